From an optimization exercise on the open Yosys and OpenROAD flow, aimed at small area; shortcuts taken in it are not production practice. The RTL was checked by simulation tests, not by an equivalence proof against the original design. The runs stand in the order in which they began. Some may have run side by side, so a run need not build on the results above it, and the first need not be the original design. Not every run is shown, and edits may drop behaviour that the tests do not exercise.

### run.sh
#!/bin/bash
# synth_recipe.tcl (not shown) runs the flow's synth.tcl, then flattens the netlist and writes it again
# the make line also repeats each setting of config.mk as NAME=value (left out here)
make -C /OpenROAD-flow-scripts/flow DESIGN_CONFIG=/design/flow/config.mk WORK_HOME=/design/flow/orfs CLKGATE_MAP_FILE= SYNTH_SCRIPT=/design/flow/synth_recipe.tcl finish
### config.mk
export PLATFORM = sky130hd
export DESIGN_NAME = avr_cpu
export DESIGN_NICKNAME = avr_cpu
export VERILOG_FILES = /design/flow/design.v
export SDC_FILE = /design/flow/constraint.sdc
export NUM_CORES = 4
export LEC_CHECK = 0
export ABC_AREA = 1
export CAP_MARGIN = 20
export CORE_MARGIN = 2
export CORE_UTILIZATION = 35
export SLEW_MARGIN = 20
### constraint.sdc
create_clock -name core_clock -period 12.0 [get_ports {clk}]
set_input_delay 2.4000 -clock core_clock [delete_from_list [all_inputs] [get_ports {clk}]]
set_output_delay 2.4000 -clock core_clock [all_outputs]
set_load 0.01 [all_outputs]
### design.v
`timescale 1 ns / 1 ns
module Adder(
              A, 
	      B, 
	      CI, 
	      S, 
	      CO
	      );
   parameter AdderType = 1;
   input [15:0]    A;
   input [15:0]    B;
   input           CI;
   output [15:0]   S;
   output          CO;
   generate
      if (AdderType == 1)
      begin : AdderType1Gen
         CLA16B1x16S CLA16B1x16S_Inst(.A(A), .B(B), .CI(CI), .S(S), .CO(CO));
      end
   endgenerate
   generate
      if (AdderType == 2)
      begin : AdderType2Gen
         CLA16B2x8S CLA16B2x8S_Inst(.A(A), .B(B), .CI(CI), .S(S), .CO(CO));
      end
   endgenerate
   generate
      if (AdderType == 3)
      begin : AdderType3Gen
         CLA16B4x4S CLA16B4x4S_Inst(.A(A), .B(B), .CI(CI), .S(S), .CO(CO));
      end
   endgenerate
   generate
      if (AdderType == 0)
      begin : AdderType0Gen
         StandAdder #(.AdderWidth(16)) StandAdder_Inst(.A(A), .B(B), .CI(CI), .S(S), .CO(CO));
      end
   endgenerate
endmodule
`timescale 1 ns / 1 ns
module CLA16B(a_in, b_in, c_in, s_out, c_out);
   input [15:0]  a_in;
   input [15:0]  b_in;
   input         c_in;
   output [15:0] s_out;
   output        c_out;
   wire [15:0]   G;
   wire [15:0]   P;
   wire [15:0]   Co;
   assign G = a_in & b_in;
   assign P = a_in | b_in;
   assign Co[0] = G[0] | (P[0] & c_in);
   assign Co[1] = G[1] | (P[1] & G[0]) | (P[1] & P[0] & c_in);
   assign Co[2] = G[2] | (P[2] & G[1]) | (P[2] & P[1] & G[0]) | (P[2] & P[1] & P[0] & c_in);
   assign Co[3] = G[3] | (P[3] & G[2]) | (P[3] & P[2] & G[1]) | (P[3] & P[2] & P[1] & G[0]) | (P[3] & P[2] & P[1] & P[0] & c_in);
   assign Co[4] = G[4] | (P[4] & G[3]) | (P[4] & P[3] & G[2]) | (P[4] & P[3] & P[2] & G[1]) | (P[4] & P[3] & P[2] & P[1] & G[0]) | (P[4] & P[3] & P[2] & P[1] & P[0] & c_in);
   assign Co[5] = G[5] | (P[5] & G[4]) | (P[5] & P[4] & G[3]) | (P[5] & P[4] & P[3] & G[2]) | (P[5] & P[4] & P[3] & P[2] & G[1]) | (P[5] & P[4] & P[3] & P[2] & P[1] & G[0]) | (P[5] & P[4] & P[3] & P[2] & P[1] & P[0] & c_in);
   assign Co[6] = G[6] | (P[6] & G[5]) | (P[6] & P[5] & G[4]) | (P[6] & P[5] & P[4] & G[3]) | (P[6] & P[5] & P[4] & P[3] & G[2]) | (P[6] & P[5] & P[4] & P[3] & P[2] & G[1]) | (P[6] & P[5] & P[4] & P[3] & P[2] & P[1] & G[0]) | (P[6] & P[5] & P[4] & P[3] & P[2] & P[1] & P[0] & c_in);
   assign Co[7] = G[7] | (P[7] & G[6]) | (P[7] & P[6] & G[5]) | (P[7] & P[6] & P[5] & G[4]) | (P[7] & P[6] & P[5] & P[4] & G[3]) | (P[7] & P[6] & P[5] & P[4] & P[3] & G[2]) | (P[7] & P[6] & P[5] & P[4] & P[3] & P[2] & G[1]) | (P[7] & P[6] & P[5] & P[4] & P[3] & P[2] & P[1] & G[0]) | (P[7] & P[6] & P[5] & P[4] & P[3] & P[2] & P[1] & P[0] & c_in);
   assign Co[8] = G[8] | (P[8] & G[7]) | (P[8] & P[7] & G[6]) | (P[8] & P[7] & P[6] & G[5]) | (P[8] & P[7] & P[6] & P[5] & G[4]) | (P[8] & P[7] & P[6] & P[5] & P[4] & G[3]) | (P[8] & P[7] & P[6] & P[5] & P[4] & P[3] & G[2]) | (P[8] & P[7] & P[6] & P[5] & P[4] & P[3] & P[2] & G[1]) | (P[8] & P[7] & P[6] & P[5] & P[4] & P[3] & P[2] & P[1] & G[0]) | (P[8] & P[7] & P[6] & P[5] & P[4] & P[3] & P[2] & P[1] & P[0] & c_in);
   assign Co[9] = G[9] | (P[9] & G[8]) | (P[9] & P[8] & G[7]) | (P[9] & P[8] & P[7] & G[6]) | (P[9] & P[8] & P[7] & P[6] & G[5]) | (P[9] & P[8] & P[7] & P[6] & P[5] & G[4]) | (P[9] & P[8] & P[7] & P[6] & P[5] & P[4] & G[3]) | (P[9] & P[8] & P[7] & P[6] & P[5] & P[4] & P[3] & G[2]) | (P[9] & P[8] & P[7] & P[6] & P[5] & P[4] & P[3] & P[2] & G[1]) | (P[9] & P[8] & P[7] & P[6] & P[5] & P[4] & P[3] & P[2] & P[1] & G[0]) | (P[9] & P[8] & P[7] & P[6] & P[5] & P[4] & P[3] & P[2] & P[1] & P[0] & c_in);
   assign Co[10] = G[10] | (P[10] & G[9]) | (P[10] & P[9] & G[8]) | (P[10] & P[9] & P[8] & G[7]) | (P[10] & P[9] & P[8] & P[7] & G[6]) | (P[10] & P[9] & P[8] & P[7] & P[6] & G[5]) | (P[10] & P[9] & P[8] & P[7] & P[6] & P[5] & G[4]) | (P[10] & P[9] & P[8] & P[7] & P[6] & P[5] & P[4] & G[3]) | (P[10] & P[9] & P[8] & P[7] & P[6] & P[5] & P[4] & P[3] & G[2]) | (P[10] & P[9] & P[8] & P[7] & P[6] & P[5] & P[4] & P[3] & P[2] & G[1]) | (P[10] & P[9] & P[8] & P[7] & P[6] & P[5] & P[4] & P[3] & P[2] & P[1] & G[0]) | (P[10] & P[9] & P[8] & P[7] & P[6] & P[5] & P[4] & P[3] & P[2] & P[1] & P[0] & c_in);
   assign Co[11] = G[11] | (P[11] & G[10]) | (P[11] & P[10] & G[9]) | (P[11] & P[10] & P[9] & G[8]) | (P[11] & P[10] & P[9] & P[8] & G[7]) | (P[11] & P[10] & P[9] & P[8] & P[7] & G[6]) | (P[11] & P[10] & P[9] & P[8] & P[7] & P[6] & G[5]) | (P[11] & P[10] & P[9] & P[8] & P[7] & P[6] & P[5] & G[4]) | (P[11] & P[10] & P[9] & P[8] & P[7] & P[6] & P[5] & P[4] & G[3]) | (P[11] & P[10] & P[9] & P[8] & P[7] & P[6] & P[5] & P[4] & P[3] & G[2]) | (P[11] & P[10] & P[9] & P[8] & P[7] & P[6] & P[5] & P[4] & P[3] & P[2] & G[1]) | (P[11] & P[10] & P[9] & P[8] & P[7] & P[6] & P[5] & P[4] & P[3] & P[2] & P[1] & G[0]) | (P[11] & P[10] & P[9] & P[8] & P[7] & P[6] & P[5] & P[4] & P[3] & P[2] & P[1] & P[0] & c_in);
   assign Co[12] = G[12] | (P[12] & G[11]) | (P[12] & P[11] & G[10]) | (P[12] & P[11] & P[10] & G[9]) | (P[12] & P[11] & P[10] & P[9] & G[8]) | (P[12] & P[11] & P[10] & P[9] & P[8] & G[7]) | (P[12] & P[11] & P[10] & P[9] & P[8] & P[7] & G[6]) | (P[12] & P[11] & P[10] & P[9] & P[8] & P[7] & P[6] & G[5]) | (P[12] & P[11] & P[10] & P[9] & P[8] & P[7] & P[6] & P[5] & G[4]) | (P[12] & P[11] & P[10] & P[9] & P[8] & P[7] & P[6] & P[5] & P[4] & G[3]) | (P[12] & P[11] & P[10] & P[9] & P[8] & P[7] & P[6] & P[5] & P[4] & P[3] & G[2]) | (P[12] & P[11] & P[10] & P[9] & P[8] & P[7] & P[6] & P[5] & P[4] & P[3] & P[2] & G[1]) | (P[12] & P[11] & P[10] & P[9] & P[8] & P[7] & P[6] & P[5] & P[4] & P[3] & P[2] & P[1] & G[0]) | (P[12] & P[11] & P[10] & P[9] & P[8] & P[7] & P[6] & P[5] & P[4] & P[3] & P[2] & P[1] & P[0] & c_in);
   assign Co[13] = G[13] | (P[13] & G[12]) | (P[13] & P[12] & G[11]) | (P[13] & P[12] & P[11] & G[10]) | (P[13] & P[12] & P[11] & P[10] & G[9]) | (P[13] & P[12] & P[11] & P[10] & P[9] & G[8]) | (P[13] & P[12] & P[11] & P[10] & P[9] & P[8] & G[7]) | (P[13] & P[12] & P[11] & P[10] & P[9] & P[8] & P[7] & G[6]) | (P[13] & P[12] & P[11] & P[10] & P[9] & P[8] & P[7] & P[6] & G[5]) | (P[13] & P[12] & P[11] & P[10] & P[9] & P[8] & P[7] & P[6] & P[5] & G[4]) | (P[13] & P[12] & P[11] & P[10] & P[9] & P[8] & P[7] & P[6] & P[5] & P[4] & G[3]) | (P[13] & P[12] & P[11] & P[10] & P[9] & P[8] & P[7] & P[6] & P[5] & P[4] & P[3] & G[2]) | (P[13] & P[12] & P[11] & P[10] & P[9] & P[8] & P[7] & P[6] & P[5] & P[4] & P[3] & P[2] & G[1]) | (P[13] & P[12] & P[11] & P[10] & P[9] & P[8] & P[7] & P[6] & P[5] & P[4] & P[3] & P[2] & P[1] & G[0]) | (P[13] & P[12] & P[11] & P[10] & P[9] & P[8] & P[7] & P[6] & P[5] & P[4] & P[3] & P[2] & P[1] & P[0] & c_in);
   assign Co[14] = G[14] | (P[14] & G[13]) | (P[14] & P[13] & G[12]) | (P[14] & P[13] & P[12] & G[11]) | (P[14] & P[13] & P[12] & P[11] & G[10]) | (P[14] & P[13] & P[12] & P[11] & P[10] & G[9]) | (P[14] & P[13] & P[12] & P[11] & P[10] & P[9] & G[8]) | (P[14] & P[13] & P[12] & P[11] & P[10] & P[9] & P[8] & G[7]) | (P[14] & P[13] & P[12] & P[11] & P[10] & P[9] & P[8] & P[7] & G[6]) | (P[14] & P[13] & P[12] & P[11] & P[10] & P[9] & P[8] & P[7] & P[6] & G[5]) | (P[14] & P[13] & P[12] & P[11] & P[10] & P[9] & P[8] & P[7] & P[6] & P[5] & G[4]) | (P[14] & P[13] & P[12] & P[11] & P[10] & P[9] & P[8] & P[7] & P[6] & P[5] & P[4] & G[3]) | (P[14] & P[13] & P[12] & P[11] & P[10] & P[9] & P[8] & P[7] & P[6] & P[5] & P[4] & P[3] & G[2]) | (P[14] & P[13] & P[12] & P[11] & P[10] & P[9] & P[8] & P[7] & P[6] & P[5] & P[4] & P[3] & P[2] & G[1]) | (P[14] & P[13] & P[12] & P[11] & P[10] & P[9] & P[8] & P[7] & P[6] & P[5] & P[4] & P[3] & P[2] & P[1] & G[0]) | (P[14] & P[13] & P[12] & P[11] & P[10] & P[9] & P[8] & P[7] & P[6] & P[5] & P[4] & P[3] & P[2] & P[1] & P[0] & c_in);
   assign Co[15] = G[15] | (P[15] & G[14]) | (P[15] & P[14] & G[13]) | (P[15] & P[14] & P[13] & G[12]) | (P[15] & P[14] & P[13] & P[12] & G[11]) | (P[15] & P[14] & P[13] & P[12] & P[11] & G[10]) | (P[15] & P[14] & P[13] & P[12] & P[11] & P[10] & G[9]) | (P[15] & P[14] & P[13] & P[12] & P[11] & P[10] & P[9] & G[8]) | (P[15] & P[14] & P[13] & P[12] & P[11] & P[10] & P[9] & P[8] & G[7]) | (P[15] & P[14] & P[13] & P[12] & P[11] & P[10] & P[9] & P[8] & P[7] & G[6]) | (P[15] & P[14] & P[13] & P[12] & P[11] & P[10] & P[9] & P[8] & P[7] & P[6] & G[5]) | (P[15] & P[14] & P[13] & P[12] & P[11] & P[10] & P[9] & P[8] & P[7] & P[6] & P[5] & G[4]) | (P[15] & P[14] & P[13] & P[12] & P[11] & P[10] & P[9] & P[8] & P[7] & P[6] & P[5] & P[4] & G[3]) | (P[15] & P[14] & P[13] & P[12] & P[11] & P[10] & P[9] & P[8] & P[7] & P[6] & P[5] & P[4] & P[3] & G[2]) | (P[15] & P[14] & P[13] & P[12] & P[11] & P[10] & P[9] & P[8] & P[7] & P[6] & P[5] & P[4] & P[3] & P[2] & G[1]) | (P[15] & P[14] & P[13] & P[12] & P[11] & P[10] & P[9] & P[8] & P[7] & P[6] & P[5] & P[4] & P[3] & P[2] & P[1] & G[0]) | (P[15] & P[14] & P[13] & P[12] & P[11] & P[10] & P[9] & P[8] & P[7] & P[6] & P[5] & P[4] & P[3] & P[2] & P[1] & P[0] & c_in);
   assign s_out[0] = a_in[0] ^ b_in[0] ^ c_in;
      assign s_out[15:1] = a_in[15:1] ^ b_in[15:1] ^ Co[14:0];
      assign c_out = Co[15];  
endmodule  
`timescale 1 ns / 1 ns
module CLA16B1x16S(A, B, CI, S, CO);
   input [15:0]  A;
   input [15:0]  B;
   input         CI;
   output [15:0] S;
   output        CO;
   CLA16B CLA16B_Inst(.a_in(A[15:0]), .b_in(B[15:0]), .c_in(CI), .s_out(S[15:0]), .c_out(CO));
endmodule
`timescale 1 ns / 1 ns
module CLA16B2x8S(A, B, CI, S, CO);
   input [15:0]  A;
   input [15:0]  B;
   input         CI;
   output [15:0] S;
   output        CO;
   wire          InternalCarry;
   CLA8B AdderB0to7_Inst(.a_in(A[7:0]), .b_in(B[7:0]), .c_in(CI), .s_out(S[7:0]), .c_out(InternalCarry));
   CLA8B AdderB8to15_Inst(.a_in(A[15:8]), .b_in(B[15:8]), .c_in(InternalCarry), .s_out(S[15:8]), .c_out(CO));
endmodule
`timescale 1 ns / 1 ns
module CLA16B4x4S(A, B, CI, S, CO);
   input [15:0]  A;
   input [15:0]  B;
   input         CI;
   output [15:0] S;
   output        CO;
   wire [2:0]    InternalCarry;
   CLA4B AdderB0to3_Inst(.a_in(A[3:0]), .b_in(B[3:0]), .c_in(CI), .s_out(S[3:0]), .c_out(InternalCarry[0]));
   CLA4B AdderB4to7_Inst(.a_in(A[7:4]), .b_in(B[7:4]), .c_in(InternalCarry[0]), .s_out(S[7:4]), .c_out(InternalCarry[1]));
   CLA4B AdderB8to11_Inst(.a_in(A[11:8]), .b_in(B[11:8]), .c_in(InternalCarry[1]), .s_out(S[11:8]), .c_out(InternalCarry[2]));
   CLA4B AdderB12to15_Inst(.a_in(A[15:12]), .b_in(B[15:12]), .c_in(InternalCarry[2]), .s_out(S[15:12]), .c_out(CO));
endmodule
`timescale 1 ns / 1 ns
module StandAdder(A, B, CI, S, CO);
   parameter               AdderWidth = 16;
   input [AdderWidth-1:0]  A;
   input [AdderWidth-1:0]  B;
   input                   CI;
   output [AdderWidth-1:0] S;
   output                  CO;
   wire [AdderWidth-1+1:0] TmpRes;
   assign TmpRes = (({1'b0, A}) + ({1'b0, B})) + CI;
   assign S = TmpRes[AdderWidth-1:0];
   assign CO = TmpRes[AdderWidth-1+1];
endmodule
`timescale 1 ns / 1 ns
module mul8x8comb(
                  rd_in, 
		  rr_in, 
		  p_sum_out, 
		  p_carry_out, 
		  muls, 
		  mulsu
		  );
   input [7:0]   rd_in;
   input [7:0]   rr_in;
   output [15:0] p_sum_out;
   output [15:0] p_carry_out;
   input         muls;
   input         mulsu;
   parameter     CDnCr = 1'b0;
   wire [7+1:0]  Rs9In;
   wire [3:0]    ShiftPPLeft;
   wire [3:0]    NegPP;
   wire [3:0]    ClrPP;
   wire [15:0]   PartialProduct[4:0];		 
   wire [7+1:0]  PX;		 
   wire [7+1:0]  MX;		 
   wire [15:0]   CSA_AIn[4:0];
   wire [15:0]   CSA_BIn[4:0];
   wire [15:0]   CSA_CarryIn[4:0];
   wire [15:0]   CSA_SumOut[4:0];
   wire [15:0]   CSA_CarryOut[4:0];
   wire [6:0]    PX_H_Vector;		 
   wire [6:0]    MX_H_Vector;		 
   assign PX_H_Vector = {7{PX[7+1]}};
   assign MX_H_Vector = {7{MX[7+1]}};
   assign Rs9In = {rr_in, 1'b0};
   generate		 
    genvar        i;
     for (i = 0; i < 4; i = i + 1)
      begin : BoothDecoder
       assign ShiftPPLeft[i] = (Rs9In[i * 2 + 2:i * 2] == 3'b011 | Rs9In[i * 2 + 2:i * 2] == 3'b100) ? 1'b1 : 1'b0;
       assign NegPP[i] = (Rs9In[i * 2 + 2] == 1'b1) ? 1'b1 : 1'b0;		    
       assign ClrPP[i] = (Rs9In[i * 2 + 2:i * 2] == 3'b000 | Rs9In[i * 2 + 2:i * 2] == 3'b111) ? 1'b1 : 1'b0;  
      end
   endgenerate
      assign PX = ((muls  || mulsu )) ? {rd_in[7], rd_in} :      
                                        {1'b0, rd_in};		 
      assign MX = ((muls  || mulsu )) ? (~({rd_in[7], rd_in})) + 9'd1 :     
                                        (~({1'b0, rd_in})) + 9'd1;	    
      assign PartialProduct[0] = (ClrPP[0]) ? {16{1'b0}} : 		 
                                 (!ShiftPPLeft[0] && !NegPP[0]) ? {PX_H_Vector[6:0], PX} : 		 
                                 (!ShiftPPLeft[0] && NegPP[0]) ? {MX_H_Vector[6:0], MX} : 		 
                                 (ShiftPPLeft[0] && !NegPP[0]) ? {PX_H_Vector[6:0 + 1], PX, 1'b0} : 		 
                                 (ShiftPPLeft[0] && NegPP[0]) ? {MX_H_Vector[6:0 + 1], MX, 1'b0} : 		 
                                 {16{CDnCr}};
      assign PartialProduct[1] = (ClrPP[1]) ? {16{1'b0}} : 		 
                                 (!ShiftPPLeft[1] && !NegPP[1]) ? {PX_H_Vector[6:0 + 2], PX, 2'b00} : 		 
                                 (!ShiftPPLeft[1] && NegPP[1]) ? {MX_H_Vector[6:0 + 2], MX, 2'b00} : 		 
                                 (ShiftPPLeft[1] && !NegPP[1]) ? {PX_H_Vector[6:0 + 3], PX, 3'b000} : 		 
                                 (ShiftPPLeft[1] && NegPP[1]) ? {MX_H_Vector[6:0 + 3], MX, 3'b000} : 		 
                                 {16{CDnCr}};
      assign PartialProduct[2] = (ClrPP[2]) ? {16{1'b0}} : 		 
                                 (!ShiftPPLeft[2] && !NegPP[2]) ? {PX_H_Vector[6:0 + 4], PX, 4'b0000} : 		 
                                 (!ShiftPPLeft[2] && NegPP[2]) ? {MX_H_Vector[6:0 + 4], MX, 4'b0000} : 		 
                                 (ShiftPPLeft[2] && !NegPP[2]) ? {PX_H_Vector[6:0 + 5], PX, 5'b00000} : 		 
                                 (ShiftPPLeft[2] && NegPP[2]) ? {MX_H_Vector[6:0 + 5], MX, 5'b00000} : 		 
                                 {16{CDnCr}};
      assign PartialProduct[3] = (ClrPP[3]) ? {16{1'b0}} : 		 
                                 (!ShiftPPLeft[3] && !NegPP[3]) ? {PX_H_Vector[6:0 + 6], PX, 6'b000000} : 		 
                                 (!ShiftPPLeft[3] && NegPP[3]) ? {MX_H_Vector[6:0 + 6], MX, 6'b000000} : 		 
                                 (ShiftPPLeft[3] && !NegPP[3]) ? {PX, 7'b0000000} : 		 
                                 (ShiftPPLeft[3] && NegPP[3]) ? {MX, 7'b0000000} : 		 
                                 {16{1'b0}};
      assign PartialProduct[4] = ((((!muls && !mulsu) || mulsu) && Rs9In[7+1])) ? {PX[7+1 - 1:0], 8'b00000000} : 		 
                                 {16{1'b0}};
      assign CSA_AIn[0]     = PartialProduct[0];
      assign CSA_BIn[0]     = {16{1'b0}};
      assign CSA_CarryIn[0] = {16{1'b0}};
      generate
       genvar	     k;
       genvar	     j;
       for (k = 1; k <= 4; k = k + 1)
       begin : CSA_Connection
          assign CSA_AIn[k] = PartialProduct[k];
          assign CSA_BIn[k] = CSA_SumOut[k - 1];
          assign CSA_CarryIn[k] = {CSA_CarryOut[k - 1][14:0], 1'b0};
       end
       for (j = 0; j <= 4; j = j + 1)
        begin : CarrySaveAdders
         assign CSA_SumOut[j] = CSA_AIn[j] ^ CSA_BIn[j] ^ CSA_CarryIn[j];
         assign CSA_CarryOut[j] = (CSA_AIn[j] & CSA_BIn[j]) | ((CSA_AIn[j] | CSA_BIn[j]) & CSA_CarryIn[j]);
        end
       endgenerate
            assign p_sum_out = CSA_SumOut[4];      
            assign p_carry_out = CSA_CarryOut[4];  
endmodule  
`timescale 1 ns / 1 ns
module avr_mul(ireset, cp2, cp2en, fmul, muls, mulsu, rd_in, rr_in, mr_out, mc_out, mz_out);
   parameter     use_rst = 1;
   input         ireset;
   input         cp2;
   input         cp2en;
   input         fmul;		 
   input         muls;		 
   input         mulsu;		 
   input [7:0]   rd_in;
   input [7:0]   rr_in;
   output [15:0] mr_out;
   output        mc_out;		 
   output        mz_out;
   wire [15:0]   mr_out_tmp;
   wire [15:0]   p_sum_out;
   wire [15:0]   p_carry_out;
   wire [15:0]   p_carry_out_sh;
   reg [15:0]    adder_a_in;
   reg [15:0]    adder_b_in;
   wire [15:0]   adder_out;
   wire          gnd;
   reg           rr_zero_fl;
   reg           rd_zero_fl;
   assign gnd = 1'b0;
   mul8x8comb mul8x8comb_inst(.rd_in(rd_in), .rr_in(rr_in), .p_sum_out(p_sum_out), .p_carry_out(p_carry_out), .muls(muls), .mulsu(mulsu));
   assign p_carry_out_sh = {p_carry_out[15 - 1:0], 1'b0};
   generate
      if (use_rst == 0)
      begin : reset_is_not_used
         always @(posedge cp2)
         begin: partial_sum_carry_rg
            begin
               if (cp2en == 1'b1)		 
               begin
                  adder_a_in <= p_sum_out;
                  adder_b_in <= p_carry_out_sh;
               end
            end
         end
      end
   endgenerate
   generate
      if (use_rst == 1)
      begin : reset_is_used
         always @(negedge ireset or posedge cp2)
         begin: partial_sum_carry_rg
            if (ireset == 1'b0)		 
            begin
               adder_a_in <= {16{1'b0}};
               adder_b_in <= {16{1'b0}};
            end
            else 		 
            begin
               if (cp2en == 1'b1)		 
               begin
                  adder_a_in <= p_sum_out;
                  adder_b_in <= p_carry_out_sh;
               end
            end
         end
      end
   endgenerate
   Adder #(.AdderType(1)) Adder_Inst(.A(adder_a_in), .B(adder_b_in), .CI(gnd), .S(adder_out), .CO());
   assign mr_out_tmp = ((fmul == 1'b0)) ? adder_out : 		 
                       {adder_out[15 - 1:0], 1'b0};		 
   assign mc_out = adder_out[15];
   assign mz_out = rr_zero_fl | rd_zero_fl;
   assign mr_out = mr_out_tmp;
   generate
      if (use_rst == 1)
      begin : impl_rst
         always @(posedge cp2 or negedge ireset)
         begin: zero_det_seq
            if (ireset == 1'b0)		 
            begin
               rr_zero_fl <= 1'b0;
               rd_zero_fl <= 1'b0;
            end
            else 		 
            begin
               if (cp2en == 1'b1)		 
               begin
                  if (rr_in == 8'h00)
                     rr_zero_fl <= 1'b1;
                  else
                     rr_zero_fl <= 1'b0;
                  if (rd_in == 8'h00)
                     rd_zero_fl <= 1'b1;
                  else
                     rd_zero_fl <= 1'b0;
               end
            end
            end  
         end  
      endgenerate
      generate
         if (use_rst == 0)
         begin : impl_no_rst
            always @(posedge cp2)
            begin: zero_det_seq
               begin
                  if (cp2en == 1'b1)		 
                  begin
                     if (rr_in == 8'h00)
                        rr_zero_fl <= 1'b1;
                     else
                        rr_zero_fl <= 1'b0;
                     if (rd_in == 8'h00)
                        rd_zero_fl <= 1'b1;
                     else
                        rd_zero_fl <= 1'b0;
                  end
               end
               end  
            end  
         endgenerate
endmodule
`timescale 1 ns / 1 ns
module alu_avr(
               alu_data_r_in, 
               alu_data_d_in, 
	       alu_c_flag_in, 
	       alu_z_flag_in, 
	       idc_add, 
	       idc_adc, 
	       idc_adiw, 
	       idc_sub, 
	       idc_subi, 
	       idc_sbc, 
	       idc_sbci, 
	       idc_sbiw, 
	       adiw_st, 
	       sbiw_st, 
	       idc_and, 
	       idc_andi, 
	       idc_or, 
	       idc_ori, 
	       idc_eor, 
	       idc_com, 
	       idc_neg, 
	       idc_inc, 
	       idc_dec, 
	       idc_cp, 
	       idc_cpc, 
	       idc_cpi, 
	       idc_cpse, 
	       idc_lsr, 
	       idc_ror, 
	       idc_asr, 
	       idc_swap, 
	       alu_data_out, 
	       alu_c_flag_out, 
	       alu_z_flag_out, 
	       alu_n_flag_out, 
	       alu_v_flag_out, 
	       alu_s_flag_out, 
	       alu_h_flag_out
	       );
   input [7:0]  alu_data_r_in;
   input [7:0]  alu_data_d_in;
   input        alu_c_flag_in;
   input        alu_z_flag_in;
   input        idc_add;
   input        idc_adc;
   input        idc_adiw;
   input        idc_sub;
   input        idc_subi;
   input        idc_sbc;
   input        idc_sbci;
   input        idc_sbiw;
   input        adiw_st;
   input        sbiw_st;
   input        idc_and;
   input        idc_andi;
   input        idc_or;
   input        idc_ori;
   input        idc_eor;
   input        idc_com;
   input        idc_neg;
   input        idc_inc;
   input        idc_dec;
   input        idc_cp;
   input        idc_cpc;
   input        idc_cpi;
   input        idc_cpse;
   input        idc_lsr;
   input        idc_ror;
   input        idc_asr;
   input        idc_swap;
   output [7:0] alu_data_out;
   output       alu_c_flag_out;
   output       alu_z_flag_out;
   output       alu_n_flag_out;
   output       alu_v_flag_out;
   output       alu_s_flag_out;
   output       alu_h_flag_out;
   wire [7:0]   alu_data_out_int;
   wire         alu_z_flag_out_int;
   wire         alu_c_flag_in_int;		 
   wire         alu_n_flag_out_int;
   wire         alu_v_flag_out_int;
   wire         alu_c_flag_out_int;
   wire         adder_nadd_sub;		 
   wire         adder_v_flag_out;
   wire [8:0]   adder_carry;
   wire [8:0]   adder_d_in;
   wire [8:0]   adder_r_in;
   wire [8:0]   adder_out;
   wire [8:0]   neg_op_carry;
   wire [8:0]   neg_op_out;
   wire [7:0]   incdec_op_carry;
   wire [7:0]   incdec_op_out;
   wire [7:0]   com_op_out;
   wire [7:0]   and_op_out;
   wire [7:0]   or_op_out;
   wire [7:0]   eor_op_out;
   wire [7:0]   right_shift_out;
   wire [7:0]   swap_out;
   assign adder_nadd_sub = (idc_sub | idc_subi | idc_sbc | idc_sbci | idc_sbiw | sbiw_st | idc_cp | idc_cpc | idc_cpi | idc_cpse);		 
   assign alu_c_flag_in_int = alu_c_flag_in & (idc_adc | adiw_st | idc_sbc | idc_sbci | sbiw_st | idc_cpc | idc_ror);
   assign alu_z_flag_out = (alu_z_flag_out_int & (~(adiw_st | sbiw_st | idc_cpc | idc_sbc | idc_sbci))) | ((alu_z_flag_in & alu_z_flag_out_int) & (adiw_st | sbiw_st)) | (alu_z_flag_in & alu_z_flag_out_int & (idc_cpc | idc_sbc | idc_sbci));		 
   assign alu_n_flag_out = alu_n_flag_out_int;
   assign alu_v_flag_out = alu_v_flag_out_int;
   assign alu_c_flag_out = alu_c_flag_out_int;
   assign alu_data_out = alu_data_out_int;
   assign adder_d_in = {1'b0, alu_data_d_in};
   assign adder_r_in = {1'b0, alu_data_r_in};
   assign adder_out[0]     = adder_d_in[0] ^ adder_r_in[0] ^ alu_c_flag_in_int;
   assign adder_carry[0]   = ((adder_d_in[0] ^ adder_nadd_sub) & adder_r_in[0]) | (((adder_d_in[0] ^ adder_nadd_sub) | adder_r_in[0]) & alu_c_flag_in_int);
   assign adder_out[8:1]   = adder_d_in[8:1] ^ adder_r_in[8:1] ^ adder_carry[7:0];
   assign adder_carry[8:1] = ((adder_d_in[8:1] ^ {8{adder_nadd_sub}}) & adder_r_in[8:1]) | (((adder_d_in[8:1] ^ {8{adder_nadd_sub}}) | adder_r_in[8:1]) & adder_carry[7:0]);
      assign adder_v_flag_out = (((adder_d_in[7] & adder_r_in[7] & (~adder_out[7])) | ((~adder_d_in[7]) & (~adder_r_in[7]) & adder_out[7])) & (~adder_nadd_sub)) | (((adder_d_in[7] & (~adder_r_in[7]) & (~adder_out[7])) | ((~adder_d_in[7]) & adder_r_in[7] & adder_out[7])) & adder_nadd_sub);		 
      assign neg_op_out[0]     = alu_data_d_in[0];
      assign neg_op_carry[0]   = ~alu_data_d_in[0];
      assign neg_op_out[7:1]   = (~alu_data_d_in[7:1]) ^ neg_op_carry[6:0];
      assign neg_op_carry[7:1] = (~alu_data_d_in[7:1]) & neg_op_carry[6:0];
         assign neg_op_out[8]   = ~neg_op_carry[7];
         assign neg_op_carry[8] = neg_op_carry[7];		 
         assign incdec_op_out[0]     = ~alu_data_d_in[0];
         assign incdec_op_carry[0]   = alu_data_d_in[0] ^ idc_dec;
         assign incdec_op_out[7:1]   = alu_data_d_in[7:1] ^ incdec_op_carry[6:0];
         assign incdec_op_carry[7:1] = (alu_data_d_in[7:1] ^ {7{idc_dec}}) & incdec_op_carry[6:0];
            assign com_op_out = (~alu_data_d_in);
            assign and_op_out = alu_data_d_in & alu_data_r_in;
            assign or_op_out = alu_data_d_in | alu_data_r_in;
            assign eor_op_out = alu_data_d_in ^ alu_data_r_in;
            assign right_shift_out[7] = (idc_ror & alu_c_flag_in_int) | (idc_asr & alu_data_d_in[7]);		 
	    assign right_shift_out[6:0] = alu_data_d_in[7:1];
                  assign swap_out = {alu_data_d_in[3:0] , alu_data_d_in[7:4]};		     
assign alu_data_out_int[7:0] = (adder_out[7:0]       & {8{(idc_add | idc_adc | (idc_adiw | adiw_st) | idc_sub | idc_subi | idc_sbc | idc_sbci | (idc_sbiw | sbiw_st) | idc_cpse | idc_cp | idc_cpc | idc_cpi)}}) | 
                               (neg_op_out[7:0]      & {8{idc_neg}}) |                           
			       (incdec_op_out[7:0]   & {8{(idc_inc | idc_dec)}}) | 	         
			       (com_op_out[7:0]      & {8{idc_com}}) |  		         
			       (and_op_out[7:0]      & {8{(idc_and | idc_andi)}}) | 	         
			       (or_op_out[7:0]       & {8{(idc_or | idc_ori)}}) | 	         
			       (eor_op_out[7:0]      & {8{idc_eor}}) |  		         
			       (right_shift_out[7:0] & {8{(idc_lsr | idc_ror | idc_asr)}}) |     
			       (swap_out[7:0]        & {8{idc_swap}});			         
 assign alu_h_flag_out = (adder_carry[3] & (idc_add | idc_adc | idc_sub | idc_subi | idc_sbc | idc_sbci | idc_cp | idc_cpc | idc_cpi)) | ((~neg_op_carry[3]) & idc_neg);	  
 assign alu_s_flag_out = alu_n_flag_out_int ^ alu_v_flag_out_int;
 assign alu_v_flag_out_int = (adder_v_flag_out & (idc_add | idc_adc | idc_sub | idc_subi | idc_sbc | idc_sbci | adiw_st | sbiw_st | idc_cp | idc_cpi | idc_cpc)) | ((alu_data_d_in[7] & neg_op_carry[6]) & idc_neg) | ((~alu_data_d_in[7]) & incdec_op_carry[6] & idc_inc) | (alu_data_d_in[7] & incdec_op_carry[6] & idc_dec) | ((alu_n_flag_out_int ^ alu_c_flag_out_int) & (idc_lsr | idc_ror | idc_asr));		  
 assign alu_n_flag_out_int = alu_data_out_int[7];
 assign alu_z_flag_out_int = ~(|alu_data_out_int);
 assign alu_c_flag_out_int = (adder_out[8] & (idc_add | idc_adc | (idc_adiw | adiw_st) | idc_sub | idc_subi | idc_sbc | idc_sbci | (idc_sbiw | sbiw_st) | idc_cp | idc_cpc | idc_cpi)) | ((~alu_z_flag_out_int) & idc_neg) | (alu_data_d_in[0] & (idc_lsr | idc_ror | idc_asr)) | idc_com;		  
endmodule  
`timescale 1 ns / 1 ns
module bit_processor(
   		     input  wire        cp2,
   		     input  wire        cp2en,
   		     input  wire        ireset,
   		     input  wire [2:0]  bit_num_r_io,	   
   		     input  wire [7:0]  dbusin,  	   
   		     output wire [7:0]  bitpr_io_out,	   
   		     input  wire [7:0]  sreg_out,	   
   		     input  wire [2:0]  branch,  	   
   		     output wire [7:0]  bit_pr_sreg_out,   
   		     output wire [7:0]  bld_op_out,	   
   		     input  wire [7:0]  reg_rd_out,	   
   		     output wire        bit_test_op_out,   
   		     input  wire        sbi_st,
   		     input  wire        cbi_st,
   		     input  wire        idc_bst,
   		     input  wire        idc_bset,
   		     input  wire        idc_bclr,
   		     input  wire        idc_sbic,
   		     input  wire        idc_sbis,
   		     input  wire        idc_sbrs,
   		     input  wire        idc_sbrc,
   		     input  wire        idc_brbs,
   		     input  wire        idc_brbc,
   		     input  wire        idc_reti 	       
   		     );
   localparam LP_SYNC_RST = 0;  
   wire         sreg_t_flag;		 
   reg [7:0]    temp_in_data_current;
   wire[7:0]    temp_in_data_next;
   wire [7:0]   sreg_t_temp;
   wire [7:0]   bit_num_decode;
   wire [7:0]   bit_pr_sreg_out_int;
   wire [7:0]   bit_test_in;
   wire [7:0]   bit_test_mux_out;
   wire [7:0]   branch_decode;
   wire [7:0]   branch_mux;
function[7:0] fn_bit_num_dcd;
 input[2:0]    arg;
 reg[7:0]      res;    
 integer       i;
  begin
   res = {8{1'b0}};
   for(i=0;i<8;i=i+1) begin
    res[i] = (i[2:0] == arg) ? 1'b1 : 1'b0;
   end  
  fn_bit_num_dcd = res; 
  end
endfunction  
   assign sreg_t_flag = sreg_out[6];
   always @(posedge cp2 or negedge ireset)
   begin: main_seq
      if (!ireset)
       temp_in_data_current <= {8{1'b0}};
      else 
      begin
       temp_in_data_current <= temp_in_data_next;
      end
   end  
assign sreg_t_temp[0]   = (bit_num_decode[0]) ? reg_rd_out[0] : 1'b0;
assign sreg_t_temp[7:1] = (bit_num_decode[7:1] & reg_rd_out[7:1]) | (~bit_num_decode[7:1] & sreg_t_temp[6:0]);
assign bit_pr_sreg_out_int[6:0] = ({7{idc_bset}} & (~reg_rd_out[6:0])) | ((~{7{idc_bclr}}) & reg_rd_out[6:0]);
assign bit_pr_sreg_out_int[7] = (idc_bset & (~reg_rd_out[7])) | ((~idc_bclr) & reg_rd_out[7]) | idc_reti;
assign bit_pr_sreg_out = (idc_bst) ? {bit_pr_sreg_out_int[7], sreg_t_temp[7], bit_pr_sreg_out_int[5:0]} : bit_pr_sreg_out_int;
assign bit_test_in = (idc_sbis || idc_sbic) ? dbusin : reg_rd_out;
assign bit_test_mux_out[0] = (bit_num_decode[0]) ? bit_test_in[0] : 1'b0;
assign bit_test_mux_out[7:1] = (bit_num_decode[7:1] & bit_test_in[7:1]) | (~bit_num_decode[7:1] & bit_test_mux_out[6:0]);					     
assign bit_test_op_out = (bit_test_mux_out[7] & (idc_sbis | idc_sbrs)) | ((~bit_test_mux_out[7]) & (idc_sbic | idc_sbrc)) | (branch_mux[7] & idc_brbs) | ((~branch_mux[7]) & idc_brbc);
assign branch_mux[0] = (branch_decode[0]) ? sreg_out[0] : 1'b0;
assign branch_mux[7:1] = (branch_decode[7:1] & sreg_out[7:1]) | (~branch_decode[7:1] & branch_mux[6:0]);			 
assign bld_op_out = (fn_bit_num_dcd(bit_num_r_io) & {8{sreg_t_flag}}) | (~fn_bit_num_dcd(bit_num_r_io) & reg_rd_out);
assign branch_decode = fn_bit_num_dcd(branch); 
assign bit_num_decode = fn_bit_num_dcd(bit_num_r_io); 
 generate
  genvar       i;
   for (i = 0; i < 8; i = i + 1)
    begin : sbi_cbi_dcd_gen
      assign bitpr_io_out[i] = (sbi_st && bit_num_decode[i]) ? 1'b1 :   
                               (cbi_st && bit_num_decode[i]) ? 1'b0 :   
                               temp_in_data_current[i];		       
    end  
   if(LP_SYNC_RST) begin : sync_rst
    assign temp_in_data_next = (!ireset) ? {8{1'b0}} : ((cp2en) ? dbusin : temp_in_data_current);
   end  
   else begin : async_rst
    assign temp_in_data_next = (cp2en) ? dbusin : temp_in_data_current;
   end  
 endgenerate
endmodule  
`timescale 1 ns / 1 ns
module io_adr_dec #(
                    parameter pc22b = 0
		    ) 
		    (
   		     input wire [5:0]  adr,
   		     input wire        iore,
   		     input wire [7:0]  dbusin_ext,
   		     output reg [7:0]  dbusin_int,
   		     input wire [7:0]  spl_out,
   		     input wire [7:0]  sph_out,
   		     input wire [7:0]  sreg_out,
   		     input wire [7:0]  rampz_out,
   		     input wire [7:0]  eind_out
                     );
parameter P_SPL_Address   = 6'h3D;  
parameter P_SPH_Address   = 6'h3E;  
parameter P_SREG_Address  = 6'h3F;  
parameter P_RAMPZ_Address = 6'h3B;  
parameter P_EIND_Address  = 6'h3C;  
   generate
      if (!pc22b)
      begin : no_eind
         always @*
         begin: out_mux_comb
            if (iore)
               case (adr)
                  P_SPL_Address   : dbusin_int = spl_out;
                  P_SPH_Address   : dbusin_int = sph_out;
                  P_SREG_Address  : dbusin_int = sreg_out;
                  P_RAMPZ_Address : dbusin_int = rampz_out;
                  default         : dbusin_int = dbusin_ext;
               endcase
            else
               dbusin_int = dbusin_ext;
            end  
         end  
         else  
         begin : eind_is_impl
            always @*
            begin: out_mux_comb
               if (iore)
                  case (adr)
                     P_SPL_Address   : dbusin_int = spl_out;
                     P_SPH_Address   : dbusin_int = sph_out;
                     P_SREG_Address  : dbusin_int = sreg_out;
                     P_RAMPZ_Address : dbusin_int = rampz_out;
                     P_EIND_Address  : dbusin_int = eind_out;
                     default         : dbusin_int = dbusin_ext;
                  endcase
               else
                  dbusin_int = dbusin_ext;
               end  
            end  
         endgenerate
endmodule  
`timescale 1 ns / 1 ns
module io_reg_file(
                   cp2, 
		   cp2en, 
		   ireset, 
		   adr, 
		   iowe, 
		   dbusout, 
		   sreg_fl_in, 
		   sreg_out, 
		   sreg_fl_wr_en, 
		   spl_out, 
		   sph_out, 
		   sp_ndown_up, 
		   sp_en, 
		   rampz_out, 
		   eind_out
		   );
   parameter             pc22b = 0;
   parameter             eind_width = 1;
   parameter             rampz_width = 1;
   input                 cp2;
   input                 cp2en;
   input                 ireset;
   input [5:0]           adr;
   input                 iowe;
   input [7:0]           dbusout;
   input [7:0]           sreg_fl_in;
   output [7:0]          sreg_out;
   input [7:0]           sreg_fl_wr_en;		 
   output [7:0]          spl_out;
   output [7:0]          sph_out;
   input                 sp_ndown_up;		 
   input                 sp_en;		 
   output reg [7:0]      rampz_out;
   output [7:0]          eind_out;
   reg    [7:0]          eind_out;  
   reg [7:0]             spl_current;
   reg [7:0]             spl_next;
   reg [7:0]             sph_current;
   reg [7:0]             sph_next;
   reg [7:0]             sreg_current;
   reg [7:0]             sreg_next;
   reg [rampz_width-1:0] rampz_current;
   reg [rampz_width-1:0] rampz_next;
   reg [eind_width-1:0]  eind_current;
   reg [eind_width-1:0]  eind_next;
   wire [15:0]           sp_res;
parameter P_SPL_Address   = 6'h3D;  
parameter P_SPH_Address   = 6'h3E;  
parameter P_SREG_Address  = 6'h3F;  
parameter P_RAMPZ_Address = 6'h3B;  
parameter P_EIND_Address  = 6'h3C;  
   assign sp_res = (!sp_ndown_up) ? (({sph_current, spl_current}) - 16'd1) :    
                                    (({sph_current, spl_current}) + 16'd1);     
   always @(cp2en or adr or iowe or dbusout or sreg_fl_in or sreg_fl_wr_en or sp_res or sp_en or spl_current or sph_current or 
            sreg_current or rampz_current)
   begin: next_regs_comb
      integer               i;
      spl_next   = spl_current;
      sph_next   = sph_current;
      sreg_next  = sreg_current;
      rampz_next = rampz_current;
      if (cp2en)		 
      begin
         if (iowe)		 
         begin
            if (adr == P_SPL_Address)
               spl_next = dbusout;		 
            if (adr == P_SPH_Address)
               sph_next = dbusout;		 
         end
         else if (sp_en)		 
         begin
            spl_next = sp_res[7:0];
            sph_next = sp_res[15:8];
         end
         if (iowe)		 
         begin
            if (adr == P_SREG_Address)
               sreg_next = dbusout;		 
         end
         else 
	 begin
            for (i = 0; i < 8; i = i + 1)
             if (sreg_fl_wr_en[i])
                  sreg_next[i] = sreg_fl_in[i];
         end 
         if (iowe && adr == P_RAMPZ_Address)		 
            rampz_next = dbusout[rampz_width-1:0];
      end
      end  
      generate
        if (!pc22b)
         begin : no_eind
	  always @(*)  
           eind_out = {8{1'b0}};
         end
        else   
        begin : eind_is_impl
         always @(cp2en or adr or iowe or dbusout or eind_current)
          begin: next_eind_comb
           eind_next = eind_current;
           if (iowe && adr == P_EIND_Address)		 
            eind_next = dbusout[eind_width-1:0];
           end  
          always @(posedge cp2 or negedge ireset)
           begin: eind_seq
            if (!ireset)	    
             eind_current <= {eind_width{1'b0}};
            else	    
             eind_current <= eind_next;
            end  
           always @(eind_current)
            begin: eind_gen_comb
             integer i;
	     eind_out = {8{1'b0}};
             for (i = 0; i < 8; i = i + 1)
              if (i < eind_width)
               eind_out[i] = eind_current[i];
             end  
           end  
        endgenerate
  always @(posedge cp2 or negedge ireset)
  begin: regs_seq
     if (!ireset)	    
     begin
	spl_current   <= {8{1'b0}};
	sph_current   <= {8{1'b0}};
	sreg_current  <= {8{1'b0}};
	rampz_current <= {rampz_width{1'b0}};
     end
     else	    
     begin
	spl_current   <= spl_next;
	sph_current   <= sph_next;
	sreg_current  <= sreg_next;
	rampz_current <= rampz_next;
     end
     end  
     assign spl_out  = spl_current;
     assign sph_out  = sph_current;
     assign sreg_out = sreg_current;
     always @(rampz_current)
     begin: rampz_gen_comb
      integer i;
      rampz_out = {8{1'b0}};  
      for (i = 0; i < rampz_width; i = i + 1)
       rampz_out[i] = rampz_current[i];
     end  
endmodule  
`timescale 1 ns / 1 ns
module reg_file(
                cp2, 
		cp2en, 
		ireset, 
		reg_rd_in, 
		reg_rd_out, 
		reg_rd_adr, 
		reg_rr_out, 
		reg_rr_adr, 
		reg_rd_wr, 
		post_inc, 
		pre_dec, 
		reg_h_wr, 
		reg_h_out, 
		reg_h_adr, 
		reg_z_out, 
		w_op, 
		reg_rd_hb_in, 
		reg_rr_hb_out, 
		spm_out
		);
   parameter     use_rst = 1;  
   input         cp2;
   input         cp2en;
   input         ireset;
   input [7:0]   reg_rd_in;
   output [7:0]  reg_rd_out;
   input [4:0]   reg_rd_adr;
   output [7:0]  reg_rr_out;
   input [4:0]   reg_rr_adr;
   input         reg_rd_wr;
   input         post_inc;		 
   input         pre_dec;		 
   input         reg_h_wr;
   output [15:0] reg_h_out;
   input [2:0]   reg_h_adr;		 
   output [15:0] reg_z_out;		 
   input         w_op;
   input [7:0]   reg_rd_hb_in;
   output [7:0]  reg_rr_hb_out;
   output [15:0] spm_out;
   reg [7:0]     gprf_current[0:31];
   reg [7:0]     gprf_next[0:31];
   wire [15:0]   reg_h_in;
   wire [15:0]   sg_adr16_postinc;
   wire [15:0]   sg_adr16_predec;
   reg [15:0]    sg_tmp_h_data;
   localparam LP_GPRF_VECT_LEN = 8*32;
   reg [LP_GPRF_VECT_LEN-1:0]     gprf_current_vect;
   reg [LP_GPRF_VECT_LEN-1:0]     gprf_next_vect;   
   always@*
   begin : vec_array_cnv
   integer i;
   integer j;
   reg[7:0] tmp_rg_v2a;
   reg[7:0] tmp_rg_a2v;
    for(i = 0;i < 32;i = i + 1) begin
     tmp_rg_a2v = gprf_next[i];
     for(j = 0;j < 8;j = j + 1) begin
      gprf_next_vect[i*8+j] = tmp_rg_a2v[j];
      tmp_rg_v2a[j] = gprf_current_vect[i*8+j];
     end
      gprf_current[i] = tmp_rg_v2a; 
    end
   end  
   generate
    if (!use_rst)
     begin : impl_no_rst
      always @(posedge cp2)
      begin: gprf_seq
            gprf_current_vect <= gprf_next_vect;   
         end  
      end  
      else  
      begin : impl_rst
         always @(posedge cp2 or negedge ireset)
         begin: gprf_seq
            if (!ireset)
             gprf_current_vect <= {LP_GPRF_VECT_LEN{1'b0}};   
            else 
             gprf_current_vect <= gprf_next_vect;   
            end  
         end  
    endgenerate
         assign sg_adr16_postinc = sg_tmp_h_data + 1;		 
         assign sg_adr16_predec  = sg_tmp_h_data - 1;		 
         assign reg_h_out = ((pre_dec)) ? sg_adr16_predec : 		 
                            sg_tmp_h_data;		 
         assign reg_h_in = ((post_inc)) ? sg_adr16_postinc : 		 
                           sg_adr16_predec;		 
         always @(*)
         begin: hi_regs_mux_comb
            sg_tmp_h_data = {16{1'b0}};
            case (reg_h_adr)
               3'b001 :		 
                  sg_tmp_h_data = {gprf_current[27], gprf_current[26]};
               3'b010 :		 
                  sg_tmp_h_data = {gprf_current[29], gprf_current[28]};
               3'b100 :		 
                  sg_tmp_h_data = {gprf_current[31], gprf_current[30]};
               default :
                  sg_tmp_h_data = {16{1'b0}};
            endcase
            end  
            always @(*)
            begin: gprf_comb
               integer       i;
               for(i = 0; i < 32; i = i + 1) gprf_next[i] = gprf_current[i];		 
               if (cp2en)		 
               begin
                  if (reg_rd_wr)		 
                  begin
                     for (i = 0; i < 32; i = i + 1)
                        if ( reg_rd_adr == i[4:0])
                           gprf_next[i] = reg_rd_in;
                     if (w_op)		 
                        for (i = 0; i < 32; i = i + 1)
                         if ((reg_rd_adr[4:0] + 5'd1) == i[4:0])    
                              gprf_next[i] = reg_rd_hb_in;
                  end
                  else if (reg_h_wr)		 
                     case (reg_h_adr)
                        3'b001 :		 
                           begin
                              gprf_next[26] = reg_h_in[7:0];
                              gprf_next[27] = reg_h_in[15:8];
                           end
                        3'b010 :		 
                           begin
                              gprf_next[28] = reg_h_in[7:0];
                              gprf_next[29] = reg_h_in[15:8];
                           end
                        3'b100 :		 
                           begin
                              gprf_next[30] = reg_h_in[7:0];
                              gprf_next[31] = reg_h_in[15:8];
                           end
                        default : ;  
                     endcase
               end
               end   
               assign reg_rd_out = gprf_current[reg_rd_adr];
               assign reg_rr_out = gprf_current[reg_rr_adr];
               assign reg_z_out = {gprf_current[31], gprf_current[30]};
	       wire[4:0] reg_rr_hb_idx = (reg_rr_adr + 1);  
               assign reg_rr_hb_out = gprf_current[reg_rr_hb_idx];		 
               assign spm_out = {gprf_current[1], gprf_current[0]};
endmodule  
`timescale 1 ns / 1 ps
module pm_fetch_dec(
                    cp2, 
		    cp2en, 
		    ireset, 
		    valid_instr, 
		    insert_nop, 
		    block_irq, 
		    change_flow, 
		    pc, 
		    inst, 
		    adr, 
		    iore, 
		    iowe, 
		    ramadr, 
		    ramre, 
		    ramwe, 
		    cpuwait, 
		    dbusin, 
		    dbusout, 
		    irqlines, 
		    irqack, 
		    irqackad, 
		    sleepi, 
		    irqok, 
		    wdri, 
		    alu_data_r_in, 
		    idc_add_out, 
		    idc_adc_out, 
		    idc_adiw_out, 
		    idc_sub_out, 
		    idc_subi_out, 
		    idc_sbc_out, 
		    idc_sbci_out, 
		    idc_sbiw_out, 
		    adiw_st_out, 
		    sbiw_st_out, 
		    idc_and_out, 
		    idc_andi_out, 
		    idc_or_out, 
		    idc_ori_out, 
		    idc_eor_out, 
		    idc_com_out, 
		    idc_neg_out, 
		    idc_inc_out, 
		    idc_dec_out, 
		    idc_cp_out, 
		    idc_cpc_out, 
		    idc_cpi_out, 
		    idc_cpse_out, 
		    idc_lsr_out, 
		    idc_ror_out, 
		    idc_asr_out, 
		    idc_swap_out, 
		    alu_data_out, 
		    alu_c_flag_out, 
		    alu_z_flag_out, 
		    alu_n_flag_out, 
		    alu_v_flag_out, 
		    alu_s_flag_out, 
		    alu_h_flag_out, 
		    reg_rd_in, 
		    reg_rd_out, 
		    reg_rd_adr, 
		    reg_rr_out, 
		    reg_rr_adr, 
		    reg_rd_wr, 
		    post_inc, 
		    pre_dec, 
		    reg_h_wr, 
		    reg_h_out, 
		    reg_h_adr, 
		    reg_z_out, 
		    w_op, 
		    reg_rd_hb_in, 
		    reg_rr_hb_out, 
		    sreg_fl_in, 
		    globint, 
		    sreg_fl_wr_en, 
		    spl_out, 
		    sph_out, 
		    sp_ndown_up, 
		    sp_en, 
		    rampz_out, 
		    bit_num_r_io, 
		    bitpr_io_out, 
		    branch, 
		    bit_pr_sreg_out, 
		    bld_op_out, 
		    bit_test_op_out, 
		    sbi_st_out, 
		    cbi_st_out, 
		    idc_bst_out, 
		    idc_bset_out, 
		    idc_bclr_out, 
		    idc_sbic_out, 
		    idc_sbis_out, 
		    idc_sbrs_out, 
		    idc_sbrc_out, 
		    idc_brbs_out, 
		    idc_brbc_out, 
		    idc_reti_out, 
		    fmul, 
		    muls, 
		    mulsu, 
		    mr_out, 
		    mc_out, 
		    mz_out, 
		    spm_inst, 
		    spm_wait, 
		    eind_out
		    );
   parameter              pc22b = 0;   
   parameter              irqs_width = 23;
   input                  cp2;
   input                  cp2en;
   input                  ireset;
   output                 valid_instr;
   input                  insert_nop;
   input                  block_irq;
   output                 change_flow;
   output [15:0]          pc;
   input [15:0]           inst;
   output [5:0]           adr;
   output                 iore;
   output                 iowe;
   output [15:0]          ramadr;
   output                 ramre;
   output                 ramwe;
   input                  cpuwait;
   input [7:0]            dbusin;
   output [7:0]           dbusout;
   input [irqs_width-1:0] irqlines;
   output                 irqack;
   output [4:0]           irqackad;
   output                 sleepi;
   output                 irqok;
   output                 wdri;
   output [7:0]           alu_data_r_in;
   output                 idc_add_out;
   output                 idc_adc_out;
   output                 idc_adiw_out;
   output                 idc_sub_out;
   output                 idc_subi_out;
   output                 idc_sbc_out;
   output                 idc_sbci_out;
   output                 idc_sbiw_out;
   output                 adiw_st_out;
   output                 sbiw_st_out;
   output                 idc_and_out;
   output                 idc_andi_out;
   output                 idc_or_out;
   output                 idc_ori_out;
   output                 idc_eor_out;
   output                 idc_com_out;
   output                 idc_neg_out;
   output                 idc_inc_out;
   output                 idc_dec_out;
   output                 idc_cp_out;
   output                 idc_cpc_out;
   output                 idc_cpi_out;
   output                 idc_cpse_out;
   output                 idc_lsr_out;
   output                 idc_ror_out;
   output                 idc_asr_out;
   output                 idc_swap_out;
   input [7:0]            alu_data_out;
   input                  alu_c_flag_out;
   input                  alu_z_flag_out;
   input                  alu_n_flag_out;
   input                  alu_v_flag_out;
   input                  alu_s_flag_out;
   input                  alu_h_flag_out;
   output [7:0]           reg_rd_in;
   input [7:0]            reg_rd_out;
   output [4:0]           reg_rd_adr;
   input [7:0]            reg_rr_out;
   output [4:0]           reg_rr_adr;
   output                 reg_rd_wr;
   output                 post_inc;		 
   output                 pre_dec;		 
   output                 reg_h_wr;
   input [15:0]           reg_h_out;
   output [2:0]           reg_h_adr;		 
   input [15:0]           reg_z_out;		 
   output                 w_op;
   output [7:0]           reg_rd_hb_in;
   input [7:0]            reg_rr_hb_out;
   output [7:0]           sreg_fl_in;
   input                  globint;		 
   output [7:0]           sreg_fl_wr_en;		 
   input [7:0]            spl_out;
   input [7:0]            sph_out;
   output                 sp_ndown_up;		 
   output                 sp_en;		 
   input [7:0]            rampz_out;
   output [2:0]           bit_num_r_io;		 
   input [7:0]            bitpr_io_out;		 
   output [2:0]           branch;		 
   input [7:0]            bit_pr_sreg_out;		 
   input [7:0]            bld_op_out;		 
   input                  bit_test_op_out;		 
   output                 sbi_st_out;
   output                 cbi_st_out;
   output                 idc_bst_out;
   output                 idc_bset_out;
   output                 idc_bclr_out;
   output                 idc_sbic_out;
   output                 idc_sbis_out;
   output                 idc_sbrs_out;
   output                 idc_sbrc_out;
   output                 idc_brbs_out;
   output                 idc_brbc_out;
   output                 idc_reti_out;
   output                 fmul;		 
   output                 muls;		 
   output                 mulsu;		 
   input [15:0]           mr_out;
   input                  mc_out;		 
   input                  mz_out;		 
   output                 spm_inst;
   input                  spm_wait;
   input [5:0]            eind_out;
   wire [15:0]            ramadr_reg_in;		 
   wire                   ramadr_reg_en;		 
   reg                    irqack_int_current;
   reg [4:0]              irqackad_int_current;
   wire                   two_word_inst;		 
   localparam  const_ram_to_reg  = 11'b00000000000;	      
   localparam  const_ram_to_io_a = 11'b00000000001;	      
   localparam  const_ram_to_io_b = 11'b00000000010;	      
   wire [4:0]             adiw_sbiw_encoder_out;
   reg [4:0]              adiw_sbiw_encoder_mux_out_current;
   reg [15:0]             program_counter_tmp_current;		 
   wire [15:0]            program_counter;
   wire [15:0]            program_counter_in;
   reg [7:0]              program_counter_high_fr_current;		 
   reg [7:0]              pc_low_current;
   reg [7:0]              pc_high_current;
   wire                   pc_low_en;
   wire                   pc_high_en;
   wire [15:0]            offset_brbx;		 
   wire [15:0]            offset_rxx;		 
   wire                   pa15_pm;		 
   wire                   alu_reg_wr;		 
   reg                    reg_file_adr_space_current;		 
   reg                    io_file_adr_space_current;		 
   wire                   irq_start;
   reg                    nirq_st0_current;
   reg                    irq_st1_current;
   reg                    irq_st2_current;
   reg                    irq_st3_current;
   reg                    ncall_st0_current;
   reg                    call_st1_current;
   reg                    call_st2_current;
   reg                    call_st3_current;
   reg                    nrcall_st0_current;
   reg                    rcall_st1_current;
   reg                    rcall_st2_current;
   reg                    nicall_st0_current;
   reg                    icall_st1_current;
   reg                    icall_st2_current;
   reg                    njmp_st0_current;
   reg                    jmp_st1_current;
   reg                    jmp_st2_current;
   reg                    ijmp_st_current;
   reg                    rjmp_st_current;
   reg                    nret_st0_current;
   reg                    ret_st1_current;
   reg                    ret_st2_current;
   reg                    ret_st3_current;
   reg                    nreti_st0_current;
   reg                    reti_st1_current;
   reg                    reti_st2_current;
   reg                    reti_st3_current;
   reg                    brxx_st_current;		 
   reg                    adiw_st_current;
   reg                    sbiw_st_current;
   reg                    nskip_inst_st0_current;
   reg                    skip_inst_st1_current;
   reg                    skip_inst_st2_current;		 
   wire                   skip_inst_start;
   reg                    nlpm_st0_current;
   reg                    lpm_st1_current;
   reg                    lpm_st2_current;
   reg                    sts_st_current;
   reg                    lds_st_current;
   reg                    st_st_current;
   reg                    ld_st_current;
   reg                    sbi_st_current;
   reg                    cbi_st_current;
   reg                    push_st_current;
   reg                    pop_st_current;
   wire                   nop_insert_st;
   wire                   cpu_busy;
   wire [5:0]             adr_int;
   wire                   iore_int;
   wire                   iowe_int;
   reg [15:0]             ramadr_int_current;
   reg                    ramre_int_current;
   reg                    ramwe_int_current;
   wire [7:0]             dbusout_int;
   reg [15:0]             instruction_reg_current;		 
   wire [15:0]            instruction_code_reg;		 
   wire                   irq_int;
   reg[15:0]              irq_vector_adr;
   reg [15:0]             pc_for_interrupt_current;
   wire [7:0]             dex_dat8_immed;		 
   wire [5:0]             dex_dat6_immed;		 
   wire [11:0]            dex_adr12mem_s;		 
   wire [5:0]             dex_adr6port;		 
   wire [4:0]             dex_adr5port;		 
   wire [5:0]             dex_adr_disp;		 
   wire [2:0]             dex_condition;		 
   wire [2:0]             dex_bitnum_sreg;		 
   wire [4:0]             dex_adrreg_r;		 
   wire [4:0]             dex_adrreg_d;		 
   wire [2:0]             dex_bitop_bitnum;		 
   wire [6:0]             dex_brxx_offset;		 
   wire [1:0]             dex_adiw_sbiw_reg_adr;		 
   reg [4:0]              dex_adrreg_d_latched_current;		 
   reg [7:0]              gp_reg_tmp_current;		 
   reg [4:0]              cbi_sbi_io_adr_tmp_current;		 
   reg [2:0]              cbi_sbi_bit_num_tmp_current;		 
   wire                   idc_adc;		 
   wire                   idc_add;		 
   wire                   idc_adiw;		 
   wire                   idc_and;		 
   wire                   idc_andi;		 
   wire                   idc_asr;		 
   wire                   idc_bclr;		 
   wire                   idc_bld;		 
   wire                   idc_brbc;		 
   wire                   idc_brbs;		 
   wire                   idc_bset;		 
   wire                   idc_bst;		 
   wire                   idc_call;		 
   wire                   idc_cbi;		 
   wire                   idc_com;		 
   wire                   idc_cp;		 
   wire                   idc_cpc;		 
   wire                   idc_cpi;		 
   wire                   idc_cpse;		 
   wire                   idc_dec;		 
   wire                   idc_elpm;		 
   wire                   idc_eor;		 
   wire                   idc_icall;		 
   wire                   idc_ijmp;		 
   wire                   idc_in;		 
   wire                   idc_inc;		 
   wire                   idc_jmp;		 
   wire                   idc_ld_x;		 
   wire                   idc_ld_y;		 
   wire                   idc_ldd_y;		 
   wire                   idc_ld_z;		 
   wire                   idc_ldd_z;		 
   wire                   idc_ldi;		 
   wire                   idc_lds;		 
   wire                   idc_lpm;		 
   wire                   idc_lsr;		 
   wire                   idc_mov;		 
   wire                   idc_neg;		 
   wire                   idc_nop;		 
   wire                   idc_or;		 
   wire                   idc_ori;		 
   wire                   idc_out;		 
   wire                   idc_pop;		 
   wire                   idc_push;		 
   wire                   idc_rcall;		 
   wire                   idc_ret;		 
   wire                   idc_reti;		 
   wire                   idc_rjmp;		 
   wire                   idc_ror;		 
   wire                   idc_sbc;		 
   wire                   idc_sbci;		 
   wire                   idc_sbi;		 
   wire                   idc_sbic;		 
   wire                   idc_sbis;		 
   wire                   idc_sbiw;		 
   wire                   idc_sbrc;		 
   wire                   idc_sbrs;		 
   wire                   idc_sleep;		 
   wire                   idc_st_x;		 
   wire                   idc_st_y;		 
   wire                   idc_std_y;		 
   wire                   idc_st_z;		 
   wire                   idc_std_z;		 
   wire                   idc_sts;		 
   wire                   idc_sub;		 
   wire                   idc_subi;		 
   wire                   idc_swap;		 
   wire                   idc_wdr;		 
   wire                   idc_psinc;		 
   wire                   idc_prdec;		 
   wire                   idc_lpm_ext;
   wire                   idc_elpm_ext;
   wire                   lpm_e_ext_post_inc;
   wire                   idc_movw;
   wire                   idc_spm;
   wire                   idc_mul;
   wire                   idc_muls;
   wire                   idc_mulsu;
   wire                   idc_fmul;
   wire                   idc_fmuls;
   wire                   idc_fmulsu;
   reg                    nlpm_e_st0_current;
   reg                    lpm_e_st1_current;
   reg                    lpm_e_st2_current;
   reg                    reg_z_out_lsb_rg_current;		 
   reg                    mul_st_current;		 
   reg                    muls_st_current;		 
   reg                    xmulx_st_current;		 
   reg                    fmulx_st_current;		 
   reg                    nspm_st0_current;
   reg                    spm_st1_current;
   reg                    spm_st2_current;
   wire [7:0]             sreg_bop_wr_en;
   wire                   sreg_adr_eq;
   parameter P_SREG_Address = 6'h3F;  
   wire sreg_c_wr_en  ;  
   wire sreg_z_wr_en  ;  
   wire sreg_n_wr_en  ;  
   wire sreg_v_wr_en  ;  
   wire sreg_s_wr_en  ;  
   wire sreg_h_wr_en  ;  
   wire sreg_t_wr_en  ;  
   wire sreg_i_wr_en  ;  
   assign sreg_fl_wr_en[0] = sreg_c_wr_en;
   assign sreg_fl_wr_en[1] = sreg_z_wr_en;
   assign sreg_fl_wr_en[2] = sreg_n_wr_en;
   assign sreg_fl_wr_en[3] = sreg_v_wr_en;
   assign sreg_fl_wr_en[4] = sreg_s_wr_en;
   assign sreg_fl_wr_en[5] = sreg_h_wr_en;
   assign sreg_fl_wr_en[6] = sreg_t_wr_en;
   assign sreg_fl_wr_en[7] = sreg_i_wr_en;
   assign two_word_inst = ((({instruction_reg_current[15:9], instruction_reg_current[3:1]} == 10'b1001010111) | ({instruction_reg_current[15:9], instruction_reg_current[3:1]} == 10'b1001010110)) | ({instruction_reg_current[15:9], instruction_reg_current[3:0]} == 11'b10010000000) | ({instruction_reg_current[15:9], instruction_reg_current[3:0]} == 11'b10010010000)) ? 1'b1 : 		 
                          1'b0;		 
   assign dex_dat8_immed = {instruction_reg_current[11:8], instruction_reg_current[3:0]};
   assign dex_dat6_immed = {instruction_reg_current[7:6], instruction_reg_current[3:0]};
   assign dex_adr12mem_s = instruction_reg_current[11:0];
   assign dex_adr6port = {instruction_reg_current[10:9], instruction_reg_current[3:0]};
   assign dex_adr5port = instruction_reg_current[7:3];
   assign dex_adr_disp = {instruction_reg_current[13], instruction_reg_current[11:10], instruction_reg_current[2:0]};
   assign dex_condition = instruction_reg_current[2:0];
   assign dex_bitop_bitnum = instruction_reg_current[2:0];		 
   assign dex_bitnum_sreg = instruction_reg_current[6:4];
   assign dex_adrreg_r = {instruction_reg_current[9], instruction_reg_current[3:0]};
   assign dex_adrreg_d = instruction_reg_current[8:4];
   assign dex_brxx_offset = instruction_reg_current[9:3];		 
   assign dex_adiw_sbiw_reg_adr = instruction_reg_current[5:4];		 
   assign adiw_sbiw_encoder_out = {2'b11, dex_adiw_sbiw_reg_adr, 1'b0};
   assign instruction_code_reg = ((nop_insert_st == 1'b1 | insert_nop == 1'b1)) ? {16{1'b0}} : 		 
                                 instruction_reg_current;		 
   assign nop_insert_st = adiw_st_current | sbiw_st_current | cbi_st_current | sbi_st_current | rjmp_st_current | ijmp_st_current | pop_st_current | push_st_current | brxx_st_current | ld_st_current | st_st_current | ncall_st0_current | nirq_st0_current | nret_st0_current | nreti_st0_current | nlpm_st0_current | njmp_st0_current | nrcall_st0_current | nicall_st0_current | sts_st_current | lds_st_current | nskip_inst_st0_current | nlpm_e_st0_current | (mul_st_current | muls_st_current | xmulx_st_current) | nspm_st0_current;
   assign idc_adc = (instruction_code_reg[15:10] == 6'b000111) ? 1'b1 : 		 
                    1'b0;
   assign idc_add = (instruction_code_reg[15:10] == 6'b000011) ? 1'b1 : 		 
                    1'b0;
   assign idc_adiw = (instruction_code_reg[15:8] == 8'b10010110) ? 1'b1 : 		 
                     1'b0;
   assign idc_and = (instruction_code_reg[15:10] == 6'b001000) ? 1'b1 : 		 
                    1'b0;
   assign idc_andi = (instruction_code_reg[15:12] == 4'b0111) ? 1'b1 : 		 
                     1'b0;
   assign idc_asr = ({instruction_code_reg[15:9], instruction_code_reg[3:0]} == 11'b10010100101) ? 1'b1 : 		 
                    1'b0;
   assign idc_bclr = ({instruction_code_reg[15:7], instruction_code_reg[3:0]} == 13'b1001010011000) ? 1'b1 : 		 
                     1'b0;
   assign idc_bld = ({instruction_code_reg[15:9], instruction_code_reg[3]} == 8'b11111000) ? 1'b1 : 		 
                    1'b0;
   assign idc_brbc = (instruction_code_reg[15:10] == 6'b111101) ? 1'b1 : 		 
                     1'b0;
   assign idc_brbs = (instruction_code_reg[15:10] == 6'b111100) ? 1'b1 : 		 
                     1'b0;
   assign idc_bset = ({instruction_code_reg[15:7], instruction_code_reg[3:0]} == 13'b1001010001000) ? 1'b1 : 		 
                     1'b0;
   assign idc_bst = (instruction_code_reg[15:9] == 7'b1111101) ? 1'b1 : 		 
                    1'b0;
   assign idc_call = ({instruction_code_reg[15:9], instruction_code_reg[3:1]} == 10'b1001010111) ? 1'b1 : 		 
                     1'b0;
   assign idc_cbi = (instruction_code_reg[15:8] == 8'b10011000) ? 1'b1 : 		 
                    1'b0;
   assign idc_com = ({instruction_code_reg[15:9], instruction_code_reg[3:0]} == 11'b10010100000) ? 1'b1 : 		 
                    1'b0;
   assign idc_cp = (instruction_code_reg[15:10] == 6'b000101) ? 1'b1 : 		 
                   1'b0;
   assign idc_cpc = (instruction_code_reg[15:10] == 6'b000001) ? 1'b1 : 		 
                    1'b0;
   assign idc_cpi = (instruction_code_reg[15:12] == 4'b0011) ? 1'b1 : 		 
                    1'b0;
   assign idc_cpse = (instruction_code_reg[15:10] == 6'b000100) ? 1'b1 : 		 
                     1'b0;
   assign idc_dec = ({instruction_code_reg[15:9], instruction_code_reg[3:0]} == 11'b10010101010) ? 1'b1 : 		 
                    1'b0;
   assign idc_elpm = (instruction_code_reg == 16'b1001010111011000) ? 1'b1 : 		 
                     1'b0;
   assign idc_eor = (instruction_code_reg[15:10] == 6'b001001) ? 1'b1 : 		 
                    1'b0;
   assign idc_icall = ({instruction_code_reg[15:8], instruction_code_reg[3:0]} == 12'b100101011001) ? 1'b1 : 		 
                      1'b0;
   assign idc_ijmp = ({instruction_code_reg[15:8], instruction_code_reg[3:0]} == 12'b100101001001) ? 1'b1 : 		 
                     1'b0;
   assign idc_in = (instruction_code_reg[15:11] == 5'b10110) ? 1'b1 : 		 
                   1'b0;
   assign idc_inc = ({instruction_code_reg[15:9], instruction_code_reg[3:0]} == 11'b10010100011) ? 1'b1 : 		 
                    1'b0;
   assign idc_jmp = ({instruction_code_reg[15:9], instruction_code_reg[3:1]} == 10'b1001010110) ? 1'b1 : 		 
                    1'b0;
   assign idc_ld_x = ({instruction_code_reg[15:9], instruction_code_reg[3:0]} == 11'b10010001100 | {instruction_code_reg[15:9], instruction_code_reg[3:0]} == 11'b10010001101 | {instruction_code_reg[15:9], instruction_code_reg[3:0]} == 11'b10010001110) ? 1'b1 : 
                     1'b0;
   assign idc_ld_y = (({instruction_code_reg[15:9], instruction_code_reg[3:0]} == 11'b10010001001 | {instruction_code_reg[15:9], instruction_code_reg[3:0]} == 11'b10010001010)) ? 1'b1 : 
                     1'b0;
   assign idc_ldd_y = ({instruction_code_reg[15:14], instruction_code_reg[12], instruction_code_reg[9], instruction_code_reg[3]} == 5'b10001) ? 1'b1 : 		 
                      1'b0;
   assign idc_ld_z = (({instruction_code_reg[15:9], instruction_code_reg[3:0]} == 11'b10010000001 | {instruction_code_reg[15:9], instruction_code_reg[3:0]} == 11'b10010000010)) ? 1'b1 : 
                     1'b0;
   assign idc_ldd_z = ({instruction_code_reg[15:14], instruction_code_reg[12], instruction_code_reg[9], instruction_code_reg[3]} == 5'b10000) ? 1'b1 : 		 
                      1'b0;
   assign idc_ldi = (instruction_code_reg[15:12] == 4'b1110) ? 1'b1 : 		 
                    1'b0;
   assign idc_lds = ({instruction_code_reg[15:9], instruction_code_reg[3:0]} == 11'b10010000000) ? 1'b1 : 		 
                    1'b0;
   assign idc_lpm = (instruction_code_reg == 16'b1001010111001000) ? 1'b1 : 		 
                    1'b0;
   assign idc_lsr = ({instruction_code_reg[15:9], instruction_code_reg[3:0]} == 11'b10010100110) ? 1'b1 : 		 
                    1'b0;
   assign idc_mov = (instruction_code_reg[15:10] == 6'b001011) ? 1'b1 : 		 
                    1'b0;
   assign idc_neg = ({instruction_code_reg[15:9], instruction_code_reg[3:0]} == 11'b10010100001) ? 1'b1 : 		 
                    1'b0;
   assign idc_nop = (instruction_code_reg == 16'b0000000000000000) ? 1'b1 : 		 
                    1'b0;
   assign idc_or = (instruction_code_reg[15:10] == 6'b001010) ? 1'b1 : 		 
                   1'b0;
   assign idc_ori = (instruction_code_reg[15:12] == 4'b0110) ? 1'b1 : 		 
                    1'b0;
   assign idc_out = (instruction_code_reg[15:11] == 5'b10111) ? 1'b1 : 		 
                    1'b0;
   assign idc_pop = ({instruction_code_reg[15:9], instruction_code_reg[3:0]} == 11'b10010001111) ? 1'b1 : 		 
                    1'b0;
   assign idc_push = ({instruction_code_reg[15:9], instruction_code_reg[3:0]} == 11'b10010011111) ? 1'b1 : 		 
                     1'b0;
   assign idc_rcall = (instruction_code_reg[15:12] == 4'b1101) ? 1'b1 : 		 
                      1'b0;
   assign idc_ret = ({instruction_code_reg[15:7], instruction_code_reg[4:0]} == 14'b10010101001000) ? 1'b1 : 		 
                    1'b0;
   assign idc_reti = ({instruction_code_reg[15:7], instruction_code_reg[4:0]} == 14'b10010101011000) ? 1'b1 : 		 
                     1'b0;
   assign idc_rjmp = (instruction_code_reg[15:12] == 4'b1100) ? 1'b1 : 		 
                     1'b0;
   assign idc_ror = ({instruction_code_reg[15:9], instruction_code_reg[3:0]} == 11'b10010100111) ? 1'b1 : 		 
                    1'b0;
   assign idc_sbc = (instruction_code_reg[15:10] == 6'b000010) ? 1'b1 : 		 
                    1'b0;
   assign idc_sbci = (instruction_code_reg[15:12] == 4'b0100) ? 1'b1 : 		 
                     1'b0;
   assign idc_sbi = (instruction_code_reg[15:8] == 8'b10011010) ? 1'b1 : 		 
                    1'b0;
   assign idc_sbic = (instruction_code_reg[15:8] == 8'b10011001) ? 1'b1 : 		 
                     1'b0;
   assign idc_sbis = (instruction_code_reg[15:8] == 8'b10011011) ? 1'b1 : 		 
                     1'b0;
   assign idc_sbiw = (instruction_code_reg[15:8] == 8'b10010111) ? 1'b1 : 		 
                     1'b0;
   assign idc_sbrc = (instruction_code_reg[15:9] == 7'b1111110) ? 1'b1 : 		 
                     1'b0;
   assign idc_sbrs = (instruction_code_reg[15:9] == 7'b1111111) ? 1'b1 : 		 
                     1'b0;
   assign idc_sleep = ({instruction_code_reg[15:5], instruction_code_reg[3:0]} == 15'b100101011001000) ? 1'b1 : 		 
                      1'b0;
   assign idc_st_x = ({instruction_code_reg[15:9], instruction_code_reg[3:0]} == 11'b10010011100 | {instruction_code_reg[15:9], instruction_code_reg[3:0]} == 11'b10010011101 | {instruction_code_reg[15:9], instruction_code_reg[3:0]} == 11'b10010011110) ? 1'b1 : 
                     1'b0;
   assign idc_st_y = (({instruction_code_reg[15:9], instruction_code_reg[3:0]} == 11'b10010011001 | {instruction_code_reg[15:9], instruction_code_reg[3:0]} == 11'b10010011010)) ? 1'b1 : 
                     1'b0;
   assign idc_std_y = ({instruction_code_reg[15:14], instruction_code_reg[12], instruction_code_reg[9], instruction_code_reg[3]} == 5'b10011) ? 1'b1 : 		 
                      1'b0;
   assign idc_st_z = (({instruction_code_reg[15:9], instruction_code_reg[3:0]} == 11'b10010010001 | {instruction_code_reg[15:9], instruction_code_reg[3:0]} == 11'b10010010010)) ? 1'b1 : 
                     1'b0;
   assign idc_std_z = ({instruction_code_reg[15:14], instruction_code_reg[12], instruction_code_reg[9], instruction_code_reg[3]} == 5'b10010) ? 1'b1 : 		 
                      1'b0;
   assign idc_sts = ({instruction_code_reg[15:9], instruction_code_reg[3:0]} == 11'b10010010000) ? 1'b1 : 		 
                    1'b0;
   assign idc_sub = (instruction_code_reg[15:10] == 6'b000110) ? 1'b1 : 		 
                    1'b0;
   assign idc_subi = (instruction_code_reg[15:12] == 4'b0101) ? 1'b1 : 		 
                     1'b0;
   assign idc_swap = ({instruction_code_reg[15:9], instruction_code_reg[3:0]} == 11'b10010100010) ? 1'b1 : 		 
                     1'b0;
   assign idc_wdr = ({instruction_code_reg[15:5], instruction_code_reg[3:0]} == 15'b100101011011000) ? 1'b1 : 		 
                    1'b0;
   assign idc_psinc = ((instruction_code_reg[1:0] == 2'b01 & (idc_st_x | idc_st_y | idc_st_z | idc_ld_x | idc_ld_y | idc_ld_z) == 1'b1)) ? 1'b1 : 		 
                      1'b0;
   assign idc_prdec = ((instruction_code_reg[1:0] == 2'b10 & (idc_st_x | idc_st_y | idc_st_z | idc_ld_x | idc_ld_y | idc_ld_z) == 1'b1)) ? 1'b1 : 		 
                      1'b0;
   assign idc_lpm_ext = ((instruction_code_reg[15:9] == 7'b1001000 & instruction_code_reg[3:1] == 3'b010)) ? 1'b1 : 		 
                        1'b0;
   assign lpm_e_ext_post_inc = (instruction_code_reg[0] == 1'b1) ? 1'b1 : 		 
                               1'b0;
   assign idc_elpm_ext = ((instruction_code_reg[15:9] == 7'b1001000 & instruction_code_reg[3:1] == 3'b011)) ? 1'b1 : 		 
                         1'b0;
   assign idc_movw = ((instruction_code_reg[15:8] == 8'b00000001)) ? 1'b1 : 		 
                     1'b0;
   assign idc_spm = ((instruction_code_reg == 16'b1001010111101000)) ? 1'b1 : 		 
                    1'b0;
   assign idc_mul = ((instruction_code_reg[15:10] == 6'b100111)) ? 1'b1 : 		 
                    1'b0;
   assign idc_muls = ((instruction_code_reg[15:8] == 8'b00000010)) ? 1'b1 : 		 
                     1'b0;
   assign idc_mulsu = ((instruction_code_reg[15:7] == 9'b000000110 & instruction_code_reg[3] == 1'b0)) ? 1'b1 : 		 
                      1'b0;
   assign idc_fmul = ((instruction_code_reg[15:7] == 9'b000000110 & instruction_code_reg[3] == 1'b1)) ? 1'b1 : 		 
                     1'b0;
   assign idc_fmuls = ((instruction_code_reg[15:7] == 9'b000000111 & instruction_code_reg[3] == 1'b0)) ? 1'b1 : 		 
                      1'b0;
   assign idc_fmulsu = ((instruction_code_reg[15:7] == 9'b000000111 & instruction_code_reg[3] == 1'b1)) ? 1'b1 : 		 
                       1'b0;
   assign ramadr_reg_en = idc_ld_x | idc_ld_y | idc_ldd_y | idc_ld_z | idc_ldd_z | idc_lds | idc_st_x | idc_st_y | idc_std_y | idc_st_z | idc_std_z | idc_sts | idc_push | idc_pop | idc_rcall | (rcall_st1_current & (~cpuwait)) | idc_icall | (icall_st1_current & (~cpuwait)) | call_st1_current | (call_st2_current & (~cpuwait)) | irq_st1_current | (irq_st2_current & (~cpuwait)) | idc_ret | (ret_st1_current & (~cpuwait)) | idc_reti | (reti_st1_current & (~cpuwait));		 
   assign ramadr_reg_in = ((idc_rcall | (rcall_st1_current & (~cpuwait)) | idc_icall | (icall_st1_current & (~cpuwait)) | call_st1_current | (call_st2_current & (~cpuwait)) | irq_st1_current | (irq_st2_current & (~cpuwait)) | idc_push) == 1'b1) ? {sph_out, spl_out} :  
                          ((idc_ret | (ret_st1_current & (~cpuwait)) | idc_reti | (reti_st1_current & (~cpuwait)) | idc_pop) == 1'b1) ? ({sph_out, spl_out}) + 16'd1 : 		 
                          ((idc_lds | idc_sts) == 1'b1) ? inst : 		 
                          ((idc_ld_x | idc_ld_y | idc_ld_z | idc_st_x | idc_st_y | idc_st_z) == 1'b1) ? reg_h_out : 		 
                          (reg_h_out + ({9'b000000000, dex_adr_disp}));		 
   assign ramadr = ramadr_int_current;
   assign alu_reg_wr = idc_adc | idc_add | idc_adiw | adiw_st_current | idc_sub | idc_subi | idc_sbc | idc_sbci | idc_sbiw | sbiw_st_current | idc_and | idc_andi | idc_or | idc_ori | idc_eor | idc_com | idc_neg | idc_inc | idc_dec | idc_lsr | idc_ror | idc_asr | idc_swap;
   assign reg_rd_wr = idc_in | alu_reg_wr | idc_bld | (pop_st_current | ld_st_current | lds_st_current) | ((st_st_current | sts_st_current) & reg_file_adr_space_current) | lpm_st2_current | idc_ldi | idc_mov | lpm_e_st2_current | idc_movw | (mul_st_current | muls_st_current | xmulx_st_current);		 
   assign reg_rd_adr = ((idc_subi | idc_sbci | idc_andi | idc_ori | idc_cpi | idc_ldi | idc_muls) == 1'b1) ? {1'b1, dex_adrreg_d[3:0]} : 		 
                       ((lpm_st2_current == 1'b1 | mul_st_current == 1'b1 | muls_st_current == 1'b1 | xmulx_st_current == 1'b1)) ? 5'b00000 : 		 
                       ((idc_adiw | idc_sbiw) == 1'b1) ? adiw_sbiw_encoder_out : 
                       ((adiw_st_current | sbiw_st_current) == 1'b1) ? adiw_sbiw_encoder_mux_out_current : 
                       ((((st_st_current | sts_st_current) & (~reg_file_adr_space_current)) | ld_st_current | lds_st_current | pop_st_current | lpm_e_st2_current) == 1'b1) ? dex_adrreg_d_latched_current : 		 
                       (((st_st_current | sts_st_current) & reg_file_adr_space_current) == 1'b1) ? ramadr_int_current[4:0] : 		 
                       ((idc_movw == 1'b1)) ? {dex_adrreg_d[4 - 1:0], 1'b0} : 		 
                       ((idc_mulsu == 1'b1 | idc_fmul == 1'b1 | idc_fmuls == 1'b1 | idc_fmulsu == 1'b1)) ? {2'b10, dex_adrreg_d[2:0]} : 		 
                       dex_adrreg_d;
   assign reg_rr_adr = (((ld_st_current | lds_st_current) & reg_file_adr_space_current) == 1'b1) ? ramadr_int_current[4:0] : 		 
                       (((st_st_current | sts_st_current) & reg_file_adr_space_current) == 1'b1) ? dex_adrreg_d_latched_current : 		 
                       ((idc_movw == 1'b1)) ? {dex_adrreg_r[3:0], 1'b0} : 		 
                       ((idc_muls == 1'b1)) ? {1'b1, dex_adrreg_r[3:0]} : 		 
                       ((idc_mulsu == 1'b1 | idc_fmul == 1'b1 | idc_fmuls == 1'b1 | idc_fmulsu == 1'b1)) ? {2'b10, dex_adrreg_r[2:0]} : 		 
                       dex_adrreg_r;
   assign reg_rd_in = ((idc_in | ((lds_st_current | ld_st_current) & (~reg_file_adr_space_current)) | pop_st_current) == 1'b1) ? dbusin : 		 
                      (((lds_st_current | ld_st_current) & reg_file_adr_space_current) == 1'b1) ? reg_rr_out : 
                      (((st_st_current | sts_st_current) & reg_file_adr_space_current) == 1'b1) ? gp_reg_tmp_current : 		 
                      ((idc_bld == 1'b1)) ? bld_op_out : 		 
                      ((idc_mov == 1'b1 | idc_movw == 1'b1)) ? reg_rr_out : 		 
                      (((lpm_st2_current == 1'b1 | lpm_e_st2_current == 1'b1) & reg_z_out_lsb_rg_current == 1'b1)) ? instruction_reg_current[15:8] : 		 
                      (((lpm_st2_current == 1'b1 | lpm_e_st2_current == 1'b1) & reg_z_out_lsb_rg_current == 1'b0)) ? instruction_reg_current[7:0] : 		 
                      (idc_ldi == 1'b1) ? dex_dat8_immed : 
                      ((mul_st_current == 1'b1 | muls_st_current == 1'b1 | xmulx_st_current == 1'b1)) ? mr_out[7:0] : 		 
                      alu_data_out;		 
   assign iore_int = idc_in | idc_sbi | idc_cbi | idc_sbic | idc_sbis | ((ld_st_current | lds_st_current) & io_file_adr_space_current);		 
   assign iowe_int = (((idc_out | sbi_st_current | cbi_st_current) | ((st_st_current | sts_st_current) & io_file_adr_space_current)) == 1'b1) ? 1'b1 : 		 
                     1'b0;
   assign adr_int = ((idc_in | idc_out) == 1'b1) ? dex_adr6port : 		 
                    ((idc_cbi | idc_sbi | idc_sbic | idc_sbis) == 1'b1) ? {1'b0, dex_adr5port} : 		 
                    ((cbi_st_current | sbi_st_current) == 1'b1) ? {1'b0, cbi_sbi_io_adr_tmp_current} : 		 
                    {ramadr_int_current[6], ramadr_int_current[4:0]};		 
   generate
         genvar                 i;
         for (i = 0; i < 8; i = i + 1)
         begin : dbusout_mux_logic
            assign dbusout_int[i] = (reg_rd_out[i] & (idc_push | idc_sts | (idc_st_x | idc_st_y | idc_std_y | idc_st_z | idc_std_z))) | (gp_reg_tmp_current[i] & (st_st_current | sts_st_current)) | (bitpr_io_out[i] & (cbi_st_current | sbi_st_current)) | (program_counter[i] & (idc_rcall | idc_icall | call_st1_current)) | (program_counter_high_fr_current[i] & (rcall_st1_current | icall_st1_current | call_st2_current)) | (pc_for_interrupt_current[i] & irq_st1_current) | (pc_for_interrupt_current[i + 8] & irq_st2_current) | (reg_rd_out[i] & idc_out);		 
         end
      endgenerate
      assign alu_data_r_in = ((idc_subi | idc_sbci | idc_andi | idc_ori | idc_cpi) == 1'b1) ? dex_dat8_immed : 
                             ((idc_adiw | idc_sbiw) == 1'b1) ? {2'b00, dex_dat6_immed} : 
                             ((adiw_st_current | sbiw_st_current) == 1'b1) ? 8'b00000000 : 
                             reg_rr_out;
      assign pa15_pm = rampz_out[0] & (idc_elpm | idc_elpm_ext | idc_spm);		 
      assign offset_brbx = ((dex_brxx_offset[6] == 1'b0)) ? {10'b0000000000, dex_brxx_offset[5:0]} : 		 
                           {10'b1111111111, dex_brxx_offset[5:0]};		 
      assign offset_rxx = ((dex_adr12mem_s[11] == 1'b0)) ? {5'b00000, dex_adr12mem_s[10:0]} : 		 
                          {5'b11111, dex_adr12mem_s[10:0]};		 
      assign program_counter = {pc_high_current, pc_low_current};
      assign program_counter_in = (((idc_brbc | idc_brbs) & bit_test_op_out) == 1'b1) ? program_counter + offset_brbx : 		 
                                  ((idc_rjmp | idc_rcall) == 1'b1) ? program_counter + offset_rxx : 		 
                                  ((idc_ijmp | idc_icall) == 1'b1) ? reg_z_out : 		 
                                  ((idc_lpm | idc_elpm | idc_lpm_ext | idc_elpm_ext | idc_spm) == 1'b1) ? {pa15_pm, reg_z_out[15:1]} : 		 
                                  ((jmp_st1_current | call_st1_current) == 1'b1) ? instruction_reg_current : 		 
                                  (irq_st1_current == 1'b1) ? {10'b0000000000, irqackad_int_current, 1'b0} : 		 
                                  ((ret_st1_current | reti_st1_current) == 1'b1) ? {dbusin, 8'b00000000} : 		 
                                  ((ret_st2_current | reti_st2_current) == 1'b1) ? {8'b00000000, dbusin} : 		 
                                  ((lpm_st1_current | lpm_e_st1_current | (spm_st1_current & (~spm_wait))) == 1'b1) ? program_counter_tmp_current : 		 
                                  program_counter + 16'd1;		 
      assign pc_low_en = (~(idc_ld_x | idc_ld_y | idc_ld_z | idc_ldd_y | idc_ldd_z | idc_st_x | idc_st_y | idc_st_z | idc_std_y | idc_std_z | ((sts_st_current | lds_st_current) & cpuwait) | idc_adiw | idc_sbiw | idc_push | idc_pop | idc_cbi | idc_sbi | rcall_st1_current | icall_st1_current | call_st2_current | irq_st2_current | cpuwait | ret_st1_current | reti_st1_current | (idc_mul | idc_muls | idc_mulsu | idc_fmul | idc_fmuls | idc_fmulsu) | (spm_st1_current & spm_wait)));		 
      assign pc_high_en = (~(idc_ld_x | idc_ld_y | idc_ld_z | idc_ldd_y | idc_ldd_z | idc_st_x | idc_st_y | idc_st_z | idc_std_y | idc_std_z | ((sts_st_current | lds_st_current) & cpuwait) | idc_adiw | idc_sbiw | idc_push | idc_pop | idc_cbi | idc_sbi | rcall_st1_current | icall_st1_current | call_st2_current | irq_st2_current | cpuwait | ret_st2_current | reti_st2_current | (idc_mul | idc_muls | idc_mulsu | idc_fmul | idc_fmuls | idc_fmulsu) | (spm_st1_current & spm_wait)));		 
      assign pc = program_counter;
      assign skip_inst_start = ((idc_sbrc | idc_sbrs | idc_sbic | idc_sbis) & bit_test_op_out) | (idc_cpse & alu_z_flag_out);
      assign irq_int = |irqlines;
	always@*
	 begin : irq_vector_adr_gen
	  integer i;
	  reg[15:0] i_plus_one;
	  irq_vector_adr = {16{1'b0}};
	  for(i = irqs_width-1;i >= 0;i = i - 1) begin
	    i_plus_one = i[15:0] + 16'h1;
	    if(irqlines[i]) irq_vector_adr = {i_plus_one[14:0],1'b0};
	   end
	 end  
      assign cpu_busy = idc_adiw | idc_sbiw | idc_cbi | idc_sbi | idc_rjmp | idc_ijmp | idc_jmp | jmp_st1_current | ((idc_brbc | idc_brbs) & bit_test_op_out) | idc_lpm | idc_elpm | lpm_st1_current | skip_inst_start | (skip_inst_st1_current & two_word_inst) | idc_ld_x | idc_ld_y | idc_ldd_y | idc_ld_z | idc_ldd_z | (ld_st_current & cpuwait) | idc_st_x | idc_st_y | idc_std_y | idc_st_z | idc_std_z | (st_st_current & cpuwait) | idc_lds | (lds_st_current & cpuwait) | idc_sts | (sts_st_current & cpuwait) | idc_rcall | rcall_st1_current | (rcall_st2_current & cpuwait) | idc_icall | icall_st1_current | (icall_st2_current & cpuwait) | idc_call | call_st1_current | call_st2_current | (call_st3_current & cpuwait) | idc_push | (push_st_current & cpuwait) | idc_pop | (pop_st_current & cpuwait) | (idc_bclr & sreg_bop_wr_en[7]) | (iowe_int & sreg_adr_eq & (~dbusout_int[7])) | nirq_st0_current | idc_ret | ret_st1_current | ret_st2_current | idc_reti | reti_st1_current | reti_st2_current | idc_lpm_ext | idc_elpm_ext | lpm_e_st1_current | (idc_mul | idc_muls | idc_mulsu | idc_fmul | idc_fmuls | idc_fmulsu) | (idc_spm | spm_st1_current);		 
      assign sreg_adr_eq = (adr_int == P_SREG_Address[5:0]) ? 1'b1 : 1'b0;  
      assign irq_start = irq_int & (~cpu_busy) & globint & (~block_irq);		 
      assign irqack = irqack_int_current;
      assign irqackad = irqackad_int_current;
      generate
         begin : sreg_bop_wr_en_gen
            genvar                 i;
            for (i = 0; i < 8; i = i + 1)
            begin : bclr_bset_op_en_logic
               assign sreg_bop_wr_en[i] = (dex_bitnum_sreg == i[2:0] && (idc_bclr | idc_bset) == 1'b1) ? 1'b1 : 1'b0;  
            end
         end
         endgenerate
         assign sreg_c_wr_en = idc_add | idc_adc | (idc_adiw | adiw_st_current) | idc_sub | idc_subi | idc_sbc | idc_sbci | (idc_sbiw | sbiw_st_current) | idc_com | idc_neg | idc_cp | idc_cpc | idc_cpi | idc_lsr | idc_ror | idc_asr | sreg_bop_wr_en[0] | mul_st_current | muls_st_current | xmulx_st_current;
         assign sreg_z_wr_en = idc_add | idc_adc | (idc_adiw | adiw_st_current) | idc_sub | idc_subi | idc_sbc | idc_sbci | (idc_sbiw | sbiw_st_current) | idc_cp | idc_cpc | idc_cpi | idc_and | idc_andi | idc_or | idc_ori | idc_eor | idc_com | idc_neg | idc_inc | idc_dec | idc_lsr | idc_ror | idc_asr | sreg_bop_wr_en[1] | mul_st_current | muls_st_current | xmulx_st_current;
         assign sreg_n_wr_en = idc_add | idc_adc | adiw_st_current | idc_sub | idc_subi | idc_sbc | idc_sbci | sbiw_st_current | idc_cp | idc_cpc | idc_cpi | idc_and | idc_andi | idc_or | idc_ori | idc_eor | idc_com | idc_neg | idc_inc | idc_dec | idc_lsr | idc_ror | idc_asr | sreg_bop_wr_en[2];
         assign sreg_v_wr_en = idc_add | idc_adc | adiw_st_current | idc_sub | idc_subi | idc_sbc | idc_sbci | sbiw_st_current | idc_neg | idc_com | idc_inc | idc_dec | idc_cp | idc_cpc | idc_cpi | idc_lsr | idc_ror | idc_asr | sreg_bop_wr_en[3] | idc_and | idc_andi | idc_or | idc_ori | idc_eor;		 
         assign sreg_s_wr_en = idc_add | idc_adc | adiw_st_current | idc_sub | idc_subi | idc_sbc | idc_sbci | sbiw_st_current | idc_cp | idc_cpc | idc_cpi | idc_and | idc_andi | idc_or | idc_ori | idc_eor | idc_com | idc_neg | idc_inc | idc_dec | idc_lsr | idc_ror | idc_asr | sreg_bop_wr_en[4];
         assign sreg_h_wr_en = idc_add | idc_adc | idc_sub | idc_subi | idc_cp | idc_cpc | idc_cpi | idc_sbc | idc_sbci | idc_neg | sreg_bop_wr_en[5];
         assign sreg_t_wr_en = idc_bst | sreg_bop_wr_en[6];
         assign sreg_i_wr_en = irq_st1_current | reti_st3_current | sreg_bop_wr_en[7];		 
         assign sreg_fl_in = ((idc_bst | idc_bclr | idc_bset) == 1'b1) ? bit_pr_sreg_out : 
                             ((mul_st_current == 1'b1 | muls_st_current == 1'b1 | xmulx_st_current == 1'b1)) ? {6'b000000, mz_out, mc_out} : 		 
                             {reti_st3_current, 1'b0, alu_h_flag_out, alu_s_flag_out, alu_v_flag_out, alu_n_flag_out, alu_z_flag_out, alu_c_flag_out};
         assign idc_add_out = idc_add;
         assign idc_adc_out = idc_adc;
         assign idc_adiw_out = idc_adiw;
         assign idc_sub_out = idc_sub;
         assign idc_subi_out = idc_subi;
         assign idc_sbc_out = idc_sbc;
         assign idc_sbci_out = idc_sbci;
         assign idc_sbiw_out = idc_sbiw;
         assign adiw_st_out = adiw_st_current;
         assign sbiw_st_out = sbiw_st_current;
         assign idc_and_out = idc_and;
         assign idc_andi_out = idc_andi;
         assign idc_or_out = idc_or;
         assign idc_ori_out = idc_ori;
         assign idc_eor_out = idc_eor;
         assign idc_com_out = idc_com;
         assign idc_neg_out = idc_neg;
         assign idc_inc_out = idc_inc;
         assign idc_dec_out = idc_dec;
         assign idc_cp_out = idc_cp;
         assign idc_cpc_out = idc_cpc;
         assign idc_cpi_out = idc_cpi;
         assign idc_cpse_out = idc_cpse;
         assign idc_lsr_out = idc_lsr;
         assign idc_ror_out = idc_ror;
         assign idc_asr_out = idc_asr;
         assign idc_swap_out = idc_swap;
         assign sbi_st_out = sbi_st_current;
         assign cbi_st_out = cbi_st_current;
         assign idc_bst_out = idc_bst;
         assign idc_bset_out = idc_bset;
         assign idc_bclr_out = idc_bclr;
         assign idc_sbic_out = idc_sbic;
         assign idc_sbis_out = idc_sbis;
         assign idc_sbrs_out = idc_sbrs;
         assign idc_sbrc_out = idc_sbrc;
         assign idc_brbs_out = idc_brbs;
         assign idc_brbc_out = idc_brbc;
         assign idc_reti_out = idc_reti;
         assign post_inc = idc_psinc | ((idc_lpm_ext | idc_elpm_ext) & lpm_e_ext_post_inc);		 
         assign pre_dec = idc_prdec;
         assign reg_h_wr = ((idc_st_x | idc_st_y | idc_st_z | idc_ld_x | idc_ld_y | idc_ld_z) & (idc_psinc | idc_prdec)) | ((idc_lpm_ext | idc_elpm_ext) & lpm_e_ext_post_inc);		 
         assign reg_h_adr[0] = idc_st_x | idc_ld_x;
         assign reg_h_adr[1] = idc_st_y | idc_std_y | idc_ld_y | idc_ldd_y;
         assign reg_h_adr[2] = idc_st_z | idc_std_z | idc_ld_z | idc_ldd_z | ((idc_lpm_ext | idc_elpm_ext) & lpm_e_ext_post_inc);		 
         assign sp_ndown_up = idc_pop | idc_ret | (ret_st1_current & (~cpuwait)) | idc_reti | (reti_st1_current & (~cpuwait));		 
         assign sp_en = idc_push | idc_pop | idc_rcall | (rcall_st1_current & (~cpuwait)) | idc_icall | (icall_st1_current & (~cpuwait)) | idc_ret | (ret_st1_current & (~cpuwait)) | idc_reti | (reti_st1_current & (~cpuwait)) | call_st1_current | (call_st2_current & (~cpuwait)) | irq_st1_current | (irq_st2_current & (~cpuwait));		 
         assign branch = dex_condition;
         assign bit_num_r_io = ((cbi_st_current | sbi_st_current) == 1'b1) ? cbi_sbi_bit_num_tmp_current : 
                               dex_bitop_bitnum;
         assign adr = adr_int;
         assign ramre = ramre_int_current;
         assign ramwe = ramwe_int_current;
         assign iore = iore_int;
         assign iowe = iowe_int;
         assign dbusout = dbusout_int;
         assign sleepi = idc_sleep;
         assign irqok = irq_int;
         assign wdri = idc_wdr;
         assign w_op = idc_movw | (mul_st_current | muls_st_current | xmulx_st_current);		 
         assign reg_rd_hb_in = ((idc_movw == 1'b1)) ? reg_rr_hb_out : 		 
                               mr_out[15:8];
         assign change_flow = rjmp_st_current | nrcall_st0_current | brxx_st_current | ncall_st0_current | ijmp_st_current | nirq_st0_current | njmp_st0_current | nicall_st0_current | nskip_inst_st0_current;
         assign valid_instr = (~(adiw_st_current | sbiw_st_current | cbi_st_current | sbi_st_current | rjmp_st_current | ijmp_st_current | pop_st_current | push_st_current | brxx_st_current | ld_st_current | st_st_current | ncall_st0_current | nirq_st0_current | nret_st0_current | nreti_st0_current | nlpm_st0_current | njmp_st0_current | nrcall_st0_current | nicall_st0_current | sts_st_current | lds_st_current | nskip_inst_st0_current | nlpm_e_st0_current | (mul_st_current | muls_st_current | xmulx_st_current) | nspm_st0_current));		 
         assign fmul = fmulx_st_current;		 
         assign muls = idc_muls | idc_fmuls;		 
         assign mulsu = idc_mulsu | idc_fmulsu;		 
         assign spm_inst = idc_spm;
reg [15:0]instruction_reg_next;		   
reg [4:0] dex_adrreg_d_latched_next;	   
reg [4:0] adiw_sbiw_encoder_mux_out_next;
reg [15:0]ramadr_int_next;
reg       reg_file_adr_space_next;        
reg       io_file_adr_space_next;	  
reg       ramre_int_next;
reg       ramwe_int_next;
reg [7:0] gp_reg_tmp_next;		  
reg [7:0] program_counter_high_fr_next;		 
reg [15:0]program_counter_tmp_next;		 
reg [7:0] pc_low_next;
reg [7:0] pc_high_next;
reg [15:0]pc_for_interrupt_next;
reg	  nskip_inst_st0_next;
reg	  skip_inst_st1_next;
reg	  skip_inst_st2_next;		      
reg	  adiw_st_next;
reg	  sbiw_st_next;
reg	  nlpm_st0_next;
reg	  lpm_st1_next;
reg	  lpm_st2_next;
reg	  nlpm_e_st0_next;
reg	  lpm_e_st1_next;
reg	  lpm_e_st2_next;
reg       reg_z_out_lsb_rg_next;		 
reg	  mul_st_next;  	      
reg	  muls_st_next; 	      
reg	  xmulx_st_next;	      
reg	  fmulx_st_next;	      
reg	  nspm_st0_next;
reg	  spm_st1_next;
reg	  spm_st2_next;
reg	  lds_st_next;
reg	  sts_st_next;
reg	  njmp_st0_next;
reg	  jmp_st1_next;
reg	  jmp_st2_next;
reg	  nrcall_st0_next;
reg	  rcall_st1_next;
reg	  rcall_st2_next;
reg	  nicall_st0_next;
reg	  icall_st1_next;
reg	  icall_st2_next;
reg	  ncall_st0_next;
reg	  call_st1_next;
reg	  call_st2_next;
reg	  call_st3_next;
reg	  nret_st0_next;
reg	  ret_st1_next;
reg	  ret_st2_next;
reg	  ret_st3_next;
reg	  nreti_st0_next;
reg	  reti_st1_next;
reg	  reti_st2_next;
reg	  reti_st3_next;
reg	  nirq_st0_next;
reg	  irq_st1_next;
reg	  irq_st2_next;
reg	  irq_st3_next;
reg	  irqack_int_next;
reg [4:0] irqackad_int_next;
reg	  ijmp_st_next;
reg	  rjmp_st_next;
reg	  brxx_st_next; 	      
reg	  st_st_next;
reg	  ld_st_next;
reg	  sbi_st_next;
reg	  cbi_st_next;
reg	  push_st_next;
reg	  pop_st_next;
reg [4:0] cbi_sbi_io_adr_tmp_next;	      
reg [2:0] cbi_sbi_bit_num_tmp_next;	      
always @(posedge cp2 or negedge ireset)
 begin: main_seq
  if (!ireset) begin		 
   instruction_reg_current           <= {16{1'b0}};
   dex_adrreg_d_latched_current      <= {5{1'b0}};
   adiw_sbiw_encoder_mux_out_current <= {5{1'b0}};
   ramadr_int_current                <= {16{1'b0}};
   reg_file_adr_space_current        <= 1'b0;
   io_file_adr_space_current         <= 1'b0;
   ramre_int_current                 <= 1'b0;
   ramwe_int_current                 <= 1'b0;
   gp_reg_tmp_current                <= {8{1'b0}};
   program_counter_high_fr_current   <= {8{1'b0}};
   program_counter_tmp_current       <= {16{1'b0}};
   pc_low_current                    <= {8{1'b0}};
   pc_high_current                   <= {8{1'b0}};
   pc_for_interrupt_current          <= {16{1'b0}};
   nskip_inst_st0_current            <= 1'b0;
   skip_inst_st1_current             <= 1'b0;
   skip_inst_st2_current             <= 1'b0;
   adiw_st_current                   <= 1'b0;
   sbiw_st_current                   <= 1'b0;
   nlpm_st0_current                  <= 1'b0;
   lpm_st1_current                   <= 1'b0;
   lpm_st2_current                   <= 1'b0;
   nlpm_e_st0_current                <= 1'b0;
   lpm_e_st1_current                 <= 1'b0;
   lpm_e_st2_current                 <= 1'b0;
   reg_z_out_lsb_rg_current          <= 1'b0;
   mul_st_current                    <= 1'b0;
   muls_st_current                   <= 1'b0;
   xmulx_st_current                  <= 1'b0;
   fmulx_st_current                  <= 1'b0;
   nspm_st0_current                  <= 1'b0;
   spm_st1_current                   <= 1'b0;
   spm_st2_current                   <= 1'b0;
   lds_st_current                    <= 1'b0;
   sts_st_current                    <= 1'b0; 
   njmp_st0_current      	     <= 1'b0;
   jmp_st1_current  	             <= 1'b0;
   jmp_st2_current  	             <= 1'b0;
   nrcall_st0_current                <= 1'b0;
   rcall_st1_current                 <= 1'b0;
   rcall_st2_current                 <= 1'b0;
   nicall_st0_current                <= 1'b0;
   icall_st1_current                 <= 1'b0;
   icall_st2_current                 <= 1'b0;
   ncall_st0_current                 <= 1'b0;
   call_st1_current                  <= 1'b0;
   call_st2_current                  <= 1'b0;
   call_st3_current                  <= 1'b0;
   nret_st0_current                  <= 1'b0;
   ret_st1_current                   <= 1'b0;
   ret_st2_current                   <= 1'b0;
   ret_st3_current                   <= 1'b0;
   nreti_st0_current                 <= 1'b0;
   reti_st1_current                  <= 1'b0;
   reti_st2_current                  <= 1'b0;
   reti_st3_current                  <= 1'b0;
   nirq_st0_current                  <= 1'b0;
   irq_st1_current                   <= 1'b0;
   irq_st2_current                   <= 1'b0;
   irq_st3_current                   <= 1'b0;
   irqack_int_current	             <= 1'b0;
   irqackad_int_current              <= {5{1'b0}};
   rjmp_st_current	             <= 1'b0;
   ijmp_st_current	             <= 1'b0;
   push_st_current	             <= 1'b0;
   pop_st_current	             <= 1'b0;
   brxx_st_current	             <= 1'b0;
   ld_st_current	             <= 1'b0;
   st_st_current	             <= 1'b0;
   sbi_st_current	             <= 1'b0;
   cbi_st_current	             <= 1'b0;
   cbi_sbi_io_adr_tmp_current        <= {5{1'b0}};
   cbi_sbi_bit_num_tmp_current       <= {3{1'b0}};
  end	 
  else begin		        
   instruction_reg_current           <= instruction_reg_next;
   dex_adrreg_d_latched_current      <= dex_adrreg_d_latched_next;
   adiw_sbiw_encoder_mux_out_current <= adiw_sbiw_encoder_mux_out_next;
   ramadr_int_current                <= ramadr_int_next;
   reg_file_adr_space_current        <= reg_file_adr_space_next;
   io_file_adr_space_current         <= io_file_adr_space_next;
   ramre_int_current                 <= ramre_int_next;
   ramwe_int_current                 <= ramwe_int_next;
   gp_reg_tmp_current                <= gp_reg_tmp_next;
   program_counter_high_fr_current   <= program_counter_high_fr_next;
   program_counter_tmp_current       <= program_counter_tmp_next;
   pc_low_current                    <= pc_low_next;
   pc_high_current                   <= pc_high_next;
   pc_for_interrupt_current          <= pc_for_interrupt_next;
   nskip_inst_st0_current	     <= nskip_inst_st0_next;
   skip_inst_st1_current	     <= skip_inst_st1_next;
   skip_inst_st2_current	     <= skip_inst_st2_next;
   adiw_st_current		     <= adiw_st_next;
   sbiw_st_current		     <= sbiw_st_next;
   nlpm_st0_current                  <= nlpm_st0_next;
   lpm_st1_current                   <= lpm_st1_next;
   lpm_st2_current                   <= lpm_st2_next;
   nlpm_e_st0_current		     <= nlpm_e_st0_next;
   lpm_e_st1_current		     <= lpm_e_st1_next;
   lpm_e_st2_current		     <= lpm_e_st2_next;
   reg_z_out_lsb_rg_current          <= reg_z_out_lsb_rg_next;
   mul_st_current  		     <= mul_st_next;  
   muls_st_current 		     <= muls_st_next; 
   xmulx_st_current		     <= xmulx_st_next;
   fmulx_st_current		     <= fmulx_st_next;
   nspm_st0_current		     <= nspm_st0_next;
   spm_st1_current 		     <= spm_st1_next;
   spm_st2_current 		     <= spm_st2_next;
   lds_st_current  		     <= lds_st_next;
   sts_st_current  		     <= sts_st_next;
   njmp_st0_current		     <= njmp_st0_next;
   jmp_st1_current 		     <= jmp_st1_next;
   jmp_st2_current 		     <= jmp_st2_next; 
   nrcall_st0_current                <= nrcall_st0_next;
   rcall_st1_current                 <= rcall_st1_next;
   rcall_st2_current                 <= rcall_st2_next;
   nicall_st0_current                <= nicall_st0_next;
   icall_st1_current                 <= icall_st1_next;
   icall_st2_current                 <= icall_st2_next;
   ncall_st0_current                 <= ncall_st0_next;
   call_st1_current                  <= call_st1_next;
   call_st2_current                  <= call_st2_next;
   call_st3_current                  <= call_st3_next;
   nret_st0_current                  <= nret_st0_next;
   ret_st1_current                   <= ret_st1_next;
   ret_st2_current                   <= ret_st2_next;
   ret_st3_current                   <= ret_st3_next;
   nreti_st0_current                 <= nreti_st0_next;
   reti_st1_current                  <= reti_st1_next;
   reti_st2_current                  <= reti_st2_next;
   reti_st3_current                  <= reti_st3_next;
   nirq_st0_current                  <= nirq_st0_next;
   irq_st1_current                   <= irq_st1_next;
   irq_st2_current                   <= irq_st2_next;
   irq_st3_current                   <= irq_st3_next;
   irqack_int_current	             <= irqack_int_next;
   irqackad_int_current              <= irqackad_int_next;
   rjmp_st_current	             <= rjmp_st_next;
   ijmp_st_current	             <= ijmp_st_next;
   push_st_current	             <= push_st_next;
   pop_st_current	             <= pop_st_next;
   brxx_st_current	             <= brxx_st_next;
   ld_st_current	             <= ld_st_next;
   st_st_current	             <= st_st_next;
   sbi_st_current	             <= sbi_st_next;
   cbi_st_current	             <= cbi_st_next;
   cbi_sbi_io_adr_tmp_current        <= cbi_sbi_io_adr_tmp_next;
   cbi_sbi_bit_num_tmp_current       <= cbi_sbi_bit_num_tmp_next;
  end
 end
always @*
 begin: main_comb
   instruction_reg_next           = instruction_reg_current;
   dex_adrreg_d_latched_next      = dex_adrreg_d_latched_current;
   adiw_sbiw_encoder_mux_out_next = adiw_sbiw_encoder_mux_out_current; 
   ramadr_int_next                = ramadr_int_current;
   reg_file_adr_space_next        = reg_file_adr_space_current;
   io_file_adr_space_next         = io_file_adr_space_current; 
   ramre_int_next                 = ramre_int_current; 
   ramwe_int_next                 = ramwe_int_current;
   gp_reg_tmp_next                = gp_reg_tmp_current;
   program_counter_high_fr_next   = program_counter_high_fr_current; 
   program_counter_tmp_next       = program_counter_tmp_current; 
   pc_low_next                    = pc_low_current; 	 
   pc_high_next 		  = pc_high_current;
   pc_for_interrupt_next          = pc_for_interrupt_current;
   nskip_inst_st0_next            = nskip_inst_st0_current; 
   skip_inst_st1_next             = skip_inst_st1_current;  
   skip_inst_st2_next             = skip_inst_st2_current;  
   adiw_st_next                   = adiw_st_current;
   sbiw_st_next                   = sbiw_st_current;
   nlpm_st0_next                  = nlpm_st0_current;	      
   lpm_st1_next                   = lpm_st1_current;	      
   lpm_st2_next                   = lpm_st2_current;		     
   nlpm_e_st0_next                = nlpm_e_st0_current; 
   lpm_e_st1_next                 = lpm_e_st1_current;  
   lpm_e_st2_next                 = lpm_e_st2_current;  
   reg_z_out_lsb_rg_next          = reg_z_out_lsb_rg_current;
   mul_st_next                    = mul_st_current;	
   muls_st_next                   = muls_st_current;	
   xmulx_st_next                  = xmulx_st_current;	
   fmulx_st_next                  = fmulx_st_current;
   nspm_st0_next                  = nspm_st0_current; 
   spm_st1_next                   = spm_st1_current;  
   spm_st2_next                   = spm_st2_current;  
   lds_st_next                    = lds_st_current;
   sts_st_next                    = sts_st_current;  
   njmp_st0_next                  = njmp_st0_current;
   jmp_st1_next                   = jmp_st1_current;  
   jmp_st2_next                   = jmp_st2_current;	
   nrcall_st0_next                = nrcall_st0_current;
   rcall_st1_next                 = rcall_st1_current;
   rcall_st2_next                 = rcall_st2_current;
   nicall_st0_next                = nicall_st0_current;
   icall_st1_next                 = icall_st1_current; 
   icall_st2_next                 = icall_st2_current; 
   ncall_st0_next                 = ncall_st0_current; 
   call_st1_next                  = call_st1_current;  
   call_st2_next                  = call_st2_current;  
   call_st3_next                  = call_st3_current;  
   nret_st0_next                  = nret_st0_current;  
   ret_st1_next                   = ret_st1_current;	
   ret_st2_next                   = ret_st2_current;	
   ret_st3_next                   = ret_st3_current;	
   nreti_st0_next                 = nreti_st0_current; 
   reti_st1_next                  = reti_st1_current;  
   reti_st2_next                  = reti_st2_current;  
   reti_st3_next                  = reti_st3_current;  
   nirq_st0_next                  = nirq_st0_current;  
   irq_st1_next                   = irq_st1_current;	
   irq_st2_next                   = irq_st2_current;	
   irq_st3_next                   = irq_st3_current;	
   irqack_int_next	          =  irqack_int_current;	     
   irqackad_int_next	          =  irqackad_int_current;       
   rjmp_st_next 	          =  rjmp_st_current;	    
   ijmp_st_next 	          =  ijmp_st_current;	    
   push_st_next 	          =  push_st_current;	    
   pop_st_next  	          =  pop_st_current;	    
   brxx_st_next 	          =  brxx_st_current;	    
   ld_st_next		          =  ld_st_current; 	    
   st_st_next		          =  st_st_current; 	    
   sbi_st_next  	          =  sbi_st_current;	    
   cbi_st_next  	          =  cbi_st_current;	    
   cbi_sbi_io_adr_tmp_next        =  cbi_sbi_io_adr_tmp_current; 
   cbi_sbi_bit_num_tmp_next       =  cbi_sbi_bit_num_tmp_current;
  if (cp2en) begin		 
   instruction_reg_next = inst;
   if (((idc_ld_x || idc_ld_y || idc_ldd_y || idc_ld_z || idc_ldd_z) || idc_sts || (idc_st_x || idc_st_y || idc_std_y || idc_st_z || idc_std_z) || idc_lds || idc_pop || idc_lpm_ext || idc_elpm_ext))
    dex_adrreg_d_latched_next = dex_adrreg_d;
   adiw_sbiw_encoder_mux_out_next = adiw_sbiw_encoder_out + 1; 
   if (ramadr_reg_en)
    ramadr_int_next = ramadr_reg_in;
   if (ramadr_reg_en)
   begin
      if (ramadr_reg_in[15:5] == const_ram_to_reg)
   	 reg_file_adr_space_next = 1'b1;	        
      else
   	 reg_file_adr_space_next = 1'b0;
   end
   if (ramadr_reg_en)
   begin
      if (ramadr_reg_in[15:5] == const_ram_to_io_a || ramadr_reg_in[15:5] == const_ram_to_io_b)
   	 io_file_adr_space_next = 1'b1;	        
      else
   	 io_file_adr_space_next = 1'b0;
   end
   case (ramre_int_current)
      1'b0 :
   	 if (ramadr_reg_in[15:5] != const_ram_to_io_a && ramadr_reg_in[15:5] != const_ram_to_io_b && ramadr_reg_in[15:5] != const_ram_to_reg
	 && (idc_ld_x || idc_ld_y || idc_ldd_y || idc_ld_z || idc_ldd_z || idc_lds || idc_pop || idc_ret || idc_reti)) 	        
   	    ramre_int_next = 1'b1;
      1'b1 :
   	 if (((ld_st_current || lds_st_current || pop_st_current || ret_st2_current || reti_st2_current) && (~cpuwait)))
   	    ramre_int_next = 1'b0;
      default : ramre_int_next = 1'b0;
   endcase 
   case (ramwe_int_current)
      1'b0 :
   	 if (ramadr_reg_in[15:5] != const_ram_to_io_a && ramadr_reg_in[15:5] != const_ram_to_io_b && ramadr_reg_in[15:5] != const_ram_to_reg
	 && (idc_st_x || idc_st_y || idc_std_y || idc_st_z || idc_std_z || idc_sts || idc_push || idc_rcall || idc_icall || call_st1_current
	 || irq_st1_current))	        
   	    ramwe_int_next = 1'b1;
      1'b1 :
   	 if (((st_st_current || sts_st_current || push_st_current || rcall_st2_current || icall_st2_current ||
	 call_st3_current || irq_st3_current) && (~cpuwait)))
   	    ramwe_int_next = 1'b0;
      default : ramwe_int_next = 1'b0;
   endcase
   if (((idc_st_x || idc_st_y || idc_std_y || idc_st_z || idc_std_z) || idc_sts))		   
    gp_reg_tmp_next = reg_rd_out;
   if ((idc_rcall || idc_icall || call_st1_current || irq_st1_current))
    program_counter_high_fr_next = program_counter[15:8];	      
   if ((idc_lpm || idc_elpm || idc_lpm_ext || idc_elpm_ext || idc_spm))	     
    program_counter_tmp_next = program_counter;
   if (pc_low_en)
      pc_low_next  = program_counter_in[7:0];
   if (pc_high_en)
      pc_high_next = program_counter_in[15:8];
   if (irq_start)
      pc_for_interrupt_next = program_counter;
   nskip_inst_st0_next = ((~nskip_inst_st0_current) & skip_inst_start) | (nskip_inst_st0_current & (~((skip_inst_st1_current & (~two_word_inst)) | skip_inst_st2_current)));
   skip_inst_st1_next  = ((~skip_inst_st1_current) & (~nskip_inst_st0_current) & skip_inst_start);
   skip_inst_st2_next  = (~skip_inst_st2_current) & skip_inst_st1_current & two_word_inst;
   adiw_st_next = (~adiw_st_current) & idc_adiw;
   sbiw_st_next = (~sbiw_st_current) & idc_sbiw;
   nlpm_st0_next = ((~nlpm_st0_current) & (idc_lpm | idc_elpm)) | (nlpm_st0_current & (~lpm_st2_current));
   lpm_st1_next  = ((~lpm_st1_current) & (~nlpm_st0_current) & (idc_lpm | idc_elpm));	     
   lpm_st2_next  = (~lpm_st2_current) & lpm_st1_current;
   case (nlpm_e_st0_current)
      1'b0 :
   	 if (idc_lpm_ext || idc_elpm_ext)
   	    nlpm_e_st0_next = 1'b1;
      1'b1 :
   	 if (lpm_e_st2_current)
   	    nlpm_e_st0_next = 1'b0;
      default : nlpm_e_st0_next = 1'b0;
   endcase
   case (lpm_e_st1_current)
      1'b0 :
   	 if (!nlpm_e_st0_current && (idc_lpm_ext || idc_elpm_ext))
   	    lpm_e_st1_next = 1'b1;
      1'b1 :
   	 lpm_e_st1_next = 1'b0;
      default : lpm_e_st1_next = 1'b0;
   endcase
   lpm_e_st2_next = lpm_e_st1_current;
    if (idc_lpm || idc_elpm || idc_lpm_ext || idc_elpm_ext)
       reg_z_out_lsb_rg_next = reg_z_out[0];
    case (mul_st_current)
       1'b0 :
    	  if (idc_mul)
    	     mul_st_next = 1'b1;
       1'b1 :
    	  mul_st_next = 1'b0;
       default : mul_st_next = 1'b0;
    endcase
    case (muls_st_current)
       1'b0 :
    	  if (idc_muls)
    	     muls_st_next = 1'b1;
       1'b1 :
    	  muls_st_next = 1'b0;
       default : muls_st_next = 1'b0;
    endcase
    case (xmulx_st_current)
       1'b0 :
    	  if (idc_mulsu || idc_fmul || idc_fmuls || idc_fmulsu)
    	     xmulx_st_next = 1'b1;
       1'b1 :
    	  xmulx_st_next = 1'b0;
       default :  xmulx_st_next = 1'b0;
    endcase
    case (fmulx_st_current)
       1'b0 :
    	  if (idc_fmul || idc_fmuls || idc_fmulsu)
    	     fmulx_st_next = 1'b1;
       1'b1 :
    	  fmulx_st_next = 1'b0;
       default : fmulx_st_next = 1'b0;
    endcase
    case (nspm_st0_current)
       1'b0 :
    	  if (idc_spm)
    	     nspm_st0_next = 1'b1;
       1'b1 :
    	  if (spm_st2_current)
    	     nspm_st0_next = 1'b0;
       default : nspm_st0_next = 1'b0;
    endcase
    case (spm_st1_current)
       1'b0 :
    	  if (!nspm_st0_current && idc_spm)
    	     spm_st1_next = 1'b1;
       1'b1 :
    	  if (!spm_wait)
    	     spm_st1_next = 1'b0;
       default : spm_st1_next = 1'b0;
    endcase
    case (spm_st2_current)
       1'b0 :
    	  if (spm_st1_current && !spm_wait)
    	     spm_st2_next = 1'b1;
       1'b1 :
    	  spm_st2_next = 1'b0;
       default : spm_st2_next = 1'b0;
    endcase
    lds_st_next = ((~lds_st_current) & idc_lds) | (lds_st_current & cpuwait);
    sts_st_next = ((~sts_st_current) & idc_sts) | (sts_st_current & cpuwait);
    njmp_st0_next = ((~njmp_st0_current) & idc_jmp) | (njmp_st0_current & (~jmp_st2_current));
    jmp_st1_next  = (~jmp_st1_current) & (~njmp_st0_current) & idc_jmp;	     
    jmp_st2_next  = (~jmp_st2_current) & jmp_st1_current;
    nrcall_st0_next = ((~nrcall_st0_current) & idc_rcall) | (nrcall_st0_current & (~(rcall_st2_current & (~cpuwait))));
    rcall_st1_next  = ((~rcall_st1_current) & (~nrcall_st0_current) & idc_rcall) | (rcall_st1_current & cpuwait);
    rcall_st2_next  = ((~rcall_st2_current) & rcall_st1_current & (~cpuwait)) | (rcall_st2_current & cpuwait);
    nicall_st0_next = ((~nicall_st0_current) & idc_icall) | (nicall_st0_current & (~(icall_st2_current & (~cpuwait))));
    icall_st1_next  = ((~icall_st1_current) & (~nicall_st0_current) & idc_icall) | (icall_st1_current & cpuwait);
    icall_st2_next  = ((~icall_st2_current) & icall_st1_current & (~cpuwait)) | (icall_st2_current & cpuwait);
    ncall_st0_next = ((~ncall_st0_current) & idc_call) | (ncall_st0_current & (~(call_st3_current & (~cpuwait))));
    call_st1_next  = (~call_st1_current) & (~ncall_st0_current) & idc_call;
    call_st2_next  = ((~call_st2_current) & call_st1_current) | (call_st2_current & cpuwait);
    call_st3_next  = ((~call_st3_current) & call_st2_current & (~cpuwait)) | (call_st3_current & cpuwait);
    nret_st0_next = ((~nret_st0_current) & idc_ret) | (nret_st0_current & (~ret_st3_current));
    ret_st1_next  = ((~ret_st1_current) & (~nret_st0_current) & idc_ret) | (ret_st1_current & cpuwait);
    ret_st2_next  = ((~ret_st2_current) & ret_st1_current & (~cpuwait)) | (ret_st2_current & cpuwait);
    ret_st3_next  = (~ret_st3_current) & ret_st2_current & (~cpuwait);
    nreti_st0_next = ((~nreti_st0_current) & idc_reti) | (nreti_st0_current & (~reti_st3_current));
    reti_st1_next  = ((~reti_st1_current) & (~nreti_st0_current) & idc_reti) | (reti_st1_current & cpuwait);
    reti_st2_next  = ((~reti_st2_current) & reti_st1_current & (~cpuwait)) | (reti_st2_current & cpuwait);
    reti_st3_next  = (~reti_st3_current) & reti_st2_current & (~cpuwait);
    nirq_st0_next = ((~nirq_st0_current) & irq_start) | (nirq_st0_current & (~(irq_st3_current & (~cpuwait))));
    irq_st1_next = ((~irq_st1_current) & (~nirq_st0_current) & irq_start);
    irq_st2_next = ((~irq_st2_current) & irq_st1_current) | (irq_st2_current & cpuwait);
    irq_st3_next = ((~irq_st3_current) & irq_st2_current & (~cpuwait)) | (irq_st3_current & cpuwait);
    irqack_int_next = (~irqack_int_current) & irq_start;
    irqackad_int_next = irq_vector_adr[5:1];  
    rjmp_st_next = idc_rjmp;	      
    ijmp_st_next = idc_ijmp;
    push_st_next = ((~push_st_current) & idc_push) | (push_st_current & cpuwait);
    pop_st_next = ((~pop_st_current) & idc_pop) | (pop_st_current & cpuwait);
    brxx_st_next = (~brxx_st_current) & (idc_brbc | idc_brbs) & bit_test_op_out;
    ld_st_next = ((~ld_st_current) & (idc_ld_x | idc_ld_y | idc_ldd_y | idc_ld_z | idc_ldd_z)) | (ld_st_current & cpuwait);
    st_st_next = ((~st_st_current) & (idc_st_x | idc_st_y | idc_std_y | idc_st_z | idc_std_z)) | (st_st_current & cpuwait);
    sbi_st_next = (~sbi_st_current) & idc_sbi;
    cbi_st_next = (~cbi_st_current) & idc_cbi;
    cbi_sbi_io_adr_tmp_next = dex_adr5port;
    cbi_sbi_bit_num_tmp_next = dex_bitop_bitnum;
   end  
  end
endmodule  
`timescale 1 ns / 1 ns
module avr_core #(
   		 parameter		impl_mul    = 1,
   		 parameter		use_rst     = 1,
   		 parameter		pc22b       = 0,
   		 parameter		eind_width  = 1,
   		 parameter		rampz_width = 1,
   		 parameter		irqs_width  = 23
                 ) 
		 (
   		  input wire		      cp2,
   		  input wire		      cp2en,
   		  input wire		      ireset,
   		  output wire		      valid_instr,
   		  input wire		      insert_nop,
   		  input wire		      block_irq,
   		  output wire		      change_flow,
   		  output wire [15:0]	      pc,
   		  input wire [15:0]	      inst,
   		  output wire [5:0]	      adr,
   		  output wire		      iore,
   		  output wire		      iowe,
   		  output wire [15:0]	      ramadr,
   		  output wire		      ramre,
   		  output wire		      ramwe,
   		  input wire		      cpuwait,
   		  input wire [7:0]	      dbusin,
   		  output wire [7:0]	      dbusout,
   		  input wire [irqs_width-1:0] irqlines,
   		  output wire		      irqack,
   		  output wire [4:0]	      irqackad,
   		  output wire		      sleepi,
   		  output wire		      irqok,
   		  output wire		      globint,
   		  output wire		      wdri,
   		  output wire [15:0]	      spm_out,
   		  output wire		      spm_inst,
   		  input wire		      spm_wait
		);
   wire [7:0]             dbusin_int;
   wire                   idc_add;
   wire                   idc_adc;
   wire                   idc_adiw;
   wire                   idc_sub;
   wire                   idc_subi;
   wire                   idc_sbc;
   wire                   idc_sbci;
   wire                   idc_sbiw;
   wire                   adiw_st;
   wire                   sbiw_st;
   wire                   idc_and;
   wire                   idc_andi;
   wire                   idc_or;
   wire                   idc_ori;
   wire                   idc_eor;
   wire                   idc_com;
   wire                   idc_neg;
   wire                   idc_inc;
   wire                   idc_dec;
   wire                   idc_cp;
   wire                   idc_cpc;
   wire                   idc_cpi;
   wire                   idc_cpse;
   wire                   idc_lsr;
   wire                   idc_ror;
   wire                   idc_asr;
   wire                   idc_swap;
   wire                   sbi_st;
   wire                   cbi_st;
   wire                   idc_bst;
   wire                   idc_bset;
   wire                   idc_bclr;
   wire                   idc_sbic;
   wire                   idc_sbis;
   wire                   idc_sbrs;
   wire                   idc_sbrc;
   wire                   idc_brbs;
   wire                   idc_brbc;
   wire                   idc_reti;
   wire [7:0]             alu_data_r_in;
   wire [7:0]             alu_data_out;
   wire [7:0]             reg_rd_in;
   wire [7:0]             reg_rd_out;
   wire [7:0]             reg_rr_out;
   wire [4:0]             reg_rd_adr;
   wire [4:0]             reg_rr_adr;
   wire [15:0]            reg_h_out;
   wire [15:0]            reg_z_out;
   wire [2:0]             reg_h_adr;
   wire                   reg_rd_wr;
   wire                   post_inc;
   wire                   pre_dec;
   wire                   reg_h_wr;
   wire [7:0]             sreg_fl_in;
   wire [7:0]             sreg_out;
   wire [7:0]             sreg_fl_wr_en;
   wire [7:0]             spl_out;
   wire [7:0]             sph_out;
   wire [7:0]             rampz_out;
   wire                   sp_ndown_up;
   wire                   sp_en;
   wire [2:0]             bit_num_r_io;
   wire [2:0]             branch;
   wire [7:0]             bitpr_io_out;
   wire [7:0]             bit_pr_sreg_out;
   wire [7:0]             bld_op_out;
   wire                   bit_test_op_out;
   wire                   alu_c_flag_out;
   wire                   alu_z_flag_out;
   wire                   alu_n_flag_out;
   wire                   alu_v_flag_out;
   wire                   alu_s_flag_out;
   wire                   alu_h_flag_out;
   wire                   w_op;
   wire [7:0]             reg_rd_hb_in;
   wire [7:0]             reg_rr_hb_out;
   wire                   fmul;		 
   wire                   muls;		 
   wire                   mulsu;		 
   wire [15:0]            mr_out;
   wire                   mc_out;		 
   wire                   mz_out;		 
   wire [7:0]             eind_out;
   pm_fetch_dec #(
                  .pc22b            (pc22b), 
		  .irqs_width       (irqs_width)
		  ) 
   pm_fetch_dec_Inst (
                    .cp2             (cp2), 
		    .cp2en           (cp2en), 
		    .ireset          (ireset), 
		    .valid_instr     (valid_instr), 
		    .insert_nop      (insert_nop), 
		    .block_irq       (block_irq), 
		    .change_flow     (change_flow), 
		    .pc              (pc), 
		    .inst            (inst), 
		    .adr             (adr), 
		    .iore            (iore), 
		    .iowe            (iowe), 
		    .ramadr          (ramadr), 
		    .ramre           (ramre), 
		    .ramwe           (ramwe), 
		    .cpuwait         (cpuwait), 
		    .dbusin          (dbusin_int), 
		    .dbusout         (dbusout), 
		    .irqlines        (irqlines), 
		    .irqack          (irqack), 
		    .irqackad        (irqackad), 
		    .sleepi          (sleepi), 
		    .irqok           (irqok), 
		    .wdri            (wdri), 
		    .alu_data_r_in   (alu_data_r_in), 
		    .idc_add_out     (idc_add), 
		    .idc_adc_out     (idc_adc), 
		    .idc_adiw_out    (idc_adiw), 
		    .idc_sub_out     (idc_sub), 
		    .idc_subi_out    (idc_subi), 
		    .idc_sbc_out     (idc_sbc), 
		    .idc_sbci_out    (idc_sbci), 
		    .idc_sbiw_out    (idc_sbiw), 
		    .adiw_st_out     (adiw_st), 
		    .sbiw_st_out     (sbiw_st), 
		    .idc_and_out     (idc_and), 
		    .idc_andi_out    (idc_andi), 
		    .idc_or_out      (idc_or), 
		    .idc_ori_out     (idc_ori), 
		    .idc_eor_out     (idc_eor), 
		    .idc_com_out     (idc_com), 
		    .idc_neg_out     (idc_neg), 
		    .idc_inc_out     (idc_inc), 
		    .idc_dec_out     (idc_dec), 
		    .idc_cp_out      (idc_cp), 
		    .idc_cpc_out     (idc_cpc), 
		    .idc_cpi_out     (idc_cpi), 
		    .idc_cpse_out    (idc_cpse), 
		    .idc_lsr_out     (idc_lsr), 
		    .idc_ror_out     (idc_ror), 
		    .idc_asr_out     (idc_asr), 
		    .idc_swap_out    (idc_swap), 
		    .alu_data_out    (alu_data_out), 
		    .alu_c_flag_out  (alu_c_flag_out), 
		    .alu_z_flag_out  (alu_z_flag_out), 
		    .alu_n_flag_out  (alu_n_flag_out), 
		    .alu_v_flag_out  (alu_v_flag_out), 
		    .alu_s_flag_out  (alu_s_flag_out), 
		    .alu_h_flag_out  (alu_h_flag_out), 
		    .reg_rd_in       (reg_rd_in), 
		    .reg_rd_out      (reg_rd_out), 
		    .reg_rd_adr      (reg_rd_adr), 
		    .reg_rr_out      (reg_rr_out), 
		    .reg_rr_adr      (reg_rr_adr), 
		    .reg_rd_wr       (reg_rd_wr), 
		    .post_inc        (post_inc), 
		    .pre_dec         (pre_dec), 
		    .reg_h_wr        (reg_h_wr), 
		    .reg_h_out       (reg_h_out), 
		    .reg_h_adr       (reg_h_adr), 
		    .reg_z_out       (reg_z_out), 
		    .w_op            (w_op), 
		    .reg_rd_hb_in    (reg_rd_hb_in), 
		    .reg_rr_hb_out   (reg_rr_hb_out), 
		    .sreg_fl_in      (sreg_fl_in), 
		    .globint         (sreg_out[7]), 
		    .sreg_fl_wr_en   (sreg_fl_wr_en), 
		    .spl_out         (spl_out), 
		    .sph_out         (sph_out), 
		    .sp_ndown_up     (sp_ndown_up), 
		    .sp_en           (sp_en), 
		    .rampz_out       (rampz_out), 
		    .bit_num_r_io    (bit_num_r_io), 
		    .bitpr_io_out    (bitpr_io_out), 
		    .branch          (branch), 
		    .bit_pr_sreg_out (bit_pr_sreg_out), 
		    .bld_op_out      (bld_op_out), 
		    .bit_test_op_out (bit_test_op_out), 
		    .sbi_st_out      (sbi_st), 
		    .cbi_st_out      (cbi_st), 
		    .idc_bst_out     (idc_bst), 
		    .idc_bset_out    (idc_bset), 
		    .idc_bclr_out    (idc_bclr), 
		    .idc_sbic_out    (idc_sbic), 
		    .idc_sbis_out    (idc_sbis), 
		    .idc_sbrs_out    (idc_sbrs), 
		    .idc_sbrc_out    (idc_sbrc), 
		    .idc_brbs_out    (idc_brbs), 
		    .idc_brbc_out    (idc_brbc), 
		    .idc_reti_out    (idc_reti), 
		    .fmul            (fmul), 
		    .muls            (muls), 
		    .mulsu           (mulsu), 
		    .mr_out          (mr_out), 
		    .mc_out          (mc_out), 
		    .mz_out          (mz_out), 
		    .spm_inst        (spm_inst), 
		    .spm_wait        (spm_wait), 
		    .eind_out        (eind_out[5:0])
		    );		
   reg_file #(
              .use_rst        (use_rst)
	      ) 
     GPRF_Inst(
               .cp2           (cp2), 
	       .cp2en         (cp2en), 
	       .ireset        (ireset), 
	       .reg_rd_in     (reg_rd_in), 
	       .reg_rd_out    (reg_rd_out), 
	       .reg_rd_adr    (reg_rd_adr), 
	       .reg_rr_out    (reg_rr_out), 
	       .reg_rr_adr    (reg_rr_adr), 
	       .reg_rd_wr     (reg_rd_wr), 
	       .post_inc      (post_inc), 
	       .pre_dec       (pre_dec), 
	       .reg_h_wr      (reg_h_wr), 
	       .reg_h_out     (reg_h_out), 
	       .reg_h_adr     (reg_h_adr), 
	       .reg_z_out     (reg_z_out), 
	       .w_op          (w_op), 
	       .reg_rd_hb_in  (reg_rd_hb_in), 
	       .reg_rr_hb_out (reg_rr_hb_out), 
	       .spm_out       (spm_out)
	       );
   bit_processor BP_Inst(
                         .cp2             (cp2), 
			 .cp2en           (cp2en), 
			 .ireset          (ireset), 
			 .bit_num_r_io    (bit_num_r_io), 
			 .dbusin          (dbusin_int), 
			 .bitpr_io_out    (bitpr_io_out), 
			 .sreg_out        (sreg_out), 
			 .branch          (branch), 
			 .bit_pr_sreg_out (bit_pr_sreg_out), 
			 .bld_op_out      (bld_op_out), 
			 .reg_rd_out      (reg_rd_out), 
			 .bit_test_op_out (bit_test_op_out), 
			 .sbi_st          (sbi_st), 
			 .cbi_st          (cbi_st), 
			 .idc_bst         (idc_bst), 
			 .idc_bset 	  (idc_bset), 
			 .idc_bclr 	  (idc_bclr), 
			 .idc_sbic 	  (idc_sbic), 
			 .idc_sbis 	  (idc_sbis), 
			 .idc_sbrs 	  (idc_sbrs), 
			 .idc_sbrc 	  (idc_sbrc), 
			 .idc_brbs 	  (idc_brbs), 
			 .idc_brbc 	  (idc_brbc), 
			 .idc_reti 	  (idc_reti)
			 );
   io_adr_dec #(
                .pc22b     (pc22b)
	        ) 
   io_dec_Inst(
               .adr        (adr), 
	       .iore       (iore), 
	       .dbusin_int (dbusin_int), 
	       .dbusin_ext (dbusin), 
	       .spl_out    (spl_out), 
	       .sph_out    (sph_out), 
	       .sreg_out   (sreg_out), 
	       .rampz_out  (rampz_out), 
	       .eind_out   (eind_out)
	       );		 
   io_reg_file #(
                 .pc22b       (pc22b), 
		 .eind_width  (eind_width), 
		 .rampz_width (rampz_width)) 
   IORegs_Inst(
               .cp2           (cp2), 
	       .cp2en         (cp2en), 
	       .ireset        (ireset), 
	       .adr           (adr), 
	       .iowe          (iowe), 
	       .dbusout       (dbusout), 
	       .sreg_fl_in    (sreg_fl_in), 
	       .sreg_out      (sreg_out), 
	       .sreg_fl_wr_en (sreg_fl_wr_en), 
	       .spl_out       (spl_out), 
	       .sph_out       (sph_out), 
	       .sp_ndown_up   (sp_ndown_up), 
	       .sp_en         (sp_en), 
	       .rampz_out     (rampz_out), 
	       .eind_out      (eind_out)
	       );
   alu_avr ALU_Inst(
                    .alu_data_r_in  (alu_data_r_in), 
		    .alu_data_d_in  (reg_rd_out), 
		    .alu_c_flag_in  (sreg_out[0]), 
		    .alu_z_flag_in  (sreg_out[1]), 
		    .idc_add        (idc_add), 
		    .idc_adc        (idc_adc), 
		    .idc_adiw       (idc_adiw), 
		    .idc_sub        (idc_sub), 
		    .idc_subi       (idc_subi), 
		    .idc_sbc        (idc_sbc), 
		    .idc_sbci       (idc_sbci), 
		    .idc_sbiw       (idc_sbiw), 
		    .adiw_st        (adiw_st), 
		    .sbiw_st        (sbiw_st), 
		    .idc_and        (idc_and), 
		    .idc_andi       (idc_andi), 
		    .idc_or         (idc_or), 
		    .idc_ori        (idc_ori), 
		    .idc_eor        (idc_eor), 
		    .idc_com        (idc_com), 
		    .idc_neg        (idc_neg), 
		    .idc_inc        (idc_inc), 
		    .idc_dec        (idc_dec), 
		    .idc_cp         (idc_cp), 
		    .idc_cpc        (idc_cpc), 
		    .idc_cpi        (idc_cpi), 
		    .idc_cpse       (idc_cpse), 
		    .idc_lsr        (idc_lsr), 
		    .idc_ror        (idc_ror), 
		    .idc_asr        (idc_asr), 
		    .idc_swap       (idc_swap), 
		    .alu_data_out   (alu_data_out), 
		    .alu_c_flag_out (alu_c_flag_out), 
		    .alu_z_flag_out (alu_z_flag_out), 
		    .alu_n_flag_out (alu_n_flag_out), 
		    .alu_v_flag_out (alu_v_flag_out), 
		    .alu_s_flag_out (alu_s_flag_out), 
		    .alu_h_flag_out (alu_h_flag_out)
		    );
   generate
      if (impl_mul == 1)
      begin : mul_is_used
         avr_mul #(
	           .use_rst   (use_rst)
		   ) 
         avr_mul_Inst(
	              .ireset (ireset), 
		      .cp2    (cp2), 
		      .cp2en  (cp2en), 
		      .fmul   (fmul), 
		      .muls   (muls), 
		      .mulsu  (mulsu), 
		      .rd_in  (reg_rd_out), 
		      .rr_in  (reg_rr_out), 
		      .mr_out (mr_out), 
		      .mc_out (mc_out), 
		      .mz_out (mz_out)
		      );		 
      end
     else  
      begin : no_mul
         assign mr_out = {16{1'b0}};
         assign mc_out = 1'b0;		 
         assign mz_out = 1'b0;		 
      end
   endgenerate
   assign globint = sreg_out[7];		 
endmodule  
`timescale 1 ns / 1 ns
module avr_cpu (
    input  wire        clk,
    input  wire        rst_n,
    output wire [15:0] pc,
    input  wire [15:0] inst,
    output wire [5:0]  adr,
    output wire        iore,
    output wire        iowe,
    output wire [15:0] ramadr,
    output wire        ramre,
    output wire        ramwe,
    input  wire        cpuwait,
    input  wire [7:0]  dbusin,
    output wire [7:0]  dbusout,
    input  wire [22:0] irqlines,
    output wire        irqack,
    output wire [4:0]  irqackad,
    output wire        sleepi,
    output wire        irqok,
    output wire        globint,
    output wire        wdri,
    output wire [15:0] spm_out,
    output wire        spm_inst,
    input  wire        spm_wait,
    output wire        valid_instr,
    output wire        change_flow
);
   avr_core #(
      .impl_mul    (1),
      .use_rst     (1),
      .pc22b       (0),
      .eind_width  (1),
      .rampz_width (8),
      .irqs_width  (23)
   ) core (
      .cp2         (clk),
      .cp2en       (1'b1),
      .ireset      (rst_n),
      .valid_instr (valid_instr),
      .insert_nop  (1'b0),
      .block_irq   (1'b0),
      .change_flow (change_flow),
      .pc          (pc),
      .inst        (inst),
      .adr         (adr),
      .iore        (iore),
      .iowe        (iowe),
      .ramadr      (ramadr),
      .ramre       (ramre),
      .ramwe       (ramwe),
      .cpuwait     (cpuwait),
      .dbusin      (dbusin),
      .dbusout     (dbusout),
      .irqlines    (irqlines),
      .irqack      (irqack),
      .irqackad    (irqackad),
      .sleepi      (sleepi),
      .irqok       (irqok),
      .globint     (globint),
      .wdri        (wdri),
      .spm_out     (spm_out),
      .spm_inst    (spm_inst),
      .spm_wait    (spm_wait)
   );
endmodule
==> results of run 1 <==
[sequential cells by signal, summed over array words and instances (netlist names), 10 cells and up, named ones only]
name,flops
core.pm_fetch_dec_Inst.pc_for_interrupt_current,16
core.pm_fetch_dec_Inst.program_counter_tmp_current,16
core.pm_fetch_dec_Inst.ramadr_int_current,16
core.mul_is_used.avr_mul_Inst.adder_b_in,10
core.mul_is_used.avr_mul_Inst.adder_a_in,16
core.pm_fetch_dec_Inst.instruction_reg_current,16
core.GPRF_Inst.gprf_current_vect,256
[routing by layer]
layer  part of all wire, %  vias to the layer above  track usage, %  wire, um
met5                 0.044                        -               0       132
met4                   4.5                       20           16.72     13390
met3                    14                      721           16.65     43350
met2                    39                     4283           59.58    115700
met1                    43                    27330           63.19    127700
li1                      -                    23700               -         -
[area by class of cell]
type	instances	area (um2)	area share (%)
multi-input cells	5204	27670	54.36
flip-flops and latches	499	12490	24.53
inverters	916	3443	6.764
repair buffers	324	2828	5.555
well taps	1662	2079	4.085
clock buffers	92	1933	3.798
clock inverters	28	437.9	0.8603
diodes	10	25.02	0.04916
[per-stage QoR]
stage          instance area, um2  std cells  hold slack, ps
2_1_floorplan               44690       6916           375.1
3_3_place_gp                48430       8601           389.2
3_5_place_dp                48450       8601           401.6
4_1_cts                     50820       8721           408.0
5_1_grt                     50880       8725           414.2
6_report                    50900       8735           409.6
[cells in the mapped netlist, types with 15 or more instances]
cell type and number:
o211ai_1 138, inv_2 27, o221ai_1 60, dfrtp_1 499, clkinv_1 24, nand2_2 28
o21ai_1 46, fa_1 30, a221oi_1 66, a22oi_1 29, clkbuf_1 227, o2111ai_1 35
nor4_1 47, a211oi_1 28, nor2_1 741, or2_2 20, nand4_1 78, o21ai_0 849
a31oi_1 25, inv_1 864, nor2_2 15, nor3_1 78, o21bai_1 123, a21oi_1 376
nand3_1 330, buf_2 42, nand2_1 1488, o22ai_1 213, ha_1 104, xnor2_1 21
xor2_1 81
[worst max-delay path, cell delays in order, from the launching register on]
cell and delay [ps]:
dfrtp_1 400, nor2_2 360, nand2_1 120, nor2_2 140
nand2_2 90, nor2_8 480, nand2_1 470, nand2_2 250
nor2_1 100, nor2_4 190, inv_1 60, nor2_1 110
nand2_2 120, nand2_2 110, a21boi_2 580, nand3_4 230
nor2_4 400, nand2_1 570, inv_2 350, nand2_1 90
nand2_1 310, nor2_1 150, nand4_1 160, nor2_1 80
nand3b_1 240, nand2_1 410, o2111ai_1 910, clkdlybuf4s50_1 700
[logic make-up after synthesis]
logic type / synth area share (%)
and+or+nand+nor: 27.40
AOI/OAI and AO/OA: 27.83
buffers and inverters: 10.49
DFF: 27.94
adders and majority gates: 4.256
xor gates and xnor gates: 1.999
muxes: 0.06999
other: 0.008391
[final timing paths]
kind	from	endpoint	slack, ps	cells past startpoint
setup / recovery	core.pm_fetch_dec_Inst.sbiw_st_current$_DFF_PN0_	dbusout[5]	620	27
hold / removal	core.pm_fetch_dec_Inst.lpm_e_st1_current$_DFF_PN0_	core.pm_fetch_dec_Inst.lpm_e_st2_current$_DFF_PN0_	410	0
setup reg to reg	core.pm_fetch_dec_Inst.sbiw_st_current$_DFF_PN0_	core.GPRF_Inst.gprf_current_vect[137]$_DFFE_PN0N_	1390	43
hold reg to reg	core.pm_fetch_dec_Inst.lpm_e_st1_current$_DFF_PN0_	core.pm_fetch_dec_Inst.lpm_e_st2_current$_DFF_PN0_	410	0
max in group asynchronous	rst_n	core.pm_fetch_dec_Inst.pc_low_current[7]$_DFFE_PN0N_	8000	3
min in group asynchronous	rst_n	core.GPRF_Inst.gprf_current_vect[160]$_DFFE_PN0N_	1710	1
[placed cells by master, fill, tap and decap left out, types with 11 or more instances in the layout]
master           Yosys  final
o211ai_1           138    138
a22oi_1             29     29
o22ai_1            213    213
clkbuf_8             0     12
a21oi_1            376    376
o2111ai_1           35     35
a221oi_1            66     65
o21bai_1           123    123
xnor2_1             21     21
clkdlybuf4s50_1      0    128
nand2_2             28     30
clkbuf_16            0     69
o21ai_1             46     42
o31ai_1             13     13
nand3_1            330    330
nand2_1           1488   1485
nor2_2              15     17
clkbuf_1           227     11
ha_1               104    104
fa_1                30     30
a31oi_1             25     25
buf_4                8    187
or2_2               20     20
clkinv_1            24     23
nor2_4              13     14
inv_2               27     27
inv_1              864    864
dfrtp_1            499    499
nor3_1              78     78
o21ai_0            849    846
nor4_1              47     43
o221ai_1            60     60
nor2_1             741    738
xor2_1              81     81
a211oi_1            28     27
nand4_1             78     78
==> results.py, run 1 <==
metrics = {
    "status": {
        "status": "finished clean",
    },
    "clock_tree": {
        "tritoncts": "done",
        "numCtsBuffers": 68,
        "clock_sinks": 499,
        "cts_setup_buffers": 0,
        "clock_path_buffers": 3,
        "clk_latency_ps": 700,
        "ctsResizeCount": 0,
        "postCtsHoldBufs": 0,
        "clkTransAtPathRegs_ps": 70,
        "cts_root_buf": "clkbuf_16",
        "htreeDepth": 3,
    },
    "sta": {
        "post-route-period-util_pct": 94.83,
        "max_freq_mhz": 87.87,
        "setup_ws_ps": 620.1,
        "tightest_slew_ps": 1304,
        "setup_viol_count_final": 0,
        "maxSlewHeadroom_pct": 12.24,
        "fin_tns_setup_ps": 0,
        "rsz0062_at_grt": "false",
        "fin_worst_skew_ps": 29.80,
        "post-route-min-period_ps": 11380,
        "slew_violations": 0,
        "hold_viol_final": 0,
    },
    "synthesis": {
        "ys_seq_area_share_pct": 27.94,
        "synth-warning-count": 9,
        "ys_seq_elements": 499,
        "synth.distinct_cells": 83,
        "syn_inst": 6916,
        "synth_top_area_share_pct": 27.94,
        "yosys.area.top_type": "dfrtp_1",
        "synth-main-ff-cell": "dfrtp_1",
        "ys_top_cells_by_area": "dfrtp_1 28%, nand2_1 12%, o21ai_0 9.5%, inv_1 7.3%, nor2_1 6.2%",
        "async_reset_ff_share_pct": 100.0,
        "synthesis.area_um2": 44690,
        "synth-edff-count": 0,
        "avgSynthCellArea_um2": 6.462,
    },
    "cells_and_area": {
        "syn_to_final_growth_pct": 13.90,
        "fillers": 13830,
        "post-route-util_pct": 40.02,
        "drive_gt1_share_pct": 6.796,
        "nNetsFinal": 7198,
    },
    "die": {
        "die_area_um2": 130600,
        "die_x_um": 361.3,
        "die_h_um": 361.3,
        "initial_core_util_pct": 35.14,
        "fp-row-count": 131,
        "core_area_um2": 127200,
        "ios": 130,
    },
    "grt": {
        "grt_antenna_before_repair": 30,
        "grt_pass1_wl_um": 408000,
        "grt_remaining_overflow": 0,
        "grt_max_degree": 134,
        "grt_usage_pct": 44.30,
        "grt_pass1_vias": 49780,
    },
    "critical_path": {
        "critPathKind": "reg2out",
        "end_kind": "output pin",
        "required_ps": 9600,
        "startpoint_type": "flip-flop",
        "path_max_fanout": 28,
        "arrival_ps": 8980,
    },
    "routing": {
        "first_pass_iters": 7,
        "drtIter0Drc": 9497,
        "drtAntennaViolNets": 0,
        "drt_wl_total_um": 300300,
        "avgViaCountPerCell": 6.417,
        "wl_per_cell_um": 34.38,
        "vias": 56050,
        "drc": 0,
    },
    "placement": {
        "io_buffers": 129,
        "gp_congestion": 1.131,
        "dpl.hpwl_um": 232900,
        "place_ws_ps": 1813,
    },
    "flow_run": {
        "max_cap_viol_count": 0,
    },
    "hold_path": {
        "min_path_type": "reg2reg",
    },
}
Power of run 1 is not shown: default switching activity piles up to over one toggle a cycle in this logic, so the estimate is an artifact.
==> run 2: changes to the inputs <==
--- a/design.v
+++ b/design.v
@@ -103,17 +103,24 @@
    CLA4B AdderB12to15_Inst(.a_in(A[15:12]), .b_in(B[15:12]), .c_in(InternalCarry[2]), .s_out(S[15:12]), .c_out(CO));
 endmodule
 `timescale 1 ns / 1 ns
-module StandAdder(A, B, CI, S, CO);
-   parameter               AdderWidth = 16;
-   input [AdderWidth-1:0]  A;
-   input [AdderWidth-1:0]  B;
-   input                   CI;
-   output [AdderWidth-1:0] S;
-   output                  CO;
-   wire [AdderWidth-1+1:0] TmpRes;
-   assign TmpRes = (({1'b0, A}) + ({1'b0, B})) + CI;
-   assign S = TmpRes[AdderWidth-1:0];
-   assign CO = TmpRes[AdderWidth-1+1];
+module StandAdder #(parameter AdderWidth = 16) (
+   input  wire [AdderWidth-1:0] A,
+   input  wire [AdderWidth-1:0] B,
+   input  wire                  CI,
+   output wire [AdderWidth-1:0] S,
+   output wire                  CO
+);
+   wire [AdderWidth:0] c;
+   assign c[0] = CI;
+   genvar i;
+   generate
+      for (i = 0; i < AdderWidth; i = i + 1)
+      begin : fa
+         assign S[i]   = A[i] ^ B[i] ^ c[i];
+         assign c[i+1] = (A[i] & B[i]) | (c[i] & (A[i] ^ B[i]));
+      end
+   endgenerate
+   assign CO = c[AdderWidth];
 endmodule
 `timescale 1 ns / 1 ns
 module mul8x8comb(
@@ -209,122 +216,243 @@
             assign p_carry_out = CSA_CarryOut[4];  
 endmodule  
 `timescale 1 ns / 1 ns
-module avr_mul(ireset, cp2, cp2en, fmul, muls, mulsu, rd_in, rr_in, mr_out, mc_out, mz_out);
-   parameter     use_rst = 1;
-   input         ireset;
-   input         cp2;
-   input         cp2en;
-   input         fmul;		 
-   input         muls;		 
-   input         mulsu;		 
-   input [7:0]   rd_in;
-   input [7:0]   rr_in;
-   output [15:0] mr_out;
-   output        mc_out;		 
-   output        mz_out;
-   wire [15:0]   mr_out_tmp;
-   wire [15:0]   p_sum_out;
-   wire [15:0]   p_carry_out;
-   wire [15:0]   p_carry_out_sh;
-   reg [15:0]    adder_a_in;
-   reg [15:0]    adder_b_in;
-   wire [15:0]   adder_out;
-   wire          gnd;
-   reg           rr_zero_fl;
-   reg           rd_zero_fl;
-   assign gnd = 1'b0;
-   mul8x8comb mul8x8comb_inst(.rd_in(rd_in), .rr_in(rr_in), .p_sum_out(p_sum_out), .p_carry_out(p_carry_out), .muls(muls), .mulsu(mulsu));
-   assign p_carry_out_sh = {p_carry_out[15 - 1:0], 1'b0};
-   generate
-      if (use_rst == 0)
-      begin : reset_is_not_used
-         always @(posedge cp2)
-         begin: partial_sum_carry_rg
-            begin
-               if (cp2en == 1'b1)		 
-               begin
-                  adder_a_in <= p_sum_out;
-                  adder_b_in <= p_carry_out_sh;
-               end
-            end
-         end
-      end
-   endgenerate
-   generate
-      if (use_rst == 1)
-      begin : reset_is_used
-         always @(negedge ireset or posedge cp2)
-         begin: partial_sum_carry_rg
-            if (ireset == 1'b0)		 
-            begin
-               adder_a_in <= {16{1'b0}};
-               adder_b_in <= {16{1'b0}};
-            end
-            else 		 
-            begin
-               if (cp2en == 1'b1)		 
-               begin
-                  adder_a_in <= p_sum_out;
-                  adder_b_in <= p_carry_out_sh;
-               end
-            end
-         end
-      end
-   endgenerate
-   Adder #(.AdderType(1)) Adder_Inst(.A(adder_a_in), .B(adder_b_in), .CI(gnd), .S(adder_out), .CO());
-   assign mr_out_tmp = ((fmul == 1'b0)) ? adder_out : 		 
-                       {adder_out[15 - 1:0], 1'b0};		 
-   assign mc_out = adder_out[15];
-   assign mz_out = rr_zero_fl | rd_zero_fl;
-   assign mr_out = mr_out_tmp;
-   generate
-      if (use_rst == 1)
-      begin : impl_rst
-         always @(posedge cp2 or negedge ireset)
-         begin: zero_det_seq
-            if (ireset == 1'b0)		 
-            begin
-               rr_zero_fl <= 1'b0;
-               rd_zero_fl <= 1'b0;
-            end
-            else 		 
-            begin
-               if (cp2en == 1'b1)		 
-               begin
-                  if (rr_in == 8'h00)
-                     rr_zero_fl <= 1'b1;
-                  else
-                     rr_zero_fl <= 1'b0;
-                  if (rd_in == 8'h00)
-                     rd_zero_fl <= 1'b1;
-                  else
-                     rd_zero_fl <= 1'b0;
-               end
-            end
-            end  
-         end  
-      endgenerate
-      generate
-         if (use_rst == 0)
-         begin : impl_no_rst
-            always @(posedge cp2)
-            begin: zero_det_seq
-               begin
-                  if (cp2en == 1'b1)		 
-                  begin
-                     if (rr_in == 8'h00)
-                        rr_zero_fl <= 1'b1;
-                     else
-                        rr_zero_fl <= 1'b0;
-                     if (rd_in == 8'h00)
-                        rd_zero_fl <= 1'b1;
-                     else
-                        rd_zero_fl <= 1'b0;
-                  end
-               end
-               end  
-            end  
-         endgenerate
+module avr_mul(
+   input  wire        fmul,      
+   input  wire        muls,      
+   input  wire        mulsu,     
+   input  wire [7:0]  rd_in,
+   input  wire [7:0]  rr_in,
+   output wire [15:0] mr_out,
+   output wire        mc_out,    
+   output wire        mz_out     
+);
+   wire sa = rd_in[7] & (muls | mulsu);
+   wire sb = rr_in[7] & muls;
+   wire w0 = (rd_in[0] & rr_in[0]);
+   wire w1 = (rd_in[0] & rr_in[1]);
+   wire w2 = (rd_in[1] & rr_in[0]);
+   wire w3 = (rd_in[0] & rr_in[2]);
+   wire w4 = (rd_in[1] & rr_in[1]);
+   wire w5 = (rd_in[2] & rr_in[0]);
+   wire w6 = (rd_in[0] & rr_in[3]);
+   wire w7 = (rd_in[1] & rr_in[2]);
+   wire w8 = (rd_in[2] & rr_in[1]);
+   wire w9 = (rd_in[3] & rr_in[0]);
+   wire w10 = (rd_in[0] & rr_in[4]);
+   wire w11 = (rd_in[1] & rr_in[3]);
+   wire w12 = (rd_in[2] & rr_in[2]);
+   wire w13 = (rd_in[3] & rr_in[1]);
+   wire w14 = (rd_in[4] & rr_in[0]);
+   wire w15 = (rd_in[0] & rr_in[5]);
+   wire w16 = (rd_in[1] & rr_in[4]);
+   wire w17 = (rd_in[2] & rr_in[3]);
+   wire w18 = (rd_in[3] & rr_in[2]);
+   wire w19 = (rd_in[4] & rr_in[1]);
+   wire w20 = (rd_in[5] & rr_in[0]);
+   wire w21 = (rd_in[0] & rr_in[6]);
+   wire w22 = (rd_in[1] & rr_in[5]);
+   wire w23 = (rd_in[2] & rr_in[4]);
+   wire w24 = (rd_in[3] & rr_in[3]);
+   wire w25 = (rd_in[4] & rr_in[2]);
+   wire w26 = (rd_in[5] & rr_in[1]);
+   wire w27 = (rd_in[6] & rr_in[0]);
+   wire w28 = (rd_in[0] & rr_in[7]);
+   wire w29 = (rd_in[1] & rr_in[6]);
+   wire w30 = (rd_in[2] & rr_in[5]);
+   wire w31 = (rd_in[3] & rr_in[4]);
+   wire w32 = (rd_in[4] & rr_in[3]);
+   wire w33 = (rd_in[5] & rr_in[2]);
+   wire w34 = (rd_in[6] & rr_in[1]);
+   wire w35 = (rd_in[7] & rr_in[0]);
+   wire w36 = (rd_in[1] & rr_in[7]);
+   wire w37 = (rd_in[2] & rr_in[6]);
+   wire w38 = (rd_in[3] & rr_in[5]);
+   wire w39 = (rd_in[4] & rr_in[4]);
+   wire w40 = (rd_in[5] & rr_in[3]);
+   wire w41 = (rd_in[6] & rr_in[2]);
+   wire w42 = (rd_in[7] & rr_in[1]);
+   wire w43 = ~(sa & rr_in[0]);
+   wire w44 = ~(sb & rd_in[0]);
+   wire w45 = (rd_in[2] & rr_in[7]);
+   wire w46 = (rd_in[3] & rr_in[6]);
+   wire w47 = (rd_in[4] & rr_in[5]);
+   wire w48 = (rd_in[5] & rr_in[4]);
+   wire w49 = (rd_in[6] & rr_in[3]);
+   wire w50 = (rd_in[7] & rr_in[2]);
+   wire w51 = ~(sa & rr_in[1]);
+   wire w52 = ~(sb & rd_in[1]);
+   wire w53 = 1'b1;
+   wire w54 = (rd_in[3] & rr_in[7]);
+   wire w55 = (rd_in[4] & rr_in[6]);
+   wire w56 = (rd_in[5] & rr_in[5]);
+   wire w57 = (rd_in[6] & rr_in[4]);
+   wire w58 = (rd_in[7] & rr_in[3]);
+   wire w59 = ~(sa & rr_in[2]);
+   wire w60 = ~(sb & rd_in[2]);
+   wire w61 = (rd_in[4] & rr_in[7]);
+   wire w62 = (rd_in[5] & rr_in[6]);
+   wire w63 = (rd_in[6] & rr_in[5]);
+   wire w64 = (rd_in[7] & rr_in[4]);
+   wire w65 = ~(sa & rr_in[3]);
+   wire w66 = ~(sb & rd_in[3]);
+   wire w67 = (rd_in[5] & rr_in[7]);
+   wire w68 = (rd_in[6] & rr_in[6]);
+   wire w69 = (rd_in[7] & rr_in[5]);
+   wire w70 = ~(sa & rr_in[4]);
+   wire w71 = ~(sb & rd_in[4]);
+   wire w72 = (rd_in[6] & rr_in[7]);
+   wire w73 = (rd_in[7] & rr_in[6]);
+   wire w74 = ~(sa & rr_in[5]);
+   wire w75 = ~(sb & rd_in[5]);
+   wire w76 = (rd_in[7] & rr_in[7]);
+   wire w77 = ~(sa & rr_in[6]);
+   wire w78 = ~(sb & rd_in[6]);
+   wire w79 = ~(sa & rr_in[7]);
+   wire w80 = ~(sb & rd_in[7]);
+   wire w81 = w3 ^ w4 ^ w5;
+   wire w82 = (w3 & w4) | (w5 & (w3 ^ w4));
+   wire w83 = w6 ^ w7 ^ w8;
+   wire w84 = (w6 & w7) | (w8 & (w6 ^ w7));
+   wire w85 = w9 ^ w82 ^ w83;
+   wire w86 = (w9 & w82) | (w83 & (w9 ^ w82));
+   wire w87 = w10 ^ w11 ^ w12;
+   wire w88 = (w10 & w11) | (w12 & (w10 ^ w11));
+   wire w89 = w13 ^ w14 ^ w84;
+   wire w90 = (w13 & w14) | (w84 & (w13 ^ w14));
+   wire w91 = w86 ^ w87 ^ w89;
+   wire w92 = (w86 & w87) | (w89 & (w86 ^ w87));
+   wire w93 = w15 ^ w16 ^ w17;
+   wire w94 = (w15 & w16) | (w17 & (w15 ^ w16));
+   wire w95 = w18 ^ w19 ^ w20;
+   wire w96 = (w18 & w19) | (w20 & (w18 ^ w19));
+   wire w97 = w88 ^ w90 ^ w92;
+   wire w98 = (w88 & w90) | (w92 & (w88 ^ w90));
+   wire w99 = w93 ^ w95 ^ w97;
+   wire w100 = (w93 & w95) | (w97 & (w93 ^ w95));
+   wire w101 = w21 ^ w22 ^ w23;
+   wire w102 = (w21 & w22) | (w23 & (w21 ^ w22));
+   wire w103 = w24 ^ w25 ^ w26;
+   wire w104 = (w24 & w25) | (w26 & (w24 ^ w25));
+   wire w105 = w27 ^ w94 ^ w96;
+   wire w106 = (w27 & w94) | (w96 & (w27 ^ w94));
+   wire w107 = w98 ^ w100 ^ w101;
+   wire w108 = (w98 & w100) | (w101 & (w98 ^ w100));
+   wire w109 = w103 ^ w105 ^ w107;
+   wire w110 = (w103 & w105) | (w107 & (w103 ^ w105));
+   wire w111 = w28 ^ w29 ^ w30;
+   wire w112 = (w28 & w29) | (w30 & (w28 ^ w29));
+   wire w113 = w31 ^ w32 ^ w33;
+   wire w114 = (w31 & w32) | (w33 & (w31 ^ w32));
+   wire w115 = w34 ^ w35 ^ w102;
+   wire w116 = (w34 & w35) | (w102 & (w34 ^ w35));
+   wire w117 = w104 ^ w106 ^ w108;
+   wire w118 = (w104 & w106) | (w108 & (w104 ^ w106));
+   wire w119 = w110 ^ w111 ^ w113;
+   wire w120 = (w110 & w111) | (w113 & (w110 ^ w111));
+   wire w121 = w115 ^ w117 ^ w119;
+   wire w122 = (w115 & w117) | (w119 & (w115 ^ w117));
+   wire w123 = w36 ^ w37 ^ w38;
+   wire w124 = (w36 & w37) | (w38 & (w36 ^ w37));
+   wire w125 = w39 ^ w40 ^ w41;
+   wire w126 = (w39 & w40) | (w41 & (w39 ^ w40));
+   wire w127 = w42 ^ w43 ^ w44;
+   wire w128 = (w42 & w43) | (w44 & (w42 ^ w43));
+   wire w129 = w112 ^ w114 ^ w116;
+   wire w130 = (w112 & w114) | (w116 & (w112 ^ w114));
+   wire w131 = w118 ^ w120 ^ w122;
+   wire w132 = (w118 & w120) | (w122 & (w118 ^ w120));
+   wire w133 = w123 ^ w125 ^ w127;
+   wire w134 = (w123 & w125) | (w127 & (w123 ^ w125));
+   wire w135 = w129 ^ w131 ^ w133;
+   wire w136 = (w129 & w131) | (w133 & (w129 ^ w131));
+   wire w137 = w45 ^ w46 ^ w47;
+   wire w138 = (w45 & w46) | (w47 & (w45 ^ w46));
+   wire w139 = w48 ^ w49 ^ w50;
+   wire w140 = (w48 & w49) | (w50 & (w48 ^ w49));
+   wire w141 = w51 ^ w52 ^ w53;
+   wire w142 = (w51 & w52) | (w53 & (w51 ^ w52));
+   wire w143 = w124 ^ w126 ^ w128;
+   wire w144 = (w124 & w126) | (w128 & (w124 ^ w126));
+   wire w145 = w130 ^ w132 ^ w134;
+   wire w146 = (w130 & w132) | (w134 & (w130 ^ w132));
+   wire w147 = w136 ^ w137 ^ w139;
+   wire w148 = (w136 & w137) | (w139 & (w136 ^ w137));
+   wire w149 = w141 ^ w143 ^ w145;
+   wire w150 = (w141 & w143) | (w145 & (w141 ^ w143));
+   wire w151 = w54 ^ w55 ^ w56;
+   wire w152 = (w54 & w55) | (w56 & (w54 ^ w55));
+   wire w153 = w57 ^ w58 ^ w59;
+   wire w154 = (w57 & w58) | (w59 & (w57 ^ w58));
+   wire w155 = w60 ^ w138 ^ w140;
+   wire w156 = (w60 & w138) | (w140 & (w60 ^ w138));
+   wire w157 = w142 ^ w144 ^ w146;
+   wire w158 = (w142 & w144) | (w146 & (w142 ^ w144));
+   wire w159 = w148 ^ w150 ^ w151;
+   wire w160 = (w148 & w150) | (w151 & (w148 ^ w150));
+   wire w161 = w153 ^ w155 ^ w157;
+   wire w162 = (w153 & w155) | (w157 & (w153 ^ w155));
+   wire w163 = w61 ^ w62 ^ w63;
+   wire w164 = (w61 & w62) | (w63 & (w61 ^ w62));
+   wire w165 = w64 ^ w65 ^ w66;
+   wire w166 = (w64 & w65) | (w66 & (w64 ^ w65));
+   wire w167 = w152 ^ w154 ^ w156;
+   wire w168 = (w152 & w154) | (w156 & (w152 ^ w154));
+   wire w169 = w158 ^ w160 ^ w162;
+   wire w170 = (w158 & w160) | (w162 & (w158 ^ w160));
+   wire w171 = w163 ^ w165 ^ w167;
+   wire w172 = (w163 & w165) | (w167 & (w163 ^ w165));
+   wire w173 = w67 ^ w68 ^ w69;
+   wire w174 = (w67 & w68) | (w69 & (w67 ^ w68));
+   wire w175 = w70 ^ w71 ^ w164;
+   wire w176 = (w70 & w71) | (w164 & (w70 ^ w71));
+   wire w177 = w166 ^ w168 ^ w170;
+   wire w178 = (w166 & w168) | (w170 & (w166 ^ w168));
+   wire w179 = w172 ^ w173 ^ w175;
+   wire w180 = (w172 & w173) | (w175 & (w172 ^ w173));
+   wire w181 = w72 ^ w73 ^ w74;
+   wire w182 = (w72 & w73) | (w74 & (w72 ^ w73));
+   wire w183 = w75 ^ w174 ^ w176;
+   wire w184 = (w75 & w174) | (w176 & (w75 ^ w174));
+   wire w185 = w178 ^ w180 ^ w181;
+   wire w186 = (w178 & w180) | (w181 & (w178 ^ w180));
+   wire w187 = w76 ^ w77 ^ w78;
+   wire w188 = (w76 & w77) | (w78 & (w76 ^ w77));
+   wire w189 = w182 ^ w184 ^ w186;
+   wire w190 = (w182 & w184) | (w186 & (w182 ^ w184));
+   wire w191 = w79 ^ w80 ^ w188;
+   wire w192 = w1 ^ w2;
+   wire w193 = w1 & w2;
+   wire w194 = w81 ^ w193;
+   wire w195 = w81 & w193;
+   wire w196 = w85 ^ w195;
+   wire w197 = w85 & w195;
+   wire w198 = w91 ^ w197;
+   wire w199 = w91 & w197;
+   wire w200 = w99 ^ w199;
+   wire w201 = w99 & w199;
+   wire w202 = w109 ^ w201;
+   wire w203 = w109 & w201;
+   wire w204 = w121 ^ w203;
+   wire w205 = w121 & w203;
+   wire w206 = w135 ^ w205;
+   wire w207 = w135 & w205;
+   wire w208 = w147 ^ w149 ^ w207;
+   wire w209 = (w147 & w149) | (w207 & (w147 ^ w149));
+   wire w210 = w159 ^ w161 ^ w209;
+   wire w211 = (w159 & w161) | (w209 & (w159 ^ w161));
+   wire w212 = w169 ^ w171 ^ w211;
+   wire w213 = (w169 & w171) | (w211 & (w169 ^ w171));
+   wire w214 = w177 ^ w179 ^ w213;
+   wire w215 = (w177 & w179) | (w213 & (w177 ^ w179));
+   wire w216 = w183 ^ w185 ^ w215;
+   wire w217 = (w183 & w185) | (w215 & (w183 ^ w185));
+   wire w218 = w187 ^ w189 ^ w217;
+   wire w219 = (w187 & w189) | (w217 & (w187 ^ w189));
+   wire w220 = w190 ^ w191 ^ w219;
+   wire [15:0] p = {w220, w218, w216, w214, w212, w210, w208, w206, w204, w202, w200, w198, w196, w194, w192, w0};
+   assign mr_out = fmul ? {p[14:0], 1'b0} : p;
+   assign mc_out = p[15];
+   assign mz_out = ~(|rd_in) | ~(|rr_in);
 endmodule
 `timescale 1 ns / 1 ns
 module alu_avr(
@@ -635,6 +763,7 @@
 		   sph_out, 
 		   sp_ndown_up, 
 		   sp_en, 
+		   sp_res, 
 		   rampz_out, 
 		   eind_out
 		   );
@@ -667,14 +796,13 @@
    reg [rampz_width-1:0] rampz_next;
    reg [eind_width-1:0]  eind_current;
    reg [eind_width-1:0]  eind_next;
-   wire [15:0]           sp_res;
+   output [15:0]         sp_res;
 parameter P_SPL_Address   = 6'h3D;  
 parameter P_SPH_Address   = 6'h3E;  
 parameter P_SREG_Address  = 6'h3F;  
 parameter P_RAMPZ_Address = 6'h3B;  
 parameter P_EIND_Address  = 6'h3C;  
-   assign sp_res = (!sp_ndown_up) ? (({sph_current, spl_current}) - 16'd1) :    
-                                    (({sph_current, spl_current}) + 16'd1);     
+   StandAdder #(.AdderWidth(16)) sp_adder(.A({sph_current, spl_current}), .B({{15{~sp_ndown_up}}, 1'b1}), .CI(1'b0), .S(sp_res), .CO());
    always @(cp2en or adr or iowe or dbusout or sreg_fl_in or sreg_fl_wr_en or sp_res or sp_en or spl_current or sph_current or 
             sreg_current or rampz_current)
    begin: next_regs_comb
@@ -773,152 +901,70 @@
 endmodule  
 `timescale 1 ns / 1 ns
 module reg_file(
-                cp2, 
-		cp2en, 
-		ireset, 
-		reg_rd_in, 
-		reg_rd_out, 
-		reg_rd_adr, 
-		reg_rr_out, 
-		reg_rr_adr, 
-		reg_rd_wr, 
-		post_inc, 
-		pre_dec, 
-		reg_h_wr, 
-		reg_h_out, 
-		reg_h_adr, 
-		reg_z_out, 
-		w_op, 
-		reg_rd_hb_in, 
-		reg_rr_hb_out, 
-		spm_out
-		);
-   parameter     use_rst = 1;  
-   input         cp2;
-   input         cp2en;
-   input         ireset;
-   input [7:0]   reg_rd_in;
-   output [7:0]  reg_rd_out;
-   input [4:0]   reg_rd_adr;
-   output [7:0]  reg_rr_out;
-   input [4:0]   reg_rr_adr;
-   input         reg_rd_wr;
-   input         post_inc;		 
-   input         pre_dec;		 
-   input         reg_h_wr;
-   output [15:0] reg_h_out;
-   input [2:0]   reg_h_adr;		 
-   output [15:0] reg_z_out;		 
-   input         w_op;
-   input [7:0]   reg_rd_hb_in;
-   output [7:0]  reg_rr_hb_out;
-   output [15:0] spm_out;
-   reg [7:0]     gprf_current[0:31];
-   reg [7:0]     gprf_next[0:31];
-   wire [15:0]   reg_h_in;
-   wire [15:0]   sg_adr16_postinc;
-   wire [15:0]   sg_adr16_predec;
-   reg [15:0]    sg_tmp_h_data;
-   localparam LP_GPRF_VECT_LEN = 8*32;
-   reg [LP_GPRF_VECT_LEN-1:0]     gprf_current_vect;
-   reg [LP_GPRF_VECT_LEN-1:0]     gprf_next_vect;   
-   always@*
-   begin : vec_array_cnv
-   integer i;
-   integer j;
-   reg[7:0] tmp_rg_v2a;
-   reg[7:0] tmp_rg_a2v;
-    for(i = 0;i < 32;i = i + 1) begin
-     tmp_rg_a2v = gprf_next[i];
-     for(j = 0;j < 8;j = j + 1) begin
-      gprf_next_vect[i*8+j] = tmp_rg_a2v[j];
-      tmp_rg_v2a[j] = gprf_current_vect[i*8+j];
-     end
-      gprf_current[i] = tmp_rg_v2a; 
-    end
-   end  
+                input  wire        cp2,
+                input  wire        ireset,
+                input  wire [7:0]  reg_rd_in,
+                output wire [7:0]  reg_rd_out,
+                input  wire [4:0]  reg_rd_adr,      
+                input  wire [4:0]  reg_wr_adr,      
+                output wire [7:0]  reg_rr_out,
+                input  wire [4:0]  reg_rr_adr,
+                input  wire        reg_rd_wr,
+                input  wire        post_inc,
+                input  wire        pre_dec,
+                input  wire        reg_h_wr,
+                output wire [15:0] reg_h_out,
+                input  wire [2:0]  reg_h_adr,       
+                input  wire [15:0] reg_h_addend,    
+                output wire [15:0] reg_h_sum,       
+                output wire [15:0] reg_z_out,
+                input  wire        w_op,            
+                input  wire [7:0]  reg_rd_hb_in,
+                output wire [7:0]  reg_rr_hb_out,   
+                output wire [15:0] spm_out
+                );
+   wire [255:0] gv;                    
+   wire [15:0] x_reg = gv[26*8 +: 16];
+   wire [15:0] y_reg = gv[28*8 +: 16];
+   wire [15:0] z_reg = gv[30*8 +: 16];
+   wire [15:0] h_data = (x_reg & {16{reg_h_adr[0]}}) |
+                        (y_reg & {16{reg_h_adr[1]}}) |
+                        (z_reg & {16{reg_h_adr[2]}});
+   wire [15:0] reg_h_in;
+   StandAdder #(.AdderWidth(16)) h_adder(.A(h_data), .B(reg_h_addend), .CI(1'b0), .S(reg_h_in), .CO());
+   assign reg_h_sum = reg_h_in;
+   assign reg_h_out = pre_dec ? reg_h_in : h_data;
+   wire [15:0] rr_pair = gv[reg_rr_adr[4:1]*16 +: 16];
+   assign reg_rr_out    = reg_rr_adr[0] ? rr_pair[15:8] : rr_pair[7:0];
+   assign reg_rr_hb_out = rr_pair[15:8];
+   assign reg_rd_out = gv[reg_rd_adr*8 +: 8];
+   assign reg_z_out = z_reg;
+   assign spm_out   = gv[15:0];
+   wire h_wr = ~reg_rd_wr & reg_h_wr;
+   wire [7:0] odd_data = w_op ? reg_rd_hb_in : reg_rd_in;
+   genvar i;
    generate
-    if (!use_rst)
-     begin : impl_no_rst
-      always @(posedge cp2)
-      begin: gprf_seq
-            gprf_current_vect <= gprf_next_vect;   
-         end  
-      end  
-      else  
-      begin : impl_rst
+      for (i = 0; i < 32; i = i + 1)
+      begin : regs
+         wire       hsel = (i == 26 || i == 27) ? reg_h_adr[0] :
+                           (i == 28 || i == 29) ? reg_h_adr[1] :
+                           (i == 30 || i == 31) ? reg_h_adr[2] : 1'b0;
+         wire       rd_sel  = (i % 2 == 1) ? (reg_rd_wr & (reg_wr_adr[4:1] == (i / 2)) & (reg_wr_adr[0] | w_op)) :
+                                             (reg_rd_wr & (reg_wr_adr == i));
+         wire [7:0] rd_data = (i % 2 == 1) ? odd_data : reg_rd_in;
+         wire       h_sel   = h_wr & hsel;
+         wire [7:0] h_byte  = (i % 2 == 1) ? reg_h_in[15:8] : reg_h_in[7:0];
+         reg  [7:0] q;
          always @(posedge cp2 or negedge ireset)
-         begin: gprf_seq
             if (!ireset)
-             gprf_current_vect <= {LP_GPRF_VECT_LEN{1'b0}};   
-            else 
-             gprf_current_vect <= gprf_next_vect;   
-            end  
-         end  
-    endgenerate
-         assign sg_adr16_postinc = sg_tmp_h_data + 1;		 
-         assign sg_adr16_predec  = sg_tmp_h_data - 1;		 
-         assign reg_h_out = ((pre_dec)) ? sg_adr16_predec : 		 
-                            sg_tmp_h_data;		 
-         assign reg_h_in = ((post_inc)) ? sg_adr16_postinc : 		 
-                           sg_adr16_predec;		 
-         always @(*)
-         begin: hi_regs_mux_comb
-            sg_tmp_h_data = {16{1'b0}};
-            case (reg_h_adr)
-               3'b001 :		 
-                  sg_tmp_h_data = {gprf_current[27], gprf_current[26]};
-               3'b010 :		 
-                  sg_tmp_h_data = {gprf_current[29], gprf_current[28]};
-               3'b100 :		 
-                  sg_tmp_h_data = {gprf_current[31], gprf_current[30]};
-               default :
-                  sg_tmp_h_data = {16{1'b0}};
-            endcase
-            end  
-            always @(*)
-            begin: gprf_comb
-               integer       i;
-               for(i = 0; i < 32; i = i + 1) gprf_next[i] = gprf_current[i];		 
-               if (cp2en)		 
-               begin
-                  if (reg_rd_wr)		 
-                  begin
-                     for (i = 0; i < 32; i = i + 1)
-                        if ( reg_rd_adr == i[4:0])
-                           gprf_next[i] = reg_rd_in;
-                     if (w_op)		 
-                        for (i = 0; i < 32; i = i + 1)
-                         if ((reg_rd_adr[4:0] + 5'd1) == i[4:0])    
-                              gprf_next[i] = reg_rd_hb_in;
-                  end
-                  else if (reg_h_wr)		 
-                     case (reg_h_adr)
-                        3'b001 :		 
-                           begin
-                              gprf_next[26] = reg_h_in[7:0];
-                              gprf_next[27] = reg_h_in[15:8];
-                           end
-                        3'b010 :		 
-                           begin
-                              gprf_next[28] = reg_h_in[7:0];
-                              gprf_next[29] = reg_h_in[15:8];
-                           end
-                        3'b100 :		 
-                           begin
-                              gprf_next[30] = reg_h_in[7:0];
-                              gprf_next[31] = reg_h_in[15:8];
-                           end
-                        default : ;  
-                     endcase
-               end
-               end   
-               assign reg_rd_out = gprf_current[reg_rd_adr];
-               assign reg_rr_out = gprf_current[reg_rr_adr];
-               assign reg_z_out = {gprf_current[31], gprf_current[30]};
-	       wire[4:0] reg_rr_hb_idx = (reg_rr_adr + 1);  
-               assign reg_rr_hb_out = gprf_current[reg_rr_hb_idx];		 
-               assign spm_out = {gprf_current[1], gprf_current[0]};
+               q <= 8'h00;
+            else if (rd_sel)
+               q <= rd_data;
+            else if (h_sel)
+               q <= h_byte;
+         assign gv[i*8 +: 8] = q;
+      end
+   endgenerate
 endmodule  
 `timescale 1 ns / 1 ps
 module pm_fetch_dec(
@@ -984,6 +1030,7 @@
 		    reg_rd_in, 
 		    reg_rd_out, 
 		    reg_rd_adr, 
+		    reg_wr_adr, 
 		    reg_rr_out, 
 		    reg_rr_adr, 
 		    reg_rd_wr, 
@@ -992,6 +1039,9 @@
 		    reg_h_wr, 
 		    reg_h_out, 
 		    reg_h_adr, 
+		    reg_h_addend, 
+		    reg_h_sum, 
+		    sp_res, 
 		    reg_z_out, 
 		    w_op, 
 		    reg_rd_hb_in, 
@@ -1096,6 +1146,7 @@
    output [7:0]           reg_rd_in;
    input [7:0]            reg_rd_out;
    output [4:0]           reg_rd_adr;
+   output [4:0]           reg_wr_adr;
    input [7:0]            reg_rr_out;
    output [4:0]           reg_rr_adr;
    output                 reg_rd_wr;
@@ -1104,6 +1155,9 @@
    output                 reg_h_wr;
    input [15:0]           reg_h_out;
    output [2:0]           reg_h_adr;		 
+   output [15:0]          reg_h_addend;	 
+   input  [15:0]          reg_h_sum;		 
+   input  [15:0]          sp_res;		 
    input [15:0]           reg_z_out;		 
    output                 w_op;
    output [7:0]           reg_rd_hb_in;
@@ -1145,18 +1199,18 @@
    input [5:0]            eind_out;
    wire [15:0]            ramadr_reg_in;		 
    wire                   ramadr_reg_en;		 
-   reg                    irqack_int_current;
+   wire                    irqack_int_current;
    reg [4:0]              irqackad_int_current;
    wire                   two_word_inst;		 
    localparam  const_ram_to_reg  = 11'b00000000000;	      
    localparam  const_ram_to_io_a = 11'b00000000001;	      
    localparam  const_ram_to_io_b = 11'b00000000010;	      
    wire [4:0]             adiw_sbiw_encoder_out;
-   reg [4:0]              adiw_sbiw_encoder_mux_out_current;
+   wire [4:0]             adiw_sbiw_encoder_mux_out_current;
    reg [15:0]             program_counter_tmp_current;		 
    wire [15:0]            program_counter;
    wire [15:0]            program_counter_in;
-   reg [7:0]              program_counter_high_fr_current;		 
+   wire [7:0]             program_counter_high_fr_current;		 
    reg [7:0]              pc_low_current;
    reg [7:0]              pc_high_current;
    wire                   pc_low_en;
@@ -1168,45 +1222,45 @@
    reg                    reg_file_adr_space_current;		 
    reg                    io_file_adr_space_current;		 
    wire                   irq_start;
-   reg                    nirq_st0_current;
+   wire                    nirq_st0_current;
    reg                    irq_st1_current;
    reg                    irq_st2_current;
    reg                    irq_st3_current;
-   reg                    ncall_st0_current;
+   wire                    ncall_st0_current;
    reg                    call_st1_current;
    reg                    call_st2_current;
    reg                    call_st3_current;
-   reg                    nrcall_st0_current;
+   wire                    nrcall_st0_current;
    reg                    rcall_st1_current;
    reg                    rcall_st2_current;
-   reg                    nicall_st0_current;
+   wire                    nicall_st0_current;
    reg                    icall_st1_current;
    reg                    icall_st2_current;
-   reg                    njmp_st0_current;
+   wire                    njmp_st0_current;
    reg                    jmp_st1_current;
    reg                    jmp_st2_current;
-   reg                    ijmp_st_current;
+   wire                    ijmp_st_current;
    reg                    rjmp_st_current;
-   reg                    nret_st0_current;
+   wire                    nret_st0_current;
    reg                    ret_st1_current;
    reg                    ret_st2_current;
    reg                    ret_st3_current;
-   reg                    nreti_st0_current;
+   wire                    nreti_st0_current;
    reg                    reti_st1_current;
    reg                    reti_st2_current;
    reg                    reti_st3_current;
-   reg                    brxx_st_current;		 
+   wire                    brxx_st_current;		 
    reg                    adiw_st_current;
    reg                    sbiw_st_current;
-   reg                    nskip_inst_st0_current;
+   wire                    nskip_inst_st0_current;
    reg                    skip_inst_st1_current;
    reg                    skip_inst_st2_current;		 
    wire                   skip_inst_start;
-   reg                    nlpm_st0_current;
+   wire                    nlpm_st0_current;
    reg                    lpm_st1_current;
    reg                    lpm_st2_current;
-   reg                    sts_st_current;
-   reg                    lds_st_current;
+   wire                    sts_st_current;
+   wire                    lds_st_current;
    reg                    st_st_current;
    reg                    ld_st_current;
    reg                    sbi_st_current;
@@ -1226,7 +1280,7 @@
    wire [15:0]            instruction_code_reg;		 
    wire                   irq_int;
    reg[15:0]              irq_vector_adr;
-   reg [15:0]             pc_for_interrupt_current;
+   wire [15:0]            pc_for_interrupt_current;		 
    wire [7:0]             dex_dat8_immed;		 
    wire [5:0]             dex_dat6_immed;		 
    wire [11:0]            dex_adr12mem_s;		 
@@ -1325,15 +1379,15 @@
    wire                   idc_fmul;
    wire                   idc_fmuls;
    wire                   idc_fmulsu;
-   reg                    nlpm_e_st0_current;
+   wire                    nlpm_e_st0_current;
    reg                    lpm_e_st1_current;
    reg                    lpm_e_st2_current;
    reg                    reg_z_out_lsb_rg_current;		 
    reg                    mul_st_current;		 
    reg                    muls_st_current;		 
    reg                    xmulx_st_current;		 
-   reg                    fmulx_st_current;		 
-   reg                    nspm_st0_current;
+   reg [1:0]              prev_ir_hi_current;		 
+   wire                    nspm_st0_current;
    reg                    spm_st1_current;
    reg                    spm_st2_current;
    wire [7:0]             sreg_bop_wr_en;
@@ -1347,6 +1401,25 @@
    wire sreg_h_wr_en  ;  
    wire sreg_t_wr_en  ;  
    wire sreg_i_wr_en  ;  
+   assign nirq_st0_current = irq_st1_current | irq_st2_current | irq_st3_current;
+   assign nreti_st0_current = reti_st1_current | reti_st2_current | reti_st3_current;
+   assign nret_st0_current = ret_st1_current | ret_st2_current | ret_st3_current;
+   assign ncall_st0_current = call_st1_current | call_st2_current | call_st3_current;
+   assign nicall_st0_current = icall_st1_current | icall_st2_current;
+   assign nrcall_st0_current = rcall_st1_current | rcall_st2_current;
+   assign njmp_st0_current = jmp_st1_current | jmp_st2_current;
+   assign nspm_st0_current = spm_st1_current | spm_st2_current;
+   assign nlpm_e_st0_current = lpm_e_st1_current | lpm_e_st2_current;
+   assign nlpm_st0_current = lpm_st1_current | lpm_st2_current;
+   assign nskip_inst_st0_current = skip_inst_st1_current | skip_inst_st2_current;
+   assign program_counter_high_fr_current = program_counter_tmp_current[15:8];
+   assign pc_for_interrupt_current        = program_counter_tmp_current;
+   assign adiw_sbiw_encoder_mux_out_current = {2'b11, cbi_sbi_io_adr_tmp_current[2:1], 1'b1};
+   assign lds_st_current = 1'b0;
+   assign sts_st_current = 1'b0;
+   assign ijmp_st_current = 1'b0;
+   assign brxx_st_current = 1'b0;
+   assign irqack_int_current = irq_st1_current;
    assign sreg_fl_wr_en[0] = sreg_c_wr_en;
    assign sreg_fl_wr_en[1] = sreg_z_wr_en;
    assign sreg_fl_wr_en[2] = sreg_n_wr_en;
@@ -1538,14 +1611,16 @@
                        1'b0;
    assign ramadr_reg_en = idc_ld_x | idc_ld_y | idc_ldd_y | idc_ld_z | idc_ldd_z | idc_lds | idc_st_x | idc_st_y | idc_std_y | idc_st_z | idc_std_z | idc_sts | idc_push | idc_pop | idc_rcall | (rcall_st1_current & (~cpuwait)) | idc_icall | (icall_st1_current & (~cpuwait)) | call_st1_current | (call_st2_current & (~cpuwait)) | irq_st1_current | (irq_st2_current & (~cpuwait)) | idc_ret | (ret_st1_current & (~cpuwait)) | idc_reti | (reti_st1_current & (~cpuwait));		 
    assign ramadr_reg_in = ((idc_rcall | (rcall_st1_current & (~cpuwait)) | idc_icall | (icall_st1_current & (~cpuwait)) | call_st1_current | (call_st2_current & (~cpuwait)) | irq_st1_current | (irq_st2_current & (~cpuwait)) | idc_push) == 1'b1) ? {sph_out, spl_out} :  
-                          ((idc_ret | (ret_st1_current & (~cpuwait)) | idc_reti | (reti_st1_current & (~cpuwait)) | idc_pop) == 1'b1) ? ({sph_out, spl_out}) + 16'd1 : 		 
+                          ((idc_ret | (ret_st1_current & (~cpuwait)) | idc_reti | (reti_st1_current & (~cpuwait)) | idc_pop) == 1'b1) ? sp_res : 		 
                           ((idc_lds | idc_sts) == 1'b1) ? inst : 		 
                           ((idc_ld_x | idc_ld_y | idc_ld_z | idc_st_x | idc_st_y | idc_st_z) == 1'b1) ? reg_h_out : 		 
-                          (reg_h_out + ({9'b000000000, dex_adr_disp}));		 
+                          reg_h_sum;		 
+   assign reg_h_addend = (idc_ldd_y | idc_ldd_z | idc_std_y | idc_std_z) ? {10'b0000000000, dex_adr_disp} :
+                         post_inc ? 16'h0001 : 16'hFFFF;
    assign ramadr = ramadr_int_current;
    assign alu_reg_wr = idc_adc | idc_add | idc_adiw | adiw_st_current | idc_sub | idc_subi | idc_sbc | idc_sbci | idc_sbiw | sbiw_st_current | idc_and | idc_andi | idc_or | idc_ori | idc_eor | idc_com | idc_neg | idc_inc | idc_dec | idc_lsr | idc_ror | idc_asr | idc_swap;
    assign reg_rd_wr = idc_in | alu_reg_wr | idc_bld | (pop_st_current | ld_st_current | lds_st_current) | ((st_st_current | sts_st_current) & reg_file_adr_space_current) | lpm_st2_current | idc_ldi | idc_mov | lpm_e_st2_current | idc_movw | (mul_st_current | muls_st_current | xmulx_st_current);		 
-   assign reg_rd_adr = ((idc_subi | idc_sbci | idc_andi | idc_ori | idc_cpi | idc_ldi | idc_muls) == 1'b1) ? {1'b1, dex_adrreg_d[3:0]} : 		 
+   assign reg_wr_adr = ((idc_subi | idc_sbci | idc_andi | idc_ori | idc_cpi | idc_ldi | idc_muls) == 1'b1) ? {1'b1, dex_adrreg_d[3:0]} : 		 
                        ((lpm_st2_current == 1'b1 | mul_st_current == 1'b1 | muls_st_current == 1'b1 | xmulx_st_current == 1'b1)) ? 5'b00000 : 		 
                        ((idc_adiw | idc_sbiw) == 1'b1) ? adiw_sbiw_encoder_out : 
                        ((adiw_st_current | sbiw_st_current) == 1'b1) ? adiw_sbiw_encoder_mux_out_current : 
@@ -1554,7 +1629,18 @@
                        ((idc_movw == 1'b1)) ? {dex_adrreg_d[4 - 1:0], 1'b0} : 		 
                        ((idc_mulsu == 1'b1 | idc_fmul == 1'b1 | idc_fmuls == 1'b1 | idc_fmulsu == 1'b1)) ? {2'b10, dex_adrreg_d[2:0]} : 		 
                        dex_adrreg_d;
-   assign reg_rr_adr = (((ld_st_current | lds_st_current) & reg_file_adr_space_current) == 1'b1) ? ramadr_int_current[4:0] : 		 
+   wire [9:0]  mul_ir = {prev_ir_hi_current, cbi_sbi_io_adr_tmp_current, cbi_sbi_bit_num_tmp_current};
+   wire        mul_any_st = mul_st_current | muls_st_current | xmulx_st_current;
+   wire [4:0]  mul_rd_adr = mul_st_current  ? mul_ir[8:4] :
+                            muls_st_current ? {1'b1, mul_ir[7:4]} :
+                                              {2'b10, mul_ir[6:4]};
+   wire [4:0]  mul_rr_adr = mul_st_current  ? {mul_ir[9], mul_ir[3:0]} :
+                            muls_st_current ? {1'b1, mul_ir[3:0]} :
+                                              {2'b10, mul_ir[2:0]};
+   assign reg_rd_adr = mul_any_st ? mul_rd_adr : reg_wr_adr;
+   wire [4:0] reg_rr_adr_int;
+   assign reg_rr_adr = mul_any_st ? mul_rr_adr : reg_rr_adr_int;
+   assign reg_rr_adr_int = (((ld_st_current | lds_st_current) & reg_file_adr_space_current) == 1'b1) ? ramadr_int_current[4:0] : 		 
                        (((st_st_current | sts_st_current) & reg_file_adr_space_current) == 1'b1) ? dex_adrreg_d_latched_current : 		 
                        ((idc_movw == 1'b1)) ? {dex_adrreg_r[3:0], 1'b0} : 		 
                        ((idc_muls == 1'b1)) ? {1'b1, dex_adrreg_r[3:0]} : 		 
@@ -1594,8 +1680,12 @@
       assign offset_rxx = ((dex_adr12mem_s[11] == 1'b0)) ? {5'b00000, dex_adr12mem_s[10:0]} : 		 
                           {5'b11111, dex_adr12mem_s[10:0]};		 
       assign program_counter = {pc_high_current, pc_low_current};
-      assign program_counter_in = (((idc_brbc | idc_brbs) & bit_test_op_out) == 1'b1) ? program_counter + offset_brbx : 		 
-                                  ((idc_rjmp | idc_rcall) == 1'b1) ? program_counter + offset_rxx : 		 
+      wire        pc_brbx  = (idc_brbc | idc_brbs) & bit_test_op_out;
+      wire [15:0] pc_addend = pc_brbx ? offset_brbx : ((idc_rjmp | idc_rcall) == 1'b1) ? offset_rxx : 16'd1;
+      wire [15:0] pc_sum;
+      StandAdder #(.AdderWidth(16)) pc_adder(.A(program_counter), .B(pc_addend), .CI(1'b0), .S(pc_sum), .CO());
+      assign program_counter_in = (pc_brbx == 1'b1) ? pc_sum : 		 
+                                  ((idc_rjmp | idc_rcall) == 1'b1) ? pc_sum : 		 
                                   ((idc_ijmp | idc_icall) == 1'b1) ? reg_z_out : 		 
                                   ((idc_lpm | idc_elpm | idc_lpm_ext | idc_elpm_ext | idc_spm) == 1'b1) ? {pa15_pm, reg_z_out[15:1]} : 		 
                                   ((jmp_st1_current | call_st1_current) == 1'b1) ? instruction_reg_current : 		 
@@ -1603,7 +1693,7 @@
                                   ((ret_st1_current | reti_st1_current) == 1'b1) ? {dbusin, 8'b00000000} : 		 
                                   ((ret_st2_current | reti_st2_current) == 1'b1) ? {8'b00000000, dbusin} : 		 
                                   ((lpm_st1_current | lpm_e_st1_current | (spm_st1_current & (~spm_wait))) == 1'b1) ? program_counter_tmp_current : 		 
-                                  program_counter + 16'd1;		 
+                                  pc_sum;		 
       assign pc_low_en = (~(idc_ld_x | idc_ld_y | idc_ld_z | idc_ldd_y | idc_ldd_z | idc_st_x | idc_st_y | idc_st_z | idc_std_y | idc_std_z | ((sts_st_current | lds_st_current) & cpuwait) | idc_adiw | idc_sbiw | idc_push | idc_pop | idc_cbi | idc_sbi | rcall_st1_current | icall_st1_current | call_st2_current | irq_st2_current | cpuwait | ret_st1_current | reti_st1_current | (idc_mul | idc_muls | idc_mulsu | idc_fmul | idc_fmuls | idc_fmulsu) | (spm_st1_current & spm_wait)));		 
       assign pc_high_en = (~(idc_ld_x | idc_ld_y | idc_ld_z | idc_ldd_y | idc_ldd_z | idc_st_x | idc_st_y | idc_st_z | idc_std_y | idc_std_z | ((sts_st_current | lds_st_current) & cpuwait) | idc_adiw | idc_sbiw | idc_push | idc_pop | idc_cbi | idc_sbi | rcall_st1_current | icall_st1_current | call_st2_current | irq_st2_current | cpuwait | ret_st2_current | reti_st2_current | (idc_mul | idc_muls | idc_mulsu | idc_fmul | idc_fmuls | idc_fmulsu) | (spm_st1_current & spm_wait)));		 
       assign pc = program_counter;
@@ -1708,9 +1798,9 @@
                                mr_out[15:8];
          assign change_flow = rjmp_st_current | nrcall_st0_current | brxx_st_current | ncall_st0_current | ijmp_st_current | nirq_st0_current | njmp_st0_current | nicall_st0_current | nskip_inst_st0_current;
          assign valid_instr = (~(adiw_st_current | sbiw_st_current | cbi_st_current | sbi_st_current | rjmp_st_current | ijmp_st_current | pop_st_current | push_st_current | brxx_st_current | ld_st_current | st_st_current | ncall_st0_current | nirq_st0_current | nret_st0_current | nreti_st0_current | nlpm_st0_current | njmp_st0_current | nrcall_st0_current | nicall_st0_current | sts_st_current | lds_st_current | nskip_inst_st0_current | nlpm_e_st0_current | (mul_st_current | muls_st_current | xmulx_st_current) | nspm_st0_current));		 
-         assign fmul = fmulx_st_current;		 
-         assign muls = idc_muls | idc_fmuls;		 
-         assign mulsu = idc_mulsu | idc_fmulsu;		 
+         assign fmul  = xmulx_st_current & (mul_ir[7] | mul_ir[3]);		 
+         assign muls  = muls_st_current | (xmulx_st_current & mul_ir[7] & ~mul_ir[3]);		 
+         assign mulsu = xmulx_st_current & ~(mul_ir[7] ^ mul_ir[3]);		 
          assign spm_inst = idc_spm;
 reg [15:0]instruction_reg_next;		   
 reg [4:0] dex_adrreg_d_latched_next;	   
@@ -1741,7 +1831,6 @@
 reg	  mul_st_next;  	      
 reg	  muls_st_next; 	      
 reg	  xmulx_st_next;	      
-reg	  fmulx_st_next;	      
 reg	  nspm_st0_next;
 reg	  spm_st1_next;
 reg	  spm_st2_next;
@@ -1790,71 +1879,52 @@
   if (!ireset) begin		 
    instruction_reg_current           <= {16{1'b0}};
    dex_adrreg_d_latched_current      <= {5{1'b0}};
-   adiw_sbiw_encoder_mux_out_current <= {5{1'b0}};
    ramadr_int_current                <= {16{1'b0}};
    reg_file_adr_space_current        <= 1'b0;
    io_file_adr_space_current         <= 1'b0;
    ramre_int_current                 <= 1'b0;
    ramwe_int_current                 <= 1'b0;
    gp_reg_tmp_current                <= {8{1'b0}};
-   program_counter_high_fr_current   <= {8{1'b0}};
    program_counter_tmp_current       <= {16{1'b0}};
    pc_low_current                    <= {8{1'b0}};
    pc_high_current                   <= {8{1'b0}};
-   pc_for_interrupt_current          <= {16{1'b0}};
-   nskip_inst_st0_current            <= 1'b0;
    skip_inst_st1_current             <= 1'b0;
    skip_inst_st2_current             <= 1'b0;
    adiw_st_current                   <= 1'b0;
    sbiw_st_current                   <= 1'b0;
-   nlpm_st0_current                  <= 1'b0;
    lpm_st1_current                   <= 1'b0;
    lpm_st2_current                   <= 1'b0;
-   nlpm_e_st0_current                <= 1'b0;
    lpm_e_st1_current                 <= 1'b0;
    lpm_e_st2_current                 <= 1'b0;
    reg_z_out_lsb_rg_current          <= 1'b0;
    mul_st_current                    <= 1'b0;
    muls_st_current                   <= 1'b0;
    xmulx_st_current                  <= 1'b0;
-   fmulx_st_current                  <= 1'b0;
-   nspm_st0_current                  <= 1'b0;
+   prev_ir_hi_current                <= 2'b00;
    spm_st1_current                   <= 1'b0;
    spm_st2_current                   <= 1'b0;
-   lds_st_current                    <= 1'b0;
-   sts_st_current                    <= 1'b0; 
-   njmp_st0_current      	     <= 1'b0;
    jmp_st1_current  	             <= 1'b0;
    jmp_st2_current  	             <= 1'b0;
-   nrcall_st0_current                <= 1'b0;
    rcall_st1_current                 <= 1'b0;
    rcall_st2_current                 <= 1'b0;
-   nicall_st0_current                <= 1'b0;
    icall_st1_current                 <= 1'b0;
    icall_st2_current                 <= 1'b0;
-   ncall_st0_current                 <= 1'b0;
    call_st1_current                  <= 1'b0;
    call_st2_current                  <= 1'b0;
    call_st3_current                  <= 1'b0;
-   nret_st0_current                  <= 1'b0;
    ret_st1_current                   <= 1'b0;
    ret_st2_current                   <= 1'b0;
    ret_st3_current                   <= 1'b0;
-   nreti_st0_current                 <= 1'b0;
    reti_st1_current                  <= 1'b0;
    reti_st2_current                  <= 1'b0;
    reti_st3_current                  <= 1'b0;
-   nirq_st0_current                  <= 1'b0;
    irq_st1_current                   <= 1'b0;
    irq_st2_current                   <= 1'b0;
    irq_st3_current                   <= 1'b0;
-   irqack_int_current	             <= 1'b0;
    irqackad_int_current              <= {5{1'b0}};
    rjmp_st_current	             <= 1'b0;
-   ijmp_st_current	             <= 1'b0;
    push_st_current	             <= 1'b0;
    pop_st_current	             <= 1'b0;
-   brxx_st_current	             <= 1'b0;
    ld_st_current	             <= 1'b0;
    st_st_current	             <= 1'b0;
    sbi_st_current	             <= 1'b0;
@@ -1865,71 +1935,52 @@
   else begin		        
    instruction_reg_current           <= instruction_reg_next;
    dex_adrreg_d_latched_current      <= dex_adrreg_d_latched_next;
-   adiw_sbiw_encoder_mux_out_current <= adiw_sbiw_encoder_mux_out_next;
    ramadr_int_current                <= ramadr_int_next;
    reg_file_adr_space_current        <= reg_file_adr_space_next;
    io_file_adr_space_current         <= io_file_adr_space_next;
    ramre_int_current                 <= ramre_int_next;
    ramwe_int_current                 <= ramwe_int_next;
    gp_reg_tmp_current                <= gp_reg_tmp_next;
-   program_counter_high_fr_current   <= program_counter_high_fr_next;
    program_counter_tmp_current       <= program_counter_tmp_next;
    pc_low_current                    <= pc_low_next;
    pc_high_current                   <= pc_high_next;
-   pc_for_interrupt_current          <= pc_for_interrupt_next;
-   nskip_inst_st0_current	     <= nskip_inst_st0_next;
    skip_inst_st1_current	     <= skip_inst_st1_next;
    skip_inst_st2_current	     <= skip_inst_st2_next;
    adiw_st_current		     <= adiw_st_next;
    sbiw_st_current		     <= sbiw_st_next;
-   nlpm_st0_current                  <= nlpm_st0_next;
    lpm_st1_current                   <= lpm_st1_next;
    lpm_st2_current                   <= lpm_st2_next;
-   nlpm_e_st0_current		     <= nlpm_e_st0_next;
    lpm_e_st1_current		     <= lpm_e_st1_next;
    lpm_e_st2_current		     <= lpm_e_st2_next;
    reg_z_out_lsb_rg_current          <= reg_z_out_lsb_rg_next;
    mul_st_current  		     <= mul_st_next;  
    muls_st_current 		     <= muls_st_next; 
    xmulx_st_current		     <= xmulx_st_next;
-   fmulx_st_current		     <= fmulx_st_next;
-   nspm_st0_current		     <= nspm_st0_next;
+   prev_ir_hi_current		     <= instruction_reg_current[9:8];
    spm_st1_current 		     <= spm_st1_next;
    spm_st2_current 		     <= spm_st2_next;
-   lds_st_current  		     <= lds_st_next;
-   sts_st_current  		     <= sts_st_next;
-   njmp_st0_current		     <= njmp_st0_next;
    jmp_st1_current 		     <= jmp_st1_next;
    jmp_st2_current 		     <= jmp_st2_next; 
-   nrcall_st0_current                <= nrcall_st0_next;
    rcall_st1_current                 <= rcall_st1_next;
    rcall_st2_current                 <= rcall_st2_next;
-   nicall_st0_current                <= nicall_st0_next;
    icall_st1_current                 <= icall_st1_next;
    icall_st2_current                 <= icall_st2_next;
-   ncall_st0_current                 <= ncall_st0_next;
    call_st1_current                  <= call_st1_next;
    call_st2_current                  <= call_st2_next;
    call_st3_current                  <= call_st3_next;
-   nret_st0_current                  <= nret_st0_next;
    ret_st1_current                   <= ret_st1_next;
    ret_st2_current                   <= ret_st2_next;
    ret_st3_current                   <= ret_st3_next;
-   nreti_st0_current                 <= nreti_st0_next;
    reti_st1_current                  <= reti_st1_next;
    reti_st2_current                  <= reti_st2_next;
    reti_st3_current                  <= reti_st3_next;
-   nirq_st0_current                  <= nirq_st0_next;
    irq_st1_current                   <= irq_st1_next;
    irq_st2_current                   <= irq_st2_next;
    irq_st3_current                   <= irq_st3_next;
-   irqack_int_current	             <= irqack_int_next;
    irqackad_int_current              <= irqackad_int_next;
    rjmp_st_current	             <= rjmp_st_next;
-   ijmp_st_current	             <= ijmp_st_next;
    push_st_current	             <= push_st_next;
    pop_st_current	             <= pop_st_next;
-   brxx_st_current	             <= brxx_st_next;
    ld_st_current	             <= ld_st_next;
    st_st_current	             <= st_st_next;
    sbi_st_current	             <= sbi_st_next;
@@ -1941,19 +1992,16 @@
 always @*
  begin: main_comb
    instruction_reg_next           = instruction_reg_current;
-   dex_adrreg_d_latched_next      = dex_adrreg_d_latched_current;
-   adiw_sbiw_encoder_mux_out_next = adiw_sbiw_encoder_mux_out_current; 
+   dex_adrreg_d_latched_next      = dex_adrreg_d_latched_current; 
    ramadr_int_next                = ramadr_int_current;
    reg_file_adr_space_next        = reg_file_adr_space_current;
    io_file_adr_space_next         = io_file_adr_space_current; 
    ramre_int_next                 = ramre_int_current; 
    ramwe_int_next                 = ramwe_int_current;
-   gp_reg_tmp_next                = gp_reg_tmp_current;
-   program_counter_high_fr_next   = program_counter_high_fr_current; 
+   gp_reg_tmp_next                = gp_reg_tmp_current; 
    program_counter_tmp_next       = program_counter_tmp_current; 
    pc_low_next                    = pc_low_current; 	 
    pc_high_next 		  = pc_high_current;
-   pc_for_interrupt_next          = pc_for_interrupt_current;
    nskip_inst_st0_next            = nskip_inst_st0_current; 
    skip_inst_st1_next             = skip_inst_st1_current;  
    skip_inst_st2_next             = skip_inst_st2_current;  
@@ -1969,12 +2017,9 @@
    mul_st_next                    = mul_st_current;	
    muls_st_next                   = muls_st_current;	
    xmulx_st_next                  = xmulx_st_current;	
-   fmulx_st_next                  = fmulx_st_current;
    nspm_st0_next                  = nspm_st0_current; 
    spm_st1_next                   = spm_st1_current;  
    spm_st2_next                   = spm_st2_current;  
-   lds_st_next                    = lds_st_current;
-   sts_st_next                    = sts_st_current;  
    njmp_st0_next                  = njmp_st0_current;
    jmp_st1_next                   = jmp_st1_current;  
    jmp_st2_next                   = jmp_st2_current;	
@@ -2000,13 +2045,10 @@
    irq_st1_next                   = irq_st1_current;	
    irq_st2_next                   = irq_st2_current;	
    irq_st3_next                   = irq_st3_current;	
-   irqack_int_next	          =  irqack_int_current;	     
    irqackad_int_next	          =  irqackad_int_current;       
-   rjmp_st_next 	          =  rjmp_st_current;	    
-   ijmp_st_next 	          =  ijmp_st_current;	    
+   rjmp_st_next 	          =  rjmp_st_current;	    	    
    push_st_next 	          =  push_st_current;	    
-   pop_st_next  	          =  pop_st_current;	    
-   brxx_st_next 	          =  brxx_st_current;	    
+   pop_st_next  	          =  pop_st_current;	    	    
    ld_st_next		          =  ld_st_current; 	    
    st_st_next		          =  st_st_current; 	    
    sbi_st_next  	          =  sbi_st_current;	    
@@ -2017,7 +2059,6 @@
    instruction_reg_next = inst;
    if (((idc_ld_x || idc_ld_y || idc_ldd_y || idc_ld_z || idc_ldd_z) || idc_sts || (idc_st_x || idc_st_y || idc_std_y || idc_st_z || idc_std_z) || idc_lds || idc_pop || idc_lpm_ext || idc_elpm_ext))
     dex_adrreg_d_latched_next = dex_adrreg_d;
-   adiw_sbiw_encoder_mux_out_next = adiw_sbiw_encoder_out + 1; 
    if (ramadr_reg_en)
     ramadr_int_next = ramadr_reg_in;
    if (ramadr_reg_en)
@@ -2058,16 +2099,12 @@
    endcase
    if (((idc_st_x || idc_st_y || idc_std_y || idc_st_z || idc_std_z) || idc_sts))		   
     gp_reg_tmp_next = reg_rd_out;
-   if ((idc_rcall || idc_icall || call_st1_current || irq_st1_current))
-    program_counter_high_fr_next = program_counter[15:8];	      
-   if ((idc_lpm || idc_elpm || idc_lpm_ext || idc_elpm_ext || idc_spm))	     
+   if ((idc_lpm || idc_elpm || idc_lpm_ext || idc_elpm_ext || idc_spm || idc_rcall || idc_icall || call_st1_current || irq_start))
     program_counter_tmp_next = program_counter;
    if (pc_low_en)
       pc_low_next  = program_counter_in[7:0];
    if (pc_high_en)
       pc_high_next = program_counter_in[15:8];
-   if (irq_start)
-      pc_for_interrupt_next = program_counter;
    nskip_inst_st0_next = ((~nskip_inst_st0_current) & skip_inst_start) | (nskip_inst_st0_current & (~((skip_inst_st1_current & (~two_word_inst)) | skip_inst_st2_current)));
    skip_inst_st1_next  = ((~skip_inst_st1_current) & (~nskip_inst_st0_current) & skip_inst_start);
    skip_inst_st2_next  = (~skip_inst_st2_current) & skip_inst_st1_current & two_word_inst;
@@ -2120,14 +2157,6 @@
     	  xmulx_st_next = 1'b0;
        default :  xmulx_st_next = 1'b0;
     endcase
-    case (fmulx_st_current)
-       1'b0 :
-    	  if (idc_fmul || idc_fmuls || idc_fmulsu)
-    	     fmulx_st_next = 1'b1;
-       1'b1 :
-    	  fmulx_st_next = 1'b0;
-       default : fmulx_st_next = 1'b0;
-    endcase
     case (nspm_st0_current)
        1'b0 :
     	  if (idc_spm)
@@ -2154,8 +2183,6 @@
     	  spm_st2_next = 1'b0;
        default : spm_st2_next = 1'b0;
     endcase
-    lds_st_next = ((~lds_st_current) & idc_lds) | (lds_st_current & cpuwait);
-    sts_st_next = ((~sts_st_current) & idc_sts) | (sts_st_current & cpuwait);
     njmp_st0_next = ((~njmp_st0_current) & idc_jmp) | (njmp_st0_current & (~jmp_st2_current));
     jmp_st1_next  = (~jmp_st1_current) & (~njmp_st0_current) & idc_jmp;	     
     jmp_st2_next  = (~jmp_st2_current) & jmp_st1_current;
@@ -2181,15 +2208,12 @@
     irq_st1_next = ((~irq_st1_current) & (~nirq_st0_current) & irq_start);
     irq_st2_next = ((~irq_st2_current) & irq_st1_current) | (irq_st2_current & cpuwait);
     irq_st3_next = ((~irq_st3_current) & irq_st2_current & (~cpuwait)) | (irq_st3_current & cpuwait);
-    irqack_int_next = (~irqack_int_current) & irq_start;
     irqackad_int_next = irq_vector_adr[5:1];  
-    rjmp_st_next = idc_rjmp;	      
-    ijmp_st_next = idc_ijmp;
+    rjmp_st_next = idc_rjmp | idc_ijmp | ((idc_brbc | idc_brbs) & bit_test_op_out);
     push_st_next = ((~push_st_current) & idc_push) | (push_st_current & cpuwait);
     pop_st_next = ((~pop_st_current) & idc_pop) | (pop_st_current & cpuwait);
-    brxx_st_next = (~brxx_st_current) & (idc_brbc | idc_brbs) & bit_test_op_out;
-    ld_st_next = ((~ld_st_current) & (idc_ld_x | idc_ld_y | idc_ldd_y | idc_ld_z | idc_ldd_z)) | (ld_st_current & cpuwait);
-    st_st_next = ((~st_st_current) & (idc_st_x | idc_st_y | idc_std_y | idc_st_z | idc_std_z)) | (st_st_current & cpuwait);
+    ld_st_next = ((~ld_st_current) & (idc_ld_x | idc_ld_y | idc_ldd_y | idc_ld_z | idc_ldd_z | idc_lds)) | (ld_st_current & cpuwait);
+    st_st_next = ((~st_st_current) & (idc_st_x | idc_st_y | idc_std_y | idc_st_z | idc_std_z | idc_sts)) | (st_st_current & cpuwait);
     sbi_st_next = (~sbi_st_current) & idc_sbi;
     cbi_st_next = (~cbi_st_current) & idc_cbi;
     cbi_sbi_io_adr_tmp_next = dex_adr5port;
@@ -2282,8 +2306,12 @@
    wire [7:0]             reg_rd_out;
    wire [7:0]             reg_rr_out;
    wire [4:0]             reg_rd_adr;
+   wire [4:0]             reg_wr_adr;
    wire [4:0]             reg_rr_adr;
    wire [15:0]            reg_h_out;
+   wire [15:0]            reg_h_addend;
+   wire [15:0]            reg_h_sum;
+   wire [15:0]            sp_res;
    wire [15:0]            reg_z_out;
    wire [2:0]             reg_h_adr;
    wire                   reg_rd_wr;
@@ -2387,6 +2415,7 @@
 		    .reg_rd_in       (reg_rd_in), 
 		    .reg_rd_out      (reg_rd_out), 
 		    .reg_rd_adr      (reg_rd_adr), 
+		    .reg_wr_adr      (reg_wr_adr), 
 		    .reg_rr_out      (reg_rr_out), 
 		    .reg_rr_adr      (reg_rr_adr), 
 		    .reg_rd_wr       (reg_rd_wr), 
@@ -2395,6 +2424,9 @@
 		    .reg_h_wr        (reg_h_wr), 
 		    .reg_h_out       (reg_h_out), 
 		    .reg_h_adr       (reg_h_adr), 
+		    .reg_h_addend    (reg_h_addend), 
+		    .reg_h_sum       (reg_h_sum), 
+		    .sp_res          (sp_res), 
 		    .reg_z_out       (reg_z_out), 
 		    .w_op            (w_op), 
 		    .reg_rd_hb_in    (reg_rd_hb_in), 
@@ -2435,16 +2467,14 @@
 		    .spm_wait        (spm_wait), 
 		    .eind_out        (eind_out[5:0])
 		    );		
-   reg_file #(
-              .use_rst        (use_rst)
-	      ) 
+   reg_file
      GPRF_Inst(
                .cp2           (cp2), 
-	       .cp2en         (cp2en), 
 	       .ireset        (ireset), 
 	       .reg_rd_in     (reg_rd_in), 
 	       .reg_rd_out    (reg_rd_out), 
 	       .reg_rd_adr    (reg_rd_adr), 
+	       .reg_wr_adr    (reg_wr_adr), 
 	       .reg_rr_out    (reg_rr_out), 
 	       .reg_rr_adr    (reg_rr_adr), 
 	       .reg_rd_wr     (reg_rd_wr), 
@@ -2453,6 +2483,8 @@
 	       .reg_h_wr      (reg_h_wr), 
 	       .reg_h_out     (reg_h_out), 
 	       .reg_h_adr     (reg_h_adr), 
+	       .reg_h_addend  (reg_h_addend), 
+	       .reg_h_sum     (reg_h_sum), 
 	       .reg_z_out     (reg_z_out), 
 	       .w_op          (w_op), 
 	       .reg_rd_hb_in  (reg_rd_hb_in), 
@@ -2517,6 +2549,7 @@
 	       .sph_out       (sph_out), 
 	       .sp_ndown_up   (sp_ndown_up), 
 	       .sp_en         (sp_en), 
+	       .sp_res        (sp_res), 
 	       .rampz_out     (rampz_out), 
 	       .eind_out      (eind_out)
 	       );
@@ -2563,13 +2596,8 @@
    generate
       if (impl_mul == 1)
       begin : mul_is_used
-         avr_mul #(
-	           .use_rst   (use_rst)
-		   ) 
+         avr_mul
          avr_mul_Inst(
-	              .ireset (ireset), 
-		      .cp2    (cp2), 
-		      .cp2en  (cp2en), 
 		      .fmul   (fmul), 
 		      .muls   (muls), 
 		      .mulsu  (mulsu), 
--- a/config.mk
+++ b/config.mk
@@ -5,7 +5,6 @@
 export SDC_FILE = /design/flow/constraint.sdc
 export NUM_CORES = 4
 export LEC_CHECK = 0
-export ABC_AREA = 1
 export CAP_MARGIN = 20
 export CORE_MARGIN = 2
 export CORE_UTILIZATION = 35
==> run 2 against run 1 <==
Compared with the run above: now fails the layout checks on setup timing; via count shrank 36%; critical path depth increased by 19; synthesized area fell by 25%; core utilization is 4.1 points higher; hold slack gained 16 ps; register-to-register slack worse by 1700 ps; clock skew increased by 20 ps; highest routed layer unchanged.
==> results.py, run 2 <==
metrics = {
    "critical_path": {
        "critPathTopFamily": "adder cells",
        "cp_slowest_stage_delay_ps": 570,
        "cp_slowest_cell": "fa_1",
        "end_kind": "flip-flop",
        "cp_common_cell": "fa_2",
        "path_buf_inv": 11,
        "required_ps": 12510,
        "startpoint_type": "flip-flop",
        "critPathKind": "reg2reg",
        "path_max_fanout": 8,
        "arrival_ps": 12820,
    },
    "clock_tree": {
        "postCtsHoldBufs": 0,
        "clkTransAtPathRegs_ps": 60,
        "htreeDepth": 2,
        "tritoncts": "done",
        "numCtsBuffers": 53,
        "clock_path_buffers": 3,
        "cts_root_buf": "clkbuf_16",
        "clk_latency_ps": 670,
        "clock_sinks": 431,
    },
    "synthesis": {
        "yosys.cell_count.top_type": "nand2_1",
        "synthesis.area_um2": 33450,
        "ys_seq_area_share_pct": 32.24,
        "synth_common_cells": "747 x nand2_1, 431 x dfrtp_1, 357 x nor2_1, 317 x o21ai_0, 292 x a21oi_1",
        "synth.distinct_cells": 114,
        "synth_top_area_share_pct": 32.24,
        "ys_seq_elements": 431,
        "ys_top_cells_by_area": "dfrtp_1 32%, nand2_1 8.4%, fa_1 6.1%, mux2i_1 5.4%, o21ai_0 4.7%",
        "avgSynthCellArea_um2": 8.194,
        "synth-main-ff-cell": "dfrtp_1",
        "synth-edff-count": 0,
        "yosys.area.top_type": "dfrtp_1",
        "synth-warning-count": 5,
        "syn_inst": 4082,
        "async_reset_ff_share_pct": 100.0,
    },
    "cells_and_area": {
        "fin_area_um2": 41880,
        "fillers": 9498,
        "drive_gt1_share_pct": 20.10,
        "nNetsFinal": 4694,
        "largest-register": "core.GPRF_Inst.regs.q",
        "syn_to_final_growth_pct": 25.22,
        "largest_reg_flops": 256,
        "final_common_cell": "nand2_1",
        "layout_common_cells": "741 x nand2_1, 494 x buf_4, 430 x dfrtp_1",
    },
    "flow_run": {
        "max_cap_viol_count": 0,
    },
    "die": {
        "die_h_um": 313.1,
        "core_area_um2": 94870,
        "die_area_um2": 98060,
        "die_x_um": 313.1,
        "fp-row-count": 113,
        "initial_core_util_pct": 35.26,
        "ios": 130,
    },
    "sta": {
        "setup_viol_count_final": 32,
        "post-route-period-util_pct": 102.5,
        "slew_violations": 0,
        "fin_tns_setup_ps": -5666,
        "fin_worst_skew_ps": 49.48,
        "hold_viol_final": 0,
        "post-route-min-period_ps": 12300,
        "rsz0062_at_grt": "true",
        "maxSlewHeadroom_pct": 24.72,
        "setup_ws_ps": -301.0,
        "tightest_slew_ps": 1123,
        "max_freq_mhz": 81.29,
    },
    "grt": {
        "grt_use_met3_pct": 7.642,
        "grt_pass1_vias": 34110,
        "grt_pass1_wl_um": 247300,
        "use_met2_pct": 51.30,
        "grt_usage_pct": 34.43,
        "grt_busiest_layer": "met2",
        "grt_max_degree": 138,
        "grt_remaining_overflow": 0,
        "grt_antenna_before_repair": 8,
        "grt_util_met1_pct": 47.88,
    },
    "routing": {
        "vias": 36020,
        "first_pass_iters": 9,
        "drc": 0,
        "drtIter0Drc": 5240,
        "wl_per_cell_um": 29.90,
        "avgViaCountPerCell": 6.201,
        "drtAntennaViolNets": 0,
        "drt_wl_total_um": 173700,
    },
    "placement": {
        "io_buffers": 129,
        "gp_congestion": 1.055,
        "place_ws_ps": -713.8,
        "placed_cell_area_um2": 39090,
        "dpl.hpwl_um": 132900,
    },
    "status": {
        "so.violations": "setup timing",
        "status": "complete, but fails checks",
    },
    "hold_path": {
        "min_path_type": "reg2reg",
    },
}
==> run 2: cell count changes after synthesis, moves of 75 or more <==
cell | before | now
nand2_1 | 1488 | 747
o21bai_1 | 123 | 6
inv_1 | 864 | 144
o22ai_1 | 213 | 30
nand3_1 | 330 | 131
nor2_1 | 741 | 357
o21ai_0 | 849 | 317
mux2i_1 | 2 | 182
mux2_2 | 1 | 76
o211ai_1 | 138 | 35
a21oi_1 | 376 | 292
==> run 2: layer usage <==
metal  share of wire [%]  up-vias
li1                    -    15510
met1                  41    17800
met2                  43     2226
met3                  11      475
met4                 5.2        4
met5               0.016        -
==> run 2: area by class of cell <==
class                   count  area [um2]  area share, %
repair buffers            669        5821          13.90
flip-flops and latches    431       10790          25.75
clock buffers              67        1470          3.510
multi-input cells        3195       21270          50.79
clock inverters            29       374.1         0.8932
inverters                 152       571.8          1.365
well taps                1265        1583          3.779
diodes                      1       2.502       0.005975
==> run 2: worst paths after layout <==
| kind | start | endpoint | slack [ps] | depth (start not counted) |
|---|---|---|---|---|
| setup / recovery | core.pm_fetch_dec_Inst.call_st2_current$_DFF_PN0_ | core.GPRF_Inst.regs[3].q[7]$_DFFE_PN0P_ | -300 | 46 |
| max in group asynchronous | rst_n | core.pm_fetch_dec_Inst.gp_reg_tmp_current[4]$_DFFE_PN0P_ | 7830 | 3 |
| hold / removal | core.pm_fetch_dec_Inst.spm_st2_current$_DFF_PN0_ | core.pm_fetch_dec_Inst.spm_st2_current$_DFF_PN0_ | 430 | 1 |
| setup reg to reg | core.pm_fetch_dec_Inst.call_st2_current$_DFF_PN0_ | core.GPRF_Inst.regs[3].q[7]$_DFFE_PN0P_ | -300 | 46 |
| hold reg to reg | core.pm_fetch_dec_Inst.spm_st2_current$_DFF_PN0_ | core.pm_fetch_dec_Inst.spm_st2_current$_DFF_PN0_ | 430 | 1 |
| min in group asynchronous | rst_n | core.GPRF_Inst.regs[7].q[5]$_DFFE_PN0P_ | 1820 | 1 |
==> run 2: cell families after synthesis <==
logic type,after synthesis,synth area share [%]
xor+xnor,26,0.7033
flops,431,32.24
mux,295,9.890
simple gates,1595,21.47
buf+inv,456,5.858
compound gates,1136,22.21
fa+ha+maj,143,7.624
==> run 2: stage by stage <==
step	instances	util, %	hold WS (ps)
2_1_floorplan	4082	-	351.9
3_3_place_gp	5662	41.20	413.4
3_5_place_dp	5662	41.20	414.9
4_1_cts	5792	43.78	431.1
5_1_grt	5809	44.15	467.0
6_report	5809	44.15	426.0
==> run 2: repair_timing <==
item | CTS | global route
setup buffers | 32 | 16
resized for setup | 66 | 59
gates cloned | 3 | 1
pin swaps | 21 | 21
endpoints found under the setup margin | 49 | 49
Power of run 2 is not shown: the default activity estimate is doubtful for this run.
==> run 3: changes to the inputs <==
--- a/config.mk
+++ b/config.mk
@@ -5,7 +5,10 @@
 export SDC_FILE = /design/flow/constraint.sdc
 export NUM_CORES = 4
 export LEC_CHECK = 0
-export CAP_MARGIN = 20
+export CAP_MARGIN = 10
 export CORE_MARGIN = 2
 export CORE_UTILIZATION = 35
-export SLEW_MARGIN = 20
+export CTS_CLUSTER_DIAMETER = 100
+export CTS_CLUSTER_SIZE = 30
+export GPL_TIMING_DRIVEN = 0
+export SLEW_MARGIN = 10
==> run 3 against run 2 <==
Compared with the run above: cell area decreased by 2.8%; sequential share of layout area is 0.79 points higher; sequential cell count unchanged; routed wire length increased by 15%; the layout still fails its checks (setup timing); global-route usage increased by 5.1 points.
==> results.py, run 3 <==
metrics = {
    "grt": {
        "grt_pass1_vias": 33970,
        "grt_max_degree": 100,
        "grt_pass1_wl_um": 274000,
        "grt_antenna_before_repair": 7,
        "grt_usage_pct": 39.55,
        "grt_remaining_overflow": 0,
    },
    "die": {
        "die_h_um": 313.1,
        "ios": 130,
        "core_area_um2": 94870,
        "initial_core_util_pct": 35.26,
        "die_x_um": 313.1,
        "fp-row-count": 113,
        "die_area_um2": 98060,
    },
    "critical_path": {
        "path_max_fanout": 10,
        "cp_common_cell": "fa_2",
        "startpoint_type": "flip-flop",
        "required_ps": 12530,
        "cp_slowest_stage_delay_ps": 790,
        "arrival_ps": 13210,
        "cp_slowest_cell": "o211ai_1",
        "end_kind": "flip-flop",
        "critPathKind": "reg2reg",
    },
    "clock_tree": {
        "clk_latency_ps": 720,
        "cts_root_buf": "clkbuf_16",
        "clock_sinks": 431,
        "numCtsBuffers": 29,
        "clkTransAtPathRegs_ps": 110,
        "tritoncts": "done",
        "htreeDepth": 1,
        "clock_path_buffers": 3,
    },
    "synthesis": {
        "synth-main-ff-cell": "dfrtp_1",
        "synth_common_cells": "747 x nand2_1, 431 x dfrtp_1, 357 x nor2_1, 317 x o21ai_0, 292 x a21oi_1",
        "synth.distinct_cells": 114,
        "ys_top_cells_by_area": "dfrtp_1 32%, nand2_1 8.4%, fa_1 6.1%, mux2i_1 5.4%, o21ai_0 4.7%",
        "async_reset_ff_share_pct": 100.0,
        "synth-edff-count": 0,
        "yosys.cell_count.top_type": "nand2_1",
        "synth_top_area_share_pct": 32.24,
        "ys_seq_elements": 431,
        "ys_seq_area_share_pct": 32.24,
        "synth-warning-count": 5,
        "syn_inst": 4082,
        "yosys.area.top_type": "dfrtp_1",
        "synthesis.area_um2": 33450,
        "avgSynthCellArea_um2": 8.194,
    },
    "sta": {
        "max_freq_mhz": 78.85,
        "post-route-min-period_ps": 12680,
        "holdWs_ps": 404.5,
        "setup_ws_ps": -682.6,
        "setup_viol_count_final": 44,
        "slew_violations": 0,
        "hold_viol_final": 0,
        "tightest_slew_ps": 1399,
        "maxSlewHeadroom_pct": 6.755,
        "post-route-period-util_pct": 105.7,
        "rsz0062_at_grt": "true",
        "fin_tns_setup_ps": -17620,
        "fin_worst_skew_ps": 77.54,
    },
    "cells_and_area": {
        "syn_to_final_growth_pct": 21.67,
        "fin_cells": 5674,
        "final_common_cell": "nand2_1",
        "largest-register": "core.GPRF_Inst.regs.q",
        "drive_gt1_share_pct": 16.23,
        "layout_common_cells": "741 x nand2_1, 416 x dfrtp_1, 344 x nor2_1",
        "largest_reg_flops": 256,
        "fin_area_um2": 40700,
        "fillers": 9675,
        "nNetsFinal": 4575,
    },
    "routing": {
        "first_pass_iters": 9,
        "drtIter0Drc": 5807,
        "vias": 37180,
        "drt_wl_total_um": 199700,
        "drc": 0,
        "avgViaCountPerCell": 6.552,
        "drtAntennaViolNets": 0,
        "wl_per_cell_um": 35.20,
    },
    "placement": {
        "placed_cell_area_um2": 36790,
        "io_buffers": 129,
        "dp_cells": 5497,
        "dpl.hpwl_um": 154100,
        "gp_congestion": 1.045,
    },
    "flow_run": {
        "max_cap_viol_count": 0,
    },
    "hold_path": {
        "min_path_type": "reg2reg",
    },
    "status": {
        "status": "complete, but fails checks",
        "so.violations": "setup timing",
    },
}
-- run 3: cell types whose count changed in the layout (fill, tap and decap cells not counted), sizes merged, moves of 5 or more --
| cell | change |
|---|---|
| buf | -267 |
| inv | +14 |
| bufinv | -5 |
| clkinv | -12 |
| clkbuf | +136 |
-- run 3: cell type report --
class | instances | area [um2] | area share, %
repair buffers | 283 | 2816 | 6.920
diodes | 4 | 10.01 | 0.02459
well taps | 1265 | 1583 | 3.889
plain buffers | 291 | 1844 | 4.532
inverters | 152 | 579.3 | 1.423
clock inverters | 23 | 422.9 | 1.039
clock buffers | 30 | 739.5 | 1.817
multi-input cells | 3195 | 21900 | 53.81
flip-flops and latches | 431 | 10800 | 26.55
-- run 3: kinds of logic (layout without fill, tap and decap cells) --
group	after synthesis	after routing	synth area share, %
simple gates	1595	1595	21.47
mux	295	295	9.890
buf+inv	456	779	5.858
fa+ha+maj	143	143	7.624
compound gates	1136	1136	22.21
flops	431	431	32.24
other cells	0	4	0
xor+xnor	26	26	0.7033
-- run 3: final timing paths --
check	startpoint	endpoint	cells after the start	slack, ps
setup / recovery	core.pm_fetch_dec_Inst.pop_st_current$_DFF_PN0_	core.GPRF_Inst.regs[25].q[7]$_DFFE_PN0P_	41	-680
hold / removal	core.pm_fetch_dec_Inst.instruction_reg_current[7]$_DFF_PN0_	flip-flop	0	400
setup reg to reg	core.pm_fetch_dec_Inst.pop_st_current$_DFF_PN0_	core.GPRF_Inst.regs[25].q[7]$_DFFE_PN0P_	41	-680
hold reg to reg	core.pm_fetch_dec_Inst.instruction_reg_current[7]$_DFF_PN0_	flip-flop	0	400
max in group asynchronous	rst_n	core.pm_fetch_dec_Inst.ramre_int_current$_DFF_PN0_	3	8840
min in group asynchronous	rst_n	core.GPRF_Inst.regs[6].q[1]$_DFFE_PN0P_	1	1680
-- run 3: through the flow --
| stage | utilization [%] | setup WS, ps |
|---|---|---|
| 6_report | 42.90 | -682.6 |
| 5_1_grt | 42.89 | -873.8 |
| 4_1_cts | 42.00 | -710.0 |
| 3_5_place_dp | 38.78 | -5112 |
| 3_3_place_gp | 38.38 | -13530 |
| 2_1_floorplan | - | 60.03 |
-- run 3: timing repair --
action,4_1_cts,5_1_grt
pin swaps,60,33
buffers inserted,84,45
setup endpoints to repair,186,95
cloned,4,0
hold buffers,0,0
resized for setup,302,153
-- run 3: per-layer routing --
metal / vias up / track usage (%) / wire (um)
li1: 15300 / - / -
met1: 18710 / 55.08 / 82090
met2: 2596 / 56.38 / 81790
met3: 566 / 10.39 / 23140
met4: 4 / 19.76 / 12680
met5: - / 0 / 31
-- run 3: critical path, delay by kind of cell (launching register included) --
kind                       cells  cell delay [ps]
adders and majority gates     13             5100
DFF                            1              470
and+or+nand+nor                6             1620
xor gates and xnor gates       2              340
AOI/OAI and AO/OA              9             2570
buffers and inverters         11             2420
Power of run 3 is left out: the tool's default activity adds up to more than one toggle a clock period on the data nets, which glitch-free logic cannot reach.
==> run 4: changes to the inputs <==
--- a/design.v
+++ b/design.v
@@ -122,6 +122,24 @@
    endgenerate
    assign CO = c[AdderWidth];
 endmodule
+module IncDec #(parameter W = 16) (
+   input  wire [W-1:0] A,
+   input  wire         UP,
+   input  wire         EN,
+   output wire [W-1:0] Y
+);
+   wire [W-1:0] t = UP ? A : ~A;
+   wire [W:0]   p;
+   assign p[0] = EN;
+   genvar i;
+   generate
+      for (i = 0; i < W; i = i + 1)
+      begin : chain
+         assign p[i+1] = p[i] & t[i];
+         assign Y[i]   = A[i] ^ p[i];
+      end
+   endgenerate
+endmodule
 `timescale 1 ns / 1 ns
 module mul8x8comb(
                   rd_in, 
@@ -217,15 +235,28 @@
 endmodule  
 `timescale 1 ns / 1 ns
 module avr_mul(
+   input  wire        cp2,
+   input  wire        ireset,
    input  wire        fmul,      
    input  wire        muls,      
    input  wire        mulsu,     
-   input  wire [7:0]  rd_in,
-   input  wire [7:0]  rr_in,
+   input  wire [7:0]  rd_d,      
+   input  wire [7:0]  rr_d,      
    output wire [15:0] mr_out,
    output wire        mc_out,    
    output wire        mz_out     
 );
+   reg  [7:0] rd_in;
+   reg  [7:0] rr_in;
+   always @(posedge cp2 or negedge ireset)
+      if (!ireset) begin
+         rd_in <= 8'h00;
+         rr_in <= 8'h00;
+      end
+      else begin
+         rd_in <= rd_d;
+         rr_in <= rr_d;
+      end
    wire sa = rd_in[7] & (muls | mulsu);
    wire sb = rr_in[7] & muls;
    wire w0 = (rd_in[0] & rr_in[0]);
@@ -313,143 +344,131 @@
    wire w82 = (w3 & w4) | (w5 & (w3 ^ w4));
    wire w83 = w6 ^ w7 ^ w8;
    wire w84 = (w6 & w7) | (w8 & (w6 ^ w7));
-   wire w85 = w9 ^ w82 ^ w83;
-   wire w86 = (w9 & w82) | (w83 & (w9 ^ w82));
-   wire w87 = w10 ^ w11 ^ w12;
-   wire w88 = (w10 & w11) | (w12 & (w10 ^ w11));
-   wire w89 = w13 ^ w14 ^ w84;
-   wire w90 = (w13 & w14) | (w84 & (w13 ^ w14));
-   wire w91 = w86 ^ w87 ^ w89;
-   wire w92 = (w86 & w87) | (w89 & (w86 ^ w87));
-   wire w93 = w15 ^ w16 ^ w17;
-   wire w94 = (w15 & w16) | (w17 & (w15 ^ w16));
-   wire w95 = w18 ^ w19 ^ w20;
-   wire w96 = (w18 & w19) | (w20 & (w18 ^ w19));
-   wire w97 = w88 ^ w90 ^ w92;
-   wire w98 = (w88 & w90) | (w92 & (w88 ^ w90));
-   wire w99 = w93 ^ w95 ^ w97;
-   wire w100 = (w93 & w95) | (w97 & (w93 ^ w95));
-   wire w101 = w21 ^ w22 ^ w23;
-   wire w102 = (w21 & w22) | (w23 & (w21 ^ w22));
-   wire w103 = w24 ^ w25 ^ w26;
-   wire w104 = (w24 & w25) | (w26 & (w24 ^ w25));
-   wire w105 = w27 ^ w94 ^ w96;
-   wire w106 = (w27 & w94) | (w96 & (w27 ^ w94));
-   wire w107 = w98 ^ w100 ^ w101;
-   wire w108 = (w98 & w100) | (w101 & (w98 ^ w100));
-   wire w109 = w103 ^ w105 ^ w107;
-   wire w110 = (w103 & w105) | (w107 & (w103 ^ w105));
-   wire w111 = w28 ^ w29 ^ w30;
-   wire w112 = (w28 & w29) | (w30 & (w28 ^ w29));
-   wire w113 = w31 ^ w32 ^ w33;
-   wire w114 = (w31 & w32) | (w33 & (w31 ^ w32));
-   wire w115 = w34 ^ w35 ^ w102;
-   wire w116 = (w34 & w35) | (w102 & (w34 ^ w35));
-   wire w117 = w104 ^ w106 ^ w108;
-   wire w118 = (w104 & w106) | (w108 & (w104 ^ w106));
-   wire w119 = w110 ^ w111 ^ w113;
-   wire w120 = (w110 & w111) | (w113 & (w110 ^ w111));
-   wire w121 = w115 ^ w117 ^ w119;
-   wire w122 = (w115 & w117) | (w119 & (w115 ^ w117));
-   wire w123 = w36 ^ w37 ^ w38;
-   wire w124 = (w36 & w37) | (w38 & (w36 ^ w37));
-   wire w125 = w39 ^ w40 ^ w41;
-   wire w126 = (w39 & w40) | (w41 & (w39 ^ w40));
-   wire w127 = w42 ^ w43 ^ w44;
-   wire w128 = (w42 & w43) | (w44 & (w42 ^ w43));
-   wire w129 = w112 ^ w114 ^ w116;
-   wire w130 = (w112 & w114) | (w116 & (w112 ^ w114));
-   wire w131 = w118 ^ w120 ^ w122;
-   wire w132 = (w118 & w120) | (w122 & (w118 ^ w120));
-   wire w133 = w123 ^ w125 ^ w127;
-   wire w134 = (w123 & w125) | (w127 & (w123 ^ w125));
-   wire w135 = w129 ^ w131 ^ w133;
-   wire w136 = (w129 & w131) | (w133 & (w129 ^ w131));
-   wire w137 = w45 ^ w46 ^ w47;
-   wire w138 = (w45 & w46) | (w47 & (w45 ^ w46));
-   wire w139 = w48 ^ w49 ^ w50;
-   wire w140 = (w48 & w49) | (w50 & (w48 ^ w49));
-   wire w141 = w51 ^ w52 ^ w53;
-   wire w142 = (w51 & w52) | (w53 & (w51 ^ w52));
-   wire w143 = w124 ^ w126 ^ w128;
-   wire w144 = (w124 & w126) | (w128 & (w124 ^ w126));
-   wire w145 = w130 ^ w132 ^ w134;
-   wire w146 = (w130 & w132) | (w134 & (w130 ^ w132));
-   wire w147 = w136 ^ w137 ^ w139;
-   wire w148 = (w136 & w137) | (w139 & (w136 ^ w137));
-   wire w149 = w141 ^ w143 ^ w145;
-   wire w150 = (w141 & w143) | (w145 & (w141 ^ w143));
-   wire w151 = w54 ^ w55 ^ w56;
-   wire w152 = (w54 & w55) | (w56 & (w54 ^ w55));
-   wire w153 = w57 ^ w58 ^ w59;
-   wire w154 = (w57 & w58) | (w59 & (w57 ^ w58));
-   wire w155 = w60 ^ w138 ^ w140;
-   wire w156 = (w60 & w138) | (w140 & (w60 ^ w138));
-   wire w157 = w142 ^ w144 ^ w146;
-   wire w158 = (w142 & w144) | (w146 & (w142 ^ w144));
-   wire w159 = w148 ^ w150 ^ w151;
-   wire w160 = (w148 & w150) | (w151 & (w148 ^ w150));
-   wire w161 = w153 ^ w155 ^ w157;
-   wire w162 = (w153 & w155) | (w157 & (w153 ^ w155));
-   wire w163 = w61 ^ w62 ^ w63;
-   wire w164 = (w61 & w62) | (w63 & (w61 ^ w62));
-   wire w165 = w64 ^ w65 ^ w66;
-   wire w166 = (w64 & w65) | (w66 & (w64 ^ w65));
-   wire w167 = w152 ^ w154 ^ w156;
-   wire w168 = (w152 & w154) | (w156 & (w152 ^ w154));
-   wire w169 = w158 ^ w160 ^ w162;
-   wire w170 = (w158 & w160) | (w162 & (w158 ^ w160));
-   wire w171 = w163 ^ w165 ^ w167;
-   wire w172 = (w163 & w165) | (w167 & (w163 ^ w165));
-   wire w173 = w67 ^ w68 ^ w69;
-   wire w174 = (w67 & w68) | (w69 & (w67 ^ w68));
-   wire w175 = w70 ^ w71 ^ w164;
-   wire w176 = (w70 & w71) | (w164 & (w70 ^ w71));
-   wire w177 = w166 ^ w168 ^ w170;
-   wire w178 = (w166 & w168) | (w170 & (w166 ^ w168));
-   wire w179 = w172 ^ w173 ^ w175;
-   wire w180 = (w172 & w173) | (w175 & (w172 ^ w173));
-   wire w181 = w72 ^ w73 ^ w74;
-   wire w182 = (w72 & w73) | (w74 & (w72 ^ w73));
-   wire w183 = w75 ^ w174 ^ w176;
-   wire w184 = (w75 & w174) | (w176 & (w75 ^ w174));
-   wire w185 = w178 ^ w180 ^ w181;
-   wire w186 = (w178 & w180) | (w181 & (w178 ^ w180));
-   wire w187 = w76 ^ w77 ^ w78;
-   wire w188 = (w76 & w77) | (w78 & (w76 ^ w77));
-   wire w189 = w182 ^ w184 ^ w186;
-   wire w190 = (w182 & w184) | (w186 & (w182 ^ w184));
-   wire w191 = w79 ^ w80 ^ w188;
-   wire w192 = w1 ^ w2;
-   wire w193 = w1 & w2;
-   wire w194 = w81 ^ w193;
-   wire w195 = w81 & w193;
-   wire w196 = w85 ^ w195;
-   wire w197 = w85 & w195;
-   wire w198 = w91 ^ w197;
-   wire w199 = w91 & w197;
-   wire w200 = w99 ^ w199;
-   wire w201 = w99 & w199;
-   wire w202 = w109 ^ w201;
-   wire w203 = w109 & w201;
-   wire w204 = w121 ^ w203;
-   wire w205 = w121 & w203;
-   wire w206 = w135 ^ w205;
-   wire w207 = w135 & w205;
-   wire w208 = w147 ^ w149 ^ w207;
-   wire w209 = (w147 & w149) | (w207 & (w147 ^ w149));
-   wire w210 = w159 ^ w161 ^ w209;
-   wire w211 = (w159 & w161) | (w209 & (w159 ^ w161));
-   wire w212 = w169 ^ w171 ^ w211;
-   wire w213 = (w169 & w171) | (w211 & (w169 ^ w171));
-   wire w214 = w177 ^ w179 ^ w213;
-   wire w215 = (w177 & w179) | (w213 & (w177 ^ w179));
-   wire w216 = w183 ^ w185 ^ w215;
-   wire w217 = (w183 & w185) | (w215 & (w183 ^ w185));
-   wire w218 = w187 ^ w189 ^ w217;
-   wire w219 = (w187 & w189) | (w217 & (w187 ^ w189));
-   wire w220 = w190 ^ w191 ^ w219;
-   wire [15:0] p = {w220, w218, w216, w214, w212, w210, w208, w206, w204, w202, w200, w198, w196, w194, w192, w0};
+   wire w85 = w10 ^ w11 ^ w12;
+   wire w86 = (w10 & w11) | (w12 & (w10 ^ w11));
+   wire w87 = w13 ^ w14;
+   wire w88 = w13 & w14;
+   wire w89 = w15 ^ w16 ^ w17;
+   wire w90 = (w15 & w16) | (w17 & (w15 ^ w16));
+   wire w91 = w18 ^ w19 ^ w20;
+   wire w92 = (w18 & w19) | (w20 & (w18 ^ w19));
+   wire w93 = w21 ^ w22 ^ w23;
+   wire w94 = (w21 & w22) | (w23 & (w21 ^ w22));
+   wire w95 = w24 ^ w25 ^ w26;
+   wire w96 = (w24 & w25) | (w26 & (w24 ^ w25));
+   wire w97 = w28 ^ w29 ^ w30;
+   wire w98 = (w28 & w29) | (w30 & (w28 ^ w29));
+   wire w99 = w31 ^ w32 ^ w33;
+   wire w100 = (w31 & w32) | (w33 & (w31 ^ w32));
+   wire w101 = w34 ^ w35;
+   wire w102 = w34 & w35;
+   wire w103 = w36 ^ w37 ^ w38;
+   wire w104 = (w36 & w37) | (w38 & (w36 ^ w37));
+   wire w105 = w39 ^ w40 ^ w41;
+   wire w106 = (w39 & w40) | (w41 & (w39 ^ w40));
+   wire w107 = w42 ^ w43 ^ w44;
+   wire w108 = (w42 & w43) | (w44 & (w42 ^ w43));
+   wire w109 = w45 ^ w46 ^ w47;
+   wire w110 = (w45 & w46) | (w47 & (w45 ^ w46));
+   wire w111 = w48 ^ w49 ^ w50;
+   wire w112 = (w48 & w49) | (w50 & (w48 ^ w49));
+   wire w113 = w51 ^ w52 ^ w53;
+   wire w114 = (w51 & w52) | (w53 & (w51 ^ w52));
+   wire w115 = w54 ^ w55 ^ w56;
+   wire w116 = (w54 & w55) | (w56 & (w54 ^ w55));
+   wire w117 = w57 ^ w58 ^ w59;
+   wire w118 = (w57 & w58) | (w59 & (w57 ^ w58));
+   wire w119 = w61 ^ w62 ^ w63;
+   wire w120 = (w61 & w62) | (w63 & (w61 ^ w62));
+   wire w121 = w64 ^ w65 ^ w66;
+   wire w122 = (w64 & w65) | (w66 & (w64 ^ w65));
+   wire w123 = w67 ^ w68 ^ w69;
+   wire w124 = (w67 & w68) | (w69 & (w67 ^ w68));
+   wire w125 = w70 ^ w71;
+   wire w126 = w70 & w71;
+   wire w127 = w72 ^ w73 ^ w74;
+   wire w128 = (w72 & w73) | (w74 & (w72 ^ w73));
+   wire w129 = w76 ^ w77 ^ w78;
+   wire w130 = (w76 & w77) | (w78 & (w76 ^ w77));
+   wire w131 = w82 ^ w83 ^ w9;
+   wire w132 = (w82 & w83) | (w9 & (w82 ^ w83));
+   wire w133 = w84 ^ w85 ^ w87;
+   wire w134 = (w84 & w85) | (w87 & (w84 ^ w85));
+   wire w135 = w86 ^ w88 ^ w89;
+   wire w136 = (w86 & w88) | (w89 & (w86 ^ w88));
+   wire w137 = w90 ^ w92 ^ w93;
+   wire w138 = (w90 & w92) | (w93 & (w90 ^ w92));
+   wire w139 = w95 ^ w27;
+   wire w140 = w95 & w27;
+   wire w141 = w94 ^ w96 ^ w97;
+   wire w142 = (w94 & w96) | (w97 & (w94 ^ w96));
+   wire w143 = w99 ^ w101;
+   wire w144 = w99 & w101;
+   wire w145 = w98 ^ w100 ^ w102;
+   wire w146 = (w98 & w100) | (w102 & (w98 ^ w100));
+   wire w147 = w103 ^ w105 ^ w107;
+   wire w148 = (w103 & w105) | (w107 & (w103 ^ w105));
+   wire w149 = w104 ^ w106 ^ w108;
+   wire w150 = (w104 & w106) | (w108 & (w104 ^ w106));
+   wire w151 = w109 ^ w111 ^ w113;
+   wire w152 = (w109 & w111) | (w113 & (w109 ^ w111));
+   wire w153 = w110 ^ w112 ^ w114;
+   wire w154 = (w110 & w112) | (w114 & (w110 ^ w112));
+   wire w155 = w115 ^ w117 ^ w60;
+   wire w156 = (w115 & w117) | (w60 & (w115 ^ w117));
+   wire w157 = w116 ^ w118 ^ w119;
+   wire w158 = (w116 & w118) | (w119 & (w116 ^ w118));
+   wire w159 = w120 ^ w122 ^ w123;
+   wire w160 = (w120 & w122) | (w123 & (w120 ^ w122));
+   wire w161 = w124 ^ w126 ^ w127;
+   wire w162 = (w124 & w126) | (w127 & (w124 ^ w126));
+   wire w163 = w130 ^ w79 ^ w80;
+   wire w164 = w134 ^ w135 ^ w91;
+   wire w165 = (w134 & w135) | (w91 & (w134 ^ w135));
+   wire w166 = w136 ^ w137 ^ w139;
+   wire w167 = (w136 & w137) | (w139 & (w136 ^ w137));
+   wire w168 = w138 ^ w140 ^ w141;
+   wire w169 = (w138 & w140) | (w141 & (w138 ^ w140));
+   wire w170 = w142 ^ w144 ^ w145;
+   wire w171 = (w142 & w144) | (w145 & (w142 ^ w144));
+   wire w172 = w146 ^ w148 ^ w149;
+   wire w173 = (w146 & w148) | (w149 & (w146 ^ w148));
+   wire w174 = w150 ^ w152 ^ w153;
+   wire w175 = (w150 & w152) | (w153 & (w150 ^ w152));
+   wire w176 = w154 ^ w156 ^ w157;
+   wire w177 = (w154 & w156) | (w157 & (w154 ^ w156));
+   wire w178 = w158 ^ w159 ^ w125;
+   wire w179 = (w158 & w159) | (w125 & (w158 ^ w159));
+   wire w180 = w160 ^ w161 ^ w75;
+   wire w181 = (w160 & w161) | (w75 & (w160 ^ w161));
+   wire w182 = w162 ^ w128 ^ w129;
+   wire w183 = (w162 & w128) | (w129 & (w162 ^ w128));
+   wire w184 = w167 ^ w168 ^ w143;
+   wire w185 = (w167 & w168) | (w143 & (w167 ^ w168));
+   wire w186 = w169 ^ w170 ^ w147;
+   wire w187 = (w169 & w170) | (w147 & (w169 ^ w170));
+   wire w188 = w171 ^ w172 ^ w151;
+   wire w189 = (w171 & w172) | (w151 & (w171 ^ w172));
+   wire w190 = w173 ^ w174 ^ w155;
+   wire w191 = (w173 & w174) | (w155 & (w173 ^ w174));
+   wire w192 = w175 ^ w176 ^ w121;
+   wire w193 = (w175 & w176) | (w121 & (w175 ^ w176));
+   wire w194 = w193 ^ w177 ^ w178;
+   wire w195 = (w193 & w177) | (w178 & (w193 ^ w177));
+   wire w196 = w195 ^ w179 ^ w180;
+   wire w197 = (w195 & w179) | (w180 & (w195 ^ w179));
+   wire w198 = w197 ^ w181 ^ w182;
+   wire w199 = (w197 & w181) | (w182 & (w197 ^ w181));
+   wire w200 = w199 ^ w183 ^ w163;
+   wire [15:0] ra = {w200, w198, w196, w194, w191, w189, w187, w185, w184, w165, w164, w132, w131, w81, w1, w0};
+   wire [15:0] rb = {1'b0, 1'b0, 1'b0, 1'b0, w192, w190, w188, w186, 1'b0, w166, 1'b0, w133, 1'b0, 1'b0, w2, 1'b0};
+   wire        c8;
+   wire [15:0] p;
+   wire [7:0]  s_hi0, s_hi1;
+   StandAdder #(.AdderWidth(8)) fa_lo (.A(ra[7:0]),  .B(rb[7:0]),  .CI(1'b0), .S(p[7:0]), .CO(c8));
+   StandAdder #(.AdderWidth(8)) fa_hi0(.A(ra[15:8]), .B(rb[15:8]), .CI(1'b0), .S(s_hi0),  .CO());
+   StandAdder #(.AdderWidth(8)) fa_hi1(.A(ra[15:8]), .B(rb[15:8]), .CI(1'b1), .S(s_hi1),  .CO());
+   assign p[15:8] = c8 ? s_hi1 : s_hi0;
    assign mr_out = fmul ? {p[14:0], 1'b0} : p;
    assign mc_out = p[15];
    assign mz_out = ~(|rd_in) | ~(|rr_in);
@@ -802,7 +821,7 @@
 parameter P_SREG_Address  = 6'h3F;  
 parameter P_RAMPZ_Address = 6'h3B;  
 parameter P_EIND_Address  = 6'h3C;  
-   StandAdder #(.AdderWidth(16)) sp_adder(.A({sph_current, spl_current}), .B({{15{~sp_ndown_up}}, 1'b1}), .CI(1'b0), .S(sp_res), .CO());
+   IncDec #(.W(16)) sp_incdec(.A({sph_current, spl_current}), .UP(sp_ndown_up), .EN(1'b1), .Y(sp_res));
    always @(cp2en or adr or iowe or dbusout or sreg_fl_in or sreg_fl_wr_en or sp_res or sp_en or spl_current or sph_current or 
             sreg_current or rampz_current)
    begin: next_regs_comb
@@ -931,7 +950,9 @@
                         (y_reg & {16{reg_h_adr[1]}}) |
                         (z_reg & {16{reg_h_adr[2]}});
    wire [15:0] reg_h_in;
-   StandAdder #(.AdderWidth(16)) h_adder(.A(h_data), .B(reg_h_addend), .CI(1'b0), .S(reg_h_in), .CO());
+   wire        h_c6;
+   StandAdder #(.AdderWidth(6)) h_adder(.A(h_data[5:0]), .B(reg_h_addend[5:0]), .CI(1'b0), .S(reg_h_in[5:0]), .CO(h_c6));
+   IncDec #(.W(10)) h_incdec(.A(h_data[15:6]), .UP(~reg_h_addend[15]), .EN(reg_h_addend[15] ^ h_c6), .Y(reg_h_in[15:6]));
    assign reg_h_sum = reg_h_in;
    assign reg_h_out = pre_dec ? reg_h_in : h_data;
    wire [15:0] rr_pair = gv[reg_rr_adr[4:1]*16 +: 16];
@@ -1250,8 +1271,10 @@
    reg                    reti_st2_current;
    reg                    reti_st3_current;
    wire                    brxx_st_current;		 
-   reg                    adiw_st_current;
-   reg                    sbiw_st_current;
+   reg                    wop_st_current;		 
+   wire                   adiw_st_current;
+   wire                   sbi_st_current;
+   wire                    sbiw_st_current;
    wire                    nskip_inst_st0_current;
    reg                    skip_inst_st1_current;
    reg                    skip_inst_st2_current;		 
@@ -1263,8 +1286,8 @@
    wire                    lds_st_current;
    reg                    st_st_current;
    reg                    ld_st_current;
-   reg                    sbi_st_current;
-   reg                    cbi_st_current;
+   reg                    bio_st_current;		 
+   wire                    cbi_st_current;
    reg                    push_st_current;
    reg                    pop_st_current;
    wire                   nop_insert_st;
@@ -1420,6 +1443,10 @@
    assign ijmp_st_current = 1'b0;
    assign brxx_st_current = 1'b0;
    assign irqack_int_current = irq_st1_current;
+   assign sbiw_st_current = wop_st_current & prev_ir_hi_current[0];
+   assign cbi_st_current = bio_st_current & ~prev_ir_hi_current[1];
+   assign adiw_st_current = wop_st_current & ~prev_ir_hi_current[0];
+   assign sbi_st_current  = bio_st_current & prev_ir_hi_current[1];
    assign sreg_fl_wr_en[0] = sreg_c_wr_en;
    assign sreg_fl_wr_en[1] = sreg_z_wr_en;
    assign sreg_fl_wr_en[2] = sreg_n_wr_en;
@@ -1446,7 +1473,7 @@
    assign adiw_sbiw_encoder_out = {2'b11, dex_adiw_sbiw_reg_adr, 1'b0};
    assign instruction_code_reg = ((nop_insert_st == 1'b1 | insert_nop == 1'b1)) ? {16{1'b0}} : 		 
                                  instruction_reg_current;		 
-   assign nop_insert_st = adiw_st_current | sbiw_st_current | cbi_st_current | sbi_st_current | rjmp_st_current | ijmp_st_current | pop_st_current | push_st_current | brxx_st_current | ld_st_current | st_st_current | ncall_st0_current | nirq_st0_current | nret_st0_current | nreti_st0_current | nlpm_st0_current | njmp_st0_current | nrcall_st0_current | nicall_st0_current | sts_st_current | lds_st_current | nskip_inst_st0_current | nlpm_e_st0_current | (mul_st_current | muls_st_current | xmulx_st_current) | nspm_st0_current;
+   assign nop_insert_st = wop_st_current | sbiw_st_current | cbi_st_current | bio_st_current | rjmp_st_current | ijmp_st_current | pop_st_current | push_st_current | brxx_st_current | ld_st_current | st_st_current | ncall_st0_current | nirq_st0_current | nret_st0_current | nreti_st0_current | nlpm_st0_current | njmp_st0_current | nrcall_st0_current | nicall_st0_current | sts_st_current | lds_st_current | nskip_inst_st0_current | nlpm_e_st0_current | (mul_st_current | muls_st_current | xmulx_st_current) | nspm_st0_current;
    assign idc_adc = (instruction_code_reg[15:10] == 6'b000111) ? 1'b1 : 		 
                     1'b0;
    assign idc_add = (instruction_code_reg[15:10] == 6'b000011) ? 1'b1 : 		 
@@ -1618,12 +1645,12 @@
    assign reg_h_addend = (idc_ldd_y | idc_ldd_z | idc_std_y | idc_std_z) ? {10'b0000000000, dex_adr_disp} :
                          post_inc ? 16'h0001 : 16'hFFFF;
    assign ramadr = ramadr_int_current;
-   assign alu_reg_wr = idc_adc | idc_add | idc_adiw | adiw_st_current | idc_sub | idc_subi | idc_sbc | idc_sbci | idc_sbiw | sbiw_st_current | idc_and | idc_andi | idc_or | idc_ori | idc_eor | idc_com | idc_neg | idc_inc | idc_dec | idc_lsr | idc_ror | idc_asr | idc_swap;
+   assign alu_reg_wr = idc_adc | idc_add | idc_adiw | wop_st_current | idc_sub | idc_subi | idc_sbc | idc_sbci | idc_sbiw | sbiw_st_current | idc_and | idc_andi | idc_or | idc_ori | idc_eor | idc_com | idc_neg | idc_inc | idc_dec | idc_lsr | idc_ror | idc_asr | idc_swap;
    assign reg_rd_wr = idc_in | alu_reg_wr | idc_bld | (pop_st_current | ld_st_current | lds_st_current) | ((st_st_current | sts_st_current) & reg_file_adr_space_current) | lpm_st2_current | idc_ldi | idc_mov | lpm_e_st2_current | idc_movw | (mul_st_current | muls_st_current | xmulx_st_current);		 
    assign reg_wr_adr = ((idc_subi | idc_sbci | idc_andi | idc_ori | idc_cpi | idc_ldi | idc_muls) == 1'b1) ? {1'b1, dex_adrreg_d[3:0]} : 		 
                        ((lpm_st2_current == 1'b1 | mul_st_current == 1'b1 | muls_st_current == 1'b1 | xmulx_st_current == 1'b1)) ? 5'b00000 : 		 
                        ((idc_adiw | idc_sbiw) == 1'b1) ? adiw_sbiw_encoder_out : 
-                       ((adiw_st_current | sbiw_st_current) == 1'b1) ? adiw_sbiw_encoder_mux_out_current : 
+                       ((wop_st_current | sbiw_st_current) == 1'b1) ? adiw_sbiw_encoder_mux_out_current : 
                        ((((st_st_current | sts_st_current) & (~reg_file_adr_space_current)) | ld_st_current | lds_st_current | pop_st_current | lpm_e_st2_current) == 1'b1) ? dex_adrreg_d_latched_current : 		 
                        (((st_st_current | sts_st_current) & reg_file_adr_space_current) == 1'b1) ? ramadr_int_current[4:0] : 		 
                        ((idc_movw == 1'b1)) ? {dex_adrreg_d[4 - 1:0], 1'b0} : 		 
@@ -1631,15 +1658,9 @@
                        dex_adrreg_d;
    wire [9:0]  mul_ir = {prev_ir_hi_current, cbi_sbi_io_adr_tmp_current, cbi_sbi_bit_num_tmp_current};
    wire        mul_any_st = mul_st_current | muls_st_current | xmulx_st_current;
-   wire [4:0]  mul_rd_adr = mul_st_current  ? mul_ir[8:4] :
-                            muls_st_current ? {1'b1, mul_ir[7:4]} :
-                                              {2'b10, mul_ir[6:4]};
-   wire [4:0]  mul_rr_adr = mul_st_current  ? {mul_ir[9], mul_ir[3:0]} :
-                            muls_st_current ? {1'b1, mul_ir[3:0]} :
-                                              {2'b10, mul_ir[2:0]};
-   assign reg_rd_adr = mul_any_st ? mul_rd_adr : reg_wr_adr;
+   assign reg_rd_adr = reg_wr_adr;
    wire [4:0] reg_rr_adr_int;
-   assign reg_rr_adr = mul_any_st ? mul_rr_adr : reg_rr_adr_int;
+   assign reg_rr_adr = reg_rr_adr_int;
    assign reg_rr_adr_int = (((ld_st_current | lds_st_current) & reg_file_adr_space_current) == 1'b1) ? ramadr_int_current[4:0] : 		 
                        (((st_st_current | sts_st_current) & reg_file_adr_space_current) == 1'b1) ? dex_adrreg_d_latched_current : 		 
                        ((idc_movw == 1'b1)) ? {dex_adrreg_r[3:0], 1'b0} : 		 
@@ -1657,22 +1678,22 @@
                       ((mul_st_current == 1'b1 | muls_st_current == 1'b1 | xmulx_st_current == 1'b1)) ? mr_out[7:0] : 		 
                       alu_data_out;		 
    assign iore_int = idc_in | idc_sbi | idc_cbi | idc_sbic | idc_sbis | ((ld_st_current | lds_st_current) & io_file_adr_space_current);		 
-   assign iowe_int = (((idc_out | sbi_st_current | cbi_st_current) | ((st_st_current | sts_st_current) & io_file_adr_space_current)) == 1'b1) ? 1'b1 : 		 
+   assign iowe_int = (((idc_out | bio_st_current | cbi_st_current) | ((st_st_current | sts_st_current) & io_file_adr_space_current)) == 1'b1) ? 1'b1 : 		 
                      1'b0;
    assign adr_int = ((idc_in | idc_out) == 1'b1) ? dex_adr6port : 		 
                     ((idc_cbi | idc_sbi | idc_sbic | idc_sbis) == 1'b1) ? {1'b0, dex_adr5port} : 		 
-                    ((cbi_st_current | sbi_st_current) == 1'b1) ? {1'b0, cbi_sbi_io_adr_tmp_current} : 		 
+                    ((cbi_st_current | bio_st_current) == 1'b1) ? {1'b0, cbi_sbi_io_adr_tmp_current} : 		 
                     {ramadr_int_current[6], ramadr_int_current[4:0]};		 
    generate
          genvar                 i;
          for (i = 0; i < 8; i = i + 1)
          begin : dbusout_mux_logic
-            assign dbusout_int[i] = (reg_rd_out[i] & (idc_push | idc_sts | (idc_st_x | idc_st_y | idc_std_y | idc_st_z | idc_std_z))) | (gp_reg_tmp_current[i] & (st_st_current | sts_st_current)) | (bitpr_io_out[i] & (cbi_st_current | sbi_st_current)) | (program_counter[i] & (idc_rcall | idc_icall | call_st1_current)) | (program_counter_high_fr_current[i] & (rcall_st1_current | icall_st1_current | call_st2_current)) | (pc_for_interrupt_current[i] & irq_st1_current) | (pc_for_interrupt_current[i + 8] & irq_st2_current) | (reg_rd_out[i] & idc_out);		 
+            assign dbusout_int[i] = (reg_rd_out[i] & (idc_push | idc_sts | (idc_st_x | idc_st_y | idc_std_y | idc_st_z | idc_std_z))) | (gp_reg_tmp_current[i] & (st_st_current | sts_st_current)) | (bitpr_io_out[i] & (cbi_st_current | bio_st_current)) | (program_counter[i] & (idc_rcall | idc_icall | call_st1_current)) | (program_counter_high_fr_current[i] & (rcall_st1_current | icall_st1_current | call_st2_current)) | (pc_for_interrupt_current[i] & irq_st1_current) | (pc_for_interrupt_current[i + 8] & irq_st2_current) | (reg_rd_out[i] & idc_out);		 
          end
       endgenerate
       assign alu_data_r_in = ((idc_subi | idc_sbci | idc_andi | idc_ori | idc_cpi) == 1'b1) ? dex_dat8_immed : 
                              ((idc_adiw | idc_sbiw) == 1'b1) ? {2'b00, dex_dat6_immed} : 
-                             ((adiw_st_current | sbiw_st_current) == 1'b1) ? 8'b00000000 : 
+                             ((wop_st_current | sbiw_st_current) == 1'b1) ? 8'b00000000 : 
                              reg_rr_out;
       assign pa15_pm = rampz_out[0] & (idc_elpm | idc_elpm_ext | idc_spm);		 
       assign offset_brbx = ((dex_brxx_offset[6] == 1'b0)) ? {10'b0000000000, dex_brxx_offset[5:0]} : 		 
@@ -1681,11 +1702,13 @@
                           {5'b11111, dex_adr12mem_s[10:0]};		 
       assign program_counter = {pc_high_current, pc_low_current};
       wire        pc_brbx  = (idc_brbc | idc_brbs) & bit_test_op_out;
-      wire [15:0] pc_addend = pc_brbx ? offset_brbx : ((idc_rjmp | idc_rcall) == 1'b1) ? offset_rxx : 16'd1;
-      wire [15:0] pc_sum;
-      StandAdder #(.AdderWidth(16)) pc_adder(.A(program_counter), .B(pc_addend), .CI(1'b0), .S(pc_sum), .CO());
-      assign program_counter_in = (pc_brbx == 1'b1) ? pc_sum : 		 
-                                  ((idc_rjmp | idc_rcall) == 1'b1) ? pc_sum : 		 
+      wire [15:0] pc_addend = (idc_brbc | idc_brbs) ? offset_brbx : offset_rxx;
+      wire [15:0] pc_rel;
+      wire [15:0] pc_inc;
+      StandAdder #(.AdderWidth(16)) pc_adder(.A(program_counter), .B(pc_addend), .CI(1'b0), .S(pc_rel), .CO());
+      IncDec #(.W(16)) pc_incr(.A(program_counter), .UP(1'b1), .EN(1'b1), .Y(pc_inc));
+      assign program_counter_in = (pc_brbx == 1'b1) ? pc_rel : 		 
+                                  ((idc_rjmp | idc_rcall) == 1'b1) ? pc_rel : 		 
                                   ((idc_ijmp | idc_icall) == 1'b1) ? reg_z_out : 		 
                                   ((idc_lpm | idc_elpm | idc_lpm_ext | idc_elpm_ext | idc_spm) == 1'b1) ? {pa15_pm, reg_z_out[15:1]} : 		 
                                   ((jmp_st1_current | call_st1_current) == 1'b1) ? instruction_reg_current : 		 
@@ -1693,7 +1716,7 @@
                                   ((ret_st1_current | reti_st1_current) == 1'b1) ? {dbusin, 8'b00000000} : 		 
                                   ((ret_st2_current | reti_st2_current) == 1'b1) ? {8'b00000000, dbusin} : 		 
                                   ((lpm_st1_current | lpm_e_st1_current | (spm_st1_current & (~spm_wait))) == 1'b1) ? program_counter_tmp_current : 		 
-                                  pc_sum;		 
+                                  pc_inc;		 
       assign pc_low_en = (~(idc_ld_x | idc_ld_y | idc_ld_z | idc_ldd_y | idc_ldd_z | idc_st_x | idc_st_y | idc_st_z | idc_std_y | idc_std_z | ((sts_st_current | lds_st_current) & cpuwait) | idc_adiw | idc_sbiw | idc_push | idc_pop | idc_cbi | idc_sbi | rcall_st1_current | icall_st1_current | call_st2_current | irq_st2_current | cpuwait | ret_st1_current | reti_st1_current | (idc_mul | idc_muls | idc_mulsu | idc_fmul | idc_fmuls | idc_fmulsu) | (spm_st1_current & spm_wait)));		 
       assign pc_high_en = (~(idc_ld_x | idc_ld_y | idc_ld_z | idc_ldd_y | idc_ldd_z | idc_st_x | idc_st_y | idc_st_z | idc_std_y | idc_std_z | ((sts_st_current | lds_st_current) & cpuwait) | idc_adiw | idc_sbiw | idc_push | idc_pop | idc_cbi | idc_sbi | rcall_st1_current | icall_st1_current | call_st2_current | irq_st2_current | cpuwait | ret_st2_current | reti_st2_current | (idc_mul | idc_muls | idc_mulsu | idc_fmul | idc_fmuls | idc_fmulsu) | (spm_st1_current & spm_wait)));		 
       assign pc = program_counter;
@@ -1723,11 +1746,11 @@
             end
          end
          endgenerate
-         assign sreg_c_wr_en = idc_add | idc_adc | (idc_adiw | adiw_st_current) | idc_sub | idc_subi | idc_sbc | idc_sbci | (idc_sbiw | sbiw_st_current) | idc_com | idc_neg | idc_cp | idc_cpc | idc_cpi | idc_lsr | idc_ror | idc_asr | sreg_bop_wr_en[0] | mul_st_current | muls_st_current | xmulx_st_current;
-         assign sreg_z_wr_en = idc_add | idc_adc | (idc_adiw | adiw_st_current) | idc_sub | idc_subi | idc_sbc | idc_sbci | (idc_sbiw | sbiw_st_current) | idc_cp | idc_cpc | idc_cpi | idc_and | idc_andi | idc_or | idc_ori | idc_eor | idc_com | idc_neg | idc_inc | idc_dec | idc_lsr | idc_ror | idc_asr | sreg_bop_wr_en[1] | mul_st_current | muls_st_current | xmulx_st_current;
-         assign sreg_n_wr_en = idc_add | idc_adc | adiw_st_current | idc_sub | idc_subi | idc_sbc | idc_sbci | sbiw_st_current | idc_cp | idc_cpc | idc_cpi | idc_and | idc_andi | idc_or | idc_ori | idc_eor | idc_com | idc_neg | idc_inc | idc_dec | idc_lsr | idc_ror | idc_asr | sreg_bop_wr_en[2];
-         assign sreg_v_wr_en = idc_add | idc_adc | adiw_st_current | idc_sub | idc_subi | idc_sbc | idc_sbci | sbiw_st_current | idc_neg | idc_com | idc_inc | idc_dec | idc_cp | idc_cpc | idc_cpi | idc_lsr | idc_ror | idc_asr | sreg_bop_wr_en[3] | idc_and | idc_andi | idc_or | idc_ori | idc_eor;		 
-         assign sreg_s_wr_en = idc_add | idc_adc | adiw_st_current | idc_sub | idc_subi | idc_sbc | idc_sbci | sbiw_st_current | idc_cp | idc_cpc | idc_cpi | idc_and | idc_andi | idc_or | idc_ori | idc_eor | idc_com | idc_neg | idc_inc | idc_dec | idc_lsr | idc_ror | idc_asr | sreg_bop_wr_en[4];
+         assign sreg_c_wr_en = idc_add | idc_adc | (idc_adiw | wop_st_current) | idc_sub | idc_subi | idc_sbc | idc_sbci | (idc_sbiw | sbiw_st_current) | idc_com | idc_neg | idc_cp | idc_cpc | idc_cpi | idc_lsr | idc_ror | idc_asr | sreg_bop_wr_en[0] | mul_st_current | muls_st_current | xmulx_st_current;
+         assign sreg_z_wr_en = idc_add | idc_adc | (idc_adiw | wop_st_current) | idc_sub | idc_subi | idc_sbc | idc_sbci | (idc_sbiw | sbiw_st_current) | idc_cp | idc_cpc | idc_cpi | idc_and | idc_andi | idc_or | idc_ori | idc_eor | idc_com | idc_neg | idc_inc | idc_dec | idc_lsr | idc_ror | idc_asr | sreg_bop_wr_en[1] | mul_st_current | muls_st_current | xmulx_st_current;
+         assign sreg_n_wr_en = idc_add | idc_adc | wop_st_current | idc_sub | idc_subi | idc_sbc | idc_sbci | sbiw_st_current | idc_cp | idc_cpc | idc_cpi | idc_and | idc_andi | idc_or | idc_ori | idc_eor | idc_com | idc_neg | idc_inc | idc_dec | idc_lsr | idc_ror | idc_asr | sreg_bop_wr_en[2];
+         assign sreg_v_wr_en = idc_add | idc_adc | wop_st_current | idc_sub | idc_subi | idc_sbc | idc_sbci | sbiw_st_current | idc_neg | idc_com | idc_inc | idc_dec | idc_cp | idc_cpc | idc_cpi | idc_lsr | idc_ror | idc_asr | sreg_bop_wr_en[3] | idc_and | idc_andi | idc_or | idc_ori | idc_eor;		 
+         assign sreg_s_wr_en = idc_add | idc_adc | wop_st_current | idc_sub | idc_subi | idc_sbc | idc_sbci | sbiw_st_current | idc_cp | idc_cpc | idc_cpi | idc_and | idc_andi | idc_or | idc_ori | idc_eor | idc_com | idc_neg | idc_inc | idc_dec | idc_lsr | idc_ror | idc_asr | sreg_bop_wr_en[4];
          assign sreg_h_wr_en = idc_add | idc_adc | idc_sub | idc_subi | idc_cp | idc_cpc | idc_cpi | idc_sbc | idc_sbci | idc_neg | sreg_bop_wr_en[5];
          assign sreg_t_wr_en = idc_bst | sreg_bop_wr_en[6];
          assign sreg_i_wr_en = irq_st1_current | reti_st3_current | sreg_bop_wr_en[7];		 
@@ -1782,7 +1805,7 @@
          assign sp_ndown_up = idc_pop | idc_ret | (ret_st1_current & (~cpuwait)) | idc_reti | (reti_st1_current & (~cpuwait));		 
          assign sp_en = idc_push | idc_pop | idc_rcall | (rcall_st1_current & (~cpuwait)) | idc_icall | (icall_st1_current & (~cpuwait)) | idc_ret | (ret_st1_current & (~cpuwait)) | idc_reti | (reti_st1_current & (~cpuwait)) | call_st1_current | (call_st2_current & (~cpuwait)) | irq_st1_current | (irq_st2_current & (~cpuwait));		 
          assign branch = dex_condition;
-         assign bit_num_r_io = ((cbi_st_current | sbi_st_current) == 1'b1) ? cbi_sbi_bit_num_tmp_current : 
+         assign bit_num_r_io = ((cbi_st_current | bio_st_current) == 1'b1) ? cbi_sbi_bit_num_tmp_current : 
                                dex_bitop_bitnum;
          assign adr = adr_int;
          assign ramre = ramre_int_current;
@@ -1797,7 +1820,7 @@
          assign reg_rd_hb_in = ((idc_movw == 1'b1)) ? reg_rr_hb_out : 		 
                                mr_out[15:8];
          assign change_flow = rjmp_st_current | nrcall_st0_current | brxx_st_current | ncall_st0_current | ijmp_st_current | nirq_st0_current | njmp_st0_current | nicall_st0_current | nskip_inst_st0_current;
-         assign valid_instr = (~(adiw_st_current | sbiw_st_current | cbi_st_current | sbi_st_current | rjmp_st_current | ijmp_st_current | pop_st_current | push_st_current | brxx_st_current | ld_st_current | st_st_current | ncall_st0_current | nirq_st0_current | nret_st0_current | nreti_st0_current | nlpm_st0_current | njmp_st0_current | nrcall_st0_current | nicall_st0_current | sts_st_current | lds_st_current | nskip_inst_st0_current | nlpm_e_st0_current | (mul_st_current | muls_st_current | xmulx_st_current) | nspm_st0_current));		 
+         assign valid_instr = (~(wop_st_current | sbiw_st_current | cbi_st_current | bio_st_current | rjmp_st_current | ijmp_st_current | pop_st_current | push_st_current | brxx_st_current | ld_st_current | st_st_current | ncall_st0_current | nirq_st0_current | nret_st0_current | nreti_st0_current | nlpm_st0_current | njmp_st0_current | nrcall_st0_current | nicall_st0_current | sts_st_current | lds_st_current | nskip_inst_st0_current | nlpm_e_st0_current | (mul_st_current | muls_st_current | xmulx_st_current) | nspm_st0_current));		 
          assign fmul  = xmulx_st_current & (mul_ir[7] | mul_ir[3]);		 
          assign muls  = muls_st_current | (xmulx_st_current & mul_ir[7] & ~mul_ir[3]);		 
          assign mulsu = xmulx_st_current & ~(mul_ir[7] ^ mul_ir[3]);		 
@@ -1819,7 +1842,7 @@
 reg	  nskip_inst_st0_next;
 reg	  skip_inst_st1_next;
 reg	  skip_inst_st2_next;		      
-reg	  adiw_st_next;
+reg	  wop_st_next;
 reg	  sbiw_st_next;
 reg	  nlpm_st0_next;
 reg	  lpm_st1_next;
@@ -1868,7 +1891,7 @@
 reg	  brxx_st_next; 	      
 reg	  st_st_next;
 reg	  ld_st_next;
-reg	  sbi_st_next;
+reg	  bio_st_next;
 reg	  cbi_st_next;
 reg	  push_st_next;
 reg	  pop_st_next;
@@ -1890,8 +1913,7 @@
    pc_high_current                   <= {8{1'b0}};
    skip_inst_st1_current             <= 1'b0;
    skip_inst_st2_current             <= 1'b0;
-   adiw_st_current                   <= 1'b0;
-   sbiw_st_current                   <= 1'b0;
+   wop_st_current                   <= 1'b0;
    lpm_st1_current                   <= 1'b0;
    lpm_st2_current                   <= 1'b0;
    lpm_e_st1_current                 <= 1'b0;
@@ -1927,8 +1949,7 @@
    pop_st_current	             <= 1'b0;
    ld_st_current	             <= 1'b0;
    st_st_current	             <= 1'b0;
-   sbi_st_current	             <= 1'b0;
-   cbi_st_current	             <= 1'b0;
+   bio_st_current	             <= 1'b0;
    cbi_sbi_io_adr_tmp_current        <= {5{1'b0}};
    cbi_sbi_bit_num_tmp_current       <= {3{1'b0}};
   end	 
@@ -1946,8 +1967,7 @@
    pc_high_current                   <= pc_high_next;
    skip_inst_st1_current	     <= skip_inst_st1_next;
    skip_inst_st2_current	     <= skip_inst_st2_next;
-   adiw_st_current		     <= adiw_st_next;
-   sbiw_st_current		     <= sbiw_st_next;
+   wop_st_current		     <= wop_st_next;
    lpm_st1_current                   <= lpm_st1_next;
    lpm_st2_current                   <= lpm_st2_next;
    lpm_e_st1_current		     <= lpm_e_st1_next;
@@ -1983,8 +2003,7 @@
    pop_st_current	             <= pop_st_next;
    ld_st_current	             <= ld_st_next;
    st_st_current	             <= st_st_next;
-   sbi_st_current	             <= sbi_st_next;
-   cbi_st_current	             <= cbi_st_next;
+   bio_st_current	             <= bio_st_next;
    cbi_sbi_io_adr_tmp_current        <= cbi_sbi_io_adr_tmp_next;
    cbi_sbi_bit_num_tmp_current       <= cbi_sbi_bit_num_tmp_next;
   end
@@ -2005,8 +2024,7 @@
    nskip_inst_st0_next            = nskip_inst_st0_current; 
    skip_inst_st1_next             = skip_inst_st1_current;  
    skip_inst_st2_next             = skip_inst_st2_current;  
-   adiw_st_next                   = adiw_st_current;
-   sbiw_st_next                   = sbiw_st_current;
+   wop_st_next                   = wop_st_current;
    nlpm_st0_next                  = nlpm_st0_current;	      
    lpm_st1_next                   = lpm_st1_current;	      
    lpm_st2_next                   = lpm_st2_current;		     
@@ -2051,8 +2069,7 @@
    pop_st_next  	          =  pop_st_current;	    	    
    ld_st_next		          =  ld_st_current; 	    
    st_st_next		          =  st_st_current; 	    
-   sbi_st_next  	          =  sbi_st_current;	    
-   cbi_st_next  	          =  cbi_st_current;	    
+   bio_st_next  	          =  bio_st_current;	    	    
    cbi_sbi_io_adr_tmp_next        =  cbi_sbi_io_adr_tmp_current; 
    cbi_sbi_bit_num_tmp_next       =  cbi_sbi_bit_num_tmp_current;
   if (cp2en) begin		 
@@ -2108,8 +2125,7 @@
    nskip_inst_st0_next = ((~nskip_inst_st0_current) & skip_inst_start) | (nskip_inst_st0_current & (~((skip_inst_st1_current & (~two_word_inst)) | skip_inst_st2_current)));
    skip_inst_st1_next  = ((~skip_inst_st1_current) & (~nskip_inst_st0_current) & skip_inst_start);
    skip_inst_st2_next  = (~skip_inst_st2_current) & skip_inst_st1_current & two_word_inst;
-   adiw_st_next = (~adiw_st_current) & idc_adiw;
-   sbiw_st_next = (~sbiw_st_current) & idc_sbiw;
+   wop_st_next = idc_adiw | idc_sbiw;
    nlpm_st0_next = ((~nlpm_st0_current) & (idc_lpm | idc_elpm)) | (nlpm_st0_current & (~lpm_st2_current));
    lpm_st1_next  = ((~lpm_st1_current) & (~nlpm_st0_current) & (idc_lpm | idc_elpm));	     
    lpm_st2_next  = (~lpm_st2_current) & lpm_st1_current;
@@ -2214,8 +2230,7 @@
     pop_st_next = ((~pop_st_current) & idc_pop) | (pop_st_current & cpuwait);
     ld_st_next = ((~ld_st_current) & (idc_ld_x | idc_ld_y | idc_ldd_y | idc_ld_z | idc_ldd_z | idc_lds)) | (ld_st_current & cpuwait);
     st_st_next = ((~st_st_current) & (idc_st_x | idc_st_y | idc_std_y | idc_st_z | idc_std_z | idc_sts)) | (st_st_current & cpuwait);
-    sbi_st_next = (~sbi_st_current) & idc_sbi;
-    cbi_st_next = (~cbi_st_current) & idc_cbi;
+    bio_st_next = idc_sbi | idc_cbi;
     cbi_sbi_io_adr_tmp_next = dex_adr5port;
     cbi_sbi_bit_num_tmp_next = dex_bitop_bitnum;
    end  
@@ -2598,11 +2613,13 @@
       begin : mul_is_used
          avr_mul
          avr_mul_Inst(
+		      .cp2    (cp2), 
+		      .ireset (ireset), 
 		      .fmul   (fmul), 
 		      .muls   (muls), 
 		      .mulsu  (mulsu), 
-		      .rd_in  (reg_rd_out), 
-		      .rr_in  (reg_rr_out), 
+		      .rd_d   (reg_rd_out), 
+		      .rr_d   (reg_rr_out), 
 		      .mr_out (mr_out), 
 		      .mc_out (mc_out), 
 		      .mz_out (mz_out)
==> config.mk (replaced) <==
export PLATFORM = sky130hd
export DESIGN_NAME = avr_cpu
export DESIGN_NICKNAME = avr_cpu
export VERILOG_FILES = /design/flow/design.v
export SDC_FILE = /design/flow/constraint.sdc
export NUM_CORES = 4
export LEC_CHECK = 0
export CAP_MARGIN = 20
export CORE_MARGIN = 2
export CORE_UTILIZATION = 35
export SLEW_MARGIN = 20
==> run 4 against run 3 <==
Compared with the run above: now clean on timing, DRC and antenna; via count shrank 0.83%; hold slack got worse by 4.0 ps; critical path depth fell by 15; count of clock-buffer cells in the layout is 49 higher; fmax increased by 18%; cell count decreased by 1.0%; routed wire length down 10%; sequential share of layout area increased by 1.6 points; clock skew down 42 ps; cell area is 2.9% lower; register-to-register slack gained 1900 ps; first-iteration DRC count decreased by 13%; critical path type unchanged; largest cell class unchanged; highest routed layer unchanged.
==> results.py, run 4 <==
metrics = {
    "status": {
        "status": "finished clean",
    },
    "cells_and_area": {
        "layout_common_cells": "688 x nand2_1, 445 x dfrtp_1, 353 x nor2_1",
        "drive_gt1_share_pct": 10.79,
        "syn_to_final_growth_pct": 12.92,
        "nNetsFinal": 4469,
        "largest-register": "core.GPRF_Inst.regs.q",
        "fillers": 10100,
        "fin_area_um2": 39510,
        "largest_reg_flops": 256,
        "final_common_cell": "nand2_1",
    },
    "clock_tree": {
        "clock_path_buffers": 3,
        "cts_root_buf": "clkbuf_16",
        "ctsResizeCount": 0,
        "htreeDepth": 2,
        "clkTransAtPathRegs_ps": 70,
        "cts_setup_buffers": 0,
        "clock_sinks": 445,
        "clk_latency_ps": 660,
        "numCtsBuffers": 55,
        "postCtsHoldBufs": 0,
        "tritoncts": "done",
    },
    "synthesis": {
        "synth_common_cells": "688 x nand2_1, 445 x dfrtp_1, 360 x nor2_1, 326 x o21ai_0, 276 x a21oi_1",
        "avgSynthCellArea_um2": 8.181,
        "synth-edff-count": 0,
        "synth-main-ff-cell": "dfrtp_1",
        "synth-warning-count": 6,
        "syn_inst": 4277,
        "yosys.area.top_type": "dfrtp_1",
        "synthesis.area_um2": 34990,
        "ys_seq_elements": 445,
        "async_reset_ff_share_pct": 100.0,
        "synth.distinct_cells": 118,
        "ys_top_cells_by_area": "dfrtp_1 32%, nand2_1 7.4%, o21ai_0 4.7%, fa_1 4.4%, mux2i_1 4.3%",
        "yosys.cell_count.top_type": "nand2_1",
        "synth_top_area_share_pct": 31.83,
        "ys_seq_area_share_pct": 31.83,
    },
    "sta": {
        "max_freq_mhz": 93.10,
        "setup_viol_count_final": 0,
        "maxSlewHeadroom_pct": 15.99,
        "hold_viol_final": 0,
        "rsz0062_at_grt": "false",
        "fin_tns_setup_ps": 0,
        "slew_violations": 0,
        "fin_worst_skew_ps": 36.03,
        "post-route-period-util_pct": 89.51,
        "tightest_slew_ps": 1260,
        "post-route-min-period_ps": 10740,
    },
    "routing": {
        "vias": 36870,
        "first_pass_iters": 9,
        "avgViaCountPerCell": 6.565,
        "drtIter0Drc": 5058,
        "drc": 0,
        "wl_per_cell_um": 31.88,
        "drtAntennaViolNets": 0,
        "drt_wl_total_um": 179000,
    },
    "critical_path": {
        "path_max_fanout": 32,
        "startpoint_type": "flip-flop",
        "end_kind": "flip-flop",
        "arrival_ps": 11300,
        "critPathKind": "reg2reg",
        "required_ps": 12560,
    },
    "grt": {
        "grt_usage_pct": 34.02,
        "grt_max_degree": 154,
        "grt_pass1_wl_um": 255500,
        "grt_remaining_overflow": 0,
        "grt_pass1_vias": 34650,
        "grt_antenna_before_repair": 7,
    },
    "die": {
        "die_area_um2": 102500,
        "die_x_um": 320.2,
        "initial_core_util_pct": 35.45,
        "die_h_um": 320.2,
        "core_area_um2": 98710,
        "ios": 130,
        "fp-row-count": 115,
    },
    "placement": {
        "dpl.hpwl_um": 133400,
        "gp_congestion": 1.091,
        "io_buffers": 129,
        "placed_cell_area_um2": 37630,
    },
    "flow_run": {
        "max_cap_viol_count": 0,
    },
    "hold_path": {
        "min_path_type": "reg2reg",
    },
}
## run 4: cell count changes in the layout (fill, tap and decap cells not counted), sizes merged, moves of 25 or more
cell	before	now
buf	271	141
clkbuf	204	79
nand2	748	690
and2	30	82
mux2i	182	150
fa	102	77
## run 4: stage by stage
step | utilization (%) | instances | hold WS, ps | setup slack, ps
floorplan | - | 4277 | 351.9 | 3472
global placement | 38.11 | 5510 | 383.0 | 1918
detailed placement | 38.12 | 5510 | 393.7 | 1749
CTS | 39.99 | 5613 | 403.0 | 1715
global route | 40.02 | 5614 | 414.0 | 972.1
finish | 40.03 | 5616 | 400.5 | 1258
## run 4: final timing paths
path                                                                      endpoint  slack [ps]                                          startpoint  cells after the start
worst max register to register                                           flip-flop        1260    core.pm_fetch_dec_Inst.irq_st1_current$_DFF_PN0_                     26
worst min-delay path            core.pm_fetch_dec_Inst.lpm_e_st2_current$_DFF_PN0_         400  core.pm_fetch_dec_Inst.lpm_e_st1_current$_DFF_PN0_                      0
worst min register to register  core.pm_fetch_dec_Inst.lpm_e_st2_current$_DFF_PN0_         400  core.pm_fetch_dec_Inst.lpm_e_st1_current$_DFF_PN0_                      0
max in group asynchronous                               asynchronous set/reset pin        7850                                               rst_n                      3
worst max-delay path                                                     flip-flop        1260    core.pm_fetch_dec_Inst.irq_st1_current$_DFF_PN0_                     26
min in group asynchronous                  core.GPRF_Inst.regs[3].q[4]$_DFFE_PN0P_        1830                                               rst_n                      1
## run 4: area by class of cell
class                   count  area (um2)  share of cell area (%)
multi-input cells        3362       22000                   55.67
flip-flops and latches    445       11140                   28.18
repair buffers            269        2367                   5.992
well taps                1287        1610                   4.076
clock buffers              79        1556                   3.939
inverters                 148       555.5                   1.406
clock inverters            24       282.8                  0.7157
diodes                      2       5.005                 0.01267
## run 4: logic make-up after synthesis
| logic type | share of synthesized area, % |
|---|---|
| and+or+nand+nor | 22.11 |
| xor gates and xnor gates | 1.241 |
| DFF | 31.83 |
| buffers and inverters | 5.839 |
| AOI/OAI and AO/OA | 23.31 |
| adders and majority gates | 6.608 |
| muxes | 9.065 |
## run 4: worst max-delay path, cell delays in order, from the launching register on
cell       delay, ps
dfrtp_1          660
nor3_1           580
nand4_1          670
nor4_4           650
o2bb2ai_2        180
o22a_2           830
buf_4            410
nor2_2           200
a32oi_1          250
a31o_1           150
and3b_1          990
inv_2            420
ha_1             340
ha_1             180
ha_1             220
ha_1             200
ha_1             270
a221oi_1         270
o21ai_0          120
a221oi_1         240
nand3_1          110
a211oi_1         170
o211ai_1         200
or4_1            650
and4b_1          980
nor2_2           380
o21ai_1          230
## run 4: metal layers
metal | routed length, um | up-vias | global-route usage (%)
li1 | - | 15580 | -
met1 | 66940 | 17910 | 42.90
met2 | 74480 | 2644 | 50.05
met3 | 20240 | 735 | 8.215
met4 | 17350 | 6 | 26.32
met5 | 34 | - | 0
Power of run 4 is not shown: the default activity estimate is doubtful for this run.
==> run 5: changes to the inputs <==
==> flow/run.sh (new file) <==
#!/bin/bash
# Own layout flow: the standard ORFS flow (standard.sh, unchanged synthesis) with these changes:
#  - port buffers use the smallest buffer cell (every input and output port still gets one)
#  - CTS: larger sink clusters and no dummy loads
# Each tool's full output is in orfs/logs/...; make's own output goes to flow_make.log.
set -euo pipefail
export REMOVE_ABC_BUFFERS=1
export BUFFER_PORTS_ARGS="-buffer_cell sky130_fd_sc_hd__buf_1"
export CTS_ARGS="-sink_clustering_enable -repair_clock_nets -dont_use_dummy_load -sink_clustering_size 30 -sink_clustering_max_diameter 100"
bash standard.sh finish > flow_make.log 2>&1
test -s out/final.def
==> standard.sh (new file) <==
#!/bin/bash
# synth_recipe.tcl (not shown) runs the flow's synth.tcl, then flattens the netlist and writes it again
# the make line also repeats each setting of config.mk as NAME=value (left out here)
make -C /OpenROAD-flow-scripts/flow DESIGN_CONFIG=/design/flow/config.mk WORK_HOME=/design/flow/orfs CLKGATE_MAP_FILE= SYNTH_SCRIPT=/design/flow/synth_recipe.tcl "${@:-finish}"
--- a/config.mk
+++ b/config.mk
@@ -7,5 +7,5 @@
 export LEC_CHECK = 0
 export CAP_MARGIN = 20
 export CORE_MARGIN = 2
-export CORE_UTILIZATION = 35
+export CORE_UTILIZATION = 50
 export SLEW_MARGIN = 20
removed: run.sh
==> run 5 against run 4 <==
Compared with the run above: count of clock-buffer cells in the layout fell by 52; still clean on timing, DRC and antenna; cell area fell by 6.0%; routed wire length fell by 5.4%.
==> results.py, run 5 <==
metrics = {
    "clock_tree": {
        "cts_setup_buffers": 0,
        "clkTransAtPathRegs_ps": 110,
        "htreeDepth": 1,
        "ctsResizeCount": 0,
        "clock_sinks": 445,
        "numCtsBuffers": 27,
        "postCtsHoldBufs": 0,
        "tritoncts": "done",
        "cts_root_buf": "clkbuf_16",
        "clock_path_buffers": 3,
        "clk_latency_ps": 680,
    },
    "synthesis": {
        "synth-edff-count": 0,
        "yosys.cell_count.top_type": "nand2_1",
        "async_reset_ff_share_pct": 100.0,
        "ys_top_cells_by_area": "dfrtp_1 32%, nand2_1 7.4%, o21ai_0 4.7%, fa_1 4.4%, mux2i_1 4.3%",
        "synth-warning-count": 6,
        "synthesis.area_um2": 34990,
        "ys_seq_elements": 445,
        "avgSynthCellArea_um2": 8.181,
        "synth-main-ff-cell": "dfrtp_1",
        "synth_top_area_share_pct": 31.83,
        "ys_seq_area_share_pct": 31.83,
        "synth.distinct_cells": 118,
        "yosys.area.top_type": "dfrtp_1",
        "synth_common_cells": "688 x nand2_1, 445 x dfrtp_1, 360 x nor2_1, 326 x o21ai_0, 276 x a21oi_1",
        "syn_inst": 4277,
    },
    "grt": {
        "grt_usage_pct": 46.49,
        "grt_pass1_wl_um": 243900,
        "grt_antenna_before_repair": 4,
        "grt_max_degree": 165,
        "grt_pass1_vias": 34210,
        "grt_remaining_overflow": 0,
    },
    "critical_path": {
        "reg2reg_setup_slack_ps": 1750,
        "path_max_fanout": 61,
        "cp_slowest_stage_delay_ps": 1030,
        "required_ps": 12530,
        "end_kind": "flip-flop",
        "cp_common_cell": "ha_1",
        "startpoint_type": "flip-flop",
        "cp_slowest_cell": "and4b_1",
        "arrival_ps": 10780,
        "critPathKind": "reg2reg",
    },
    "cells_and_area": {
        "largest-register": "core.GPRF_Inst.regs.q",
        "multi_input_area_um2": 22010,
        "fillers": 6772,
        "largest_reg_flops": 256,
        "nNetsFinal": 4445,
        "final_common_cell": "nand2_1",
        "syn_to_final_growth_pct": 6.133,
        "layout_common_cells": "688 x nand2_1, 445 x dfrtp_1, 355 x nor2_1",
        "layout.area.seq_um2": 11140,
        "post-route-util_pct": 53.86,
        "drive_gt1_share_pct": 9.589,
        "fin_cells": 5190,
    },
    "placement": {
        "dpl.hpwl_um": 126400,
        "io_buffers": 129,
        "dp_cells": 5158,
        "gp_congestion": 1.119,
    },
    "sta": {
        "setup_viol_count_final": 0,
        "post-route-period-util_pct": 85.42,
        "hold_viol_final": 0,
        "slew_violations": 0,
        "maxSlewHeadroom_pct": 15.07,
        "tightest_slew_ps": 1266,
        "post-route-min-period_ps": 10250,
        "rsz0062_at_grt": "false",
        "fin_worst_skew_ps": 113.1,
        "fin_tns_setup_ps": 0,
        "max_freq_mhz": 97.56,
        "holdWs_ps": 445.6,
    },
    "routing": {
        "avgViaCountPerCell": 7.025,
        "drtIter0Drc": 5488,
        "wl_per_cell_um": 32.64,
        "drc": 0,
        "vias": 36460,
        "drtAntennaViolNets": 0,
        "first_pass_iters": 7,
        "drt_wl_total_um": 169400,
    },
    "die": {
        "die_x_um": 268.5,
        "die_area_um2": 72110,
        "core_area_um2": 68950,
        "die_h_um": 268.5,
        "fp-row-count": 96,
        "initial_core_util_pct": 50.75,
        "ios": 130,
    },
    "status": {
        "status": "finished clean",
    },
    "hold_path": {
        "min_path_type": "reg2reg",
    },
    "flow_run": {
        "max_cap_viol_count": 0,
    },
}
## run 5: cell types whose count changed in the layout (fill, tap and decap cells not counted), moves of 3 or more
cell and change:
clkinv_2 -9, clkdlybuf4s50_1 -128, clkinvlp_4 -4, clkbuf_1 -15, bufinv_16 -4, buf_1 +128
clkbuf_16 -28, clkbuf_8 -9, clkinv_4 -3, buf_4 +4
## run 5: worst paths after layout
kind,from,endpoint,cells past startpoint
max,core.pm_fetch_dec_Inst.icall_st1_current$_DFF_PN0_,flip-flop,29
min,core.pm_fetch_dec_Inst.lpm_e_st1_current$_DFF_PN0_,core.pm_fetch_dec_Inst.lpm_e_st2_current$_DFF_PN0_,0
max reg2reg,core.pm_fetch_dec_Inst.icall_st1_current$_DFF_PN0_,flip-flop,29
min reg2reg,core.pm_fetch_dec_Inst.lpm_e_st1_current$_DFF_PN0_,core.pm_fetch_dec_Inst.lpm_e_st2_current$_DFF_PN0_,0
max in group asynchronous,rst_n,core.pm_fetch_dec_Inst.pc_low_current[3]$_DFFE_PN0N_,3
min in group asynchronous,rst_n,core.pm_fetch_dec_Inst.instruction_reg_current[13]$_DFF_PN0_,1
## run 5: cells by family (layout without fill, tap and decap cells)
logic type	after synthesis	in the layout	share of synthesized area [%]
buffers and inverters	470	448	5.839
XOR/XNOR	48	48	1.241
other	0	4	0
adder cells (fa/ha/maj)	139	139	6.608
flip-flops	445	445	31.83
multiplexers	280	280	9.065
AND/OR/NAND/NOR	1672	1672	22.11
AO/OA/AOI/OAI	1223	1223	23.31
## run 5: layer usage
metal  routed length, um  part of all wire (%)  up-vias  global-route usage (%)
li1                    -                     -    15490                       -
met1               61520                    36    17570                   57.78
met2               72400                    43     2625                   69.69
met3               19050                    11      778                   11.58
met4               16410                   9.7        2                   35.38
met5                  15                0.0089        -                       0
## run 5: metrics by stage
| step | instance area [um2] | worst slack, ps |
|---|---|---|
| detailed placement | 36430 | 1957 |
| finish | 37140 | 1750 |
| global route | 37130 | 1421 |
| CTS | 37100 | 1934 |
| floorplan | 33500 | 904.1 |
| global placement | 36400 | 1916 |
## run 5: worst max-delay path, delay by kind of cell, from the launching register on
family	cells	cell delay [ps]
AO/OA/AOI/OAI	6	1180
adder cells (fa/ha/maj)	6	1360
buffers and inverters	5	1280
flip-flops	1	420
multiplexers	2	710
AND/OR/NAND/NOR	10	5150
## run 5: cell type report
type / count / area share (%)
Clock buffer: 27 / 1.819
Sequential cell: 445 / 29.99
Tap cell: 931 / 3.137
Antenna cell: 4 / 0.02695
Inverter: 148 / 1.496
Timing Repair Buffer: 273 / 4.269
Multi-Input combinational cell: 3362 / 59.27
Power of run 5 is not shown: the default activity estimate is doubtful for this run.
==> run 6: changes to the inputs <==
--- a/design.v
+++ b/design.v
@@ -681,17 +681,14 @@
        temp_in_data_current <= temp_in_data_next;
       end
    end  
-assign sreg_t_temp[0]   = (bit_num_decode[0]) ? reg_rd_out[0] : 1'b0;
-assign sreg_t_temp[7:1] = (bit_num_decode[7:1] & reg_rd_out[7:1]) | (~bit_num_decode[7:1] & sreg_t_temp[6:0]);
+assign sreg_t_temp = {reg_rd_out[bit_num_r_io], 7'b0000000};
 assign bit_pr_sreg_out_int[6:0] = ({7{idc_bset}} & (~reg_rd_out[6:0])) | ((~{7{idc_bclr}}) & reg_rd_out[6:0]);
 assign bit_pr_sreg_out_int[7] = (idc_bset & (~reg_rd_out[7])) | ((~idc_bclr) & reg_rd_out[7]) | idc_reti;
 assign bit_pr_sreg_out = (idc_bst) ? {bit_pr_sreg_out_int[7], sreg_t_temp[7], bit_pr_sreg_out_int[5:0]} : bit_pr_sreg_out_int;
 assign bit_test_in = (idc_sbis || idc_sbic) ? dbusin : reg_rd_out;
-assign bit_test_mux_out[0] = (bit_num_decode[0]) ? bit_test_in[0] : 1'b0;
-assign bit_test_mux_out[7:1] = (bit_num_decode[7:1] & bit_test_in[7:1]) | (~bit_num_decode[7:1] & bit_test_mux_out[6:0]);					     
+assign bit_test_mux_out = {bit_test_in[bit_num_r_io], 7'b0000000};					     
 assign bit_test_op_out = (bit_test_mux_out[7] & (idc_sbis | idc_sbrs)) | ((~bit_test_mux_out[7]) & (idc_sbic | idc_sbrc)) | (branch_mux[7] & idc_brbs) | ((~branch_mux[7]) & idc_brbc);
-assign branch_mux[0] = (branch_decode[0]) ? sreg_out[0] : 1'b0;
-assign branch_mux[7:1] = (branch_decode[7:1] & sreg_out[7:1]) | (~branch_decode[7:1] & branch_mux[6:0]);			 
+assign branch_mux = {sreg_out[branch], 7'b0000000};			 
 assign bld_op_out = (fn_bit_num_dcd(bit_num_r_io) & {8{sreg_t_flag}}) | (~fn_bit_num_dcd(bit_num_r_io) & reg_rd_out);
 assign branch_decode = fn_bit_num_dcd(branch); 
 assign bit_num_decode = fn_bit_num_dcd(bit_num_r_io); 
@@ -1702,7 +1699,7 @@
                           {5'b11111, dex_adr12mem_s[10:0]};		 
       assign program_counter = {pc_high_current, pc_low_current};
       wire        pc_brbx  = (idc_brbc | idc_brbs) & bit_test_op_out;
-      wire [15:0] pc_addend = (idc_brbc | idc_brbs) ? offset_brbx : offset_rxx;
+      wire [15:0] pc_addend = (instruction_reg_current[15:11] == 5'b11110) ? offset_brbx : offset_rxx;
       wire [15:0] pc_rel;
       wire [15:0] pc_inc;
       StandAdder #(.AdderWidth(16)) pc_adder(.A(program_counter), .B(pc_addend), .CI(1'b0), .S(pc_rel), .CO());
--- a/config.mk
+++ b/config.mk
@@ -7,5 +7,5 @@
 export LEC_CHECK = 0
 export CAP_MARGIN = 20
 export CORE_MARGIN = 2
-export CORE_UTILIZATION = 50
+export CORE_UTILIZATION = 60
 export SLEW_MARGIN = 20
==> run 6 against run 5 <==
Compared with the run above: still clean on timing, DRC and antenna; setup slack got worse by 510 ps; fmax fell by 4.8%; hold slack got worse by 27 ps; global-route usage rose by 4.7 points; first-iteration DRC count fell by 3.2%; register-to-register slack got worse by 510 ps; sequential share of layout area rose by 1.3 points; via count fell by 1.5%; clock skew fell by 18 ps; die area fell by 19%; critical path type unchanged; highest routed layer unchanged.
==> results.py, run 6 <==
metrics = {
    "cells_and_area": {
        "largest_reg_flops": 256,
        "final_common_cell": "nand2_1",
        "fin_cells": 4964,
        "largest-register": "core.GPRF_Inst.regs.q",
        "drive_gt1_share_pct": 6.399,
        "syn_to_final_growth_pct": 4.426,
        "layout_common_cells": "805 x nand2_1, 445 x dfrtp_1, 412 x o21ai_0",
        "post-route-util_pct": 63.21,
        "nNetsFinal": 4394,
        "fillers": 5184,
    },
    "grt": {
        "grt_antenna_before_repair": 7,
        "grt_remaining_overflow": 0,
        "grt_pass1_vias": 33380,
        "grt_pass1_wl_um": 225100,
        "grt_max_degree": 179,
        "grt_usage_pct": 51.20,
    },
    "placement": {
        "gp_congestion": 1.117,
        "io_buffers": 129,
        "dpl.hpwl_um": 111100,
        "dp_cells": 4936,
    },
    "sta": {
        "setup_viol_count_final": 0,
        "maxSlewHeadroom_pct": 13.94,
        "post-route-min-period_ps": 10760,
        "max_freq_mhz": 92.91,
        "hold_viol_final": 0,
        "rsz0062_at_grt": "false",
        "post-route-period-util_pct": 89.69,
        "holdWs_ps": 418.7,
        "tightest_slew_ps": 1283,
        "fin_worst_skew_ps": 94.86,
        "slew_violations": 0,
        "fin_tns_setup_ps": 0,
    },
    "clock_tree": {
        "ctsResizeCount": 0,
        "clock_path_buffers": 3,
        "clk_latency_ps": 630,
        "clkTransAtPathRegs_ps": 70,
        "cts_setup_buffers": 0,
        "tritoncts": "done",
        "numCtsBuffers": 23,
        "clock_sinks": 445,
        "htreeDepth": 1,
        "postCtsHoldBufs": 0,
        "cts_root_buf": "clkbuf_16",
    },
    "routing": {
        "vias": 35930,
        "drtAntennaViolNets": 0,
        "first_pass_iters": 11,
        "drtIter0Drc": 5311,
        "drc": 0,
        "avgViaCountPerCell": 7.237,
        "wl_per_cell_um": 30.78,
        "drt_wl_total_um": 152800,
    },
    "synthesis": {
        "synth-main-ff-cell": "dfrtp_1",
        "yosys.area.top_type": "dfrtp_1",
        "synth.distinct_cells": 105,
        "synth-edff-count": 0,
        "synth_common_cells": "806 x nand2_1, 445 x dfrtp_1, 414 x o21ai_0, 329 x nor2_1, 242 x clkbuf_1",
        "yosys.cell_count.top_type": "nand2_1",
        "avgSynthCellArea_um2": 7.944,
        "async_reset_ff_share_pct": 100.0,
        "ys_top_cells_by_area": "dfrtp_1 33%, nand2_1 8.9%, o21ai_0 6.1%, fa_1 4.5%, nor2_1 3.6%",
        "syn_inst": 4288,
        "ys_seq_elements": 445,
        "synth_top_area_share_pct": 32.69,
        "ys_seq_area_share_pct": 32.69,
        "synthesis.area_um2": 34060,
        "synth-warning-count": 6,
    },
    "critical_path": {
        "path_buf_inv": 2,
        "critPathTopFamily": "compound AO/OA/AOI/OAI gates",
        "critPathKind": "reg2reg",
        "cp_slowest_cell": "o22ai_1",
        "cp_common_cell": "ha_1",
        "required_ps": 12370,
        "arrival_ps": 11140,
        "startpoint_type": "flip-flop",
        "path_max_fanout": 29,
        "end_kind": "flip-flop",
        "cp_slowest_stage_delay_ps": 1040,
    },
    "die": {
        "fp-row-count": 87,
        "ios": 130,
        "die_h_um": 242.3,
        "die_x_um": 242.3,
        "initial_core_util_pct": 60.53,
        "core_area_um2": 56280,
        "die_area_um2": 58690,
    },
    "hold_path": {
        "min_path_type": "reg2reg",
    },
    "status": {
        "status": "finished clean",
    },
    "flow_run": {
        "max_cap_viol_count": 0,
    },
}
-- run 6: area by class of cell --
type	count	area (um2)	area share (%)
Clock buffer	23	575.6	1.618
Inverter	134	503.0	1.414
Timing Repair Buffer	236	1316	3.700
Multi-Input combinational cell	3366	21080	59.27
Tap cell	756	945.9	2.659
Antenna cell	4	10.01	0.02814
Sequential cell	445	11140	31.31
-- run 6: layer usage --
layer | vias up | track usage, % | wire, um
met5 | - | 0 | 147
met4 | 14 | 40.60 | 15540
met3 | 841 | 16.57 | 20960
met2 | 2832 | 74.17 | 63010
met1 | 16960 | 62.90 | 53150
li1 | 15280 | - | -
-- run 6: kinds of logic after synthesis --
group | count (synthesis) | share of synthesized area (%)
xor+xnor | 52 | 1.337
fa+ha+maj | 141 | 6.851
compound gates | 1252 | 24.05
simple gates | 1735 | 23.17
mux | 186 | 6.024
flops | 445 | 32.69
buf+inv | 477 | 5.870
-- run 6: final timing paths --
check	start	endpoint	slack [ps]	cells after the start
setup / recovery	core.pm_fetch_dec_Inst.st_st_current$_DFF_PN0_	core.GPRF_Inst.regs[3].q[4]$_DFFE_PN0P_	1240	26
hold / removal	core.pm_fetch_dec_Inst.lpm_e_st1_current$_DFF_PN0_	core.pm_fetch_dec_Inst.lpm_e_st2_current$_DFF_PN0_	420	0
setup reg to reg	core.pm_fetch_dec_Inst.st_st_current$_DFF_PN0_	core.GPRF_Inst.regs[3].q[4]$_DFFE_PN0P_	1240	26
hold reg to reg	core.pm_fetch_dec_Inst.lpm_e_st1_current$_DFF_PN0_	core.pm_fetch_dec_Inst.lpm_e_st2_current$_DFF_PN0_	420	0
max in group asynchronous	rst_n	asynchronous set/reset pin	7840	3
min in group asynchronous	rst_n	core.pm_fetch_dec_Inst.pc_high_current[0]$_DFFE_PN0N_	1880	1
-- run 6: through the flow --
step / area, um2 / worst slack, ps
floorplan: 32570 / 2113
global placement: 34950 / 1838
detailed placement: 34960 / 1628
CTS: 35540 / 1634
global route: 35560 / 955.7
finish: 35570 / 1237
-- run 6: worst reg2reg max path, stage by stage, from the launching register on --
cell,delay (ps)
dfrtp_1,700
nor3_1,500
nand4_1,690
or4_1,1020
a211o_1,650
buf_4,360
and2_2,450
mux2i_1,200
mux4_2,500
a211oi_1,340
and3_1,580
inv_2,270
ha_1,260
ha_1,180
ha_1,220
ha_1,300
a22oi_1,150
o21ai_0,100
a221oi_1,240
o221ai_1,150
a221oi_1,230
o211a_1,270
o21ai_0,100
a21oi_1,260
o221ai_1,540
o22ai_1,1040
o21ai_0,220
Power of run 6 is not shown: the default activity estimate is doubtful for this run.
==> run 7: changes to the inputs <==
--- a/design.v
+++ b/design.v
@@ -960,6 +960,8 @@
    assign spm_out   = gv[15:0];
    wire h_wr = ~reg_rd_wr & reg_h_wr;
    wire [7:0] odd_data = w_op ? reg_rd_hb_in : reg_rd_in;
+   wire [7:0] xyz_lo_data = h_wr ? reg_h_in[7:0]  : reg_rd_in;
+   wire [7:0] xyz_hi_data = h_wr ? reg_h_in[15:8] : odd_data;
    genvar i;
    generate
       for (i = 0; i < 32; i = i + 1)
@@ -969,17 +971,15 @@
                            (i == 30 || i == 31) ? reg_h_adr[2] : 1'b0;
          wire       rd_sel  = (i % 2 == 1) ? (reg_rd_wr & (reg_wr_adr[4:1] == (i / 2)) & (reg_wr_adr[0] | w_op)) :
                                              (reg_rd_wr & (reg_wr_adr == i));
-         wire [7:0] rd_data = (i % 2 == 1) ? odd_data : reg_rd_in;
+         wire [7:0] rd_data = (i >= 26) ? ((i % 2 == 1) ? xyz_hi_data : xyz_lo_data) :
+                              (i % 2 == 1) ? odd_data : reg_rd_in;
          wire       h_sel   = h_wr & hsel;
-         wire [7:0] h_byte  = (i % 2 == 1) ? reg_h_in[15:8] : reg_h_in[7:0];
          reg  [7:0] q;
          always @(posedge cp2 or negedge ireset)
             if (!ireset)
                q <= 8'h00;
-            else if (rd_sel)
+            else if (rd_sel | h_sel)
                q <= rd_data;
-            else if (h_sel)
-               q <= h_byte;
          assign gv[i*8 +: 8] = q;
       end
    endgenerate
@@ -2201,26 +2201,26 @@
     jmp_st2_next  = (~jmp_st2_current) & jmp_st1_current;
     nrcall_st0_next = ((~nrcall_st0_current) & idc_rcall) | (nrcall_st0_current & (~(rcall_st2_current & (~cpuwait))));
     rcall_st1_next  = ((~rcall_st1_current) & (~nrcall_st0_current) & idc_rcall) | (rcall_st1_current & cpuwait);
-    rcall_st2_next  = ((~rcall_st2_current) & rcall_st1_current & (~cpuwait)) | (rcall_st2_current & cpuwait);
+    rcall_st2_next  = cpuwait ? rcall_st2_current : rcall_st1_current;	 
     nicall_st0_next = ((~nicall_st0_current) & idc_icall) | (nicall_st0_current & (~(icall_st2_current & (~cpuwait))));
     icall_st1_next  = ((~icall_st1_current) & (~nicall_st0_current) & idc_icall) | (icall_st1_current & cpuwait);
-    icall_st2_next  = ((~icall_st2_current) & icall_st1_current & (~cpuwait)) | (icall_st2_current & cpuwait);
+    icall_st2_next  = cpuwait ? icall_st2_current : icall_st1_current;	 
     ncall_st0_next = ((~ncall_st0_current) & idc_call) | (ncall_st0_current & (~(call_st3_current & (~cpuwait))));
     call_st1_next  = (~call_st1_current) & (~ncall_st0_current) & idc_call;
     call_st2_next  = ((~call_st2_current) & call_st1_current) | (call_st2_current & cpuwait);
-    call_st3_next  = ((~call_st3_current) & call_st2_current & (~cpuwait)) | (call_st3_current & cpuwait);
+    call_st3_next  = cpuwait ? call_st3_current : call_st2_current;	 
     nret_st0_next = ((~nret_st0_current) & idc_ret) | (nret_st0_current & (~ret_st3_current));
     ret_st1_next  = ((~ret_st1_current) & (~nret_st0_current) & idc_ret) | (ret_st1_current & cpuwait);
-    ret_st2_next  = ((~ret_st2_current) & ret_st1_current & (~cpuwait)) | (ret_st2_current & cpuwait);
+    ret_st2_next  = cpuwait ? ret_st2_current : ret_st1_current;	 
     ret_st3_next  = (~ret_st3_current) & ret_st2_current & (~cpuwait);
     nreti_st0_next = ((~nreti_st0_current) & idc_reti) | (nreti_st0_current & (~reti_st3_current));
     reti_st1_next  = ((~reti_st1_current) & (~nreti_st0_current) & idc_reti) | (reti_st1_current & cpuwait);
-    reti_st2_next  = ((~reti_st2_current) & reti_st1_current & (~cpuwait)) | (reti_st2_current & cpuwait);
+    reti_st2_next  = cpuwait ? reti_st2_current : reti_st1_current;	 
     reti_st3_next  = (~reti_st3_current) & reti_st2_current & (~cpuwait);
     nirq_st0_next = ((~nirq_st0_current) & irq_start) | (nirq_st0_current & (~(irq_st3_current & (~cpuwait))));
     irq_st1_next = ((~irq_st1_current) & (~nirq_st0_current) & irq_start);
     irq_st2_next = ((~irq_st2_current) & irq_st1_current) | (irq_st2_current & cpuwait);
-    irq_st3_next = ((~irq_st3_current) & irq_st2_current & (~cpuwait)) | (irq_st3_current & cpuwait);
+    irq_st3_next = cpuwait ? irq_st3_current : irq_st2_current;	 
     irqackad_int_next = irq_vector_adr[5:1];  
     rjmp_st_next = idc_rjmp | idc_ijmp | ((idc_brbc | idc_brbs) & bit_test_op_out);
     push_st_next = ((~push_st_current) & idc_push) | (push_st_current & cpuwait);
==> flow/run.sh (replaced) <==
#!/bin/bash
# Own layout flow: the standard ORFS flow (standard.sh, ORFS synthesis with synth_recipe.tcl)
# with these changes:
#  - abc maps the logic with an area-recovering script (flow/abc_speed.script, used in place of
#    ORFS's abc_speed.script through a copy of ORFS's scripts folder); registers are untouched
#  - the buffers abc inserted during synthesis are removed at floorplan (REMOVE_ABC_BUFFERS)
#  - port buffers use the smallest buffer cell (every input and output port still gets one)
#  - CTS: larger sink clusters and no dummy loads
# Each tool's full output is in orfs/logs/...; make's own output goes to flow_make.log.
set -euo pipefail
W=$PWD
rm -rf "$W/orfs_scripts"
cp -r "$FLOW_HOME/scripts" "$W/orfs_scripts"
cp "$W/flow/abc_speed.script" "$W/orfs_scripts/abc_speed.script"
export SCRIPTS_DIR="$W/orfs_scripts"
export REMOVE_ABC_BUFFERS=1
export BUFFER_PORTS_ARGS="-buffer_cell sky130_fd_sc_hd__buf_1"
export CTS_ARGS="-sink_clustering_enable -repair_clock_nets -dont_use_dummy_load -sink_clustering_size 20 -sink_clustering_max_diameter 80"
bash standard.sh finish > flow_make.log 2>&1
test -s out/final.def
==> flow/abc_speed.script (new file) <==
&get -n
&st
&dch
&nf
&st
&dch -f
&nf -a
&put
topo
stime -c
upsize -c
dnsize -c
==> run 7 against run 6 <==
Compared with the run above: largest cell class unchanged; clock skew is 14 ps lower; still clean; register-to-register slack improved by 440 ps; cell count decreased by 9.1%; sequential share of layout area is 1.5 points higher; fmax increased by 4.3%; first-iteration DRC count is 16% higher; count of clock-buffer cells in the layout increased by 11; setup slack improved by 440 ps; global-route usage is 1.8 points higher.
==> results.py, run 7 <==
metrics = {
    "sta": {
        "post-route-period-util_pct": 86.02,
        "fin_tns_setup_ps": 0,
        "slew_violations": 0,
        "maxSlewHeadroom_pct": 8.631,
        "setup_viol_count_final": 0,
        "post-route-min-period_ps": 10320,
        "rsz0062_at_grt": "false",
        "tightest_slew_ps": 1356,
        "fin_worst_skew_ps": 80.54,
        "hold_viol_final": 0,
        "max_freq_mhz": 96.88,
    },
    "synthesis": {
        "syn_inst": 3579,
        "synth_top_area_share_pct": 35.94,
        "async_reset_ff_share_pct": 100.0,
        "avgSynthCellArea_um2": 8.657,
        "synth-edff-count": 0,
        "ys_top_cells_by_area": "dfrtp_1 36%, a21oi_1 6.9%, nor2_1 6.8%, fa_1 5.0%, o21ai_0 4.7%",
        "synthesis.area_um2": 30980,
        "yosys.cell_count.top_type": "nor2_1",
        "ys_seq_elements": 445,
        "synth-main-ff-cell": "dfrtp_1",
        "synth_common_cells": "565 x nor2_1, 445 x dfrtp_1, 425 x a21oi_1, 388 x nand2_1, 293 x o21ai_0",
        "yosys.area.top_type": "dfrtp_1",
        "ys_seq_area_share_pct": 35.94,
        "synth-warning-count": 6,
        "synth.distinct_cells": 102,
    },
    "grt": {
        "grt_remaining_overflow": 0,
        "grt_pass1_vias": 31620,
        "grt_antenna_before_repair": 18,
        "grt_pass1_wl_um": 208200,
        "grt_max_degree": 187,
        "grt_usage_pct": 53.02,
    },
    "clock_tree": {
        "tritoncts": "done",
        "clkTransAtPathRegs_ps": 80,
        "numCtsBuffers": 34,
        "clk_latency_ps": 600,
        "clock_sinks": 445,
        "cts_setup_buffers": 0,
        "cts_root_buf": "clkbuf_16",
        "ctsResizeCount": 0,
        "clock_path_buffers": 3,
        "htreeDepth": 2,
        "postCtsHoldBufs": 0,
    },
    "placement": {
        "io_buffers": 129,
        "dpl.hpwl_um": 103300,
        "gp_congestion": 1.110,
    },
    "critical_path": {
        "end_kind": "flip-flop",
        "arrival_ps": 10770,
        "cp_slowest_cell": "o21ai_0",
        "rr_startpoint": "core.pm_fetch_dec_Inst.reti_st2_current$_DFFE_PN0N_",
        "cp-startpoint": "core.pm_fetch_dec_Inst.reti_st2_current$_DFFE_PN0N_",
        "startpoint_type": "flip-flop",
        "path_max_fanout": 23,
        "required_ps": 12450,
        "cp_slowest_stage_delay_ps": 760,
        "critPathKind": "reg2reg",
        "path_buf_inv": 5,
        "critPathTopFamily": "compound AO/OA/AOI/OAI gates",
        "cp_common_cell": "ha_1",
    },
    "die": {
        "die_x_um": 231.2,
        "ios": 130,
        "core_area_um2": 51200,
        "initial_core_util_pct": 60.52,
        "fp-row-count": 83,
        "die_area_um2": 53470,
        "die_h_um": 231.2,
    },
    "routing": {
        "drt_wl_total_um": 142800,
        "avgViaCountPerCell": 7.458,
        "drtAntennaViolNets": 0,
        "first_pass_iters": 11,
        "drc": 0,
        "drtIter0Drc": 6153,
        "wl_per_cell_um": 31.65,
        "vias": 33640,
    },
    "hold_path": {
        "min_path_type": "reg2reg",
        "hp-start": "core.pm_fetch_dec_Inst.skip_inst_st2_current$_DFF_PN0_",
    },
    "cells_and_area": {
        "syn_to_final_growth_pct": 9.530,
        "largest-register": "core.GPRF_Inst.regs.q",
        "final_common_cell": "nor2_1",
        "nNetsFinal": 4016,
        "layout_common_cells": "560 x nor2_1, 445 x dfrtp_1, 424 x a21oi_1",
        "largest_reg_flops": 256,
        "drive_gt1_share_pct": 6.012,
    },
    "flow_run": {
        "max_cap_viol_count": 0,
    },
    "status": {
        "status": "finished clean",
    },
}
[run 7: layout make-up]
| type | instances | area (um2) |
|---|---|---|
| multi-input combinational | 2981 | 19270 |
| tap | 680 | 850.8 |
| clock buffer | 34 | 850.8 |
| timing repair buffer | 229 | 1285 |
| antenna | 5 | 12.51 |
| fill | 4166 | 17260 |
| sequential | 445 | 11140 |
| inverter | 137 | 530.5 |
[run 7: path summary, 6_finish.rpt]
path / endpoint / slack [ps] / cells past startpoint
worst max-delay path: core.GPRF_Inst.regs[31].q[6]$_DFFE_PN0P_ / 1680 / 36
worst min-delay path: core.pm_fetch_dec_Inst.skip_inst_st2_current$_DFF_PN0_ / 440 / 1
worst max register to register: core.GPRF_Inst.regs[31].q[6]$_DFFE_PN0P_ / 1680 / 36
worst min register to register: core.pm_fetch_dec_Inst.skip_inst_st2_current$_DFF_PN0_ / 440 / 1
max in group asynchronous: core.pm_fetch_dec_Inst.ramadr_int_current[7]$_DFFE_PN0P_ / 7800 / 3
min in group asynchronous: core.pm_fetch_dec_Inst.pc_low_current[6]$_DFFE_PN0N_ / 2000 / 1
[run 7: cells by family after synthesis]
| kind of cell | count (synthesis) | share of synthesized area [%] |
|---|---|---|
| mux | 217 | 8.629 |
| xor+xnor | 68 | 1.922 |
| flops | 445 | 35.94 |
| buf+inv | 153 | 2.100 |
| fa+ha+maj | 138 | 7.430 |
| simple gates | 1341 | 19.45 |
| compound gates | 1217 | 24.53 |
[run 7: per-stage QoR]
stage	std cells	utilization [%]	hold slack [ps]	worst slack, ps	area [um2]
finish	4511	66.29	442.4	1677	33940
global route	4507	66.27	459.9	1209	33930
CTS	4504	66.19	441.6	2140	33890
detailed placement	4470	64.53	424.8	2167	33040
global placement	4470	64.52	414.4	2505	33030
floorplan	3563	-	375.2	3443	30860
[run 7: per-layer routing]
metal	routed length (um)	up-vias	global-route usage [%]	part of all wire, %
met5	156	-	0.2757	0.11
met4	14810	20	43.10	10
met3	21260	872	19.38	15
met2	58470	3047	75.26	41
met1	48080	15990	64.62	34
li1	-	13710	-	-
Power of run 7 is not shown: default switching activity piles up to over one toggle a cycle in this logic, so the estimate is an artifact.
==> run 8: changes to the inputs <==
--- a/flow/run.sh
+++ b/flow/run.sh
@@ -15,6 +15,6 @@
 export SCRIPTS_DIR="$W/orfs_scripts"
 export REMOVE_ABC_BUFFERS=1
 export BUFFER_PORTS_ARGS="-buffer_cell sky130_fd_sc_hd__buf_1"
-export CTS_ARGS="-sink_clustering_enable -repair_clock_nets -dont_use_dummy_load -sink_clustering_size 20 -sink_clustering_max_diameter 80"
+export CTS_ARGS="-sink_clustering_enable -repair_clock_nets -dont_use_dummy_load -sink_clustering_size 25 -sink_clustering_max_diameter 90"
 bash standard.sh finish > flow_make.log 2>&1
 test -s out/final.def
==> run 8 against run 7 <==
Compared with the run above: global-route usage shrank 0.72 points; register-to-register slack is essentially flat; cell count is essentially flat; clock skew shrank 2.3 ps; synthesized cell count is the same; core utilization shrank 0.34 points; hold slack gained 4.8 ps; sequential share of layout area grew 0.17 points.
==> results.py, run 8 <==
metrics = {
    "cells_and_area": {
        "nNetsFinal": 4007,
        "layout_common_cells": "560 x nor2_1, 445 x dfrtp_1, 424 x a21oi_1",
        "post-route-util_pct": 65.94,
        "syn_to_final_growth_pct": 8.965,
        "fin_cells": 4508,
        "multi_input_area_um2": 19280,
        "final_common_cell": "nor2_1",
        "drive_gt1_share_pct": 5.816,
        "largest_reg_flops": 256,
        "largest-register": "core.GPRF_Inst.regs.q",
        "layout.area.seq_um2": 11140,
        "fillers": 4198,
    },
    "synthesis": {
        "yosys.cell_count.top_type": "nor2_1",
        "ys_seq_area_share_pct": 35.94,
        "synth_top_area_share_pct": 35.94,
        "syn_inst": 3579,
        "async_reset_ff_share_pct": 100.0,
        "avgSynthCellArea_um2": 8.657,
        "synth-edff-count": 0,
        "ys_top_cells_by_area": "dfrtp_1 36%, a21oi_1 6.9%, nor2_1 6.8%, fa_1 5.0%, o21ai_0 4.7%",
        "synthesis.area_um2": 30980,
        "ys_seq_elements": 445,
        "yosys.area.top_type": "dfrtp_1",
        "synth-main-ff-cell": "dfrtp_1",
        "synth.distinct_cells": 102,
        "synth-warning-count": 6,
        "synth_common_cells": "565 x nor2_1, 445 x dfrtp_1, 425 x a21oi_1, 388 x nand2_1, 293 x o21ai_0",
    },
    "clock_tree": {
        "htreeDepth": 1,
        "cts_root_buf": "clkbuf_16",
        "ctsResizeCount": 0,
        "clock_sinks": 445,
        "cts_setup_buffers": 0,
        "clock_path_buffers": 3,
        "tritoncts": "done",
        "clkTransAtPathRegs_ps": 100,
        "postCtsHoldBufs": 0,
        "clk_latency_ps": 650,
        "numCtsBuffers": 27,
    },
    "critical_path": {
        "path_max_fanout": 29,
        "end_kind": "flip-flop",
        "cp_slowest_stage_delay_ps": 940,
        "required_ps": 12500,
        "critPathKind": "reg2reg",
        "cp_common_cell": "ha_1",
        "startpoint_type": "flip-flop",
        "arrival_ps": 10820,
        "cp_slowest_cell": "nor2b_2",
    },
    "routing": {
        "drtAntennaViolNets": 0,
        "drt_wl_total_um": 141400,
        "wl_per_cell_um": 31.36,
        "avgViaCountPerCell": 7.429,
        "drtIter0Drc": 6098,
        "first_pass_iters": 9,
        "vias": 33490,
        "drc": 0,
    },
    "die": {
        "die_area_um2": 53470,
        "die_x_um": 231.2,
        "ios": 130,
        "die_h_um": 231.2,
        "core_area_um2": 51200,
        "initial_core_util_pct": 60.52,
        "fp-row-count": 83,
    },
    "hold_path": {
        "min_path_type": "reg2reg",
    },
    "sta": {
        "post-route-min-period_ps": 10320,
        "fin_worst_skew_ps": 78.23,
        "hold_viol_final": 0,
        "maxSlewHeadroom_pct": 8.955,
        "post-route-period-util_pct": 85.97,
        "max_freq_mhz": 96.93,
        "tightest_slew_ps": 1359,
        "slew_violations": 0,
        "holdWs_ps": 447.2,
        "fin_tns_setup_ps": 0,
        "setup_viol_count_final": 0,
        "rsz0062_at_grt": "false",
    },
    "placement": {
        "io_buffers": 129,
        "dp_cells": 4470,
        "dpl.hpwl_um": 103300,
        "gp_congestion": 1.110,
    },
    "grt": {
        "grt_pass1_vias": 31400,
        "grt_antenna_before_repair": 12,
        "grt_max_degree": 187,
        "grt_usage_pct": 52.31,
        "grt_remaining_overflow": 0,
        "grt_pass1_wl_um": 206800,
    },
    "status": {
        "status": "finished clean",
    },
    "flow_run": {
        "max_cap_viol_count": 0,
    },
}
-- run 8: cell counts after synthesis --
No cell type changed its count.
-- run 8: kinds of logic (layout without fill, tap and decap cells) --
logic type      Yosys count  count (layout)  share of synthesized area (%)
other cells               0              11                              0
compound gates         1217            1217                          24.53
simple gates           1341            1341                          19.45
mux                     217             217                          8.629
xor+xnor                 68              68                          1.922
buf+inv                 153             391                          2.100
flops                   445             445                          35.94
fa+ha+maj               138             138                          7.430
-- run 8: final timing paths --
check | depth (start not counted) | slack [ps] | end | start
max | 34 | 1680 | flip-flop | core.pm_fetch_dec_Inst.reti_st2_current$_DFFE_PN0N_
min | 1 | 450 | core.pm_fetch_dec_Inst.skip_inst_st2_current$_DFF_PN0_ | core.pm_fetch_dec_Inst.skip_inst_st2_current$_DFF_PN0_
max reg2reg | 34 | 1680 | flip-flop | core.pm_fetch_dec_Inst.reti_st2_current$_DFFE_PN0N_
min reg2reg | 1 | 450 | core.pm_fetch_dec_Inst.skip_inst_st2_current$_DFF_PN0_ | core.pm_fetch_dec_Inst.skip_inst_st2_current$_DFF_PN0_
max in group asynchronous | 3 | 7780 | core.pm_fetch_dec_Inst.ramadr_int_current[8]$_DFFE_PN0P_ | rst_n
min in group asynchronous | 1 | 1930 | core.pm_fetch_dec_Inst.pc_low_current[6]$_DFFE_PN0N_ | rst_n
-- run 8: through the flow --
step | setup WS [ps] | area [um2]
6_report | 1683 | 33760
5_1_grt | 1195 | 33740
4_1_cts | 2124 | 33710
3_5_place_dp | 2167 | 33040
3_3_place_gp | 2505 | 33030
2_1_floorplan | 3443 | 30860
-- run 8: metal layers --
layer,vias to the layer above,global-route usage [%],part of all wire [%]
met4,10,42.96,11
met1,15880,64.21,34
met2,3033,74.84,41
met5,-,0,0.050
met3,885,17.41,14
li1,13680,-,-
-- run 8: worst max-delay path: cells and delay by family (launching register included) --
family | cells | cell delay, ps
compound gates | 11 | 2500
fa+ha+maj | 6 | 1090
buf+inv | 4 | 1040
flops | 1 | 420
mux | 1 | 350
simple gates | 12 | 4780
-- run 8: cell type report --
| class | count | area share (%) |
|---|---|---|
| timing repair buffer | 227 | 3.747 |
| antenna | 11 | 0.08153 |
| inverter | 137 | 1.571 |
| multi-input combinational | 2981 | 57.10 |
| sequential | 445 | 32.98 |
| tap | 680 | 2.520 |
| clock buffer | 27 | 2.001 |
Power of run 8 is left out for the same reason.

[re-timing with driven ports]
No port has a modelled driver above. Below, the same layouts with a new extraction and two added sets of constraints.
Step 1 (the two cells are an assumption about what drives the block):
set clk [get_ports {clk}]
set_driving_cell -lib_cell sky130_fd_sc_hd__clkbuf_16 $clk
set_driving_cell -lib_cell sky130_fd_sc_hd__buf_2 [delete_from_list [all_inputs] $clk]
Step 2 moves the port delays by t, midway between the first and last clock arrival at a register: inputs arrive t later, outputs are due t later. That takes back most of the time a late clock gives input paths.
Three values: no drivers, after step 1, after step 2; two values: the first two.
run | t (ns) | setup slack, ns | latest minus earliest clock arrival (ns) | worst data-port slew with drivers (ns) | cell pins on the clock port's net
run 1 | 0.776 | 0.620 / 0.534 / 1.310 | 0.034 / 0.033 | 0.07 | 1
run 2 | 0.720 | -0.301 / -0.301 / -0.301 | 0.050 / 0.049 | 0.05 | 1
run 3 | 0.745 | -0.683 / -0.683 / -0.683 | 0.078 / 0.078 | 0.05 | 1
run 4 | 0.714 | 1.258 / 1.258 / 1.258 | 0.036 / 0.036 | 0.06 | 1
run 5 | 0.690 | 1.750 / 1.750 / 1.750 | 0.113 / 0.113 | 0.04 | 1
run 6 | 0.651 | 1.237 / 1.237 / 1.237 | 0.095 / 0.095 | 0.04 | 1
run 7 | 0.629 | 1.677 / 1.677 / 1.677 | 0.081 / 0.080 | 0.07 | 1
run 8 | 0.676 | 1.683 / 1.683 / 1.683 | 0.078 / 0.079 | 0.07 | 1
